This design comes from an exercise in tuning for small area, a short achievable clock period and few clock cycles on the open sky130 flow, not from production work. RTL that was checked went through simulation tests only; none was proved equivalent to the original. Order is by start time. A run may have started before the one above it ended, and the first run may already hold edits. The series may have gaps, and a smaller design here may also do less where the tests do not look. The RTL of runs 5, 7, 8, 11 to 13, 16 and 20 was laid out without a check of its function. Power figures rest on the tool's default switching activity, not on a simulated workload.

$ cat design/flow/design.v
module CBP(
    input wire 							clk_i,
    input wire 							rst,
    input wire 							ED_train_valid_i,
    input wire	[7 - 1:0]	ED_train_global_history_i,
    input wire							ED_train_global_predict_i,
    input wire							ED_train_global_taken_i,
    input wire [7 - 1:0] 	MD_PC_i,
    input wire [7 - 1:0]	MD_train_global_history_i,
    input wire 							MD_train_valid_i,
    input wire							MD_train_predict_i,
    input wire							MD_train_taken_i,
    input wire							MD_train_global_taken_i,
    input wire							MD_train_global_predict_i,
	input wire							MD_train_local_predict_i,
	input wire							MD_train_local_taken_i,
    input wire	[7 - 1:0]	F_PC_i,
    input wire							mini_op_branch_i,
    output wire							F_train_predict_o,
    output wire [7 - 1:0] 	F_train_global_history_o,
    output wire 						F_train_local_predict_o,
    output wire							F_train_global_predict_o
);
	reg [1:0] state, next_state;
	global_CBP global_CBP(
		.rst					(rst						),
		.clk_i					(clk_i						),
		.MD_PC_i				(MD_PC_i					),
    	.MD_train_valid_i		(MD_train_valid_i			),
    	.MD_train_history_i		(MD_train_global_history_i	),
    	.MD_train_predict_i		(MD_train_global_predict_i	),
    	.MD_train_taken_i		(MD_train_global_taken_i	),
   		.ED_train_valid_i		(ED_train_valid_i			),
		.ED_train_history_i		(ED_train_global_history_i	),
    	.ED_train_predict_i		(ED_train_global_predict_i	),
    	.ED_train_taken_i		(ED_train_global_taken_i	),
    	.F_PC_i					(F_PC_i						),
    	.mini_op_branch_i		(mini_op_branch_i			),
		.F_train_predict_o		(F_train_global_predict_o	),
    	.F_train_history_o		(F_train_global_history_o	)
	);
	local_CBP local_CBP(
    	.clk_i					(clk_i						),
    	.rst					(rst						),
    	.MD_PC_i				(MD_PC_i					),
    	.MD_train_valid_i		(MD_train_valid_i			),
    	.MD_train_predict_i		(MD_train_local_predict_i	),
    	.MD_train_taken_i		(MD_train_local_taken_i		),
    	.F_PC_i					(F_PC_i						),
    	.F_train_predict_o		(F_train_local_predict_o	)
	);
	always @(*) begin
		case(state)
			2'b00:next_state = MD_train_local_taken_i ^ MD_train_global_taken_i ? MD_train_local_taken_i ? 2'b00 : 2'b01: 2'b00;
			2'b01:next_state = MD_train_local_taken_i ^ MD_train_global_taken_i ? MD_train_local_taken_i ? 2'b00 : 2'b10: 2'b01;
			2'b10:next_state = MD_train_local_taken_i ^ MD_train_global_taken_i ? MD_train_local_taken_i ? 2'b01 : 2'b11: 2'b10;
			2'b11:next_state = MD_train_local_taken_i ^ MD_train_global_taken_i ? MD_train_local_taken_i ? 2'b01 : 2'b11: 2'b11;
		endcase
	end
	always @(posedge clk_i)begin
		if(rst) state <= 2'b01;
		else if(MD_train_valid_i) state <= next_state;
	end
	assign F_train_predict_o = 1'b0;
endmodule
module global_CBP(
    input wire 							clk_i,
    input wire 							rst,
    input wire	[7 - 1:0]	ED_train_history_i,
    input wire 							ED_train_valid_i,
    input wire							ED_train_predict_i,
    input wire							ED_train_taken_i,
    input wire [7 - 1:0] 	MD_PC_i,
    input wire [7 - 1:0]	MD_train_history_i,
    input wire 							MD_train_valid_i,
    input wire							MD_train_predict_i,
    input wire							MD_train_taken_i,
    input wire	[7 - 1:0]	F_PC_i,
    input wire							mini_op_branch_i,
    output wire							F_train_predict_o,
    output reg [7 - 1:0] 	F_train_history_o
);
	reg [7 - 1:0] predict_history;
	reg [1:0] PHT [128 - 1:0];
    wire [7 - 1:0] F_sum = F_train_history_o^F_PC_i;
    wire [7 - 1:0] MD_sum = MD_PC_i^MD_train_history_i;
	always @(posedge clk_i) begin
        if(rst) begin
            predict_history <= 7'b0;
            for(int i = 0; i <= 127; i ++) begin
                PHT[i] = 2'b01;
            end
        end
        else begin
            	if(ED_train_valid_i & ~ED_train_taken_i)
              	 	 predict_history <= {ED_train_history_i[5:0], ~ED_train_predict_i};
           	 else if(mini_op_branch_i)
            		predict_history <= {predict_history[5:0], F_train_predict_o};
        	if(MD_train_valid_i) begin
            		if(MD_train_taken_i) begin
                		if(MD_train_predict_i) PHT[MD_sum]<=(PHT[MD_sum]==2'b11)?2'b11:PHT[MD_sum]+1;
                		else PHT[MD_sum]<=(PHT[MD_sum]==2'b00)?2'b00:PHT[MD_sum]-1;
            		end
            		else begin
            			if(MD_train_predict_i) PHT[MD_sum]<=(PHT[MD_sum]==2'b00)?2'b00:PHT[MD_sum]-1;
                		else PHT[MD_sum]<=(PHT[MD_sum]==2'b11)?2'b11:PHT[MD_sum]+1;
            		end
        	end
        	F_train_history_o <= predict_history;
        end
    end
    assign F_train_predict_o = PHT[F_sum][1];
endmodule
module local_CBP(
    input wire 							clk_i,
    input wire 							rst,
    input wire [7 - 1:0] 	MD_PC_i,
    input wire 							MD_train_valid_i,
    input wire							MD_train_predict_i,
    input wire							MD_train_taken_i,
    input wire	[7 - 1:0]	F_PC_i,
    output wire							F_train_predict_o
);
	reg [1:0] PHT [128 - 1:0];
	reg [7 - 1:0] BHT[128 - 1:0];
	wire [7 - 1:0] F_sum = BHT[F_PC_i] ^ F_PC_i;
	wire [7 - 1:0] MD_sum = BHT[MD_PC_i] ^ MD_PC_i;
	always @(posedge clk_i) begin
        	if(rst) begin
            		for(int i = 0; i <= 128 - 1; i ++) begin
               			PHT[i] = 2'b01;
            		end
            		for(int i = 0; i <= 128 - 1; i ++) begin
            			BHT[i] = 7'b0;
            		end
        	end
        	else begin
        		if(MD_train_valid_i) begin
            			if(MD_train_taken_i) begin
            				BHT[MD_PC_i] <= {BHT[MD_PC_i][5:0], MD_train_predict_i};
                			if(MD_train_predict_i) PHT[MD_sum]<=(PHT[MD_sum]==2'b11)?2'b11:PHT[MD_sum]+1;
                			else PHT[MD_sum]<=(PHT[MD_sum]==2'b00)?2'b00:PHT[MD_sum]-1;
            			end
            			else begin
            				BHT[MD_PC_i] <= {BHT[MD_PC_i][5:0], ~MD_train_predict_i};
            				if(MD_train_predict_i) PHT[MD_sum]<=(PHT[MD_sum]==2'b00)?2'b00:PHT[MD_sum]-1;
                			else PHT[MD_sum]<=(PHT[MD_sum]==2'b11)?2'b11:PHT[MD_sum]+1;
            			end
				end
        	end
        end
		wire [7 - 1:0] debug = BHT[MD_PC_i];
        assign F_train_predict_o = PHT[F_sum][1];
endmodule
module CSR(
	input wire								rst,
	input wire 								clk_i,
	input wire [8 - 1:0]			D_csr_op_i,
	input wire [12 - 1:0]	D_csr_read_addr_i,
	input wire [8 - 1:0]			MD_csr_op_i,
	input wire 								MD_need_CSR_i,
	input wire [12 - 1:0]	MD_csr_addr_i,
	input wire [32 - 1:0]				MD_csr_valE_i,
	output wire [32 - 1:0]       		D_csr_data_o
);
	reg [31:0] mstatus;
	reg [31:0] mtvec;
	reg [31:0] mcause;
	reg [31:0] mepc;
	wire D_ecall = D_csr_op_i[6];
	wire D_mret = D_csr_op_i[7];
	wire W_ecall = MD_csr_op_i[6];
	wire W_mret = MD_csr_op_i[7];
	wire W_mstatus = (MD_csr_addr_i == 12'h300);
	wire W_mtvec   = (MD_csr_addr_i == 12'h305);
	wire W_mepc    = (MD_csr_addr_i == 12'h341);
	wire W_mcause  = (MD_csr_addr_i == 12'h342);
	wire D_mstatus = (D_csr_read_addr_i == 12'h300);
	wire D_mtvec   = (D_csr_read_addr_i == 12'h305);
	wire D_mepc    = (D_csr_read_addr_i == 12'h341);
	wire D_mcause  = (D_csr_read_addr_i == 12'h342);
	always @(posedge clk_i) begin
		if(rst) begin
			mtvec   <= 32'd0;
			mstatus <= 32'h1800;
			mepc    <= 32'd0;
			mcause  <= 32'hb;
		end
		else if(W_ecall) begin
			mepc	<= MD_csr_valE_i;
		end
		else if(W_mret) begin
		end
		else if(MD_need_CSR_i)begin
			if(W_mstatus) mstatus <= MD_csr_valE_i;
			else if(W_mtvec) mtvec <= MD_csr_valE_i;
			else if(W_mepc) mepc <= MD_csr_valE_i;
			else if(W_mcause) mcause <= MD_csr_valE_i;
		end
	end
	assign D_csr_data_o = 	D_mstatus ? mstatus :
							D_mtvec ? mtvec : 
							D_mepc ? mepc : 
							D_mcause ? mcause : 0;
endmodule
module PC_instr(
	input wire								rst,
	input wire 								clk_i,
	input wire [32 - 1 : 0] 			F_PC_i,
	output wire								imem_req_o,
	output wire [32 - 1 : 0]			imem_addr_o,
	input wire								imem_ack_i,
	input wire [128 - 1 : 0]		imem_line_i,
	output wire								mini_op_branch_o,
	output wire 							mini_op_jal_o,
	output wire [32 - 1:0]				mini_jal_jmp_o,
	output wire [32 - 1:0]				mini_branch_jmp_o,
	output wire 							F_train_vaild_o,
	output wire								F_commit_o,
	output wire [32 - 1 : 0] 		instr_o,
	output wire 							instr_data_ok_o
);
	wire[12 - 1:0] mini_epcode;
	wire[32 - 1:0] mini_imme;
	icache icache(
		.rst(rst),
		.clk_i(clk_i),
		.instr_addr_i(F_PC_i),
		.imem_req_o(imem_req_o),
		.imem_addr_o(imem_addr_o),
		.imem_ack_i(imem_ack_i),
		.imem_line_i(imem_line_i),
		.instr_data_ok_o(instr_data_ok_o),
		.instr_data_o(instr_o)
	);
	id mini_decode(
		.FD_instr_i			(instr_o		),
		.D_epcode_o			(mini_epcode	),
		.D_branch_op_o		(				),
		.D_store_op_o		(				),
		.D_load_op_o		(				),
		.D_ALU_op_o			(				),
		.D_need_dstE_o		(				),
		.D_sel_reg_o		(				),
		.D_csr_read_addr_o	(				),
		.D_csr_op_o			(				),
		.D_csr_addr_o		(				),
		.D_need_CSR_o		(				),
		.D_csr_ecall_o		(				),
		.D_csr_mret_o		(				),
		.D_rs1_o			(				),
		.D_rs2_o			(				),
		.D_imme_o			(mini_imme		),
		.D_dstE_o			(				)
	);
	assign mini_op_branch_o = mini_epcode[0];
	assign mini_op_jal_o = mini_epcode[1];
	assign F_train_vaild_o = mini_op_branch_o;
	assign mini_jal_jmp_o = mini_imme + F_PC_i;
	assign mini_branch_jmp_o = mini_imme + F_PC_i;
	assign F_commit_o = 1;
endmodule
module PC_next(
	input wire							rst,
	input wire							clk_i,
	input wire[32 - 1 : 0] 		F_PC_i,	
	input wire[32 - 1:0] 		mini_jal_jmp_i,
	input wire[32 - 1:0] 		mini_branch_jmp_i,
	input wire							F_train_predict_i,
	input wire							mini_op_branch_i,
	input wire 							mini_op_jal_i,
	output wire[32 - 1 : 0] 		nPC_o,
	output wire 						F_success_hit_o
);
	assign nPC_o = 	mini_op_branch_i & F_train_predict_i ? mini_branch_jmp_i :
			mini_op_jal_i ? mini_jal_jmp_i : F_PC_i + 4;
	wire hit;
	wire [32 - 1:0] addr;
	target_buff target_buff(
		.rst				(rst													),
    	.clk_i				(clk_i													),
    	.jmp_vaild			((mini_op_branch_i & F_train_predict_i) |mini_op_jal_i	),
    	.index				(F_PC_i[4:2]											),
    	.tag				(F_PC_i													),
    	.nex_PC				(nPC_o													),
    	.hit				(hit													),
    	.addr				(addr													)
	);
	assign F_success_hit_o = hit & (addr == nPC_o);
endmodule
module PC_reg(
	input wire 						rst,
	input wire 						clk_i,
	input wire [32 - 1 : 0] 	nPC_i,
	input wire						fetch_allow_in_i,
	input wire 						PC_ready_i,
	output reg 						PC_vaild_o,
	output reg [32 - 1 : 0] 	F_PC_o
);
	always @(posedge clk_i) begin
		if(rst) begin
			F_PC_o <= 32'h80000000;
			PC_vaild_o <= 1'b1;
		end
		else if(fetch_allow_in_i & PC_ready_i) begin
			F_PC_o <= nPC_i;
		end
	end
endmodule
module PC_sel(
	input wire[32 - 1:0]			br_PC_i,
	input wire[1:0]						br_cancel_i,
	input wire							DD_op_jalr_i,
	input wire							DD_train_vaild_i,
	input wire							DD_train_taken_i,
	input wire 							MD_need_CSR_i,
	input wire[32 - 1:0]			MD_nPC_i,
	input wire[32 - 1:0] 		DD_jmp_i,
	input wire 							instr_data_ok_i,
	input wire[32 - 1:0] 		F_PC_i,
	output wire[32 - 1:0]		F_sel_PC_o
);
	assign F_sel_PC_o = (br_cancel_i == 2) ? br_PC_i :
						MD_need_CSR_i & instr_data_ok_i ? MD_nPC_i : 
						((DD_train_vaild_i & (~DD_train_taken_i)) | DD_op_jalr_i) & instr_data_ok_i  ? DD_jmp_i : F_PC_i;
endmodule
module branch_unit(
	input wire [32 - 1:0] 			D_fwdA_i,
	input wire [32 - 1:0] 			D_fwdB_i,
	input wire [32 - 1:0]			D_csr_data_i,
	input wire [8 - 1:0]	  	D_csr_op_i,
	input wire [12 - 1:0]    	FD_epcode_i,
	input wire [6 - 1:0] 	FD_branch_op_i,
	input wire 							FD_train_predict_i,
	input wire 							FD_train_local_predict_i,
	input wire 							FD_train_global_predict_i,
	input wire [32 - 1:0]         	FD_imme_i,
    input wire [32 - 1:0]        FD_PC_i,
	input wire [32 - 1:0]    	FD_nPC_i,
	output wire 						D_train_global_taken_o,
	output wire 						D_train_local_taken_o,
	output wire 						D_train_taken_o,
	output wire [32 - 1:0]	 	D_nPC_o,
	output wire [32 - 1:0]			D_jmp_o,
	output wire							D_op_jalr_o
);
	wire csr_ecall = D_csr_op_i[6];
	wire csr_mret = D_csr_op_i[7];
	wire op_branch = FD_epcode_i[0];
	wire op_jalr = FD_epcode_i[2];
	wire cout;
	wire [32 - 1:0] sub;
	wire [32 - 1:0] adder_OP1 = D_fwdA_i;
	wire [32 - 1:0] adder_OP2 = {32{1'b1}} ^ D_fwdB_i;
	assign {cout, sub} = adder_OP1 + adder_OP2 + {{31{1'b0}},1'b1};
	wire branch_eq = FD_branch_op_i[0];
	wire branch_ne = FD_branch_op_i[1];
	wire branch_lt = FD_branch_op_i[2];
	wire branch_ge = FD_branch_op_i[3];
	wire branch_ltu = FD_branch_op_i[4];
	wire branch_geu = FD_branch_op_i[5];
	wire lt = (D_fwdA_i[32 - 1] & ~D_fwdB_i[32 - 1]) | ((~(D_fwdB_i[32 - 1] ^ D_fwdA_i[32 - 1])) & sub[32 - 1]);
	wire ltu = ~cout;
	wire ne = (|sub);
	wire ge = ~lt;
	wire geu = ~ltu;
	wire eq = ~ne;
	assign D_train_taken_o =~(((branch_eq & eq) |
				(branch_ne & ne) | 
				(branch_lt & lt) | 
				(branch_ge & ge) | 
				(branch_ltu & ltu) |
				(branch_geu & geu)) ^ FD_train_predict_i);
	assign D_train_local_taken_o =~(((branch_eq & eq) |
				(branch_ne & ne) | 
				(branch_lt & lt) | 
				(branch_ge & ge) | 
				(branch_ltu & ltu) |
				(branch_geu & geu)) ^ FD_train_local_predict_i);
	assign D_train_global_taken_o =~(((branch_eq & eq) | 
				(branch_ne & ne) | 
				(branch_lt & lt) | 
				(branch_ge & ge) | 
				(branch_ltu & ltu) | 
				(branch_geu & geu)) ^ FD_train_global_predict_i);
	wire [32 - 1 : 0] PC_op1 = (op_jalr) ? D_fwdA_i : FD_PC_i;
	wire [32 - 1 : 0] PC_op2 = (op_jalr | (op_branch & ~FD_train_predict_i)) ? FD_imme_i : 4;
	assign D_jmp_o = csr_ecall | csr_mret ? D_csr_data_i : PC_op1 + PC_op2;
	assign D_op_jalr_o = op_jalr;
	assign D_nPC_o = (op_branch & ~D_train_taken_o) | op_jalr | csr_ecall | csr_mret ? D_jmp_o : FD_nPC_i;
endmodule
module decode(
	input wire					rst,
	input wire                	clk_i,
	input wire [4:0]			D_rs1_i,
	input wire [4:0]			D_rs2_i,
	input wire                	MD_need_dstE_i,
	input wire					memory_vaild_i,
	input wire [4:0]          	MD_dstE_i,
	input wire [32 - 1:0]  	data_i,
	output wire [32 - 1:0] 	D_rs1_data_o,
	output wire [32 - 1:0] 	D_rs2_data_o
);
	reg[32 - 1:0] reg_file[32 - 1:0];
	always @(posedge clk_i) begin
		if(rst) 
			reg_file[0] <= 0;
		else if(MD_need_dstE_i & (MD_dstE_i != 0) & memory_vaild_i) 
			reg_file[MD_dstE_i] <= data_i;
	end
	assign D_rs1_data_o = reg_file[D_rs1_i];
	assign D_rs2_data_o = reg_file[D_rs2_i];
endmodule
module decode_reg(
	input wire							rst,
	input wire							clk_i,
	input wire [12 - 1:0]     	D_epcode_i,
	input wire [4 - 1:0]  	D_store_op_i,
	input wire [7 - 1:0]   	D_load_op_i,
	input wire [6 - 1:0] 	D_branch_op_i,
	input wire [18 - 1:0]    	D_ALU_op_i,
	input wire							D_sel_reg_i,
	input wire [32 - 1:0]     	D_PC_i,
	input wire [32 - 1:0]		D_nPC_i,
	input wire                       	D_need_dstE_i,
	input wire [4:0]                 	D_dstE_i,
	input wire [32 - 1:0]			D_rs1_data_i,
	input wire [32 - 1:0]			D_rs2_data_i,
	input wire [32 - 1:0] 			D_imme_i,
	input wire 							D_commit_i,
	input wire [32 - 1:0]		D_instr_i,
	input wire							D_train_predict_i,
	input wire 							D_train_vaild_i,
	input wire [7 - 1:0] 	D_train_global_history_i,
	input wire 							D_train_global_predict_i,
	input wire							D_train_local_predict_i,
	input wire							D_success_hit_i,
	input wire							D_jal_i,
	input wire							D_train_taken_i,
	input wire							D_train_global_taken_i,
	input wire							D_train_local_taken_i,
	input wire							D_op_jalr_i,
	input wire [32 - 1:0]    	D_jmp_i,
	input wire 							decode_control_i,
	input wire							decode_ready_i,
	input wire							execute_allow_in_i,
	input wire 							D_need_CSR_i,
	input wire [12 - 1:0]D_csr_addr_i,
	input wire [8 - 1:0]	  	D_csr_op_i,
	input wire [32 - 1:0]			D_csr_data_i,
	input wire 							D_csr_ecall_i,
	input wire  						D_csr_mret_i,
	output reg 							DD_csr_ecall_o,
	output reg  						DD_csr_mret_o,
	output reg [32 - 1:0]			DD_csr_data_o,
	output reg 							DD_need_CSR_o,
	output reg [12 - 1:0]DD_csr_addr_o,
	output reg [8 - 1:0]	  	DD_csr_op_o,
	output reg							decode_vaild_o,
	output reg [32 - 1:0]    	DD_jmp_o,
	output reg							DD_op_jalr_o,
	output reg							DD_train_taken_o,
	output reg							DD_train_global_taken_o,
	output reg							DD_train_local_taken_o,
	output reg							DD_jal_o,
	output reg							DD_train_local_predict_o,
	output reg							DD_train_global_predict_o,
	output reg[7 - 1:0]	DD_train_global_history_o,
	output reg[32 - 1:0]		DD_instr_o,
	output reg [12 - 1:0]     	DD_epcode_o,
	output reg [4 - 1:0]  	DD_store_op_o,
	output reg [7 - 1:0]   	DD_load_op_o,
	output reg [6 - 1:0] 	DD_branch_op_o,
	output reg [18 - 1:0]    	DD_ALU_op_o,
	output reg							DD_sel_reg_o,
	output reg [32 - 1:0]		DD_nPC_o,
	output reg [32 - 1:0]     	DD_PC_o,
	output reg                       	DD_need_dstE_o,
	output reg [4:0]                 	DD_dstE_o,
	output reg [32 - 1:0]			DD_rs1_data_o,
	output reg [32 - 1:0]			DD_rs2_data_o,
	output reg							DD_train_predict_o,
	output reg 							DD_train_vaild_o,
	output reg [32 - 1:0] 			DD_imme_o,
	output reg 							DD_commit_o,
	output reg							DD_success_hit_o
);
	always @(posedge clk_i) begin
		if(rst | (~decode_control_i & execute_allow_in_i)) begin
			decode_vaild_o				<= 0;
			DD_epcode_o 				<= 0;
			DD_store_op_o				<= 0;
			DD_load_op_o				<= 0;
			DD_branch_op_o				<= 0;
			DD_ALU_op_o					<= 0;
			DD_sel_reg_o				<= 0;
			DD_need_dstE_o				<= 0;
			DD_dstE_o					<= 0;
			DD_rs1_data_o				<= 0;
			DD_rs2_data_o				<= 0;
			DD_imme_o					<= 0;
			DD_PC_o						<= 32'd0;
			DD_nPC_o					<= 32'd0;
			DD_commit_o					<= 1'b0;
			DD_instr_o					<= 32'h00000013;
			DD_train_vaild_o			<= 0;
			DD_train_predict_o			<= 0;
			DD_train_global_history_o	<= 0;
			DD_train_global_predict_o	<= 0;
			DD_train_local_predict_o	<= 0;
			DD_success_hit_o			<= 0;
			DD_jal_o					<= 0;
			DD_train_taken_o			<= 0;
			DD_train_global_taken_o 	<= 0;
			DD_train_local_taken_o 		<= 0;
			DD_jmp_o					<= 0;
			DD_op_jalr_o				<= 0;
			DD_csr_op_o					<= 0;
			DD_need_CSR_o				<= 0;
			DD_csr_addr_o				<= 0;
			DD_csr_data_o				<= 0;
			DD_csr_mret_o				<= 0;
			DD_csr_ecall_o				<= 0;
		end
		else if(decode_ready_i & execute_allow_in_i) begin
			decode_vaild_o				<= decode_control_i;
			DD_epcode_o 				<= D_epcode_i;
			DD_store_op_o				<= D_store_op_i;
			DD_load_op_o				<= D_load_op_i;
			DD_branch_op_o				<= D_branch_op_i;
			DD_ALU_op_o					<= D_ALU_op_i;
			DD_sel_reg_o				<= D_sel_reg_i;
			DD_PC_o						<= D_PC_i;
			DD_need_dstE_o				<= D_need_dstE_i;
			DD_dstE_o					<= D_dstE_i;
			DD_rs1_data_o				<= D_rs1_data_i;
			DD_rs2_data_o				<= D_rs2_data_i;
			DD_imme_o					<= D_imme_i;
			DD_nPC_o					<= D_nPC_i;
			DD_commit_o					<= D_commit_i;
			DD_instr_o					<= D_instr_i;
			DD_train_vaild_o			<= D_train_vaild_i;
			DD_train_predict_o			<= D_train_predict_i;
			DD_train_global_history_o	<= D_train_global_history_i;
			DD_train_global_predict_o	<= D_train_global_predict_i;
			DD_train_local_predict_o	<= D_train_local_predict_i;
			DD_success_hit_o			<= D_success_hit_i;
			DD_jal_o					<= D_jal_i;
			DD_train_taken_o			<= D_train_taken_i;
			DD_train_global_taken_o 	<= D_train_global_taken_i;
			DD_train_local_taken_o 		<= D_train_local_taken_i;
			DD_jmp_o					<= D_jmp_i;
			DD_op_jalr_o				<= D_op_jalr_i;
			DD_csr_op_o					<= D_csr_op_i;
			DD_need_CSR_o				<= D_need_CSR_i;
			DD_csr_addr_o				<= D_csr_addr_i;
			DD_csr_data_o				<= D_csr_data_i;
			DD_csr_mret_o				<= D_csr_mret_i;
			DD_csr_ecall_o				<= D_csr_ecall_i;
		end
		else if(~decode_ready_i & execute_allow_in_i) begin
			decode_vaild_o				<= 0;
			DD_epcode_o 				<= 0;
			DD_store_op_o				<= 0;
			DD_load_op_o				<= 0;
			DD_branch_op_o				<= 0;
			DD_ALU_op_o					<= 0;
			DD_sel_reg_o				<= 0;			
			DD_need_dstE_o				<= 0;
			DD_dstE_o					<= 0;
			DD_rs1_data_o				<= 0;
			DD_rs2_data_o				<= 0;
			DD_imme_o					<= 0;
			DD_PC_o						<= 32'd0;
			DD_nPC_o					<= 32'd0;
			DD_commit_o					<= 1'b0;
			DD_instr_o					<= 32'h00000013;
			DD_train_vaild_o			<= 0;
			DD_train_predict_o			<= 0;
			DD_train_global_history_o	<= 0;
			DD_train_global_predict_o	<= 0;
			DD_train_local_predict_o	<= 0;
			DD_success_hit_o			<= 0;
			DD_jal_o					<= 0;
			DD_train_taken_o			<= 0;
			DD_train_global_taken_o 	<= 0;
			DD_train_local_taken_o 		<= 0;
			DD_jmp_o					<= 0;
			DD_op_jalr_o				<= 0;
			DD_csr_op_o					<= 0;
			DD_need_CSR_o				<= 0;
			DD_csr_addr_o				<= 0;
			DD_csr_data_o				<= 0;
			DD_csr_mret_o				<= 0;
			DD_csr_ecall_o				<= 0;
		end
	end
endmodule
module div(
	input wire 					rst,
	input wire 					clk_i,
	input wire 					need,
	input wire [32 - 1:0] 	Dividend_i,
	input wire [32 - 1:0] 	Divisor_i,
	output wire [32 - 1:0] 	Q,
	output wire [32 - 1:0] 	D,
    output wire 				state_o,
    output wire [5:0] 			cnt_o
);
	reg 					state;
	reg [5:0] 				cnt;
	reg [32 * 2 - 1:0] 	Divisor;
	reg [32 * 2 - 1:0] 	Dividend;
	reg [32 - 1:0] 		Quotent;
	wire [32 * 2 - 1:0] 	sum;
	wire select;
	control control(
		.Divisor		(Divisor	),
		.Dividend		(Dividend	),
		.sum			(sum		),
		.select			(select		)
	);
	always @(posedge clk_i) begin
		if(rst)
			state <= 0;
		else if(need) begin
			if(state == 0) begin
				state 	<= 1;
				cnt		<=	33;	
				Divisor <= {Divisor_i, 32'b0};
				Dividend <= {32'b0, Dividend_i};
				Quotent	<= 32'b0;
			end
			else if(cnt == 0) begin
				state <= 0;
			end
			else begin
				cnt <= cnt - 1;
				Divisor <= Divisor >> 1; 
				Quotent <= {Quotent[30:0], select};
				if(select) begin
					Dividend <= sum;
				end
			end
		end
	end
	assign Q = Quotent;
	assign D = Dividend[32 - 1:0];
    assign state_o = state;
    assign cnt_o = cnt;
endmodule
module control(
	input wire [32 * 2 - 1:0]	Divisor,
	input wire [32 * 2 - 1:0] 	Dividend,
	output wire [32 * 2 - 1:0]	sum,
	output wire select
);
	wire [32 * 2 - 1:0] OP1 = Dividend;
	wire [32 * 2 - 1:0] OP2 = {64{1'b1}} ^ Divisor;
	assign sum = OP1 + OP2 + 64'b1;
	wire lt =  (Dividend[32 * 2 - 1] & ~Divisor[32 * 2 - 1]) | ((~(Divisor[32 * 2 - 1] ^ Dividend[32 * 2 - 1])) & sum[32 * 2 - 1]);
	assign select = ~lt;
endmodule
module execute(
	input wire 							rst,
	input wire							clk_i,
	input wire [32 - 1:0] 			DD_rs1_data_i,
	input wire [32 - 1:0] 			DD_rs2_data_i,
	input wire [12 - 1:0]    	DD_epcode_i,
	input wire [6 - 1:0]	DD_branch_op_i,
	input wire [32 - 1:0]         	DD_imme_i,
	input wire [18 - 1:0]   	DD_ALU_op_i,
	input wire [32 - 1:0]    	DD_PC_i,
	input wire [8 - 1:0]	  	DD_csr_op_i,
	input wire [32 - 1:0]			DD_csr_data_i,
	output wire [32 - 1:0]			E_csr_valE_o,
	output wire [32 - 1:0]			E_valE_o,
	output wire 						E_ready_o
);
	wire op_branch = DD_epcode_i[0];
	wire op_jal = DD_epcode_i[1];
	wire op_jalr = DD_epcode_i[2];
	wire op_store = DD_epcode_i[3];
	wire op_load = DD_epcode_i[4];
	wire op_alur = DD_epcode_i[5];
	wire op_alurw = DD_epcode_i[6];
	wire op_alui = DD_epcode_i[7];
	wire op_aluiw = DD_epcode_i[8];
	wire op_lui = DD_epcode_i[9];
	wire op_auipc = DD_epcode_i[10];
	wire op_system = DD_epcode_i[11];
	wire alu_add = DD_ALU_op_i[0];
	wire alu_sub = DD_ALU_op_i[1];
	wire alu_sll = DD_ALU_op_i[2];
	wire alu_slt = DD_ALU_op_i[3];
	wire alu_sltu = DD_ALU_op_i[4];
	wire alu_xor = DD_ALU_op_i[5];
	wire alu_srl = DD_ALU_op_i[6];
	wire alu_sra = DD_ALU_op_i[7];
	wire alu_or = DD_ALU_op_i[8];
	wire alu_and = DD_ALU_op_i[9];
	wire alu_mul = DD_ALU_op_i[10];
	wire alu_mulh = DD_ALU_op_i[11];
	wire alu_mulhu = DD_ALU_op_i[12];
	wire alu_mulhsu = DD_ALU_op_i[13];
	wire alu_div = DD_ALU_op_i[14];
	wire alu_divu = DD_ALU_op_i[15];
	wire alu_rem = DD_ALU_op_i[16];
	wire alu_remu = DD_ALU_op_i[17];
	wire branch_eq = DD_branch_op_i[0];
	wire branch_ne = DD_branch_op_i[1];
	wire branch_lt = DD_branch_op_i[2];
	wire branch_ge = DD_branch_op_i[3];
	wire branch_ltu = DD_branch_op_i[4];
	wire branch_geu = DD_branch_op_i[5];
	wire csr_rw = DD_csr_op_i[0];
	wire csr_rs = DD_csr_op_i[1];
	wire csr_rc = DD_csr_op_i[2];
	wire csr_wi = DD_csr_op_i[3];
	wire csr_si = DD_csr_op_i[4];
	wire csr_ci = DD_csr_op_i[5];
	wire csr_ecall = DD_csr_op_i[6];
	wire csr_mret = DD_csr_op_i[7];
	wire [32 - 1:0] OP1 =  	(op_jal | op_jalr | op_auipc | csr_ecall) ? DD_PC_i :
								(csr_wi | csr_si | csr_ci) ? DD_imme_i :
								(op_lui) ? 0 : DD_rs1_data_i;
	wire [32 - 1:0] OP2 = 	(csr_ecall) ? 0 :
								(op_jal | op_jalr) ? 4 :
								(op_system) ? DD_csr_data_i : 
								(op_store | op_load | op_lui | op_alui | op_aluiw | op_auipc) ? DD_imme_i : DD_rs2_data_i;
	wire use_sub = alu_sub | alu_slt | alu_sltu | op_branch;
	wire sel_add = alu_add | op_lui | op_auipc | op_store | op_load | op_jal | op_jalr;
	wire sel_sub = alu_sub;
	wire sel_sll = alu_sll;
	wire sel_slt = alu_slt;
	wire sel_sltu = alu_sltu;
	wire sel_xor = alu_xor;
	wire sel_srl = alu_srl;
	wire sel_sra = alu_sra;
	wire sel_or = alu_or;
	wire sel_and = alu_and;
	wire sel_mul = alu_mul;
	wire sel_mulh = alu_mulh | alu_mulhsu | alu_mulhu;
	wire sel_div = alu_div;
	wire sel_divu = alu_divu;
	wire sel_rem = alu_rem;
	wire sel_remu = alu_remu;
	wire sel_csr = op_system;
	wire sel_w = csr_rw | csr_wi;
	wire sel_s = csr_rs | csr_si;
	wire sel_c = csr_rc | csr_ci;
	wire sel_ecall = csr_ecall;
	wire [32 - 1:0] res_add_sub;
	wire [32 - 1:0] res_sll;
	wire [32 - 1:0] res_slt;
	wire [32 - 1:0] res_sltu;
	wire [32 - 1:0] res_xor;
	wire [32 - 1:0] res_srl;
	wire [32 - 1:0] res_sra;
	wire [32 - 1:0] res_or;
	wire [32 - 1:0] res_and;
	wire [32 - 1:0] res_OP1;
	wire [32 - 1:0] res_csr;
	wire cin = use_sub;
	wire cout;
	wire [32 - 1:0] adder_OP1 = OP1;
	wire [32 - 1:0] adder_OP2 = {32{use_sub}} ^ OP2;
	assign {cout, res_add_sub} = adder_OP1 + adder_OP2 + {{31{1'b0}},cin};
	wire lt = (OP1[32 - 1] & ~OP2[32 - 1]) | ((~(OP2[32 - 1] ^ OP1[32 - 1])) & res_add_sub[32 - 1]);
	wire ltu = ~cout;
	assign res_slt = {31'b0, lt};
	assign res_sltu = {31'b0, ltu};
	wire [4:0] shift_OP2 = (op_alurw | op_aluiw) ? {1'b0,OP2[3:0]} : OP2[4:0];
	assign res_sll =  OP1 << shift_OP2;
	assign res_srl = OP1 >> shift_OP2;
	assign res_sra = $signed(OP1) >>> shift_OP2;
	assign res_xor = OP1 ^ OP2;
	assign res_and = OP1 & OP2;
	assign res_or = OP1 | OP2;
	assign res_csr = OP2;
	wire [32:0] smul_OP1 = {OP1[32 - 1], OP1};
	wire [32:0] smul_OP2 = {OP2[32 - 1], OP2};
	wire [32:0] umul_OP1 = {1'b0, OP1};
	wire [32:0] umul_OP2 = {1'b0, OP2};
	wire [32:0] mul_OP1 = alu_mul | alu_mulh | alu_mulhsu ? smul_OP1 : umul_OP1;
	wire [32:0] mul_OP2 = alu_mul | alu_mulh ? smul_OP2 : umul_OP2;
	wire need_mul = sel_mul | sel_mulh;
	wire mul_state;
	wire mul_cnt;
	wire [32 * 2 + 1:0] res_mul;
	mul mul(
		.rst(rst),
		.clk_i(clk_i),
		.need(need_mul),
		.x(mul_OP1),
		.y(mul_OP2),
		.z(res_mul),
		.state_o(mul_state),
		.cnt_o(mul_cnt)
	);
	wire E_mul_ready =  (mul_state == 0 & ~need_mul) | (mul_state == 1 & ~(|mul_cnt));
	wire need_div = sel_div | sel_divu | sel_rem | sel_remu;
	wire div_state;
	wire [5:0] div_cnt;
	wire sign_rem = OP1[32 - 1];
	wire sign_div = OP1[32 - 1] ^ OP2[32 - 1];
	wire [32 - 1:0]div_OP1 =  OP1[32 - 1] ? (~OP1) + 1 : OP1;
	wire [32 - 1:0]div_OP2 =  OP2[32 - 1] ? (~OP2) + 1 : OP2;
	wire [32 - 1:0]divu_num;
	wire [32 - 1:0]remu_num;
	div div(
		.rst(rst),
		.clk_i(clk_i),
		.need(need_div),
		.Dividend_i(div_OP1),
		.Divisor_i(div_OP2),
		.Q(divu_num),
		.D(remu_num),
		.state_o(div_state),
		.cnt_o(div_cnt)
	);
	wire E_div_ready = (div_state == 0 & ~need_div) | (div_state == 1 & ~(|div_cnt));
	wire [32 - 1:0]div_num = sign_div ? (~divu_num) + 1 : divu_num;
	wire [32 - 1:0]rem_num = sign_rem ? (~remu_num) + 1 : remu_num;
	wire [32 - 1:0]res_div = |OP2 ? (OP1 == {1'b1,31'b0}) & (&OP2) ? OP1 : div_num : {32{1'b1}};
	wire [32 - 1:0]res_divu = |OP2 ? OP1 / OP2 : {32{1'b1}};
	wire [32 - 1:0]res_rem = |OP2 ? (OP1 == {1'b1,31'b0}) & (&OP2) ? 32'b0 : rem_num : OP1;
	wire [32 - 1:0]res_remu =  |OP2 ? OP1 % OP2 : OP1;
	wire [32 - 1:0] res = 
									({32{sel_slt}} & res_slt ) | 
									({32{sel_sltu}} & res_sltu ) | 
									({32{sel_add | sel_sub}} & res_add_sub ) | 
									({32{sel_sll}} & res_sll ) | 
									({32{sel_xor}} & res_xor ) | 
									({32{sel_srl}} & res_srl ) | 
									({32{sel_sra}} & res_sra ) | 
									({32{sel_mul}} & res_mul[32 - 1:0] ) | 
									({32{sel_mulh}} & res_mul[32 * 2 - 1:32] ) | 
									({32{sel_div}} & res_div ) | 
									({32{sel_divu}} & res_divu ) | 
									({32{sel_rem}} & res_rem ) |  
									({32{sel_csr}} & res_csr ) | 
									({32{sel_remu}} & res_remu ) | 
									({32{sel_or}} & res_or ) | 
									({32{sel_and}} & res_and );
	wire [32 - 1:0]resw = {res[31:0]};
	assign E_valE_o = (op_alurw | op_aluiw) ? resw : res;
	wire [32 - 1:0] w = OP1;
	wire [32 - 1:0] s = OP1 | OP2;
	wire [32 - 1:0] c = (~OP1 & OP2);
	assign E_csr_valE_o = 
									({32{csr_ecall}} & res_add_sub ) | 
									({32{sel_w}} & w ) | 
									({32{sel_s}} & s ) |
									({32{sel_c}} & c );
	assign E_ready_o = E_div_ready & E_mul_ready;
endmodule
module execute_reg(
	input wire							rst,
	input wire							clk_i,
	input wire [4 - 1:0]  	DD_store_op_i,
	input wire [7 - 1:0]   	DD_load_op_i,
	input wire							DD_sel_reg_i,
	input wire [32 - 1:0]			DD_rs2_data_i,
	input wire                       	DD_need_dstE_i,
	input wire [4:0]                 	DD_dstE_i,
	input wire [32 - 1:0]		DD_PC_i,
	input wire [32 - 1:0]		DD_nPC_i,
	input wire 							DD_commit_i,
	input wire [32 - 1:0]			E_valE_i,
	input wire [32 - 1:0]    	DD_jmp_i,
	input wire							DD_train_taken_i,
	input wire							DD_train_global_taken_i,
	input wire							DD_train_local_taken_i,
	input wire [32 - 1:0]		DD_instr_i,
	input wire							DD_train_predict_i,
	input wire 							DD_train_vaild_i,
	input wire [7 - 1:0] 	DD_train_global_history_i,
	input wire 							DD_train_global_predict_i,
	input wire							DD_train_local_predict_i,
	input wire							DD_op_jalr_i,
	input wire							DD_success_hit_i,
	input wire							DD_jal_i,
	input wire							decode_vaild_i,
	input wire							execute_ready_i,
	input wire							memory_allow_in_i,
	input wire 							DD_need_CSR_i,
	input wire [12 - 1:0]DD_csr_addr_i,
	input wire [8 - 1:0]	  	DD_csr_op_i,
	input wire [32 - 1:0]			E_csr_valE_i,
	output reg [32 - 1:0]			ED_csr_valE_o,
	output reg 							ED_need_CSR_o,
	output reg [12 - 1:0]ED_csr_addr_o,
	output reg [8 - 1:0]	  	ED_csr_op_o,
	output reg							execute_vaild_o,
	output reg							ED_jal_o,
	output reg							ED_train_global_taken_o,
	output reg							ED_train_local_taken_o,
	output reg [32 - 1:0]		ED_instr_o,
	output reg [4 - 1:0]  	ED_store_op_o,
	output reg [7 - 1:0]   	ED_load_op_o,
	output reg							ED_sel_reg_o,
	output reg [32 - 1:0]			ED_rs2_data_o,
	output reg [32 - 1:0]			ED_valE_o,
	output reg                       	ED_need_dstE_o,
	output reg [32 - 1:0]    	ED_jmp_o,
	output reg [32 - 1:0]		ED_PC_o,
	output reg [32 - 1:0]		ED_nPC_o,
	output reg							ED_commit_o,
	output reg							ED_train_predict_o,
	output reg 							ED_train_vaild_o,
	output reg							ED_train_taken_o,
	output reg							ED_train_local_predict_o,
	output reg							ED_train_global_predict_o,
	output reg[7 - 1:0]	ED_train_global_history_o,
	output reg							ED_op_jalr_o,
	output reg							ED_success_hit_o,
	output reg [4:0]                 	ED_dstE_o
);
	always @(posedge clk_i) begin
		if(rst | (~decode_vaild_i & memory_allow_in_i)) begin
			execute_vaild_o					<= 0;
			ED_store_op_o 					<= 0;
			ED_load_op_o 					<= 0;
			ED_sel_reg_o					<= 0;
			ED_rs2_data_o					<= 0;
			ED_valE_o						<= 0;
			ED_need_dstE_o 					<= 0;
			ED_dstE_o						<= 0;
			ED_jmp_o						<= 0;
			ED_PC_o							<= 32'd0;
			ED_nPC_o						<= 32'd0;
			ED_commit_o						<= 1'b0;
			ED_instr_o						<= 32'h00000013;
			ED_op_jalr_o					<= 0;
			ED_train_vaild_o				<= 0;
			ED_train_predict_o				<= 0;
			ED_train_global_history_o		<= 0;
			ED_train_global_predict_o		<= 0;
			ED_train_local_predict_o		<= 0;
			ED_train_taken_o				<= 0;
			ED_train_global_taken_o 		<= 0;
			ED_train_local_taken_o 			<= 0;
			ED_success_hit_o				<= 0;
			ED_jal_o						<= 0;
			ED_csr_op_o						<= 0;
			ED_need_CSR_o					<= 0;
			ED_csr_addr_o					<= 0;
			ED_csr_valE_o					<= 0;
		end
		else if(execute_ready_i & memory_allow_in_i)begin
			execute_vaild_o					<= decode_vaild_i;
			ED_store_op_o 					<= DD_store_op_i;
			ED_load_op_o 					<= DD_load_op_i;
			ED_sel_reg_o					<= DD_sel_reg_i;
			ED_rs2_data_o					<= DD_rs2_data_i;
			ED_valE_o						<= E_valE_i;
			ED_need_dstE_o					<= DD_need_dstE_i;
			ED_dstE_o						<= DD_dstE_i;
			ED_jmp_o						<= DD_jmp_i;
			ED_PC_o							<= DD_PC_i;
			ED_nPC_o						<= DD_nPC_i;
			ED_commit_o						<= DD_commit_i;
			ED_instr_o						<= DD_instr_i;
			ED_op_jalr_o					<= DD_op_jalr_i;
			ED_train_vaild_o				<= DD_train_vaild_i;
			ED_train_predict_o				<= DD_train_predict_i;
			ED_train_global_history_o		<= DD_train_global_history_i;
			ED_train_global_predict_o		<= DD_train_global_predict_i;
			ED_train_local_predict_o		<= DD_train_local_predict_i;
			ED_train_taken_o				<= DD_train_taken_i;
			ED_train_global_taken_o 		<= DD_train_global_taken_i;
			ED_train_local_taken_o 			<= DD_train_local_taken_i;
			ED_success_hit_o				<= DD_success_hit_i;
			ED_jal_o						<= DD_jal_i;
			ED_csr_op_o						<= DD_csr_op_i;
			ED_need_CSR_o					<= DD_need_CSR_i;
			ED_csr_addr_o					<= DD_csr_addr_i;
			ED_csr_valE_o					<= E_csr_valE_i;
		end
		else if(~execute_ready_i & memory_allow_in_i) begin
			execute_vaild_o					<= 0;
			ED_store_op_o 					<= 0;
			ED_load_op_o 					<= 0;
			ED_sel_reg_o					<= 0;
			ED_rs2_data_o					<= 0;
			ED_valE_o						<= 0;
			ED_need_dstE_o 					<= 0;
			ED_dstE_o						<= 0;
			ED_jmp_o						<= 0;
			ED_PC_o							<= 32'd0;
			ED_nPC_o						<= 32'd0;
			ED_commit_o						<= 1'b0;
			ED_instr_o						<= 32'h00000013;
			ED_op_jalr_o					<= 0;
			ED_train_vaild_o				<= 0;
			ED_train_predict_o				<= 0;
			ED_train_global_history_o		<= 0;
			ED_train_global_predict_o		<= 0;
			ED_train_local_predict_o		<= 0;
			ED_train_taken_o				<= 0;
			ED_train_global_taken_o 		<= 0;
			ED_train_local_taken_o 			<= 0;
			ED_success_hit_o				<= 0;
			ED_jal_o						<= 0;
			ED_csr_op_o						<= 0;
			ED_need_CSR_o					<= 0;
			ED_csr_addr_o					<= 0;
			ED_csr_valE_o					<= 0;
		end
	end
endmodule
module fetch_reg(
	input wire							rst,
	input wire							clk_i,
	input wire[32 - 1:0]		instr_i,
	input wire[32 - 1:0]			F_PC_i,
	input wire[32 - 1:0]			F_nPC_i,
	input wire							F_commit_i,
	input wire							F_train_predict_i,
	input wire 							F_train_vaild_i,
	input wire [7 - 1:0] 	F_train_global_history_i,
	input wire 							F_train_global_predict_i,
	input wire							F_train_local_predict_i,
	input wire							F_success_hit_i,
	input wire							F_jal_i,
	input wire							fetch_control_i,
	input wire							decode_allow_in_i,
	input wire							fetch_ready_i,
	output reg							fetch_vaild_o,
	output reg							FD_jal_o,
	output reg							FD_success_hit_o,
	output reg							FD_train_local_predict_o,
	output reg							FD_train_global_predict_o,
	output reg[7 - 1:0]	FD_train_global_history_o,
	output reg[32 - 1:0]		FD_instr_o,
	output reg[32 - 1:0]			FD_PC_o,
	output reg[32 - 1:0]			FD_nPC_o,
	output reg							FD_train_predict_o,
	output reg 							FD_train_vaild_o,
	output reg							FD_commit_o
);
	always @(posedge clk_i) begin
		if(rst | (~fetch_control_i & decode_allow_in_i)) begin
			FD_instr_o					<=32'h00000013;
			FD_PC_o						<=32'd0;
			FD_nPC_o					<=32'd0;
			FD_commit_o 				<=1'b0;
			FD_train_predict_o			<= 0;
			FD_train_vaild_o			<= 0;
			FD_train_global_history_o	<= 0;
			FD_train_global_predict_o	<= 0;
			FD_train_local_predict_o	<= 0;
			FD_success_hit_o			<= 0;
			FD_jal_o					<= 0;
			fetch_vaild_o				<= 0;
		end
		else if(decode_allow_in_i & fetch_ready_i)begin
			fetch_vaild_o				<= fetch_control_i;
			FD_instr_o					<= instr_i;
			FD_PC_o						<= F_PC_i;
			FD_nPC_o					<= F_nPC_i;
			FD_commit_o 				<= F_commit_i;
			FD_train_vaild_o			<= F_train_vaild_i;
			FD_train_predict_o			<= F_train_predict_i;
			FD_train_global_history_o	<= F_train_global_history_i;
			FD_train_global_predict_o	<= F_train_global_predict_i;
			FD_train_local_predict_o	<= F_train_local_predict_i;
			FD_success_hit_o			<= F_success_hit_i;
			FD_jal_o					<= F_jal_i;
		end
		else if(~fetch_ready_i & decode_allow_in_i) begin
			FD_instr_o					<= 32'h00000013;
			FD_PC_o						<= 32'd0;
			FD_nPC_o					<= 32'd0;
			FD_commit_o 				<= 1'b0;
			FD_train_predict_o			<= 0;
			FD_train_vaild_o			<= 0;
			FD_train_global_history_o	<= 0;
			FD_train_global_predict_o	<= 0;
			FD_train_local_predict_o	<= 0;
			FD_success_hit_o			<= 0;
			FD_jal_o					<= 0;
			fetch_vaild_o				<= 0;
		end
	end
endmodule
module fwd(
	input wire[4:0]				D_rs1_i,
	input wire[4:0] 			D_rs2_i,
	input wire[32 - 1:0]		D_rs1_data_i,
	input wire[32 - 1:0] 	D_rs2_data_i,
	input wire					DD_need_dstE_i,
	input wire[4:0] 			DD_dstE_i,
	input wire[32 - 1:0] 	E_valE_i,
	input wire 					ED_need_dstE_i,
	input wire[4:0] 			ED_dstE_i,
	input wire					ED_sel_reg_i,
	input wire[32 - 1:0] 	ED_valE_i,
	input wire[32 - 1:0] 	M_valM_i,
	input wire					MD_need_dstE_i,
	input wire[4:0]				MD_dstE_i,
	input wire[32 - 1:0]		W_data_i,
	output wire [32 - 1:0] 	D_fwdA_o,
	output wire [32 - 1:0] 	D_fwdB_o
);
	assign D_fwdA_o = 	(D_rs1_i == 5'b0) ? {32{1'b0}} :
						(D_rs1_i == DD_dstE_i & DD_need_dstE_i) ? E_valE_i :
						(D_rs1_i == ED_dstE_i & ED_sel_reg_i & ED_need_dstE_i) ? ED_valE_i :
						(D_rs1_i == ED_dstE_i & ED_need_dstE_i) ? M_valM_i :
						(D_rs1_i == MD_dstE_i & MD_need_dstE_i) ? W_data_i : D_rs1_data_i;
	assign D_fwdB_o = 	(D_rs2_i == 5'b0) ? {32{1'b0}} :
						(D_rs2_i == DD_dstE_i & DD_need_dstE_i) ? E_valE_i :
						(D_rs2_i == ED_dstE_i & ED_sel_reg_i & ED_need_dstE_i) ? ED_valE_i :
						(D_rs2_i == ED_dstE_i & ED_need_dstE_i) ? M_valM_i :
						(D_rs2_i == MD_dstE_i & MD_need_dstE_i) ? W_data_i : D_rs2_data_i;
endmodule
module icache(
		input wire					    rst,
		input wire					    clk_i,
		input wire [32-1:0] 	    instr_addr_i,
		output wire                     imem_req_o,
		output wire [32-1:0]     imem_addr_o,
		input wire                      imem_ack_i,
		input wire [128-1:0]    imem_line_i,
		output wire					    instr_data_ok_o,
		output reg [32-1:0]  	instr_data_o
	);
	reg cache_vaild[8 - 1:0];
	reg cache_dirty[8 - 1:0];
	reg [25 - 1:0] cache_tag[8 - 1:0];
	reg [128 - 1:0] cache_data[8 - 1:0];
	wire [4 - 1:0]  offset = instr_addr_i[3:0];
	wire [3 - 1:0]   index = instr_addr_i[4 + 3 - 1:4];
	wire [25 - 1:0]     tag = instr_addr_i[32 - 1:4 + 3];
	reg [2:0] state, nex_state;
	wire hit = (state == 1) & cache_vaild[index] & (cache_tag[index] == tag);
		always @(*)begin
		case(state)
			0:nex_state = 1;
			1:nex_state = hit ? 4 : 2;
			2:nex_state = imem_ack_i ? 3 : 2;
			3:nex_state = 4;
            4:nex_state = 0;
			default:nex_state = 0;
		endcase
	end
	integer i;
	always @(posedge clk_i) begin
		if(rst) begin
			state <= 0;
		end
		else begin
			state <= nex_state;
		end
	end
	wire [32 - 1:0] addr = instr_addr_i & {{28{1'b1}},{4{1'b0}}};
    reg [32 - 1:0] block_0;
    reg [32 - 1:0] block_1;
    reg [32 - 1:0] block_2;
    reg [32 - 1:0] block_3;
	always @(*) begin
		casez(offset)
			4'b00zz: instr_data_o = cache_data[index][31:0];
			4'b01zz: instr_data_o = cache_data[index][63:32];
			4'b10zz: instr_data_o = cache_data[index][95:64];
			4'b11zz: instr_data_o = cache_data[index][127:96];
		endcase
	end
	always @(posedge clk_i) begin
		if(rst) begin
			for(i = 0; i < 8; i = i + 1) begin
				cache_vaild[i] <= 0;
			end
		end
		else if(state == 3) begin
            cache_data[index] <= {block_3, block_2, block_1, block_0};
		    cache_tag[index] <= tag;
		    cache_vaild[index] <= 1;
		    cache_dirty[index] <= 1;
        end
		else if(state == 2 & imem_ack_i) begin
			block_0 <= imem_line_i[31:0];
			block_1 <= imem_line_i[63:32];
			block_2 <= imem_line_i[95:64];
			block_3 <= imem_line_i[127:96];
		end
	end
    assign instr_data_ok_o = state == 4;
	assign imem_req_o = state == 2;
	assign imem_addr_o = addr;
endmodule
module id(
	input wire [32 - 1:0]   	FD_instr_i,
	output wire							D_sel_reg_o,
	output wire [4:0]                	D_rs1_o,
	output wire [4:0]                	D_rs2_o,
	output wire                       	D_need_dstE_o,
	output wire [4:0]                 	D_dstE_o,
	output wire [12 - 1:0]     	D_epcode_o,
	output wire [6 - 1:0] 	D_branch_op_o,
	output wire [4 - 1:0]  	D_store_op_o,
	output wire [7 - 1:0]	  	D_load_op_o,
	output wire [32 - 1:0]         	D_imme_o,
	output wire [18 - 1:0]    	D_ALU_op_o,
	output wire 						D_need_CSR_o,
	output wire [12 - 1:0] D_csr_addr_o,
	output wire [12 - 1:0] D_csr_read_addr_o,
	output wire 						D_csr_ecall_o,
	output wire							D_csr_mret_o,
	output wire [8 - 1:0]	  	D_csr_op_o
);
	wire [6:0] opcode = FD_instr_i[6:0];
	wire [4:0] rd = FD_instr_i[11:7];
	wire [2:0] fun3 = FD_instr_i[14:12];
	wire [4:0] rs1 = FD_instr_i[19:15];
	wire [4:0] rs2 = FD_instr_i[24:20];
	wire [6:0] fun7 = FD_instr_i[31:25];
	assign D_rs1_o = rs1;
	assign D_rs2_o = rs2;
	assign D_dstE_o = rd;
	wire op_branch = (opcode == 7'b1100011);
	wire op_jal = (opcode == 7'b1101111);
	wire op_jalr = (opcode == 7'b1100111);
	wire op_store = (opcode == 7'b0100011);
	wire op_load = (opcode == 7'b0000011);
	wire op_alur = (opcode == 7'b0110011);
	wire op_alurw = (opcode == 7'b0111011);
	wire op_alui = (opcode == 7'b0010011);
	wire op_aluiw = (opcode == 7'b0011011);
	wire op_lui = (opcode == 7'b0110111);
	wire op_auipc = (opcode == 7'b0010111);
	wire op_system = (opcode == 7'b1110011);
	assign D_epcode_o = {
						op_system,
						op_auipc,  
						op_lui,	 
						op_aluiw,
						op_alui,
						op_alurw,
						op_alur,
						op_load,
						op_store,
						op_jalr,
						op_jal,
						op_branch
					};
	wire rv_addi = (op_alui) & (fun3 == 3'b000);
	wire rv_slti = (op_alui) & (fun3 == 3'b010);
	wire rv_sltiu = (op_alui) & (fun3 == 3'b011);
	wire rv_xori = (op_alui) & (fun3 == 3'b100);
	wire rv_ori = (op_alui) & (fun3 == 3'b110);
	wire rv_andi = (op_alui) & (fun3 == 3'b111) ;
	wire rv_slli = (op_alui) & (fun3 == 3'b001) & (fun7 == 7'b0000000);
	wire rv_srli = (op_alui) & (fun3 == 3'b101) & (fun7 == 7'b0000000);
	wire rv_srai = (op_alui) & (fun3 == 3'b101) & (fun7 == 7'b0100000);
	wire rv_addiw = (op_aluiw) & (fun3 == 3'b000) & (fun7 == 7'b0000000);
	wire rv_slliw = (op_aluiw) & (fun3 == 3'b001) & (fun7 == 7'b0000000);
	wire rv_srliw = (op_aluiw) & (fun3 == 3'b101) & (fun7 == 7'b0000000);
	wire rv_sraiw = (op_aluiw) & (fun3 == 3'b101) & (fun7 == 7'b0100000);
	wire rv_add = (op_alur) & (fun3 == 3'b000) & (fun7 == 7'b0000000);
	wire rv_sub = (op_alur) & (fun3 == 3'b000) & (fun7 == 7'b0100000);
	wire rv_slt = (op_alur) & (fun3 == 3'b010) & (fun7 == 7'b0000000);
	wire rv_sltu = (op_alur) & (fun3 == 3'b011) & (fun7 == 7'b0000000);
	wire rv_xor = (op_alur) & (fun3 == 3'b100) & (fun7 == 7'b0000000);
	wire rv_sll = (op_alur) & (fun3 == 3'b001) & (fun7 == 7'b0000000);
	wire rv_srl = (op_alur) & (fun3 == 3'b101) & (fun7 == 7'b0000000);
	wire rv_sra = (op_alur) & (fun3 == 3'b101) & (fun7 == 7'b0100000);
	wire rv_or = (op_alur) & (fun3 == 3'b110) & (fun7 == 7'b0000000);
	wire rv_and = (op_alur) & (fun3 == 3'b111) & (fun7 == 7'b0000000);
	wire rv_addw = (op_alurw) & (fun3 == 3'b000) & (fun7 == 7'b0000000);
	wire rv_subw = (op_alurw) & (fun3 == 3'b000) & (fun7 == 7'b0100000);
	wire rv_sllw = (op_alur) & (fun3 == 3'b001) & (fun7 == 7'b0000000);
	wire rv_srlw = (op_alur) & (fun3 == 3'b101) & (fun7 == 7'b0000000);
	wire rv_sraw = (op_alur) & (fun3 == 3'b101) & (fun7 == 7'b0100000);
	wire rv_mul = (op_alur) & (fun3 == 3'b000) & (fun7 == 7'b0000001);
	wire rv_mulh = (op_alur) & (fun3 == 3'b001) & (fun7 == 7'b0000001);
	wire rv_mulhsu = (op_alur) & (fun3 == 3'b010) & (fun7 == 7'b0000001);
	wire rv_mulhu = (op_alur) & (fun3 == 3'b011) & (fun7 == 7'b0000001);
	wire rv_div = (op_alur) & (fun3 == 3'b100) & (fun7 == 7'b0000001);
	wire rv_divu = (op_alur) & (fun3 == 3'b101) & (fun7 == 7'b0000001);
	wire rv_rem = (op_alur) & (fun3 == 3'b110) & (fun7 == 7'b0000001);
	wire rv_remu = (op_alur) & (fun3 == 3'b111) & (fun7 == 7'b0000001);
	wire ALU_add = rv_addi | rv_add | rv_addw | rv_addiw;
	wire ALU_sub = rv_sub | rv_subw;
	wire ALU_slt = rv_slt | rv_slti;
	wire ALU_sltu = rv_sltu | rv_sltiu;
	wire ALU_xor = rv_xor | rv_xori;
	wire ALU_or = rv_or | rv_ori;
	wire ALU_and = rv_and | rv_andi;
	wire ALU_sll = rv_sll | rv_slli | rv_slliw | rv_sllw;
	wire ALU_sra = rv_sra | rv_srai | rv_sraiw | rv_sraw;
	wire ALU_srl = rv_srl | rv_srli | rv_srliw | rv_srlw;
	wire ALU_mul = rv_mul;
	wire ALU_mulh = rv_mulh;
	wire ALU_mulhu = rv_mulhu;
	wire ALU_mulhsu = rv_mulhsu;
	wire ALU_div = rv_div;
	wire ALU_divu = rv_divu;
	wire ALU_rem = rv_rem;
	wire ALU_remu = rv_remu;
	assign D_ALU_op_o = {
						ALU_remu,
						ALU_rem,
						ALU_divu,
						ALU_div,
						ALU_mulhsu,
						ALU_mulhu,
						ALU_mulh,
						ALU_mul,
						ALU_and,
						ALU_or,
						ALU_sra,
						ALU_srl,
						ALU_xor,
						ALU_sltu,
						ALU_slt,
						ALU_sll,
						ALU_sub,
						ALU_add
				};
	wire ne = (op_branch) & (fun3 == 3'b001);
	wire eq = (op_branch) & (fun3 == 3'b000);
	wire lt = (op_branch) & (fun3 == 3'b100);
	wire ge = (op_branch) & (fun3 == 3'b101);
	wire ltu = (op_branch) & (fun3 == 3'b110);
	wire geu = (op_branch) & (fun3 == 3'b111);
	assign D_branch_op_o = {
						geu,
						ltu,
						ge,
						lt,
						ne,
						eq
	};
	wire [32 - 1 : 0] I_imme = {{21{FD_instr_i[31]}}, FD_instr_i[30:20]};
	wire [32 - 1 : 0] S_imme = {{21{FD_instr_i[31]}}, FD_instr_i[30:25], FD_instr_i[11:8], FD_instr_i[7]};
	wire [32 - 1 : 0] B_imme = {{20{FD_instr_i[31]}}, FD_instr_i[7], FD_instr_i[30:25], FD_instr_i[11:8], 1'b0};
	wire [32 - 1 : 0] U_imme = {FD_instr_i[31:12], 12'b0};
	wire [32 - 1 : 0] J_imme = {{12{FD_instr_i[31]}}, FD_instr_i[19:12], FD_instr_i[20], FD_instr_i[30:21], 1'b0};
	wire [32 - 1 : 0] csr_imme = {{27{1'b0}}, FD_instr_i[19:15]};
	wire I_type = op_load | op_aluiw | op_alui | op_jalr;
	wire S_type = op_store;
	wire J_type = op_jal;
	wire U_type = op_auipc | op_lui;
	wire B_type = op_branch;
	wire csr_type = op_system;
	assign D_imme_o = 	({32{I_type}} & I_imme) |
						({32{S_type}} & S_imme) |
						({32{B_type}} & B_imme) |
						({32{U_type}} & U_imme) |
						({32{csr_type}} & csr_imme) |
						({32{J_type}} & J_imme);
	wire sb = op_store & (fun3 == 3'b000);
	wire sh = op_store & (fun3 == 3'b001);
	wire sw = op_store & (fun3 == 3'b010);
	wire sd = op_store & (fun3 == 3'b011);
	assign D_store_op_o = 	{
								sd,
								sw,
								sh,
								sb
						};
	wire lb = op_load & (fun3 == 3'b000);
	wire lh = op_load & (fun3 == 3'b001);
	wire lw = op_load & (fun3 == 3'b010);
	wire ld = op_load & (fun3 == 3'b011);
	wire lbu = op_load & (fun3 == 3'b100);
	wire lhu = op_load & (fun3 == 3'b101);
	wire lwu = op_load & (fun3 == 3'b110);
	assign D_load_op_o = {
							lwu,
							lhu,
							lbu,
							ld,
							lw,
							lh,
							lb
						};
	assign D_sel_reg_o = ~op_load;
	wire rw = (op_system) & (fun3 == 3'b001);
	wire rs = (op_system) & (fun3 == 3'b010);
	wire rc = (op_system) & (fun3 == 3'b011);
	wire wi = (op_system) & (fun3 == 3'b101);
	wire si = (op_system) & (fun3 == 3'b110);
	wire ci = (op_system) & (fun3 == 3'b111);
	wire rv32_ecall = (FD_instr_i == 32'h00000073);
	wire rv32_mret  = (FD_instr_i == 32'h30200073);
	assign D_csr_op_o = {
							rv32_mret,
							rv32_ecall,
							ci,
							si,
							wi,
							rc,
							rs,
							rw
	};
	assign D_csr_read_addr_o = rv32_ecall ? 12'h305 : 
							rv32_mret ? 12'h341:
							FD_instr_i[31:20];
	assign D_csr_addr_o = 	rv32_ecall ? 12'h341 : 
							FD_instr_i[31:20];
	assign D_csr_ecall_o = rv32_ecall;
	assign D_csr_mret_o	 = rv32_mret;
	assign D_need_CSR_o = |D_csr_op_o;
	assign D_need_dstE_o = (op_jal) | (op_jalr) | (op_load) | (op_alur) | (op_alurw) | (op_alui) | (op_aluiw) | (op_lui) | (op_auipc) | (rw) | (rs) | (rc) | (wi) | (si) | (ci);
endmodule
module memory(
	input clk_i,
	input wire [4 - 1:0]  	ED_store_op_i,
	input wire [7 - 1:0]	 	ED_load_op_i,
	input wire [32 - 1:0]         	ED_valE_i,
	input wire [32 - 1:0]			ED_rs2_data_i,
	input wire 							execute_vaild_i,
	input wire [32 - 1:0]			dmem_rdata_i,
	output wire [32 - 1:0]			dmem_addr_o,
	output wire							dmem_we_o,
	output wire [1:0]					dmem_wsize_o,
	output wire [32 - 1:0]			dmem_wdata_o,
	output wire [32 - 1:0]        	M_valM_o
);
	wire load_lb = ED_load_op_i[0];
	wire load_lh = ED_load_op_i[1];
	wire load_lw = ED_load_op_i[2];
	wire load_ld = ED_load_op_i[3];
	wire load_lbu = ED_load_op_i[4];
	wire load_lhu = ED_load_op_i[5];
	wire load_lwu = ED_load_op_i[6];
	wire store_sb = ED_store_op_i[0];
	wire store_sh = ED_store_op_i[1];
	wire store_sw = ED_store_op_i[2];
	wire store_sd = ED_store_op_i[3];
	wire op_load = (load_lb | load_lh | load_lw | load_ld | load_lbu | load_lhu | load_lwu) & execute_vaild_i;
	wire op_store = (store_sb | store_sh | store_sw | store_sd) & execute_vaild_i;
	reg [32 - 1:0] data;
always @(*) begin
    if(op_load) begin
	data = dmem_rdata_i;
    end
    else begin
		data = 32'B0;
    end
end
	assign dmem_addr_o = ED_valE_i;
	assign dmem_we_o = store_sb | store_sh | store_sw;
	assign dmem_wsize_o = store_sb ? 2'd0 : store_sh ? 2'd1 : 2'd2;
	assign dmem_wdata_o = ED_rs2_data_i;
	assign M_valM_o = load_lb ? {{24{data[7]}},data[7:0]} :
					 load_lh ? {{16{data[15]}},data[15:0]} :
					 load_lw ? data :
					 load_lbu ? {{24{1'b0}},data[7:0]} :
					 {{16{1'b0}},data[15:0]};
endmodule
module memory_reg(
	input wire							rst,
	input wire							clk_i,
	input wire							ED_sel_reg_i,
	input wire [32 - 1:0]			ED_valE_i,
	input wire [32 - 1:0]			M_valM_i,
	input wire                      	ED_need_dstE_i,
	input wire [4:0]                	ED_dstE_i,
	input wire [32 - 1:0]		ED_PC_i,
	input wire [32 -1:0]			ED_nPC_i,
	input wire 							ED_commit_i,
	input wire [32 - 1:0]		ED_instr_i,
	input wire							ED_train_predict_i,
	input wire 							ED_train_vaild_i,
	input wire 							ED_train_taken_i,
	input wire [7 - 1:0] 	ED_train_global_history_i,
	input wire 							ED_train_global_predict_i,
	input wire							ED_train_local_predict_i,
	input wire							ED_train_global_taken_i,
	input wire							ED_train_local_taken_i,
	input wire							ED_success_hit_i,
	input wire							ED_jal_i,
	input wire							execute_vaild_i,
	input wire							memory_ready_i,
	input wire							write_back_allow_in_i,
	input wire 							ED_need_CSR_i,
	input wire [12 - 1:0]ED_csr_addr_i,
	input wire [8 - 1:0]	  	ED_csr_op_i,
	input wire [32 - 1:0]			ED_csr_valE_i,
	output reg [32 - 1:0]			MD_csr_valE_o,
	output reg 							MD_need_CSR_o,
	output reg [12 - 1:0]MD_csr_addr_o,
	output reg [8 - 1:0]	  	MD_csr_op_o,
	output reg							memory_vaild_o,
	output reg							MD_jal_o,
	output reg							MD_train_local_predict_o,
	output reg							MD_train_global_predict_o,
	output reg[7 - 1:0]	MD_train_global_history_o,
	output reg							MD_train_global_taken_o,
	output reg							MD_train_local_taken_o,
	output reg [32 - 1:0]		MD_instr_o,
	output reg							MD_sel_reg_o,
	output reg [32 - 1:0]			MD_valM_o,
	output reg [32 - 1:0]			MD_valE_o,
	output reg                     		MD_need_dstE_o,
	output reg [4:0]                	MD_dstE_o,
	output reg							MD_train_predict_o,
	output reg 							MD_train_vaild_o,
	output reg 							MD_train_taken_o,
	output reg							MD_success_hit_o,
	output reg [32 - 1:0]		MD_PC_o,
	output reg [32 -1:0]			MD_nPC_o,
	output reg 							MD_commit_o
);
	always @(posedge clk_i) begin
		if(rst | (~execute_vaild_i & write_back_allow_in_i))begin
			memory_vaild_o				<= 0;
			MD_sel_reg_o 				<= 0;
			MD_valM_o					<= 0;
			MD_valE_o					<= 0;
			MD_need_dstE_o				<= 0;
			MD_dstE_o					<= 0;
			MD_PC_o						<= 32'd0;
			MD_nPC_o					<= 32'd0;
			MD_commit_o					<= 1'b0;
			MD_instr_o					<= 32'h00000013;
			MD_train_taken_o			<= 0;
			MD_train_vaild_o			<= 0;
			MD_train_predict_o			<= 0;
			MD_train_global_history_o	<= 0;
			MD_train_global_predict_o	<= 0;
			MD_train_local_predict_o	<= 0;
			MD_train_global_taken_o 	<= 0;
			MD_train_local_taken_o 		<= 0;
			MD_success_hit_o			<= 0;
			MD_jal_o					<= 0;
			MD_csr_op_o					<= 0;
			MD_need_CSR_o				<= 0;
			MD_csr_addr_o				<= 0;
			MD_csr_valE_o				<= 0;
		end
		else if(memory_ready_i & write_back_allow_in_i)begin
			memory_vaild_o				<= execute_vaild_i;
			MD_sel_reg_o 				<= ED_sel_reg_i;
			MD_valM_o					<= M_valM_i;
			MD_valE_o					<= ED_valE_i;
			MD_need_dstE_o				<= ED_need_dstE_i;
			MD_dstE_o					<= ED_dstE_i;
			MD_PC_o						<= ED_PC_i;
			MD_nPC_o					<= ED_nPC_i;
			MD_commit_o					<= ED_commit_i;
			MD_instr_o					<= ED_instr_i;
			MD_train_taken_o			<= ED_train_taken_i;
			MD_train_vaild_o			<= ED_train_vaild_i;
			MD_train_predict_o			<= ED_train_predict_i;
			MD_train_global_history_o	<= ED_train_global_history_i;
			MD_train_global_predict_o	<= ED_train_global_predict_i;
			MD_train_local_predict_o	<= ED_train_local_predict_i;
			MD_train_global_taken_o 	<= ED_train_global_taken_i;
			MD_train_local_taken_o 		<= ED_train_local_taken_i;
			MD_success_hit_o			<= ED_success_hit_i;
			MD_jal_o					<= ED_jal_i;
			MD_csr_op_o					<= ED_csr_op_i;
			MD_need_CSR_o				<= ED_need_CSR_i;
			MD_csr_addr_o				<= ED_csr_addr_i;
			MD_csr_valE_o				<= ED_csr_valE_i;
		end
		else if(~memory_ready_i & write_back_allow_in_i) begin
			memory_vaild_o				<= 0;
			MD_sel_reg_o 				<= 0;
			MD_valM_o					<= 0;
			MD_valE_o					<= 0;
			MD_need_dstE_o				<= 0;
			MD_dstE_o					<= 0;
			MD_PC_o						<= 32'd0;
			MD_nPC_o					<= 32'd0;
			MD_commit_o					<= 1'b0;
			MD_instr_o					<= 32'h00000013;
			MD_train_taken_o			<= 0;
			MD_train_vaild_o			<= 0;
			MD_train_predict_o			<= 0;
			MD_train_global_history_o	<= 0;
			MD_train_global_predict_o	<= 0;
			MD_train_local_predict_o	<= 0;
			MD_train_global_taken_o 	<= 0;
			MD_train_local_taken_o 		<= 0;
			MD_success_hit_o			<= 0;
			MD_jal_o					<= 0;
			MD_csr_op_o					<= 0;
			MD_need_CSR_o				<= 0;
			MD_csr_addr_o				<= 0;
			MD_csr_valE_o				<= 0;
		end
	end
endmodule
module mul(
    input wire 						rst,
    input wire 						clk_i,
    input wire 						need,
    input wire[32:0] 			x,
    input wire[32:0] 			y,
    output wire[32 * 2 + 1:0] 	z,
    output reg 						state_o,
    output reg 						cnt_o
);
    wire [32 * 2 + 1:0] X = {{33{x[32]}},x};
    wire [32 * 2 + 1:0] add_x = X;
    wire [32 * 2 + 1:0] sub_x = ~X + {65'b0,1'b1};
    wire [32 * 2 + 1:0] tmp[16:0];
    reg  [32 * 2 + 1:0] tmp_1[16:0];
    wire [32 * 2 + 1:0] S_1[4:0];
    wire [32 * 2 + 1:0] C_1[4:0];
    wire [32 * 2 + 1:0] S_2[3:0];
    wire [32 * 2 + 1:0] C_2[3:0];
    wire [32 * 2 + 1:0] S_3[1:0];
    wire [32 * 2 + 1:0] C_3[1:0];
    wire [32 * 2 + 1:0] S_4[1:0];
    wire [32 * 2 + 1:0] C_4[1:0];
    wire [32 * 2 + 1:0] S_5;
    wire [32 * 2 + 1:0] C_5;
    wire [32 * 2 + 1:0] S_6;
    wire [32 * 2 + 1:0] C_6;
    genvar i;
    generate
        for(i = 0; i < 17; i = i + 1) begin:BLOCK1
            booth booth(
                .y_u(i == 16 ? y[i * 2] : y[i * 2 + 1]), 
                .y_i(y[i * 2]), 
                .y_d(i == 0 ? 1'b0 : y[i * 2 - 1]),
                .add_x(add_x << (i * 2)),
                .sub_x(sub_x << (i * 2)),
                .value(tmp[i]));
        end
    endgenerate
    full_add full_add_0(tmp_1[0], tmp_1[1], tmp_1[2], C_1[0], S_1[0]);
    full_add full_add_1(tmp_1[3], tmp_1[4], tmp_1[5], C_1[1], S_1[1]);
    full_add full_add_2(tmp_1[6], tmp_1[7], tmp_1[8], C_1[2], S_1[2]);
    full_add full_add_3(tmp_1[9], tmp_1[10], tmp_1[11], C_1[3], S_1[3]);
    full_add full_add_4(tmp_1[12], tmp_1[13], tmp_1[14], C_1[4], S_1[4]);
    full_add full_add_5(tmp_1[15], C_1[0], C_1[1], C_2[0], S_2[0]);
    full_add full_add_6(C_1[2], C_1[3],  C_1[4], C_2[1], S_2[1]);
    full_add full_add_7(S_1[0], S_1[1],  S_1[2], C_2[2], S_2[2]);
    full_add full_add_8(tmp_1[16], S_1[3], S_1[4], C_2[3], S_2[3]);
    full_add full_add_9(C_2[3], S_2[3],  C_2[0], C_3[0], S_3[0]);
    full_add full_add_10(C_2[1], C_2[2],  S_2[0], C_3[1], S_3[1]);
    full_add full_add_11(S_2[1], S_2[2],  C_3[0], C_4[0], S_4[0]);
    full_add full_add_12(C_3[1], S_3[0],  S_3[1], C_4[1], S_4[1]);
    full_add full_add_13(C_4[0], C_4[1],  S_4[0], C_5, S_5);
    full_add full_add_14(S_4[1], C_5,  S_5, C_6, S_6);
	assign z = C_6 + S_6;
    integer k;
    always @(posedge clk_i) begin
        if(rst) begin
            state_o <= 0;
        end
        else if(need) begin
            if(state_o == 0) begin
                state_o <= 1;
                cnt_o   <= 1;
            end
            else if(|cnt_o) begin
                cnt_o   <= cnt_o - 1;
                for(k = 0; k < 17; k = k + 1) tmp_1[k] <= tmp[k];
            end
            else state_o <= 0;
        end
    end
endmodule
module booth(
    input wire 				y_u,
    input wire 				y_i,
    input wire 				y_d,
    input [32 * 2 + 1:0] add_x,
    input [32 * 2 + 1:0] sub_x,
    output reg [32 * 2 + 1:0] value
);
    reg [2:0] op;
    always@(*)begin
        case({y_u,y_i,y_d})
            3'b000: op = 3'b000;
            3'b001: op = 3'b001;
            3'b010: op = 3'b001;
            3'b011: op = 3'b010;
            3'b100: op = 3'b011;
            3'b101: op = 3'b100;
            3'b110: op = 3'b100;
            3'b111: op = 3'b000;
        endcase
    end
    always @(*)begin
        case(op)
            3'b000:value = {(32*2+2){1'b0}};
            3'b001:value = add_x;
            3'b010:value = add_x << 1;
            3'b011:value = sub_x << 1;
            3'b100:value = sub_x;
            default: value = {(32*2+2){1'b0}};
        endcase
    end
endmodule
module full_add(
    input  wire [32 * 2 + 1:0] x,
    input  wire [32 * 2 + 1:0] y,
    input  wire [32 * 2 + 1:0] z,
    output wire [32 * 2 + 1:0] c,
    output wire [32 * 2 + 1:0] s
);
	reg [32 * 2 + 1:0] cout;
	reg [32 * 2 + 1:0] sum;
    always @(*)begin:full_add
		integer i;
		for(i = 0; i < 32 * 2 + 2; i = i + 1) begin
			sum[i] = x[i] ^ y[i] ^ z[i];
			cout[i] = (x[i] & y[i]) | (x[i] & z[i]) | (z[i] & y[i]);
		end
	end
	assign s = sum;
	assign c = cout << 1;
endmodule
module target_buff(
    input wire                      rst,
    input wire                      clk_i,
    input wire                      jmp_vaild,
    input wire [2:0]                index,
    input wire [32 - 1:0]   	tag,
    input wire [32 - 1:0]    nex_PC,
    output wire                     hit,
    output wire [32 - 1:0]  addr
);
    reg                    vaild   [8 - 1:0];
    reg [32 - 1:0] BTA     [8 - 1:0];
    reg [32 - 1:0]  BIA     [8 - 1:0];
    assign hit = jmp_vaild & vaild[index] & BIA[index] == tag;
    assign addr = hit ? BTA[index] : 32'b0;
    always @(posedge clk_i) begin
        if(rst) begin
            for(int i = 0; i < 8; i ++)
                vaild[i] = 1'b0;
            end
        else if(~hit & jmp_vaild) begin
            vaild[index] <= 1;
            BIA[index] <= tag;
            BTA[index] <= nex_PC;
        end
    end
endmodule
module write_back(
	input wire[32 - 1:0] 	MD_instr_i,
	input wire               		MD_sel_reg_i,
	input wire[32 - 1:0]  		MD_valE_i,
	input wire [32 - 1:0] 		MD_valM_i,
	output wire[32 - 1:0] 		W_data_o
);
	assign W_data_o = (MD_sel_reg_i) ? MD_valE_i : MD_valM_i;
endmodule
module CPU(
	input wire clk,
	input wire rst,
	output wire 						imem_req,
	output wire	[32 - 1:0]		imem_addr,
	input wire 							imem_ack,
	input wire	[128 - 1:0]		imem_line,
	output wire	[32 - 1:0]			dmem_addr,
	input wire	[32 - 1:0]			dmem_rdata,
	output wire 						dmem_we,
	output wire	[1:0]					dmem_wsize,
	output wire	[32 - 1:0]			dmem_wdata,
	output wire 						commit,
	output wire	[32 - 1:0]		commit_pc,
	output wire 						commit_wen,
	output wire	[4:0]					commit_rd,
	output wire	[32 - 1:0]			commit_wdata
);
	wire 								PC_vaild;
	wire								fetch_vaild;
	wire								decode_vaild;
	wire								execute_vaild;
	wire								memory_vaild;
	wire								PC_ready;
	wire 								fetch_ready;
	wire								decode_ready;
	wire								execute_ready;
	wire								memory_ready;
	wire								fetch_allow_in;
	wire								decode_allow_in;
	wire								execute_allow_in;
	wire								memory_allow_in;
	wire								write_back_allow_in;
	wire [12 - 1:0]     			F_epcode;
	wire [4 - 1:0]  			F_store_op;
	wire [7 - 1:0]   			F_load_op;
	wire [6 - 1:0] 			F_branch_op;
	wire [18 - 1:0]				F_ALU_op;
	wire								F_sel_reg;
	wire [32 - 1:0]     			F_PC;
	wire [32 - 1:0]    			nPC;
	wire [32 - 1:0]  			instr;
	wire [4:0]                 			F_rs1;
	wire [4:0]              			F_rs2;
	wire [32 - 1:0]      			F_imme;
	wire								F_commit;
	wire                       			F_need_dstE;
	wire [4:0]                 			F_dstE;
	wire [32 - 1:0]	   			F_sel_PC;
	wire								mini_op_branch;
	wire								mini_op_jal;
	wire [32 - 1:0]	   			mini_jal_jmp;
	wire [32 - 1:0]				mini_branch_jmp;
	wire 								F_train_predict;
	wire 								F_train_vaild;
	wire [7 - 1:0]			F_train_global_history;
	wire 								F_train_local_predict;
	wire								F_train_global_predict;
	wire								F_success_hit;
	wire								instr_data_ok;
	wire [32 - 1:0]			FD_instr;
	wire [32 - 1:0]     			FD_PC;
	wire [32 - 1:0]     			FD_nPC;
	wire 								FD_commit;
	wire 								FD_train_predict;
	wire 								FD_train_vaild;
	wire [7 - 1:0]			FD_train_global_history;
	wire 								FD_train_local_predict;
	wire								FD_train_global_predict;
	wire								FD_success_hit;
	wire								FD_jal;
	wire								D_sel_reg;
	wire [4:0]                 			D_rs1;
	wire [4:0]                 			D_rs2;
	wire                       			D_need_dstE;
	wire [4:0]                 			D_dstE;
	wire [12 - 1:0]     			D_epcode;
	wire [6 - 1:0] 			D_branch_op;
	wire [4 - 1:0]  			D_store_op;
	wire [7 - 1:0]			D_load_op;
	wire [32 - 1:0]         			D_imme;
	wire [18 - 1:0]    			D_ALU_op;
	wire 								D_need_CSR;
	wire [12 - 1:0] 		D_csr_addr;
	wire [8 - 1:0]	  			D_csr_op;
	wire [32 - 1:0] 					D_rs1_data;
	wire [32 - 1:0] 					D_rs2_data;
	wire [32 - 1:0] 					D_csr_data;
	wire								D_csr_ecall;
	wire								D_csr_mret;
	wire [32 - 1:0]					D_jmp;
	wire 								D_train_taken;
	wire								D_train_local_taken;
	wire								D_train_global_taken;
	wire [32 - 1:0]  			D_nPC;
	wire 								D_op_jalr;
	wire [12 - 1:0] 		D_csr_read_addr;
	wire [32 - 1:0] 					D_fwdA;
	wire [32 - 1:0] 					D_fwdB;
	wire								DD_csr_ecall;
	wire								DD_csr_mret;
	wire [12 - 1:0]     			DD_epcode;
	wire [4 - 1:0]  			DD_store_op;
	wire [7 - 1:0]   			DD_load_op;
	wire [6 - 1:0] 			DD_branch_op;
	wire [18 - 1:0]    			DD_ALU_op;
	wire								DD_sel_reg;
	wire [32 - 1:0]     			DD_PC;
	wire [32 - 1:0]     			DD_nPC;
	wire								DD_commit;
	wire                       			DD_need_dstE;
	wire [4:0]                 			DD_dstE;
	wire [32 - 1:0]					DD_rs1_data;
	wire [32 - 1:0]					DD_rs2_data;
	wire [32 - 1:0] 					DD_imme;
	wire [32 - 1:0]			DD_instr;
	wire 								DD_train_predict;
	wire 								DD_train_vaild;
	wire [7 - 1:0]			DD_train_global_history;
	wire 								DD_train_local_predict;
	wire								DD_train_global_predict;
	wire								DD_success_hit;
	wire								DD_jal;
	wire								DD_op_jalr;
	wire [32 - 1:0] 				DD_jmp;
	wire								DD_train_local_taken;
	wire								DD_train_global_taken;
	wire								DD_train_taken;
	wire 								DD_need_CSR;
	wire [12 - 1:0] 		DD_csr_addr;
	wire [8 - 1:0]	  			DD_csr_op;
	wire [32 - 1:0] 					DD_csr_data;
	wire [32 - 1:0]					E_valE;
	wire [32 - 1:0]					E_csr_valE;
	wire 								E_ready;
	wire [4 - 1:0]  			ED_store_op;
	wire [7 - 1:0]   			ED_load_op;
	wire								ED_sel_reg;
	wire [32 - 1:0]					ED_rs2_data;
	wire [32 - 1:0]					ED_valE;
	wire                       			ED_need_dstE;
	wire [4:0]                 			ED_dstE;
	wire [32 - 1:0]    			ED_jmp;
	wire [32 - 1:0]     			ED_PC;
	wire [32 - 1:0]     			ED_nPC;
	wire								ED_commit;
	wire [32 - 1:0]			ED_instr;
	wire								ED_train_taken;
	wire 								ED_train_predict;
	wire 								ED_train_vaild;
	wire								ED_op_jalr;
	wire [7 - 1:0]			ED_train_global_history;
	wire								ED_train_local_taken;
	wire								ED_train_global_taken;
	wire 								ED_train_local_predict;
	wire								ED_train_global_predict;
	wire								ED_success_hit;
	wire								ED_jal;
	wire 								ED_need_CSR;
	wire [12 - 1:0] 		ED_csr_addr;
	wire [8 - 1:0]	  			ED_csr_op;
	wire [32 - 1:0]					ED_csr_valE;
	wire [32 - 1:0]        			M_valM;
	wire				   				MD_sel_reg;
	wire [32 - 1:0]					MD_valM;
	wire [32 - 1:0]					MD_valE;
	wire                       			MD_need_dstE;
	wire [4:0]                 			MD_dstE;
	wire [32 - 1:0]     			MD_PC;
	wire [32 - 1:0]     			MD_nPC;
	wire								MD_commit;
	wire [32 - 1:0]			MD_instr;
	wire								MD_train_taken;
	wire 								MD_train_predict;
	wire 								MD_train_vaild;
	wire [7 - 1:0]			MD_train_global_history;
	wire								MD_train_local_taken;
	wire								MD_train_global_taken;
	wire 								MD_train_local_predict;
	wire								MD_train_global_predict;
	wire								MD_success_hit;
	wire								MD_jal;
	wire 								MD_need_CSR;
	wire [12 - 1:0] 		MD_csr_addr;
	wire [8 - 1:0]	  			MD_csr_op;
	wire [32 - 1:0]					MD_csr_valE;
	wire [32 - 1:0]       			W_data;
	assign PC_ready = 1'b1;
	PC_reg PC(
		.rst							(rst							),
		.clk_i							(clk							),
		.nPC_i							(nPC							),
		.fetch_allow_in_i				(fetch_allow_in					),
		.PC_ready_i						(PC_ready						),
		.PC_vaild_o						(PC_vaild						),
		.F_PC_o							(F_PC							)
	);
	PC_sel PC_sel(
		.instr_data_ok_i				(instr_data_ok					),
		.br_cancel_i					(br_cancel						),
		.br_PC_i						(br_PC							),
		.MD_need_CSR_i					(MD_need_CSR					),
		.MD_nPC_i						(MD_nPC							),
		.DD_op_jalr_i					(DD_op_jalr						),
		.DD_train_vaild_i				(DD_train_vaild					),
		.DD_train_taken_i				(DD_train_taken					),
		.DD_jmp_i						(DD_jmp							),
		.F_PC_i							(F_PC							),
		.F_sel_PC_o						(F_sel_PC						)
	);
	PC_instr PC_instr(
		.rst							(rst							),
		.clk_i							(clk							),
		.F_PC_i							(F_sel_PC						),
		.imem_req_o						(imem_req						),
		.imem_addr_o					(imem_addr						),
		.imem_ack_i						(imem_ack						),
		.imem_line_i					(imem_line						),
		.instr_o						(instr							),
		.mini_jal_jmp_o					(mini_jal_jmp					),
		.mini_branch_jmp_o				(mini_branch_jmp				),
		.F_commit_o						(F_commit						),
		.F_train_vaild_o				(F_train_vaild					),
		.mini_op_branch_o				(mini_op_branch					),
		.mini_op_jal_o					(mini_op_jal					),
		.instr_data_ok_o				(instr_data_ok					)
	);
	CBP CBP(
		.rst							(rst							),
		.clk_i							(clk							),
		.MD_PC_i						(MD_PC[7 - 1:0]	),
    	.MD_train_global_history_i		(MD_train_global_history		),
    	.MD_train_valid_i				(MD_train_vaild					),
    	.MD_train_predict_i				(MD_train_predict				),
    	.MD_train_taken_i				(MD_train_taken					),
		.MD_train_global_taken_i		(MD_train_global_taken			),
		.MD_train_global_predict_i		(MD_train_global_predict		),
		.MD_train_local_predict_i		(MD_train_local_predict			),
		.MD_train_local_taken_i			(MD_train_local_taken			),
   		.ED_train_valid_i				(ED_train_vaild					),
		.ED_train_global_history_i		(ED_train_global_history		),
    	.ED_train_global_predict_i		(ED_train_global_predict		),
    	.ED_train_global_taken_i		(ED_train_global_taken			),
    	.F_PC_i							(F_sel_PC[7 - 1:0]	),
    	.mini_op_branch_i				(mini_op_branch					),
		.F_train_predict_o				(F_train_predict				),
    	.F_train_global_history_o		(F_train_global_history			),
    	.F_train_local_predict_o		(F_train_local_predict			),
    	.F_train_global_predict_o		(F_train_global_predict			)
	);
	PC_next PC_next(
		.rst							(rst							),
		.clk_i							(clk							),
		.F_PC_i							(F_sel_PC						),
		.mini_op_branch_i				(mini_op_branch					),
		.mini_op_jal_i					(mini_op_jal					),
		.mini_jal_jmp_i					(mini_jal_jmp					),
		.mini_branch_jmp_i				(mini_branch_jmp				),
		.F_train_predict_i				(F_train_predict				),
		.nPC_o							(nPC							),
		.F_success_hit_o				(F_success_hit					)
	);
	wire D_branch = D_epcode[0];
	wire D_jalr = D_epcode[2];
	wire D_ecall = D_csr_op[6];
	wire D_mret = D_csr_op[7];
	wire cancel_PC = ((D_branch & (~D_train_taken)) | D_jalr | D_need_CSR | DD_need_CSR | ED_need_CSR) ? decode_allow_in ? 1'b0 : PC_vaild : PC_vaild;
	reg [1:0] br_cancel;
	reg [32 - 1:0] br_PC;
	always@(posedge clk) begin
		if(rst) begin
			br_cancel <= 1;
		end
		else if(fetch_allow_in) begin
			if(br_cancel == 0) begin
				br_cancel <= 2;
			end
			else if(br_cancel == 2) begin
				br_cancel <= 1;
			end
		end
		else if(~fetch_ready & ~cancel_PC)begin
			br_cancel <= 0;
			if(ED_need_CSR) begin
				br_PC <= ED_nPC;
			end
			else if(DD_need_CSR) begin
				br_PC <= DD_nPC;
			end
			else if(D_need_CSR) begin
				br_PC <= D_nPC;
			end
			else if((D_branch & (~D_train_taken)) | D_jalr) begin
				br_PC <= D_jmp;
			end
		end
	end
	wire fetch_control = cancel_PC & (br_cancel != 0);
	assign fetch_allow_in = fetch_ready & decode_allow_in;
	assign fetch_ready = instr_data_ok;
	fetch_reg fetch_reg(
		.rst							(rst							),
		.clk_i							(clk							),
		.instr_i						(instr							),
		.F_PC_i							(F_sel_PC						),
		.F_nPC_i						(nPC							),
		.F_commit_i						(F_commit						),
		.F_train_predict_i				(F_train_predict				),
		.F_train_vaild_i				(F_train_vaild					),
		.F_train_global_history_i		(F_train_global_history			),
    	.F_train_local_predict_i		(F_train_local_predict			),
    	.F_train_global_predict_i		(F_train_global_predict			),
		.F_success_hit_i				(F_success_hit					),
		.F_jal_i						(mini_op_jal					),
		.fetch_control_i				(fetch_control					),
		.fetch_ready_i					(fetch_ready					),
		.decode_allow_in_i				(decode_allow_in				),
		.fetch_vaild_o					(fetch_vaild					),
		.FD_jal_o						(FD_jal							),
		.FD_success_hit_o				(FD_success_hit					),
    	.FD_train_local_predict_o		(FD_train_local_predict			),
    	.FD_train_global_predict_o		(FD_train_global_predict		),
		.FD_train_global_history_o		(FD_train_global_history		),
		.FD_train_predict_o				(FD_train_predict				),
		.FD_train_vaild_o				(FD_train_vaild					),
		.FD_PC_o						(FD_PC							),
		.FD_nPC_o						(FD_nPC							),
		.FD_commit_o					(FD_commit						),
		.FD_instr_o						(FD_instr						)
	);
	id id(
		.FD_instr_i						(FD_instr						),
		.D_epcode_o						(D_epcode						),
		.D_branch_op_o					(D_branch_op					),
		.D_store_op_o					(D_store_op						),
		.D_load_op_o					(D_load_op						),
		.D_ALU_op_o						(D_ALU_op						),
		.D_need_dstE_o					(D_need_dstE					),
		.D_sel_reg_o					(D_sel_reg						),
		.D_csr_addr_o					(D_csr_addr						),
		.D_csr_op_o						(D_csr_op						),
		.D_need_CSR_o					(D_need_CSR						),
		.D_csr_read_addr_o				(D_csr_read_addr				),
		.D_csr_ecall_o					(D_csr_ecall					),
		.D_csr_mret_o					(D_csr_mret						),
		.D_rs1_o						(D_rs1							),
		.D_rs2_o						(D_rs2							),
		.D_imme_o						(D_imme							),
		.D_dstE_o						(D_dstE							)
	);
	decode decode(
		.rst							(rst							),
		.clk_i							(clk							),
		.D_rs1_i						(D_rs1							),
		.D_rs2_i						(D_rs2							),
		.MD_need_dstE_i					(MD_need_dstE					),
		.MD_dstE_i						(MD_dstE						),
		.data_i							(W_data							),
		.memory_vaild_i					(memory_vaild					),
		.D_rs1_data_o					(D_rs1_data						),
		.D_rs2_data_o					(D_rs2_data						)
	);
	CSR CSR(
		.rst							(rst							),
		.clk_i							(clk							),
		.D_csr_op_i						(D_csr_op						),
		.MD_csr_op_i					(MD_csr_op						),
		.MD_need_CSR_i					(MD_need_CSR					),
		.MD_csr_addr_i					(MD_csr_addr					),
		.MD_csr_valE_i					(MD_csr_valE					),
		.D_csr_read_addr_i				(D_csr_read_addr				),
		.D_csr_data_o					(D_csr_data						)
	);
	fwd fwd(
		.D_rs1_i						(D_rs1							),
		.D_rs2_i						(D_rs2							),
		.D_rs1_data_i					(D_rs1_data						),
		.D_rs2_data_i					(D_rs2_data						),
		.DD_need_dstE_i					(DD_need_dstE					),
		.DD_dstE_i						(DD_dstE						),
		.E_valE_i						(E_valE							),
		.ED_need_dstE_i					(ED_need_dstE					),
		.ED_dstE_i						(ED_dstE						),
		.ED_sel_reg_i					(ED_sel_reg						),
		.ED_valE_i						(ED_valE						),
		.M_valM_i						(M_valM							),
		.MD_need_dstE_i					(MD_need_dstE					),
		.MD_dstE_i						(MD_dstE						),
		.W_data_i						(W_data							),
		.D_fwdA_o						(D_fwdA),
		.D_fwdB_o						(D_fwdB)
	);
	branch_unit branch_unit(
		.D_csr_data_i					(D_csr_data						),
		.D_fwdA_i						(D_fwdA							),
		.D_fwdB_i						(D_fwdB							),
		.D_csr_op_i						(D_csr_op						),
		.FD_epcode_i					(D_epcode						),
		.FD_branch_op_i					(D_branch_op					),
		.FD_imme_i						(D_imme							),
		.FD_PC_i						(FD_PC							),
		.FD_nPC_i						(FD_nPC							),
		.FD_train_predict_i				(FD_train_predict				),
    	.FD_train_local_predict_i		(FD_train_local_predict			),
    	.FD_train_global_predict_i		(FD_train_global_predict		),
		.D_jmp_o						(D_jmp							),
		.D_nPC_o						(D_nPC							),
		.D_train_local_taken_o			(D_train_local_taken			),
		.D_train_global_taken_o			(D_train_global_taken			),
		.D_train_taken_o				(D_train_taken					),
		.D_op_jalr_o					(D_op_jalr						)
	);
	wire DD_op_load = DD_epcode[4];
	wire decode_control = fetch_vaild;
	assign decode_ready = ~((DD_op_load) & (D_rs1 == DD_dstE | D_rs2 == DD_dstE) & DD_need_dstE & decode_vaild) | (~fetch_vaild);
	assign decode_allow_in = (execute_allow_in & decode_ready);
	decode_reg decode_reg(
		.rst							(rst							),
		.clk_i							(clk							),
		.D_epcode_i						(D_epcode						),
		.D_store_op_i					(D_store_op						),
		.D_load_op_i					(D_load_op						),
		.D_branch_op_i					(D_branch_op					),
		.D_ALU_op_i						(D_ALU_op						),
		.D_csr_ecall_i					(D_csr_ecall					),
		.D_csr_mret_i					(D_csr_mret						),
		.D_sel_reg_i					(D_sel_reg						),
		.D_PC_i							(FD_PC							),
		.D_nPC_i						(D_nPC							),
		.D_commit_i						(FD_commit						),
		.D_need_dstE_i					(D_need_dstE					),
		.D_dstE_i						(D_dstE							),
		.D_rs1_data_i					(D_fwdA							),
		.D_rs2_data_i					(D_fwdB							),
		.D_imme_i						(D_imme							),
		.D_instr_i						(FD_instr						),
		.D_train_predict_i				(FD_train_predict				),
		.D_train_vaild_i				(FD_train_vaild					),
		.D_train_global_history_i		(FD_train_global_history		),
    	.D_train_local_predict_i		(FD_train_local_predict			),
    	.D_train_global_predict_i		(FD_train_global_predict		),
		.D_success_hit_i				(FD_success_hit					),
		.D_jal_i						(FD_jal							),
		.D_train_taken_i				(D_train_taken					),
		.D_train_local_taken_i			(D_train_local_taken			),
    	.D_train_global_taken_i			(D_train_global_taken			),
		.D_jmp_i						(D_jmp							),
		.D_op_jalr_i					(D_op_jalr						),
		.decode_control_i				(decode_control					),
		.decode_ready_i					(decode_ready					),
		.execute_allow_in_i				(execute_allow_in				),
		.D_csr_addr_i					(D_csr_addr						),
		.D_csr_op_i						(D_csr_op						),
		.D_need_CSR_i					(D_need_CSR						),
		.D_csr_data_i					(D_csr_data						),
		.DD_csr_ecall_o					(DD_csr_ecall					),
		.DD_csr_mret_o					(DD_csr_mret					),
		.DD_csr_data_o					(DD_csr_data					),
		.DD_csr_addr_o					(DD_csr_addr					),
		.DD_csr_op_o					(DD_csr_op						),
		.DD_need_CSR_o					(DD_need_CSR					),
		.decode_vaild_o					(decode_vaild					),
		.DD_jmp_o						(DD_jmp							),		
		.DD_op_jalr_o					(DD_op_jalr						),
		.DD_train_taken_o				(DD_train_taken					),
		.DD_train_local_taken_o			(DD_train_local_taken			),
    	.DD_train_global_taken_o		(DD_train_global_taken			),
		.DD_jal_o						(DD_jal							),
		.DD_success_hit_o				(DD_success_hit					),
    	.DD_train_local_predict_o		(DD_train_local_predict			),
    	.DD_train_global_predict_o		(DD_train_global_predict		),
		.DD_train_global_history_o		(DD_train_global_history		),
		.DD_instr_o						(DD_instr						),
		.DD_train_predict_o				(DD_train_predict				),
		.DD_train_vaild_o				(DD_train_vaild					),
		.DD_epcode_o					(DD_epcode						),
		.DD_store_op_o					(DD_store_op					),		
		.DD_load_op_o					(DD_load_op						),
		.DD_branch_op_o					(DD_branch_op					),
		.DD_ALU_op_o					(DD_ALU_op						),
		.DD_sel_reg_o					(DD_sel_reg						),
		.DD_PC_o						(DD_PC							),
		.DD_nPC_o						(DD_nPC							),
		.DD_commit_o					(DD_commit						),
		.DD_need_dstE_o					(DD_need_dstE					),
		.DD_dstE_o						(DD_dstE						),
		.DD_rs1_data_o					(DD_rs1_data					),
		.DD_rs2_data_o					(DD_rs2_data					),
		.DD_imme_o						(DD_imme						)
	);
	execute execute(
		.rst							(rst							),
		.clk_i							(clk							),
		.DD_csr_data_i					(DD_csr_data					),
		.DD_rs1_data_i					(DD_rs1_data					),
		.DD_csr_op_i					(DD_csr_op						),
		.DD_rs2_data_i					(DD_rs2_data					),
		.DD_epcode_i					(DD_epcode						),
		.DD_branch_op_i					(DD_branch_op					),
		.DD_imme_i						(DD_imme						),
		.DD_ALU_op_i					(DD_ALU_op						),
		.DD_PC_i						(DD_PC							),
		.E_valE_o						(E_valE							),
		.E_ready_o						(E_ready						),
		.E_csr_valE_o					(E_csr_valE						)
	);
	assign execute_ready = E_ready;
	assign execute_allow_in = execute_ready & memory_allow_in;
	execute_reg execute_reg(
		.rst							(rst							),
		.clk_i							(clk							),
		.DD_dstE_i						(DD_dstE						),		
		.DD_need_dstE_i					(DD_need_dstE					),
		.DD_store_op_i					(DD_store_op					),
		.DD_load_op_i					(DD_load_op						),
		.DD_sel_reg_i					(DD_sel_reg						),
		.DD_rs2_data_i					(DD_rs2_data					),
		.DD_PC_i						(DD_PC							),
		.DD_commit_i					(DD_commit						),
		.DD_instr_i						(DD_instr						),
		.DD_nPC_i						(DD_nPC							),
		.E_valE_i						(E_valE							),
		.DD_jmp_i						(DD_jmp							),	
		.DD_train_taken_i				(DD_train_taken					),
		.DD_train_predict_i				(DD_train_predict				),
		.DD_train_vaild_i				(DD_train_vaild					),
		.DD_op_jalr_i					(DD_op_jalr						),
		.DD_train_global_history_i		(DD_train_global_history		),
    	.DD_train_local_predict_i		(DD_train_local_predict			),
    	.DD_train_global_predict_i		(DD_train_global_predict		),
    	.DD_train_local_taken_i			(DD_train_local_taken			),
    	.DD_train_global_taken_i		(DD_train_global_taken			),
		.DD_success_hit_i				(DD_success_hit					),
		.DD_jal_i						(DD_jal							),
		.decode_vaild_i					(decode_vaild					),
		.execute_ready_i				(execute_ready					),
		.memory_allow_in_i				(memory_allow_in				),
		.DD_csr_addr_i					(DD_csr_addr					),
		.DD_csr_op_i					(DD_csr_op						),
		.DD_need_CSR_i					(DD_need_CSR					),
		.E_csr_valE_i					(E_csr_valE						),
		.ED_csr_valE_o					(ED_csr_valE					),
		.ED_csr_addr_o					(ED_csr_addr					),
		.ED_csr_op_o					(ED_csr_op						),			
		.ED_need_CSR_o					(ED_need_CSR					),
		.execute_vaild_o				(execute_vaild					),
		.ED_jal_o						(ED_jal							),
		.ED_success_hit_o				(ED_success_hit					),
		.ED_train_local_taken_o			(ED_train_local_taken			),
		.ED_train_global_taken_o		(ED_train_global_taken			),
    	.ED_train_local_predict_o		(ED_train_local_predict			),
    	.ED_train_global_predict_o		(ED_train_global_predict		),
		.ED_train_global_history_o		(ED_train_global_history		),
		.ED_op_jalr_o					(ED_op_jalr						),
		.ED_instr_o						(ED_instr						),
		.ED_PC_o						(ED_PC							),
		.ED_train_predict_o				(ED_train_predict				),
		.ED_train_vaild_o				(ED_train_vaild					),
		.ED_nPC_o						(ED_nPC							),
		.ED_commit_o					(ED_commit						),
		.ED_store_op_o					(ED_store_op					),
		.ED_need_dstE_o					(ED_need_dstE					),
		.ED_dstE_o						(ED_dstE						),
		.ED_load_op_o					(ED_load_op						),
		.ED_sel_reg_o					(ED_sel_reg						),
		.ED_jmp_o						(ED_jmp							),
		.ED_train_taken_o				(ED_train_taken					),
		.ED_rs2_data_o					(ED_rs2_data					),
		.ED_valE_o						(ED_valE						)
	);
	assign memory_ready = 1'b1;
	assign memory_allow_in = 1'b1;
	memory memory(
		.clk_i							(clk							),
		.ED_store_op_i					(ED_store_op					),
		.ED_load_op_i					(ED_load_op						),
		.ED_valE_i						(ED_valE						),
		.ED_rs2_data_i					(ED_rs2_data					),
		.execute_vaild_i				(execute_vaild					),
		.dmem_rdata_i					(dmem_rdata						),
		.dmem_addr_o					(dmem_addr						),
		.dmem_we_o						(dmem_we						),
		.dmem_wsize_o					(dmem_wsize						),
		.dmem_wdata_o					(dmem_wdata						),
		.M_valM_o						(M_valM							)
	);
	memory_reg memory_reg(
		.rst							(rst							),
		.clk_i							(clk							),
		.ED_sel_reg_i					(ED_sel_reg						),
		.ED_valE_i						(ED_valE						),
		.M_valM_i						(M_valM							),
		.ED_need_dstE_i					(ED_need_dstE					),
		.ED_dstE_i						(ED_dstE						),
		.ED_PC_i						(ED_PC							),
		.ED_nPC_i						(ED_nPC							),
		.ED_commit_i					(ED_commit						),
		.ED_instr_i						(ED_instr						),
		.ED_train_taken_i				(ED_train_taken					),
		.ED_train_predict_i				(ED_train_predict				),
		.ED_train_vaild_i				(ED_train_vaild					),
		.ED_train_global_history_i		(ED_train_global_history		),
    	.ED_train_local_predict_i		(ED_train_local_predict			),
    	.ED_train_global_predict_i		(ED_train_global_predict		),
    	.ED_train_local_taken_i			(ED_train_local_taken			),
    	.ED_train_global_taken_i		(ED_train_global_taken			),
		.ED_success_hit_i				(ED_success_hit					),
		.ED_jal_i						(ED_jal							),
		.execute_vaild_i				(execute_vaild					),
		.memory_ready_i					(memory_ready					),
		.write_back_allow_in_i			(write_back_allow_in			),
		.ED_csr_addr_i					(ED_csr_addr					),
		.ED_csr_op_i					(ED_csr_op						),
		.ED_need_CSR_i					(ED_need_CSR					),
		.ED_csr_valE_i					(ED_csr_valE					),
		.MD_csr_valE_o					(MD_csr_valE					),
		.MD_csr_addr_o					(MD_csr_addr					),
		.MD_csr_op_o					(MD_csr_op						),
		.MD_need_CSR_o					(MD_need_CSR					),
		.memory_vaild_o					(memory_vaild					),
		.MD_jal_o						(MD_jal							),
		.MD_success_hit_o				(MD_success_hit					),
		.MD_train_local_taken_o			(MD_train_local_taken			),
		.MD_train_global_taken_o		(MD_train_global_taken			),
    	.MD_train_local_predict_o		(MD_train_local_predict			),
    	.MD_train_global_predict_o		(MD_train_global_predict		),
		.MD_train_global_history_o		(MD_train_global_history		),
		.MD_instr_o						(MD_instr						),
		.MD_train_taken_o				(MD_train_taken					),
		.MD_train_predict_o				(MD_train_predict				),
		.MD_train_vaild_o				(MD_train_vaild					),
		.MD_PC_o						(MD_PC							),
		.MD_nPC_o						(MD_nPC							),
		.MD_commit_o					(MD_commit						),
		.MD_need_dstE_o					(MD_need_dstE					),
		.MD_dstE_o						(MD_dstE						),
		.MD_sel_reg_o					(MD_sel_reg						),
		.MD_valM_o						(MD_valM						),
		.MD_valE_o						(MD_valE						)
	);
	write_back write_back(
		.MD_instr_i						(MD_instr						),
		.MD_sel_reg_i					(MD_sel_reg						),
		.MD_valM_i						(MD_valM						),
		.MD_valE_i						(MD_valE						),
		.W_data_o						(W_data							)
	);
	assign write_back_allow_in = 1'b1;
	assign commit_pc 	= MD_PC;
	assign commit 		= MD_commit & memory_vaild;
	assign commit_wen	= commit & MD_need_dstE & (MD_dstE != 5'd0);
	assign commit_rd	= MD_dstE;
	assign commit_wdata	= W_data;
endmodule
$ cat design/flow/run.sh
#!/bin/bash
# synth_recipe.tcl (not shown) runs the flow's synth.tcl, then flattens the netlist and writes it again
# the make line also repeats each setting of config.mk as NAME=value (left out here)
make -C /OpenROAD-flow-scripts/flow DESIGN_CONFIG=/design/flow/config.mk WORK_HOME=/design/flow/orfs CLKGATE_MAP_FILE= SYNTH_SCRIPT=/design/flow/synth_recipe.tcl finish
$ cat design/flow/config.mk
export PLATFORM = sky130hd
export DESIGN_NAME = CPU
export DESIGN_NICKNAME = CPU
export VERILOG_FILES = /design/flow/design.v
export SDC_FILE = /design/flow/constraint.sdc
export NUM_CORES = 8
export LEC_CHECK = 0
export CAP_MARGIN = 20
export CORE_MARGIN = 2
export CORE_UTILIZATION = 30
export PLACE_DENSITY = 0.4
export SLEW_MARGIN = 20
$ cat design/flow/constraint.sdc
create_clock -name core_clock -period 90.0 [get_ports {clk}]
set_input_delay 18.0000 -clock core_clock [delete_from_list [all_inputs] [get_ports {clk}]]
set_output_delay 18.0000 -clock core_clock [all_outputs]
set_load 0.01 [all_outputs]
==> results of run 1 <==
-- stage by stage --
step | hold slack [ns] | std cells | util | worst slack [ns]
2_1_floorplan | 0.406 | 24636 | - | 2.80
3_3_place_gp | 0.410 | 36412 | 0.332 | 0.925
3_5_place_dp | 0.413 | 36426 | 0.333 | 1.06
4_1_cts | 0.417 | 37400 | 0.353 | 0.494
5_1_grt | 0.433 | 37440 | 0.354 | 0.0239
6_report | 0.420 | 37525 | 0.355 | 4.50
-- what timing repair did --
item                       4_1_cts  5_1_grt
setup endpoints to repair        0      237
resized for setup                0      120
buffers inserted                 0        8
-- critical path, delay by kind of cell (launching register included) --
kind            cells  cell delay [ns]
mux                 8             2.58
flops               1             0.42
fa+ha+maj          34            11.01
xor+xnor            1             0.30
simple gates       95            20.38
compound gates    194            41.84
buf+inv            50             8.44
-- Yosys cell counts (all sizes together), types with 103 or more instances --
master and instances:
edfxtp 3391, nand2 2707, nor2 1876, o21ai 1769, a21oi 1520, clkbuf 1519
inv 1324, ha 1012, dfxtp 957, fa 678, mux4 640, xnor2 549
nand3 500, and2 403, nor3 381, o221ai 330, and3 328, a22oi 312
buf 296, o211ai 291, a311oi 262, xor2 256, mux2i 253, a21o 250
a222oi 246, a31oi 210, o21a 189, a211oi 174, mux2 163, nor2b 147
nand4 144, or2 127, nand2b 123, or3 109, a221oi 103
-- sequential cells by signal, indices dropped and copies added, names as in the netlist, 64 cells and up, named ones only --
| signal | cells |
|---|---|
| PC_instr.icache.cache_tag | 200 |
| decode.reg_file | 1024 |
| execute.div.Divisor | 64 |
| PC_instr.icache.cache_data | 1024 |
| execute.mul.tmp_1 | 816 |
| execute.div.Dividend | 64 |
-- metal layers --
metal | part of all wire | GRT usage
met1 | 0.40 | 0.393
met4 | 0.074 | 0.186
met5 | 0.00037 | 0.00103
met3 | 0.084 | 0.0761
met2 | 0.44 | 0.472
-- path summary, 6_finish.rpt --
check                                              to  slack, ns  cells past startpoint
worst min-delay path            memory_reg.MD_PC_o[3]       0.42                      1
worst min register to register  memory_reg.MD_PC_o[3]       0.42                      1
worst max register to register              br_PC[30]       4.50                    382
worst max-delay path                        br_PC[30]       4.50                    382
-- kinds of logic after synthesis --
| logic type | after synthesis | share of synthesized area |
|---|---|---|
| AND/OR/NAND/NOR | 7148 | 0.126 |
| AO/OA/AOI/OAI | 6434 | 0.162 |
| flip-flops | 4348 | 0.466 |
| buffers and inverters | 3151 | 0.0460 |
| adder cells (fa/ha/maj) | 1690 | 0.101 |
| multiplexers | 1056 | 0.0724 |
| XOR/XNOR | 805 | 0.0271 |
| other | 1 | 0.0000144 |
-- final cells by class --
| class | instances | area, sq um |
|---|---|---|
| antenna | 106 | 265 |
| fill | 86418 | 557000 |
| tap | 11490 | 14400 |
| sequential | 4348 | 121000 |
| clock buffer | 699 | 14700 |
| clock inverter | 275 | 3190 |
| inverter | 1336 | 5050 |
| timing repair buffer | 2132 | 17600 |
| multi-input combinational | 17139 | 130000 |
==> impl_metrics.env, run 1 <==
export IMPL_outcome="complete, no violations"
export IMPL_die_h_um=935
export IMPL_drtIter0Drc=29462
export IMPL_ant_nets=0
export IMPL_root_buffer="clkbuf_16"
export IMPL_fin_setup_tns_ns=0
export IMPL_period_share=0.950
export IMPL_syn_inst=24633
export IMPL_vias_per_cell=5.86
export IMPL_drive_gt1_frac=0.158
export IMPL_fp_coreArea_sq_mm=0.863
export IMPL_clk_pin_slew_ns=0.06
export IMPL_grt_pass1_vias=212540
export IMPL_timing_rr_start="decode_reg.DD_epcode_o[9]"
export IMPL_grt_usage=0.308
export IMPL_cts_sinks=4348
export IMPL_start_util=0.301
export IMPL_maxSlewHeadroom=0.0946
export IMPL_wire_per_inst_um=37.2
export IMPL_nNetsFinal=27352
export IMPL_slowest_delay_ns=0.67
export IMPL_worst_setup_path_end_kind="flop"
export IMPL_min_delay_start="execute_reg.ED_PC_o[3]"
export IMPL_postCtsHoldBufs=0
export IMPL_drc=0
export IMPL_io_pins=334
export IMPL_cp_max_fo=23
export IMPL_drt_total_wl_mm=1390
export IMPL_synthFlopType="edfxtp_1"
export IMPL_critical_path_startpoint_type="flop"
export IMPL_drv_cap=0
export IMPL_dp_hpwl_mm=981
export IMPL_syn_area_sq_mm=0.260
export IMPL_synth_area_per_cell_sq_um=10.5
export IMPL_design_area_sq_mm=0.306
export IMPL_first_pass_iters=11
export IMPL_gp_congestion=1.07
export IMPL_rows=341
export IMPL_fmax_mhz=11.7
export IMPL_die_area_sq_mm=0.873
export IMPL_clock_skew_final_ns=0.129
export IMPL_cts_tree="done"
export IMPL_yosysTopAreaCell="edfxtp_1"
export IMPL_crit_type="flop to flop"
export IMPL_synth_distinct_cells=121
export IMPL_cp_arrival_ns=86.29
export IMPL_worstMarginPinSlew_ns=1.35
export IMPL_rsz0062_at_grt="no"
export IMPL_crit_top_cell="buf_4"
export IMPL_synth_edff_count=3391
export IMPL_setup_viol=0
export IMPL_io_buffers=329
export IMPL_synth_top_area_share=0.392
export IMPL_yosys_top_cells_area="edfxtp_1 (39%), dfxtp_1 (7.4%), mux4_2 (5.5%), fa_1 (5.2%), ha_1 (4.9%)"
export IMPL_clockBufferDepth=4
export IMPL_synth_warnings=23
export IMPL_grt_pass1_wl_mm=1880
export IMPL_syn_to_final_growth_pct=17.8
export IMPL_yosysSeqAreaShare=0.466
export IMPL_ys_ff_latch=4348
export IMPL_die_w_um=935
export IMPL_place_area_sq_mm=0.287
export IMPL_layout_common_cells="edfxtp_1 (3391), nand2_1 (2691), nor2_1 (1789)"
export IMPL_cts_buffers=542
export IMPL_worstSkewPairLatency_ns=1.15
export IMPL_fin_crit_ns=85.50
export IMPL_vias=219760
export IMPL_hold_violations=0
export IMPL_hp_class="flop to flop"
export IMPL_async_flop_share=0
export IMPL_htreeDepth=6
export IMPL_grt_overflow=0
export IMPL_cp_startpoint="decode_reg.DD_epcode_o[9]"
export IMPL_grt_max_degree=147
export IMPL_antenna_found_initial=182
export IMPL_slew_violations=0
export IMPL_layout_commonest_cell="edfxtp_1"
export IMPL_cp_required_ns=90.78
export IMPL_cp_slowest_cell="or4_4"
Testbench counts, summed over its fixed seeds: cycles 234,629.
Power of run 1 is left out: the tool's default activity adds up to more than one toggle a clock period on the data nets, which glitch-free logic cannot reach.
==> inputs of run 2 (changes only) <==
==> design/flow/design.v (replaced) <==
module CPU (
	input  wire         clk,
	input  wire         rst,
	output wire         imem_req,
	output wire [31:0]  imem_addr,
	input  wire         imem_ack,
	input  wire [127:0] imem_line,
	output wire [31:0]  dmem_addr,
	input  wire [31:0]  dmem_rdata,
	output wire         dmem_we,
	output wire [1:0]   dmem_wsize,
	output wire [31:0]  dmem_wdata,
	output wire         commit,
	output wire [31:0]  commit_pc,
	output wire         commit_wen,
	output wire [4:0]   commit_rd,
	output wire [31:0]  commit_wdata
);
	localparam LN = 2;               
	localparam NL = 1 << LN;
	localparam TW = 28 - LN;         
	reg  [31:0]  pc_q;
	reg  [127:0] fdata_q;            
	reg  [27:0]  fline_q;            
	reg          fv_q;               
	reg          pend_q;             
	reg  [27:0]  paddr_q;            
	reg  [31:0]  cword [0:4*NL-1];
	reg  [TW-1:0] ctag [0:NL-1];
	reg  [NL-1:0] cval;
	assign imem_req  = pend_q;
	assign imem_addr = {paddr_q, 4'b0};
	always @(posedge clk) begin
		fdata_q <= imem_line;
		fline_q <= paddr_q;
		fv_q    <= ~rst & pend_q & imem_ack;
	end
	wire [27:0]   pcl  = pc_q[31:4];
	wire [LN-1:0] pidx = pcl[LN-1:0];
	wire c_hit = cval[pidx] & (ctag[pidx] == pcl[27:LN]);
	wire b_hit = fv_q & (fline_q == pcl);
	wire ihit  = c_hit | b_hit;
	wire [31:0] bword = fdata_q[pc_q[3:2]*32 +: 32];
	wire [31:0] instr = b_hit ? bword : cword[{pidx, pc_q[3:2]}];
	wire [LN-1:0] fidx = fline_q[LN-1:0];
	wire fwr = fv_q & ~(c_hit & (fidx == pidx) & (fline_q != pcl));
	always @(posedge clk) begin
		if (rst) cval <= {NL{1'b0}};
		else if (fwr) cval[fidx] <= 1'b1;
		if (fwr) begin
			ctag[fidx] <= fline_q[27:LN];
			cword[{fidx, 2'd0}] <= fdata_q[31:0];
			cword[{fidx, 2'd1}] <= fdata_q[63:32];
			cword[{fidx, 2'd2}] <= fdata_q[95:64];
			cword[{fidx, 2'd3}] <= fdata_q[127:96];
		end
	end
	wire [31:0] npc;                 
	wire [27:0] nl  = npc[31:4];
	wire [27:0] nl1 = nl + 28'd1;
	wire [LN-1:0] ni0 = nl[LN-1:0];
	wire [LN-1:0] ni1 = nl1[LN-1:0];
	wire np0 = (cval[ni0] & (ctag[ni0] == nl[27:LN]))
	         | (fv_q & (fline_q == nl))  | (pend_q & (paddr_q == nl));
	wire np1 = (cval[ni1] & (ctag[ni1] == nl1[27:LN]))
	         | (fv_q & (fline_q == nl1)) | (pend_q & (paddr_q == nl1));
	wire want = ~np0 | ~np1;
	always @(posedge clk) begin
		if (rst) pend_q <= 1'b0;
		else if (~pend_q | imem_ack) begin
			pend_q <= want;
			if (want) paddr_q <= np0 ? nl1 : nl;
		end
	end
	wire [6:0] opc = instr[6:0];
	wire [4:0] rd  = instr[11:7];
	wire [2:0] f3  = instr[14:12];
	wire [4:0] rs1 = instr[19:15];
	wire [4:0] rs2 = instr[24:20];
	wire [6:0] f7  = instr[31:25];
	wire o_lui   = opc == 7'b0110111;
	wire o_auipc = opc == 7'b0010111;
	wire o_jal   = opc == 7'b1101111;
	wire o_jalr  = opc == 7'b1100111;
	wire o_br    = opc == 7'b1100011;
	wire o_ld    = opc == 7'b0000011;
	wire o_st    = opc == 7'b0100011;
	wire o_alui  = opc == 7'b0010011;
	wire o_alur  = opc == 7'b0110011;
	wire o_sys   = opc == 7'b1110011;
	wire o_md    = o_alur & (f7 == 7'b0000001);
	wire o_div   = o_md & f3[2];
	wire o_csr   = o_sys & (f3[1:0] != 2'b00);
	wire o_ecall = instr == 32'h00000073;
	wire o_mret  = instr == 32'h30200073;
	wire wen_i = (o_jal | o_jalr | o_ld | o_alur | o_alui | o_lui | o_auipc | o_csr) & (rd != 5'd0);
	wire [31:0] imm_i = {{20{instr[31]}}, instr[31:20]};
	wire [31:0] imm_s = {{20{instr[31]}}, instr[31:25], instr[11:7]};
	wire [31:0] imm_b = {{19{instr[31]}}, instr[31], instr[7], instr[30:25], instr[11:8], 1'b0};
	wire [31:0] imm_u = {instr[31:12], 12'b0};
	wire [31:0] imm_j = {{11{instr[31]}}, instr[31], instr[19:12], instr[20], instr[30:21], 1'b0};
	reg  [31:0] rf [1:31];
	wire [31:0] a = (rs1 == 5'd0) ? 32'd0 : rf[rs1];
	wire [31:0] b = (rs2 == 5'd0) ? 32'd0 : rf[rs2];
	reg [31:0] mstatus, mtvec, mepc, mcause;
	wire [11:0] csr_a = instr[31:20];
	wire cs_mstatus = csr_a == 12'h300;
	wire cs_mtvec   = csr_a == 12'h305;
	wire cs_mepc    = csr_a == 12'h341;
	wire cs_mcause  = csr_a == 12'h342;
	wire [31:0] csr_old = cs_mstatus ? mstatus : cs_mtvec ? mtvec :
	                      cs_mepc ? mepc : cs_mcause ? mcause : 32'd0;
	wire [31:0] csr_src = f3[2] ? {27'd0, rs1} : a;
	wire [31:0] csr_new = (f3[1:0] == 2'b01) ? csr_src :
	                      (f3[1:0] == 2'b10) ? (csr_old | csr_src) : (csr_old & ~csr_src);
	wire use_b  = o_alur | o_br;
	wire [31:0] y = use_b ? b : (o_st ? imm_s : imm_i);
	wire do_sub = o_br | ((o_alur | o_alui) & ((f3 == 3'd2) | (f3 == 3'd3))) |
	              (o_alur & (f3 == 3'd0) & f7[5]);
	wire [32:0] sum33 = {1'b0, a} + {1'b0, y ^ {32{do_sub}}} + {32'd0, do_sub};
	wire [31:0] sum = sum33[31:0];
	wire ltu = ~sum33[32];
	wire lt  = (a[31] & ~y[31]) | (~(a[31] ^ y[31]) & sum[31]);
	wire eq  = a == b;
	wire [4:0]  shamt = o_alur ? b[4:0] : instr[24:20];
	wire        sh_l  = (f3 == 3'd1);
	reg  [31:0] sh_in, sh_res;
	integer bi;
	always @(*) begin
		for (bi = 0; bi < 32; bi = bi + 1) sh_in[bi] = sh_l ? a[31-bi] : a[bi];
	end
	wire [32:0] sh_ext = {~sh_l & f7[5] & a[31], sh_in};
	wire [32:0] sh_out = $signed(sh_ext) >>> shamt;
	always @(*) begin
		for (bi = 0; bi < 32; bi = bi + 1) sh_res[bi] = sh_l ? sh_out[31-bi] : sh_out[bi];
	end
	wire alu_ok = o_alui ? ((f3 == 3'd1) ? (f7 == 7'd0) :
	                        (f3 == 3'd5) ? ((f7 == 7'd0) | (f7 == 7'h20)) : 1'b1) :
	              ((f7 == 7'd0) | ((f7 == 7'h20) & ((f3 == 3'd0) | (f3 == 3'd5))));
	reg [31:0] alu_res;
	always @(*) begin
		case (f3)
			3'd0: alu_res = sum;
			3'd1: alu_res = sh_res;
			3'd2: alu_res = {31'd0, lt};
			3'd3: alu_res = {31'd0, ltu};
			3'd4: alu_res = a ^ y;
			3'd5: alu_res = sh_res;
			3'd6: alu_res = a | y;
			default: alu_res = a & y;
		endcase
		if (~alu_ok) alu_res = 32'd0;
	end
	wire [32:0] ma = {(f3 != 3'd3) & a[31], a};
	wire [32:0] mb = {~f3[1] & b[31], b};
	wire [65:0] prod = $signed(ma) * $signed(mb);
	wire [31:0] mul_res = (f3[1:0] == 2'd0) ? prod[31:0] : prod[63:32];
	function [5:0] clz32;
		input [31:0] v;
		integer k;
		begin
			clz32 = 6'd32;
			for (k = 0; k < 32; k = k + 1) if (v[k]) clz32 = 31 - k;
		end
	endfunction
	reg  [1:0]  dv_st;               
	reg  [31:0] dv_r, dv_d, dv_q;
	reg  [4:0]  dv_n;
	wire dv_sg  = ~f3[0];
	wire dv_rem = f3[1];
	wire [31:0] dv_A = (dv_sg & a[31]) ? -a : a;
	wire [31:0] dv_B = (dv_sg & b[31]) ? -b : b;
	wire dv_bz  = b == 32'd0;
	wire dv_ovf = dv_sg & (a == 32'h80000000) & (b == 32'hffffffff);
	wire dv_bmn = dv_sg & (b == 32'h80000000);
	wire dv_triv = dv_bz | dv_ovf | dv_bmn | (dv_A < dv_B);
	wire [31:0] dv_tres = dv_bz ? (dv_rem ? a : 32'hffffffff) :
	                      dv_ovf ? (dv_rem ? 32'd0 : a) : (dv_rem ? a : 32'd0);
	wire [5:0]  dv_za = clz32(dv_A);
	wire [5:0]  dv_zb = clz32(dv_B);
	wire [4:0]  dv_k  = dv_zb[4:0] - dv_za[4:0];
	wire [32:0] dv_diff = {1'b0, dv_r} - {1'b0, dv_d};
	wire dv_ge = ~dv_diff[32];
	wire [31:0] dv_x = dv_rem ? dv_r : dv_q;
	wire dv_neg = dv_sg & (dv_rem ? a[31] : (a[31] ^ b[31]));
	wire [31:0] dv_res = dv_neg ? -dv_x : dv_x;
	reg        ld_q;                 
	reg [4:0]  ld_rd;
	reg        ld_wen;
	reg [2:0]  ld_f3;
	reg [31:0] dm_addr_q, dm_wdata_q;
	reg        dm_we_q;
	reg [1:0]  dm_wsize_q;
	wire go      = ihit & ~ld_q;     
	wire dv_done = (dv_st == 2'd2) | ((dv_st == 2'd0) & dv_triv);
	wire fin     = go & (o_ld ? 1'b0 : o_div ? dv_done : 1'b1);
	wire done    = fin | ld_q;       
	wire taken = o_br & ((f3 == 3'd0) ? eq : (f3 == 3'd1) ? ~eq :
	                     (f3 == 3'd4) ? lt : (f3 == 3'd5) ? ~lt :
	                     (f3 == 3'd6) ? ltu : (f3 == 3'd7) ? ~ltu : 1'b0);
	wire [31:0] pc4   = pc_q + 32'd4;
	wire [31:0] pcimm = pc_q + (o_jal ? imm_j : o_br ? imm_b : imm_u);
	wire [31:0] nxt   = (o_jal | taken) ? pcimm : o_jalr ? sum :
	                    o_ecall ? mtvec : o_mret ? mepc : pc4;
	assign npc = ld_q ? pc4 : fin ? nxt : pc_q;
	wire [31:0] res = o_lui ? imm_u : o_auipc ? pcimm : (o_jal | o_jalr) ? pc4 :
	                  o_sys ? csr_old : o_div ? ((dv_st == 2'd2) ? dv_res : dv_tres) :
	                  o_md ? mul_res : alu_res;
	wire [31:0] ldv = (ld_f3 == 3'd0) ? {{24{dmem_rdata[7]}}, dmem_rdata[7:0]} :
	                  (ld_f3 == 3'd1) ? {{16{dmem_rdata[15]}}, dmem_rdata[15:0]} :
	                  (ld_f3 == 3'd2) ? dmem_rdata :
	                  (ld_f3 == 3'd4) ? {24'd0, dmem_rdata[7:0]} :
	                  (ld_f3 == 3'd7) ? 32'd0 : {16'd0, dmem_rdata[15:0]};
	wire        w_en = ld_q ? ld_wen : (fin & wen_i);
	wire [4:0]  w_rd = ld_q ? ld_rd : rd;
	wire [31:0] w_d  = ld_q ? ldv : res;
	always @(posedge clk) begin
		if (w_en) rf[w_rd] <= w_d;
	end
	always @(posedge clk) begin
		if (rst) begin
			pc_q    <= 32'h80000000;
			ld_q    <= 1'b0;
			dm_we_q <= 1'b0;
			dv_st   <= 2'd0;
			mstatus <= 32'h1800;
			mtvec   <= 32'd0;
			mepc    <= 32'd0;
			mcause  <= 32'hb;
		end else begin
			pc_q    <= npc;
			ld_q    <= go & o_ld;
			dm_we_q <= go & o_st & ~f3[2] & (f3[1:0] != 2'b11);
			if (go & o_ecall) mepc <= pc_q;
			else if (go & o_csr) begin
				if (cs_mstatus) mstatus <= csr_new;
				if (cs_mtvec)   mtvec   <= csr_new;
				if (cs_mepc)    mepc    <= csr_new;
				if (cs_mcause)  mcause  <= csr_new;
			end
			if (go & o_div) begin
				if (dv_st == 2'd0) begin
					if (~dv_triv) dv_st <= 2'd1;
				end else if (dv_st == 2'd1) begin
					if (dv_n == 5'd0) dv_st <= 2'd2;
				end else dv_st <= 2'd0;
			end
		end
		if (go & o_ld) begin
			ld_rd  <= rd;
			ld_wen <= rd != 5'd0;
			ld_f3  <= f3;
		end
		if (~ld_q) begin
			dm_addr_q  <= sum;
			dm_wdata_q <= b;
			dm_wsize_q <= (f3[1:0] == 2'd0) ? 2'd0 : (f3[1:0] == 2'd1) ? 2'd1 : 2'd2;
		end
		if (dv_st == 2'd0) begin
			dv_r <= dv_A;
			dv_d <= dv_B << dv_k;
			dv_n <= dv_k;
			dv_q <= 32'd0;
		end else if (go & (dv_st == 2'd1)) begin
			if (dv_ge) dv_r <= dv_diff[31:0];
			dv_q <= {dv_q[30:0], dv_ge};
			dv_d <= {1'b0, dv_d[31:1]};
			dv_n <= dv_n - 5'd1;
		end
	end
	assign dmem_addr  = dm_addr_q;
	assign dmem_we    = dm_we_q;
	assign dmem_wsize = dm_wsize_q;
	assign dmem_wdata = dm_wdata_q;
	reg        c_v, c_wen;
	reg [31:0] c_pc, c_wd;
	reg [4:0]  c_rd;
	always @(posedge clk) begin
		if (rst) begin
			c_v   <= 1'b0;
			c_wen <= 1'b0;
		end else begin
			c_v   <= done;
			c_wen <= w_en;
		end
		c_pc <= pc_q;
		c_rd <= w_rd;
		c_wd <= w_d;
	end
	assign commit       = c_v;
	assign commit_pc    = c_pc;
	assign commit_wen   = c_wen;
	assign commit_rd    = c_rd;
	assign commit_wdata = c_wd;
endmodule
==> impl_metrics.env, run 2 <==
export IMPL_hold_violations=0
export IMPL_grt_usage=0.283
export IMPL_worst_setup_path_end_kind="flop"
export IMPL_die_area_sq_mm=0.527
export IMPL_rows=265
export IMPL_wire_per_inst_um=34.3
export IMPL_syn_inst=15046
export IMPL_clock_skew_final_ns=0.111
export IMPL_fin_crit_ns=20.38
export IMPL_first_pass_iters=7
export IMPL_synth_area_per_cell_sq_um=10.4
export IMPL_clockBufferDepth=4
export IMPL_htreeDepth=5
export IMPL_layout_common_cells="nand2_1 (2335), edfxtp_1 (1780), inv_1 (1396)"
export IMPL_critical_path_startpoint_type="input port"
export IMPL_syn_to_final_growth_pct=14.4
export IMPL_r2r_setup_slack_ns=70.45
export IMPL_start_util=0.301
export IMPL_reg_top3="rf: 992 flops, cword: 512 flops, fdata_q: 128 flops"
export IMPL_synth_top_area_share=0.342
export IMPL_layout_commonest_cell="nand2_1"
export IMPL_slew_violations=0
export IMPL_post_cts_buffers=0
export IMPL_grt_pass1_wl_mm=1050
export IMPL_grt_util_met3=0.0490
export IMPL_die_w_um=726
export IMPL_yosysTopAreaCell="edfxtp_1"
export IMPL_worstMarginPinSlew_ns=1.22
export IMPL_cts_tree="done"
export IMPL_antenna_found_initial=73
export IMPL_fmax_mhz=49.1
export IMPL_cts_resized=0
export IMPL_cp_arrival_ns=20.96
export IMPL_holdWs_ns=0.423
export IMPL_synth_most_common_cell="nand2_1"
export IMPL_largest_reg_flops=992
export IMPL_num_fill_cells=52557
export IMPL_layout_setup_ws_ns=69.62
export IMPL_drv_cap=0
export IMPL_synthTopCellsByCount="nand2_1 (2344), edfxtp_1 (1780), inv_1 (1402), fa_1 (1129), nor2_1 (959)"
export IMPL_synth_warnings=1
export IMPL_outcome="complete, no violations"
export IMPL_grt_pass1_vias=124758
export IMPL_gp_congestion=0.949
export IMPL_grt_use_met1=0.387
export IMPL_fin_setup_tns_ns=0
export IMPL_rsz0062_at_grt="no"
export IMPL_clk_pin_slew_ns=0.05
export IMPL_drtIter0Drc=14019
export IMPL_cts_sinks=2209
export IMPL_regArea_sq_mm=0.0621
export IMPL_drive_gt1_frac=0.109
export IMPL_drc=0
export IMPL_syn_area_sq_mm=0.156
export IMPL_ant_nets=0
export IMPL_async_flop_share=0
export IMPL_root_buffer="clkbuf_16"
export IMPL_grt_max_degree=115
export IMPL_period_share=0.226
export IMPL_hp_class="flop to flop"
export IMPL_ys_ff_latch=2209
export IMPL_multiInputGateArea_sq_mm=0.0857
export IMPL_crit_type="input port to flop"
export IMPL_setup_viol=0
export IMPL_synth_edff_count=1780
export IMPL_fp_coreArea_sq_mm=0.520
export IMPL_dp_hpwl_mm=528
export IMPL_synthFlopType="edfxtp_1"
export IMPL_die_h_um=726
export IMPL_yosysSeqAreaShare=0.396
export IMPL_io_pins=334
export IMPL_regMostFlops="rf"
export IMPL_final_util=0.344
export IMPL_cts_buffers=280
export IMPL_postCtsHoldBufs=0
export IMPL_vias=125571
export IMPL_io_buffers=329
export IMPL_grt_overflow=0
export IMPL_yosys_top_cells_area="edfxtp_1 (34%), fa_1 (14%), nand2_1 (5.6%), dfxtp_1 (5.5%), ha_1 (3.6%)"
export IMPL_vias_per_cell=5.61
export IMPL_nNetsFinal=16932
export IMPL_cp_max_fo=32
export IMPL_drt_total_wl_mm=769
export IMPL_worstSkewPairLatency_ns=1.00
export IMPL_maxSlewHeadroom=0.187
export IMPL_pre_cts_slack_ns=68.64
export IMPL_grt_busiest_layer="met2"
export IMPL_synth_distinct_cells=131
export IMPL_cp_required_ns=90.58
export IMPL_grtUsageMet2=0.443
-- run 2: cell types whose count changed in the layout (fill, tap and decap cells not counted), sizes merged, moves of 451 or more --
cell / previous run / this run
edfxtp: 3391 / 1780
o21ai: 1769 / 478
fa: 678 / 1129
a21oi: 1520 / 639
nor2: 1876 / 959
buf: 1803 / 568
dfxtp: 957 / 429
ha: 1012 / 447
-- run 2: logic make-up after synthesis --
| kind of cell | Yosys count | share of synthesized area |
|---|---|---|
| buf+inv | 2467 | 0.0663 |
| mux | 871 | 0.0744 |
| other cells | 1 | 0.0000240 |
| flops | 2209 | 0.396 |
| xor+xnor | 567 | 0.0321 |
| compound gates | 2838 | 0.124 |
| simple gates | 4517 | 0.127 |
| fa+ha+maj | 1576 | 0.180 |
-- run 2: worst max-delay path, cell delays in order --
cell and delay, ns:
clkdlybuf4s50_1 0.71, mux2i_1 0.16, nor3_2 0.12, buf_4 0.25, nand2b_1 0.35, a21oi_1 0.08, a31oi_1 0.18, o21ai_0 0.20
a21oi_4 0.83
-- run 2: metal layers --
layer / vias up / wire (um)
li1: 53107 / -
met1: 65452 / 328000
met3: 1235 / 59300
met4: 16 / 38800
met5: - / 103
met2: 5761 / 343000
-- run 2: per-stage QoR --
stage	cell area [sq um]	std cells
detailed placement	170000	21852
finish	179000	22382
CTS	179000	22362
global placement	170000	21848
floorplan	156000	15049
global route	179000	22366
-- run 2: path summary, 6_finish.rpt --
path / from / endpoint / depth (start not counted)
worst max register to register: pc_q[2] / rf[28][15] / 52
worst min register to register: paddr_q[26] / fline_q[26] / 0
worst max-delay path: dmem_rdata[15] / rf[10][20] / 9
worst min-delay path: paddr_q[26] / fline_q[26] / 0
-- run 2: area by class of cell --
class / instances / share of cell area
multi-input cells: 10373 / 0.479
flip-flops and latches: 2209 / 0.347
well taps: 6942 / 0.0485
repair buffers: 896 / 0.0439
clock buffers: 385 / 0.0434
inverters: 1433 / 0.0301
clock inverters: 125 / 0.00816
diodes: 19 / 0.000266
Testbench counts for the RTL of run 2, summed over its fixed seeds: cycles 77,938.
Power of run 2 is not shown: the default activity estimate is doubtful for this run.
==> inputs of run 3 (changes only) <==
--- a/design/flow/design.v
+++ b/design/flow/design.v
@@ -17,7 +17,33 @@
 	output wire [31:0]  commit_wdata
 );
-	localparam LN = 2;               
+	localparam LN = 3;               
 	localparam NL = 1 << LN;
 	localparam TW = 28 - LN;         
+	function [32:0] radd;            
+		input [31:0] x, y;
+		input        ci;
+		integer k;
+		reg c;
+		begin
+			c = ci;
+			for (k = 0; k < 32; k = k + 1) begin
+				radd[k] = x[k] ^ y[k] ^ c;
+				c = (x[k] & y[k]) | (x[k] & c) | (y[k] & c);
+			end
+			radd[32] = c;
+		end
+	endfunction
+	function [31:0] rinc;            
+		input [31:0] x;
+		integer k;
+		reg c;
+		begin
+			c = 1'b1;
+			for (k = 0; k < 32; k = k + 1) begin
+				rinc[k] = x[k] ^ c;
+				c = x[k] & c;
+			end
+		end
+	endfunction
 	reg  [31:0]  pc_q;
 	reg  [127:0] fdata_q;            
@@ -57,18 +83,22 @@
 	end
 	wire [31:0] npc;                 
-	wire [27:0] nl  = npc[31:4];
+	wire [27:0] nl  = npc_pf[31:4];
 	wire [27:0] nl1 = nl + 28'd1;
+	wire [27:0] nl2 = nl + 28'd2;
 	wire [LN-1:0] ni0 = nl[LN-1:0];
 	wire [LN-1:0] ni1 = nl1[LN-1:0];
+	wire [LN-1:0] ni2 = nl2[LN-1:0];
 	wire np0 = (cval[ni0] & (ctag[ni0] == nl[27:LN]))
 	         | (fv_q & (fline_q == nl))  | (pend_q & (paddr_q == nl));
 	wire np1 = (cval[ni1] & (ctag[ni1] == nl1[27:LN]))
 	         | (fv_q & (fline_q == nl1)) | (pend_q & (paddr_q == nl1));
-	wire want = ~np0 | ~np1;
+	wire np2 = (cval[ni2] & (ctag[ni2] == nl2[27:LN]))
+	         | (fv_q & (fline_q == nl2)) | (pend_q & (paddr_q == nl2));
+	wire want = ~np0 | ~np1 | ~np2;
 	always @(posedge clk) begin
 		if (rst) pend_q <= 1'b0;
 		else if (~pend_q | imem_ack) begin
 			pend_q <= want;
-			if (want) paddr_q <= np0 ? nl1 : nl;
+			if (want) paddr_q <= ~np0 ? nl : ~np1 ? nl1 : nl2;
 		end
 	end
@@ -100,7 +130,21 @@
 	wire [31:0] imm_u = {instr[31:12], 12'b0};
 	wire [31:0] imm_j = {{11{instr[31]}}, instr[31], instr[19:12], instr[20], instr[30:21], 1'b0};
+	reg         w_v, w_wen, w_ld;
+	reg  [4:0]  w_rd;
+	reg  [2:0]  w_f3;
+	reg  [31:0] w_pc, w_val;
+	reg         c_v, c_wen;
+	reg  [31:0] c_pc, c_wd;
+	reg  [4:0]  c_rd;
 	reg  [31:0] rf [1:31];
-	wire [31:0] a = (rs1 == 5'd0) ? 32'd0 : rf[rs1];
-	wire [31:0] b = (rs2 == 5'd0) ? 32'd0 : rf[rs2];
+	wire fw1 = w_wen & (w_rd == rs1);
+	wire fw2 = w_wen & (w_rd == rs2);
+	wire fc1 = c_wen & (c_rd == rs1);
+	wire fc2 = c_wen & (c_rd == rs2);
+	wire [31:0] a = (rs1 == 5'd0) ? 32'd0 : fw1 ? w_val : fc1 ? c_wd : rf[rs1];
+	wire [31:0] b = (rs2 == 5'd0) ? 32'd0 : fw2 ? w_val : fc2 ? c_wd : rf[rs2];
+	wire use1 = ~(o_lui | o_auipc | o_jal);
+	wire use2 = o_alur | o_st | o_br;
+	wire lu_stall = w_ld & ((fw1 & use1) | (fw2 & use2));
 	reg [31:0] mstatus, mtvec, mepc, mcause;
 	wire [11:0] csr_a = instr[31:20];
@@ -117,9 +161,10 @@
 	wire [31:0] y = use_b ? b : (o_st ? imm_s : imm_i);
 	wire do_sub = o_br | ((o_alur | o_alui) & ((f3 == 3'd2) | (f3 == 3'd3))) |
-	              (o_alur & (f3 == 3'd0) & f7[5]);
-	wire [32:0] sum33 = {1'b0, a} + {1'b0, y ^ {32{do_sub}}} + {32'd0, do_sub};
+	              (o_alur & (f3 == 3'd0) & f7[5]) | o_div;
+	wire [31:0] x = o_div ? 32'd0 : a;       
+	wire [32:0] sum33 = {1'b0, x} + {1'b0, y ^ {32{do_sub}}} + {32'd0, do_sub};
 	wire [31:0] sum = sum33[31:0];
 	wire ltu = ~sum33[32];
-	wire lt  = (a[31] & ~y[31]) | (~(a[31] ^ y[31]) & sum[31]);
+	wire lt  = (x[31] & ~y[31]) | (~(x[31] ^ y[31]) & sum[31]);
 	wire eq  = a == b;
 	wire [4:0]  shamt = o_alur ? b[4:0] : instr[24:20];
@@ -152,8 +197,36 @@
 		if (~alu_ok) alu_res = 32'd0;
 	end
-	wire [32:0] ma = {(f3 != 3'd3) & a[31], a};
-	wire [32:0] mb = {~f3[1] & b[31], b};
-	wire [65:0] prod = $signed(ma) * $signed(mb);
-	wire [31:0] mul_res = (f3[1:0] == 2'd0) ? prod[31:0] : prod[63:32];
+	reg         mul_st;
+	wire [49:0] mul_p;               
+	wire [32:0] ma  = {(f3 != 3'd3) & a[31], a};
+	wire [32:0] mb  = {~f3[1] & b[31], b};
+	wire [17:0] dig = mul_st ? {mb[32], mb[32:16]} : {2'b00, mb[15:0]};
+	wire [50:0] macc = mul_st ? {17'd0, ~mul_p[49], mul_p[48:16]} : 51'd0;
+	wire [50:0] mk   = mul_st ? (51'd0 - (51'd1 << 33)) : 51'd0;
+	reg  [50:0] mrow [0:8];
+	reg  [50:0] mneg, mkc;
+	reg  [2:0]  mg;
+	reg  [34:0] mv;
+	integer mi;
+	always @(*) begin
+		mneg = 51'd0;
+		mkc  = 51'd0;
+		for (mi = 0; mi < 9; mi = mi + 1) begin
+			mg = {dig[2*mi+1], dig[2*mi], (mi == 0) ? 1'b0 : dig[2*mi-1]};
+			case (mg)
+				3'b001, 3'b010: mv = {{2{ma[32]}}, ma};
+				3'b011:         mv = {ma[32], ma, 1'b0};
+				3'b100:         mv = ~{ma[32], ma, 1'b0};
+				3'b101, 3'b110: mv = ~{{2{ma[32]}}, ma};
+				default:        mv = 35'd0;
+			endcase
+			mrow[mi] = {15'd0, ~mv[34], mv} << (2*mi);
+			mneg[2*mi] = mg[2] & ~(mg[1] & mg[0]);
+			mkc = mkc - (51'd1 << (35 + 2*mi));
+		end
+	end
+	wire [50:0] mp = mrow[0] + mrow[1] + mrow[2] + mrow[3] + mrow[4] + mrow[5] + mrow[6] +
+	                 mrow[7] + mrow[8] + mneg + mkc + macc + mk;
+	wire [31:0] mul_res = (f3[1:0] == 2'd0) ? {mp[15:0], mul_p[15:0]} : mp[47:16];
 	function [5:0] clz32;
 		input [31:0] v;
@@ -169,59 +242,69 @@
 	wire dv_sg  = ~f3[0];
 	wire dv_rem = f3[1];
-	wire [31:0] dv_A = (dv_sg & a[31]) ? -a : a;
-	wire [31:0] dv_B = (dv_sg & b[31]) ? -b : b;
+	wire [31:0] dv_A = (dv_sg & a[31]) ? rinc(~a) : a;
+	wire [31:0] dv_B = (dv_sg & b[31]) ? sum : b;
 	wire dv_bz  = b == 32'd0;
 	wire dv_ovf = dv_sg & (a == 32'h80000000) & (b == 32'hffffffff);
 	wire dv_bmn = dv_sg & (b == 32'h80000000);
-	wire dv_triv = dv_bz | dv_ovf | dv_bmn | (dv_A < dv_B);
-	wire [31:0] dv_tres = dv_bz ? (dv_rem ? a : 32'hffffffff) :
-	                      dv_ovf ? (dv_rem ? 32'd0 : a) : (dv_rem ? a : 32'd0);
 	wire [5:0]  dv_za = clz32(dv_A);
 	wire [5:0]  dv_zb = clz32(dv_B);
+	wire dv_triv = dv_bz | dv_ovf | dv_bmn | (dv_za > dv_zb);
+	wire [31:0] dv_tres = dv_bz ? (dv_rem ? a : 32'hffffffff) :
+	                      dv_ovf ? (dv_rem ? 32'd0 : a) : (dv_rem ? a : 32'd0);
 	wire [4:0]  dv_k  = dv_zb[4:0] - dv_za[4:0];
-	wire [32:0] dv_diff = {1'b0, dv_r} - {1'b0, dv_d};
-	wire dv_ge = ~dv_diff[32];
+	wire [32:0] dv_diff = radd(dv_r, ~dv_d, 1'b1);
+	wire dv_ge = dv_diff[32];
 	wire [31:0] dv_x = dv_rem ? dv_r : dv_q;
 	wire dv_neg = dv_sg & (dv_rem ? a[31] : (a[31] ^ b[31]));
-	wire [31:0] dv_res = dv_neg ? -dv_x : dv_x;
-	reg        ld_q;                 
-	reg [4:0]  ld_rd;
-	reg        ld_wen;
-	reg [2:0]  ld_f3;
+	wire [31:0] dv_res = dv_neg ? rinc(~dv_x) : dv_x;
+	assign mul_p = {dv_q[17:0], dv_r};
 	reg [31:0] dm_addr_q, dm_wdata_q;
 	reg        dm_we_q;
 	reg [1:0]  dm_wsize_q;
-	wire go      = ihit & ~ld_q;     
+	wire go      = ihit & ~lu_stall;  
 	wire dv_done = (dv_st == 2'd2) | ((dv_st == 2'd0) & dv_triv);
-	wire fin     = go & (o_ld ? 1'b0 : o_div ? dv_done : 1'b1);
-	wire done    = fin | ld_q;       
+	wire fin     = go & (o_div ? dv_done : o_md ? mul_st : 1'b1);
 	wire taken = o_br & ((f3 == 3'd0) ? eq : (f3 == 3'd1) ? ~eq :
 	                     (f3 == 3'd4) ? lt : (f3 == 3'd5) ? ~lt :
 	                     (f3 == 3'd6) ? ltu : (f3 == 3'd7) ? ~ltu : 1'b0);
-	wire [31:0] pc4   = pc_q + 32'd4;
+	wire [31:0] pc4   = {rinc({2'b00, pc_q[31:2]}), pc_q[1:0]};
 	wire [31:0] pcimm = pc_q + (o_jal ? imm_j : o_br ? imm_b : imm_u);
 	wire [31:0] nxt   = (o_jal | taken) ? pcimm : o_jalr ? sum :
 	                    o_ecall ? mtvec : o_mret ? mepc : pc4;
-	assign npc = ld_q ? pc4 : fin ? nxt : pc_q;
+	assign npc = fin ? nxt : pc_q;
+	wire [31:0] npc_pf = (ihit & ~o_md) ? nxt : pc_q;
 	wire [31:0] res = o_lui ? imm_u : o_auipc ? pcimm : (o_jal | o_jalr) ? pc4 :
 	                  o_sys ? csr_old : o_div ? ((dv_st == 2'd2) ? dv_res : dv_tres) :
 	                  o_md ? mul_res : alu_res;
-	wire [31:0] ldv = (ld_f3 == 3'd0) ? {{24{dmem_rdata[7]}}, dmem_rdata[7:0]} :
-	                  (ld_f3 == 3'd1) ? {{16{dmem_rdata[15]}}, dmem_rdata[15:0]} :
-	                  (ld_f3 == 3'd2) ? dmem_rdata :
-	                  (ld_f3 == 3'd4) ? {24'd0, dmem_rdata[7:0]} :
-	                  (ld_f3 == 3'd7) ? 32'd0 : {16'd0, dmem_rdata[15:0]};
-	wire        w_en = ld_q ? ld_wen : (fin & wen_i);
-	wire [4:0]  w_rd = ld_q ? ld_rd : rd;
-	wire [31:0] w_d  = ld_q ? ldv : res;
+	wire [31:0] ldv = (w_f3 == 3'd0) ? {{24{dmem_rdata[7]}}, dmem_rdata[7:0]} :
+	                  (w_f3 == 3'd1) ? {{16{dmem_rdata[15]}}, dmem_rdata[15:0]} :
+	                  (w_f3 == 3'd2) ? dmem_rdata :
+	                  (w_f3 == 3'd4) ? {24'd0, dmem_rdata[7:0]} :
+	                  (w_f3 == 3'd7) ? 32'd0 : {16'd0, dmem_rdata[15:0]};
+	wire [31:0] w_d = w_ld ? ldv : w_val;
+	always @(posedge clk) begin
+		if (c_wen) rf[c_rd] <= c_wd;
+	end
 	always @(posedge clk) begin
-		if (w_en) rf[w_rd] <= w_d;
+		if (rst) begin
+			w_v   <= 1'b0;
+			w_wen <= 1'b0;
+			w_ld  <= 1'b0;
+		end else begin
+			w_v   <= fin;
+			w_wen <= fin & wen_i;
+			w_ld  <= fin & o_ld;
+		end
+		w_rd  <= rd;
+		w_f3  <= f3;
+		w_pc  <= pc_q;
+		w_val <= res;
 	end
 	always @(posedge clk) begin
 		if (rst) begin
 			pc_q    <= 32'h80000000;
-			ld_q    <= 1'b0;
 			dm_we_q <= 1'b0;
 			dv_st   <= 2'd0;
+			mul_st  <= 1'b0;
 			mstatus <= 32'h1800;
 			mtvec   <= 32'd0;
@@ -230,6 +313,5 @@
 		end else begin
 			pc_q    <= npc;
-			ld_q    <= go & o_ld;
-			dm_we_q <= go & o_st & ~f3[2] & (f3[1:0] != 2'b11);
+			dm_we_q <= fin & o_st & ~f3[2] & (f3[1:0] != 2'b11);
 			if (go & o_ecall) mepc <= pc_q;
 			else if (go & o_csr) begin
@@ -239,4 +321,5 @@
 				if (cs_mcause)  mcause  <= csr_new;
 			end
+			if (go & o_md & ~f3[2]) mul_st <= ~mul_st;
 			if (go & o_div) begin
 				if (dv_st == 2'd0) begin
@@ -247,19 +330,17 @@
 			end
 		end
-		if (go & o_ld) begin
-			ld_rd  <= rd;
-			ld_wen <= rd != 5'd0;
-			ld_f3  <= f3;
-		end
-		if (~ld_q) begin
-			dm_addr_q  <= sum;
-			dm_wdata_q <= b;
-			dm_wsize_q <= (f3[1:0] == 2'd0) ? 2'd0 : (f3[1:0] == 2'd1) ? 2'd1 : 2'd2;
-		end
+		dm_addr_q  <= sum;
+		dm_wdata_q <= b;
+		dm_wsize_q <= (f3[1:0] == 2'd0) ? 2'd0 : (f3[1:0] == 2'd1) ? 2'd1 : 2'd2;
 		if (dv_st == 2'd0) begin
-			dv_r <= dv_A;
+			if (o_div) begin
+				dv_r <= dv_A;
+				dv_q <= 32'd0;
+			end else begin
+				dv_r <= mp[31:0];
+				dv_q[17:0] <= mp[49:32];
+			end
 			dv_d <= dv_B << dv_k;
 			dv_n <= dv_k;
-			dv_q <= 32'd0;
 		end else if (go & (dv_st == 2'd1)) begin
 			if (dv_ge) dv_r <= dv_diff[31:0];
@@ -273,7 +354,4 @@
 	assign dmem_wsize = dm_wsize_q;
 	assign dmem_wdata = dm_wdata_q;
-	reg        c_v, c_wen;
-	reg [31:0] c_pc, c_wd;
-	reg [4:0]  c_rd;
 	always @(posedge clk) begin
 		if (rst) begin
@@ -281,8 +359,8 @@
 			c_wen <= 1'b0;
 		end else begin
-			c_v   <= done;
-			c_wen <= w_en;
+			c_v   <= w_v;
+			c_wen <= w_wen;
 		end
-		c_pc <= pc_q;
+		c_pc <= w_pc;
 		c_rd <= w_rd;
 		c_wd <= w_d;
==> impl_metrics.env, run 3 <==
export IMPL_rsz0062_at_grt="no"
export IMPL_post_cts_buffers=0
export IMPL_synth_distinct_cells=128
export IMPL_synth_top_family_by_area="compound AO/OA/AOI/OAI gates"
export IMPL_powerDensity_mw_per_mm2=20.6
export IMPL_grt_overflow=0
export IMPL_cp_arrival_ns=2.70
export IMPL_cp_slowest_cell="clkdlybuf4s50_1"
export IMPL_critical_path_startpoint_type="flop"
export IMPL_maxSlewHeadroom=0.177
export IMPL_p_leak_nw=67.2
export IMPL_yosysTopAreaCell="edfxtp_1"
export IMPL_htreeDepth=5
export IMPL_hold_depth=0
export IMPL_fin_setup_tns_ns=0
export IMPL_start_util=0.301
export IMPL_regArea_sq_mm=0.0814
export IMPL_crit_cells=1
export IMPL_period_share=0.230
export IMPL_synth_top_area_share=0.427
export IMPL_worst_setup_path_end_kind="output port"
export IMPL_drv_cap=0
export IMPL_drtIter0Drc=17153
export IMPL_grt_pass1_vias=126827
export IMPL_synth_xor_area_frac=0.0438
export IMPL_grt_usage=0.287
export IMPL_drive_gt1_frac=0.127
export IMPL_multiInputGateArea_sq_mm=0.0778
export IMPL_worstSkewPairLatency_ns=1.04
export IMPL_syn_area_sq_mm=0.165
export IMPL_r2r_setup_slack_ns=70.13
export IMPL_clk_pin_slew_ns=0.06
export IMPL_drt_total_wl_mm=823
export IMPL_synthMuxAreaShare=0.108
export IMPL_io_pins=334
export IMPL_cts_sinks=2892
export IMPL_clockBufferDepth=4
export IMPL_rows=272
export IMPL_synth_compound_area_share=0.133
export IMPL_ys_ff_latch=2892
export IMPL_synth_simple_area_share=0.113
export IMPL_vias_per_cell=5.84
export IMPL_crit_buf_inv=1
export IMPL_die_h_um=745
export IMPL_reg_top3="cword: 1024 flops, rf: 992 flops, ctag: 200 flops"
export IMPL_reg2reg_to="paddr_q[1]"
export IMPL_crit_chain="clkdlybuf4s50_1"
export IMPL_fp_coreArea_sq_mm=0.548
export IMPL_num_fill_cells=54479
export IMPL_layout_common_cells="edfxtp_1 (2345), nand2_1 (1896), nor2_1 (950)"
export IMPL_cts_tree="done"
export IMPL_worstMarginPinSlew_ns=1.23
export IMPL_ant_nets=0
export IMPL_min_to="c_pc[24]"
export IMPL_cp_max_fo=33
export IMPL_cpLargestDelayFamily="buffers and inverters"
export IMPL_synth_warnings=2
export IMPL_root_buffer="clkbuf_16"
export IMPL_yosysSeqAreaShare=0.494
export IMPL_regMostFlops="cword"
export IMPL_cts_resized=0
export IMPL_irDropWorstVdd_mv=0.0476
export IMPL_setup_viol=0
export IMPL_die_w_um=745
export IMPL_wire_per_inst_um=36.2
export IMPL_cp_required_ns=72.00
export IMPL_grt_max_degree=134
export IMPL_nNetsFinal=15931
export IMPL_synthTopCellsByCount="edfxtp_1 (2345), nand2_1 (1910), nor2_1 (1008), mux2i_1 (889), a21oi_1 (828)"
export IMPL_synth_area_per_cell_sq_um=11.0
export IMPL_largest_reg_flops=1024
export IMPL_clock_skew_final_ns=0.0867
export IMPL_syn_inst=14922
export IMPL_fin_crit_ns=20.70
export IMPL_hold_violations=0
export IMPL_async_flop_share=0
export IMPL_timing_rr_start="fline_q[11]"
export IMPL_hp_class="flop to flop"
export IMPL_die_area_sq_mm=0.555
export IMPL_first_pass_iters=6
export IMPL_vias=132527
export IMPL_fmax_mhz=48.3
export IMPL_gp_congestion=0.967
export IMPL_holdWs_ns=0.325
export IMPL_postCtsHoldBufs=0
export IMPL_synth_adder_area_share=0.0656
export IMPL_synth_most_common_cell="edfxtp_1"
export IMPL_slowest_delay_ns=0.92
export IMPL_dp_hpwl_mm=550
export IMPL_drc=0
export IMPL_crit_type="flop to output port"
export IMPL_cts_buffers=350
export IMPL_io_buffers=329
export IMPL_grt_pass1_wl_mm=1110
export IMPL_syn_to_final_growth_pct=15.6
export IMPL_layout_commonest_cell="edfxtp_1"
export IMPL_synthFlopType="edfxtp_1"
export IMPL_outcome="complete, no violations"
export IMPL_antenna_found_initial=96
export IMPL_yosys_top_cells_area="edfxtp_1 (43%), dfxtp_1 (6.6%), mux2i_1 (5.4%), mux4_2 (4.7%), nand2_1 (4.4%)"
export IMPL_synth_edff_count=2345
export IMPL_min_delay_start="w_pc[24]"
export IMPL_slew_violations=0
export IMPL_reg2regPathDepth=54
-- run 3: cell families (layout without fill, tap and decap cells) --
| group | Yosys count | count (layout) |
|---|---|---|
| and+or+nand+nor | 4258 | 4258 |
| xor gates and xnor gates | 801 | 801 |
| AOI/OAI and AO/OA | 3291 | 3291 |
| adders and majority gates | 675 | 675 |
| muxes | 1329 | 1329 |
| DFF | 2892 | 2892 |
| buffers and inverters | 1675 | 2139 |
| other | 1 | 64 |
-- run 3: through the flow --
stage | worst slack (ns) | utilization | power, W | area (sq um) | cells
2_1_floorplan | 69.07 | - | 0.00203 | 165000 | 14925
3_3_place_gp | 69.35 | 0.326 | 0.00245 | 178000 | 21998
3_5_place_dp | 69.36 | 0.326 | 0.00245 | 178000 | 21999
4_1_cts | 69.25 | 0.347 | 0.00393 | 190000 | 22647
5_1_grt | 69.18 | 0.347 | 0.00405 | 190000 | 22659
6_report | 69.30 | 0.348 | 0.00392 | 190000 | 22710
-- run 3: worst max path at each step --
stage                       start               to
floorplan                     rst       paddr_q[0]
global placement    dmem_rdata[7]         c_wd[19]
detailed placement  dmem_rdata[7]         c_wd[25]
CTS                       c_wd[8]  commit_wdata[8]
global route              c_wd[8]  commit_wdata[8]
finish                    c_wd[8]  commit_wdata[8]
-- run 3: power by group --
group          leakage [nW]  switching [W]  internal, W  total [W]
clock                  5.74       0.000612     0.000860    0.00147
sequential             26.3      0.0000416      0.00149    0.00153
combinational          35.2       0.000617     0.000300   0.000918
total                  67.2        0.00127      0.00265    0.00392
-- run 3: layout make-up --
cell class / instances / share of cell area
Antenna cell: 60 / 0.000788
Clock buffer: 472 / 0.0512
Clock inverter: 176 / 0.0106
Inverter: 528 / 0.0105
Multi-Input combinational cell: 10358 / 0.408
Sequential cell: 2892 / 0.427
Tap cell: 7261 / 0.0477
Timing Repair Buffer: 963 / 0.0434
-- run 3: per-layer routing --
metal	share of wire	global-route usage	vias up	wire, um
li1	-	-	55827	-
met1	0.42	0.388	68123	345000
met2	0.44	0.442	7003	365000
met3	0.091	0.0657	1548	75100
met4	0.046	0.117	26	37700
met5	0.00024	0	-	200
Testbench counts for the RTL of run 3, summed over its fixed seeds: cycles 59,946.
==> inputs of run 4 (changes only) <==
--- a/design/flow/design.v
+++ b/design/flow/design.v
@@ -19,5 +19,6 @@
 	localparam LN = 3;               
 	localparam NL = 1 << LN;
-	localparam TW = 28 - LN;         
+	localparam RB = 12;              
+	localparam TW = RB - LN;         
 	function [32:0] radd;            
 		input [31:0] x, y;
@@ -34,4 +35,33 @@
 		end
 	endfunction
+	function [11:0] radd11;          
+		input [10:0] x, y;
+		input        ci;
+		integer k;
+		reg c;
+		begin
+			c = ci;
+			for (k = 0; k < 11; k = k + 1) begin
+				radd11[k] = x[k] ^ y[k] ^ c;
+				c = (x[k] & y[k]) | (x[k] & c) | (y[k] & c);
+			end
+			radd11[11] = c;
+		end
+	endfunction
+	function [33:0] csub;            
+		input [32:0] x, y;
+		reg [11:0] l, m0, m1, h0, h1;
+		reg [11:0] m, h;
+		begin
+			l  = radd11(x[10:0],  ~y[10:0],  1'b1);
+			m0 = radd11(x[21:11], ~y[21:11], 1'b0);
+			m1 = radd11(x[21:11], ~y[21:11], 1'b1);
+			h0 = radd11(x[32:22], ~y[32:22], 1'b0);
+			h1 = radd11(x[32:22], ~y[32:22], 1'b1);
+			m  = l[11] ? m1 : m0;
+			h  = m[11] ? h1 : h0;
+			csub = {h, m[10:0], l[10:0]};
+		end
+	endfunction
 	function [31:0] rinc;            
 		input [31:0] x;
@@ -47,7 +77,4 @@
 	endfunction
 	reg  [31:0]  pc_q;
-	reg  [127:0] fdata_q;            
-	reg  [27:0]  fline_q;            
-	reg          fv_q;               
 	reg          pend_q;             
 	reg  [27:0]  paddr_q;            
@@ -55,29 +82,28 @@
 	reg  [TW-1:0] ctag [0:NL-1];
 	reg  [NL-1:0] cval;
+	reg  [27-RB:0] region_q;         
 	assign imem_req  = pend_q;
 	assign imem_addr = {paddr_q, 4'b0};
-	always @(posedge clk) begin
-		fdata_q <= imem_line;
-		fline_q <= paddr_q;
-		fv_q    <= ~rst & pend_q & imem_ack;
-	end
 	wire [27:0]   pcl  = pc_q[31:4];
 	wire [LN-1:0] pidx = pcl[LN-1:0];
-	wire c_hit = cval[pidx] & (ctag[pidx] == pcl[27:LN]);
-	wire b_hit = fv_q & (fline_q == pcl);
-	wire ihit  = c_hit | b_hit;
-	wire [31:0] bword = fdata_q[pc_q[3:2]*32 +: 32];
-	wire [31:0] instr = b_hit ? bword : cword[{pidx, pc_q[3:2]}];
-	wire [LN-1:0] fidx = fline_q[LN-1:0];
-	wire fwr = fv_q & ~(c_hit & (fidx == pidx) & (fline_q != pcl));
+	wire c_hit = cval[pidx] & (ctag[pidx] == pcl[RB-1:LN]) & (region_q == pcl[27:RB]);
+	wire ihit  = c_hit;
+	wire [31:0] instr = cword[{pidx, pc_q[3:2]}];
+	wire [LN-1:0] fidx = paddr_q[LN-1:0];
+	wire fnew = paddr_q[27:RB] != region_q;
+	wire fwr = pend_q & imem_ack & ~(c_hit & (fnew | ((fidx == pidx) & (paddr_q != pcl))));
 	always @(posedge clk) begin
 		if (rst) cval <= {NL{1'b0}};
-		else if (fwr) cval[fidx] <= 1'b1;
+		else if (fwr) begin
+			if (fnew) cval <= {NL{1'b0}} | ({{(NL-1){1'b0}}, 1'b1} << fidx);
+			else cval[fidx] <= 1'b1;
+		end
+		if (fwr & fnew) region_q <= paddr_q[27:RB];
 		if (fwr) begin
-			ctag[fidx] <= fline_q[27:LN];
-			cword[{fidx, 2'd0}] <= fdata_q[31:0];
-			cword[{fidx, 2'd1}] <= fdata_q[63:32];
-			cword[{fidx, 2'd2}] <= fdata_q[95:64];
-			cword[{fidx, 2'd3}] <= fdata_q[127:96];
+			ctag[fidx] <= paddr_q[RB-1:LN];
+			cword[{fidx, 2'd0}] <= imem_line[31:0];
+			cword[{fidx, 2'd1}] <= imem_line[63:32];
+			cword[{fidx, 2'd2}] <= imem_line[95:64];
+			cword[{fidx, 2'd3}] <= imem_line[127:96];
 		end
 	end
@@ -89,10 +115,10 @@
 	wire [LN-1:0] ni1 = nl1[LN-1:0];
 	wire [LN-1:0] ni2 = nl2[LN-1:0];
-	wire np0 = (cval[ni0] & (ctag[ni0] == nl[27:LN]))
-	         | (fv_q & (fline_q == nl))  | (pend_q & (paddr_q == nl));
-	wire np1 = (cval[ni1] & (ctag[ni1] == nl1[27:LN]))
-	         | (fv_q & (fline_q == nl1)) | (pend_q & (paddr_q == nl1));
-	wire np2 = (cval[ni2] & (ctag[ni2] == nl2[27:LN]))
-	         | (fv_q & (fline_q == nl2)) | (pend_q & (paddr_q == nl2));
+	wire np0 = (cval[ni0] & (ctag[ni0] == nl[RB-1:LN]) & (region_q == nl[27:RB]))
+	           | (pend_q & (paddr_q == nl));
+	wire np1 = (cval[ni1] & (ctag[ni1] == nl1[RB-1:LN]) & (region_q == nl1[27:RB]))
+	          | (pend_q & (paddr_q == nl1));
+	wire np2 = (cval[ni2] & (ctag[ni2] == nl2[RB-1:LN]) & (region_q == nl2[27:RB]))
+	          | (pend_q & (paddr_q == nl2));
 	wire want = ~np0 | ~np1 | ~np2;
 	always @(posedge clk) begin
@@ -142,6 +168,16 @@
 	wire fc1 = c_wen & (c_rd == rs1);
 	wire fc2 = c_wen & (c_rd == rs2);
-	wire [31:0] a = (rs1 == 5'd0) ? 32'd0 : fw1 ? w_val : fc1 ? c_wd : rf[rs1];
-	wire [31:0] b = (rs2 == 5'd0) ? 32'd0 : fw2 ? w_val : fc2 ? c_wd : rf[rs2];
+	reg  [31:0] rf1, rf2;
+	integer ri;
+	always @(*) begin
+		rf1 = 32'd0;
+		rf2 = 32'd0;
+		for (ri = 1; ri < 32; ri = ri + 1) begin
+			rf1 = rf1 | (rf[ri] & {32{rs1 == ri}});
+			rf2 = rf2 | (rf[ri] & {32{rs2 == ri}});
+		end
+	end
+	wire [31:0] a = (rs1 == 5'd0) ? 32'd0 : fw1 ? w_val : fc1 ? c_wd : rf1;
+	wire [31:0] b = (rs2 == 5'd0) ? 32'd0 : fw2 ? w_val : fc2 ? c_wd : rf2;
 	wire use1 = ~(o_lui | o_auipc | o_jal);
 	wire use2 = o_alur | o_st | o_br;
@@ -238,5 +274,6 @@
 	endfunction
 	reg  [1:0]  dv_st;               
-	reg  [31:0] dv_r, dv_d, dv_q;
+	reg  [31:0] dv_r, dv_q;
+	reg  [32:0] dv_d;
 	reg  [4:0]  dv_n;
 	wire dv_sg  = ~f3[0];
@@ -253,6 +290,11 @@
 	                      dv_ovf ? (dv_rem ? 32'd0 : a) : (dv_rem ? a : 32'd0);
 	wire [4:0]  dv_k  = dv_zb[4:0] - dv_za[4:0];
-	wire [32:0] dv_diff = radd(dv_r, ~dv_d, 1'b1);
-	wire dv_ge = dv_diff[32];
+	wire [4:0]  dv_sh = {dv_k[4:1], 1'b1};
+	wire [33:0] dv_s1 = csub({1'b0, dv_r}, dv_d);
+	wire        dv_g1 = dv_s1[33];
+	wire [31:0] dv_r1 = dv_g1 ? dv_s1[31:0] : dv_r;
+	wire [33:0] dv_s2 = csub({1'b0, dv_r1}, {1'b0, dv_d[32:1]});
+	wire        dv_g2 = dv_s2[33];
+	wire [31:0] dv_r2 = dv_g2 ? dv_s2[31:0] : dv_r1;
 	wire [31:0] dv_x = dv_rem ? dv_r : dv_q;
 	wire dv_neg = dv_sg & (dv_rem ? a[31] : (a[31] ^ b[31]));
@@ -341,10 +383,10 @@
 				dv_q[17:0] <= mp[49:32];
 			end
-			dv_d <= dv_B << dv_k;
-			dv_n <= dv_k;
+			dv_d <= {1'b0, dv_B} << dv_sh;
+			dv_n <= {1'b0, dv_k[4:1]};
 		end else if (go & (dv_st == 2'd1)) begin
-			if (dv_ge) dv_r <= dv_diff[31:0];
-			dv_q <= {dv_q[30:0], dv_ge};
-			dv_d <= {1'b0, dv_d[31:1]};
+			dv_r <= dv_r2;
+			dv_q <= {dv_q[29:0], dv_g1, dv_g2};
+			dv_d <= {2'b00, dv_d[32:2]};
 			dv_n <= dv_n - 5'd1;
 		end
==> impl_metrics.env, run 4 <==
export IMPL_outcome="complete, no violations"
export IMPL_vias=129926
export IMPL_regArea_sq_mm=0.0749
export IMPL_syn_area_sq_mm=0.151
export IMPL_postCtsHoldBufs=0
export IMPL_cpLargestDelayFamily="buffers and inverters"
export IMPL_cp_required_ns=90.61
export IMPL_clockBufferDepth=4
export IMPL_powerDensity_mw_per_mm2=28.4
export IMPL_synth_simple_area_share=0.110
export IMPL_syn_inst=13337
export IMPL_drive_gt1_frac=0.138
export IMPL_hp_class="flop to flop"
export IMPL_fin_setup_tns_ns=0
export IMPL_layout_commonest_cell="edfxtp_1"
export IMPL_slowest_delay_ns=0.81
export IMPL_synth_warnings=2
export IMPL_placed_cells=20014
export IMPL_finalNonFillerCells=20690
export IMPL_reg_top3="cword: 1024 flops, rf: 992 flops, ctag: 72 flops"
export IMPL_synth_most_common_cell="edfxtp_1"
export IMPL_antenna_found_initial=161
export IMPL_multiInputGateArea_sq_mm=0.0709
export IMPL_fp_coreArea_sq_mm=0.501
export IMPL_p_leak_nw=61.9
export IMPL_synth_xor_area_frac=0.0423
export IMPL_cts_tree="done"
export IMPL_synth_top_family_by_area="compound AO/OA/AOI/OAI gates"
export IMPL_worst_setup_path_end_kind="flop"
export IMPL_rsz0062_at_grt="no"
export IMPL_grt_overflow=0
export IMPL_crit_buf_inv=4
export IMPL_maxSlewHeadroom=0.0932
export IMPL_synthMuxAreaShare=0.0848
export IMPL_cts_sinks=2624
export IMPL_irDropWorstVdd_mv=0.0606
export IMPL_critical_path_startpoint_type="input port"
export IMPL_grt_max_degree=129
export IMPL_clock_skew_final_ns=0.103
export IMPL_die_w_um=713
export IMPL_hold_violations=0
export IMPL_period_share=0.239
export IMPL_crit_chain="clkdlybuf4s50_1, o211a_1, nand2_1, nor3_2, buf_4, buf_4, buf_4"
export IMPL_grt_pass1_vias=124172
export IMPL_yosysTopAreaCell="edfxtp_1"
export IMPL_dp_hpwl_mm=585
export IMPL_drv_cap=0
export IMPL_grt_pass1_wl_mm=1140
export IMPL_grt_usage=0.326
export IMPL_ant_nets=0
export IMPL_design_area_sq_mm=0.176
export IMPL_root_buffer="clkbuf_16"
export IMPL_clk_pin_slew_ns=0.06
export IMPL_post_cts_buffers=0
export IMPL_drc=0
export IMPL_vias_per_cell=6.28
export IMPL_ys_ff_latch=2624
export IMPL_first_pass_iters=10
export IMPL_regMostFlops="cword"
export IMPL_cp_max_fo=55
export IMPL_async_flop_share=0
export IMPL_die_area_sq_mm=0.509
export IMPL_synth_edff_count=2233
export IMPL_num_fill_cells=49542
export IMPL_largest_reg_flops=1024
export IMPL_worstSkewPairLatency_ns=1.04
export IMPL_synth_distinct_cells=129
export IMPL_io_buffers=329
export IMPL_synth_top_area_share=0.444
export IMPL_drt_total_wl_mm=860
export IMPL_gp_congestion=1.02
export IMPL_final_util=0.351
export IMPL_synth_compound_area_share=0.148
export IMPL_worstMarginPinSlew_ns=1.35
export IMPL_slew_violations=0
export IMPL_setup_viol=0
export IMPL_yosys_top_cells_area="edfxtp_1 (44%), dfxtp_1 (5.2%), fa_1 (4.0%), mux4_2 (4.0%), mux2i_1 (3.9%)"
export IMPL_synthFlopType="edfxtp_1"
export IMPL_layout_common_cells="edfxtp_1 (2233), nand2_1 (861), nor2_1 (848)"
export IMPL_cp_arrival_ns=22.09
export IMPL_cts_buffers=318
export IMPL_fmax_mhz=46.6
export IMPL_drtIter0Drc=22189
export IMPL_syn_to_final_growth_pct=16.6
export IMPL_synth_adder_area_share=0.0742
export IMPL_wire_per_inst_um=41.6
export IMPL_rows=260
export IMPL_pre_cts_slack_ns=67.41
export IMPL_layout_setup_ws_ns=68.52
export IMPL_fin_crit_ns=21.48
export IMPL_die_h_um=713
export IMPL_crit_top_cell="buf_4"
export IMPL_io_pins=334
export IMPL_crit_type="input port to flop"
export IMPL_synthTopCellsByCount="edfxtp_1 (2233), nor2_1 (916), nand2_1 (867), a21oi_1 (781), clkbuf_1 (694)"
export IMPL_nNetsFinal=14537
export IMPL_htreeDepth=5
export IMPL_cp_slowest_cell="nor3_2"
export IMPL_start_util=0.301
export IMPL_place_area_sq_mm=0.165
export IMPL_yosysSeqAreaShare=0.496
export IMPL_cts_resized=0
export IMPL_synth_area_per_cell_sq_um=11.3
-- run 4: per-layer routing --
metal	track usage	wire (um)	vias up
li1	-	-	51219
met1	0.419	337000	65793
met2	0.466	351000	10098
met3	0.122	108000	2700
met4	0.195	62800	116
met5	0	770	-
-- run 4: final cells by class --
type,instances,area share
multi-input combinational,9078,0.403
clock inverter,170,0.0106
sequential,2624,0.426
clock buffer,411,0.0494
tap,6681,0.0475
timing repair buffer,1013,0.0490
antenna,87,0.00124
inverter,626,0.0134
-- run 4: logic make-up after synthesis --
group,count (synthesis)
adders and majority gates,713
xor gates and xnor gates,726
other,1
buffers and inverters,1638
muxes,935
AOI/OAI and AO/OA,3281
and+or+nand+nor,3419
DFF,2624
-- run 4: report_power, final --
part / total (W) / switching [W] / internal [W]
Clock: 0.00132 / 0.000570 / 0.000754
Sequential: 0.00143 / 0.0000393 / 0.00139
Combinational: 0.00224 / 0.00156 / 0.000678
-- run 4: path summary, 6_finish.rpt --
kind                            startpoint            to  slack, ns  cells after the start
worst max-delay path              imem_ack  cword[15][6]      68.52                      7
worst min-delay path              w_pc[19]      c_pc[19]       0.32                      0
worst max register to register        flop     w_val[31]      70.00                     57
worst min register to register    w_pc[19]      c_pc[19]       0.32                      0
-- run 4: metrics by stage --
step | total power [W] | hold WS, ns
3_5_place_dp | 0.00364 | 0.315
2_1_floorplan | 0.00262 | 0.310
3_3_place_gp | 0.00362 | 0.310
4_1_cts | 0.00497 | 0.321
5_1_grt | 0.00519 | 0.330
6_report | 0.00499 | 0.323
-- run 4: worst reg2reg max path: cells and delay by family (launching register included) --
kind	cells	cell delay (ns)
mux	3	0.79
xor+xnor	1	0.70
simple gates	8	3.82
buf+inv	9	4.30
compound gates	29	6.75
fa+ha+maj	7	2.75
flops	1	0.75
Testbench counts for the RTL of run 4, summed over its fixed seeds: cycles 57,927.
==> inputs of run 5 (changes only) <==
--- a/design/flow/design.v
+++ b/design/flow/design.v
@@ -156,5 +156,5 @@
 	wire [31:0] imm_u = {instr[31:12], 12'b0};
 	wire [31:0] imm_j = {{11{instr[31]}}, instr[31], instr[19:12], instr[20], instr[30:21], 1'b0};
-	reg         w_v, w_wen, w_ld;
+	reg         w_v, w_wen, w_ld, w_mul;
 	reg  [4:0]  w_rd;
 	reg  [2:0]  w_f3;
@@ -182,5 +182,5 @@
 	wire use1 = ~(o_lui | o_auipc | o_jal);
 	wire use2 = o_alur | o_st | o_br;
-	wire lu_stall = w_ld & ((fw1 & use1) | (fw2 & use2));
+	wire lu_stall = ((w_ld | w_mul) & ((fw1 & use1) | (fw2 & use2))) | (w_mul & o_mul);
 	reg [31:0] mstatus, mtvec, mepc, mcause;
 	wire [11:0] csr_a = instr[31:20];
@@ -233,11 +233,14 @@
 		if (~alu_ok) alu_res = 32'd0;
 	end
-	reg         mul_st;
-	wire [49:0] mul_p;               
+	wire o_mul = o_md & ~f3[2];
+	reg  [32:0] mq_a;                
+	reg  [17:0] mq_d;
+	reg  [49:0] mq_p;
 	wire [32:0] ma  = {(f3 != 3'd3) & a[31], a};
 	wire [32:0] mb  = {~f3[1] & b[31], b};
-	wire [17:0] dig = mul_st ? {mb[32], mb[32:16]} : {2'b00, mb[15:0]};
-	wire [50:0] macc = mul_st ? {17'd0, ~mul_p[49], mul_p[48:16]} : 51'd0;
-	wire [50:0] mk   = mul_st ? (51'd0 - (51'd1 << 33)) : 51'd0;
+	wire [32:0] mx  = w_mul ? mq_a : ma;
+	wire [17:0] dig = w_mul ? mq_d : {2'b00, mb[15:0]};
+	wire [50:0] macc = w_mul ? {17'd0, ~mq_p[49], mq_p[48:16]} : 51'd0;
+	wire [50:0] mk   = w_mul ? (51'd0 - (51'd1 << 33)) : 51'd0;
 	reg  [50:0] mrow [0:8];
 	reg  [50:0] mneg, mkc;
@@ -251,8 +254,8 @@
 			mg = {dig[2*mi+1], dig[2*mi], (mi == 0) ? 1'b0 : dig[2*mi-1]};
 			case (mg)
-				3'b001, 3'b010: mv = {{2{ma[32]}}, ma};
-				3'b011:         mv = {ma[32], ma, 1'b0};
-				3'b100:         mv = ~{ma[32], ma, 1'b0};
-				3'b101, 3'b110: mv = ~{{2{ma[32]}}, ma};
+				3'b001, 3'b010: mv = {{2{mx[32]}}, mx};
+				3'b011:         mv = {mx[32], mx, 1'b0};
+				3'b100:         mv = ~{mx[32], mx, 1'b0};
+				3'b101, 3'b110: mv = ~{{2{mx[32]}}, mx};
 				default:        mv = 35'd0;
 			endcase
@@ -264,5 +267,10 @@
 	wire [50:0] mp = mrow[0] + mrow[1] + mrow[2] + mrow[3] + mrow[4] + mrow[5] + mrow[6] +
 	                 mrow[7] + mrow[8] + mneg + mkc + macc + mk;
-	wire [31:0] mul_res = (f3[1:0] == 2'd0) ? {mp[15:0], mul_p[15:0]} : mp[47:16];
+	wire [31:0] mul_res = (w_f3[1:0] == 2'd0) ? {mp[15:0], mq_p[15:0]} : mp[47:16];
+	always @(posedge clk) begin
+		mq_a <= ma;
+		mq_d <= {mb[32], mb[32:16]};
+		mq_p <= mp[49:0];
+	end
 	function [5:0] clz32;
 		input [31:0] v;
@@ -300,5 +308,4 @@
 	wire dv_neg = dv_sg & (dv_rem ? a[31] : (a[31] ^ b[31]));
 	wire [31:0] dv_res = dv_neg ? rinc(~dv_x) : dv_x;
-	assign mul_p = {dv_q[17:0], dv_r};
 	reg [31:0] dm_addr_q, dm_wdata_q;
 	reg        dm_we_q;
@@ -306,5 +313,5 @@
 	wire go      = ihit & ~lu_stall;  
 	wire dv_done = (dv_st == 2'd2) | ((dv_st == 2'd0) & dv_triv);
-	wire fin     = go & (o_div ? dv_done : o_md ? mul_st : 1'b1);
+	wire fin     = go & (o_div ? dv_done : 1'b1);
 	wire taken = o_br & ((f3 == 3'd0) ? eq : (f3 == 3'd1) ? ~eq :
 	                     (f3 == 3'd4) ? lt : (f3 == 3'd5) ? ~lt :
@@ -318,5 +325,5 @@
 	wire [31:0] res = o_lui ? imm_u : o_auipc ? pcimm : (o_jal | o_jalr) ? pc4 :
 	                  o_sys ? csr_old : o_div ? ((dv_st == 2'd2) ? dv_res : dv_tres) :
-	                  o_md ? mul_res : alu_res;
+	                  alu_res;
 	wire [31:0] ldv = (w_f3 == 3'd0) ? {{24{dmem_rdata[7]}}, dmem_rdata[7:0]} :
 	                  (w_f3 == 3'd1) ? {{16{dmem_rdata[15]}}, dmem_rdata[15:0]} :
@@ -324,5 +331,5 @@
 	                  (w_f3 == 3'd4) ? {24'd0, dmem_rdata[7:0]} :
 	                  (w_f3 == 3'd7) ? 32'd0 : {16'd0, dmem_rdata[15:0]};
-	wire [31:0] w_d = w_ld ? ldv : w_val;
+	wire [31:0] w_d = w_ld ? ldv : w_mul ? mul_res : w_val;
 	always @(posedge clk) begin
 		if (c_wen) rf[c_rd] <= c_wd;
@@ -333,8 +340,10 @@
 			w_wen <= 1'b0;
 			w_ld  <= 1'b0;
+			w_mul <= 1'b0;
 		end else begin
 			w_v   <= fin;
 			w_wen <= fin & wen_i;
 			w_ld  <= fin & o_ld;
+			w_mul <= fin & o_mul;
 		end
 		w_rd  <= rd;
@@ -348,5 +357,4 @@
 			dm_we_q <= 1'b0;
 			dv_st   <= 2'd0;
-			mul_st  <= 1'b0;
 			mstatus <= 32'h1800;
 			mtvec   <= 32'd0;
@@ -363,5 +371,4 @@
 				if (cs_mcause)  mcause  <= csr_new;
 			end
-			if (go & o_md & ~f3[2]) mul_st <= ~mul_st;
 			if (go & o_div) begin
 				if (dv_st == 2'd0) begin
@@ -376,11 +383,6 @@
 		dm_wsize_q <= (f3[1:0] == 2'd0) ? 2'd0 : (f3[1:0] == 2'd1) ? 2'd1 : 2'd2;
 		if (dv_st == 2'd0) begin
-			if (o_div) begin
-				dv_r <= dv_A;
-				dv_q <= 32'd0;
-			end else begin
-				dv_r <= mp[31:0];
-				dv_q[17:0] <= mp[49:32];
-			end
+			dv_r <= dv_A;
+			dv_q <= 32'd0;
 			dv_d <= {1'b0, dv_B} << dv_sh;
 			dv_n <= {1'b0, dv_k[4:1]};
--- a/design/flow/config.mk
+++ b/design/flow/config.mk
@@ -8,5 +8,6 @@
 export CAP_MARGIN = 20
 export CORE_MARGIN = 2
-export CORE_UTILIZATION = 30
-export PLACE_DENSITY = 0.4
+export CORE_UTILIZATION = 50
+export CTS_BUF_LIST = sky130_fd_sc_hd__clkbuf_4 sky130_fd_sc_hd__clkbuf_8
+export PLACE_DENSITY = 0.6
 export SLEW_MARGIN = 20
==> impl_metrics.env, run 5 <==
export IMPL_placed_cells=17444
export IMPL_finalNonFillerCells=18357
export IMPL_syn_to_final_growth_pct=12.1
export IMPL_period_share=0.236
export IMPL_wl_met3_mm=113
export IMPL_synth_edff_count=2201
export IMPL_die_w_um=556
export IMPL_layout_setup_ws_ns=68.72
export IMPL_p_leak_nw=62.1
export IMPL_antenna_found_initial=126
export IMPL_yosysSeqAreaShare=0.500
export IMPL_clk_pin_slew_ns=0.06
export IMPL_reg_top3="cword: 1024 flops, rf: 992 flops, ctag: 72 flops"
export IMPL_slowest_delay_ns=0.84
export IMPL_postCtsHoldBufs=0
export IMPL_wire_per_inst_um=38.3
export IMPL_failed_checks="antenna violations"
export IMPL_synth_area_per_cell_sq_um=11.2
export IMPL_grt_overflow=0
export IMPL_hp_class="flop to flop"
export IMPL_yosysTopAreaCell="edfxtp_1"
export IMPL_cp_startpoint="imem_ack"
export IMPL_async_flop_share=0
export IMPL_topRoutingLayerUsed="met5"
export IMPL_worstMarginPinSlew_ns=1.30
export IMPL_synth_most_common_cell="edfxtp_1"
export IMPL_grt_usage=0.440
export IMPL_fmax_mhz=47.0
export IMPL_synthTopCellsByCount="edfxtp_1 (2201), nor2_1 (1038), nand2_1 (940), a21oi_1 (803), a22oi_1 (729)"
export IMPL_maxSlewHeadroom=0.129
export IMPL_cp_max_fo=64
export IMPL_die_area_sq_mm=0.309
export IMPL_fin_crit_ns=21.28
export IMPL_cp_arrival_ns=21.98
export IMPL_vias=131616
export IMPL_ys_ff_latch=2708
export IMPL_post_cts_buffers=0
export IMPL_crit_chain="clkdlybuf4s50_1, nand2_1, a21oi_1, nand2_1, nor2_4, buf_4, buf_4"
export IMPL_outcome="finished with violations"
export IMPL_fp_coreArea_sq_mm=0.303
export IMPL_pre_cts_slack_ns=67.67
export IMPL_drtIter0Drc=24680
export IMPL_cts_sinks=2708
export IMPL_critical_path_startpoint_type="input port"
export IMPL_clockBufferDepth=4
export IMPL_rsz0062_at_grt="no"
export IMPL_gp_congestion=1.05
export IMPL_cp_required_ns=90.69
export IMPL_powerDensity_mw_per_mm2=21.9
export IMPL_syn_area_sq_mm=0.152
export IMPL_yosys_top_cells_area="edfxtp_1 (43%), dfxtp_1 (6.7%), fa_1 (4.0%), mux2i_1 (3.9%), a22oi_1 (3.6%)"
export IMPL_route_met2_wl_mm=282
export IMPL_slew_violations=0
export IMPL_worstSkewPairLatency_ns=1.17
export IMPL_hold_violations=0
export IMPL_drc=0
export IMPL_start_util=0.503
export IMPL_grt_pass1_vias=123047
export IMPL_io_buffers=329
export IMPL_min_delay_start="w_pc[18]"
export IMPL_cts_tree="done"
export IMPL_synth_top_area_share=0.433
export IMPL_irDropWorstVdd_mv=0.0479
export IMPL_worst_setup_path_end_kind="flop"
export IMPL_root_buffer="clkbuf_8"
export IMPL_synth_distinct_cells=136
export IMPL_dp_hpwl_mm=455
export IMPL_synth_warnings=2
export IMPL_first_pass_iters=17
export IMPL_regMostFlops="cword"
export IMPL_htreeDepth=5
export IMPL_synthFlopType="edfxtp_1"
export IMPL_drt_met1_wl_mm=246
export IMPL_drv_cap=0
export IMPL_vias_per_cell=7.17
export IMPL_cp_slowest_cell="buf_4"
export IMPL_clock_skew_final_ns=0.0993
export IMPL_drive_gt1_frac=0.136
export IMPL_fin_setup_tns_ns=0
export IMPL_grt_pass1_wl_mm=959
export IMPL_grt_max_degree=138
export IMPL_layout_common_cells="edfxtp_1 (2201), nor2_1 (984), nand2_1 (935)"
export IMPL_cts_resized=0
export IMPL_rows=202
export IMPL_ant_nets=1
export IMPL_largest_reg_flops=1024
export IMPL_cts_buffers=443
export IMPL_io_pins=334
export IMPL_crit_type="input port to flop"
export IMPL_final_util=0.564
export IMPL_drt_total_wl_mm=703
export IMPL_die_h_um=556
export IMPL_syn_inst=13586
export IMPL_setup_viol=0
export IMPL_nNetsFinal=14788
export IMPL_layout_commonest_cell="edfxtp_1"
run 5: cell count changes in the layout (fill, tap and decap cells not counted), moves of 72 or more:
cell,before,now
inv_1,601,529
clkbuf_8,26,477
clkbuf_16,324,0
and3_1,199,332
dfxtp_1,383,500
xnor2_1,537,416
buf_4,667,566
nor2_1,848,984
nand2_1,861,935
xor2_1,168,263
clkbuf_4,0,152
run 5: where the power goes:
part	switching, W	internal (W)
sequential	0.0000155	0.00139
clock	0.000535	0.000576
combinational	0.000809	0.000418
run 5: worst paths after layout:
| kind | to | slack, ns | cells after the start |
|---|---|---|---|
| worst max-delay path | cword[25][20] | 68.72 | 7 |
| worst min-delay path | c_pc[18] | 0.32 | 0 |
| worst max register to register | paddr_q[13] | 70.56 | 51 |
| worst min register to register | c_pc[18] | 0.32 | 0 |
run 5: cell families (layout without fill, tap and decap cells):
kind of cell,after synthesis,after routing,share of synthesized area
fa+ha+maj,713,713,0.0735
buf+inv,1566,2258,0.0445
xor+xnor,693,693,0.0399
mux,865,865,0.0740
flops,2708,2708,0.500
other cells,1,102,0.0000246
simple gates,3724,3724,0.119
compound gates,3316,3316,0.149
run 5: area by class of cell:
type | count | area [sq um]
timing repair buffer | 902 | 7690
tap | 3978 | 4980
sequential | 2708 | 76300
multi-input combinational | 9315 | 70700
antenna | 98 | 245
clock buffer | 629 | 7710
inverter | 542 | 2030
clock inverter | 185 | 1250
fill | 25445 | 132000
run 5: worst max-delay path: cells and delay by family:
kind / cells / cell delay, ns
buffers and inverters: 3 / 2.06
AND/OR/NAND/NOR: 3 / 1.12
AO/OA/AOI/OAI: 1 / 0.63
run 5: metrics by stage:
stage                     hold slack, ns  total power, W  area (sq um)
after floorplan                    0.310         0.00217        152000
after global placement             0.311         0.00260        162000
after detailed placement           0.312         0.00261        162000
after CTS                          0.302         0.00371        171000
after global routing               0.317         0.00388        171000
final                              0.322         0.00374        171000
run 5: routing by layer:
metal	vias to the layer above	global-route usage
met5	-	0.0152
met2	11990	0.613
li1	52124	-
met4	94	0.294
met3	3479	0.208
met1	63929	0.539
==> inputs of run 6 (changes only) <==
--- a/design/flow/design.v
+++ b/design/flow/design.v
@@ -76,34 +76,54 @@
 		end
 	endfunction
+	function [3:0] opclass;
+		input [6:0] op;
+		case (op)
+			7'b0110111: opclass = 4'd1;      
+			7'b0010111: opclass = 4'd2;      
+			7'b1101111: opclass = 4'd3;      
+			7'b1100111: opclass = 4'd4;      
+			7'b1100011: opclass = 4'd5;      
+			7'b0000011: opclass = 4'd6;      
+			7'b0100011: opclass = 4'd7;      
+			7'b0010011: opclass = 4'd8;      
+			7'b0110011: opclass = 4'd9;      
+			7'b1110011: opclass = 4'd10;     
+			default:    opclass = 4'd0;      
+		endcase
+	endfunction
 	reg  [31:0]  pc_q;
 	reg          pend_q;             
 	reg  [27:0]  paddr_q;            
-	reg  [31:0]  cword [0:4*NL-1];
+	reg  [28:0]  cword [0:4*NL-1];    
 	reg  [TW-1:0] ctag [0:NL-1];
 	reg  [NL-1:0] cval;
 	reg  [27-RB:0] region_q;         
-	assign imem_req  = pend_q;
-	assign imem_addr = {paddr_q, 4'b0};
+	reg          po_req;
+	reg  [27:0]  po_addr;
+	assign imem_req  = po_req;
+	assign imem_addr = {po_addr, 4'b0};
 	wire [27:0]   pcl  = pc_q[31:4];
 	wire [LN-1:0] pidx = pcl[LN-1:0];
 	wire c_hit = cval[pidx] & (ctag[pidx] == pcl[RB-1:LN]) & (region_q == pcl[27:RB]);
 	wire ihit  = c_hit;
-	wire [31:0] instr = cword[{pidx, pc_q[3:2]}];
+	wire [28:0] cw    = cword[{pidx, pc_q[3:2]}];
+	wire [31:0] instr = {cw[28:4], 7'd0};   
+	wire [3:0]  cls   = cw[3:0];
 	wire [LN-1:0] fidx = paddr_q[LN-1:0];
 	wire fnew = paddr_q[27:RB] != region_q;
-	wire fwr = pend_q & imem_ack & ~(c_hit & (fnew | ((fidx == pidx) & (paddr_q != pcl))));
+	wire fld  = pend_q & ~(c_hit & (fnew | ((fidx == pidx) & (paddr_q != pcl))));
 	always @(posedge clk) begin
 		if (rst) cval <= {NL{1'b0}};
-		else if (fwr) begin
-			if (fnew) cval <= {NL{1'b0}} | ({{(NL-1){1'b0}}, 1'b1} << fidx);
-			else cval[fidx] <= 1'b1;
+		else if (fld) begin
+			if (imem_ack & fnew) cval <= {{(NL-1){1'b0}}, 1'b1} << fidx;
+			else cval[fidx] <= imem_ack;
 		end
-		if (fwr & fnew) region_q <= paddr_q[27:RB];
-		if (fwr) begin
+		if (fld & imem_ack & fnew) region_q <= paddr_q[27:RB];
+		if (fld) begin
 			ctag[fidx] <= paddr_q[RB-1:LN];
-			cword[{fidx, 2'd0}] <= imem_line[31:0];
-			cword[{fidx, 2'd1}] <= imem_line[63:32];
-			cword[{fidx, 2'd2}] <= imem_line[95:64];
-			cword[{fidx, 2'd3}] <= imem_line[127:96];
+			cword[{fidx, 2'd0}] <= {imem_line[31:7],   opclass(imem_line[6:0])};
+			cword[{fidx, 2'd1}] <= {imem_line[63:39],  opclass(imem_line[38:32])};
+			cword[{fidx, 2'd2}] <= {imem_line[95:71],  opclass(imem_line[70:64])};
+			cword[{fidx, 2'd3}] <= {imem_line[127:103], opclass(imem_line[102:96])};
 		end
 	end
@@ -128,6 +148,7 @@
 			if (want) paddr_q <= ~np0 ? nl : ~np1 ? nl1 : nl2;
 		end
+		po_req <= ~rst & (want | (pend_q & ~imem_ack));
+		if (~pend_q | imem_ack) po_addr <= ~np0 ? nl : ~np1 ? nl1 : nl2;
 	end
-	wire [6:0] opc = instr[6:0];
 	wire [4:0] rd  = instr[11:7];
 	wire [2:0] f3  = instr[14:12];
@@ -135,19 +156,19 @@
 	wire [4:0] rs2 = instr[24:20];
 	wire [6:0] f7  = instr[31:25];
-	wire o_lui   = opc == 7'b0110111;
-	wire o_auipc = opc == 7'b0010111;
-	wire o_jal   = opc == 7'b1101111;
-	wire o_jalr  = opc == 7'b1100111;
-	wire o_br    = opc == 7'b1100011;
-	wire o_ld    = opc == 7'b0000011;
-	wire o_st    = opc == 7'b0100011;
-	wire o_alui  = opc == 7'b0010011;
-	wire o_alur  = opc == 7'b0110011;
-	wire o_sys   = opc == 7'b1110011;
+	wire o_lui   = cls == 4'd1;
+	wire o_auipc = cls == 4'd2;
+	wire o_jal   = cls == 4'd3;
+	wire o_jalr  = cls == 4'd4;
+	wire o_br    = cls == 4'd5;
+	wire o_ld    = cls == 4'd6;
+	wire o_st    = cls == 4'd7;
+	wire o_alui  = cls == 4'd8;
+	wire o_alur  = cls == 4'd9;
+	wire o_sys   = cls == 4'd10;
 	wire o_md    = o_alur & (f7 == 7'b0000001);
 	wire o_div   = o_md & f3[2];
 	wire o_csr   = o_sys & (f3[1:0] != 2'b00);
-	wire o_ecall = instr == 32'h00000073;
-	wire o_mret  = instr == 32'h30200073;
+	wire o_ecall = o_sys & (instr[31:7] == 25'h0000000);
+	wire o_mret  = o_sys & (instr[31:7] == 25'h0604000);
 	wire wen_i = (o_jal | o_jalr | o_ld | o_alur | o_alui | o_lui | o_auipc | o_csr) & (rd != 5'd0);
 	wire [31:0] imm_i = {{20{instr[31]}}, instr[31:20]};
@@ -163,9 +184,12 @@
 	reg  [31:0] c_pc, c_wd;
 	reg  [4:0]  c_rd;
+	reg         r_wen;
+	reg  [31:0] r_wd;
+	reg  [4:0]  r_rd;
 	reg  [31:0] rf [1:31];
 	wire fw1 = w_wen & (w_rd == rs1);
 	wire fw2 = w_wen & (w_rd == rs2);
-	wire fc1 = c_wen & (c_rd == rs1);
-	wire fc2 = c_wen & (c_rd == rs2);
+	wire fc1 = r_wen & (r_rd == rs1);
+	wire fc2 = r_wen & (r_rd == rs2);
 	reg  [31:0] rf1, rf2;
 	integer ri;
@@ -178,6 +202,6 @@
 		end
 	end
-	wire [31:0] a = (rs1 == 5'd0) ? 32'd0 : fw1 ? w_val : fc1 ? c_wd : rf1;
-	wire [31:0] b = (rs2 == 5'd0) ? 32'd0 : fw2 ? w_val : fc2 ? c_wd : rf2;
+	wire [31:0] a = (rs1 == 5'd0) ? 32'd0 : fw1 ? w_val : fc1 ? r_wd : rf1;
+	wire [31:0] b = (rs2 == 5'd0) ? 32'd0 : fw2 ? w_val : fc2 ? r_wd : rf2;
 	wire use1 = ~(o_lui | o_auipc | o_jal);
 	wire use2 = o_alur | o_st | o_br;
@@ -234,7 +258,7 @@
 	end
 	wire o_mul = o_md & ~f3[2];
-	reg  [32:0] mq_a;                
-	reg  [17:0] mq_d;
-	reg  [49:0] mq_p;
+	wire [32:0] mq_a;                
+	reg  [17:0] mq_d;                
+	wire [49:0] mq_p;
 	wire [32:0] ma  = {(f3 != 3'd3) & a[31], a};
 	wire [32:0] mb  = {~f3[1] & b[31], b};
@@ -269,7 +293,5 @@
 	wire [31:0] mul_res = (w_f3[1:0] == 2'd0) ? {mp[15:0], mq_p[15:0]} : mp[47:16];
 	always @(posedge clk) begin
-		mq_a <= ma;
 		mq_d <= {mb[32], mb[32:16]};
-		mq_p <= mp[49:0];
 	end
 	function [5:0] clz32;
@@ -302,4 +324,6 @@
 	wire        dv_g1 = dv_s1[33];
 	wire [31:0] dv_r1 = dv_g1 ? dv_s1[31:0] : dv_r;
+	assign mq_a = dv_d;
+	assign mq_p = {dv_q[17:0], dv_r};
 	wire [33:0] dv_s2 = csub({1'b0, dv_r1}, {1'b0, dv_d[32:1]});
 	wire        dv_g2 = dv_s2[33];
@@ -326,12 +350,18 @@
 	                  o_sys ? csr_old : o_div ? ((dv_st == 2'd2) ? dv_res : dv_tres) :
 	                  alu_res;
-	wire [31:0] ldv = (w_f3 == 3'd0) ? {{24{dmem_rdata[7]}}, dmem_rdata[7:0]} :
-	                  (w_f3 == 3'd1) ? {{16{dmem_rdata[15]}}, dmem_rdata[15:0]} :
-	                  (w_f3 == 3'd2) ? dmem_rdata :
-	                  (w_f3 == 3'd4) ? {24'd0, dmem_rdata[7:0]} :
-	                  (w_f3 == 3'd7) ? 32'd0 : {16'd0, dmem_rdata[15:0]};
-	wire [31:0] w_d = w_ld ? ldv : w_mul ? mul_res : w_val;
+	wire [31:0] w_o  = w_mul ? mul_res : w_val;
+	wire s_lo  = w_ld & (w_f3 != 3'd7);
+	wire s_mid = w_ld & ((w_f3 == 3'd1) | (w_f3 == 3'd2) | (w_f3 == 3'd3) | (w_f3 == 3'd5) | (w_f3 == 3'd6));
+	wire s_hi  = w_ld & (w_f3 == 3'd2);
+	wire s_b   = w_ld & (w_f3 == 3'd0);
+	wire s_h   = w_ld & (w_f3 == 3'd1);
+	wire [31:0] rd_ = dmem_rdata;
+	wire [31:0] w_d;
+	assign w_d[7:0]   = (rd_[7:0] & {8{s_lo}}) | (w_o[7:0] & {8{~w_ld}});
+	assign w_d[15:8]  = (rd_[15:8] & {8{s_mid}}) | ({8{rd_[7] & s_b}}) | (w_o[15:8] & {8{~w_ld}});
+	assign w_d[31:16] = (rd_[31:16] & {16{s_hi}}) | ({16{rd_[7] & s_b}}) | ({16{rd_[15] & s_h}}) |
+	                    (w_o[31:16] & {16{~w_ld}});
 	always @(posedge clk) begin
-		if (c_wen) rf[c_rd] <= c_wd;
+		if (r_wen) rf[r_rd] <= r_wd;
 	end
 	always @(posedge clk) begin
@@ -383,7 +413,13 @@
 		dm_wsize_q <= (f3[1:0] == 2'd0) ? 2'd0 : (f3[1:0] == 2'd1) ? 2'd1 : 2'd2;
 		if (dv_st == 2'd0) begin
-			dv_r <= dv_A;
-			dv_q <= 32'd0;
-			dv_d <= {1'b0, dv_B} << dv_sh;
+			if (o_div) begin
+				dv_r <= dv_A;
+				dv_q <= 32'd0;
+				dv_d <= {1'b0, dv_B} << dv_sh;
+			end else begin
+				dv_r <= mp[31:0];
+				dv_q[17:0] <= mp[49:32];
+				dv_d <= ma;
+			end
 			dv_n <= {1'b0, dv_k[4:1]};
 		end else if (go & (dv_st == 2'd1)) begin
@@ -402,7 +438,13 @@
 			c_v   <= 1'b0;
 			c_wen <= 1'b0;
+			r_wen <= 1'b0;
 		end else begin
 			c_v   <= w_v;
 			c_wen <= w_wen;
+			r_wen <= w_wen & (w_rd != 5'd0);
+		end
+		if (w_wen) begin
+			r_rd <= w_rd;
+			r_wd <= w_d;
 		end
 		c_pc <= w_pc;
==> design/flow/flow/run.sh (new file) <==
#!/bin/bash
# The standard layout, with the timing repair aimed at paths well
# inside the clock period (the clock and constraints stay as given).
export SETUP_SLACK_MARGIN=71
bash standard.sh > standard.log 2>&1
==> design/flow/standard.sh (new file) <==
#!/bin/bash
# synth_recipe.tcl (not shown) runs the flow's synth.tcl, then flattens the netlist and writes it again
# the make line also repeats each setting of config.mk as NAME=value (left out here)
make -C /OpenROAD-flow-scripts/flow DESIGN_CONFIG=/design/flow/config.mk WORK_HOME=/design/flow/orfs CLKGATE_MAP_FILE= SYNTH_SCRIPT=/design/flow/synth_recipe.tcl "${@:-finish}"
--- a/design/flow/config.mk
+++ b/design/flow/config.mk
@@ -8,6 +8,5 @@
 export CAP_MARGIN = 20
 export CORE_MARGIN = 2
-export CORE_UTILIZATION = 50
-export CTS_BUF_LIST = sky130_fd_sc_hd__clkbuf_4 sky130_fd_sc_hd__clkbuf_8
-export PLACE_DENSITY = 0.6
+export CORE_UTILIZATION = 30
+export PLACE_DENSITY = 0.4
 export SLEW_MARGIN = 20
removed: design/flow/run.sh
==> impl_metrics.env, run 6 <==
export IMPL_outcome="complete, no violations"
export IMPL_start_util=0.302
export IMPL_die_h_um=712
export IMPL_synth_top_area_share=0.440
export IMPL_clock_skew_final_ns=0.0916
export IMPL_fin_setup_tns_ns=0
export IMPL_hold_violations=0
export IMPL_regMostFlops="rf"
export IMPL_syn_area_sq_mm=0.150
export IMPL_cp_slowest_cell="edfxtp_1"
export IMPL_powerDensity_mw_per_mm2=31.1
export IMPL_first_pass_iters=10
export IMPL_crit_buf_inv=1
export IMPL_clk_pin_slew_ns=0.06
export IMPL_critical_path_startpoint_type="flop"
export IMPL_yosys_top_cells_area="edfxtp_1 (44%), dfxtp_1 (5.2%), fa_1 (4.0%), mux2i_1 (3.6%), ha_1 (3.4%)"
export IMPL_clockBufferDepth=4
export IMPL_nNetsFinal=14765
export IMPL_drtIter0Drc=21634
export IMPL_synthTopCellsByCount="edfxtp_1 (2202), nand2_1 (1193), nor2_1 (979), a21oi_1 (893), clkbuf_1 (612)"
export IMPL_layout_common_cells="edfxtp_1 (2202), nand2_1 (1188), nor2_1 (908)"
export IMPL_io_buffers=329
export IMPL_fp_coreArea_sq_mm=0.498
export IMPL_grt_max_degree=132
export IMPL_synth_area_per_cell_sq_um=11.2
export IMPL_worst_setup_path_end_kind="output port"
export IMPL_slew_violations=0
export IMPL_dp_hpwl_mm=593
export IMPL_synth_distinct_cells=123
export IMPL_p_leak_nw=61.4
export IMPL_drv_cap=0
export IMPL_rsz0062_at_grt="yes"
export IMPL_route_met2_wl_mm=358
export IMPL_synth_edff_count=2202
export IMPL_layout_commonest_cell="edfxtp_1"
export IMPL_design_area_sq_mm=0.176
export IMPL_htreeDepth=5
export IMPL_synth_warnings=2
export IMPL_grt_usage=0.327
export IMPL_root_buffer="clkbuf_16"
export IMPL_cpLargestDelayFamily="flip-flops"
export IMPL_grt_overflow=0
export IMPL_fin_crit_ns=19.51
export IMPL_synth_most_common_cell="edfxtp_1"
export IMPL_io_pins=334
export IMPL_crit_chain="buf_2"
export IMPL_reg_top3="rf: 992 flops, cword: 928 flops, ctag: 72 flops"
export IMPL_async_flop_share=0
export IMPL_drt_met1_wl_mm=339
export IMPL_cp_max_fo=1
export IMPL_wire_per_inst_um=41.3
export IMPL_place_area_sq_mm=0.165
export IMPL_syn_inst=13470
export IMPL_worstSkewPairLatency_ns=1.02
export IMPL_fmax_mhz=51.2
export IMPL_rows=259
export IMPL_hp_class="flop to flop"
export IMPL_crit_type="flop to output port"
export IMPL_topRoutingLayerUsed="met5"
export IMPL_cp_required_ns=72.00
export IMPL_gp_congestion=0.993
export IMPL_cp_arrival_ns=1.51
export IMPL_antenna_found_initial=164
export IMPL_drive_gt1_frac=0.156
export IMPL_yosysTopAreaCell="edfxtp_1"
export IMPL_die_area_sq_mm=0.507
export IMPL_cts_sinks=2596
export IMPL_slowest_delay_ns=0.39
export IMPL_irDropWorstVdd_mv=0.0717
export IMPL_cts_buffers=317
export IMPL_yosysSeqAreaShare=0.492
export IMPL_syn_to_final_growth_pct=16.8
export IMPL_drt_total_wl_mm=861
export IMPL_holdWs_ns=0.327
export IMPL_vias_per_cell=6.25
export IMPL_wl_met3_mm=100
export IMPL_die_w_um=712
export IMPL_grt_pass1_vias=124381
export IMPL_cts_tree="done"
export IMPL_maxSlewHeadroom=0.112
export IMPL_period_share=0.217
export IMPL_grt_pass1_wl_mm=1140
export IMPL_ys_ff_latch=2596
export IMPL_setup_viol=0
export IMPL_vias=130504
export IMPL_worstMarginPinSlew_ns=1.32
export IMPL_ant_nets=0
export IMPL_drc=0
export IMPL_synthFlopType="edfxtp_1"
export IMPL_largest_reg_flops=992
-- run 6: changes by cell type after synthesis, sizes merged, moves of 60 or more --
cell,delta
nand2,+262
and3,-189
a22oi,-180
nand3,-158
dfxtp,-113
a21oi,+91
a221oi,+87
a22o,+81
o211ai,-63
nor2,-61
o22ai,+60
-- run 6: through the flow --
stage | setup WS (ns) | power [W] | instances | utilization
after detailed placement | 69.13 | 0.00410 | 20201 | 0.331
final | 70.49 | 0.00546 | 20876 | 0.352
after global routing | 70.41 | 0.00567 | 20811 | 0.352
after floorplan | 70.49 | 0.00294 | 13473 | -
after CTS | 70.39 | 0.00543 | 20787 | 0.351
after global placement | 69.20 | 0.00410 | 20196 | 0.330
-- run 6: layer usage --
layer / GRT usage / vias up
li1: - / 52002
met1: 0.422 / 66327
met2: 0.478 / 9678
met3: 0.103 / 2399
met4: 0.196 / 98
met5: 0 / -
-- run 6: worst paths after layout --
check / startpoint / endpoint / cells past startpoint / slack (ns)
hold / removal: w_pc[24] / c_pc[24] / 0 / 0.33
setup / recovery: po_addr[20] / imem_addr[24] / 1 / 70.49
hold reg to reg: w_pc[24] / c_pc[24] / 0 / 0.33
setup reg to reg: flop / paddr_q[4] / 53 / 71.28
-- run 6: final cells by class --
cell class	instances	area (sq um)
Multi-Input combinational cell	9377	71600
Tap cell	6655	8330
Antenna cell	77	193
Timing Repair Buffer	1059	8810
Clock inverter	171	1900
Inverter	539	2030
Fill cell	49582	323000
Sequential cell	2596	74200
Clock buffer	402	8600
-- run 6: power by group --
| group | switching [W] | internal, W |
|---|---|---|
| Combinational | 0.00180 | 0.000893 |
| Clock | 0.000566 | 0.000760 |
| Sequential | 0.0000441 | 0.00139 |
| Total | 0.00241 | 0.00305 |
-- run 6: cells by family after synthesis --
family                   after synthesis  synth area share
AO/OA/AOI/OAI                       3601             0.165
XOR/XNOR                             727            0.0425
adder cells (fa/ha/maj)              712            0.0744
buffers and inverters               1502            0.0428
flip-flops                          2596             0.492
multiplexers                         810            0.0707
other                                  1         0.0000249
AND/OR/NAND/NOR                     3521             0.112
-- run 6: what timing repair did --
item / 4_1_cts / 5_1_grt
buffers inserted: 11 / 6
cloned: 2 / 0
setup endpoints to repair: 211 / 303
hold buffers: 0 / 0
pin swaps: 2 / 2
resized for setup: 796 / 100
Testbench counts for the RTL of run 6, summed over its fixed seeds: cycles 56,298.
==> inputs of run 7 (changes only) <==
--- a/design/flow/design.v
+++ b/design/flow/design.v
@@ -99,8 +99,6 @@
 	reg  [NL-1:0] cval;
 	reg  [27-RB:0] region_q;         
-	reg          po_req;
-	reg  [27:0]  po_addr;
-	assign imem_req  = po_req;
-	assign imem_addr = {po_addr, 4'b0};
+	assign imem_req  = pend_q;
+	assign imem_addr = {paddr_q, 4'b0};
 	wire [27:0]   pcl  = pc_q[31:4];
 	wire [LN-1:0] pidx = pcl[LN-1:0];
@@ -148,6 +146,4 @@
 			if (want) paddr_q <= ~np0 ? nl : ~np1 ? nl1 : nl2;
 		end
-		po_req <= ~rst & (want | (pend_q & ~imem_ack));
-		if (~pend_q | imem_ack) po_addr <= ~np0 ? nl : ~np1 ? nl1 : nl2;
 	end
 	wire [4:0] rd  = instr[11:7];
@@ -184,7 +180,7 @@
 	reg  [31:0] c_pc, c_wd;
 	reg  [4:0]  c_rd;
-	reg         r_wen;
-	reg  [31:0] r_wd;
-	reg  [4:0]  r_rd;
+	wire        r_wen = c_wen;
+	wire [31:0] r_wd  = c_wd;
+	wire [4:0]  r_rd  = c_rd;
 	reg  [31:0] rf [1:31];
 	wire fw1 = w_wen & (w_rd == rs1);
@@ -223,5 +219,6 @@
 	              (o_alur & (f3 == 3'd0) & f7[5]) | o_div;
 	wire [31:0] x = o_div ? 32'd0 : a;       
-	wire [32:0] sum33 = {1'b0, x} + {1'b0, y ^ {32{do_sub}}} + {32'd0, do_sub};
+	wire [33:0] sum34 = {1'b0, x, 1'b1} + {1'b0, y ^ {32{do_sub}}, do_sub};
+	wire [32:0] sum33 = sum34[33:1];
 	wire [31:0] sum = sum33[31:0];
 	wire ltu = ~sum33[32];
@@ -438,13 +435,7 @@
 			c_v   <= 1'b0;
 			c_wen <= 1'b0;
-			r_wen <= 1'b0;
 		end else begin
 			c_v   <= w_v;
 			c_wen <= w_wen;
-			r_wen <= w_wen & (w_rd != 5'd0);
-		end
-		if (w_wen) begin
-			r_rd <= w_rd;
-			r_wd <= w_d;
 		end
 		c_pc <= w_pc;
==> impl_metrics.env, run 7 <==
export IMPL_irDropWorstVdd_mv=0.0781
export IMPL_design_area_sq_mm=0.175
export IMPL_rsz0062_at_grt="yes"
export IMPL_synth_top_area_share=0.432
export IMPL_postCtsHoldBufs=0
export IMPL_rows=258
export IMPL_grt_pass1_vias=125140
export IMPL_cp_max_fo=2
export IMPL_syn_to_final_growth_pct=17.9
export IMPL_nNetsFinal=14792
export IMPL_cp_required_ns=72.00
export IMPL_die_area_sq_mm=0.500
export IMPL_clockBufferDepth=4
export IMPL_start_util=0.301
export IMPL_reg_top3="rf: 992 flops, cword: 928 flops, ctag: 72 flops"
export IMPL_fmax_mhz=50.7
export IMPL_syn_area_sq_mm=0.148
export IMPL_ant_nets=0
export IMPL_vias=130961
export IMPL_fin_crit_ns=19.72
export IMPL_io_buffers=329
export IMPL_io_pins=334
export IMPL_yosysSeqAreaShare=0.485
export IMPL_cpLargestDelayFamily="flip-flops"
export IMPL_gp_congestion=0.984
export IMPL_final_util=0.355
export IMPL_cts_sinks=2529
export IMPL_outcome="complete, no violations"
export IMPL_yosys_top_cells_area="edfxtp_1 (43%), dfxtp_1 (5.3%), mux2i_1 (4.6%), fa_1 (4.1%), a22oi_1 (3.5%)"
export IMPL_layout_common_cells="edfxtp_1 (2137), nand2_1 (1198), nor2_1 (850)"
export IMPL_cp_arrival_ns=1.72
export IMPL_clock_skew_final_ns=0.0822
export IMPL_maxSlewHeadroom=0.104
export IMPL_drt_total_wl_mm=850
export IMPL_grt_pass1_wl_mm=1130
export IMPL_slowest_delay_ns=0.53
export IMPL_crit_type="flop to output port"
export IMPL_root_buffer="clkbuf_16"
export IMPL_antenna_found_initial=114
export IMPL_fin_setup_tns_ns=0
export IMPL_synth_distinct_cells=124
export IMPL_syn_inst=13464
export IMPL_p_leak_nw=61.3
export IMPL_worstMarginPinSlew_ns=1.33
export IMPL_drive_gt1_frac=0.154
export IMPL_crit_buf_inv=1
export IMPL_synth_most_common_cell="edfxtp_1"
export IMPL_synth_warnings=2
export IMPL_worstSkewPairLatency_ns=1.03
export IMPL_die_w_um=707
export IMPL_worst_setup_path_end_kind="output port"
export IMPL_hp_class="flop to flop"
export IMPL_cts_buffers=312
export IMPL_layout_commonest_cell="edfxtp_1"
export IMPL_yosysTopAreaCell="edfxtp_1"
export IMPL_grt_max_degree=120
export IMPL_holdWs_ns=0.314
export IMPL_cp_slowest_cell="edfxtp_1"
export IMPL_grt_usage=0.327
export IMPL_htreeDepth=5
export IMPL_powerDensity_mw_per_mm2=30.3
export IMPL_grt_overflow=0
export IMPL_fp_coreArea_sq_mm=0.493
export IMPL_drtIter0Drc=21139
export IMPL_setup_viol=0
export IMPL_cts_tree="done"
export IMPL_place_area_sq_mm=0.162
export IMPL_critical_path_startpoint_type="flop"
export IMPL_slew_violations=0
export IMPL_wire_per_inst_um=41.0
export IMPL_regMostFlops="rf"
export IMPL_synthTopCellsByCount="edfxtp_1 (2137), nand2_1 (1208), nor2_1 (931), a21oi_1 (836), a22oi_1 (699)"
export IMPL_synth_edff_count=2137
export IMPL_first_pass_iters=13
export IMPL_synthFlopType="edfxtp_1"
export IMPL_drv_cap=0
export IMPL_dp_hpwl_mm=573
export IMPL_synth_area_per_cell_sq_um=11.0
export IMPL_crit_chain="buf_6"
export IMPL_clk_pin_slew_ns=0.06
export IMPL_die_h_um=707
export IMPL_hold_violations=0
export IMPL_async_flop_share=0
export IMPL_period_share=0.219
export IMPL_drc=0
export IMPL_vias_per_cell=6.31
export IMPL_largest_reg_flops=992
export IMPL_ys_ff_latch=2529
==> run 7: area by class of cell <==
cell class	count	area, sq um
multi-input combinational	9414	71700
clock buffer	384	8380
clock inverter	170	1630
inverter	529	1990
fill	48769	318000
tap	6500	8130
sequential	2529	72300
antenna	91	228
timing repair buffer	1131	10700
==> run 7: power breakdown <==
group / leakage, nW / switching, W / internal, W
Clock: 4.85 / 0.000547 / 0.000726
Combinational: 33.4 / 0.00172 / 0.000908
Sequential: 23.0 / 0.0000410 / 0.00137
Total: 61.3 / 0.00231 / 0.00300
==> run 7: layer usage <==
layer  vias up  global-route usage  wire length [um]
met5         -             0.00567               915
met4        78               0.212             68400
li1      52013                   -                 -
met2      9894               0.483            358000
met3      2585              0.0975             94700
met1     66391               0.415            328000
==> run 7: worst paths after layout <==
check | startpoint | to | slack, ns | cells after the start
setup reg to reg | flop | paddr_q[1] | 71.45 | 48
setup / recovery | paddr_q[11] | imem_addr[15] | 70.28 | 1
hold / removal | w_pc[16] | c_pc[16] | 0.31 | 0
hold reg to reg | w_pc[16] | c_pc[16] | 0.31 | 0
==> run 7: timing repair <==
item,in CTS,in global routing
endpoints found under the setup margin,240,305
pin swaps,3,1
buffers inserted,116,4
gates cloned,28,0
resized for setup,1136,44
==> run 7: cells by family after synthesis <==
kind of cell | Yosys count | synth area share
adder cells (fa/ha/maj) | 712 | 0.0753
XOR/XNOR | 721 | 0.0428
multiplexers | 900 | 0.0755
AO/OA/AOI/OAI | 3567 | 0.166
buffers and inverters | 1525 | 0.0437
AND/OR/NAND/NOR | 3509 | 0.111
flip-flops | 2529 | 0.485
other | 1 | 0.0000253
==> run 7: through the flow <==
step                total power (W)  std cells  setup slack, ns
detailed placement          0.00400      19953            69.64
floorplan                   0.00293      13467            70.90
CTS                         0.00530      20651            70.22
global placement            0.00399      19952            69.68
finish                      0.00531      20748            70.28
global route                0.00556      20679            70.27
==> inputs of run 8 (changes only) <==
==> design/flow/flow/run.sh (replaced) <==
#!/bin/bash
# The standard layout with three changes to how it is made (the clock
# and constraints stay as given):
#  - timing repair aims at paths well inside the clock period,
#  - smaller clock buffers at the leaves and no dummy clock loads,
#  - plain buffers on the ports.
export SETUP_SLACK_MARGIN=71
export CTS_ARGS="-sink_clustering_enable -repair_clock_nets -dont_use_dummy_load -root_buf sky130_fd_sc_hd__clkbuf_16 -buf_list {sky130_fd_sc_hd__clkbuf_8}"
export BUFFER_PORTS_ARGS="-buffer_cell sky130_fd_sc_hd__buf_2"
bash standard.sh > standard.log 2>&1
==> impl_metrics.env, run 8 <==
export IMPL_grt_max_degree=85
export IMPL_yosys_top_cells_area="edfxtp_1 (43%), dfxtp_1 (5.3%), mux2i_1 (4.6%), fa_1 (4.1%), a22oi_1 (3.5%)"
export IMPL_p_leak_nw=59.9
export IMPL_grtUsageMet2=0.471
export IMPL_cp_slowest_cell="edfxtp_1"
export IMPL_slew_violations=0
export IMPL_async_flop_share=0
export IMPL_largest_reg_flops=992
export IMPL_htreeDepth=5
export IMPL_ant_nets=0
export IMPL_first_pass_iters=9
export IMPL_hp_class="flop to flop"
export IMPL_r2r_setup_slack_ns=71.49
export IMPL_drv_cap=0
export IMPL_critical_path_startpoint_type="flop"
export IMPL_num_fill_cells=49077
export IMPL_die_w_um=707
export IMPL_period_share=0.220
export IMPL_nNetsFinal=14934
export IMPL_yosysTopAreaCell="edfxtp_1"
export IMPL_place_area_sq_mm=0.160
export IMPL_vias_per_cell=6.33
export IMPL_hold_violations=0
export IMPL_cts_sinks=2529
export IMPL_layout_commonest_cell="edfxtp_1"
export IMPL_cts_buffers=455
export IMPL_synth_area_per_cell_sq_um=11.0
export IMPL_worstMarginPinSlew_ns=1.29
export IMPL_rsz0062_at_grt="yes"
export IMPL_die_area_sq_mm=0.500
export IMPL_fin_crit_ns=19.80
export IMPL_irDropWorstVdd_mv=0.118
export IMPL_clockBufferDepth=4
export IMPL_cp_max_fo=2
export IMPL_grt_busiest_layer="met2"
export IMPL_fin_setup_tns_ns=0
export IMPL_grt_pass1_vias=125686
export IMPL_synthFlopType="edfxtp_1"
export IMPL_regMostFlops="rf"
export IMPL_powerDensity_mw_per_mm2=28.7
export IMPL_clk_pin_slew_ns=0.06
export IMPL_reg2regPathDepth=49
export IMPL_hold_depth=0
export IMPL_grt_pass1_wl_mm=1120
export IMPL_reg_top3="rf: 992 flops, cword: 928 flops, ctag: 72 flops"
export IMPL_drt_total_wl_mm=840
export IMPL_root_buffer="clkbuf_16"
export IMPL_yosysSeqAreaShare=0.485
export IMPL_grt_util_met3=0.111
export IMPL_fmax_mhz=50.5
export IMPL_fp_coreArea_sq_mm=0.493
export IMPL_syn_to_final_growth_pct=15.0
export IMPL_io_pins=334
export IMPL_reg2reg_to="paddr_q[11]"
export IMPL_min_delay_start="w_pc[31]"
export IMPL_maxSlewHeadroom=0.130
export IMPL_layout_common_cells="edfxtp_1 (2137), nand2_1 (1199), nor2_1 (847)"
export IMPL_postCtsHoldBufs=0
export IMPL_crit_type="flop to output port"
export IMPL_ys_ff_latch=2529
export IMPL_cp_required_ns=72.00
export IMPL_grt_overflow=0
export IMPL_setup_viol=0
export IMPL_synthTopCellsByCount="edfxtp_1 (2137), nand2_1 (1208), nor2_1 (931), a21oi_1 (836), a22oi_1 (699)"
export IMPL_min_to="c_pc[31]"
export IMPL_design_area_sq_mm=0.171
export IMPL_grt_use_met1=0.405
export IMPL_cts_tree="done"
export IMPL_syn_inst=13464
export IMPL_drc=0
export IMPL_outcome="complete, no violations"
export IMPL_die_h_um=707
export IMPL_placed_cells=19948
export IMPL_drtIter0Drc=21160
export IMPL_worst_setup_path_end_kind="output port"
export IMPL_slowest_delay_ns=0.52
export IMPL_synth_warnings=2
export IMPL_wire_per_inst_um=40.7
export IMPL_synth_most_common_cell="edfxtp_1"
export IMPL_grt_usage=0.323
export IMPL_worstSkewPairLatency_ns=1.10
export IMPL_vias=130671
export IMPL_cpLargestDelayFamily="flip-flops"
export IMPL_cp_arrival_ns=1.80
export IMPL_rows=258
export IMPL_synth_edff_count=2137
export IMPL_synth_distinct_cells=124
export IMPL_start_util=0.301
export IMPL_crit_buf_inv=1
export IMPL_dp_hpwl_mm=565
export IMPL_io_buffers=329
export IMPL_synth_top_area_share=0.432
export IMPL_gp_congestion=0.988
export IMPL_drive_gt1_frac=0.168
export IMPL_antenna_found_initial=138
export IMPL_clock_skew_final_ns=0.102
export IMPL_finalNonFillerCells=20639
export IMPL_syn_area_sq_mm=0.148
export IMPL_crit_chain="buf_2"
-- run 8: cell types whose count changed in the layout (fill, tap and decap cells not counted), sizes merged, moves of 17 or more --
cell           change
buf              +162
clkbuf            +71
clkinv           -117
bufinv            -22
clkdlybuf4s50    -160
inv               -17
-- run 8: layout make-up --
type | instances | area (sq um) | share of cell area
inverter | 529 | 1990 | 0.0116
clock buffer | 455 | 6630 | 0.0389
timing repair buffer | 1131 | 9840 | 0.0576
tap | 6500 | 8130 | 0.0476
antenna | 82 | 205 | 0.00120
multi-input combinational | 9413 | 71600 | 0.420
sequential | 2529 | 72300 | 0.424
-- run 8: worst max-delay path by stage --
stage / slack [ns] / start / endpoint / cells past startpoint
after floorplan: 70.90 / rst / paddr_q[0] / 3
after global placement: 69.61 / rst / w_v / 5
after detailed placement: 69.63 / rst / dm_we_q / 5
after CTS: 70.12 / paddr_q[22] / imem_addr[26] / 1
after global routing: 70.17 / paddr_q[2] / imem_addr[6] / 1
final: 70.20 / paddr_q[21] / imem_addr[25] / 1
-- run 8: where the power goes --
part           switching (W)  internal, W  total, W  leakage (nW)
combinational        0.00167     0.000878   0.00255          33.4
clock               0.000476     0.000475  0.000951          3.44
sequential         0.0000395      0.00137   0.00141          23.0
total                0.00219      0.00272   0.00491          59.9
-- run 8: cells by family (layout without fill, tap and decap cells) --
group | count (synthesis) | after routing | synth area share
and+or+nand+nor | 3509 | 3509 | 0.111
AOI/OAI and AO/OA | 3567 | 3567 | 0.166
other | 1 | 86 | 0.0000253
DFF | 2529 | 2529 | 0.485
muxes | 900 | 900 | 0.0755
xor gates and xnor gates | 721 | 721 | 0.0428
buffers and inverters | 1525 | 2115 | 0.0437
adders and majority gates | 712 | 712 | 0.0753
-- run 8: layer usage --
metal  vias to the layer above  part of all wire
li1                      51982                 -
met1                     65759              0.38
met2                     10141              0.42
met3                      2697              0.12
met4                        92             0.081
met5                         -           0.00077
-- run 8: timing repair --
action                     CTS  global route
setup endpoints to repair  176           228
setup buffers              111            11
gates resized for setup    410            39
cloned                      26             0
-- run 8: stage by stage --
step	setup slack (ns)	power, W	utilization	hold WS, ns
after detailed placement	69.63	0.00392	0.325	0.312
after floorplan	70.90	0.00293	-	0.310
after global placement	69.61	0.00391	0.325	0.313
final	70.20	0.00491	0.346	0.303
after global routing	70.17	0.00515	0.346	0.316
after CTS	70.12	0.00490	0.345	0.311
==> inputs of run 9 (changes only) <==
--- a/design/flow/design.v
+++ b/design/flow/design.v
@@ -99,6 +99,8 @@
 	reg  [NL-1:0] cval;
 	reg  [27-RB:0] region_q;         
-	assign imem_req  = pend_q;
-	assign imem_addr = {paddr_q, 4'b0};
+	reg          po_req;
+	reg  [27:0]  po_addr;
+	assign imem_req  = po_req;
+	assign imem_addr = {po_addr, 4'b0};
 	wire [27:0]   pcl  = pc_q[31:4];
 	wire [LN-1:0] pidx = pcl[LN-1:0];
@@ -114,8 +116,8 @@
 		if (rst) cval <= {NL{1'b0}};
 		else if (fld) begin
-			if (imem_ack & fnew) cval <= {{(NL-1){1'b0}}, 1'b1} << fidx;
+			if (fnew) cval <= {{(NL-1){1'b0}}, imem_ack} << fidx;
 			else cval[fidx] <= imem_ack;
 		end
-		if (fld & imem_ack & fnew) region_q <= paddr_q[27:RB];
+		if (fld & fnew) region_q <= paddr_q[27:RB];
 		if (fld) begin
 			ctag[fidx] <= paddr_q[RB-1:LN];
@@ -146,4 +148,6 @@
 			if (want) paddr_q <= ~np0 ? nl : ~np1 ? nl1 : nl2;
 		end
+		po_req <= ~rst & (want | (pend_q & ~imem_ack));
+		if (~pend_q | imem_ack) po_addr <= ~np0 ? nl : ~np1 ? nl1 : nl2;
 	end
 	wire [4:0] rd  = instr[11:7];
@@ -180,7 +184,7 @@
 	reg  [31:0] c_pc, c_wd;
 	reg  [4:0]  c_rd;
-	wire        r_wen = c_wen;
-	wire [31:0] r_wd  = c_wd;
-	wire [4:0]  r_rd  = c_rd;
+	reg         r_wen;
+	reg  [31:0] r_wd;
+	reg  [4:0]  r_rd;
 	reg  [31:0] rf [1:31];
 	wire fw1 = w_wen & (w_rd == rs1);
@@ -435,7 +439,13 @@
 			c_v   <= 1'b0;
 			c_wen <= 1'b0;
+			r_wen <= 1'b0;
 		end else begin
 			c_v   <= w_v;
 			c_wen <= w_wen;
+			r_wen <= w_wen & (w_rd != 5'd0);
+		end
+		if (w_wen) begin
+			r_rd <= w_rd;
+			r_wd <= w_d;
 		end
 		c_pc <= w_pc;
==> design/flow/flow/run.sh (replaced) <==
#!/bin/bash
# The standard layout with three changes to how it is made (the clock
# and constraints stay as given):
#  - timing repair aims at paths well inside the clock period,
#  - larger clock-tree leaf clusters and no dummy clock loads,
#  - plain buffers on the ports.
export SETUP_SLACK_MARGIN=71
export CTS_ARGS="-sink_clustering_enable -repair_clock_nets -dont_use_dummy_load -sink_clustering_size 24 -sink_clustering_max_diameter 90"
export BUFFER_PORTS_ARGS="-buffer_cell sky130_fd_sc_hd__buf_2"
bash standard.sh > standard.log 2>&1
==> impl_metrics.env, run 9 <==
export IMPL_outcome="complete, no violations"
export IMPL_worst_setup_path_end_kind="output port"
export IMPL_rows=259
export IMPL_cp_arrival_ns=1.57
export IMPL_powerDensity_mw_per_mm2=28.4
export IMPL_hp_class="flop to flop"
export IMPL_htreeDepth=4
export IMPL_final_util=0.338
export IMPL_crit_chain="buf_6"
export IMPL_design_area_sq_mm=0.168
export IMPL_grt_max_degree=127
export IMPL_synthTopCellsByCount="edfxtp_1 (2202), nand2_1 (1129), a21oi_1 (959), nor2_1 (921), a22oi_1 (765)"
export IMPL_clock_skew_final_ns=0.175
export IMPL_worstSkewPairLatency_ns=0.98
export IMPL_layout_common_cells="edfxtp_1 (2202), nand2_1 (1121), a21oi_1 (924)"
export IMPL_slew_violations=0
export IMPL_start_util=0.301
export IMPL_gp_congestion=1.00
export IMPL_synth_area_per_cell_sq_um=11.1
export IMPL_vias_per_cell=6.26
export IMPL_hold_violations=0
export IMPL_clockBufferDepth=4
export IMPL_crit_type="flop to output port"
export IMPL_setup_viol=0
export IMPL_drive_gt1_frac=0.146
export IMPL_dp_hpwl_mm=568
export IMPL_worstMarginPinSlew_ns=1.36
export IMPL_cts_tree="done"
export IMPL_rsz0062_at_grt="yes"
export IMPL_vias=127773
export IMPL_synthFlopType="edfxtp_1"
export IMPL_io_buffers=329
export IMPL_first_pass_iters=12
export IMPL_async_flop_share=0
export IMPL_nNetsFinal=14572
export IMPL_reg_top3="rf: 992 flops, cword: 928 flops, ctag: 72 flops"
export IMPL_cp_max_fo=1
export IMPL_antenna_found_initial=129
export IMPL_drc=0
export IMPL_pre_cts_slack_ns=69.65
export IMPL_drt_total_wl_mm=817
export IMPL_irDropWorstVdd_mv=0.120
export IMPL_maxSlewHeadroom=0.0955
export IMPL_yosysSeqAreaShare=0.494
export IMPL_cts_sinks=2596
export IMPL_grt_overflow=0
export IMPL_die_h_um=711
export IMPL_crit_buf_inv=1
export IMPL_critical_path_startpoint_type="flop"
export IMPL_period_share=0.217
export IMPL_cp_slowest_cell="edfxtp_1"
export IMPL_largest_reg_flops=992
export IMPL_layout_setup_ws_ns=70.43
export IMPL_layout_commonest_cell="edfxtp_1"
export IMPL_cp_required_ns=72.00
export IMPL_grt_usage=0.311
export IMPL_slowest_delay_ns=0.49
export IMPL_ant_nets=0
export IMPL_holdWs_ns=0.330
export IMPL_cpLargestDelayFamily="flip-flops"
export IMPL_root_buffer="clkbuf_16"
export IMPL_drtIter0Drc=20091
export IMPL_synth_warnings=2
export IMPL_synth_most_common_cell="edfxtp_1"
export IMPL_drv_cap=0
export IMPL_grt_pass1_vias=122464
export IMPL_fp_coreArea_sq_mm=0.498
export IMPL_clk_pin_slew_ns=0.09
export IMPL_fmax_mhz=51.1
export IMPL_wire_per_inst_um=40.0
export IMPL_io_pins=334
export IMPL_synth_distinct_cells=118
export IMPL_num_fill_cells=49890
export IMPL_die_w_um=711
export IMPL_fin_crit_ns=19.57
export IMPL_syn_area_sq_mm=0.150
export IMPL_synth_edff_count=2202
export IMPL_die_area_sq_mm=0.505
export IMPL_cts_buffers=166
export IMPL_ys_ff_latch=2596
export IMPL_synth_top_area_share=0.441
export IMPL_yosys_top_cells_area="edfxtp_1 (44%), dfxtp_1 (5.3%), fa_1 (4.0%), a22oi_1 (3.8%), mux2i_1 (3.5%)"
export IMPL_syn_to_final_growth_pct=12.1
export IMPL_syn_inst=13514
export IMPL_fin_setup_tns_ns=0
export IMPL_regMostFlops="rf"
export IMPL_place_area_sq_mm=0.162
export IMPL_yosysTopAreaCell="edfxtp_1"
export IMPL_grt_pass1_wl_mm=1090
export IMPL_p_leak_nw=58.0
==> run 9: cell families (layout without fill, tap and decap cells) <==
logic type / count (synthesis) / in the layout / share of synthesized area
adder cells (fa/ha/maj): 709 / 709 / 0.0744
other: 1 / 63 / 0.0000250
XOR/XNOR: 729 / 729 / 0.0426
AND/OR/NAND/NOR: 3472 / 3472 / 0.111
AO/OA/AOI/OAI: 3699 / 3700 / 0.166
buffers and inverters: 1529 / 1709 / 0.0421
flip-flops: 2596 / 2596 / 0.494
multiplexers: 779 / 779 / 0.0700
==> run 9: metrics by stage <==
| step | cells | total power (W) |
|---|---|---|
| after global routing | 20367 | 0.00501 |
| after detailed placement | 20175 | 0.00403 |
| after CTS | 20346 | 0.00480 |
| final | 20412 | 0.00478 |
| after floorplan | 13517 | 0.00289 |
| after global placement | 20171 | 0.00403 |
==> run 9: power by group <==
| group | internal (W) | leakage (nW) | switching, W |
|---|---|---|---|
| Combinational | 0.000871 | 32.5 | 0.00172 |
| Sequential | 0.00140 | 23.5 | 0.0000391 |
| Clock | 0.000328 | 2.05 | 0.000422 |
| Total | 0.00259 | 58.0 | 0.00219 |
==> run 9: path summary, 6_finish.rpt <==
path              slack (ns)       endpoint  startpoint  cells past startpoint
setup / recovery       70.43  imem_addr[10]  po_addr[6]                      1
hold / removal          0.33       c_pc[11]    w_pc[11]                      0
setup reg to reg       71.73       r_wd[31]        flop                     61
hold reg to reg         0.33       c_pc[11]    w_pc[11]                      0
==> run 9: routing by layer <==
layer  vias to the layer above  share of wire  GRT usage
met4                        76          0.071      0.179
li1                      51342              -          -
met3                      2149           0.11     0.0936
met1                     65117           0.40      0.407
met5                         -        0.00069   0.000754
met2                      9089           0.42      0.456
==> run 9: final cells by class <==
| cell class | count | area [sq um] | area share |
|---|---|---|---|
| Clock buffer | 166 | 4150 | 0.0247 |
| Tap cell | 6655 | 8330 | 0.0496 |
| Sequential cell | 2596 | 74200 | 0.442 |
| Antenna cell | 59 | 148 | 0.000879 |
| Inverter | 530 | 2000 | 0.0119 |
| Multi-Input combinational cell | 9393 | 71300 | 0.425 |
| Timing Repair Buffer | 1013 | 7830 | 0.0466 |
==> run 9: repair_timing <==
action / CTS / global route
setup endpoints to repair: 260 / 224
setup buffers: 5 / 3
gates resized for setup: 222 / 70
hold buffers: 0 / 0
pin swaps: 0 / 0
cloned: 0 / 1
Testbench counts for the RTL of run 9, summed over its fixed seeds: cycles 56,298.
==> inputs of run 10 (changes only) <==
--- a/design/flow/flow/run.sh
+++ b/design/flow/flow/run.sh
@@ -6,5 +6,5 @@
 #  - plain buffers on the ports.
 export SETUP_SLACK_MARGIN=71
-export CTS_ARGS="-sink_clustering_enable -repair_clock_nets -dont_use_dummy_load -sink_clustering_size 24 -sink_clustering_max_diameter 90"
+export CTS_ARGS="-sink_clustering_enable -repair_clock_nets -dont_use_dummy_load -sink_clustering_size 20 -sink_clustering_max_diameter 120"
 export BUFFER_PORTS_ARGS="-buffer_cell sky130_fd_sc_hd__buf_2"
 bash standard.sh > standard.log 2>&1
==> impl_metrics.env, run 10 <==
export IMPL_synth_area_per_cell_sq_um=11.1
export IMPL_drt_total_wl_mm=819
export IMPL_crit_chain="buf_6"
export IMPL_crit_type="flop to output port"
export IMPL_irDropWorstVdd_mv=0.121
export IMPL_io_pins=334
export IMPL_fin_crit_ns=19.56
export IMPL_maxSlewHeadroom=0.0960
export IMPL_largest_reg_flops=992
export IMPL_crit_buf_inv=1
export IMPL_syn_to_final_growth_pct=12.1
export IMPL_cts_tree="done"
export IMPL_drtIter0Drc=20297
export IMPL_grt_pass1_vias=122478
export IMPL_fp_coreArea_sq_mm=0.498
export IMPL_gp_congestion=1.00
export IMPL_hold_depth=0
export IMPL_fmax_mhz=51.1
export IMPL_min_delay_start="w_pc[7]"
export IMPL_clockBufferDepth=4
export IMPL_vias=127914
export IMPL_dp_hpwl_mm=568
export IMPL_p_leak_nw=58.0
export IMPL_layout_common_cells="edfxtp_1 (2202), nand2_1 (1121), a21oi_1 (923)"
export IMPL_die_h_um=711
export IMPL_die_w_um=711
export IMPL_synthFlopType="edfxtp_1"
export IMPL_syn_area_sq_mm=0.150
export IMPL_powerDensity_mw_per_mm2=28.5
export IMPL_io_buffers=329
export IMPL_worstSkewPairLatency_ns=0.98
export IMPL_p_int_w=0.00259
export IMPL_period_share=0.217
export IMPL_setup_viol=0
export IMPL_cpLargestDelayFamily="flip-flops"
export IMPL_pre_cts_slack_ns=69.65
export IMPL_clk_pin_slew_ns=0.08
export IMPL_hp_class="flop to flop"
export IMPL_grt_overflow=0
export IMPL_cp_slowest_cell="edfxtp_1"
export IMPL_layout_setup_ws_ns=70.44
export IMPL_grt_usage=0.312
export IMPL_ys_ff_latch=2596
export IMPL_htreeDepth=4
export IMPL_cts_sinks=2596
export IMPL_async_flop_share=0
export IMPL_reg_top3="rf: 992 flops, cword: 928 flops, ctag: 72 flops"
export IMPL_synth_edff_count=2202
export IMPL_syn_inst=13514
export IMPL_grt_pass1_wl_mm=1090
export IMPL_crit_cells=1
export IMPL_hold_violations=0
export IMPL_cp_startpoint="po_addr[0]"
export IMPL_postCtsHoldBufs=0
export IMPL_root_buffer="clkbuf_16"
export IMPL_outcome="complete, no violations"
export IMPL_pwr_share_clk=0.157
export IMPL_finalNonFillerCells=20410
export IMPL_vias_per_cell=6.27
export IMPL_yosysSeqAreaShare=0.494
export IMPL_yosysTopAreaCell="edfxtp_1"
export IMPL_wire_per_inst_um=40.1
export IMPL_cp_arrival_ns=1.56
export IMPL_reg2regPathDepth=60
export IMPL_synth_warnings=2
export IMPL_worst_setup_path_end_kind="output port"
export IMPL_synth_distinct_cells=118
export IMPL_rows=259
export IMPL_pwr_share_comb=0.543
export IMPL_slowest_delay_ns=0.49
export IMPL_start_util=0.301
export IMPL_antenna_found_initial=130
export IMPL_worstMarginPinSlew_ns=1.36
export IMPL_cp_max_fo=1
export IMPL_synth_most_common_cell="edfxtp_1"
export IMPL_drv_cap=0
export IMPL_first_pass_iters=9
export IMPL_p_sw_w=0.00219
export IMPL_slew_violations=0
export IMPL_clock_skew_final_ns=0.151
export IMPL_layout_commonest_cell="edfxtp_1"
export IMPL_num_fill_cells=49879
export IMPL_grt_max_degree=127
export IMPL_die_area_sq_mm=0.505
export IMPL_critical_path_startpoint_type="flop"
export IMPL_fin_setup_tns_ns=0
export IMPL_drc=0
export IMPL_synth_top_area_share=0.441
export IMPL_placed_cells=20175
export IMPL_yosys_top_cells_area="edfxtp_1 (44%), dfxtp_1 (5.3%), fa_1 (4.0%), a22oi_1 (3.8%), mux2i_1 (3.5%)"
export IMPL_cp_required_ns=72.00
export IMPL_rsz0062_at_grt="yes"
export IMPL_regMostFlops="rf"
export IMPL_pwr_share_seq=0.300
export IMPL_synthTopCellsByCount="edfxtp_1 (2202), nand2_1 (1129), a21oi_1 (959), nor2_1 (921), a22oi_1 (765)"
export IMPL_ant_nets=0
export IMPL_cts_buffers=165
export IMPL_nNetsFinal=14572
export IMPL_p_sw_frac=0.458
export IMPL_drive_gt1_frac=0.146
-- run 10: metal layers --
metal	global-route usage	routed length, um
met5	0	449
met4	0.178	56500
met3	0.0948	92600
met2	0.456	342000
met1	0.408	327000
-- run 10: timing repair --
action,in CTS,in global routing
buffers inserted,5,3
gates cloned,0,1
setup endpoints to repair,260,227
resized for setup,219,74
-- run 10: stage by stage --
stage          instance area, sq um  power, W  hold slack (ns)   util
5_1_grt                      168000   0.00501            0.325  0.337
3_5_place_dp                 162000   0.00403            0.312  0.326
3_3_place_gp                 162000   0.00403            0.315  0.326
2_1_floorplan                150000   0.00289            0.310      -
4_1_cts                      167000   0.00480            0.323  0.336
6_report                     168000   0.00479            0.317  0.338
-- run 10: logic make-up (layout without fill, tap and decap cells) --
group,Yosys count,in the layout,share of synthesized area
AOI/OAI and AO/OA,3699,3700,0.166
xor gates and xnor gates,729,729,0.0426
adders and majority gates,709,709,0.0744
buffers and inverters,1529,1709,0.0421
DFF,2596,2596,0.494
muxes,779,779,0.0700
other,1,61,0.0000250
and+or+nand+nor,3472,3472,0.111
-- run 10: layout make-up --
class / count / area [sq um] / share of cell area
Antenna cell: 57 / 143 / 0.000849
Clock buffer: 165 / 4130 / 0.0246
Inverter: 530 / 2000 / 0.0119
Multi-Input combinational cell: 9393 / 71300 / 0.425
Sequential cell: 2596 / 74200 / 0.442
Tap cell: 6655 / 8330 / 0.0496
Timing Repair Buffer: 1014 / 7840 / 0.0467
-- run 10: worst paths after layout --
check                      end  slack [ns]
setup / recovery  imem_addr[4]       70.44
setup reg to reg      r_wd[31]       71.83
hold / removal         c_pc[7]        0.32
hold reg to reg        c_pc[7]        0.32
-- run 10: power groups by stage --
stage / clock [W] / combinational [W] / sequential, W
2_1_floorplan: 0 / 0.00145 / 0.00144
3_3_place_gp: 0 / 0.00257 / 0.00146
3_5_place_dp: 0 / 0.00257 / 0.00146
4_1_cts: 0.000768 / 0.00260 / 0.00143
5_1_grt: 0.000803 / 0.00277 / 0.00144
6_report: 0.000753 / 0.00260 / 0.00143
==> inputs of run 11 (changes only) <==
--- a/design/flow/design.v
+++ b/design/flow/design.v
@@ -21,18 +21,4 @@
 	localparam RB = 12;              
 	localparam TW = RB - LN;         
-	function [32:0] radd;            
-		input [31:0] x, y;
-		input        ci;
-		integer k;
-		reg c;
-		begin
-			c = ci;
-			for (k = 0; k < 32; k = k + 1) begin
-				radd[k] = x[k] ^ y[k] ^ c;
-				c = (x[k] & y[k]) | (x[k] & c) | (y[k] & c);
-			end
-			radd[32] = c;
-		end
-	endfunction
 	function [11:0] radd11;          
 		input [10:0] x, y;
@@ -128,27 +114,4 @@
 		end
 	end
-	wire [31:0] npc;                 
-	wire [27:0] nl  = npc_pf[31:4];
-	wire [27:0] nl1 = nl + 28'd1;
-	wire [27:0] nl2 = nl + 28'd2;
-	wire [LN-1:0] ni0 = nl[LN-1:0];
-	wire [LN-1:0] ni1 = nl1[LN-1:0];
-	wire [LN-1:0] ni2 = nl2[LN-1:0];
-	wire np0 = (cval[ni0] & (ctag[ni0] == nl[RB-1:LN]) & (region_q == nl[27:RB]))
-	           | (pend_q & (paddr_q == nl));
-	wire np1 = (cval[ni1] & (ctag[ni1] == nl1[RB-1:LN]) & (region_q == nl1[27:RB]))
-	          | (pend_q & (paddr_q == nl1));
-	wire np2 = (cval[ni2] & (ctag[ni2] == nl2[RB-1:LN]) & (region_q == nl2[27:RB]))
-	          | (pend_q & (paddr_q == nl2));
-	wire want = ~np0 | ~np1 | ~np2;
-	always @(posedge clk) begin
-		if (rst) pend_q <= 1'b0;
-		else if (~pend_q | imem_ack) begin
-			pend_q <= want;
-			if (want) paddr_q <= ~np0 ? nl : ~np1 ? nl1 : nl2;
-		end
-		po_req <= ~rst & (want | (pend_q & ~imem_ack));
-		if (~pend_q | imem_ack) po_addr <= ~np0 ? nl : ~np1 ? nl1 : nl2;
-	end
 	wire [4:0] rd  = instr[11:7];
 	wire [2:0] f3  = instr[14:12];
@@ -177,5 +140,5 @@
 	wire [31:0] imm_u = {instr[31:12], 12'b0};
 	wire [31:0] imm_j = {{11{instr[31]}}, instr[31], instr[19:12], instr[20], instr[30:21], 1'b0};
-	reg         w_v, w_wen, w_ld, w_mul;
+	reg         w_v, w_wen, w_ld, w_mul, w_neg;
 	reg  [4:0]  w_rd;
 	reg  [2:0]  w_f3;
@@ -206,10 +169,10 @@
 	wire use1 = ~(o_lui | o_auipc | o_jal);
 	wire use2 = o_alur | o_st | o_br;
-	wire lu_stall = ((w_ld | w_mul) & ((fw1 & use1) | (fw2 & use2))) | (w_mul & o_mul);
+	wire lu_stall = ((w_ld | w_mul | w_neg) & ((fw1 & use1) | (fw2 & use2))) | (w_mul & o_mul);
 	reg [31:0] mstatus, mtvec, mepc, mcause;
 	wire [11:0] csr_a = instr[31:20];
 	wire cs_mstatus = csr_a == 12'h300;
-	wire cs_mtvec   = csr_a == 12'h305;
-	wire cs_mepc    = csr_a == 12'h341;
+	wire cs_mtvec   = (csr_a == 12'h305) | o_ecall;
+	wire cs_mepc    = (csr_a == 12'h341) | o_mret;
 	wire cs_mcause  = csr_a == 12'h342;
 	wire [31:0] csr_old = cs_mstatus ? mstatus : cs_mtvec ? mtvec :
@@ -330,12 +293,11 @@
 	wire        dv_g2 = dv_s2[33];
 	wire [31:0] dv_r2 = dv_g2 ? dv_s2[31:0] : dv_r1;
-	wire [31:0] dv_x = dv_rem ? dv_r : dv_q;
+	wire [31:0] dv_x = dv_rem ? dv_r2 : {dv_q[29:0], dv_g1, dv_g2};
 	wire dv_neg = dv_sg & (dv_rem ? a[31] : (a[31] ^ b[31]));
-	wire [31:0] dv_res = dv_neg ? rinc(~dv_x) : dv_x;
 	reg [31:0] dm_addr_q, dm_wdata_q;
 	reg        dm_we_q;
 	reg [1:0]  dm_wsize_q;
 	wire go      = ihit & ~lu_stall;  
-	wire dv_done = (dv_st == 2'd2) | ((dv_st == 2'd0) & dv_triv);
+	wire dv_done = ((dv_st == 2'd1) & (dv_n == 5'd0)) | ((dv_st == 2'd0) & dv_triv);
 	wire fin     = go & (o_div ? dv_done : 1'b1);
 	wire taken = o_br & ((f3 == 3'd0) ? eq : (f3 == 3'd1) ? ~eq :
@@ -344,12 +306,36 @@
 	wire [31:0] pc4   = {rinc({2'b00, pc_q[31:2]}), pc_q[1:0]};
 	wire [31:0] pcimm = pc_q + (o_jal ? imm_j : o_br ? imm_b : imm_u);
+	wire [31:0] npc;                 
 	wire [31:0] nxt   = (o_jal | taken) ? pcimm : o_jalr ? sum :
-	                    o_ecall ? mtvec : o_mret ? mepc : pc4;
+	                    (o_ecall | o_mret) ? csr_old : pc4;
 	assign npc = fin ? nxt : pc_q;
 	wire [31:0] npc_pf = (ihit & ~o_md) ? nxt : pc_q;
+	wire [27:0] nl  = npc_pf[31:4];
+	wire [27:0] nl1 = nl + 28'd1;
+	wire [27:0] nl2 = nl + 28'd2;
+	wire [LN-1:0] ni0 = nl[LN-1:0];
+	wire [LN-1:0] ni1 = nl1[LN-1:0];
+	wire [LN-1:0] ni2 = nl2[LN-1:0];
+	wire nrg = region_q == nl[27:RB];
+	wire np0 = (cval[ni0] & (ctag[ni0] == nl[RB-1:LN]) & nrg)
+	           | (pend_q & (paddr_q == nl));
+	wire np1 = (cval[ni1] & (ctag[ni1] == nl1[RB-1:LN]) & nrg & ~(&nl[RB-1:0]))
+	          | (pend_q & (paddr_q == nl1));
+	wire np2 = (cval[ni2] & (ctag[ni2] == nl2[RB-1:LN]) & nrg & ~(&nl[RB-1:1]))
+	          | (pend_q & (paddr_q == nl2));
+	wire want = ~np0 | ~np1 | ~np2;
+	always @(posedge clk) begin
+		if (rst) pend_q <= 1'b0;
+		else if (~pend_q | imem_ack) begin
+			pend_q <= want;
+			if (want) paddr_q <= ~np0 ? nl : ~np1 ? nl1 : nl2;
+		end
+		po_req <= ~rst & (want | (pend_q & ~imem_ack));
+		if (~pend_q | imem_ack) po_addr <= ~np0 ? nl : ~np1 ? nl1 : nl2;
+	end
 	wire [31:0] res = o_lui ? imm_u : o_auipc ? pcimm : (o_jal | o_jalr) ? pc4 :
-	                  o_sys ? csr_old : o_div ? ((dv_st == 2'd2) ? dv_res : dv_tres) :
+	                  o_sys ? csr_old : o_div ? ((dv_st == 2'd1) ? dv_x : dv_tres) :
 	                  alu_res;
-	wire [31:0] w_o  = w_mul ? mul_res : w_val;
+	wire [31:0] w_o  = w_mul ? mul_res : w_neg ? rinc(~w_val) : w_val;
 	wire s_lo  = w_ld & (w_f3 != 3'd7);
 	wire s_mid = w_ld & ((w_f3 == 3'd1) | (w_f3 == 3'd2) | (w_f3 == 3'd3) | (w_f3 == 3'd5) | (w_f3 == 3'd6));
@@ -372,4 +358,5 @@
 			w_ld  <= 1'b0;
 			w_mul <= 1'b0;
+			w_neg <= 1'b0;
 		end else begin
 			w_v   <= fin;
@@ -377,4 +364,5 @@
 			w_ld  <= fin & o_ld;
 			w_mul <= fin & o_mul;
+			w_neg <= fin & o_div & (dv_st == 2'd1) & dv_neg;
 		end
 		w_rd  <= rd;
@@ -405,7 +393,5 @@
 				if (dv_st == 2'd0) begin
 					if (~dv_triv) dv_st <= 2'd1;
-				end else if (dv_st == 2'd1) begin
-					if (dv_n == 5'd0) dv_st <= 2'd2;
-				end else dv_st <= 2'd0;
+				end else if (dv_n == 5'd0) dv_st <= 2'd0;
 			end
 		end
==> impl_metrics.env, run 11 <==
export IMPL_outcome="complete, no violations"
export IMPL_critical_path_startpoint_type="flop"
export IMPL_synth_edff_count=2200
export IMPL_cp_startpoint="c_wd[18]"
export IMPL_die_h_um=712
export IMPL_layout_commonest_cell="edfxtp_1"
export IMPL_grt_max_degree=126
export IMPL_place_area_sq_mm=0.163
export IMPL_cp_arrival_ns=1.63
export IMPL_period_share=0.218
export IMPL_cp_slowest_cell="dfxtp_4"
export IMPL_root_buffer="clkbuf_16"
export IMPL_drive_gt1_frac=0.143
export IMPL_maxSlewHeadroom=0.110
export IMPL_synth_distinct_cells=123
export IMPL_design_area_sq_mm=0.168
export IMPL_reg_top3="rf: 992 flops, cword: 928 flops, ctag: 72 flops"
export IMPL_crit_buf_inv=1
export IMPL_clockBufferDepth=4
export IMPL_syn_area_sq_mm=0.151
export IMPL_cp_endpoint="commit_wdata[18]"
export IMPL_drc=0
export IMPL_slew_violations=0
export IMPL_wire_per_inst_um=41.0
export IMPL_fin_setup_tns_ns=0
export IMPL_hold_violations=0
export IMPL_powerDensity_mw_per_mm2=28.3
export IMPL_ant_nets=0
export IMPL_syn_to_final_growth_pct=11.8
export IMPL_drt_total_wl_mm=842
export IMPL_synth_most_common_cell="edfxtp_1"
export IMPL_syn_inst=13601
export IMPL_cts_sinks=2594
export IMPL_yosysTopAreaCell="edfxtp_1"
export IMPL_async_flop_share=0
export IMPL_first_pass_iters=10
export IMPL_die_area_sq_mm=0.508
export IMPL_die_w_um=712
export IMPL_synth_area_per_cell_sq_um=11.1
export IMPL_rows=260
export IMPL_crit_type="flop to output port"
export IMPL_drtIter0Drc=21408
export IMPL_p_leak_nw=58.5
export IMPL_holdWs_ns=0.328
export IMPL_r2r_setup_slack_ns=71.23
export IMPL_irDropWorstVdd_mv=0.0937
export IMPL_synthTopCellsByCount="edfxtp_1 (2200), nand2_1 (1245), nor2_1 (961), a21oi_1 (786), clkbuf_1 (698)"
export IMPL_crit_chain="buf_6"
export IMPL_fp_coreArea_sq_mm=0.501
export IMPL_io_buffers=329
export IMPL_cts_buffers=164
export IMPL_layout_setup_ws_ns=70.37
export IMPL_gp_congestion=0.991
export IMPL_hp_class="flop to flop"
export IMPL_antenna_found_initial=143
export IMPL_yosysSeqAreaShare=0.491
export IMPL_rsz0062_at_grt="yes"
export IMPL_grt_usage=0.319
export IMPL_io_pins=334
export IMPL_fmax_mhz=50.9
export IMPL_vias=130181
export IMPL_dp_hpwl_mm=575
export IMPL_fin_crit_ns=19.63
export IMPL_cp_max_fo=1
export IMPL_slowest_delay_ns=0.58
export IMPL_grt_overflow=0
export IMPL_cts_tree="done"
export IMPL_min_delay_start="w_pc[8]"
export IMPL_nNetsFinal=14636
export IMPL_grt_pass1_vias=123569
export IMPL_regMostFlops="rf"
export IMPL_largest_reg_flops=992
export IMPL_cpLargestDelayFamily="flip-flops"
export IMPL_ys_ff_latch=2594
export IMPL_reg2regPathDepth=48
export IMPL_clock_skew_final_ns=0.165
export IMPL_worstSkewPairLatency_ns=0.99
export IMPL_drv_cap=0
export IMPL_clk_pin_slew_ns=0.08
export IMPL_grt_pass1_wl_mm=1110
export IMPL_synth_top_area_share=0.439
export IMPL_postCtsHoldBufs=0
export IMPL_start_util=0.301
export IMPL_synthFlopType="edfxtp_1"
export IMPL_reg2reg_to="po_addr[10]"
export IMPL_worstMarginPinSlew_ns=1.33
export IMPL_setup_viol=0
export IMPL_htreeDepth=4
export IMPL_yosys_top_cells_area="edfxtp_1 (44%), dfxtp_1 (5.2%), fa_1 (4.0%), mux2i_1 (3.9%), ha_1 (3.4%)"
export IMPL_crit_cells=1
export IMPL_cp_required_ns=72.00
export IMPL_pre_cts_slack_ns=70.02
export IMPL_num_fill_cells=50010
export IMPL_layout_common_cells="edfxtp_1 (2200), nand2_1 (1240), nor2_1 (867)"
export IMPL_worst_setup_path_end_kind="output port"
export IMPL_synth_warnings=2
export IMPL_vias_per_cell=6.34
==> run 11: cell count changes after synthesis, sizes merged, moves of 40 or more <==
| cell | delta |
|---|---|
| a22oi | -130 |
| nand2 | +114 |
| o21ai | -138 |
| xnor2 | -61 |
| a22o | -47 |
| nand3 | +60 |
| and3 | +77 |
| a21oi | -175 |
| mux2i | +59 |
| o22ai | -40 |
==> run 11: cells by family after synthesis <==
group	synth area share
AND/OR/NAND/NOR	0.121
other	0.0000249
XOR/XNOR	0.0404
adder cells (fa/ha/maj)	0.0741
multiplexers	0.0754
buffers and inverters	0.0446
flip-flops	0.491
AO/OA/AOI/OAI	0.153
==> run 11: layout make-up <==
class	instances	area, sq um	share of cell area
timing repair buffer	1007	7690	0.0457
antenna	86	215	0.00128
clock buffer	164	4100	0.0244
multi-input combinational	9428	71700	0.426
tap	6681	8360	0.0497
sequential	2594	74200	0.441
inverter	569	2140	0.0127
==> run 11: power breakdown <==
part | total [W] | switching, W | internal, W
logic | 0.00257 | 0.00173 | 0.000836
clock network | 0.000755 | 0.000431 | 0.000324
registers | 0.00144 | 0.0000483 | 0.00139
==> run 11: repair_timing <==
action | 4_1_cts | 5_1_grt
gates cloned | 0 | 0
endpoints found under the hold margin | 0 | 0
gates resized for setup | 182 | 82
pin swaps | 0 | 0
buffers inserted | 5 | 1
setup endpoints to repair | 169 | 371
==> run 11: how the worst min path moves through the flow <==
stage	slack [ns]	cells past startpoint	end
CTS	0.33	0	c_pc[17]
finish	0.33	0	c_pc[8]
global route	0.33	0	c_pc[8]
detailed placement	0.31	0	c_pc[12]
global placement	0.32	0	c_pc[26]
floorplan	0.31	0	c_pc[0]
==> run 11: routing by layer <==
layer  vias up  wire (um)  global-route usage
li1      51537          -                   -
met1     66558     337000               0.420
met2      9769     351000               0.464
met3      2245      96800              0.0986
met4        72      56400               0.176
met5         -        753             0.00255
==> run 11: per-stage QoR <==
step	instances	util	power [W]
after floorplan	13604	-	0.00288
after global placement	20265	0.325	0.00398
after detailed placement	20269	0.325	0.00398
after CTS	20438	0.335	0.00475
after global routing	20457	0.336	0.00498
final	20529	0.336	0.00476
==> inputs of run 12 (changes only) <==
--- a/design/flow/flow/run.sh
+++ b/design/flow/flow/run.sh
@@ -5,5 +5,5 @@
 #  - larger clock-tree leaf clusters and no dummy clock loads,
 #  - plain buffers on the ports.
-export SETUP_SLACK_MARGIN=71
+export SETUP_SLACK_MARGIN=70.5
 export CTS_ARGS="-sink_clustering_enable -repair_clock_nets -dont_use_dummy_load -sink_clustering_size 20 -sink_clustering_max_diameter 120"
 export BUFFER_PORTS_ARGS="-buffer_cell sky130_fd_sc_hd__buf_2"
==> impl_metrics.env, run 12 <==
export IMPL_synth_xor_area_frac=0.0404
export IMPL_grt_max_degree=121
export IMPL_clock_skew_final_ns=0.210
export IMPL_worst_setup_path_end_kind="output port"
export IMPL_hp_class="flop to flop"
export IMPL_slowest_delay_ns=0.50
export IMPL_vias=130363
export IMPL_grt_busiest_layer="met2"
export IMPL_grt_util_met3=0.105
export IMPL_finalPower_w=0.00474
export IMPL_crit_buf_inv=1
export IMPL_cts_sinks=2594
export IMPL_rsz0062_at_grt="yes"
export IMPL_powerDensity_mw_per_mm2=28.3
export IMPL_synthMuxAreaShare=0.0754
export IMPL_synthTopCellsByCount="edfxtp_1 (2200), nand2_1 (1245), nor2_1 (961), a21oi_1 (786), clkbuf_1 (698)"
export IMPL_reg2regPathDepth=50
export IMPL_cp_required_ns=72.00
export IMPL_drt_total_wl_mm=853
export IMPL_synth_adder_area_share=0.0741
export IMPL_synth_top_area_share=0.439
export IMPL_grt_use_met1=0.420
export IMPL_worstSkewPairLatency_ns=1.01
export IMPL_grt_usage=0.323
export IMPL_setup_viol=0
export IMPL_fin_setup_tns_ns=0
export IMPL_cp_slowest_cell="edfxtp_1"
export IMPL_critical_path_startpoint_type="flop"
export IMPL_cp_startpoint="po_addr[2]"
export IMPL_period_share=0.218
export IMPL_cts_tree="done"
export IMPL_cp_max_fo=1
export IMPL_r2r_setup_slack_ns=71.19
export IMPL_synth_warnings=2
export IMPL_crit_chain="buf_2"
export IMPL_synth_simple_area_share=0.121
export IMPL_drtIter0Drc=22925
export IMPL_cp_arrival_ns=1.61
export IMPL_p_leak_nw=58.5
export IMPL_reg_top3="rf: 992 flops, cword: 928 flops, ctag: 72 flops"
export IMPL_regMostFlops="rf"
export IMPL_synth_top_family_by_area="compound AO/OA/AOI/OAI gates"
export IMPL_synth_edff_count=2200
export IMPL_wire_per_inst_um=41.5
export IMPL_hold_violations=0
export IMPL_first_pass_iters=10
export IMPL_cp_endpoint="imem_addr[6]"
export IMPL_synthFlopType="edfxtp_1"
export IMPL_nNetsFinal=14657
export IMPL_htreeDepth=4
export IMPL_syn_inst=13601
export IMPL_grt_pass1_vias=124218
export IMPL_final_util=0.335
export IMPL_outcome="complete, no violations"
export IMPL_dp_hpwl_mm=588
export IMPL_worstMarginPinSlew_ns=1.32
export IMPL_slew_violations=0
export IMPL_crit_cells=1
export IMPL_syn_area_sq_mm=0.151
export IMPL_synth_compound_area_share=0.153
export IMPL_cpLargestDelayFamily="flip-flops"
export IMPL_syn_to_final_growth_pct=11.2
export IMPL_yosys_top_cells_area="edfxtp_1 (44%), dfxtp_1 (5.2%), fa_1 (4.0%), mux2i_1 (3.9%), ha_1 (3.4%)"
export IMPL_irDropWorstVdd_mv=0.0930
export IMPL_grt_overflow=0
export IMPL_io_pins=334
export IMPL_yosysTopAreaCell="edfxtp_1"
export IMPL_ys_ff_latch=2594
export IMPL_async_flop_share=0
export IMPL_die_w_um=712
export IMPL_clockBufferDepth=4
export IMPL_vias_per_cell=6.35
export IMPL_synth_distinct_cells=123
export IMPL_largest_reg_flops=992
export IMPL_layout_common_cells="edfxtp_1 (2200), nand2_1 (1237), nor2_1 (869)"
export IMPL_placed_cells=20293
export IMPL_fp_coreArea_sq_mm=0.501
export IMPL_cts_buffers=166
export IMPL_drc=0
export IMPL_root_buffer="clkbuf_16"
export IMPL_crit_type="flop to output port"
export IMPL_finalNonFillerCells=20539
export IMPL_rows=260
export IMPL_clk_pin_slew_ns=0.08
export IMPL_io_buffers=329
export IMPL_grtUsageMet2=0.473
export IMPL_grt_pass1_wl_mm=1130
export IMPL_reg2reg_to="r_wd[30]"
export IMPL_fmax_mhz=51.0
export IMPL_drv_cap=0
export IMPL_synth_most_common_cell="edfxtp_1"
export IMPL_drive_gt1_frac=0.136
export IMPL_ant_nets=0
export IMPL_die_h_um=712
export IMPL_maxSlewHeadroom=0.118
export IMPL_yosysSeqAreaShare=0.491
export IMPL_layout_commonest_cell="edfxtp_1"
export IMPL_start_util=0.301
export IMPL_antenna_found_initial=148
export IMPL_fin_crit_ns=19.61
export IMPL_postCtsHoldBufs=0
export IMPL_die_area_sq_mm=0.508
export IMPL_synth_area_per_cell_sq_um=11.1
export IMPL_gp_congestion=0.998
run 12: power breakdown:
| group | switching, W | total, W | internal (W) |
|---|---|---|---|
| Sequential | 0.0000487 | 0.00144 | 0.00139 |
| Combinational | 0.00172 | 0.00255 | 0.000830 |
| Clock | 0.000429 | 0.000757 | 0.000328 |
| Total | 0.00220 | 0.00474 | 0.00255 |
run 12: final cells by class:
cell class | instances | area [sq um]
Sequential cell | 2594 | 74000
Antenna cell | 75 | 188
Timing Repair Buffer | 1026 | 7140
Tap cell | 6681 | 8360
Clock buffer | 166 | 4150
Fill cell | 50069 | 333000
Inverter | 569 | 2140
Multi-Input combinational cell | 9428 | 71500
run 12: how the worst min path moves through the flow:
stage	start	endpoint	slack, ns	cells past startpoint
6_report	w_pc[11]	c_pc[11]	0.33	0
5_1_grt	w_pc[19]	c_pc[19]	0.34	0
3_3_place_gp	w_pc[1]	c_pc[1]	0.32	0
4_1_cts	w_pc[11]	c_pc[11]	0.33	0
3_5_place_dp	w_pc[4]	c_pc[4]	0.31	0
2_1_floorplan	w_pc[0]	c_pc[0]	0.31	0
run 12: metal layers:
metal,vias up,share of wire
met5,-,0.00075
met4,89,0.068
met1,66580,0.39
met2,9772,0.42
met3,2356,0.12
li1,51566,-
run 12: cells by family (layout without fill, tap and decap cells):
kind of cell | count (synthesis) | count (layout)
AOI/OAI and AO/OA | 3338 | 3338
xor gates and xnor gates | 690 | 690
adders and majority gates | 710 | 710
buffers and inverters | 1582 | 1761
DFF | 2594 | 2594
muxes | 860 | 860
other | 1 | 79
and+or+nand+nor | 3826 | 3826
run 12: metrics by stage:
stage,area (sq um),hold slack (ns),worst slack [ns]
floorplan,151000,0.310,70.52
global placement,163000,0.316,69.82
detailed placement,163000,0.312,69.78
CTS,167000,0.330,70.33
global route,167000,0.335,70.35
finish,167000,0.329,70.39
run 12: repair_timing:
action | CTS | global route
gates resized for setup | 70 | 4
setup buffers | 2 | 0
pin swaps | 0 | 0
setup endpoints to repair | 69 | 46
==> inputs of run 13 (changes only) <==
--- a/design/flow/flow/run.sh
+++ b/design/flow/flow/run.sh
@@ -5,5 +5,5 @@
 #  - larger clock-tree leaf clusters and no dummy clock loads,
 #  - plain buffers on the ports.
-export SETUP_SLACK_MARGIN=70.5
+export SETUP_SLACK_MARGIN=71
 export CTS_ARGS="-sink_clustering_enable -repair_clock_nets -dont_use_dummy_load -sink_clustering_size 20 -sink_clustering_max_diameter 120"
 export BUFFER_PORTS_ARGS="-buffer_cell sky130_fd_sc_hd__buf_2"
--- a/design/flow/config.mk
+++ b/design/flow/config.mk
@@ -8,5 +8,5 @@
 export CAP_MARGIN = 20
 export CORE_MARGIN = 2
-export CORE_UTILIZATION = 30
-export PLACE_DENSITY = 0.4
+export CORE_UTILIZATION = 40
+export PLACE_DENSITY = 0.5
 export SLEW_MARGIN = 20
==> impl_metrics.env, run 13 <==
export IMPL_outcome="complete, no violations"
export IMPL_io_pins=334
export IMPL_drt_total_wl_mm=795
export IMPL_yosysTopAreaCell="edfxtp_1"
export IMPL_holdWs_ns=0.328
export IMPL_rows=225
export IMPL_ant_nets=0
export IMPL_htreeDepth=4
export IMPL_cp_slowest_cell="dfxtp_4"
export IMPL_layout_common_cells="edfxtp_1 (2200), nand2_1 (1237), nor2_1 (868)"
export IMPL_synth_distinct_cells=123
export IMPL_cp_required_ns=72.00
export IMPL_grt_max_degree=128
export IMPL_grt_pass1_vias=123494
export IMPL_synth_edff_count=2200
export IMPL_nNetsFinal=14601
export IMPL_finalPower_w=0.00474
export IMPL_clockBufferDepth=4
export IMPL_fin_setup_tns_ns=0
export IMPL_pwr_share_clk=0.153
export IMPL_crit_type="flop to output port"
export IMPL_reg_top3="rf: 992 flops, cword: 928 flops, ctag: 72 flops"
export IMPL_cts_buffers=158
export IMPL_fmax_mhz=51.2
export IMPL_maxSlewHeadroom=0.0852
export IMPL_regMostFlops="rf"
export IMPL_async_flop_share=0
export IMPL_die_area_sq_mm=0.381
export IMPL_p_leak_nw=58.2
export IMPL_antenna_found_initial=146
export IMPL_fp_coreArea_sq_mm=0.375
export IMPL_slowest_delay_ns=0.48
export IMPL_rsz0062_at_grt="yes"
export IMPL_postCtsHoldBufs=0
export IMPL_vias=131808
export IMPL_worst_setup_path_end_kind="output port"
export IMPL_final_util=0.441
export IMPL_cts_tree="done"
export IMPL_setup_viol=0
export IMPL_syn_inst=13601
export IMPL_hold_violations=0
export IMPL_io_buffers=329
export IMPL_synth_area_per_cell_sq_um=11.1
export IMPL_root_buffer="clkbuf_16"
export IMPL_synth_most_common_cell="edfxtp_1"
export IMPL_fin_crit_ns=19.52
export IMPL_p_sw_frac=0.465
export IMPL_p_int_w=0.00254
export IMPL_p_sw_w=0.00220
export IMPL_die_w_um=618
export IMPL_hp_class="flop to flop"
export IMPL_period_share=0.217
export IMPL_worstMarginPinSlew_ns=1.36
export IMPL_synthTopCellsByCount="edfxtp_1 (2200), nand2_1 (1245), nor2_1 (961), a21oi_1 (786), clkbuf_1 (698)"
export IMPL_clk_pin_slew_ns=0.09
export IMPL_grt_overflow=0
export IMPL_cp_max_fo=1
export IMPL_die_h_um=618
export IMPL_drive_gt1_frac=0.138
export IMPL_yosys_top_cells_area="edfxtp_1 (44%), dfxtp_1 (5.2%), fa_1 (4.0%), mux2i_1 (3.9%), ha_1 (3.4%)"
export IMPL_ys_ff_latch=2594
export IMPL_first_pass_iters=12
export IMPL_vias_per_cell=7.00
export IMPL_syn_to_final_growth_pct=9.96
export IMPL_clock_skew_final_ns=0.150
export IMPL_start_util=0.401
export IMPL_drc=0
export IMPL_worstSkewPairLatency_ns=0.99
export IMPL_layout_setup_ws_ns=70.48
export IMPL_grt_pass1_wl_mm=1060
export IMPL_drtIter0Drc=24966
export IMPL_crit_chain="buf_6"
export IMPL_pwr_share_comb=0.545
export IMPL_slew_violations=0
export IMPL_irDropWorstVdd_mv=0.102
export IMPL_layout_commonest_cell="edfxtp_1"
export IMPL_critical_path_startpoint_type="flop"
export IMPL_cp_arrival_ns=1.52
export IMPL_yosysSeqAreaShare=0.491
export IMPL_crit_buf_inv=1
export IMPL_largest_reg_flops=992
export IMPL_synth_warnings=2
export IMPL_pwr_share_seq=0.302
export IMPL_powerDensity_mw_per_mm2=28.6
export IMPL_dp_hpwl_mm=533
export IMPL_synth_top_area_share=0.439
export IMPL_grt_usage=0.404
export IMPL_pre_cts_slack_ns=69.53
export IMPL_syn_area_sq_mm=0.151
export IMPL_wire_per_inst_um=42.3
export IMPL_cts_sinks=2594
export IMPL_gp_congestion=1.05
export IMPL_cpLargestDelayFamily="flip-flops"
export IMPL_drv_cap=0
export IMPL_synthFlopType="edfxtp_1"
[run 13: cell families after synthesis]
kind of cell,synth area share
AOI/OAI and AO/OA,0.153
other,0.0000249
DFF,0.491
adders and majority gates,0.0741
muxes,0.0754
xor gates and xnor gates,0.0404
and+or+nand+nor,0.121
buffers and inverters,0.0446
[run 13: path summary, 6_finish.rpt]
path,startpoint,to,slack [ns],cells after the start
worst max register to register,flop,r_wd[29],71.62,55
worst min-delay path,w_pc[14],c_pc[14],0.33,0
worst max-delay path,c_wd[2],commit_wdata[2],70.48,1
worst min register to register,w_pc[14],c_pc[14],0.33,0
[run 13: power groups by stage]
stage	clock network (W)	registers, W	logic, W
6_report	0.000727	0.00143	0.00258
5_1_grt	0.000766	0.00143	0.00272
3_3_place_gp	0	0.00146	0.00247
4_1_cts	0.000729	0.00143	0.00250
2_1_floorplan	0	0.00143	0.00145
3_5_place_dp	0	0.00146	0.00248
[run 13: layer usage]
| metal | wire length, um | GRT usage |
|---|---|---|
| met3 | 108000 | 0.145 |
| met5 | 828 | 0.00455 |
| met4 | 66300 | 0.265 |
| met2 | 327000 | 0.580 |
| met1 | 293000 | 0.511 |
[run 13: repair_timing]
| item | 4_1_cts | 5_1_grt |
|---|---|---|
| setup buffers | 11 | 2 |
| pin swaps | 0 | 1 |
| setup endpoints to repair | 241 | 181 |
| gates cloned | 0 | 1 |
| endpoints found under the hold margin | 0 | 0 |
| resized for setup | 100 | 97 |
[run 13: layout make-up]
cell class / instances / area [sq um]
flip-flops and latches: 2594 / 74100
multi-input cells: 9429 / 71700
repair buffers: 977 / 7230
inverters: 569 / 2140
well taps: 4994 / 6250
diodes: 97 / 243
clock buffers: 158 / 3950
fillers: 35017 / 210000
[run 13: metrics by stage]
stage / cell area [sq um] / std cells
floorplan: 151000 / 13604
global placement: 160000 / 18542
detailed placement: 160000 / 18547
CTS: 165000 / 18716
global route: 165000 / 18731
finish: 166000 / 18818
==> inputs of run 14 (changes only) <==
--- a/design/flow/design.v
+++ b/design/flow/design.v
@@ -176,6 +176,6 @@
 	wire cs_mepc    = (csr_a == 12'h341) | o_mret;
 	wire cs_mcause  = csr_a == 12'h342;
-	wire [31:0] csr_old = cs_mstatus ? mstatus : cs_mtvec ? mtvec :
-	                      cs_mepc ? mepc : cs_mcause ? mcause : 32'd0;
+	wire [31:0] csr_old = (mstatus & {32{cs_mstatus}}) | (mtvec & {32{cs_mtvec}}) |
+	                      (mepc & {32{cs_mepc}}) | (mcause & {32{cs_mcause}});
 	wire [31:0] csr_src = f3[2] ? {27'd0, rs1} : a;
 	wire [31:0] csr_new = (f3[1:0] == 2'b01) ? csr_src :
@@ -334,7 +334,8 @@
 		if (~pend_q | imem_ack) po_addr <= ~np0 ? nl : ~np1 ? nl1 : nl2;
 	end
-	wire [31:0] res = o_lui ? imm_u : o_auipc ? pcimm : (o_jal | o_jalr) ? pc4 :
-	                  o_sys ? csr_old : o_div ? ((dv_st == 2'd1) ? dv_x : dv_tres) :
-	                  alu_res;
+	wire [31:0] res = (imm_u & {32{o_lui}}) | (pcimm & {32{o_auipc}}) |
+	                  (pc4 & {32{o_jal | o_jalr}}) | (csr_old & {32{o_sys}}) |
+	                  (((dv_st == 2'd1) ? dv_x : dv_tres) & {32{o_div}}) |
+	                  (alu_res & {32{~(o_lui | o_auipc | o_jal | o_jalr | o_sys | o_div)}});
 	wire [31:0] w_o  = w_mul ? mul_res : w_neg ? rinc(~w_val) : w_val;
 	wire s_lo  = w_ld & (w_f3 != 3'd7);
--- a/design/flow/flow/run.sh
+++ b/design/flow/flow/run.sh
@@ -5,5 +5,5 @@
 #  - larger clock-tree leaf clusters and no dummy clock loads,
 #  - plain buffers on the ports.
-export SETUP_SLACK_MARGIN=71
+export SETUP_SLACK_MARGIN=70.5
 export CTS_ARGS="-sink_clustering_enable -repair_clock_nets -dont_use_dummy_load -sink_clustering_size 20 -sink_clustering_max_diameter 120"
 export BUFFER_PORTS_ARGS="-buffer_cell sky130_fd_sc_hd__buf_2"
==> impl_metrics.env, run 14 <==
export IMPL_first_pass_iters=10
export IMPL_synth_xor_area_frac=0.0425
export IMPL_grt_pass1_wl_mm=1060
export IMPL_holdWs_ns=0.322
export IMPL_layout_commonest_cell="edfxtp_1"
export IMPL_synth_edff_count=2200
export IMPL_crit_chain="buf_6"
export IMPL_start_util=0.402
export IMPL_grt_overflow=0
export IMPL_worst_setup_path_end_kind="output port"
export IMPL_syn_to_final_growth_pct=9.88
export IMPL_htreeDepth=4
export IMPL_syn_area_sq_mm=0.149
export IMPL_maxSlewHeadroom=0.0589
export IMPL_cpLargestDelayFamily="flip-flops"
export IMPL_worstMarginPinSlew_ns=1.40
export IMPL_root_buffer="clkbuf_16"
export IMPL_cp_startpoint="c_wd[8]"
export IMPL_setup_viol=0
export IMPL_hp_class="flop to flop"
export IMPL_grt_usage=0.414
export IMPL_ys_ff_latch=2594
export IMPL_fin_crit_ns=19.53
export IMPL_worstSkewPairLatency_ns=0.98
export IMPL_drtIter0Drc=23708
export IMPL_grt_max_degree=126
export IMPL_async_flop_share=0
export IMPL_cp_required_ns=72.00
export IMPL_drive_gt1_frac=0.136
export IMPL_cp_max_fo=1
export IMPL_fmax_mhz=51.2
export IMPL_cts_tree="done"
export IMPL_clockBufferDepth=4
export IMPL_drt_total_wl_mm=802
export IMPL_reg_top3="rf: 992 flops, cword: 928 flops, ctag: 72 flops"
export IMPL_yosysSeqAreaShare=0.497
export IMPL_synth_simple_area_share=0.110
export IMPL_slowest_delay_ns=0.50
export IMPL_cts_sinks=2594
export IMPL_antenna_found_initial=146
export IMPL_synth_distinct_cells=118
export IMPL_outcome="complete, no violations"
export IMPL_wire_per_inst_um=43.2
export IMPL_clock_skew_final_ns=0.167
export IMPL_powerDensity_mw_per_mm2=28.4
export IMPL_io_buffers=329
export IMPL_min_delay_start="w_pc[21]"
export IMPL_slew_violations=0
export IMPL_synth_top_family_by_area="compound AO/OA/AOI/OAI gates"
export IMPL_synth_adder_area_share=0.0750
export IMPL_nNetsFinal=14401
export IMPL_die_area_sq_mm=0.377
export IMPL_rows=223
export IMPL_crit_buf_inv=1
export IMPL_syn_inst=13367
export IMPL_period_share=0.217
export IMPL_grt_pass1_vias=120011
export IMPL_die_h_um=614
export IMPL_ant_nets=0
export IMPL_gp_congestion=1.06
export IMPL_cts_buffers=158
export IMPL_synth_top_area_share=0.444
export IMPL_drc=0
export IMPL_post_cts_buffers=0
export IMPL_synth_area_per_cell_sq_um=11.1
export IMPL_yosysTopAreaCell="edfxtp_1"
export IMPL_synthMuxAreaShare=0.0772
export IMPL_p_leak_nw=56.9
export IMPL_synthFlopType="edfxtp_1"
export IMPL_critical_path_startpoint_type="flop"
export IMPL_drv_cap=0
export IMPL_layout_common_cells="edfxtp_1 (2200), nand2_1 (1225), a21oi_1 (840)"
export IMPL_dp_hpwl_mm=532
export IMPL_cp_arrival_ns=1.53
export IMPL_synth_most_common_cell="edfxtp_1"
export IMPL_multiInputGateArea_sq_mm=0.0702
export IMPL_crit_type="flop to output port"
export IMPL_regArea_sq_mm=0.0740
export IMPL_yosys_top_cells_area="edfxtp_1 (44%), dfxtp_1 (5.3%), fa_1 (4.1%), mux2i_1 (3.7%), a22oi_1 (3.5%)"
export IMPL_synthTopCellsByCount="edfxtp_1 (2200), nand2_1 (1230), nor2_1 (921), a21oi_1 (876), clkbuf_1 (724)"
export IMPL_vias=129931
export IMPL_hold_violations=0
export IMPL_rsz0062_at_grt="yes"
export IMPL_postCtsHoldBufs=0
export IMPL_irDropWorstVdd_mv=0.173
export IMPL_largest_reg_flops=992
export IMPL_synth_warnings=2
export IMPL_vias_per_cell=6.99
export IMPL_clk_pin_slew_ns=0.08
export IMPL_fp_coreArea_sq_mm=0.370
export IMPL_num_fill_cells=34277
export IMPL_regMostFlops="rf"
export IMPL_io_pins=334
export IMPL_fin_setup_tns_ns=0
export IMPL_synth_compound_area_share=0.156
export IMPL_die_w_um=614
export IMPL_cp_slowest_cell="dfxtp_4"
run 14: routing by layer:
| metal | vias to the layer above | global-route usage | routed length, um |
|---|---|---|---|
| met5 | - | 0.00336 | 1010 |
| li1 | 50567 | - | - |
| met4 | 112 | 0.270 | 66600 |
| met3 | 2984 | 0.156 | 110000 |
| met2 | 11245 | 0.579 | 324000 |
| met1 | 65023 | 0.532 | 301000 |
run 14: layout make-up:
| cell class | count | share of cell area |
|---|---|---|
| Multi-Input combinational cell | 9240 | 0.429 |
| Clock buffer | 158 | 0.0242 |
| Inverter | 562 | 0.0129 |
| Timing Repair Buffer | 973 | 0.0414 |
| Antenna cell | 102 | 0.00156 |
| Tap cell | 4950 | 0.0379 |
| Sequential cell | 2594 | 0.453 |
run 14: metrics by stage:
stage | util | instances | total power [W] | instance area [sq um] | setup WS, ns
final | 0.442 | 18579 | 0.00464 | 163000 | 70.47
after global routing | 0.442 | 18495 | 0.00483 | 163000 | 70.45
after CTS | 0.441 | 18471 | 0.00458 | 163000 | 70.43
after detailed placement | 0.430 | 18313 | 0.00385 | 159000 | 70.11
after global placement | 0.430 | 18307 | 0.00385 | 159000 | 70.14
after floorplan | - | 13370 | 0.00286 | 149000 | 70.54
run 14: kinds of logic after synthesis:
kind of cell               Yosys count
buffers and inverters             1537
and+or+nand+nor                   3513
xor gates and xnor gates           717
DFF                               2594
muxes                              850
other                                1
AOI/OAI and AO/OA                 3444
adders and majority gates          711
run 14: worst reg2reg max path, delay by kind of cell (launching register included):
| kind | cells | cell delay, ns |
|---|---|---|
| and+or+nand+nor | 11 | 3.45 |
| buffers and inverters | 8 | 3.85 |
| xor gates and xnor gates | 2 | 0.47 |
| adders and majority gates | 6 | 2.16 |
| muxes | 3 | 0.77 |
| AOI/OAI and AO/OA | 29 | 7.22 |
| DFF | 1 | 0.81 |
run 14: power by group:
part	internal [W]	switching (W)	total [W]
registers	0.00139	0.0000274	0.00142
logic	0.000829	0.00166	0.00249
clock network	0.000313	0.000417	0.000729
run 14: repair_timing:
| item | in CTS | in global routing |
|---|---|---|
| pin swaps | 0 | 1 |
| gates resized for setup | 36 | 3 |
| endpoints found under the setup margin | 27 | 12 |
| cloned | 0 | 1 |
run 14: path summary, 6_finish.rpt:
check | slack (ns) | endpoint | cells past startpoint
worst max-delay path | 70.47 | commit_wdata[8] | 1
worst min-delay path | 0.32 | c_pc[21] | 0
worst max register to register | 70.98 | r_wd[30] | 59
worst min register to register | 0.32 | c_pc[21] | 0
Testbench counts for the RTL of run 14, summed over its fixed seeds: cycles 55,937.
==> inputs of run 15 (changes only) <==
--- a/design/flow/flow/run.sh
+++ b/design/flow/flow/run.sh
@@ -6,5 +6,5 @@
 #  - plain buffers on the ports.
 export SETUP_SLACK_MARGIN=70.5
-export CTS_ARGS="-sink_clustering_enable -repair_clock_nets -dont_use_dummy_load -sink_clustering_size 20 -sink_clustering_max_diameter 120"
+export CTS_ARGS="-sink_clustering_enable -repair_clock_nets -dont_use_dummy_load -sink_clustering_size 32 -sink_clustering_max_diameter 70"
 export BUFFER_PORTS_ARGS="-buffer_cell sky130_fd_sc_hd__buf_2"
 bash standard.sh > standard.log 2>&1
--- a/design/flow/config.mk
+++ b/design/flow/config.mk
@@ -9,4 +9,4 @@
 export CORE_MARGIN = 2
 export CORE_UTILIZATION = 40
-export PLACE_DENSITY = 0.5
+export PLACE_DENSITY = 0.6
 export SLEW_MARGIN = 20
==> impl_metrics.env, run 15 <==
export IMPL_outcome="finished with violations"
export IMPL_failed_checks="antenna violations"
export IMPL_hp_class="flop to flop"
export IMPL_cts_tree="done"
export IMPL_reg2regPathDepth=49
export IMPL_grt_usage=0.382
export IMPL_final_util=0.443
export IMPL_io_pins=334
export IMPL_crit_cells=1
export IMPL_die_w_um=614
export IMPL_synthFlopType="edfxtp_1"
export IMPL_maxSlewHeadroom=0.0491
export IMPL_cp_arrival_ns=1.60
export IMPL_place_area_sq_mm=0.159
export IMPL_p_leak_nw=57.1
export IMPL_worstSkewPairLatency_ns=1.02
export IMPL_drive_gt1_frac=0.137
export IMPL_wire_per_inst_um=39.9
export IMPL_start_util=0.402
export IMPL_clockBufferDepth=4
export IMPL_synth_adder_area_share=0.0750
export IMPL_synthTopCellsByCount="edfxtp_1 (2200), nand2_1 (1230), nor2_1 (921), a21oi_1 (876), clkbuf_1 (724)"
export IMPL_cts_buffers=178
export IMPL_clock_skew_final_ns=0.182
export IMPL_regMostFlops="rf"
export IMPL_synth_edff_count=2200
export IMPL_cp_max_fo=2
export IMPL_setup_viol=0
export IMPL_crit_type="flop to output port"
export IMPL_design_area_sq_mm=0.164
export IMPL_synth_most_common_cell="edfxtp_1"
export IMPL_layout_commonest_cell="edfxtp_1"
export IMPL_slowest_delay_ns=0.46
export IMPL_gp_congestion=1.10
export IMPL_crit_chain="buf_6"
export IMPL_fin_crit_ns=19.60
export IMPL_num_fill_cells=34401
export IMPL_cts_sinks=2594
export IMPL_syn_area_sq_mm=0.149
export IMPL_hold_violations=0
export IMPL_synth_warnings=2
export IMPL_worstMarginPinSlew_ns=1.42
export IMPL_synth_area_per_cell_sq_um=11.1
export IMPL_fmax_mhz=51.0
export IMPL_root_buffer="clkbuf_16"
export IMPL_vias_per_cell=7.05
export IMPL_ys_ff_latch=2594
export IMPL_post_cts_buffers=0
export IMPL_first_pass_iters=14
export IMPL_drt_total_wl_mm=743
export IMPL_syn_to_final_growth_pct=10.2
export IMPL_min_delay_start="w_pc[9]"
export IMPL_synth_compound_area_share=0.156
export IMPL_crit_buf_inv=1
export IMPL_antenna_found_initial=144
export IMPL_hold_depth=0
export IMPL_async_flop_share=0
export IMPL_clk_pin_slew_ns=0.10
export IMPL_worst_setup_path_end_kind="output port"
export IMPL_die_h_um=614
export IMPL_grt_pass1_vias=118114
export IMPL_yosysTopAreaCell="edfxtp_1"
export IMPL_drc=0
export IMPL_powerDensity_mw_per_mm2=28.1
export IMPL_grt_max_degree=173
export IMPL_cp_slowest_cell="dfxtp_4"
export IMPL_largest_reg_flops=992
export IMPL_drtIter0Drc=26107
export IMPL_synthMuxAreaShare=0.0772
export IMPL_synth_xor_area_frac=0.0425
export IMPL_irDropWorstVdd_mv=0.0782
export IMPL_io_buffers=329
export IMPL_fin_setup_tns_ns=0
export IMPL_fp_coreArea_sq_mm=0.370
export IMPL_nNetsFinal=14415
export IMPL_grt_overflow=0
export IMPL_yosys_top_cells_area="edfxtp_1 (44%), dfxtp_1 (5.3%), fa_1 (4.1%), mux2i_1 (3.7%), a22oi_1 (3.5%)"
export IMPL_yosysSeqAreaShare=0.497
export IMPL_synth_top_family_by_area="compound AO/OA/AOI/OAI gates"
export IMPL_grt_pass1_wl_mm=996
export IMPL_critical_path_startpoint_type="flop"
export IMPL_cpLargestDelayFamily="flip-flops"
export IMPL_rows=223
export IMPL_dp_hpwl_mm=492
export IMPL_htreeDepth=4
export IMPL_cp_required_ns=72.00
export IMPL_ant_nets=1
export IMPL_period_share=0.218
export IMPL_cp_startpoint="c_wd[16]"
export IMPL_rsz0062_at_grt="yes"
export IMPL_drv_cap=0
export IMPL_synth_top_area_share=0.444
export IMPL_die_area_sq_mm=0.377
export IMPL_synth_distinct_cells=118
export IMPL_synth_simple_area_share=0.110
export IMPL_syn_inst=13367
export IMPL_layout_common_cells="edfxtp_1 (2200), nand2_1 (1225), a21oi_1 (839), nor2_1 (839), a22oi_1 (698)"
export IMPL_reg_top3="rf: 992 flops, cword: 928 flops, ctag: 72 flops"
export IMPL_slew_violations=0
export IMPL_vias=131321
==> run 15: final cells by class <==
class	instances	area (sq um)	area share
antenna	140	350	0.00214
tap	4950	6190	0.0378
inverter	562	2110	0.0129
sequential	2594	74000	0.452
multi-input combinational	9240	70100	0.428
timing repair buffer	967	6660	0.0406
clock buffer	178	4450	0.0272
==> run 15: cell families (layout without fill, tap and decap cells) <==
family | after synthesis | count (layout)
compound gates | 3444 | 3445
flops | 2594 | 2594
xor+xnor | 717 | 717
mux | 850 | 850
simple gates | 3513 | 3513
buf+inv | 1537 | 1707
other cells | 1 | 144
fa+ha+maj | 711 | 711
==> run 15: where the power goes <==
part | internal (W) | switching, W | leakage, nW
registers | 0.00139 | 0.0000273 | 23.4
clock network | 0.000349 | 0.000419 | 2.19
logic | 0.000825 | 0.00159 | 31.5
==> run 15: layer usage <==
metal	global-route usage	share of wire	wire [um]
met3	0.195	0.16	122000
met2	0.509	0.38	286000
met1	0.469	0.35	261000
met5	0.0314	0.0033	2440
met4	0.269	0.097	72000
==> run 15: worst paths after layout <==
check	to	slack, ns
max reg2reg	paddr_q[25]	70.94
max	commit_wdata[16]	70.40
min	c_pc[9]	0.31
min reg2reg	c_pc[9]	0.31
==> run 15: what timing repair did <==
action                                  4_1_cts  5_1_grt
pin swaps                                     0        1
hold buffers                                  0        0
cloned                                        0        1
endpoints found under the setup margin       52       85
resized for setup                            58        8
==> run 15: per-stage QoR <==
stage	worst slack [ns]	power, W	instances	hold WS [ns]
after detailed placement	70.06	0.00374	18309	0.312
final	70.40	0.00460	18631	0.311
after CTS	70.38	0.00451	18487	0.313
after floorplan	70.54	0.00286	13370	0.310
after global placement	70.05	0.00374	18306	0.312
after global routing	70.39	0.00477	18516	0.321
==> inputs of run 16 (changes only) <==
--- a/design/flow/design.v
+++ b/design/flow/design.v
@@ -85,8 +85,6 @@
 	reg  [NL-1:0] cval;
 	reg  [27-RB:0] region_q;         
-	reg          po_req;
-	reg  [27:0]  po_addr;
-	assign imem_req  = po_req;
-	assign imem_addr = {po_addr, 4'b0};
+	assign imem_req  = pend_q;
+	assign imem_addr = {paddr_q, 4'b0};
 	wire [27:0]   pcl  = pc_q[31:4];
 	wire [LN-1:0] pidx = pcl[LN-1:0];
@@ -147,7 +145,7 @@
 	reg  [31:0] c_pc, c_wd;
 	reg  [4:0]  c_rd;
-	reg         r_wen;
-	reg  [31:0] r_wd;
-	reg  [4:0]  r_rd;
+	wire        r_wen = c_wen;
+	wire [31:0] r_wd  = c_wd;
+	wire [4:0]  r_rd  = c_rd;
 	reg  [31:0] rf [1:31];
 	wire fw1 = w_wen & (w_rd == rs1);
@@ -331,6 +329,4 @@
 			if (want) paddr_q <= ~np0 ? nl : ~np1 ? nl1 : nl2;
 		end
-		po_req <= ~rst & (want | (pend_q & ~imem_ack));
-		if (~pend_q | imem_ack) po_addr <= ~np0 ? nl : ~np1 ? nl1 : nl2;
 	end
 	wire [31:0] res = (imm_u & {32{o_lui}}) | (pcimm & {32{o_auipc}}) |
@@ -426,13 +422,7 @@
 			c_v   <= 1'b0;
 			c_wen <= 1'b0;
-			r_wen <= 1'b0;
 		end else begin
 			c_v   <= w_v;
 			c_wen <= w_wen;
-			r_wen <= w_wen & (w_rd != 5'd0);
-		end
-		if (w_wen) begin
-			r_rd <= w_rd;
-			r_wd <= w_d;
 		end
 		c_pc <= w_pc;
--- a/design/flow/flow/run.sh
+++ b/design/flow/flow/run.sh
@@ -6,5 +6,5 @@
 #  - plain buffers on the ports.
 export SETUP_SLACK_MARGIN=70.5
-export CTS_ARGS="-sink_clustering_enable -repair_clock_nets -dont_use_dummy_load -sink_clustering_size 32 -sink_clustering_max_diameter 70"
+export CTS_ARGS="-sink_clustering_enable -repair_clock_nets -dont_use_dummy_load -sink_clustering_size 20 -sink_clustering_max_diameter 120"
 export BUFFER_PORTS_ARGS="-buffer_cell sky130_fd_sc_hd__buf_2"
 bash standard.sh > standard.log 2>&1
--- a/design/flow/config.mk
+++ b/design/flow/config.mk
@@ -9,4 +9,4 @@
 export CORE_MARGIN = 2
 export CORE_UTILIZATION = 40
-export PLACE_DENSITY = 0.6
+export PLACE_DENSITY = 0.5
 export SLEW_MARGIN = 20
==> impl_metrics.env, run 16 <==
export IMPL_outcome="complete, no violations"
export IMPL_p_sw_w=0.00217
export IMPL_largest_reg_flops=992
export IMPL_drv_cap=0
export IMPL_regMostFlops="rf"
export IMPL_ys_ff_latch=2527
export IMPL_maxSlewHeadroom=0.139
export IMPL_die_area_sq_mm=0.372
export IMPL_regArea_sq_mm=0.0721
export IMPL_root_buffer="clkbuf_16"
export IMPL_reg2regPathDepth=53
export IMPL_fin_crit_ns=19.61
export IMPL_io_buffers=329
export IMPL_htreeDepth=4
export IMPL_cts_tree="done"
export IMPL_clk_pin_slew_ns=0.09
export IMPL_fin_setup_tns_ns=0
export IMPL_fmax_mhz=51.0
export IMPL_multiInputGateArea_sq_mm=0.0701
export IMPL_antenna_found_initial=116
export IMPL_gp_congestion=1.02
export IMPL_crit_chain="buf_12, buf_8"
export IMPL_crit_buf_inv=2
export IMPL_p_leak_nw=58.2
export IMPL_hold_violations=0
export IMPL_synthTopCellsByCount="edfxtp_1 (2135), nand2_1 (1218), a22oi_1 (810), nor2_1 (774), a21oi_1 (751)"
export IMPL_reg2reg_to="paddr_q[17]"
export IMPL_slew_violations=0
export IMPL_fp_coreArea_sq_mm=0.366
export IMPL_p_sw_frac=0.459
export IMPL_wire_per_inst_um=41.5
export IMPL_min_to="c_pc[13]"
export IMPL_r2r_setup_slack_ns=70.82
export IMPL_synthFlopType="edfxtp_1"
export IMPL_grt_usage=0.397
export IMPL_min_delay_start="w_pc[13]"
export IMPL_synth_distinct_cells=124
export IMPL_grt_pass1_wl_mm=1020
export IMPL_first_pass_iters=10
export IMPL_synth_most_common_cell="edfxtp_1"
export IMPL_syn_inst=13238
export IMPL_dp_hpwl_mm=502
export IMPL_clockBufferDepth=4
export IMPL_async_flop_share=0
export IMPL_critical_path_startpoint_type="flop"
export IMPL_cp_required_ns=72.00
export IMPL_grt_max_degree=182
export IMPL_synth_edff_count=2135
export IMPL_powerDensity_mw_per_mm2=28.9
export IMPL_die_w_um=610
export IMPL_crit_cells=2
export IMPL_cts_sinks=2527
export IMPL_grt_overflow=0
export IMPL_worstMarginPinSlew_ns=1.29
export IMPL_finalNonFillerCells=18390
export IMPL_drive_gt1_frac=0.143
export IMPL_yosys_top_cells_area="edfxtp_1 (44%), dfxtp_1 (5.3%), mux2i_1 (4.5%), a22oi_1 (4.1%), fa_1 (4.1%)"
export IMPL_drtIter0Drc=22831
export IMPL_setup_viol=0
export IMPL_num_fill_cells=33945
export IMPL_layout_common_cells="edfxtp_1 (2135), nand2_1 (1213), a22oi_1 (810)"
export IMPL_clock_skew_final_ns=0.152
export IMPL_start_util=0.402
export IMPL_cp_arrival_ns=1.61
export IMPL_yosysSeqAreaShare=0.490
export IMPL_drt_total_wl_mm=763
export IMPL_crit_type="flop to output port"
export IMPL_slowest_delay_ns=0.36
export IMPL_rsz0062_at_grt="yes"
export IMPL_pwr_share_clk=0.152
export IMPL_vias_per_cell=6.97
export IMPL_hold_depth=0
export IMPL_vias=128129
export IMPL_period_share=0.218
export IMPL_pwr_share_comb=0.554
export IMPL_placed_cells=18016
export IMPL_synth_warnings=2
export IMPL_cp_max_fo=2
export IMPL_hp_class="flop to flop"
export IMPL_cpLargestDelayFamily="flip-flops"
export IMPL_irDropWorstVdd_mv=0.126
export IMPL_syn_to_final_growth_pct=11.1
export IMPL_synth_top_area_share=0.436
export IMPL_nNetsFinal=14371
export IMPL_drc=0
export IMPL_io_pins=334
export IMPL_cp_slowest_cell="dfxtp_4"
export IMPL_grt_pass1_vias=120032
export IMPL_yosysTopAreaCell="edfxtp_1"
export IMPL_cts_buffers=156
export IMPL_layout_commonest_cell="edfxtp_1"
export IMPL_synth_area_per_cell_sq_um=11.1
export IMPL_die_h_um=610
export IMPL_worstSkewPairLatency_ns=0.98
export IMPL_ant_nets=0
export IMPL_pwr_share_seq=0.294
export IMPL_rows=222
export IMPL_worst_setup_path_end_kind="output port"
export IMPL_reg_top3="rf: 992 flops, cword: 928 flops, ctag: 72 flops"
export IMPL_p_int_w=0.00256
export IMPL_syn_area_sq_mm=0.147
[run 16: cell count changes after synthesis, moves of 53 or more]
| cell | change |
|---|---|
| nor2_1 | -147 |
| and3_1 | +130 |
| a21oi_1 | -125 |
| mux2i_1 | +113 |
| a22oi_1 | +111 |
| edfxtp_1 | -65 |
| mux4_2 | -53 |
[run 16: stage by stage]
stage | area (sq um) | power [W] | setup slack, ns | hold WS, ns | util
after floorplan | 147000 | 0.00292 | 70.54 | 0.310 | -
after global placement | 156000 | 0.00393 | 70.35 | 0.317 | 0.428
after detailed placement | 156000 | 0.00394 | 70.30 | 0.312 | 0.428
after CTS | 163000 | 0.00467 | 70.14 | 0.302 | 0.445
after global routing | 163000 | 0.00490 | 70.36 | 0.290 | 0.446
final | 163000 | 0.00472 | 70.39 | 0.282 | 0.447
[run 16: final cells by class]
type / count / area share
well taps: 4816 / 0.0369
repair buffers: 1064 / 0.0538
multi-input cells: 9180 / 0.429
clock buffers: 156 / 0.0239
inverters: 570 / 0.0131
diodes: 77 / 0.00118
flip-flops and latches: 2527 / 0.442
[run 16: power groups by stage]
stage	clock network [W]	logic [W]	registers, W
final	0.000716	0.00262	0.00139
after global routing	0.000754	0.00276	0.00139
after CTS	0.000720	0.00256	0.00139
after detailed placement	0	0.00252	0.00142
after global placement	0	0.00252	0.00142
after floorplan	0	0.00151	0.00141
[run 16: logic make-up after synthesis]
logic type      count (synthesis)  share of synthesized area
fa+ha+maj                     709                     0.0759
compound gates               3353                      0.157
other cells                     1                  0.0000255
xor+xnor                      701                     0.0418
mux                           913                     0.0781
buf+inv                      1534                     0.0429
flops                        2527                      0.490
simple gates                 3500                      0.114
[run 16: how the worst max path moves through the flow]
stage / endpoint / slack (ns) / start
global placement: dm_we_q / 70.35 / rst
finish: commit_wdata[6] / 70.39 / c_wd[6]
detailed placement: dm_we_q / 70.30 / rst
CTS: commit_wdata[12] / 70.14 / c_wd[12]
global route: imem_addr[6] / 70.36 / paddr_q[2]
floorplan: cword[0][3] / 70.54 / imem_line[6]
[run 16: what timing repair did]
action,CTS,global route
resized for setup,248,8
endpoints found under the hold margin,0,0
gates cloned,30,0
setup endpoints to repair,68,55
buffers inserted,98,10
hold buffers,0,0
[run 16: layer usage]
metal | GRT usage | vias to the layer above | wire length (um)
met5 | 0.00116 | - | 680
met4 | 0.267 | 86 | 65100
met3 | 0.150 | 2918 | 105000
met2 | 0.565 | 11043 | 313000
met1 | 0.498 | 63694 | 280000
li1 | - | 50388 | -
==> inputs of run 17 (changes only) <==
--- a/design/flow/design.v
+++ b/design/flow/design.v
@@ -85,6 +85,8 @@
 	reg  [NL-1:0] cval;
 	reg  [27-RB:0] region_q;         
-	assign imem_req  = pend_q;
-	assign imem_addr = {paddr_q, 4'b0};
+	reg          po_req;
+	reg  [27:0]  po_addr;
+	assign imem_req  = po_req;
+	assign imem_addr = {po_addr, 4'b0};
 	wire [27:0]   pcl  = pc_q[31:4];
 	wire [LN-1:0] pidx = pcl[LN-1:0];
@@ -145,7 +147,7 @@
 	reg  [31:0] c_pc, c_wd;
 	reg  [4:0]  c_rd;
-	wire        r_wen = c_wen;
-	wire [31:0] r_wd  = c_wd;
-	wire [4:0]  r_rd  = c_rd;
+	reg         r_wen;
+	reg  [31:0] r_wd;
+	reg  [4:0]  r_rd;
 	reg  [31:0] rf [1:31];
 	wire fw1 = w_wen & (w_rd == rs1);
@@ -329,4 +331,6 @@
 			if (want) paddr_q <= ~np0 ? nl : ~np1 ? nl1 : nl2;
 		end
+		po_req <= ~rst & (want | (pend_q & ~imem_ack));
+		if (~pend_q | imem_ack) po_addr <= ~np0 ? nl : ~np1 ? nl1 : nl2;
 	end
 	wire [31:0] res = (imm_u & {32{o_lui}}) | (pcimm & {32{o_auipc}}) |
@@ -422,7 +426,13 @@
 			c_v   <= 1'b0;
 			c_wen <= 1'b0;
+			r_wen <= 1'b0;
 		end else begin
 			c_v   <= w_v;
 			c_wen <= w_wen;
+			r_wen <= w_wen & (w_rd != 5'd0);
+		end
+		if (w_wen) begin
+			r_rd <= w_rd;
+			r_wd <= w_d;
 		end
 		c_pc <= w_pc;
--- a/design/flow/config.mk
+++ b/design/flow/config.mk
@@ -8,5 +8,5 @@
 export CAP_MARGIN = 20
 export CORE_MARGIN = 2
-export CORE_UTILIZATION = 40
-export PLACE_DENSITY = 0.5
+export CORE_UTILIZATION = 45
+export PLACE_DENSITY = 0.52
 export SLEW_MARGIN = 20
==> impl_metrics.env, run 17 <==
export IMPL_min_to="c_pc[6]"
export IMPL_cp_required_ns=72.00
export IMPL_reg_top3="rf: 992 flops, cword: 928 flops, ctag: 72 flops"
export IMPL_root_buffer="clkbuf_16"
export IMPL_syn_to_final_growth_pct=9.68
export IMPL_cts_tree="done"
export IMPL_clk_pin_slew_ns=0.10
export IMPL_die_area_sq_mm=0.335
export IMPL_critical_path_startpoint_type="flop"
export IMPL_finalNonFillerCells=18059
export IMPL_hold_depth=0
export IMPL_gp_congestion=1.09
export IMPL_layout_setup_ws_ns=70.44
export IMPL_outcome="complete, no violations"
export IMPL_htreeDepth=4
export IMPL_synth_warnings=2
export IMPL_p_leak_nw=57.1
export IMPL_wire_per_inst_um=44.1
export IMPL_cpLargestDelayFamily="flip-flops"
export IMPL_io_pins=334
export IMPL_yosysSeqAreaShare=0.497
export IMPL_rows=211
export IMPL_worstSkewPairLatency_ns=0.99
export IMPL_placed_cells=17765
export IMPL_powerDensity_mw_per_mm2=28.7
export IMPL_worst_setup_path_end_kind="output port"
export IMPL_grt_max_degree=126
export IMPL_die_w_um=579
export IMPL_post_cts_buffers=0
export IMPL_holdWs_ns=0.333
export IMPL_num_fill_cells=29510
export IMPL_synthFlopType="edfxtp_1"
export IMPL_rsz0062_at_grt="yes"
export IMPL_pre_cts_slack_ns=70.11
export IMPL_reg2reg_to="dv_q[16]"
export IMPL_regMostFlops="rf"
export IMPL_irDropWorstVdd_mv=0.128
export IMPL_io_buffers=329
export IMPL_cp_slowest_cell="edfxtp_1"
export IMPL_crit_buf_inv=1
export IMPL_worstMarginPinSlew_ns=1.45
export IMPL_die_h_um=579
export IMPL_fin_setup_tns_ns=0
export IMPL_synth_area_per_cell_sq_um=11.1
export IMPL_vias_per_cell=7.33
export IMPL_layout_commonest_cell="edfxtp_1"
export IMPL_syn_inst=13367
export IMPL_r2r_setup_slack_ns=71.13
export IMPL_async_flop_share=0
export IMPL_syn_area_sq_mm=0.149
export IMPL_yosys_top_cells_area="edfxtp_1 (44%), dfxtp_1 (5.3%), fa_1 (4.1%), mux2i_1 (3.7%), a22oi_1 (3.5%)"
export IMPL_synth_edff_count=2200
export IMPL_antenna_found_initial=140
export IMPL_vias=132337
export IMPL_yosysTopAreaCell="edfxtp_1"
export IMPL_min_delay_start="w_pc[6]"
export IMPL_hold_violations=0
export IMPL_ys_ff_latch=2594
export IMPL_layout_common_cells="edfxtp_1 (2200), nand2_1 (1226), a21oi_1 (839)"
export IMPL_first_pass_iters=12
export IMPL_fmax_mhz=51.1
export IMPL_cts_buffers=159
export IMPL_largest_reg_flops=992
export IMPL_nNetsFinal=14439
export IMPL_setup_viol=0
export IMPL_drtIter0Drc=24591
export IMPL_drive_gt1_frac=0.139
export IMPL_fin_crit_ns=19.56
export IMPL_postCtsHoldBufs=0
export IMPL_grt_overflow=0
export IMPL_slew_violations=0
export IMPL_reg2regPathDepth=58
export IMPL_grt_pass1_vias=121447
export IMPL_slowest_delay_ns=0.46
export IMPL_cts_sinks=2594
export IMPL_final_util=0.495
export IMPL_clock_skew_final_ns=0.152
export IMPL_drc=0
export IMPL_drt_total_wl_mm=796
export IMPL_start_util=0.451
export IMPL_synth_distinct_cells=118
export IMPL_fp_coreArea_sq_mm=0.330
export IMPL_maxSlewHeadroom=0.0253
export IMPL_cp_max_fo=1
export IMPL_synthTopCellsByCount="edfxtp_1 (2200), nand2_1 (1230), nor2_1 (921), a21oi_1 (876), clkbuf_1 (724)"
export IMPL_cp_arrival_ns=1.56
export IMPL_drv_cap=0
export IMPL_grt_usage=0.462
export IMPL_synth_top_area_share=0.444
export IMPL_ant_nets=0
export IMPL_period_share=0.217
export IMPL_grt_pass1_wl_mm=1060
export IMPL_clockBufferDepth=4
export IMPL_crit_chain="buf_2"
export IMPL_synth_most_common_cell="edfxtp_1"
export IMPL_dp_hpwl_mm=536
export IMPL_crit_type="flop to output port"
export IMPL_hp_class="flop to flop"
==> run 17: cell count changes after synthesis, sizes merged, moves of 26 or more <==
cell and change:
nor2 +143, mux4 +53, a22oi -111, xor2 -39, mux2i -118, nor3 +34
xnor2 +52, clkbuf +48, buf -37, a32oi +26, a21oi +120, and3 -130
edfxtp +65, o21ai +38
==> run 17: cell type report <==
type | instances | area (sq um) | share of cell area
diodes | 128 | 320 | 0.00196
clock buffers | 159 | 3980 | 0.0244
inverters | 562 | 2110 | 0.0129
multi-input cells | 9239 | 70100 | 0.430
flip-flops and latches | 2594 | 74000 | 0.454
well taps | 4366 | 5460 | 0.0335
repair buffers | 1011 | 7150 | 0.0438
==> run 17: worst max-delay path by stage <==
| stage | cells past startpoint | start | slack [ns] | endpoint |
|---|---|---|---|---|
| floorplan | 2 | imem_line[6] | 70.54 | cword[0][3] |
| global placement | 3 | rst | 70.18 | dv_st[0] |
| detailed placement | 3 | rst | 70.11 | dv_st[0] |
| CTS | 1 | po_addr[3] | 70.40 | imem_addr[7] |
| global route | 1 | po_addr[3] | 70.42 | imem_addr[7] |
| finish | 1 | po_addr[3] | 70.44 | imem_addr[7] |
==> run 17: cells by family (layout without fill, tap and decap cells) <==
group	after synthesis	count (layout)	share of synthesized area
buffers and inverters	1537	1732	0.0418
AOI/OAI and AO/OA	3444	3444	0.156
and+or+nand+nor	3513	3513	0.110
muxes	850	850	0.0772
adders and majority gates	711	711	0.0750
other	1	132	0.0000252
xor gates and xnor gates	717	717	0.0425
DFF	2594	2594	0.497
==> run 17: routing by layer <==
layer / global-route usage / share of wire / wire, um
met5: 0.0119 / 0.0010 / 831
met4: 0.324 / 0.090 / 72000
met3: 0.196 / 0.15 / 117000
met2: 0.639 / 0.40 / 319000
met1: 0.577 / 0.36 / 287000
==> run 17: repair_timing <==
item,4_1_cts,5_1_grt
cloned,0,2
resized for setup,48,12
endpoints found under the setup margin,41,56
==> run 17: where the power goes <==
| group | internal [W] | total (W) | switching (W) |
|---|---|---|---|
| registers | 0.00139 | 0.00142 | 0.0000284 |
| clock network | 0.000315 | 0.000734 | 0.000420 |
| logic | 0.000832 | 0.00253 | 0.00169 |
| total | 0.00254 | 0.00468 | 0.00214 |
==> run 17: through the flow <==
stage	power [W]	area [sq um]
finish	0.00468	163000
global placement	0.00385	158000
floorplan	0.00286	149000
CTS	0.00458	163000
detailed placement	0.00385	159000
global route	0.00483	163000
Testbench counts for the RTL of run 17, summed over its fixed seeds: cycles 55,937.
==> inputs of run 18 (changes only) <==
--- a/design/flow/config.mk
+++ b/design/flow/config.mk
@@ -8,5 +8,6 @@
 export CAP_MARGIN = 20
 export CORE_MARGIN = 2
-export CORE_UTILIZATION = 45
-export PLACE_DENSITY = 0.52
+export CORE_UTILIZATION = 40
+export GPL_TIMING_DRIVEN = 1
+export PLACE_DENSITY = 0.5
 export SLEW_MARGIN = 20
==> impl_metrics.env, run 18 <==
export IMPL_dp_hpwl_mm=532
export IMPL_root_buffer="clkbuf_16"
export IMPL_crit_buf_inv=1
export IMPL_layout_common_cells="edfxtp_1 (2200), nand2_1 (1225), a21oi_1 (840)"
export IMPL_ant_nets=0
export IMPL_yosysTopAreaCell="edfxtp_1"
export IMPL_clockBufferDepth=4
export IMPL_synth_warnings=2
export IMPL_fmax_mhz=51.2
export IMPL_drt_total_wl_mm=802
export IMPL_crit_type="flop to output port"
export IMPL_first_pass_iters=10
export IMPL_min_delay_start="w_pc[21]"
export IMPL_synth_edff_count=2200
export IMPL_setup_viol=0
export IMPL_postCtsHoldBufs=0
export IMPL_synthTopCellsByCount="edfxtp_1 (2200), nand2_1 (1230), nor2_1 (921), a21oi_1 (876), clkbuf_1 (724)"
export IMPL_powerDensity_mw_per_mm2=28.4
export IMPL_io_buffers=329
export IMPL_cts_tree="done"
export IMPL_gp_congestion=1.06
export IMPL_rsz0062_at_grt="yes"
export IMPL_worstSkewPairLatency_ns=0.98
export IMPL_cp_slowest_cell="dfxtp_4"
export IMPL_start_util=0.402
export IMPL_reg2reg_to="r_wd[30]"
export IMPL_p_leak_nw=56.9
export IMPL_grt_pass1_vias=120011
export IMPL_ys_ff_latch=2594
export IMPL_grt_overflow=0
export IMPL_rows=223
export IMPL_final_util=0.442
export IMPL_slowest_delay_ns=0.50
export IMPL_synth_top_area_share=0.444
export IMPL_synth_distinct_cells=118
export IMPL_die_area_sq_mm=0.377
export IMPL_drc=0
export IMPL_layout_commonest_cell="edfxtp_1"
export IMPL_fp_coreArea_sq_mm=0.370
export IMPL_critical_path_startpoint_type="flop"
export IMPL_drive_gt1_frac=0.136
export IMPL_cp_arrival_ns=1.53
export IMPL_fin_setup_tns_ns=0
export IMPL_drv_cap=0
export IMPL_regArea_sq_mm=0.0740
export IMPL_synth_area_per_cell_sq_um=11.1
export IMPL_die_w_um=614
export IMPL_syn_to_final_growth_pct=9.88
export IMPL_grt_usage=0.414
export IMPL_largest_reg_flops=992
export IMPL_outcome="complete, no violations"
export IMPL_syn_area_sq_mm=0.149
export IMPL_synth_most_common_cell="edfxtp_1"
export IMPL_worst_setup_path_end_kind="output port"
export IMPL_cp_required_ns=72.00
export IMPL_cpLargestDelayFamily="flip-flops"
export IMPL_maxSlewHeadroom=0.0589
export IMPL_vias_per_cell=6.99
export IMPL_regMostFlops="rf"
export IMPL_period_share=0.217
export IMPL_cts_buffers=158
export IMPL_htreeDepth=4
export IMPL_grt_max_degree=126
export IMPL_slew_violations=0
export IMPL_synthFlopType="edfxtp_1"
export IMPL_grt_pass1_wl_mm=1060
export IMPL_wire_per_inst_um=43.2
export IMPL_min_to="c_pc[21]"
export IMPL_cp_max_fo=1
export IMPL_fin_crit_ns=19.53
export IMPL_multiInputGateArea_sq_mm=0.0702
export IMPL_crit_chain="buf_6"
export IMPL_irDropWorstVdd_mv=0.173
export IMPL_yosysSeqAreaShare=0.497
export IMPL_hold_violations=0
export IMPL_hold_depth=0
export IMPL_worstMarginPinSlew_ns=1.40
export IMPL_syn_inst=13367
export IMPL_die_h_um=614
export IMPL_reg2regPathDepth=59
export IMPL_antenna_found_initial=146
export IMPL_clk_pin_slew_ns=0.08
export IMPL_pre_cts_slack_ns=70.11
export IMPL_yosys_top_cells_area="edfxtp_1 (44%), dfxtp_1 (5.3%), fa_1 (4.1%), mux2i_1 (3.7%), a22oi_1 (3.5%)"
export IMPL_async_flop_share=0
export IMPL_io_pins=334
export IMPL_nNetsFinal=14401
export IMPL_drtIter0Drc=23708
export IMPL_r2r_setup_slack_ns=70.98
export IMPL_reg_top3="rf: 992 flops, cword: 928 flops, ctag: 72 flops"
export IMPL_num_fill_cells=34277
export IMPL_clock_skew_final_ns=0.167
export IMPL_hp_class="flop to flop"
export IMPL_layout_setup_ws_ns=70.47
export IMPL_cts_sinks=2594
export IMPL_vias=129931
-- run 18: final cells by class --
cell class              instances  area share
flip-flops and latches       2594       0.453
multi-input cells            9240       0.429
repair buffers                973      0.0414
well taps                    4950      0.0379
clock buffers                 158      0.0242
inverters                     562      0.0129
diodes                        102     0.00156
-- run 18: through the flow --
stage | area (sq um) | cells | total power, W | hold slack [ns]
after floorplan | 149000 | 13370 | 0.00286 | 0.310
after global placement | 159000 | 18307 | 0.00385 | 0.314
after detailed placement | 159000 | 18313 | 0.00385 | 0.312
after CTS | 163000 | 18471 | 0.00458 | 0.326
after global routing | 163000 | 18495 | 0.00483 | 0.334
final | 163000 | 18579 | 0.00464 | 0.322
-- run 18: worst max-delay path by stage --
stage                            to     startpoint  cells after the start
floorplan               cword[0][3]   imem_line[6]                      2
global placement       cword[10][0]  imem_line[66]                      4
detailed placement     cword[17][0]  imem_line[34]                      4
CTS                 commit_wdata[8]        c_wd[8]                      1
global route        commit_wdata[8]        c_wd[8]                      1
finish              commit_wdata[8]        c_wd[8]                      1
-- run 18: report_power, final --
| part | total [W] | switching (W) | internal, W | leakage (nW) |
|---|---|---|---|---|
| Sequential | 0.00142 | 0.0000274 | 0.00139 | 23.4 |
| Combinational | 0.00249 | 0.00166 | 0.000829 | 31.6 |
| Clock | 0.000729 | 0.000417 | 0.000313 | 1.95 |
| Total | 0.00464 | 0.00211 | 0.00253 | 56.9 |
-- run 18: kinds of logic after synthesis --
logic type      share of synthesized area
fa+ha+maj                          0.0750
buf+inv                            0.0418
mux                                0.0772
xor+xnor                           0.0425
compound gates                      0.156
other cells                     0.0000252
simple gates                        0.110
flops                               0.497
-- run 18: per-layer routing --
metal,track usage,up-vias,share of wire
met5,0.00336,-,0.0013
met4,0.270,112,0.083
met3,0.156,2984,0.14
met2,0.579,11245,0.40
met1,0.532,65023,0.38
li1,-,50567,-
-- run 18: timing repair --
item                       in CTS  in global routing
pin swaps                       0                  1
setup endpoints to repair      27                 12
hold endpoints to repair        0                  0
gates resized for setup        36                  3
buffers inserted                0                  0
cloned                          0                  1
==> inputs of run 19 (changes only) <==
--- a/design/flow/design.v
+++ b/design/flow/design.v
@@ -98,5 +98,6 @@
 	wire [LN-1:0] fidx = paddr_q[LN-1:0];
 	wire fnew = paddr_q[27:RB] != region_q;
-	wire fld  = pend_q & ~(c_hit & (fnew | ((fidx == pidx) & (paddr_q != pcl))));
+	reg  fresh_q;
+	wire fld  = pend_q & ~fresh_q & ~(c_hit & (fnew | ((fidx == pidx) & (paddr_q != pcl))));
 	always @(posedge clk) begin
 		if (rst) cval <= {NL{1'b0}};
@@ -326,4 +327,5 @@
 	wire want = ~np0 | ~np1 | ~np2;
 	always @(posedge clk) begin
+		fresh_q <= ~rst & (~pend_q | imem_ack) & want;
 		if (rst) pend_q <= 1'b0;
 		else if (~pend_q | imem_ack) begin
--- a/design/flow/config.mk
+++ b/design/flow/config.mk
@@ -9,5 +9,4 @@
 export CORE_MARGIN = 2
 export CORE_UTILIZATION = 40
-export GPL_TIMING_DRIVEN = 1
 export PLACE_DENSITY = 0.5
 export SLEW_MARGIN = 20
==> impl_metrics.env, run 19 <==
export IMPL_fin_setup_tns_ns=0
export IMPL_regMostFlops="rf"
export IMPL_crit_type="flop to output port"
export IMPL_synth_distinct_cells=125
export IMPL_cts_sinks=2595
export IMPL_fp_coreArea_sq_mm=0.372
export IMPL_slew_violations=0
export IMPL_design_area_sq_mm=0.163
export IMPL_vias_per_cell=6.85
export IMPL_crit_cells=1
export IMPL_syn_inst=13274
export IMPL_cp_endpoint="commit_wdata[16]"
export IMPL_layout_commonest_cell="edfxtp_1"
export IMPL_die_w_um=615
export IMPL_start_util=0.401
export IMPL_synthTopCellsByCount="edfxtp_1 (2200), nand2_1 (1148), a21oi_1 (775), nor2_1 (735), a22oi_1 (708)"
export IMPL_hp_class="flop to flop"
export IMPL_fmax_mhz=51.1
export IMPL_yosysTopAreaCell="edfxtp_1"
export IMPL_cts_tree="done"
export IMPL_die_h_um=615
export IMPL_worstMarginPinSlew_ns=1.35
export IMPL_drt_total_wl_mm=733
export IMPL_final_util=0.438
export IMPL_synth_edff_count=2200
export IMPL_synth_top_area_share=0.443
export IMPL_crit_buf_inv=1
export IMPL_fin_crit_ns=19.55
export IMPL_p_int_w=0.00240
export IMPL_postCtsHoldBufs=0
export IMPL_first_pass_iters=14
export IMPL_cts_buffers=159
export IMPL_cp_startpoint="c_wd[16]"
export IMPL_grt_use_met1=0.486
export IMPL_grt_busiest_layer="met2"
export IMPL_drc=0
export IMPL_synth_adder_area_share=0.0747
export IMPL_cp_arrival_ns=1.55
export IMPL_synth_warnings=2
export IMPL_grt_usage=0.374
export IMPL_clock_skew_final_ns=0.178
export IMPL_synthMuxAreaShare=0.0742
export IMPL_pwr_share_comb=0.492
export IMPL_r2r_setup_slack_ns=70.95
export IMPL_io_buffers=329
export IMPL_p_sw_w=0.00178
export IMPL_ys_ff_latch=2595
export IMPL_powerDensity_mw_per_mm2=25.7
export IMPL_grt_pass1_wl_mm=994
export IMPL_reg2reg_to="paddr_q[13]"
export IMPL_place_area_sq_mm=0.158
export IMPL_yosysSeqAreaShare=0.496
export IMPL_cp_required_ns=72.00
export IMPL_critical_path_startpoint_type="flop"
export IMPL_p_sw_frac=0.427
export IMPL_grt_max_degree=126
export IMPL_grt_util_met3=0.117
export IMPL_antenna_found_initial=123
export IMPL_layout_common_cells="edfxtp_1 (2200), nand2_1 (1141), a21oi_1 (738)"
export IMPL_root_buffer="clkbuf_16"
export IMPL_syn_to_final_growth_pct=9.02
export IMPL_p_leak_nw=57.5
export IMPL_synth_most_common_cell="edfxtp_1"
export IMPL_largest_reg_flops=992
export IMPL_worstSkewPairLatency_ns=0.99
export IMPL_async_flop_share=0
export IMPL_gp_congestion=1.02
export IMPL_die_area_sq_mm=0.378
export IMPL_grt_pass1_vias=119143
export IMPL_period_share=0.217
export IMPL_rows=224
export IMPL_cp_max_fo=1
export IMPL_htreeDepth=4
export IMPL_synth_area_per_cell_sq_um=11.2
export IMPL_vias=125967
export IMPL_irDropWorstVdd_mv=0.0578
export IMPL_synth_compound_area_share=0.155
export IMPL_ant_nets=0
export IMPL_slowest_delay_ns=0.48
export IMPL_pwr_share_seq=0.335
export IMPL_wire_per_inst_um=39.8
export IMPL_placed_cells=18163
export IMPL_worst_setup_path_end_kind="output port"
export IMPL_drv_cap=0
export IMPL_syn_area_sq_mm=0.149
export IMPL_synthFlopType="edfxtp_1"
export IMPL_drive_gt1_frac=0.133
export IMPL_io_pins=334
export IMPL_clockBufferDepth=4
export IMPL_cp_slowest_cell="dfxtp_4"
export IMPL_clk_pin_slew_ns=0.10
export IMPL_hold_violations=0
export IMPL_crit_chain="buf_6"
export IMPL_grt_overflow=0
export IMPL_pwr_share_clk=0.173
export IMPL_yosys_top_cells_area="edfxtp_1 (44%), dfxtp_1 (5.3%), fa_1 (4.1%), mux2i_1 (4.0%), a22oi_1 (3.6%)"
export IMPL_finalNonFillerCells=18396
export IMPL_holdWs_ns=0.329
export IMPL_grtUsageMet2=0.539
export IMPL_maxSlewHeadroom=0.0922
export IMPL_nNetsFinal=14227
export IMPL_reg_top3="rf: 992 flops, cword: 928 flops, ctag: 72 flops"
export IMPL_rsz0062_at_grt="yes"
export IMPL_synth_top_family_by_area="compound AO/OA/AOI/OAI gates"
export IMPL_outcome="complete, no violations"
export IMPL_cpLargestDelayFamily="flip-flops"
export IMPL_synth_simple_area_share=0.114
export IMPL_setup_viol=0
export IMPL_reg2regPathDepth=50
export IMPL_drtIter0Drc=22411
export IMPL_dp_hpwl_mm=487
export IMPL_synth_xor_area_frac=0.0418
## run 19: stage by stage
stage | setup WS, ns | total power, W
after floorplan | 70.54 | 0.00263
after global placement | 70.19 | 0.00341
after detailed placement | 70.19 | 0.00341
after CTS | 70.39 | 0.00414
after global routing | 70.43 | 0.00435
final | 70.45 | 0.00418
## run 19: repair_timing
action                     in CTS  in global routing
setup endpoints to repair      14                  3
setup buffers                   1                  0
gates resized for setup        28                  0
## run 19: worst reg2reg max path, delay by kind of cell (launching register included)
kind / cells / cell delay (ns)
mux: 3 / 0.73
compound gates: 18 / 5.63
buf+inv: 10 / 3.94
fa+ha+maj: 2 / 0.94
simple gates: 15 / 6.12
xor+xnor: 2 / 0.44
flops: 1 / 0.90
## run 19: area by class of cell
| type | instances | area, sq um |
|---|---|---|
| timing repair buffer | 909 | 6120 |
| multi-input combinational | 9124 | 70100 |
| sequential | 2595 | 74000 |
| fill | 34627 | 209000 |
| clock buffer | 159 | 3980 |
| inverter | 566 | 2130 |
| tap | 4972 | 6220 |
| antenna | 71 | 178 |
## run 19: worst min path at each step
stage,endpoint,start,depth (start not counted),slack [ns]
global placement,c_pc[6],w_pc[6],0,0.31
detailed placement,c_pc[0],w_pc[0],0,0.31
global route,c_pc[2],w_pc[2],0,0.34
CTS,c_pc[3],w_pc[3],0,0.33
floorplan,c_pc[0],w_pc[0],0,0.31
finish,c_pc[0],w_pc[0],0,0.33
## run 19: cells by family after synthesis
logic type	count (synthesis)
adders and majority gates	709
AOI/OAI and AO/OA	3356
and+or+nand+nor	3484
buffers and inverters	1558
muxes	861
other	1
DFF	2595
xor gates and xnor gates	710
## run 19: power groups by stage
stage | clock network, W | logic, W | registers (W)
after floorplan | 0 | 0.00122 | 0.00142
after detailed placement | 0 | 0.00198 | 0.00143
final | 0.000724 | 0.00206 | 0.00140
after global placement | 0 | 0.00199 | 0.00143
after CTS | 0.000731 | 0.00201 | 0.00140
after global routing | 0.000767 | 0.00218 | 0.00140
## run 19: routing by layer
metal / part of all wire / wire length [um] / up-vias
met3: 0.13 / 97200 / 2373
met5: 0.00062 / 455 / -
li1: - / - / 50298
met1: 0.37 / 275000 / 63042
met4: 0.076 / 55800 / 59
met2: 0.42 / 305000 / 10195
Testbench counts for the RTL of run 19, summed over its fixed seeds: cycles 55,824.
==> inputs of run 20 (changes only) <==
--- a/design/flow/design.v
+++ b/design/flow/design.v
@@ -35,17 +35,32 @@
 		end
 	endfunction
-	function [33:0] csub;            
-		input [32:0] x, y;
-		reg [11:0] l, m0, m1, h0, h1;
+	function [12:0] radd12;          
+		input [11:0] x, y;
+		input        ci;
+		integer k;
+		reg c;
+		begin
+			c = ci;
+			for (k = 0; k < 12; k = k + 1) begin
+				radd12[k] = x[k] ^ y[k] ^ c;
+				c = (x[k] & y[k]) | (x[k] & c) | (y[k] & c);
+			end
+			radd12[12] = c;
+		end
+	endfunction
+	function [34:0] csub;            
+		input [33:0] x, y;
+		reg [12:0] l;
+		reg [11:0] m0, m1, h0, h1;
 		reg [11:0] m, h;
 		begin
-			l  = radd11(x[10:0],  ~y[10:0],  1'b1);
-			m0 = radd11(x[21:11], ~y[21:11], 1'b0);
-			m1 = radd11(x[21:11], ~y[21:11], 1'b1);
-			h0 = radd11(x[32:22], ~y[32:22], 1'b0);
-			h1 = radd11(x[32:22], ~y[32:22], 1'b1);
-			m  = l[11] ? m1 : m0;
+			l  = radd12(x[11:0],  ~y[11:0],  1'b1);
+			m0 = radd11(x[22:12], ~y[22:12], 1'b0);
+			m1 = radd11(x[22:12], ~y[22:12], 1'b1);
+			h0 = radd11(x[33:23], ~y[33:23], 1'b0);
+			h1 = radd11(x[33:23], ~y[33:23], 1'b1);
+			m  = l[12] ? m1 : m0;
 			h  = m[11] ? h1 : h0;
-			csub = {h, m[10:0], l[10:0]};
+			csub = {h, m[10:0], l[11:0]};
 		end
 	endfunction
@@ -270,5 +285,5 @@
 	reg  [1:0]  dv_st;               
 	reg  [31:0] dv_r, dv_q;
-	reg  [32:0] dv_d;
+	reg  [33:0] dv_d;
 	reg  [4:0]  dv_n;
 	wire dv_sg  = ~f3[0];
@@ -285,14 +300,33 @@
 	                      dv_ovf ? (dv_rem ? 32'd0 : a) : (dv_rem ? a : 32'd0);
 	wire [4:0]  dv_k  = dv_zb[4:0] - dv_za[4:0];
-	wire [4:0]  dv_sh = {dv_k[4:1], 1'b1};
-	wire [33:0] dv_s1 = csub({1'b0, dv_r}, dv_d);
-	wire        dv_g1 = dv_s1[33];
+	reg  [3:0]  dv_m;                
+	always @(*) begin
+		case (dv_k)
+			5'd0, 5'd1, 5'd2:    dv_m = 4'd0;
+			5'd3, 5'd4, 5'd5:    dv_m = 4'd1;
+			5'd6, 5'd7, 5'd8:    dv_m = 4'd2;
+			5'd9, 5'd10, 5'd11:  dv_m = 4'd3;
+			5'd12, 5'd13, 5'd14: dv_m = 4'd4;
+			5'd15, 5'd16, 5'd17: dv_m = 4'd5;
+			5'd18, 5'd19, 5'd20: dv_m = 4'd6;
+			5'd21, 5'd22, 5'd23: dv_m = 4'd7;
+			5'd24, 5'd25, 5'd26: dv_m = 4'd8;
+			5'd27, 5'd28, 5'd29: dv_m = 4'd9;
+			default:             dv_m = 4'd10;
+		endcase
+	end
+	wire [5:0]  dv_sh3 = {dv_m, 1'b0} + {2'b00, dv_m} + 6'd2;    
+	wire [34:0] dv_s1 = csub({2'b00, dv_r}, dv_d);
+	wire        dv_g1 = dv_s1[34];
 	wire [31:0] dv_r1 = dv_g1 ? dv_s1[31:0] : dv_r;
-	assign mq_a = dv_d;
+	assign mq_a = dv_d[32:0];
 	assign mq_p = {dv_q[17:0], dv_r};
-	wire [33:0] dv_s2 = csub({1'b0, dv_r1}, {1'b0, dv_d[32:1]});
-	wire        dv_g2 = dv_s2[33];
+	wire [34:0] dv_s2 = csub({2'b00, dv_r1}, {1'b0, dv_d[33:1]});
+	wire        dv_g2 = dv_s2[34];
 	wire [31:0] dv_r2 = dv_g2 ? dv_s2[31:0] : dv_r1;
-	wire [31:0] dv_x = dv_rem ? dv_r2 : {dv_q[29:0], dv_g1, dv_g2};
+	wire [34:0] dv_s3 = csub({2'b00, dv_r2}, {2'b00, dv_d[33:2]});
+	wire        dv_g3 = dv_s3[34];
+	wire [31:0] dv_r3 = dv_g3 ? dv_s3[31:0] : dv_r2;
+	wire [31:0] dv_x = dv_rem ? dv_r3 : {dv_q[28:0], dv_g1, dv_g2, dv_g3};
 	wire dv_neg = dv_sg & (dv_rem ? a[31] : (a[31] ^ b[31]));
 	reg [31:0] dm_addr_q, dm_wdata_q;
@@ -406,15 +440,15 @@
 				dv_r <= dv_A;
 				dv_q <= 32'd0;
-				dv_d <= {1'b0, dv_B} << dv_sh;
+				dv_d <= {2'b00, dv_B} << dv_sh3;
 			end else begin
 				dv_r <= mp[31:0];
 				dv_q[17:0] <= mp[49:32];
-				dv_d <= ma;
+				dv_d <= {1'b0, ma};
 			end
-			dv_n <= {1'b0, dv_k[4:1]};
+			dv_n <= {1'b0, dv_m};
 		end else if (go & (dv_st == 2'd1)) begin
-			dv_r <= dv_r2;
-			dv_q <= {dv_q[29:0], dv_g1, dv_g2};
-			dv_d <= {2'b00, dv_d[32:2]};
+			dv_r <= dv_r3;
+			dv_q <= {dv_q[28:0], dv_g1, dv_g2, dv_g3};
+			dv_d <= {3'b000, dv_d[33:3]};
 			dv_n <= dv_n - 5'd1;
 		end
==> impl_metrics.env, run 20 <==
export IMPL_gp_congestion=1.01
export IMPL_cts_tree="done"
export IMPL_drt_total_wl_mm=768
export IMPL_num_fill_cells=35112
export IMPL_worstMarginPinSlew_ns=1.28
export IMPL_yosysTopAreaCell="edfxtp_1"
export IMPL_synth_edff_count=2200
export IMPL_drive_gt1_frac=0.140
export IMPL_clock_skew_final_ns=0.142
export IMPL_synthFlopType="edfxtp_1"
export IMPL_async_flop_share=0
export IMPL_synth_warnings=2
export IMPL_grt_pass1_wl_mm=1030
export IMPL_timing_rr_start="dv_r[0]"
export IMPL_crit_type="flop to flop"
export IMPL_final_util=0.444
export IMPL_fp_coreArea_sq_mm=0.376
export IMPL_start_util=0.402
export IMPL_irDropWorstVdd_mv=0.0813
export IMPL_vias=129549
export IMPL_yosys_top_cells_area="edfxtp_1 (44%), dfxtp_1 (5.2%), fa_1 (4.2%), mux2i_1 (4.1%), ha_1 (3.6%)"
export IMPL_cts_sinks=2595
export IMPL_cp_startpoint="dv_r[0]"
export IMPL_die_w_um=619
export IMPL_largest_reg_flops=992
export IMPL_fin_setup_tns_ns=0
export IMPL_maxSlewHeadroom=0.137
export IMPL_period_share=0.233
export IMPL_cp_slowest_cell="edfxtp_1"
export IMPL_synthMuxAreaShare=0.0748
export IMPL_crit_top_cell="fa_2"
export IMPL_ant_nets=0
export IMPL_hold_violations=0
export IMPL_finalNonFillerCells=18933
export IMPL_ys_ff_latch=2595
export IMPL_die_area_sq_mm=0.383
export IMPL_clk_pin_slew_ns=0.10
export IMPL_synth_adder_area_share=0.0778
export IMPL_topRoutingLayerUsed="met5"
export IMPL_r2r_setup_slack_ns=68.99
export IMPL_clockBufferDepth=4
export IMPL_p_leak_nw=59.1
export IMPL_cp_arrival_ns=21.66
export IMPL_io_pins=334
export IMPL_synthTopCellsByCount="edfxtp_1 (2200), nand2_1 (1215), nor2_1 (853), a21oi_1 (820), clkbuf_1 (729)"
export IMPL_slew_violations=0
export IMPL_outcome="complete, no violations"
export IMPL_fin_crit_ns=21.01
export IMPL_rsz0062_at_grt="yes"
export IMPL_placed_cells=18653
export IMPL_fmax_mhz=47.6
export IMPL_powerDensity_mw_per_mm2=34.3
export IMPL_slowest_delay_ns=0.42
export IMPL_drc=0
export IMPL_critical_path_startpoint_type="flop"
export IMPL_synth_area_per_cell_sq_um=11.0
export IMPL_reg2regPathDepth=84
export IMPL_regArea_sq_mm=0.0741
export IMPL_grt_max_degree=126
export IMPL_synth_compound_area_share=0.153
export IMPL_hp_class="flop to flop"
export IMPL_finalPower_w=0.00573
export IMPL_grt_usage=0.389
export IMPL_synth_top_family_by_area="compound AO/OA/AOI/OAI gates"
export IMPL_synth_distinct_cells=119
export IMPL_synth_most_common_cell="edfxtp_1"
export IMPL_wire_per_inst_um=40.6
export IMPL_setup_viol=0
export IMPL_drtIter0Drc=22898
export IMPL_die_h_um=619
export IMPL_reg2reg_to="dv_r[0]"
export IMPL_synth_top_area_share=0.437
export IMPL_multiInputGateArea_sq_mm=0.0729
export IMPL_cp_max_fo=6
export IMPL_io_buffers=329
export IMPL_worstSkewPairLatency_ns=0.98
export IMPL_vias_per_cell=6.84
export IMPL_cp_endpoint="dv_r[0]"
export IMPL_syn_inst=13709
export IMPL_syn_area_sq_mm=0.151
export IMPL_first_pass_iters=19
export IMPL_root_buffer="clkbuf_16"
export IMPL_antenna_found_initial=110
export IMPL_layout_common_cells="edfxtp_1 (2200), nand2_1 (1203), nor2_1 (782)"
export IMPL_syn_to_final_growth_pct=10.4
export IMPL_drt_met1_wl_mm=288
export IMPL_worst_setup_path_end_kind="flop"
export IMPL_yosysSeqAreaShare=0.489
export IMPL_grt_pass1_vias=122501
export IMPL_layout_commonest_cell="edfxtp_1"
export IMPL_reg_top3="rf: 992 flops, cword: 928 flops, ctag: 72 flops"
export IMPL_rows=225
export IMPL_synth_simple_area_share=0.120
export IMPL_wl_met3_mm=98.7
export IMPL_drv_cap=0
export IMPL_nNetsFinal=14795
export IMPL_grt_overflow=0
export IMPL_cts_buffers=157
export IMPL_synth_xor_area_frac=0.0429
export IMPL_dp_hpwl_mm=515
export IMPL_htreeDepth=4
export IMPL_regMostFlops="rf"
export IMPL_route_met2_wl_mm=319
export IMPL_cp_required_ns=90.65
run 20: cell types whose count changed after synthesis, moves of 53 or more:
cell / previous run / this run
o21ai_0: 475 / 537
nand3_1: 295 / 348
nor2_1: 735 / 853
and3_1: 331 / 404
nand2_1: 1148 / 1215
clkbuf_1: 625 / 729
buf_2: 180 / 112
run 20: cells by family (layout without fill, tap and decap cells):
kind of cell               count (synthesis)  in the layout
DFF                                     2595           2595
buffers and inverters                   1591           1760
adders and majority gates                750            750
other                                      1             62
AOI/OAI and AO/OA                       3391           3391
xor gates and xnor gates                 736            736
and+or+nand+nor                         3756           3756
muxes                                    889            889
run 20: worst min-delay path by stage:
stage          startpoint  endpoint  slack [ns]  cells after the start
2_1_floorplan     w_pc[0]   c_pc[0]        0.31                      0
3_3_place_gp     w_pc[24]  c_pc[24]        0.32                      0
3_5_place_dp      w_pc[8]   c_pc[8]        0.31                      0
4_1_cts          w_pc[19]  c_pc[19]        0.31                      0
5_1_grt          w_pc[19]  c_pc[19]        0.32                      0
6_report         w_pc[19]  c_pc[19]        0.32                      0
run 20: metal layers:
metal	track usage	vias to the layer above
met5	0	-
met4	0.257	68
met3	0.122	2535
met2	0.563	10480
met1	0.499	64625
li1	-	51841
run 20: stage by stage:
stage	worst slack (ns)	area [sq um]	hold WS (ns)
CTS	68.93	166000	0.305
detailed placement	66.85	161000	0.312
floorplan	69.47	152000	0.310
global route	68.42	167000	0.324
finish	68.99	167000	0.316
global placement	66.81	161000	0.315
run 20: what timing repair did:
item | 4_1_cts | 5_1_grt
endpoints found under the setup margin | 96 | 158
hold endpoints to repair | 0 | 0
resized for setup | 152 | 59
buffers inserted | 31 | 24
gates cloned | 5 | 1
hold buffers | 0 | 0
pin swaps | 38 | 27
run 20: report_power, final:
part           switching, W  internal, W
clock network      0.000415     0.000311
logic               0.00219      0.00137
registers         0.0000597      0.00138
total               0.00267      0.00306
run 20: area by class of cell:
| cell class | count | area share |
|---|---|---|
| Sequential cell | 2595 | 0.444 |
| Antenna cell | 58 | 0.000870 |
| Tap cell | 4994 | 0.0374 |
| Inverter | 587 | 0.0133 |
| Multi-Input combinational cell | 9526 | 0.437 |
| Clock buffer | 157 | 0.0235 |
| Timing Repair Buffer | 1016 | 0.0439 |
run 20: critical path, delay by kind of cell (launching register included):
family | cells | cell delay [ns]
mux | 4 | 1.09
buf+inv | 9 | 1.23
simple gates | 8 | 0.66
flops | 1 | 0.42
fa+ha+maj | 35 | 12.31
compound gates | 28 | 4.97
==> inputs of run 21 (changes only) <==
==> design/flow/design.v: back to that of run 19 <==
--- a/design/flow/config.mk
+++ b/design/flow/config.mk
@@ -6,7 +6,7 @@
 export NUM_CORES = 8
 export LEC_CHECK = 0
-export CAP_MARGIN = 20
+export CAP_MARGIN = 5
 export CORE_MARGIN = 2
 export CORE_UTILIZATION = 40
 export PLACE_DENSITY = 0.5
-export SLEW_MARGIN = 20
+export SLEW_MARGIN = 5
==> impl_metrics.env, run 21 <==
export IMPL_outcome="finished with violations"
export IMPL_failed_checks="max-capacitance violations, max-slew violations"
export IMPL_ys_ff_latch=2595
export IMPL_slew_violations=2
export IMPL_cts_sinks=2595
export IMPL_multiInputGateArea_sq_mm=0.0700
export IMPL_syn_area_sq_mm=0.149
export IMPL_synth_distinct_cells=125
export IMPL_async_flop_share=0
export IMPL_root_buffer="clkbuf_16"
export IMPL_worstSkewPairLatency_ns=0.98
export IMPL_yosysTopAreaCell="edfxtp_1"
export IMPL_fmax_mhz=51.1
export IMPL_finalNonFillerCells=18375
export IMPL_io_buffers=329
export IMPL_layout_commonest_cell="edfxtp_1"
export IMPL_first_pass_iters=8
export IMPL_rsz0062_at_grt="yes"
export IMPL_synth_top_area_share=0.443
export IMPL_grt_max_degree=126
export IMPL_maxSlewHeadroom=-0.0124
export IMPL_synth_most_common_cell="edfxtp_1"
export IMPL_reg_top3="rf: 992 flops, cword: 928 flops, ctag: 72 flops"
export IMPL_cp_max_fo=1
export IMPL_powerDensity_mw_per_mm2=25.8
export IMPL_grt_pass1_vias=118869
export IMPL_clockBufferDepth=4
export IMPL_ant_nets=0
export IMPL_layout_common_cells="edfxtp_1 (2200), nand2_1 (1141), a21oi_1 (738)"
export IMPL_critical_path_startpoint_type="flop"
export IMPL_synth_edff_count=2200
export IMPL_min_delay_start="w_pc[8]"
export IMPL_crit_type="flop to output port"
export IMPL_cp_startpoint="c_wd[17]"
export IMPL_worst_setup_path_end_kind="output port"
export IMPL_drtIter0Drc=23220
export IMPL_antenna_found_initial=116
export IMPL_yosys_top_cells_area="edfxtp_1 (44%), dfxtp_1 (5.3%), fa_1 (4.1%), mux2i_1 (4.0%), a22oi_1 (3.6%)"
export IMPL_wire_per_inst_um=39.9
export IMPL_placed_cells=18158
export IMPL_slowest_delay_ns=0.48
export IMPL_final_util=0.437
export IMPL_synthFlopType="edfxtp_1"
export IMPL_cts_buffers=158
export IMPL_crit_buf_inv=1
export IMPL_fin_setup_tns_ns=0
export IMPL_vias=126044
export IMPL_setup_viol=0
export IMPL_drive_gt1_frac=0.131
export IMPL_num_fill_cells=34603
export IMPL_cp_required_ns=72.00
export IMPL_die_w_um=615
export IMPL_yosysSeqAreaShare=0.496
export IMPL_syn_to_final_growth_pct=8.85
export IMPL_irDropWorstVdd_mv=0.0681
export IMPL_drt_total_wl_mm=733
export IMPL_crit_chain="buf_6"
export IMPL_drc=0
export IMPL_grt_overflow=0
export IMPL_synth_area_per_cell_sq_um=11.2
export IMPL_holdWs_ns=0.330
export IMPL_hp_class="flop to flop"
export IMPL_die_area_sq_mm=0.378
export IMPL_period_share=0.217
export IMPL_cts_tree="done"
export IMPL_grt_usage=0.373
export IMPL_die_h_um=615
export IMPL_hold_violations=0
export IMPL_fp_coreArea_sq_mm=0.372
export IMPL_gp_congestion=1.02
export IMPL_clock_skew_final_ns=0.135
export IMPL_dp_hpwl_mm=487
export IMPL_clk_pin_slew_ns=0.09
export IMPL_worstMarginPinSlew_ns=1.50
export IMPL_cpLargestDelayFamily="flip-flops"
export IMPL_htreeDepth=4
export IMPL_io_pins=334
export IMPL_fin_crit_ns=19.56
export IMPL_regMostFlops="rf"
export IMPL_regArea_sq_mm=0.0740
export IMPL_cp_slowest_cell="dfxtp_4"
export IMPL_synthTopCellsByCount="edfxtp_1 (2200), nand2_1 (1148), a21oi_1 (775), nor2_1 (735), a22oi_1 (708)"
export IMPL_rows=224
export IMPL_largest_reg_flops=992
export IMPL_p_leak_nw=57.4
export IMPL_cp_arrival_ns=1.56
export IMPL_start_util=0.401
export IMPL_nNetsFinal=14219
export IMPL_syn_inst=13274
export IMPL_drv_cap=3
export IMPL_synth_warnings=2
export IMPL_postCtsHoldBufs=0
export IMPL_vias_per_cell=6.86
export IMPL_grt_pass1_wl_mm=990
## run 21: final cells by class
cell class | count | area share
Tap cell | 4972 | 0.0383
Timing Repair Buffer | 902 | 0.0371
Inverter | 566 | 0.0131
Sequential cell | 2595 | 0.456
Antenna cell | 58 | 0.000893
Clock buffer | 158 | 0.0243
Multi-Input combinational cell | 9124 | 0.431
## run 21: cell families after synthesis
logic type	count (synthesis)	share of synthesized area
AO/OA/AOI/OAI	3356	0.155
other	1	0.0000251
XOR/XNOR	710	0.0418
buffers and inverters	1558	0.0444
flip-flops	2595	0.496
adder cells (fa/ha/maj)	709	0.0747
AND/OR/NAND/NOR	3484	0.114
multiplexers	861	0.0742
## run 21: metal layers
metal  track usage  share of wire
met4         0.224          0.076
met1         0.485           0.37
met5      0.000631        0.00059
met3         0.121           0.13
met2         0.540           0.41
## run 21: worst paths after layout
check | end | slack [ns] | cells after the start
worst min-delay path | c_pc[8] | 0.33 | 0
worst min register to register | c_pc[8] | 0.33 | 0
worst max-delay path | commit_wdata[17] | 70.44 | 1
worst max register to register | paddr_q[13] | 70.90 | 50
## run 21: where the power goes
part	switching, W	internal (W)	leakage (nW)
clock	0.000411	0.000313	1.95
combinational	0.00135	0.000709	32.1
sequential	0.0000268	0.00137	23.4
## run 21: stage by stage
step	cell area (sq um)	worst slack [ns]	total power (W)
after CTS	162000	70.43	0.00413
after floorplan	149000	70.54	0.00263
after global routing	162000	70.43	0.00434
after global placement	158000	70.19	0.00341
final	162000	70.44	0.00418
after detailed placement	158000	70.17	0.00341
## run 21: timing repair
item	CTS	global route
buffers inserted	0	1
resized for setup	21	1
setup endpoints to repair	10	6
Testbench counts for the RTL of run 21, summed over its fixed seeds: cycles 55,824.

[separate check: timing with driven ports]
How much do the figures lean on ideal ports? The routed layouts below were timed once more, with nothing changed but the port constraints. Step 1 assumes that a clkbuf_16 drives the clock port and a buf_2 every other input. Step 2 times the ports against the registers' clock, not the clock port: input delays grow and output delays shrink by t, the midpoint of the rising clock arrivals with the driver on. Slacks: no drivers / after step 1 / after step 2; pairs: no drivers / after step 1.
run | t, ns | setup slack, ns | hold WS [ns]
run 1 | 1.236 | 4.497 / 4.497 / 4.497 | 0.420 / 0.420 / 0.420
run 2 | 1.071 | 69.616 / 69.545 / 68.652 | 0.423 / 0.423 / 0.423
run 3 | 1.135 | 69.300 / 69.161 / 69.041 | 0.325 / 0.325 / 0.325
run 4 | 1.124 | 68.519 / 68.616 / 67.492 | 0.323 / 0.323 / 0.323
run 5 | 1.224 | 68.715 / 68.790 / 67.565 | 0.322 / 0.322 / 0.322
run 6 | 1.092 | 70.486 / 70.362 / 69.964 | 0.327 / 0.327 / 0.327
run 7 | 1.117 | 70.278 / 70.142 / 69.980 | 0.314 / 0.314 / 0.314
run 8 | 1.187 | 70.200 / 70.069 / 70.038 | 0.303 / 0.303 / 0.303
run 9 | 1.004 | 70.430 / 70.314 / 70.099 | 0.330 / 0.330 / 0.330
run 10 | 1.022 | 70.435 / 70.317 / 70.022 | 0.317 / 0.317 / 0.317
run 11 | 1.042 | 70.365 / 70.233 / 70.204 | 0.328 / 0.328 / 0.328
run 12 | 1.028 | 70.385 / 70.261 / 69.697 | 0.329 / 0.329 / 0.329
run 13 | 1.031 | 70.479 / 70.364 / 70.095 | 0.328 / 0.328 / 0.328
run 14 | 1.005 | 70.466 / 70.357 / 70.046 | 0.322 / 0.322 / 0.322
run 15 | 1.055 | 70.401 / 70.278 / 69.942 | 0.311 / 0.311 / 0.311
run 16 | 1.020 | 70.388 / 70.276 / 70.174 | 0.282 / 0.282 / 0.282
run 17 | 1.028 | 70.436 / 70.320 / 70.186 | 0.333 / 0.333 / 0.333
run 18 | 1.005 | 70.466 / 70.357 / 70.046 | 0.322 / 0.322 / 0.322
run 19 | 1.002 | 70.445 / 70.341 / 70.078 | 0.329 / 0.329 / 0.329
run 20 | 1.039 | 68.992 / 68.992 / 68.992 | 0.316 / 0.316 / 0.316
run 21 | 1.020 | 70.442 / 70.333 / 69.981 | 0.330 / 0.330 / 0.330
The setup slack of run 5, which loses most, moves by +0.075 ns with the drivers and by -1.150 ns with both steps.
